What follows belongs to an exercise in optimizing a design on an open flow for small area, a short achievable clock period and few clock cycles per item; a production flow would make more cautious choices. RTL that was checked went through simulation tests only; none was proved equivalent to the original. Runs are listed by start time; runs that overlapped did not see each other's results, and the first one shown may already differ from the original design. Some runs may be left out. An edit can pass the tests and still lose a function that they never use. No functional check of the RTL was part of runs 7 to 28, 32, 37, 38, 40, 41, 44, 47, 50, 73 to 76, 81 to 83, 94, 98, 99, 106 to 111 and 124 to 126. The clock cells of runs 10 to 13, 15 and 17 to 126 come from the design's own scripts or RTL, not from TritonCTS. The clock input has no modelled driver; a real chip could not lean on it and would need a root buffer or a full tree.

==> flow/design.v <==
`timescale 1ns / 1ps
module automaton(
    input               clk,             
    input               rst,             
    input      [31:0]   rule,            
    output reg [5:0]    row,             
    output reg [5:0]    col,             
    output reg          world_we,        
    input               world_in,        
    output reg          world_out,       
    output reg          update_done);    
	reg [ 2:0]       state, next_state;
	reg [ 4:0]		  NVCES;
	integer 			  k;
	integer 			  buff_row;					 		 
	integer 			  buff_col;
	reg  buffer[ 2:0][65:0];						 	 
	always @(posedge clk) 
	begin
	 if(rst)
	 begin
		state  		= 0;		 				 
		row			= 1'b0;
		col			= 1'b0;
		buff_row	   = 1; 									 
		buff_col    = 0; 									
		update_done = 1'b0;
		world_we		= 1'b0;
		buffer[0][0]  = 1'b0;	buffer[1][0]  = 1'b0;   buffer[2][0]  = 1'b0;   
		buffer[0][65] = 1'b0;   buffer[1][65] = 1'b0;   buffer[2][65] = 1'b0;   
	 end
	 else
	 case(state)
		0:
		begin
			if(row == 0 && col == 0)
			begin
				for(k = 1; k < 65; k = k + 1)
						buffer[0][k] = 1'b0;
				buff_col = 1;
			end
			buffer[buff_row][buff_col] = world_in;  
			if(col < 63) 									 
			begin			 									 
				buff_col = buff_col + 1; 				 
				col = col + 1; 							 
				world_we = 1'b0;
				update_done = 1'b0;
				state = 0; 						 
			end
			else if(col == 63 && row == 0)          
			begin
				row = row + 1;     					    
				buff_row = buff_row + 1;             
				col = 0; 		                      
				buff_col = 1;		                   
				world_we = 1'b0;
				update_done = 1'b0;
				state = 0;
			end
			else if(col == 63)                       
			begin
				buff_col = 1; 								  
				buff_row = 1;								  
				NVCES[4] = buffer[0][buff_col];		    
				NVCES[3] = buffer[1][buff_col - 1];  	 
				NVCES[2] = buffer[1][buff_col];         
				NVCES[1] = buffer[1][buff_col + 1];     
				NVCES[0] = buffer[2][buff_col];	   	 
				world_out = rule[NVCES];  					 
				row = row - 1;
				col = 0;
				world_we = 1'b1;
				update_done = 1'b0;
				state = 1;
			end
		end
		1: 
		begin													 
			buff_col = buff_col + 1;					 
			NVCES[4] = buffer[0][buff_col];		    
			NVCES[3] = buffer[1][buff_col - 1];  	 
			NVCES[2] = buffer[1][buff_col];         
			NVCES[1] = buffer[1][buff_col + 1];     
			NVCES[0] = buffer[2][buff_col];	   	 
			world_out = rule[NVCES];  					 
			if(col < 63) 									 
			begin
				col = col + 1; 							 
				world_we = 1'b1;    
				update_done = 1'b0;
				state = 1;		
			end
			else if(col == 63 && row == 63)
			begin
				world_we = 1'b0;
				update_done = 1'b1;						 
				state = 2;
			end
			else if(col == 63) 							 
			begin
				if(row < 62)								 
				begin
					col = 0;
					row = row + 2; 						 
					for( k = 1; k < 65; k = k + 1)
					begin
						buffer[0][k] = buffer[1][k];   
						buffer[1][k] = buffer[2][k];
					end
					buff_row = 2;
					buff_col = 1;
					world_we = 1'b0;
					update_done = 1'b0;
					state = 0;
				end
				else if(row == 62)						 
				begin											 
					row = 63;
					col = 0;
					for( k = 1; k < 65; k = k + 1)
					begin
						buffer[0][k] = buffer[1][k];   
						buffer[1][k] = buffer[2][k];
					end
					for(k = 1; k < 65; k = k + 1)
						buffer[2][k] = 1'b0;				 
					buff_col = 1;
					buff_row = 1;
					NVCES[4] = buffer[0][buff_col];		  
					NVCES[3] = buffer[1][buff_col - 1];   
					NVCES[2] = buffer[1][buff_col];       
					NVCES[1] = buffer[1][buff_col + 1];   
					NVCES[0] = buffer[2][buff_col];		  
					world_out = rule[NVCES];   
					world_we = 1'b1;    
					update_done = 1'b0;
					state = 1;
				end
			end
		end
		2: 									 
		begin											 
			row = 0;
			col = 0;
			buff_col = 1;
			buff_row = 1;
			world_we = 1'b0;
			update_done = 1'b0;
			state = 0;
		end
	 endcase
	end
endmodule
==> flow/run.sh <==
#!/bin/bash
# synth_recipe.tcl (not shown) runs the flow's synth.tcl, then flattens the netlist and writes it again
# the make line also repeats each setting of config.mk as NAME=value (left out here)
make -C /OpenROAD-flow-scripts/flow DESIGN_CONFIG=/design/flow/config.mk WORK_HOME=/design/flow/orfs CLKGATE_MAP_FILE= SYNTH_SCRIPT=/design/flow/synth_recipe.tcl finish
==> flow/config.mk <==
export PLATFORM = sky130hd
export DESIGN_NAME = automaton
export DESIGN_NICKNAME = automaton
export VERILOG_FILES = /design/flow/design.v
export SDC_FILE = /design/flow/constraint.sdc
export NUM_CORES = 8
export LEC_CHECK = 0
export CAP_MARGIN = 20
export CORE_MARGIN = 2
export CORE_UTILIZATION = 20
export GPL_ROUTABILITY_DRIVEN = 1
export GPL_TIMING_DRIVEN = 1
export PLACE_DENSITY = 0.3
export SLEW_MARGIN = 20
==> flow/constraint.sdc <==
create_clock -name core_clock -period 10.0 [get_ports {clk}]
set_input_delay 2.0000 -clock core_clock [delete_from_list [all_inputs] [get_ports {clk}]]
set_output_delay 2.0000 -clock core_clock [all_outputs]
set_load 0.01 [all_outputs]
==> flow_metrics.tcl, run 1 <==
set metrics [dict create \
    status "complete, no violations" \
    antenna_found_initial 45 \
    gp_congestion 1.064 \
    synth_top_area_frac 0.2150 \
    cts.clk_slew.worst_paths_ns 0.07 \
    period_minus_slack_ns 8.056 \
    cap_violations 0 \
    wl_per_cell_um 43.24 \
    critPathBufInv 3 \
    syn_to_final_growth_pct 17.32 \
    numCtsBuffers 29 \
    coreArea_mm2 0.1336 \
    critPathTopFamily "simple AND/OR/NAND/NOR gates" \
    end_kind "flip-flop" \
    postSynthAreaPerCell_um2 7.294 \
    setup-violations-final 0 \
    ctsResizeCount 0 \
    grt_usage 0.3320 \
    hpwl_um 162800 \
    slowest_delay_ns 0.70 \
    chipWidth_um 371.1 \
    timing.critical_path.cells "buf_4 -> ha_2 -> xor2_2 -> inv_1 -> ha_1 -> xnor2_1 -> xor2_4 -> buf_12 -> nand2_1 -> a211oi_4 -> nor3_1 -> o21ai_0 -> nor2_1 -> or4_1 -> nor4_1 -> nand4_1 -> mux2i_4 -> and2b_2 -> a32o_2 -> a2111oi_4 -> nor3_2" \
    rows 134 \
    syn_inst 3695 \
    drive_above_1_share 0.1288 \
    wl_um 238000 \
    num_vias 36410 \
    netlist_area_mm2 0.02695 \
    grt_pass1_wl_um 316200 \
    crit_fanout 67 \
    yosysSeqAreaShare 0.2418 \
    synth_edf_count 193 \
    worst_pin_slew_ns 1.261 \
    cp-start-kind "flip-flop" \
    tritoncts "done" \
    finalSetupTns_ns 0 \
    clockRootBuffer "clkbuf_16" \
    final_nets 3761 \
    die_area_mm2 0.1377 \
    slew_headroom 0.1591 \
    rsz0062_at_grt "false" \
    min_path_type "reg2reg" \
    netlist_top_cells_area "edfxtp_1 22%, nand2_1 9.1%, a21oi_1 7.4%" \
    num-fill-cells 14840 \
    timing_worst_setup_path_type "reg2reg" \
    crit_arrival_ns 8.44 \
    initial_utilization 0.2017 \
    hold_viol 0 \
    port_buffers 49 \
    worstPathRequired_ns 10.38 \
    yosysWarningCount 2 \
    pin_count 50 \
    max_freq_ghz 0.1241 \
    firstDrtPassIters 13 \
    fin_util 0.2366 \
    drv_slew 0 \
    ys.flop_type "edfxtp_1" \
    ant_nets 0 \
    dieHeight_um 371.1 \
    globalRoute.totalOverflow 0 \
    clk_latency_ns 0.63 \
    drc 0 \
    ys_seq_elements 229 \
    postCtsSetupRepairBufs 0 \
    grt_pass1_vias 33210 \
    htree_levels 1 \
    synth_largest_area_cell "edfxtp_1" \
    period_share 0.8056 \
    cts.sinks 229 \
    fin_skew_ns 0.02713 \
    syn_nets 3766 \
    drt_iter0_drc 6033 \
    async_reset_ff_frac 0 \
    cts_hold_buf 0 \
    crit_slowest_cell "a211oi_4" \
    yosysUniqueCellTypes 112 \
    grt_max_degree 75 \
    viasPerCell 6.616 \
    clockBufferDepth 3 \
]
[cell type report]
cell class	count	area, µm²	share of cell area
well taps	1768	2212	0.06996
inverters	39	146.4	0.004630
clock inverters	16	125.1	0.003957
multi-input cells	3056	19150	0.6058
clock buffers	36	752.0	0.02378
diodes	25	62.56	0.001979
flip-flops and latches	229	6521	0.2063
repair buffers	335	2645	0.08366
[cell usage after synthesis (all sizes together) (39+ instances only)]
master and n:
a211oi 52, a21oi 400, a221oi 66, a222oi 65, a22o 114, a22oi 154
a31oi 49, a32oi 39, and3 41, buf 74, clkbuf 297, edfxtp 193
mux2i 53, nand2 653, nand3 167, nand4 64, nor2 233, nor3 123
nor4 66, o211ai 39, o21ai 156, o22ai 53
[final timing paths]
kind	from	endpoint	slack (ns)	cells past startpoint
hold reg to reg	update_done$_SDFFE_PP0P_	update_done$_SDFFE_PP0P_	0.51	2
setup / recovery	buff_col[1]$_SDFFE_PP0N_	world_out$_DFFE_PP_	1.94	21
setup reg to reg	buff_col[1]$_SDFFE_PP0N_	world_out$_DFFE_PP_	1.94	21
hold / removal	update_done$_SDFFE_PP0P_	update_done$_SDFFE_PP0P_	0.51	2
[cell usage in the layout (no fill, tap or decap), types with 49 or more instances in the layout]
cell type | synthesis | routed
nand2_1 | 652 | 650
a21oi_1 | 398 | 397
buf_4 | 6 | 285
nor2_1 | 233 | 212
edfxtp_1 | 193 | 193
nand3_1 | 166 | 166
a22oi_1 | 153 | 153
o21ai_0 | 143 | 143
a22o_1 | 114 | 114
nor3_1 | 119 | 104
a222oi_1 | 65 | 65
nand4_1 | 64 | 64
a221oi_1 | 64 | 63
nor4_1 | 62 | 58
o22ai_1 | 53 | 52
a211oi_1 | 50 | 50
mux2i_1 | 49 | 49
[metrics by stage]
step                instances  setup slack, ns  instance area (µm²)  hold slack, ns
finish                   5504            1.944                31620          0.5086
global route             5482            1.260                31560          0.5384
CTS                      5479            1.990                31550          0.5110
detailed placement       5427            1.972                30670          0.4943
global placement         5427            2.141                30670          0.4928
floorplan                3695            3.770                26950          0.4705
[state kept, by name (all words and copies together) (netlist names)]
signal       count
update_done      1
buff_row         7
row              6
col              6
state            2
world_out        1
buffer         198
buff_col         8
[worst min-delay path: stages (launching register included)]
cell and delay, ns:
dfxtp_1 0.31, nor2b_1 0.11, nor3_1 0.05
[layer usage]
layer  share of wire  global-route usage  vias up
li1                -                   -    14440
met1            0.42              0.4387    18330
met2            0.40              0.4673     2815
met3            0.11              0.1070      799
met4           0.072              0.1935       36
met5          0.0019            0.009441        -
[cell families after synthesis]
group / synth area share
multiplexers: 0.03728
buffers and inverters: 0.06124
AND/OR/NAND/NOR: 0.2526
adder cells (fa/ha/maj): 0.01699
flip-flops: 0.2418
AO/OA/AOI/OAI: 0.3700
XOR/XNOR: 0.02006
Testbench counts, summed over its fixed seeds: cycles 3,146,112, generations 384.
Power of run 1 is not shown: the default activity estimate is doubtful for this run.
==> run 2, diff against run 1 <==
==> flow/design.v (replaced) <==
`timescale 1ns / 1ps
module automaton(
    input               clk,
    input               rst,
    input      [31:0]   rule,
    output reg [5:0]    row,
    output reg [5:0]    col,
    output reg          world_we,
    input               world_in,
    output reg          world_out,
    output reg          update_done);
    reg [127:0] sr;         
    reg         c0, c1;     
    reg         we_d;       
    reg         first;      
    reg         d1, d2;     
    wire        is_read = ~world_we;
    wire mN = (row == 6'd1);                
    wire mS = (row == 6'd0);                
    wire mW = (col == 6'd0);
    wire mE = (col == 6'd63);
    wire supp = first & mS;                 
    wire bN = sr[127] & ~mN;
    wire bW = sr[64]  & ~mW;
    wire bC = sr[63];
    wire bE = sr[62]  & ~mE;
    wire r0 = rule[{bN, bW, bC, bE, 1'b0}];
    wire r1 = rule[{bN, bW, bC, bE, 1'b1}];
    wire ch      = sr[0] ? c1 : c0;
    wire do_wr   = ~we_d & ch;
    wire [11:0] cur = {row, col};
    reg  [11:0] nxt;
    always @* begin
        if (is_read)
            nxt = do_wr ? cur - 12'd65 : cur + 12'd1;
        else if (~we_d)
            nxt = do_wr ? cur + 12'd1 : cur + 12'd66;
        else
            nxt = cur + 12'd65;
    end
    always @(posedge clk) begin
        if (is_read)
            sr <= {sr[126:0], world_in};
        c0 <= ~supp & (r0 ^ bC);
        c1 <= ~supp & ((mS ? r0 : r1) ^ bC);
        world_out <= ~sr[64];
        if (rst) begin
            row <= 6'd0;
            col <= 6'd0;
            world_we <= 1'b0;
            we_d <= 1'b1;
            first <= 1'b1;
            d1 <= 1'b0;
            d2 <= 1'b0;
            update_done <= 1'b0;
        end else begin
            {row, col} <= nxt;
            world_we <= do_wr;
            we_d <= world_we;
            first <= first & mS;
            d1 <= is_read & ~first & (cur == 12'd63);
            d2 <= d1;
            update_done <= d2;
        end
    end
endmodule
==> run 2 against run 1 <==
- still clean on timing, DRC and antenna
- register-to-register slack gained 5.0 ns
- setup slack gained 4.3 ns
- routed wire length shrank 95%
- final area shrank 77%
- sequential share of layout area grew 39 points
- sequential cell count shrank 80
- utilization grew 2.0 points
- via count shrank 91%
- first-iteration DRC count shrank 96%
- synthesized cell count shrank 90%
- maximum frequency grew 110%
==> flow_metrics.tcl, run 2 <==
set metrics [dict create \
    status "complete, no violations" \
    clockRootBuffer "clkbuf_16" \
    cap_violations 0 \
    synth.mux.area_fraction 0.03505 \
    end_kind "primary output" \
    port_buffers 49 \
    crit_arrival_ns 1.77 \
    grt.busiest_layer "met1" \
    rows 61 \
    drt_iter0_drc 220 \
    fin_skew_ns 0.01635 \
    timing_worst_setup_path_type "reg2out" \
    synth_compound_area_frac 0.08119 \
    slowest_delay_ns 0.71 \
    worst_pin_slew_ns 0.9190 \
    layout.cells.non_filler 798 \
    synthAdderAreaFrac 0.01331 \
    cts_hold_buf 0 \
    yosysWarningCount 1 \
    ctsResizeCount 0 \
    r2r-end "c1$_DFF_P_" \
    yosysSeqAreaShare 0.7560 \
    startpoint "row[0]$_SDFF_PP0_" \
    gr-usage-met3 0.02380 \
    pin_count 50 \
    met1_usage 0.1201 \
    ys_seq_elements 149 \
    critPathBufInv 1 \
    chipWidth_um 171.9 \
    grt_usage 0.08395 \
    yosysUniqueCellTypes 61 \
    firstDrtPassIters 4 \
    synth_top_area_frac 0.6815 \
    slew_headroom 0.3698 \
    multi_input_area_mm2 0.001252 \
    fin_util 0.2567 \
    crit_fanout 15 \
    yosys-top-cells-count "128 x edfxtp_1, 21 x dfxtp_1, 17 x nand2_1, 16 x nor2_1, 12 x clkbuf_1" \
    final.setup.worst_slack_ns 6.226 \
    worstPathRequired_ns 8.00 \
    hold_slack_ns 0.4155 \
    placed_cells 766 \
    period_share 0.3774 \
    grtUsageMet2 0.1196 \
    postCtsSetupRepairBufs 0 \
    max_freq_ghz 0.2650 \
    async_reset_ff_frac 0 \
    syn_nets 396 \
    ys.flop_type "edfxtp_1" \
]
==> run 2: changes by cell type after synthesis, moves of 113 or more <==
cell	previous run	this run
a21oi_1	398	11
nand3_1	166	9
clkbuf_1	297	12
nand2_1	652	17
a22oi_1	153	1
o21ai_0	143	10
a22o_1	114	1
nor2_1	233	16
==> run 2: per-layer routing <==
metal | wire [µm] | share of wire | up-vias
li1 | - | - | 1477
met1 | 6121 | 0.53 | 1588
met2 | 4970 | 0.43 | 49
met3 | 378 | 0.033 | 9
met4 | 115 | 0.0099 | 0
met5 | 0 | 0 | -
==> run 2: final cells by class <==
type / count / area share
Tap cell: 378 / 0.06633
Clock buffer: 17 / 0.05966
Sequential cell: 149 / 0.5980
Clock inverter: 15 / 0.02334
Timing Repair Buffer: 52 / 0.07194
Inverter: 9 / 0.005089
Multi-Input combinational cell: 178 / 0.1756
Testbench counts for the RTL of run 2, summed over its fixed seeds: cycles 2,305,733, generations 384.
Power of run 2 is not shown: the default activity estimate is doubtful for this run.
==> run 3, diff against run 2 <==
==> flow/flow/run.sh (new file) <==
#!/bin/bash
set -euo pipefail
bash standard.sh SETUP_SLACK_MARGIN=7.3 finish > standard.log 2>&1
==> flow/standard.sh (new file) <==
#!/bin/bash
# synth_recipe.tcl (not shown) runs the flow's synth.tcl, then flattens the netlist and writes it again
# the make line also repeats each setting of config.mk as NAME=value (left out here)
make -C /OpenROAD-flow-scripts/flow DESIGN_CONFIG=/design/flow/config.mk WORK_HOME=/design/flow/orfs CLKGATE_MAP_FILE= SYNTH_SCRIPT=/design/flow/synth_recipe.tcl "${@:-finish}"
removed: flow/run.sh
==> run 3 against run 2 <==
- critical path depth did not move
- sequential cell count did not move
- sequential share of layout area fell by 1.5 points
- still clean
- highest routed layer unchanged
- area after synthesis did not move
- largest cell class unchanged
==> flow_metrics.tcl, run 3 <==
set metrics [dict create \
    min_path_type "reg2reg" \
    status "complete, no violations" \
    slowest_delay_ns 0.35 \
    drt_iter0_drc 243 \
    pin_count 50 \
    grt_usage 0.08601 \
    crit_fanout 2 \
    yosysSeqAreaShare 0.7560 \
    layout.cells.non_filler 813 \
    syn_nets 396 \
    postCtsSetupRepairBufs 15 \
    synth_top_area_frac 0.6815 \
    rows 61 \
    seq_area_frac 0.5834 \
    placed_cells 765 \
    port_buffers 49 \
    max_freq_ghz 0.3457 \
    yosysWarningCount 1 \
    final.setup.worst_slack_ns 7.107 \
    yosys-top-cells-count "128 x edfxtp_1, 21 x dfxtp_1, 17 x nand2_1, 16 x nor2_1, 12 x clkbuf_1" \
    multi_input_area_share 0.1857 \
    nMultiInputCombCells 178 \
    reg2reg_slack_ns 7.26 \
    hold_slack_ns 0.4161 \
    synth.mux.area_fraction 0.03505 \
    worst_pin_slew_ns 0.8519 \
    n_all_buffers 66 \
    nonClockInverterCount 9 \
    drv_slew 0 \
    async_reset_ff_frac 0 \
    critPathBufInv 1 \
    fin_skew_ns 0.01686 \
    yosysUniqueCellTypes 61 \
    end_kind "primary output" \
    timing_worst_setup_path_type "reg2out" \
    fin_util 0.2661 \
    ys_seq_elements 149 \
    clk_share 0.07871 \
    ys.flop_type "edfxtp_1" \
    worstPathRequired_ns 8.00 \
    period_share 0.2893 \
    crit_arrival_ns 0.89 \
    synth_compound_area_frac 0.08119 \
    firstDrtPassIters 4 \
    cts_hold_buf 0 \
    ctsResizeCount 167 \
    largest_class "flip-flops and latches" \
    clockRootBuffer "clkbuf_16" \
    synthAdderAreaFrac 0.01331 \
]
-- run 3: cell counts after synthesis --
Identical to the previous run, type by type.
-- run 3: per-layer routing --
| metal | vias to the layer above | GRT usage | part of all wire |
|---|---|---|---|
| met2 | 40 | 0.1210 | 0.43 |
| met1 | 1603 | 0.1233 | 0.53 |
| met5 | - | 0 | 0 |
| met4 | 0 | 0.03398 | 0.016 |
| li1 | 1509 | - | - |
| met3 | 14 | 0.02495 | 0.030 |
-- run 3: worst max-delay path by stage --
stage | from | end | slack [ns]
final | row[3]$_SDFF_PP0_ | row[3] | 7.11
after global routing | col[0]$_SDFFE_PP0P_ | col[0] | 7.08
after CTS | col[0]$_SDFFE_PP0P_ | col[0] | 7.08
after detailed placement | rule[10] | c1$_DFF_P_ | 6.29
after global placement | rule[10] | c1$_DFF_P_ | 6.28
after floorplan | world_we$_SDFF_PP0_ | row[5]$_SDFF_PP0_ | 6.30
Power of run 3 is not shown: the default activity estimate is doubtful for this run.
==> run 4, diff against run 3 <==
==> flow/flow/run.sh (replaced) <==
#!/bin/bash
set -euo pipefail
bash standard.sh SETUP_SLACK_MARGIN=7.3 BUFFER_PORTS_ARGS="-buffer_cell sky130_fd_sc_hd__buf_1" finish > standard.log 2>&1
==> run 4 against run 3 <==
- sequential cell count stayed put
- non-clock buffer count stayed put
- cell count is 0.12% lower
- area after synthesis stayed put
- setup slack worse by 0.0050 ns
- final area is 3.8% lower
- die area stayed put
- sequential share of layout area is 2.3 points higher
- largest cell class unchanged
==> flow_metrics.tcl, run 4 <==
set metrics [dict create \
    status "complete, no violations" \
    drt_iter0_drc 280 \
    firstDrtPassIters 4 \
    grtUsageMet2 0.1193 \
    pin_count 50 \
    timing_worst_setup_path_type "reg2out" \
    synth_top_area_frac 0.6815 \
    yosysMostFrequentCell "edfxtp_1" \
    critPathBufInv 1 \
    clockRootBuffer "clkbuf_16" \
    top_layer_used "met4" \
    port_buffers 49 \
    rows 61 \
    yosysUniqueCellTypes 61 \
    layout.cells.non_filler 812 \
    fin_util 0.2559 \
    hold_slack_ns 0.4195 \
    max_freq_ghz 0.3451 \
    wl_met2_um 5042 \
    min_path_type "reg2reg" \
    yosys-top-cells-count "128 x edfxtp_1, 21 x dfxtp_1, 17 x nand2_1, 16 x nor2_1, 12 x clkbuf_1" \
    grt_pass1_wl_um 18570 \
    wl_met1_um 6268 \
    met3_wirelength_um 361 \
    crit_arrival_ns 0.90 \
    period_minus_slack_ns 2.898 \
    yosysWarningCount 1 \
    async_reset_ff_frac 0 \
    grt.busiest_layer "met2" \
    grt_usage 0.08386 \
    ys.flop_type "edfxtp_1" \
    worstPathRequired_ns 8.00 \
    rsz0062_at_grt "true" \
    postCtsSetupRepairBufs 14 \
    fin_skew_ns 0.01972 \
    gr-usage-met3 0.02632 \
    drv_slew 0 \
    end_kind "primary output" \
    worst_pin_slew_ns 0.7137 \
    crit_fanout 2 \
    period_share 0.2898 \
    synth_largest_area_cell "edfxtp_1" \
    final.setup.worst_slack_ns 7.102 \
    met1_usage 0.1190 \
    ctsResizeCount 59 \
    placed_cells 766 \
    cts_hold_buf 0 \
    ys_seq_elements 149 \
    num_antenna_cells 0 \
]
## run 4: worst paths after layout
path,startpoint,to,slack [ns],cells past startpoint
setup / recovery,col[3]$_SDFF_PP0_,col[3],7.10,1
hold / removal,sr[94]$_DFFE_PN_,sr[95]$_DFFE_PN_,0.42,0
setup reg to reg,col[0]$_SDFFE_PP0P_,c1$_DFF_P_,7.27,8
hold reg to reg,sr[94]$_DFFE_PN_,sr[95]$_DFFE_PN_,0.42,0
## run 4: logic make-up after synthesis
family	after synthesis	share of synthesized area
compound gates	64	0.08119
xor+xnor	12	0.01863
fa+ha+maj	6	0.01331
buf+inv	28	0.02196
flops	149	0.7560
mux	16	0.03505
simple gates	80	0.07387
## run 4: area by class of cell
class                      instances  area, µm²
timing repair buffer              66      439.2
clock buffer                      18      429.2
sequential                       149       4313
clock inverter                    14      142.6
multi-input combinational        178       1275
fill                            2902      20670
inverter                           9      37.54
tap                              378      473.0
Power of run 4 is not shown: the default activity estimate is doubtful for this run.
==> run 5, diff against run 4 <==
==> flow/flow/run.sh (replaced) <==
#!/bin/bash
set -euo pipefail
bash standard.sh SETUP_SLACK_MARGIN=7.3  finish > standard.log 2>&1
--- a/flow/config.mk
+++ b/flow/config.mk
@@ -8,6 +8,9 @@
 export CAP_MARGIN = 20
 export CORE_MARGIN = 2
 export CORE_UTILIZATION = 20
+export CTS_BUF_LIST = sky130_fd_sc_hd__clkbuf_4 sky130_fd_sc_hd__clkbuf_8
+export CTS_CLUSTER_DIAMETER = 100
+export CTS_CLUSTER_SIZE = 40
 export GPL_ROUTABILITY_DRIVEN = 1
 export GPL_TIMING_DRIVEN = 1
 export PLACE_DENSITY = 0.3
==> run 5 against run 4 <==
- sequential cell count unchanged
- maximum frequency decreased by 1.1%
- utilization increased by 0.46 points
- final area increased by 1.8%
- synthesized cell count unchanged
- clock-buffer cell count increased by 1
- setup slack got worse by 0.033 ns
- via count increased by 1.4%
- first-iteration DRC count decreased by 13%
- critical path type unchanged
- highest routed layer unchanged
==> flow_metrics.tcl, run 5 <==
set metrics [dict create \
    status "complete, no violations" \
    seq_cell_count 149 \
    grt_pass1_wl_um 18900 \
    multi_input_area_share 0.1900 \
    nClkBuffers 19 \
    ys_seq_elements 149 \
    synth_largest_area_cell "edfxtp_1" \
    multi_input_area_mm2 0.001375 \
    clk_share 0.05498 \
    period_share 0.2931 \
    num-fill-cells 2911 \
    nonClockInverterCount 9 \
    n_all_buffers 70 \
    worstHoldStart "sr[34]$_DFFE_PN_" \
    fin_util 0.2605 \
    buf_share 0.08766 \
    yosysUniqueCellTypes 61 \
    async_reset_ff_frac 0 \
    taps 378 \
    crit_fanout 2 \
    period_minus_slack_ns 2.931 \
    port_buffers 49 \
    drt_iter0_drc 243 \
    largest_class "flip-flops and latches" \
    postCtsSetupRepairBufs 15 \
    reg2reg_depth 7 \
    min_to "sr[35]$_DFFE_PN_" \
    ctsResizeCount 163 \
    synth_top_area_frac 0.6815 \
    yosys-top-cells-count "128 x edfxtp_1, 21 x dfxtp_1, 17 x nand2_1, 16 x nor2_1, 12 x clkbuf_1" \
    worstPathRequired_ns 8.00 \
    ys.flop_type "edfxtp_1" \
    yosysMostFrequentCell "edfxtp_1" \
    drv_slew 0 \
    final_cell_mix "128 x edfxtp_1, 21 x buf_4, 18 x buf_6, 17 x clkbuf_8" \
    num_antenna_cells 1 \
    rsz0062_at_grt "true" \
    cts_hold_buf 0 \
    seq_area_frac 0.5960 \
    end_kind "primary output" \
    critPathCapture "col[3]" \
    firstDrtPassIters 5 \
    yosysWarningCount 1 \
    min_path_type "reg2reg" \
    grt_usage 0.08488 \
    crit_arrival_ns 0.93 \
    fin_skew_ns 0.02660 \
    max_freq_ghz 0.3412 \
    worst_pin_slew_ns 0.8528 \
]
-- run 5: cell counts after synthesis --
No cell type changed its count.
-- run 5: stage by stage --
step                cell area (µm²)  std cells  hold slack [ns]  setup WS (ns)
CTS                            7184        812           0.4220          6.890
global route                   7237        817           0.4283          7.026
detailed placement             6543        765           0.4045          6.291
global placement               6543        765           0.4009          6.283
floorplan                      5664        355           0.4003          6.298
finish                         7237        817           0.4211          7.069
-- run 5: metal layers --
layer | GRT usage | routed length [µm] | vias to the layer above
met2 | 0.1189 | 5272 | 45
met3 | 0.02289 | 371 | 11
met1 | 0.1224 | 6372 | 1644
li1 | - | - | 1509
met4 | 0.03544 | 194 | 0
met5 | 0 | 0 | -
-- run 5: cells by family after synthesis --
kind of cell    share of synthesized area
buf+inv                           0.02196
flops                              0.7560
compound gates                    0.08119
fa+ha+maj                         0.01331
simple gates                      0.07387
mux                               0.03505
xor+xnor                          0.01863
Power of run 5 is not shown: the default activity estimate is doubtful for this run.
==> run 6, diff against run 5 <==
==> flow/config.mk (replaced) <==
export PLATFORM = sky130hd
export DESIGN_NAME = automaton
export DESIGN_NICKNAME = automaton
export VERILOG_FILES = /design/flow/design.v
export SDC_FILE = /design/flow/constraint.sdc
export NUM_CORES = 8
export LEC_CHECK = 0
export CAP_MARGIN = 20
export CORE_MARGIN = 2
export CORE_UTILIZATION = 60
export GPL_ROUTABILITY_DRIVEN = 1
export GPL_TIMING_DRIVEN = 1
export PLACE_DENSITY = 0.7
export SLEW_MARGIN = 20
==> run 6 against run 5 <==
- final area decreased by 3.5%
- first-iteration DRC count decreased by 27%
- cell count decreased by 33%
- hold slack got worse by 0.0046 ns
- clock skew decreased by 0.019 ns
- die area decreased by 66%
- routed wire length decreased by 18%
- synthesized cell count unchanged
==> flow_metrics.tcl, run 6 <==
set metrics [dict create \
    grt_pass1_wl_um 15740 \
    synth_largest_area_cell "edfxtp_1" \
    synthAdderAreaFrac 0.01331 \
    rsz0062_at_grt "true" \
    final.setup.worst_slack_ns 7.008 \
    fin_area_mm2 0.006985 \
    crit_fanout 2 \
    period_share 0.2992 \
    synth.mux.area_fraction 0.03505 \
    status "complete, no violations" \
    async_reset_ff_frac 0 \
    fin_util 0.7596 \
    synth_xor_area_frac 0.01863 \
    synth_top_area_frac 0.6815 \
    num_antenna_cells 0 \
    ys.flop_type "edfxtp_1" \
    worstPathRequired_ns 8.00 \
    ctsResizeCount 161 \
    placed_cells 497 \
    port_buffers 49 \
    yosys-top-cells-count "128 x edfxtp_1, 21 x dfxtp_1, 17 x nand2_1, 16 x nor2_1, 12 x clkbuf_1" \
    layout.cells.non_filler 547 \
    yosysUniqueCellTypes 61 \
    fin_skew_ns 0.007278 \
    post-place-ws_ns 6.311 \
    crit_arrival_ns 0.99 \
    max_freq_ghz 0.3342 \
    postCtsSetupRepairBufs 16 \
    drv_slew 0 \
    final_cell_mix "128 x edfxtp_1, 18 x buf_4, 16 x nor2_1, 16 x clkbuf_16, 16 x buf_6" \
    firstDrtPassIters 5 \
    ys_seq_elements 149 \
    cts_hold_buf 0 \
    hold_slack_ns 0.4166 \
]
==> run 6: cell counts after synthesis <==
No cell type changed its count.
==> run 6: final cells by class <==
type                            instances  area (µm²)
Timing Repair Buffer                   67       604.3
Timing Repair inverter                  1       7.507
Clock inverter                          9       82.58
Tap cell                              111       138.9
Fill cell                             548        2211
Multi-Input combinational cell        178        1358
Sequential cell                       149        4310
Clock buffer                           23       446.7
Inverter                                9       37.54
==> run 6: worst paths after layout <==
check | endpoint | cells after the start
worst max-delay path | row[4] | 1
worst min-delay path | sr[122]$_DFFE_PN_ | 0
worst max register to register | c0$_DFF_P_ | 8
worst min register to register | sr[122]$_DFFE_PN_ | 0
==> run 6: metal layers <==
metal,GRT usage,vias up,wire length (µm)
met4,0.08732,0,121
li1,-,1504,-
met2,0.2867,105,4465
met5,0,-,0
met3,0.07836,16,565
met1,0.3141,1568,4919
Power of run 6 is not shown: the default activity estimate is doubtful for this run.
==> run 7, diff against run 6 <==
--- a/flow/design.v
+++ b/flow/design.v
@@ -29,15 +29,16 @@
     wire ch      = sr[0] ? c1 : c0;
     wire do_wr   = ~we_d & ch;
     wire [11:0] cur = {row, col};
-    reg  [11:0] nxt;
+    reg  [11:0] k;
     always @* begin
         if (is_read)
-            nxt = do_wr ? cur - 12'd65 : cur + 12'd1;
+            k = do_wr ? -12'd65 : 12'd1;
         else if (~we_d)
-            nxt = do_wr ? cur + 12'd1 : cur + 12'd66;
+            k = do_wr ? 12'd1 : 12'd66;
         else
-            nxt = cur + 12'd65;
+            k = 12'd65;
     end
+    wire [11:0] nxt = cur + k;
     always @(posedge clk) begin
         if (is_read)
             sr <= {sr[126:0], world_in};
==> flow/flow/run.sh (replaced) <==
#!/bin/bash
set -euo pipefail
bash standard.sh SETUP_SLACK_MARGIN=7.0 BUFFER_PORTS_ARGS="-buffer_cell sky130_fd_sc_hd__buf_1" finish > standard.log 2>&1
--- a/flow/config.mk
+++ b/flow/config.mk
@@ -5,10 +5,11 @@
 export SDC_FILE = /design/flow/constraint.sdc
 export NUM_CORES = 8
 export LEC_CHECK = 0
+export ABC_AREA = 1
 export CAP_MARGIN = 20
 export CORE_MARGIN = 2
-export CORE_UTILIZATION = 60
+export CORE_UTILIZATION = 20
 export GPL_ROUTABILITY_DRIVEN = 1
 export GPL_TIMING_DRIVEN = 1
-export PLACE_DENSITY = 0.7
+export PLACE_DENSITY = 0.3
 export SLEW_MARGIN = 20
==> run 7 against run 6 <==
- still clean on timing, DRC and antenna
- first-iteration DRC count rose by 38%
- via count fell by 8.4%
- cell count rose by 42%
- clock skew rose by 0.0038 ns
- non-clock buffer count fell by 12
- synthesized cell count rose by 0.28%
- hold slack got worse by 0.013 ns
==> flow_metrics.tcl, run 7 <==
set metrics [dict create \
    status "complete, no violations" \
    clk_share 0.08158 \
    met3_wirelength_um 475 \
    seq_area_frac 0.6486 \
    largest_class "flip-flops and latches" \
    crit_arrival_ns 0.94 \
    min_to "update_done$_SDFF_PP0_" \
    yosysUniqueCellTypes 32 \
    final.setup.worst_slack_ns 7.059 \
    drv_slew 0 \
    wl_met2_um 3779 \
    post-place-ws_ns 6.760 \
    port_buffers 49 \
    ys_seq_elements 149 \
    fin_skew_ns 0.01106 \
    nMultiInputCombCells 174 \
    placed_cells 743 \
    num_antenna_cells 0 \
    critPathCapture "row[3]" \
    async_reset_ff_frac 0 \
    multi_input_area_share 0.1487 \
    min_path_cells 2 \
    grt_pass1_wl_um 15310 \
    max_freq_ghz 0.3400 \
    taps 341 \
    crit_fanout 3 \
    synth_top_area_frac 0.7131 \
    synthAdderAreaFrac 0.02925 \
    yosys-top-cells-count "128 x edfxtp_1, 44 x nand3_1, 38 x nand2_1, 27 x inv_1" \
    r2r-end "row[3]$_SDFF_PP0_" \
    rsz0062_at_grt "false" \
    reg2reg_depth 19 \
    multi_input_area_um2 980.9 \
    num-fill-cells 2802 \
    final_cell_mix "128 x edfxtp_1, 45 x buf_1, 44 x nand3_1, 38 x nand2_1, 26 x inv_1" \
    nonClockInverterCount 27 \
    cts_hold_buf 0 \
    nClkBuffers 18 \
    worstPathRequired_ns 8.00 \
    top_layer_used "met4" \
    wl_met1_um 5072 \
    period_share 0.2941 \
    firstDrtPassIters 6 \
    synth.mux.area_fraction 0 \
    ys.flop_type "edfxtp_1" \
    seqCellArea_mm2 0.004278 \
    layout.cells.non_filler 776 \
    n_all_buffers 55 \
    seq_cell_count 149 \
]
run 7: cell count changes after synthesis, moves of 5 or more:
cell | before | now
nor2_1 | 16 | 21
nand2_1 | 17 | 38
nand2b_1 | 5 | 0
inv_1 | 9 | 27
nand3_1 | 9 | 44
mux2i_1 | 7 | 0
clkbuf_1 | 12 | 0
ha_1 | 6 | 11
nor3_1 | 10 | 2
mux2_2 | 5 | 0
xnor2_1 | 7 | 0
a21oi_1 | 11 | 20
run 7: per-stage QoR:
stage                     area [µm²]    util
after floorplan                 5403       -
after global placement          5962  0.2231
after detailed placement        6010  0.2249
after CTS                       6560  0.2455
after global routing            6595  0.2468
final                           6595  0.2468
run 7: metal layers:
layer,global-route usage,vias up
met5,0,-
met2,0.09540,70
met4,0.03823,0
met1,0.09730,1404
met3,0.02562,14
li1,-,1436
run 7: timing repair:
item	CTS	global route
setup endpoints to repair	11	9
pin swaps	0	1
setup buffers	0	3
gates resized for setup	9	6
Power of run 7 is not shown: the default activity estimate is doubtful for this run.
==> run 8, diff against run 7 <==
==> flow/flow/run.sh (replaced) <==
#!/bin/bash
set -euo pipefail
bash standard.sh SETUP_SLACK_MARGIN=7.3 BUFFER_PORTS_ARGS="-buffer_cell sky130_fd_sc_hd__buf_1" finish > standard.log 2>&1
==> run 8 against run 7 <==
- via count is 3.1% higher
- register-to-register slack improved by 0.06 ns
- clock skew shrank 0.00051 ns
- global-route usage increased by 0.090 points
- area after synthesis did not move
- synthesized cell count unchanged
- cell count increased by 1.9%
==> flow_metrics.tcl, run 8 <==
set metrics [dict create \
    status "complete, no violations" \
    dpl_cell_area_mm2 0.005982 \
    n_all_buffers 68 \
    async_reset_ff_frac 0 \
    multi_input_area_mm2 0.001017 \
    fin_skew_ns 0.01056 \
    min_path_cells 2 \
    viasPerCell 3.813 \
    ctsResizeCount 44 \
    final_cell_mix "128 x edfxtp_1, 44 x nand3_1, 38 x nand2_1, 34 x buf_1, 25 x inv_1" \
    clk_share 0.08370 \
    port_buffers 49 \
    nMultiInputCombCells 174 \
    num_antenna_cells 0 \
    post-place-ws_ns 6.758 \
    synth_top_area_frac 0.7131 \
    max_freq_ghz 0.3474 \
    crit_arrival_ns 0.88 \
    yosysUniqueCellTypes 32 \
    period_share 0.2878 \
    timing_worst_setup_path_type "reg2out" \
    clk_latency_ns 0.42 \
    layout.cells.non_filler 791 \
    cts.clk_slew.worst_paths_ns 0.07 \
    num-fill-cells 2743 \
    crit_fanout 2 \
    worstHoldStart "d2$_SDFF_PP0_" \
    reg2reg_depth 16 \
    taps 341 \
    yosys-top-cells-count "128 x edfxtp_1, 44 x nand3_1, 38 x nand2_1, 27 x inv_1" \
    fin_area_mm2 0.006847 \
    nClkBuffers 17 \
    fin_util 0.2562 \
    cts_hold_buf 0 \
    postCtsSetupRepairBufs 15 \
    placed_cells 742 \
    critPathCapture "row[3]" \
    drv_slew 0 \
    seqCellArea_mm2 0.004285 \
    seq_cell_count 149 \
    ys_seq_elements 149 \
    ys.flop_type "edfxtp_1" \
    syn_to_final_growth_pct 27.02 \
    final.setup.worst_slack_ns 7.122 \
    ant_nets 0 \
    r2r-end "row[5]$_SDFF_PP0_" \
    setup-violations-final 0 \
    rsz0062_at_grt "true" \
    firstDrtPassIters 4 \
]
[run 8: cell types whose count changed in the layout (fill, tap and decap cells not counted), moves of 4 or more]
cell | before | now
inv_8 | 0 | 4
clkinv_4 | 5 | 1
buf_1 | 45 | 34
inv_6 | 1 | 8
buf_4 | 4 | 18
a21oi_1 | 20 | 16
dfxtp_1 | 12 | 8
buf_6 | 0 | 13
[run 8: cell families (layout without fill, tap and decap cells)]
| group | after synthesis | count (layout) | share of synthesized area |
|---|---|---|---|
| AO/OA/AOI/OAI | 42 | 42 | 0.04387 |
| XOR/XNOR | 2 | 2 | 0.003250 |
| adder cells (fa/ha/maj) | 12 | 12 | 0.02925 |
| buffers and inverters | 33 | 127 | 0.02971 |
| flip-flops | 149 | 149 | 0.7911 |
| AND/OR/NAND/NOR | 118 | 118 | 0.1028 |
[run 8: routing by layer]
metal  GRT usage  share of wire
met4     0.03598          0.018
met3     0.02680          0.052
met2     0.09792           0.41
met1     0.09807           0.52
met5           0              0
Power of run 8 is not shown: the default activity estimate is doubtful for this run.
==> run 9, diff against run 8 <==
--- a/flow/config.mk
+++ b/flow/config.mk
@@ -8,8 +8,8 @@
 export ABC_AREA = 1
 export CAP_MARGIN = 20
 export CORE_MARGIN = 2
-export CORE_UTILIZATION = 20
+export CORE_UTILIZATION = 40
 export GPL_ROUTABILITY_DRIVEN = 1
 export GPL_TIMING_DRIVEN = 1
-export PLACE_DENSITY = 0.3
+export PLACE_DENSITY = 0.5
 export SLEW_MARGIN = 20
==> run 9 against run 8 <==
- still clean on timing, DRC and antenna
- hold slack got worse by 0.0061 ns
- non-clock buffer count decreased by 4
- sequential share of layout area increased by 3.0 points
- critical path depth unchanged
- synthesized cell count unchanged
- largest cell class unchanged
==> flow_metrics.tcl, run 9 <==
set metrics [dict create \
    synth_xor_area_frac 0.003250 \
    min_path_cells 2 \
    critPathCapture "row[2]" \
    port_buffers 49 \
    num_antenna_cells 0 \
    fin_util 0.4953 \
    setup-violations-final 0 \
    r2r-end "row[3]$_SDFF_PP0_" \
    async_reset_ff_frac 0 \
    syn_to_final_growth_pct 21.19 \
    worstHoldStart "d2$_SDFF_PP0_" \
    synth.mux.area_fraction 0 \
    rsz0062_at_grt "true" \
    dpl_cell_area_mm2 0.005756 \
    yosys-top-cells-count "128 x edfxtp_1, 44 x nand3_1, 38 x nand2_1, 27 x inv_1" \
    crit_fanout 3 \
    met1_usage 0.1814 \
    ant_nets 0 \
    synth_compound_area_frac 0.04387 \
    synthAdderAreaFrac 0.02925 \
    synthSimpleGateAreaFrac 0.1028 \
    timing_worst_setup_path_type "reg2out" \
    post-place-ws_ns 6.917 \
    crit_arrival_ns 0.87 \
    placed_cells 576 \
    layout.cells.non_filler 622 \
    yosysUniqueCellTypes 32 \
    grtUsageMet2 0.1612 \
    num-fill-cells 1124 \
    final_cell_mix "128 x edfxtp_1, 44 x nand3_1, 38 x nand2_1, 34 x buf_1, 26 x inv_1" \
    status "complete, no violations" \
    gr-usage-met3 0.05181 \
    fin_area_mm2 0.006533 \
    grt.busiest_layer "met1" \
]
## run 9: cell counts after synthesis
Identical to the previous run, type by type.
## run 9: final cells by class
class / count / area, µm² / area share
Sequential cell: 149 / 4288 / 0.6564
Multi-Input combinational cell: 174 / 991.0 / 0.1517
Clock buffer: 18 / 429.2 / 0.06570
Timing Repair Buffer: 64 / 425.4 / 0.06512
Tap cell: 176 / 220.2 / 0.03371
Inverter: 27 / 105.1 / 0.01609
Clock inverter: 13 / 68.82 / 0.01053
Timing Repair inverter: 1 / 5.005 / 0.0007661
## run 9: routing by layer
| metal | part of all wire | up-vias |
|---|---|---|
| li1 | - | 1460 |
| met3 | 0.061 | 12 |
| met4 | 0.015 | 0 |
| met1 | 0.51 | 1420 |
| met5 | 0 | - |
| met2 | 0.41 | 87 |
## run 9: repair_timing
item | CTS | global route
resized for setup | 42 | 10
pin swaps | 0 | 1
endpoints found under the setup margin | 19 | 20
hold buffers | 0 | 0
buffers inserted | 12 | 2
gates cloned | 0 | 1
Power of run 9 is not shown: the default activity estimate is doubtful for this run.
--- run 10: outline of the changes from run 9 ---
new, not shown: flow/flow/own_cts.tcl
==> flow/flow/run.sh (replaced) <==
#!/bin/bash
set -euo pipefail
bash standard.sh SETUP_SLACK_MARGIN=7.3 BUFFER_PORTS_ARGS="-buffer_cell sky130_fd_sc_hd__buf_1" PRE_CTS_TCL=$(pwd)/flow/own_cts.tcl OWN_CTS_NBUF=4 OWN_CTS_BUF=sky130_fd_sc_hd__clkbuf_16 finish > standard.log 2>&1
--- a/flow/config.mk
+++ b/flow/config.mk
@@ -8,8 +8,8 @@
 export ABC_AREA = 1
 export CAP_MARGIN = 20
 export CORE_MARGIN = 2
-export CORE_UTILIZATION = 40
+export CORE_UTILIZATION = 50
 export GPL_ROUTABILITY_DRIVEN = 1
 export GPL_TIMING_DRIVEN = 1
-export PLACE_DENSITY = 0.5
+export PLACE_DENSITY = 0.6
 export SLEW_MARGIN = 20
==> run 10 against run 9 <==
- still clean on timing, DRC and antenna
- via count shrank 3.9%
- critical path depth rose by 9
- cell count fell by 11%
- first-iteration DRC count up 97%
- hold slack better by 0.020 ns
- sequential share of layout area rose by 5.6 points
- maximum frequency grew 5.8%
- utilization grew 8.2 points
- routed wire length decreased by 4.7%
- area after synthesis unchanged
- synthesized cell count is the same
==> flow_metrics.tcl, run 10 <==
set metrics [dict create \
    status "complete, no violations" \
    taps 136 \
    seqCellArea_mm2 0.004283 \
    ant_nets 0 \
    postCtsSetupRepairBufs 9 \
    rsz0062_at_grt "true" \
    grtUsageMet2 0.2017 \
    met1_usage 0.2204 \
    largest_class "flip-flops and latches" \
    r2r-end "row[3]$_SDFF_PP0_" \
    yosys-top-cells-count "128 x edfxtp_1, 44 x nand3_1, 38 x nand2_1, 27 x inv_1" \
    nMultiInputCombCells 174 \
    timing_worst_setup_path_type "in2reg" \
    crit_fanout 2 \
    cts_hold_buf 0 \
    seq_cell_count 149 \
    placed_cells 537 \
    multi_input_area_share 0.1679 \
    gr-usage-met3 0.01150 \
    synth_xor_area_frac 0.003250 \
    ctsResizeCount 26 \
    async_reset_ff_frac 0 \
    setup-violations-final 0 \
    yosysUniqueCellTypes 32 \
    final_cell_mix "128 x edfxtp_1, 42 x nand3_1, 37 x nand2_1, 34 x buf_1, 25 x inv_1" \
    worstHoldStart "d2$_SDFF_PP0_" \
    port_buffers 49 \
    critPathCapture "c1$_DFF_P_" \
    synthAdderAreaFrac 0.02925 \
    seq_area_frac 0.7121 \
    wl_met1_um 4205 \
    top_layer_used "met4" \
    num-fill-cells 866 \
    nonClockInverterCount 27 \
]
==> run 10: per-stage QoR <==
| step | setup WS, ns | area [µm²] | hold WS, ns | utilization |
|---|---|---|---|---|
| 2_1_floorplan | 6.596 | 5403 | 0.3883 | - |
| 3_3_place_gp | 7.022 | 5713 | 0.3990 | 0.5485 |
| 3_5_place_dp | 6.869 | 5713 | 0.3973 | 0.5485 |
| 4_1_cts | 7.293 | 5918 | 0.4161 | 0.5682 |
| 5_1_grt | 7.200 | 6015 | 0.4368 | 0.5774 |
| 6_report | 7.288 | 6015 | 0.4144 | 0.5774 |
==> run 10: worst min path at each step <==
| stage | to | cells after the start |
|---|---|---|
| after detailed placement | update_done$_SDFF_PP0_ | 2 |
| after floorplan | d2$_SDFF_PP0_ | 2 |
| after global routing | update_done$_SDFF_PP0_ | 2 |
| after CTS | update_done$_SDFF_PP0_ | 2 |
| after global placement | update_done$_SDFF_PP0_ | 2 |
| final | update_done$_SDFF_PP0_ | 2 |
Power of run 10 is not shown: the default activity estimate is doubtful for this run.
--- run 11: outline of the changes from run 10 ---
changed, not shown: flow/flow/own_cts.tcl
==> flow/flow/run.sh (replaced) <==
#!/bin/bash
set -euo pipefail
bash standard.sh SETUP_SLACK_MARGIN=7.3 BUFFER_PORTS_ARGS="-buffer_cell sky130_fd_sc_hd__buf_1" PRE_CTS_TCL=$(pwd)/flow/own_cts.tcl OWN_CTS_BUF=sky130_fd_sc_hd__clkbuf_16 finish > standard.log 2>&1
--- a/flow/config.mk
+++ b/flow/config.mk
@@ -8,8 +8,8 @@
 export ABC_AREA = 1
 export CAP_MARGIN = 20
 export CORE_MARGIN = 2
-export CORE_UTILIZATION = 50
+export CORE_UTILIZATION = 60
 export GPL_ROUTABILITY_DRIVEN = 1
 export GPL_TIMING_DRIVEN = 1
-export PLACE_DENSITY = 0.6
+export PLACE_DENSITY = 0.65
 export SLEW_MARGIN = 20
==> run 11 against run 10 <==
- maximum frequency rose by 0.32%
- critical path depth fell by 9
- clock skew fell by 0.0092 ns
- setup slack improved by 0.0088 ns
- global-route usage rose by 1.6 points
- routed wire length fell by 2.0%
- cell count fell by 4.3%
- synthesized cell count did not move
- register-to-register slack barely moved
- sequential share of layout area rose by 0.47 points
- area after synthesis did not move
- highest routed layer unchanged
==> flow_metrics.tcl, run 11 <==
set metrics [dict create \
    min_to "update_done$_SDFF_PP0_" \
    cts_hold_buf 0 \
    top_layer_used "met4" \
    yosysUniqueCellTypes 32 \
    synth_xor_area_frac 0.003250 \
    wl_met1_um 4163 \
    status "complete, no violations" \
    placed_cells 508 \
    grtUsageMet2 0.2334 \
    ant_nets 0 \
    fin_area_mm2 0.005978 \
    met1_usage 0.2485 \
    setup-violations-final 0 \
    crit_fanout 4 \
    gr-usage-met3 0.01418 \
    min_path_type "reg2reg" \
    fin_util 0.6855 \
    dpl_cell_area_mm2 0.005670 \
    min_path_cells 2 \
    yosys-top-cells-count "128 x edfxtp_1, 44 x nand3_1, 38 x nand2_1, 27 x inv_1" \
    cts.clk_slew.worst_paths_ns 0.12 \
    final_nets 471 \
    port_buffers 49 \
    async_reset_ff_frac 0 \
    r2r-end "row[3]$_SDFF_PP0_" \
    synth.mux.area_fraction 0 \
    ctsResizeCount 26 \
    worstHoldStart "d2$_SDFF_PP0_" \
    post-place-ws_ns 6.882 \
    ys.flop_type "edfxtp_1" \
    reg2reg_slack_ns 7.49 \
    final_cell_mix "128 x edfxtp_1, 43 x nand3_1, 37 x nand2_1, 35 x buf_1, 24 x inv_1" \
    final.setup.worst_slack_ns 7.297 \
    timing_worst_setup_path_type "reg2out" \
]
==> run 11: worst max-delay path by stage <==
stage	start	end	slack (ns)	depth (start not counted)
6_report	col[0]$_SDFF_PP0_	col[0]	7.30	1
2_1_floorplan	world_we$_SDFF_PP0_	row[5]$_SDFF_PP0_	6.60	10
4_1_cts	col[0]$_SDFF_PP0_	col[0]	7.30	1
3_5_place_dp	sr[0]$_DFFE_PN_	row[3]$_SDFF_PP0_	6.88	20
5_1_grt	sr[0]$_DFFE_PN_	row[3]$_SDFF_PP0_	7.15	20
3_3_place_gp	sr[0]$_DFFE_PN_	row[3]$_SDFF_PP0_	7.03	20
==> run 11: area by class of cell <==
cell class	instances	area, µm²
repair buffers	67	336.6
well taps	108	135.1
inverters	27	107.6
flip-flops and latches	149	4285
repair inverters	1	5.005
multi-input cells	174	1008
plain buffers	4	100.1
fillers	618	2743
Power of run 11 is not shown: the default activity estimate is doubtful for this run.
==> run 12, diff against run 11 <==
--- a/flow/config.mk
+++ b/flow/config.mk
@@ -8,8 +8,8 @@
 export ABC_AREA = 1
 export CAP_MARGIN = 20
 export CORE_MARGIN = 2
-export CORE_UTILIZATION = 60
+export CORE_UTILIZATION = 50
 export GPL_ROUTABILITY_DRIVEN = 1
 export GPL_TIMING_DRIVEN = 1
-export PLACE_DENSITY = 0.65
+export PLACE_DENSITY = 0.6
 export SLEW_MARGIN = 20
==> run 12 against run 11 <==
- final area up 1.0%
- utilization shrank 11 points
- critical path depth rose by 9
- hold slack better by 0.00093 ns
- global-route usage shrank 1.6 points
- sequential cell count unchanged
- synthesized cell count did not move
- still clean on timing, DRC and antenna
- highest routed layer unchanged
==> flow_metrics.tcl, run 12 <==
set metrics [dict create \
    min_path_cells 2 \
    post-place-ws_ns 6.869 \
    grt.busiest_layer "met1" \
    ctsResizeCount 30 \
    yosys-top-cells-count "128 x edfxtp_1, 44 x nand3_1, 38 x nand2_1, 27 x inv_1" \
    crit_fanout 2 \
    cts.clk_slew.worst_paths_ns 0.12 \
    reg2reg_slack_ns 7.51 \
    ant_nets 0 \
    min_path_type "reg2reg" \
    grtUsageMet2 0.2004 \
    met3_wirelength_um 321 \
    fin_area_mm2 0.006040 \
    worstHoldStart "d2$_SDFF_PP0_" \
    final.setup.worst_slack_ns 7.277 \
    pin_count 50 \
    timing_worst_setup_path_type "in2reg" \
    synth_xor_area_frac 0.003250 \
    max_freq_ghz 0.3673 \
    async_reset_ff_frac 0 \
    yosysUniqueCellTypes 32 \
    cts_hold_buf 0 \
    final_nets 468 \
    top_layer_used "met4" \
    wl_per_cell_um 14.82 \
    status "complete, no violations" \
    gr-usage-met3 0.007264 \
    rsz0062_at_grt "true" \
    met1_usage 0.2220 \
    final_common_cell "edfxtp_1" \
    wl_met1_um 4225 \
    ys.flop_type "edfxtp_1" \
    port_buffers 49 \
    min_to "update_done$_SDFF_PP0_" \
]
## run 12: worst max-delay path by stage
stage | startpoint | endpoint | slack (ns) | cells after the start
global placement | sr[0]$_DFFE_PN_ | row[3]$_SDFF_PP0_ | 7.02 | 20
finish | rule[19] | c1$_DFF_P_ | 7.28 | 10
global route | rule[3] | c1$_DFF_P_ | 7.21 | 10
floorplan | world_we$_SDFF_PP0_ | row[5]$_SDFF_PP0_ | 6.60 | 10
CTS | rule[18] | c1$_DFF_P_ | 7.29 | 10
detailed placement | sr[0]$_DFFE_PN_ | row[3]$_SDFF_PP0_ | 6.87 | 20
## run 12: final cells by class
cell class	count	area, µm²
fillers	865	4377
plain buffers	4	100.1
repair buffers	65	345.3
flip-flops and latches	149	4283
inverters	27	107.6
well taps	136	170.2
multi-input cells	174	1033
Power of run 12 is not shown: the default activity estimate is doubtful for this run.
==> run 13, diff against run 12 <==
--- a/flow/config.mk
+++ b/flow/config.mk
@@ -8,8 +8,8 @@
 export ABC_AREA = 1
 export CAP_MARGIN = 20
 export CORE_MARGIN = 2
-export CORE_UTILIZATION = 50
+export CORE_UTILIZATION = 40
 export GPL_ROUTABILITY_DRIVEN = 1
 export GPL_TIMING_DRIVEN = 1
-export PLACE_DENSITY = 0.6
+export PLACE_DENSITY = 0.5
 export SLEW_MARGIN = 20
==> run 13 against run 12 <==
- cell count increased by 6.8%
- first-iteration DRC count shrank 56%
- die area increased by 24%
- sequential cell count did not move
- final area grew 0.39%
- register-to-register slack is essentially flat
==> flow_metrics.tcl, run 13 <==
set metrics [dict create \
    status "complete, no violations" \
    synth_edf_count 128 \
    taps 176 \
    top_layer_used "met4" \
    timing_worst_setup_path_type "in2reg" \
    largest_class "flip-flops and latches" \
    synth_xor_area_frac 0.003250 \
    worstHoldStart "d2$_SDFF_PP0_" \
    multi_input_area_share 0.1641 \
    fin_util 0.4597 \
    final_nets 466 \
    period_share 0.2710 \
    cts.clk_slew.worst_paths_ns 0.12 \
    grtUsageMet2 0.1566 \
    max_freq_ghz 0.3690 \
    num_antenna_cells 0 \
    async_reset_ff_frac 0 \
    syn_inst 356 \
    final_common_cell "edfxtp_1" \
    globalRoute.totalOverflow 0 \
    wl_per_cell_um 13.83 \
    crit_fanout 2 \
    rsz0062_at_grt "true" \
    grt.busiest_layer "met1" \
    ys.flop_type "edfxtp_1" \
    seq_cell_count 149 \
    nonClockInverterCount 28 \
    ctsResizeCount 26 \
    wl_met1_um 4459 \
    reg2reg_slack_ns 7.50 \
    met3_wirelength_um 354 \
    pin_count 50 \
    ant_nets 0 \
    num-fill-cells 1159 \
    min_path_cells 2 \
    seqCellArea_mm2 0.004282 \
    clk_latency_ns 0.18 \
    cap_violations 0 \
    min_to "update_done$_SDFF_PP0_" \
    multi_input_area_um2 994.7 \
    largest_register_ffs 128 \
    min_path_type "reg2reg" \
    cts_hold_buf 0 \
    met1_usage 0.1714 \
    gr-usage-met3 0.008555 \
    port_buffers 49 \
    nMultiInputCombCells 174 \
    yosysUniqueCellTypes 32 \
    yosys-top-cells-count "128 x edfxtp_1, 44 x nand3_1, 38 x nand2_1, 27 x inv_1" \
]
[run 13: how the worst max path moves through the flow]
stage                             start           endpoint  slack, ns  cells after the start
CTS                     sr[0]$_DFFE_PN_  row[3]$_SDFF_PP0_       7.26                     20
global placement        sr[0]$_DFFE_PN_  row[3]$_SDFF_PP0_       7.00                     20
finish                          rule[6]         c1$_DFF_P_       7.29                     10
detailed placement      sr[0]$_DFFE_PN_  row[3]$_SDFF_PP0_       6.92                     20
global route            sr[0]$_DFFE_PN_  row[3]$_SDFF_PP0_       7.20                     19
floorplan           world_we$_SDFF_PP0_  row[5]$_SDFF_PP0_       6.60                     10
[run 13: metrics by stage]
| stage | cell area (µm²) | hold slack, ns | setup slack (ns) |
|---|---|---|---|
| after floorplan | 5403 | 0.3883 | 6.596 |
| after global placement | 5756 | 0.4022 | 7.000 |
| after detailed placement | 5756 | 0.3963 | 6.917 |
| after CTS | 5929 | 0.4134 | 7.261 |
| after global routing | 6063 | 0.4180 | 7.201 |
| final | 6063 | 0.4109 | 7.290 |
Power of run 13 is not shown: the default activity estimate is doubtful for this run.
--- run 14: outline of the changes from run 13 ---
flow/design.v: 67 -> 82 lines; modules unchanged: 0
  automaton_rule: new, 16 lines, not shown
  automaton: edited, 66 -> 65 lines, not shown
changed, not shown: flow/flow/own_cts.tcl
==> flow/flow/run.sh (replaced) <==
#!/bin/bash
set -euo pipefail
bash standard.sh SETUP_SLACK_MARGIN=7.4 BUFFER_PORTS_ARGS="-buffer_cell sky130_fd_sc_hd__buf_1" PRE_CTS_TCL=$(pwd)/flow/own_cts.tcl OWN_CTS_INV1=sky130_fd_sc_hd__inv_16 OWN_CTS_INV2=sky130_fd_sc_hd__inv_16 finish > standard.log 2>&1
--- a/flow/config.mk
+++ b/flow/config.mk
@@ -8,8 +8,9 @@
 export ABC_AREA = 1
 export CAP_MARGIN = 20
 export CORE_MARGIN = 2
-export CORE_UTILIZATION = 40
+export CORE_UTILIZATION = 60
 export GPL_ROUTABILITY_DRIVEN = 1
 export GPL_TIMING_DRIVEN = 1
-export PLACE_DENSITY = 0.5
+export PLACE_DENSITY = 0.65
 export SLEW_MARGIN = 20
+export SYNTH_HIERARCHICAL = 1
==> run 14 against run 13 <==
- the flow now stops in 4_1_cts
- area after synthesis increased by 2.0%
- synthesized cell count up 14%
==> flow_metrics.tcl, run 14 <==
set metrics [dict create \
    synth_top_area_frac 0.6988 \
    status "did not finish" \
    yosysSeqAreaShare 0.7789 \
    gp_congestion 0.8538 \
    haltStage "4_1_cts" \
    synth_edf_count 128 \
    synth_largest_area_cell "edfxtp_1" \
    chipWidth_um 99.75 \
    pin_count 50 \
    netlist_area_mm2 0.005500 \
    syn_inst 407 \
    tool.error "[ERROR DPL-0038] Utilization greater than 100%, impossible to legalize" \
    rows 34 \
    initial_utilization 0.6246 \
    async_reset_ff_frac 0 \
    yosysUniqueCellTypes 25 \
    yosysWarningCount 7 \
    ys_seq_elements 150 \
    netlist_top_cells_area "edfxtp_1 70%, dfxtp_1 8.0%, nand2_1 5.8%" \
    post-place-ws_ns 7.014 \
    hpwl_um 5025 \
    syn_nets 454 \
    yosys-top-cells-count "128 x edfxtp_1, 85 x nand2_1, 44 x inv_1, 40 x nor2_1, 22 x dfxtp_1" \
    port_buffers 49 \
    dieHeight_um 99.75 \
    placed_cells 564 \
    postSynthAreaPerCell_um2 13.51 \
    yosysMostFrequentCell "edfxtp_1" \
    ys.flop_type "edfxtp_1" \
]
[run 14: cell count changes after synthesis, sizes merged, moves of 3 or more]
cell / previous run / this run
nor2: 22 / 40
nand3: 47 / 19
nand4: 1 / 4
o21ai: 12 / 15
nand2: 43 / 89
inv: 27 / 50
buf: 5 / 0
[run 14: logic make-up after synthesis]
group	Yosys count	share of synthesized area
AO/OA/AOI/OAI	36	0.03344
flip-flops	150	0.7789
buffers and inverters	51	0.03526
AND/OR/NAND/NOR	158	0.1237
adder cells (fa/ha/maj)	12	0.02866
[run 14: stage by stage]
stage	util	hold WS, ns	cell area (µm²)
after detailed placement	0.6640	0.4045	5847
after floorplan	-	0.3883	5524
after global placement	0.6640	0.4009	5847
[run 14: per-module statistics from Yosys, one instance, submodules excluded]
| module | flip-flops and latches | copies in the design | area [µm²] |
|---|---|---|---|
| automaton | 150 | 1 | 5233 |
| automaton_rule | 0 | 1 | 267.8 |
==> run 15, diff against run 14 <==
==> flow/flow/run.sh (replaced) <==
#!/bin/bash
set -euo pipefail
bash standard.sh SETUP_SLACK_MARGIN=7.4 BUFFER_PORTS_ARGS="-buffer_cell sky130_fd_sc_hd__buf_1" PRE_CTS_TCL=$(pwd)/flow/own_cts.tcl  finish > standard.log 2>&1
==> run 15 against run 14 <==
- now clean on timing, DRC and antenna
- synthesized cell count unchanged
- area after synthesis unchanged
==> flow_metrics.tcl, run 15 <==
set metrics [dict create \
    coreArea_mm2 0.008806 \
    ant_nets 0 \
    postSynthAreaPerCell_um2 13.51 \
    met3_wirelength_um 233 \
    yosysUniqueCellTypes 25 \
    syn_nets 454 \
    initial_utilization 0.6246 \
    hold_viol 0 \
    largest_register_ffs 128 \
    end_kind "primary output" \
    port_buffers 49 \
    clk_latency_ns 0.18 \
    rows 34 \
    synth_top_area_frac 0.6988 \
    yosysMostFrequentCell "edfxtp_1" \
    syn_inst 407 \
    nonClockInverterCount 51 \
    chipWidth_um 99.75 \
    taps 108 \
    top_layer_used "met4" \
    critPathTopFamily "flip-flops" \
    fin_skew_ns 0.01379 \
    wl_met2_um 3636 \
    layout.cells.non_filler 590 \
    viasPerCell 5.169 \
    hpwl_um 5025 \
    timing_worst_setup_path_type "reg2out" \
    gp_congestion 0.8538 \
    crit_arrival_ns 0.67 \
    dieHeight_um 99.75 \
    ys.flop_type "edfxtp_1" \
    nMultiInputCombCells 206 \
    pin_count 50 \
    post-place-ws_ns 7.014 \
    synth_edf_count 128 \
    yosysSeqAreaShare 0.7789 \
    async_reset_ff_frac 0 \
    dpl_cell_area_mm2 0.005847 \
    yosys-top-cells-count "128 x edfxtp_1, 85 x nand2_1, 44 x inv_1, 40 x nor2_1, 22 x dfxtp_1" \
    yosysWarningCount 7 \
    placed_cells 564 \
    slew_headroom 0.4418 \
    critPathBufInv 1 \
    ys_seq_elements 150 \
    num_vias 3050 \
    synth_largest_area_cell "edfxtp_1" \
    netlist_area_mm2 0.005500 \
    netlist_top_cells_area "edfxtp_1 70%, dfxtp_1 8.0%, nand2_1 5.8%" \
    status "complete, no violations" \
]
run 15: cell counts after synthesis:
No cell type changed its count.
run 15: final timing paths:
| kind | start | to | cells past startpoint |
|---|---|---|---|
| worst max-delay path | col[2]$_SDFF_PP0_ | col[2] | 1 |
| worst min-delay path | sr[72]$_DFFE_PN_ | sr[73]$_DFFE_PN_ | 0 |
| worst max register to register | sr[0]$_DFFE_PN_ | row[0]$_SDFF_PP0_ | 18 |
| worst min register to register | sr[72]$_DFFE_PN_ | sr[73]$_DFFE_PN_ | 0 |
run 15: modules after synthesis, one instance, submodules excluded:
module | times used | flops+latches | cells | area [µm²]
automaton | 1 | 150 | 337 | 5233
automaton_rule | 1 | 0 | 70 | 267.8
run 15: kinds of logic (layout without fill, tap and decap cells):
group | count (synthesis) | count (layout) | synth area share
adders and majority gates | 12 | 12 | 0.02866
buffers and inverters | 51 | 126 | 0.03526
DFF | 150 | 150 | 0.7789
and+or+nand+nor | 158 | 158 | 0.1237
AOI/OAI and AO/OA | 36 | 36 | 0.03344
Power of run 15 is not shown: the default activity estimate is doubtful for this run.
--- run 16: outline of the changes from run 15 ---
flow/design.v: 82 -> 67 lines; modules unchanged: 0
  automaton: edited, 65 -> 66 lines, shown in part
  removed: automaton_rule
==> module automaton, changes in run 16, first 9 of 42 lines <==
@@ -10,7 +10,6 @@
     output reg          update_done);
     reg [127:0] sr;         
     reg         c0, c1;     
-    reg         s_out;      
     reg         we_d;       
     reg         first;      
     reg         d1, d2;     
@@ -19,12 +18,15 @@
==> flow/flow/run.sh (replaced) <==
#!/bin/bash
set -euo pipefail
bash standard.sh SETUP_SLACK_MARGIN=7.4 BUFFER_PORTS_ARGS="-buffer_cell sky130_fd_sc_hd__buf_1" PRE_CTS_TCL=$(pwd)/flow/own_cts.tcl OWN_CTS_INV1=sky130_fd_sc_hd__inv_16 OWN_CTS_INV2=sky130_fd_sc_hd__inv_16 finish > standard.log 2>&1
--- a/flow/config.mk
+++ b/flow/config.mk
@@ -13,4 +13,3 @@
 export GPL_TIMING_DRIVEN = 1
 export PLACE_DENSITY = 0.65
 export SLEW_MARGIN = 20
-export SYNTH_HIERARCHICAL = 1
==> run 16 against run 15 <==
- the flow now stops in 4_1_cts
- synthesized cell count down 13%
- area after synthesis down 2.0%
==> flow_metrics.tcl, run 16 <==
set metrics [dict create \
    synthSimpleGateAreaFrac 0.1028 \
    synth_compound_area_frac 0.04387 \
    tool.error "[ERROR DPL-0038] Utilization greater than 100%, impossible to legalize" \
    chipWidth_um 98.78 \
    synthAdderAreaFrac 0.02925 \
    ys.flop_type "edfxtp_1" \
    synth.mux.area_fraction 0 \
    hpwl_um 4761 \
    yosysMostFrequentCell "edfxtp_1" \
    ys_seq_elements 149 \
    placed_cells 508 \
    haltStage "4_1_cts" \
    async_reset_ff_frac 0 \
    synth_top_family_by_area "simple AND/OR/NAND/NOR gates" \
    syn_inst 356 \
    synth_largest_area_cell "edfxtp_1" \
    yosys-top-cells-count "128 x edfxtp_1, 44 x nand3_1, 38 x nand2_1, 27 x inv_1" \
    netlist_top_cells_area "edfxtp_1 71%, dfxtp_1 7.8%, nand3_1 4.1%" \
    synth_xor_area_frac 0.003250 \
    yosysSeqAreaShare 0.7911 \
    yosysWarningCount 1 \
    postSynthAreaPerCell_um2 15.14 \
    synth_edf_count 128 \
    netlist_area_mm2 0.005390 \
    gp_congestion 0.8588 \
    yosysUniqueCellTypes 32 \
    synth_top_area_frac 0.7131 \
    initial_utilization 0.6181 \
    pin_count 50 \
    dieHeight_um 98.78 \
    rows 34 \
    port_buffers 49 \
    status "did not finish" \
    syn_nets 403 \
]
## run 16: cell types whose count changed after synthesis, moves of 2 or more
cell,previous run,this run
a21o_1,0,2
inv_2,5,0
nand2_1,85,38
nand3_1,19,44
buf_2,0,2
inv_1,44,27
o21ai_0,7,12
o21ai_1,8,0
nand3_2,0,3
nor2_1,40,21
xor2_1,0,2
nand4_1,4,1
## run 16: stage by stage
| stage | setup slack [ns] | cell area [µm²] | hold WS, ns |
|---|---|---|---|
| 3_5_place_dp | 6.864 | 5715 | 0.4045 |
| 3_3_place_gp | 7.035 | 5715 | 0.4028 |
| 2_1_floorplan | 6.596 | 5448 | 0.3883 |
## run 16: kinds of logic after synthesis
kind of cell | Yosys count
xor+xnor | 2
flops | 149
simple gates | 118
fa+ha+maj | 12
compound gates | 42
buf+inv | 33
==> run 17, diff against run 16 <==
--- a/flow/config.mk
+++ b/flow/config.mk
@@ -8,8 +8,8 @@
 export ABC_AREA = 1
 export CAP_MARGIN = 20
 export CORE_MARGIN = 2
-export CORE_UTILIZATION = 60
+export CORE_UTILIZATION = 50
 export GPL_ROUTABILITY_DRIVEN = 1
 export GPL_TIMING_DRIVEN = 1
-export PLACE_DENSITY = 0.65
+export PLACE_DENSITY = 0.6
 export SLEW_MARGIN = 20
==> run 17 against run 16 <==
- the run now finishes clean
- area after synthesis is the same
- synthesized cell count is the same
==> flow_metrics.tcl, run 17 <==
set metrics [dict create \
    fin_area_mm2 0.009520 \
    hpwl_um 4962 \
    multi_input_area_mm2 0.001294 \
    chipWidth_um 107.8 \
    reg2reg_depth 19 \
    synth_top_area_frac 0.7131 \
    nonClockInverterCount 29 \
    async_reset_ff_frac 0 \
    synthSimpleGateAreaFrac 0.1028 \
    pin_count 50 \
    cts.clk_slew.worst_paths_ns 0.08 \
    syn_inst 356 \
    synth_xor_area_frac 0.003250 \
    rows 37 \
    postSynthAreaPerCell_um2 15.14 \
    dieHeight_um 107.8 \
    final_nets 639 \
    clk_latency_ns 0.58 \
    multi_input_area_share 0.1359 \
    netlist_top_cells_area "edfxtp_1 71%, dfxtp_1 7.8%, nand3_1 4.1%" \
    synthAdderAreaFrac 0.02925 \
    syn_nets 403 \
    ys_seq_elements 149 \
    wl_per_cell_um 28.16 \
    end_kind "flip-flop" \
    yosysSeqAreaShare 0.7911 \
    yosys-top-cells-count "128 x edfxtp_1, 44 x nand3_1, 38 x nand2_1, 27 x inv_1" \
    crit_arrival_ns 3.53 \
    initial_utilization 0.5175 \
    synth_compound_area_frac 0.04387 \
    port_buffers 49 \
    yosysMostFrequentCell "edfxtp_1" \
    fin_util 0.9140 \
    grt_usage 0.2859 \
    gp_congestion 0.8324 \
    synth_edf_count 128 \
    yosysWarningCount 1 \
    synth.mux.area_fraction 0 \
    status "complete, no violations" \
    netlist_area_mm2 0.005390 \
    dpl_cell_area_mm2 0.005751 \
    synth_largest_area_cell "edfxtp_1" \
    yosysUniqueCellTypes 32 \
    antenna_found_initial 2 \
    ys.flop_type "edfxtp_1" \
    synth_top_family_by_area "simple AND/OR/NAND/NOR gates" \
    firstDrtPassIters 7 \
    placed_cells 536 \
    worst_pin_slew_ns 1.261 \
]
-- run 17: cell counts after synthesis --
Identical to the previous run, type by type.
-- run 17: cells by family after synthesis --
logic type               Yosys count
AO/OA/AOI/OAI                     42
adder cells (fa/ha/maj)           12
XOR/XNOR                           2
buffers and inverters             33
flip-flops                       149
AND/OR/NAND/NOR                  118
-- run 17: metal layers --
metal | GRT usage | up-vias | wire length [µm]
li1 | - | 1821 | -
met1 | 0.3346 | 2152 | 7287
met2 | 0.4739 | 411 | 9888
met3 | 0.09443 | 134 | 1831
met4 | 0.1401 | 2 | 1454
met5 | 0 | - | 12
-- run 17: metrics by stage --
step	setup WS (ns)	hold WS (ns)
3_3_place_gp	6.993	0.3939
6_report	6.862	0.2551
3_5_place_dp	6.830	0.3923
5_1_grt	6.874	0.4306
4_1_cts	7.024	0.3959
2_1_floorplan	6.596	0.3883
Power of run 17 is not shown: the default activity estimate is doubtful for this run.
--- run 18: outline of the changes from run 17 ---
flow/design.v: 67 -> 82 lines; modules unchanged: 0
  automaton_rule: new, 16 lines, not shown
  automaton: edited, 66 -> 65 lines, shown in part
==> module automaton, changes in run 18, first 18 of 42 lines <==
@@ -10,6 +10,7 @@
     output reg          update_done);
     reg [127:0] sr;         
     reg         c0, c1;     
+    reg         s_out;      
     reg         we_d;       
     reg         first;      
     reg         d1, d2;     
@@ -18,15 +19,12 @@
     wire mS = (row == 6'd0);                
     wire mW = (col == 6'd0);
     wire mE = (col == 6'd63);
-    wire supp = first & mS;                 
-    wire bN = sr[127] & ~mN;
-    wire bW = sr[64]  & ~mW;
-    wire bC = sr[63];
-    wire bE = sr[62]  & ~mE;
-    wire r0 = rule[{bN, bW, bC, bE, 1'b0}];
--- a/flow/config.mk
+++ b/flow/config.mk
@@ -13,3 +13,4 @@
 export GPL_TIMING_DRIVEN = 1
 export PLACE_DENSITY = 0.6
 export SLEW_MARGIN = 20
+export SYNTH_HIERARCHICAL = 1
==> run 18 against run 17 <==
- still clean on timing, DRC and antenna
- maximum frequency is 4.7% higher
- global-route usage is 6.3 points lower
- critical path depth is 18 lower
- via count is 9.0% lower
- setup slack better by 0.14 ns
- synthesized cell count is 14% higher
- sequential cell count is 1 higher
- final area is 0.80% lower
- area after synthesis is 2.0% higher
- clock skew is 0.029 ns lower
- routed wire length is 28% lower
- die area is 2.0% higher
- critical path type is now reg2out
- critical endpoint is now world_out
- largest cell class unchanged
==> flow_metrics.tcl, run 18 <==
set metrics [dict create \
    crit_arrival_ns 1.00 \
    yosys-top-cells-count "128 x edfxtp_1, 85 x nand2_1, 44 x inv_1, 40 x nor2_1, 22 x dfxtp_1" \
    gp_congestion 0.8045 \
    fin_util 0.8750 \
    syn_nets 454 \
    antenna_found_initial 0 \
    yosysSeqAreaShare 0.7789 \
    ys_seq_elements 150 \
    initial_utilization 0.5096 \
    synthAdderAreaFrac 0.02866 \
    end_kind "primary output" \
    dpl_cell_area_mm2 0.005894 \
    postSynthAreaPerCell_um2 13.51 \
    netlist_top_cells_area "edfxtp_1 70%, dfxtp_1 8.0%, nand2_1 5.8%" \
    synthSimpleGateAreaFrac 0.1237 \
    synth_edf_count 128 \
    final_nets 685 \
    status "complete, no violations" \
    syn_inst 407 \
    final.setup.worst_slack_ns 7.003 \
    hold_slack_ns 0.2944 \
    synth_top_area_frac 0.6988 \
    worst_pin_slew_ns 1.259 \
    cts.clk_slew.worst_paths_ns 0.09 \
    yosysUniqueCellTypes 25 \
    grt_usage 0.2230 \
    yosysMostFrequentCell "edfxtp_1" \
    clk_latency_ns 0.58 \
    synth_xor_area_frac 0 \
    synth_top_family_by_area "simple AND/OR/NAND/NOR gates" \
    chipWidth_um 108.9 \
    placed_cells 597 \
    synth_compound_area_frac 0.03344 \
    wl_per_cell_um 18.91 \
]
[run 18: cell types whose count changed in the layout (fill, tap and decap cells not counted), moves of 7 or more]
cell,delta
nor2_1,+26
nor2_2,-7
nand3_2,-8
inv_1,+18
buf_4,-9
nand2_1,+49
nand3_1,-20
[run 18: area by class of cell]
type	instances	area [µm²]	share of cell area
clock inverter	154	3083	0.3264
inverter	50	200.2	0.02120
multi-input combinational	206	1124	0.1190
sequential	150	4322	0.4576
tap	140	175.2	0.01855
timing repair buffer	76	540.5	0.05723
[run 18: routing by layer]
layer,GRT usage,vias to the layer above,share of wire,wire [µm]
li1,-,1908,-,-
met1,0.2821,1997,0.40,5855
met2,0.3607,172,0.52,7658
met3,0.07173,37,0.050,735
met4,0.08333,0,0.029,425
met5,0,-,0,0
[run 18: repair_timing]
item	4_1_cts	5_1_grt
gates resized for setup	59	19
pin swaps	2	6
setup buffers	15	8
gates cloned	0	2
endpoints found under the setup margin	24	24
endpoints found under the hold margin	0	0
Power of run 18 is not shown: the default activity estimate is doubtful for this run.
--- run 19: outline of the changes from run 18 ---
flow/design.v: 82 -> 67 lines; modules unchanged: 0
  automaton: edited, 65 -> 66 lines, shown in part
  removed: automaton_rule
==> module automaton, changes in run 19, first 12 of 42 lines <==
@@ -10,7 +10,6 @@
     output reg          update_done);
     reg [127:0] sr;         
     reg         c0, c1;     
-    reg         s_out;      
     reg         we_d;       
     reg         first;      
     reg         d1, d2;     
@@ -19,12 +18,15 @@
     wire mS = (row == 6'd0);                
     wire mW = (col == 6'd0);
     wire mE = (col == 6'd63);
==> flow/flow/run.sh (replaced) <==
#!/bin/bash
set -euo pipefail
bash standard.sh SETUP_SLACK_MARGIN=7.4 BUFFER_PORTS_ARGS="-buffer_cell sky130_fd_sc_hd__buf_1" PRE_CTS_TCL=$(pwd)/flow/own_cts.tcl  finish > standard.log 2>&1
--- a/flow/config.mk
+++ b/flow/config.mk
@@ -13,4 +13,3 @@
 export GPL_TIMING_DRIVEN = 1
 export PLACE_DENSITY = 0.6
 export SLEW_MARGIN = 20
-export SYNTH_HIERARCHICAL = 1
==> run 19 against run 18 <==
- register-to-register slack gained 0.23 ns
- area after synthesis shrank 2.0%
- sequential cell count shrank 1
- setup slack improved by 0.24 ns
- via count decreased by 28%
- final area fell by 34%
- maximum frequency is 8.8% higher
- critical path type is now in2reg
- hold slack improved by 0.11 ns
- global-route usage fell by 8.7 points
==> flow_metrics.tcl, run 19 <==
set metrics [dict create \
    seq_area_frac 0.6856 \
    multi_input_area_mm2 0.001106 \
    netlist_top_cells_area "edfxtp_1 71%, dfxtp_1 7.8%, nand3_1 4.1%" \
    placed_cells 536 \
    postCtsSetupRepairBufs 16 \
    yosysMostFrequentCell "edfxtp_1" \
    worst_pin_slew_ns 0.9241 \
    synth_edf_count 128 \
    synth_top_area_frac 0.7131 \
    fin_util 0.6006 \
    yosys-top-cells-count "128 x edfxtp_1, 44 x nand3_1, 38 x nand2_1, 27 x inv_1" \
    antenna_found_initial 1 \
    largest_class "flip-flops and latches" \
    nonClockInverterCount 29 \
    multi_input_area_share 0.1768 \
    yosysUniqueCellTypes 32 \
    final.setup.worst_slack_ns 7.244 \
    syn_nets 403 \
    initial_utilization 0.5175 \
    chipWidth_um 107.8 \
    ctsResizeCount 50 \
    taps 136 \
    hold_slack_ns 0.4076 \
    crit_arrival_ns 2.89 \
    syn_inst 356 \
    final_nets 476 \
    end_kind "flip-flop" \
    seqCellArea_mm2 0.004289 \
    nMultiInputCombCells 174 \
    seq_cell_count 149 \
    cts.clk_slew.worst_paths_ns 0.12 \
    status "complete, no violations" \
    clk_latency_ns 0.18 \
    wl_per_cell_um 15.43 \
]
## run 19: cell types whose count changed in the layout (fill, tap and decap cells not counted), sizes merged, moves of 2 or more
cell	before	now
a21o	0	2
buf	74	70
clkbuf	2	5
inv	202	26
a21oi	19	21
nand3	19	47
nand4	4	1
o21ai	15	12
nor2	40	22
xor2	0	2
nand2	89	43
## run 19: cells by family after synthesis
family	count (synthesis)	share of synthesized area
AOI/OAI and AO/OA	42	0.04387
adders and majority gates	12	0.02925
and+or+nand+nor	118	0.1028
DFF	149	0.7911
buffers and inverters	33	0.02971
xor gates and xnor gates	2	0.003250
## run 19: worst max-delay path, delay by kind of cell
kind	cells	cell delay [ns]
buffers and inverters	1	0.08
AND/OR/NAND/NOR	9	0.81
## run 19: per-layer routing
layer,wire (µm),share of wire,up-vias,global-route usage
met1,4284,0.49,1445,0.2121
met2,3856,0.44,80,0.2120
li1,-,-,1430,-
met3,430,0.049,12,0.01755
met5,13,0.0015,-,0
met4,104,0.012,2,0.01648
Power of run 19 is not shown: the default activity estimate is doubtful for this run.
--- run 20: outline of the changes from run 19 ---
changed, not shown: flow/flow/own_cts.tcl
==> flow/flow/run.sh (replaced) <==
#!/bin/bash
set -euo pipefail
bash standard.sh SETUP_SLACK_MARGIN=7.3 BUFFER_PORTS_ARGS="-buffer_cell sky130_fd_sc_hd__buf_1" PRE_CTS_TCL=$(pwd)/flow/own_cts.tcl OWN_CTS_INV1=sky130_fd_sc_hd__inv_16 OWN_CTS_INV2=sky130_fd_sc_hd__inv_16 finish > standard.log 2>&1
==> run 20 against run 19 <==
- final area down 4.4%
- hold slack improved by 0.0035 ns
- via count is 4.3% lower
- routed wire length down 6.3%
- highest routed layer is now met4
==> flow_metrics.tcl, run 20 <==
set metrics [dict create \
    synth_top_area_frac 0.7131 \
    fin_util 0.5743 \
    multi_input_area_share 0.1707 \
    coreArea_mm2 0.01042 \
    crit_arrival_ns 2.80 \
    cap_violations 0 \
    yosysMostFrequentCell "edfxtp_1" \
    met3_wirelength_um 290 \
    wl_met1_um 4227 \
    critPathBufInv 1 \
    seqCellArea_mm2 0.004279 \
    grt.busiest_layer "met1" \
    end_kind "flip-flop" \
    wl_per_cell_um 14.83 \
    num_vias 2841 \
    clk_latency_ns 0.12 \
    initial_utilization 0.5175 \
    drive_above_1_share 0.1308 \
    top_layer_used "met4" \
    final_nets 462 \
    met1_usage 0.2205 \
    nMultiInputCombCells 174 \
    yosys-top-cells-count "128 x edfxtp_1, 44 x nand3_1, 38 x nand2_1, 27 x inv_1" \
    cp.depth 10 \
    gp_congestion 0.8582 \
    period_share 0.2777 \
    seq_cell_count 149 \
    hold_viol 0 \
    worst_pin_slew_ns 0.8346 \
    wl_met2_um 3440 \
    postCtsSetupRepairBufs 1 \
    cts.clk_slew.worst_paths_ns 0.10 \
    syn_inst 356 \
    multi_input_area_mm2 0.001021 \
    firstDrtPassIters 4 \
    hold_slack_ns 0.4112 \
    finalSetupTns_ns 0 \
    status "complete, no violations" \
    final.setup.worst_slack_ns 7.223 \
    chipWidth_um 107.8 \
    ctsResizeCount 10 \
    netlist_top_cells_area "edfxtp_1 71%, dfxtp_1 7.8%, nand3_1 4.1%" \
    yosysUniqueCellTypes 32 \
    syn_nets 403 \
    synth_edf_count 128 \
    taps 136 \
    gr-usage-met3 0.01271 \
    critPathTopFamily "simple AND/OR/NAND/NOR gates" \
    largest_class "flip-flops and latches" \
]
==> run 20: cell counts after synthesis <==
Identical to the previous run, type by type.
==> run 20: logic make-up after synthesis <==
logic type      share of synthesized area
flops                              0.7911
xor+xnor                         0.003250
simple gates                       0.1028
fa+ha+maj                         0.02925
compound gates                    0.04387
buf+inv                           0.02971
==> run 20: worst min-delay path by stage <==
stage | slack [ns] | from | depth (start not counted) | end
finish | 0.41 | d2$_SDFF_PP0_ | 2 | update_done$_SDFF_PP0_
global route | 0.43 | d2$_SDFF_PP0_ | 2 | update_done$_SDFF_PP0_
CTS | 0.41 | d2$_SDFF_PP0_ | 2 | update_done$_SDFF_PP0_
detailed placement | 0.40 | d2$_SDFF_PP0_ | 2 | update_done$_SDFF_PP0_
global placement | 0.40 | d2$_SDFF_PP0_ | 2 | update_done$_SDFF_PP0_
floorplan | 0.39 | d1$_SDFF_PP0_ | 2 | d2$_SDFF_PP0_
Power of run 20 is not shown: the default activity estimate is doubtful for this run.
--- run 21: outline of the changes from run 20 ---
flow/design.v: 67 -> 82 lines; modules unchanged: 0
  automaton_rule: new, 16 lines, not shown
  automaton: edited, 66 -> 65 lines, shown in part
==> module automaton, changes in run 21, first 11 of 42 lines <==
@@ -10,6 +10,7 @@
     output reg          update_done);
     reg [127:0] sr;         
     reg         c0, c1;     
+    reg         s_out;      
     reg         we_d;       
     reg         first;      
     reg         d1, d2;     
@@ -18,15 +19,12 @@
     wire mS = (row == 6'd0);                
     wire mW = (col == 6'd0);
==> flow/flow/run.sh (replaced) <==
#!/bin/bash
set -euo pipefail
bash standard.sh SETUP_SLACK_MARGIN=7.3 BUFFER_PORTS_ARGS="-buffer_cell sky130_fd_sc_hd__buf_1" PRE_CTS_TCL=$(pwd)/flow/own_cts.tcl  finish > standard.log 2>&1
--- a/flow/config.mk
+++ b/flow/config.mk
@@ -13,3 +13,4 @@
 export GPL_TIMING_DRIVEN = 1
 export PLACE_DENSITY = 0.6
 export SLEW_MARGIN = 20
+export SYNTH_HIERARCHICAL = 1
==> run 21 against run 20 <==
- area after synthesis up 2.0%
- final area grew 3.6%
- sequential cell count increased by 1
- routed wire length increased by 3.8%
- global-route usage grew 0.65 points
- cell count up 12%
- still clean
- die area up 2.0%
==> flow_metrics.tcl, run 21 <==
set metrics [dict create \
    multi_input_area_share 0.1715 \
    period_share 0.2688 \
    cap_violations 0 \
    top_layer_used "met4" \
    critPathBufInv 1 \
    status "complete, no violations" \
    min_path_cells 2 \
    yosysMostFrequentCell "edfxtp_1" \
    critPathTopFamily "flip-flops" \
    drive_above_1_share 0.1519 \
    wl_per_cell_um 13.77 \
    end_kind "primary output" \
    wl_met1_um 4518 \
    final_common_cell "edfxtp_1" \
    crit_arrival_ns 0.69 \
    yosysUniqueCellTypes 25 \
    yosysSeqAreaShare 0.7789 \
    grt.busiest_layer "met1" \
    worst_pin_slew_ns 0.8772 \
    met1_usage 0.2383 \
    coreArea_mm2 0.01079 \
    synth_top_area_frac 0.6988 \
    wl_met2_um 3570 \
    final_nets 523 \
    min_to "d2$_SDFF_PP0_" \
    yosys-top-cells-count "128 x edfxtp_1, 85 x nand2_1, 44 x inv_1, 40 x nor2_1, 22 x dfxtp_1" \
    largest_class "flip-flops and latches" \
    num_antenna_cells 0 \
    worstHoldStart "d1$_SDFF_PP0_" \
    multi_input_area_mm2 0.001064 \
    clk_latency_ns 0.19 \
    hold_slack_ns 0.4209 \
    cp.depth 1 \
    hold_viol 0 \
    synth_edf_count 128 \
    chipWidth_um 108.9 \
    seq_cell_count 150 \
    gr-usage-met3 0.006575 \
    syn_nets 454 \
    taps 140 \
    crit_slowest_cell "dfxtp_4" \
    syn_inst 407 \
    initial_utilization 0.5096 \
    firstDrtPassIters 4 \
    finalSetupTns_ns 0 \
    seqCellArea_mm2 0.004314 \
    nMultiInputCombCells 206 \
    gp_congestion 0.8045 \
    final.setup.worst_slack_ns 7.312 \
]
## run 21: cell types whose count changed after synthesis, moves of 3 or more
cell     previous run  this run
nand2_1            38        85
nand3_1            44        19
inv_2               0         5
o21ai_1             0         8
nor2_1             21        40
nand4_1             1         4
o21ai_0            12         7
inv_1              27        44
nand3_2             3         0
## run 21: worst reg2reg max path: cells and delay by family (launching register included)
kind	cells	cell delay, ns
flops	1	0.47
fa+ha+maj	2	0.54
compound gates	2	0.17
buf+inv	4	0.26
simple gates	11	0.94
## run 21: kinds of logic after synthesis
kind of cell	share of synthesized area
AOI/OAI and AO/OA	0.03344
and+or+nand+nor	0.1237
DFF	0.7789
adders and majority gates	0.02866
buffers and inverters	0.03526
## run 21: what timing repair did
| item | in CTS | in global routing |
|---|---|---|
| hold buffers | 0 | 0 |
| buffers inserted | 9 | 4 |
| pin swaps | 0 | 0 |
| hold endpoints to repair | 0 | 0 |
| endpoints found under the setup margin | 16 | 15 |
| gates resized for setup | 30 | 20 |
Power of run 21 is not shown: the default activity estimate is doubtful for this run.
==> run 22, diff against run 21 <==
==> flow/flow/run.sh (replaced) <==
#!/bin/bash
set -euo pipefail
bash standard.sh SETUP_SLACK_MARGIN=7.3 BUFFER_PORTS_ARGS="-buffer_cell sky130_fd_sc_hd__buf_1" PRE_CTS_TCL=$(pwd)/flow/own_cts.tcl OWN_CTS_INV1=sky130_fd_sc_hd__inv_16 OWN_CTS_INV2=sky130_fd_sc_hd__inv_16 finish > standard.log 2>&1
==> run 22 against run 21 <==
- largest cell class unchanged
- routed wire length fell by 1.6%
- first-iteration DRC count rose by 14%
- clock skew fell by 0.0014 ns
- die area did not move
- highest routed layer unchanged
==> flow_metrics.tcl, run 22 <==
set metrics [dict create \
    worstPathRequired_ns 8.00 \
    largest_class "flip-flops and latches" \
    chipWidth_um 108.9 \
    syn_nets 454 \
    multi_input_area_mm2 0.001061 \
    clk_latency_ns 0.13 \
    crit_arrival_ns 0.67 \
    initial_utilization 0.5096 \
    firstDrtPassIters 4 \
    synth_largest_area_cell "edfxtp_1" \
    num_antenna_cells 0 \
    cap_violations 0 \
    synth_top_area_frac 0.6988 \
    cts_hold_buf 0 \
    post-place-ws_ns 7.024 \
    viasPerCell 4.954 \
    met1_usage 0.2388 \
    wl_met2_um 3507 \
    nMultiInputCombCells 206 \
    synth_top_family_by_area "simple AND/OR/NAND/NOR gates" \
    gr-usage-met3 0.01435 \
    multi_input_area_share 0.1727 \
    critPathBufInv 1 \
    yosysMostFrequentCell "edfxtp_1" \
    synthAdderAreaFrac 0.02866 \
    wl_per_cell_um 13.71 \
    drive_above_1_share 0.1285 \
    grt.busiest_layer "met1" \
    syn_inst 407 \
    period_share 0.2674 \
    seq_cell_count 150 \
    end_kind "primary output" \
    yosysSeqAreaShare 0.7789 \
    crit_slowest_cell "dfxtp_2" \
    hold_slack_ns 0.4192 \
    yosys-top-cells-count "128 x edfxtp_1, 85 x nand2_1, 44 x inv_1, 40 x nor2_1, 22 x dfxtp_1" \
    yosysUniqueCellTypes 25 \
    gp_congestion 0.8045 \
    synth.mux.area_fraction 0 \
    synth_xor_area_frac 0 \
    critPathTopFamily "flip-flops" \
    hold_viol 0 \
    synth_compound_area_frac 0.03344 \
    final_nets 516 \
    taps 140 \
    worst_pin_slew_ns 0.8717 \
    final.setup.worst_slack_ns 7.326 \
    status "complete, no violations" \
    final_common_cell "edfxtp_1" \
]
run 22: cell counts after synthesis:
Identical to the previous run, type by type.
run 22: timing repair:
item                       in CTS  in global routing
resized for setup              13                 26
hold endpoints to repair        0                  0
setup buffers                   0                  2
setup endpoints to repair      14                 19
run 22: tightest hold or removal path, stage by stage, from the launching register on:
cell and delay (ns):
dfxtp_1 0.31, inv_1 0.04, nor2_1 0.03
run 22: path summary, 6_finish.rpt:
check / from / endpoint / slack [ns] / cells past startpoint
setup reg to reg: sr[0]$_DFFE_PN_ / row[2]$_SDFF_PP0_ / 7.52 / 19
hold reg to reg: d1$_SDFF_PP0_ / d2$_SDFF_PP0_ / 0.42 / 2
setup / recovery: row[4]$_SDFF_PP0_ / row[4] / 7.33 / 1
hold / removal: d1$_SDFF_PP0_ / d2$_SDFF_PP0_ / 0.42 / 2
run 22: cell families after synthesis:
family / Yosys count
AOI/OAI and AO/OA: 36
adders and majority gates: 12
DFF: 150
buffers and inverters: 51
and+or+nand+nor: 158
Power of run 22 is not shown: the default activity estimate is doubtful for this run.
--- run 23: outline of the changes from run 22 ---
flow/design.v: 82 -> 83 lines; modules unchanged: 0
  automaton: edited, 65 -> 82 lines, shown in part
  removed: automaton_rule
==> module automaton, changes in run 23, first 11 of 115 lines <==
@@ -8,58 +8,75 @@
     input               world_in,
     output reg          world_out,
     output reg          update_done);
-    reg [127:0] sr;         
-    reg         c0, c1;     
-    reg         s_out;      
-    reg         we_d;       
-    reg         first;      
-    reg         d1, d2;     
-    wire        is_read = ~world_we;
==> flow/flow/run.sh (replaced) <==
#!/bin/bash
set -euo pipefail
bash standard.sh SETUP_SLACK_MARGIN=7.3 BUFFER_PORTS_ARGS="-buffer_cell sky130_fd_sc_hd__buf_1" PRE_CTS_TCL=$(pwd)/flow/own_cts.tcl  finish > standard.log 2>&1
--- a/flow/config.mk
+++ b/flow/config.mk
@@ -13,4 +13,3 @@
 export GPL_TIMING_DRIVEN = 1
 export PLACE_DENSITY = 0.6
 export SLEW_MARGIN = 20
-export SYNTH_HIERARCHICAL = 1
==> run 23 against run 22 <==
- register-to-register slack lost 0.44 ns
- hold slack got worse by 0.015 ns
- first-iteration DRC count fell by 53%
- critical path depth rose by 22
- setup slack worse by 0.24 ns
- clock skew up 0.00061 ns
- highest routed layer unchanged
==> flow_metrics.tcl, run 23 <==
set metrics [dict create \
    status "complete, no violations" \
    min_to "update_done$_SDFF_PP0_" \
    period_share 0.2915 \
    grt.busiest_layer "met2" \
    yosysSeqAreaShare 0.6737 \
    cp.depth 23 \
    critPathTopFamily "simple AND/OR/NAND/NOR gates" \
    reg2reg_slack_ns 7.08 \
    num_antenna_cells 0 \
    cap_violations 0 \
    viasPerCell 5.308 \
    cts_hold_buf 0 \
    firstDrtPassIters 6 \
    crit_slowest_cell "dfxtp_4" \
    post-place-ws_ns 6.611 \
    ctsResizeCount 50 \
    reg2reg_from "col[0]$_SDFF_PP0_" \
    synth_top_area_frac 0.5795 \
    synth_largest_area_cell "edfxtp_1" \
    grt_pass1_vias 2462 \
    worst_pin_slew_ns 1.015 \
    met1_usage 0.2514 \
    max_freq_ghz 0.3430 \
    netlist_top_cells_area "edfxtp_1 58%, dfxtp_1 9.4%, nand3_1 8.0%" \
    crit_arrival_ns 2.96 \
    dpl_cell_area_mm2 0.004587 \
    hold_viol 0 \
    syn_inst 366 \
    wl_met2_um 3694 \
    startpoint "col[0]$_SDFF_PP0_" \
    yosysMostFrequentCell "edfxtp_1" \
    critPathCapture "c1$_SDFF_PP0_" \
    slowest_delay_ns 0.37 \
    clk_latency_ns 0.16 \
    syn_nets 409 \
    reg2reg_depth 23 \
    worstHoldStart "d1$_SDFF_PP0_" \
    drive_above_1_share 0.2995 \
    worstPathRequired_ns 10.05 \
    min_path_cells 2 \
    gr-usage-met3 0.007048 \
    coreArea_mm2 0.008217 \
    final_common_cell "edfxtp_1" \
    final.setup.worst_slack_ns 7.085 \
    chipWidth_um 96.19 \
    gp_congestion 0.8214 \
    initial_utilization 0.5171 \
    postCtsSetupRepairBufs 9 \
    globalRoute.totalOverflow 0 \
]
[run 23: changes by cell type after synthesis, sizes merged, moves of 6 or more]
cell,delta
a21oi,-14
nand3,+49
o22ai,+6
inv,-16
edfxtp,-46
nor2,-15
nand2,-18
xor2,+8
[run 23: cell families (layout without fill, tap and decap cells)]
| family | Yosys count | count (layout) | share of synthesized area |
|---|---|---|---|
| and+or+nand+nor | 172 | 175 | 0.1938 |
| DFF | 102 | 102 | 0.6737 |
| AOI/OAI and AO/OA | 30 | 30 | 0.04034 |
| buffers and inverters | 43 | 118 | 0.04417 |
| adders and majority gates | 8 | 8 | 0.02356 |
| xor gates and xnor gates | 11 | 11 | 0.02444 |
[run 23: layout make-up]
class                   count  area, µm²
inverters                  37      153.9
multi-input cells         224       1484
well taps                 105      131.4
fillers                   672       2965
plain buffers               4      100.1
repair buffers             77      475.5
flip-flops and latches    102       2907
Power of run 23 is not shown: the default activity estimate is doubtful for this run.
==> run 24, diff against run 23 <==
--- a/flow/config.mk
+++ b/flow/config.mk
@@ -8,8 +8,8 @@
 export ABC_AREA = 1
 export CAP_MARGIN = 20
 export CORE_MARGIN = 2
-export CORE_UTILIZATION = 50
+export CORE_UTILIZATION = 60
 export GPL_ROUTABILITY_DRIVEN = 1
 export GPL_TIMING_DRIVEN = 1
-export PLACE_DENSITY = 0.6
+export PLACE_DENSITY = 0.65
 export SLEW_MARGIN = 20
==> run 24 against run 23 <==
- still clean on timing, DRC and antenna
- setup slack gained 0.032 ns
- area after synthesis is the same
- first-iteration DRC count grew 82%
- critical endpoint is now c0$_SDFF_PP0_
- highest routed layer unchanged
==> flow_metrics.tcl, run 24 <==
set metrics [dict create \
    final.setup.worst_slack_ns 7.116 \
    status "complete, no violations" \
    met1_usage 0.3217 \
    synthSimpleGateAreaFrac 0.1938 \
    syn_nets 409 \
    synth.mux.area_fraction 0 \
    grt.busiest_layer "met1" \
    reg2reg_from "col[0]$_SDFF_PP0_" \
    syn_inst 366 \
    num_antenna_cells 0 \
    gp_congestion 0.8360 \
    postCtsSetupRepairBufs 17 \
    yosysSeqAreaShare 0.6737 \
    period_share 0.2884 \
    gr-usage-met3 0.01697 \
    worstPathRequired_ns 10.05 \
    hold_viol 0 \
    grt_pass1_vias 2593 \
    min_to "update_done$_SDFF_PP0_" \
    min_path_cells 2 \
    multi_input_area_mm2 0.001608 \
    seqCellArea_mm2 0.002909 \
    crit_arrival_ns 2.93 \
    critPathCapture "c0$_SDFF_PP0_" \
    yosysMostFrequentCell "edfxtp_1" \
    synthAdderAreaFrac 0.02356 \
    ctsResizeCount 79 \
    reg2reg_slack_ns 7.12 \
    viasPerCell 5.592 \
    synth_top_family_by_area "simple AND/OR/NAND/NOR gates" \
    num-fill-cells 427 \
    startpoint "col[0]$_SDFF_PP0_" \
    chipWidth_um 88.16 \
    synth_top_area_frac 0.5795 \
    synth_compound_area_frac 0.04034 \
    cts_hold_buf 0 \
    min_path_type "reg2reg" \
    worstHoldStart "d1$_SDFF_PP0_" \
    initial_utilization 0.6220 \
    clk_latency_ns 0.16 \
    cap_violations 0 \
    worst_pin_slew_ns 1.016 \
    hpwl_um 5004 \
    synth_largest_area_cell "edfxtp_1" \
    final_cell_mix "82 x edfxtp_1, 49 x nand2_1, 49 x nand3_1, 35 x buf_1, 25 x buf_4" \
    globalRoute.totalOverflow 0 \
    dpl_cell_area_mm2 0.004576 \
    drive_above_1_share 0.3289 \
    coreArea_mm2 0.006832 \
]
run 24: final cells by class:
cell class,count,area share
plain buffers,4,0.01842
inverters,37,0.02832
flip-flops and latches,102,0.5353
repair buffers,83,0.09993
multi-input cells,224,0.2959
well taps,96,0.02210
run 24: critical path, stage by stage (launching register included):
cell,delay [ns]
dfxtp_4,0.38
ha_4,0.15
inv_4,0.04
nor2_4,0.13
nand2_4,0.07
nor2_4,0.13
ha_4,0.19
nand2_4,0.06
o21ai_4,0.14
nand2_1,0.07
nand2_1,0.08
nand3_2,0.08
nand2_4,0.11
nor2_4,0.04
nand2_2,0.08
nand2_4,0.11
nand2_8,0.13
nand2_8,0.10
nand2_4,0.12
nand3_2,0.06
nand3_2,0.09
nand3_2,0.09
nand2_2,0.08
xor2_1,0.16
nor2_1,0.06
Power of run 24 is not shown: the default activity estimate is doubtful for this run.
==> run 25, diff against run 24 <==
==> flow/flow/run.sh (replaced) <==
#!/bin/bash
set -euo pipefail
bash standard.sh SETUP_SLACK_MARGIN=7.3 BUFFER_PORTS_ARGS="-buffer_cell sky130_fd_sc_hd__buf_1" PRE_CTS_TCL=$(pwd)/flow/own_cts.tcl OWN_CTS_INV1=sky130_fd_sc_hd__inv_16 OWN_CTS_INV2=sky130_fd_sc_hd__inv_16 finish > standard.log 2>&1
--- a/flow/config.mk
+++ b/flow/config.mk
@@ -8,8 +8,8 @@
 export ABC_AREA = 1
 export CAP_MARGIN = 20
 export CORE_MARGIN = 2
-export CORE_UTILIZATION = 60
+export CORE_UTILIZATION = 50
 export GPL_ROUTABILITY_DRIVEN = 1
 export GPL_TIMING_DRIVEN = 1
-export PLACE_DENSITY = 0.65
+export PLACE_DENSITY = 0.6
 export SLEW_MARGIN = 20
==> run 25 against run 24 <==
- clock skew is 0.0025 ns higher
- setup slack worse by 0.047 ns
- die area is 19% higher
- critical path type unchanged
- critical endpoint is now c1$_SDFF_PP0_
- via count down 5.5%
- still clean on timing, DRC and antenna
- first-iteration DRC count shrank 40%
- area after synthesis stayed put
- sequential cell count is the same
- final area decreased by 3.0%
==> flow_metrics.tcl, run 25 <==
set metrics [dict create \
    period_share 0.2931 \
    syn_nets 409 \
    coreArea_mm2 0.008217 \
    synthSimpleGateAreaFrac 0.1938 \
    crit_arrival_ns 2.92 \
    crit_slowest_cell "dfxtp_4" \
    startpoint "col[0]$_SDFF_PP0_" \
    globalRoute.totalOverflow 0 \
    synthAdderAreaFrac 0.02356 \
    synth_compound_area_frac 0.04034 \
    synth_top_area_frac 0.5795 \
    critPathTopFamily "simple AND/OR/NAND/NOR gates" \
    synth.mux.area_fraction 0 \
    reg2reg_slack_ns 7.07 \
    postCtsSetupRepairBufs 12 \
    worstHoldStart "d1$_SDFF_PP0_" \
    initial_utilization 0.5171 \
    dpl_cell_area_mm2 0.004587 \
    grt_pass1_vias 2601 \
    yosysSeqAreaShare 0.6737 \
    slowest_delay_ns 0.37 \
    gp_congestion 0.8214 \
    ctsResizeCount 54 \
    grt.busiest_layer "met2" \
    num_antenna_cells 0 \
    final_cell_mix "82 x edfxtp_1, 47 x nand2_1, 47 x nand3_1, 39 x buf_1, 23 x inv_1" \
    cap_violations 0 \
    drive_above_1_share 0.3114 \
    synth_largest_area_cell "edfxtp_1" \
    status "complete, no violations" \
    syn_inst 366 \
    path_common_cell "nand2_2" \
    met1_usage 0.2558 \
    min_path_type "reg2reg" \
]
==> run 25: cell count changes in the layout (fill, tap and decap cells not counted), moves of 4 or more <==
cell | before | now
buf_4 | 25 | 15
inv_16 | 0 | 8
nand2_2 | 11 | 19
dfxtp_2 | 1 | 8
dfxtp_4 | 12 | 5
buf_2 | 7 | 1
buf_6 | 11 | 5
nand2_4 | 10 | 4
clkbuf_2 | 2 | 7
buf_1 | 35 | 39
clkbuf_16 | 4 | 0
==> run 25: area by class of cell <==
| cell class | count | area, µm² |
|---|---|---|
| fill | 656 | 2947 |
| inverter | 45 | 317.8 |
| multi-input combinational | 224 | 1539 |
| sequential | 102 | 2892 |
| tap | 105 | 131.4 |
| timing repair buffer | 69 | 390.4 |
==> run 25: worst paths after layout <==
path	endpoint	cells after the start
min	update_done$_SDFF_PP0_	2
min reg2reg	update_done$_SDFF_PP0_	2
max	c1$_SDFF_PP0_	24
max reg2reg	c1$_SDFF_PP0_	24
Power of run 25 is not shown: the default activity estimate is doubtful for this run.
==> run 26, diff against run 25 <==
--- a/flow/design.v
+++ b/flow/design.v
@@ -30,11 +30,17 @@
             nr_halo = (row[2:0] == 3'd7);
         end
     end
-    wire       ncol0 = (nr_col == 6'd0);
-    wire       mN = ncol0 ? (nr_row == 6'd8) : (nr_row == 6'd0);
-    wire       mS = ncol0 ? (nr_row == 6'd7) : (nr_row == 6'd63);
-    wire       mW = (nr_col == 6'd1);
-    wire       j0 = (nr_row[2:0] == 3'd0);      
+    wire       rh = is_read & halo;             
+    wire       rd = is_read & ~halo;            
+    wire       ncol0 = rd ? (col == 6'd0) : (col == 6'd63);    
+    wire       mW    = rd ? (col == 6'd1) : (col == 6'd0);     
+    wire       j0    = rh | (row[2:0] == 3'd7);                
+    wire       mN    = rh ? (row == 6'd8) :                    
+                       rd ? ((col == 6'd0) ? (row == 6'd7) : (row == 6'd63)) :
+                            (row == 6'd63);
+    wire       mS    = rh ? 1'b0 :                             
+                       rd ? ((col == 6'd0) ? (row == 6'd6) : (row == 6'd62)) :
+                            (row == 6'd62);
     wire       tS = is_read ? sr[6]  : sr[7];
     wire       tC = is_read ? sr[7]  : sr[8];
     wire       tN = is_read ? sr[8]  : sr[9];
@@ -74,7 +80,7 @@
             end
             world_we <= do_wr;
             c0 <= valid & (r0 ^ tC);
-            c1 <= valid & (((nr_col == 6'd0) ? r0 : r1) ^ tC);
+            c1 <= valid & ((ncol0 ? r0 : r1) ^ tC);
             first <= first & (col == 6'd0);
             d1 <= is_read & ~first & (row == 6'd7) & (col == 6'd0);
             update_done <= d1;
==> run 26 against run 25 <==
- maximum frequency shrank 8.4%
- die area is 2.1% lower
- global-route usage is 1.1 points lower
- sequential share of layout area grew 4.0 points
- sequential cell count is the same
- clock skew is 0.00065 ns higher
- routed wire length is 6.1% lower
- critical path type is now in2reg
==> flow_metrics.tcl, run 26 <==
set metrics [dict create \
    status "complete, no violations" \
    ant_nets 0 \
    yosysSeqAreaShare 0.6889 \
    gp_congestion 0.8683 \
    gr-usage-met3 0.01265 \
    rows 33 \
    grt.busiest_layer "met1" \
    dpl_cell_area_mm2 0.004446 \
    syn_nets 384 \
    period_share 0.3199 \
    synthAdderAreaFrac 0.03011 \
    rsz0062_at_grt "true" \
    synth.mux.area_fraction 0.002409 \
    reg2reg_slack_ns 7.30 \
    finalSetupTns_ns 0 \
    min_path_cells 0 \
    met1_usage 0.2581 \
    syn_inst 339 \
    cap_violations 0 \
    globalRoute.totalOverflow 0 \
    timing_worst_setup_path_type "in2reg" \
    grt_max_degree 65 \
    startpoint "world_in" \
    reg2reg_depth 15 \
    synth_top_area_frac 0.5926 \
    critPathCapture "row[5]$_SDFFE_PP0P_" \
    drive_above_1_share 0.2000 \
    post-place-ws_ns 6.464 \
    crit_arrival_ns 3.23 \
    wl_met1_um 3811 \
    synth_compound_area_frac 0.05872 \
    coreArea_mm2 0.008134 \
    initial_utilization 0.5108 \
    port_buffers 49 \
    r2r-end "row[5]$_SDFFE_PP0P_" \
    firstDrtPassIters 5 \
    fin_area_mm2 0.004892 \
    synth_largest_area_cell "edfxtp_1" \
    min_path_type "reg2reg" \
    num-fill-cells 654 \
    synthSimpleGateAreaFrac 0.1653 \
    dieHeight_um 95.16 \
    min_to "sr[5]$_DFFE_PN_" \
    final_cell_mix "82 x edfxtp_1, 46 x nand2_1, 45 x buf_1, 44 x nand3_1, 28 x inv_1" \
    final_common_cell "edfxtp_1" \
    worstHoldStart "sr[4]$_DFFE_PN_" \
    num_antenna_cells 0 \
    ys_seq_elements 102 \
    grt_pass1_vias 2309 \
]
-- run 26: area by class of cell --
| type | count | area, µm² | area share |
|---|---|---|---|
| Multi-Input combinational cell | 195 | 1260 | 0.2575 |
| Inverter | 44 | 300.3 | 0.06138 |
| Timing Repair Buffer | 64 | 322.8 | 0.06598 |
| Sequential cell | 102 | 2878 | 0.5882 |
| Tap cell | 105 | 131.4 | 0.02685 |
-- run 26: critical path: stages --
cell	delay, ns
buf_8	0.08
mux2i_4	0.25
nor2_4	0.08
inv_4	0.09
nor2_4	0.05
a31oi_4	0.18
inv_2	0.08
a31oi_1	0.13
o21ai_1	0.11
a21oi_1	0.18
-- run 26: timing repair --
item,in CTS,in global routing
pin swaps,16,11
gates resized for setup,35,28
endpoints found under the setup margin,24,22
cloned,0,0
setup buffers,11,2
Power of run 26 is not shown: the default activity estimate is doubtful for this run.
==> run 27, diff against run 26 <==
==> flow/flow/run.sh (replaced) <==
#!/bin/bash
set -euo pipefail
bash standard.sh SETUP_SLACK_MARGIN=7.3 BUFFER_PORTS_ARGS="-buffer_cell sky130_fd_sc_hd__buf_1" PRE_CTS_TCL=$(pwd)/flow/own_cts.tcl  finish > standard.log 2>&1
==> run 27 against run 26 <==
- still clean on timing, DRC and antenna
- global-route usage fell by 0.36 points
- via count decreased by 1.7%
- hold slack gained 0.0015 ns
- setup slack better by 0.047 ns
- sequential cell count unchanged
- utilization down 1.4 points
- cell count decreased by 1.4%
- largest cell class unchanged
- highest routed layer unchanged
==> flow_metrics.tcl, run 27 <==
set metrics [dict create \
    status "complete, no violations" \
    final_common_cell "edfxtp_1" \
    synth_compound_area_frac 0.05872 \
    grt_max_degree 65 \
    initial_utilization 0.5108 \
    gr-usage-met3 0.01423 \
    critPathTopFamily "compound AO/OA/AOI/OAI gates" \
    wl_met1_um 3769 \
    port_buffers 49 \
    rows 33 \
    min_path_type "reg2reg" \
    timing_worst_setup_path_type "in2reg" \
    dpl_cell_area_mm2 0.004446 \
    syn_inst 339 \
    reg2reg_slack_ns 7.58 \
    synth_top_area_frac 0.5926 \
    coreArea_mm2 0.008134 \
    synthSimpleGateAreaFrac 0.1653 \
    reg2reg_depth 15 \
    seqCellArea_mm2 0.002884 \
    period_share 0.3152 \
    drive_above_1_share 0.1935 \
    critPathBufInv 4 \
    r2r-end "row[5]$_SDFFE_PP0P_" \
    firstDrtPassIters 4 \
    dieHeight_um 95.16 \
    rsz0062_at_grt "true" \
    cp.depth 10 \
    timing.critical_path.cells "buf_8 -> mux2i_4 -> nor2_4 -> inv_2 -> nor2_2 -> a31oi_1 -> inv_1 -> buf_4 -> a31oi_1 -> a221oi_1" \
    grt_pass1_vias 2225 \
    gp_congestion 0.8683 \
    num-fill-cells 673 \
    crit_arrival_ns 3.20 \
    crit_slowest_cell "mux2i_4" \
]
## run 27: cell counts after synthesis
No cell type changed its count.
## run 27: final cells by class
| class | count | share of cell area |
|---|---|---|
| flip-flops and latches | 102 | 0.6037 |
| multi-input cells | 195 | 0.2541 |
| repair buffers | 61 | 0.06496 |
| inverters | 36 | 0.02881 |
| well taps | 105 | 0.02750 |
| plain buffers | 4 | 0.02095 |
## run 27: worst min-delay path by stage
stage / start / to / slack (ns) / cells past startpoint
after floorplan: d1$_SDFF_PP0_ / update_done$_SDFF_PP0_ / 0.39 / 2
after CTS: d1$_SDFF_PP0_ / update_done$_SDFF_PP0_ / 0.43 / 2
final: sr[4]$_DFFE_PN_ / sr[5]$_DFFE_PN_ / 0.42 / 0
after global placement: sr[2]$_DFFE_PN_ / sr[3]$_DFFE_PN_ / 0.40 / 0
after global routing: st[30]$_DFFE_PP_ / st[31]$_DFFE_PP_ / 0.43 / 0
after detailed placement: sr[2]$_DFFE_PN_ / sr[3]$_DFFE_PN_ / 0.40 / 0
Power of run 27 is not shown: the default activity estimate is doubtful for this run.
==> run 28, diff against run 27 <==
==> flow/flow/run.sh (replaced) <==
#!/bin/bash
set -euo pipefail
bash standard.sh SETUP_SLACK_MARGIN=7.0 BUFFER_PORTS_ARGS="-buffer_cell sky130_fd_sc_hd__buf_1" PRE_CTS_TCL=$(pwd)/flow/own_cts.tcl  finish > standard.log 2>&1
==> run 28 against run 27 <==
- register-to-register slack worse by 0.27 ns
- synthesized cell count unchanged
- area after synthesis unchanged
- final area down 1.8%
- critical path depth unchanged
- utilization down 1.0 points
- sequential cell count unchanged
- critical path type unchanged
- highest routed layer unchanged
==> flow_metrics.tcl, run 28 <==
set metrics [dict create \
    status "complete, no violations" \
    port_buffers 49 \
    gp_congestion 0.8696 \
    grt_pass1_vias 2223 \
    synthSimpleGateAreaFrac 0.1653 \
    drive_above_1_share 0.1215 \
    critPathTopFamily "compound AO/OA/AOI/OAI gates" \
    synth_edf_count 82 \
    coreArea_mm2 0.008134 \
    synth_top_area_frac 0.5926 \
    critPathBufInv 3 \
    reg2reg_depth 15 \
    worstHoldStart "d1$_SDFF_PP0_" \
    firstDrtPassIters 4 \
    cp.depth 10 \
    final_cell_mix "82 x edfxtp_1, 51 x nand3_1, 48 x buf_1, 47 x nand2_1, 29 x inv_1" \
    drt_iter0_drc 132 \
    crit_arrival_ns 3.21 \
    synth_compound_area_frac 0.05872 \
    num-fill-cells 673 \
    reg2reg_slack_ns 7.31 \
    grt_max_degree 65 \
    r2r-end "row[5]$_SDFFE_PP0P_" \
    period_share 0.3119 \
    initial_utilization 0.5108 \
    netlist_area_mm2 0.004155 \
    final_common_cell "edfxtp_1" \
    timing.critical_path.cells "buf_8 -> mux2i_4 -> nor2_4 -> inv_4 -> nor2_4 -> a31oi_4 -> inv_2 -> a31oi_1 -> o21ai_1 -> a21oi_1" \
    min_path_cells 2 \
    min_path_type "reg2reg" \
    rsz0062_at_grt "true" \
    min_to "update_done$_SDFF_PP0_" \
    dpl_cell_area_mm2 0.004446 \
    postSynthAreaPerCell_um2 12.26 \
]
run 28: cell types whose count changed in the layout (fill, tap and decap cells not counted), sizes merged:
cell / before / now
clkbuf: 6 / 4
buf: 59 / 58
run 28: final cells by class:
type | instances | area [µm²] | area share
Sequential cell | 102 | 2864 | 0.6102
Multi-Input combinational cell | 195 | 1194 | 0.2543
Inverter | 36 | 137.6 | 0.02933
Timing Repair Buffer | 58 | 266.5 | 0.05678
Tap cell | 105 | 131.4 | 0.02799
Buffer | 4 | 100.1 | 0.02133
run 28: metrics by stage:
step / hold slack (ns) / cells / worst slack (ns)
floorplan: 0.3883 / 339 / 6.847
global placement: 0.3957 / 489 / 6.517
detailed placement: 0.3956 / 489 / 6.452
CTS: 0.4122 / 500 / 6.916
global route: 0.4272 / 500 / 6.835
finish: 0.4084 / 500 / 6.881
run 28: per-layer routing:
metal	track usage	vias up
met4	0.02053	0
met1	0.2552	1181
met2	0.2195	51
met5	0	-
li1	-	1307
met3	0.008696	8
Power of run 28 is not shown: the default activity estimate is doubtful for this run.
--- run 29: outline of the changes from run 28 ---
flow/design.v: 89 -> 102 lines; modules unchanged: 0
  automaton_pick: new, 12 lines, not shown
  automaton: edited, 88 -> 89 lines, shown in part
==> module automaton, changes in run 29, first 8 of 42 lines <==
@@ -15,7 +15,6 @@
     reg        first;       
     reg        d1;          
     wire       is_read = ~world_we;
-    wire       do_wr = is_read & (world_in ? c1 : c0);
     reg  [5:0] nr_row, nr_col;
     reg        nr_halo;
     always @* begin
==> flow/flow/run.sh (replaced) <==
#!/bin/bash
set -euo pipefail
bash standard.sh SETUP_SLACK_MARGIN=7.3 BUFFER_PORTS_ARGS="-buffer_cell sky130_fd_sc_hd__buf_1" PRE_CTS_TCL=$(pwd)/flow/own_cts.tcl OWN_CTS_INV1=sky130_fd_sc_hd__inv_16 OWN_CTS_INV2=sky130_fd_sc_hd__inv_16 finish > standard.log 2>&1
--- a/flow/config.mk
+++ b/flow/config.mk
@@ -13,3 +13,4 @@
 export GPL_TIMING_DRIVEN = 1
 export PLACE_DENSITY = 0.6
 export SLEW_MARGIN = 20
+export SYNTH_HIERARCHICAL = 1
==> run 29 against run 28 <==
- first-iteration DRC count is 17% higher
- via count is 14% higher
- highest routed layer unchanged
- critical path depth is 1 lower
==> flow_metrics.tcl, run 29 <==
set metrics [dict create \
    end_kind "flip-flop" \
    worstHoldStart "d1$_SDFF_PP0_" \
    reg2reg_depth 14 \
    gp_congestion 0.8696 \
    final_cell_mix "82 x edfxtp_1, 62 x nand2_1, 59 x nand3_1, 49 x inv_1, 41 x buf_1" \
    coreArea_mm2 0.008721 \
    wl_per_cell_um 14.47 \
    final_common_cell "edfxtp_1" \
    grt_pass1_vias 2799 \
    netlist_area_mm2 0.004479 \
    period_share 0.2769 \
    viasPerCell 5.136 \
    ys.flop_type "edfxtp_1" \
    crit_arrival_ns 2.77 \
    drc 0 \
    netlist_top_cells_area "edfxtp_1 55%, dfxtp_1 8.9%, nand3_1 7.3%" \
    hpwl_um 5167 \
    yosys-top-cells-count "82 x edfxtp_1, 67 x nand2_1, 65 x nand3_1, 49 x inv_1, 36 x nor2_1" \
    max_freq_ghz 0.3611 \
    grt_pass1_wl_um 13740 \
    initial_utilization 0.5136 \
    dpl_cell_area_mm2 0.004732 \
    synth_edf_count 82 \
    clk_latency_ns 0.11 \
    rsz0062_at_grt "true" \
    min_to "update_done$_SDFF_PP0_" \
    hold_slack_ns 0.4134 \
    r2r-end "c1$_SDFF_PP0_" \
    firstDrtPassIters 4 \
    synth_top_area_frac 0.5497 \
    reg2reg_slack_ns 7.43 \
    status "complete, no violations" \
    min_path_type "reg2reg" \
    synth.mux.area_fraction 0.002235 \
    synth_compound_area_frac 0.03547 \
    port_buffers 49 \
    yosysSeqAreaShare 0.6391 \
    drt_iter0_drc 154 \
    postCtsSetupRepairBufs 2 \
    num_vias 2912 \
    cap_violations 0 \
    min_path_cells 2 \
    reg2reg_from "world_we$_SDFF_PP0_" \
    rows 34 \
    drive_above_1_share 0.1503 \
    synthSimpleGateAreaFrac 0.2053 \
    startpoint "rule[25]" \
    grt_max_degree 65 \
    postSynthAreaPerCell_um2 10.98 \
]
[run 29: critical path: stages]
cell	delay, ns
buf_1	0.07
nand3_1	0.07
nand3_1	0.09
nand3_2	0.10
nand3_2	0.10
nand3_2	0.09
nand2_2	0.06
nor2_1	0.13
nor2_2	0.06
[run 29: area by class of cell]
cell class	instances	area (µm²)
multi-input cells	241	1418
repair buffers	54	241.5
well taps	108	135.1
flip-flops and latches	102	2892
fillers	745	3670
inverters	62	365.4
[run 29: through the flow]
stage,cells,setup slack (ns)
after floorplan,408,7.310
after global placement,555,6.882
after detailed placement,555,6.844
after CTS,566,7.214
after global routing,567,7.122
final,567,7.231
[run 29: metal layers]
| metal | vias to the layer above | part of all wire | GRT usage |
|---|---|---|---|
| li1 | 1470 | - | - |
| met1 | 1380 | 0.48 | 0.2589 |
| met2 | 55 | 0.46 | 0.2684 |
| met3 | 7 | 0.043 | 0.01986 |
| met4 | 0 | 0.013 | 0.02424 |
| met5 | - | 0 | 0 |
Testbench counts for the RTL of run 29, summed over its fixed seeds: cycles 2,499,616, generations 384.
Power of run 29 is not shown: the default activity estimate is doubtful for this run.
==> run 30, diff against run 29 <==
==> flow/flow/run.sh (replaced) <==
#!/bin/bash
set -euo pipefail
bash standard.sh SETUP_SLACK_MARGIN=7.3 BUFFER_PORTS_ARGS="-buffer_cell sky130_fd_sc_hd__buf_1" PRE_CTS_TCL=$(pwd)/flow/own_cts.tcl  finish > standard.log 2>&1
==> run 30 against run 29 <==
- first-iteration DRC count increased by 7.8%
- die area unchanged
- sequential cell count unchanged
- area after synthesis is the same
- critical path depth down 8
- clock skew down 0.0041 ns
- maximum frequency grew 0.82%
- global-route usage is 0.40 points lower
- utilization up 0.23 points
- setup slack improved by 0.022 ns
==> flow_metrics.tcl, run 30 <==
set metrics [dict create \
    period_share 0.2747 \
    rows 34 \
    reg2reg_depth 12 \
    yosysSeqAreaShare 0.6391 \
    status "complete, no violations" \
    end_kind "primary output" \
    reg2reg_slack_ns 7.50 \
    wl_per_cell_um 14.22 \
    wl_met2_um 3658 \
    drt_iter0_drc 166 \
    gp_congestion 0.8696 \
    grt_pass1_vias 2747 \
    min_path_type "reg2reg" \
    firstDrtPassIters 4 \
    top_layer_used "met4" \
    met1_usage 0.2551 \
    timing.critical_path.cells "buf_1" \
    grt_max_degree 65 \
    grt_pass1_wl_um 13480 \
    drc 0 \
    crit_slowest_cell "dfxtp_4" \
    drive_above_1_share 0.1767 \
    initial_utilization 0.5136 \
    hpwl_um 5167 \
    grt.busiest_layer "met2" \
    cap_violations 0 \
    reg2reg_from "world_we$_SDFF_PP0_" \
    coreArea_mm2 0.008721 \
    postSynthAreaPerCell_um2 10.98 \
    critPathTopFamily "flip-flops" \
    final.setup.worst_slack_ns 7.253 \
    crit_arrival_ns 0.75 \
    ys.flop_type "edfxtp_1" \
    placed_cells 555 \
]
[run 30: layout make-up]
class	count	area (µm²)
buffer	4	100.1
fill	741	3650
inverter	54	206.4
multi-input combinational	241	1413
sequential	102	2909
tap	108	135.1
timing repair buffer	63	307.8
[run 30: cells by family after synthesis]
| group | share of synthesized area |
|---|---|
| xor+xnor | 0.02151 |
| flops | 0.6391 |
| simple gates | 0.2053 |
| buf+inv | 0.06760 |
| other cells | 0.0008372 |
| compound gates | 0.03548 |
| fa+ha+maj | 0.02793 |
| mux | 0.002235 |
[run 30: what timing repair did]
action,in CTS,in global routing
buffers inserted,2,9
cloned,0,2
setup endpoints to repair,32,25
gates resized for setup,37,21
pin swaps,8,11
[run 30: per-module statistics from Yosys (local to each module, per instance)]
| module | cell area, µm² | times used | flops+latches | cells inside |
|---|---|---|---|---|
| automaton | 4230 | 1 | 102 | 356 |
| automaton_pick | 249.0 | 1 | 0 | 52 |
Power of run 30 is not shown: the default activity estimate is doubtful for this run.
==> run 31, diff against run 30 <==
--- a/flow/config.mk
+++ b/flow/config.mk
@@ -5,7 +5,7 @@
 export SDC_FILE = /design/flow/constraint.sdc
 export NUM_CORES = 8
 export LEC_CHECK = 0
-export ABC_AREA = 1
+export ABC_AREA = 0
 export CAP_MARGIN = 20
 export CORE_MARGIN = 2
 export CORE_UTILIZATION = 50
==> run 31 against run 30 <==
- hold slack improved by 0.0095 ns
- final area decreased by 1.1%
- die area shrank 2.2%
- setup slack got worse by 0.29 ns
- global-route usage decreased by 2.1 points
- synthesized cell count down 32%
- sequential share of layout area is 0.66 points higher
- clock skew up 0.0051 ns
- maximum frequency is 9.4% lower
- sequential cell count stayed put
- via count down 20%
- largest cell class unchanged
==> flow_metrics.tcl, run 31 <==
set metrics [dict create \
    status "complete, no violations" \
    synthAdderAreaFrac 0.02860 \
    largest_class "flip-flops and latches" \
    end_kind "flip-flop" \
    num-fill-cells 699 \
    synth.mux.area_fraction 0.1218 \
    hpwl_um 4218 \
    nonClockInverterCount 14 \
    grt_pass1_vias 2221 \
    min_path_type "reg2reg" \
    period_share 0.3032 \
    drt_iter0_drc 118 \
    synth_compound_area_frac 0.04347 \
    drive_above_1_share 0.2870 \
    top_layer_used "met4" \
    postSynthAreaPerCell_um2 15.68 \
    grt_max_degree 65 \
    placed_cells 426 \
    coreArea_mm2 0.008593 \
    seq_area_frac 0.5803 \
    crit_slowest_cell "mux4_2" \
    rows 34 \
    ys.flop_type "edfxtp_1" \
    ctsResizeCount 41 \
    synth_edf_count 82 \
    synth_xor_area_frac 0.03203 \
    taps 108 \
    seqCellArea_mm2 0.002912 \
    grt.busiest_layer "met1" \
    ys_seq_elements 102 \
    final.setup.worst_slack_ns 6.968 \
    crit_arrival_ns 3.07 \
    wl_per_cell_um 15.57 \
    synthSimpleGateAreaFrac 0.08665 \
    met1_usage 0.2359 \
    synth_top_family_by_area "multiplexers" \
    nMultiInputCombCells 153 \
    seq_cell_count 102 \
    firstDrtPassIters 4 \
    yosysSeqAreaShare 0.6543 \
    postCtsSetupRepairBufs 12 \
    initial_utilization 0.5092 \
    multi_input_area_mm2 0.001454 \
    ant_nets 0 \
    critPathTopFamily "multiplexers" \
    drc 0 \
    pin_count 50 \
    cap_violations 0 \
    synth_top_area_frac 0.5628 \
]
-- run 31: cell types whose count changed in the layout (fill, tap and decap cells not counted), sizes merged, moves of 7 or more --
cell	delta
xnor2	+12
nand2	-53
mux2i	+8
nand3	-65
nor2	-32
mux2	+17
nor2b	+17
inv	-40
xor2	-7
mux4	+8
-- run 31: final timing paths --
check               startpoint                to  slack (ns)  cells past startpoint
min reg2reg   sr[15]$_DFFE_PN_  sr[16]$_DFFE_PN_        0.43                      0
max reg2reg  col[0]$_SDFF_PP0_     c1$_SDFF_PP0_        7.20                      9
min           sr[15]$_DFFE_PN_  sr[16]$_DFFE_PN_        0.43                      0
max                   rule[15]     c1$_SDFF_PP0_        6.97                      6
-- run 31: through the flow --
stage | hold WS, ns | utilization | area [µm²]
floorplan | 0.4003 | - | 4392
global placement | 0.4032 | 0.5377 | 4621
detailed placement | 0.4051 | 0.5377 | 4621
CTS | 0.4284 | 0.5748 | 4940
global route | 0.4349 | 0.5839 | 5017
finish | 0.4261 | 0.5839 | 5017
Power of run 31 is not shown: the default activity estimate is doubtful for this run.
--- run 32: outline of the changes from run 31 ---
flow/design.v: 102 -> 110 lines; modules unchanged: 1
  automaton: edited, 89 -> 97 lines, shown in part
==> module automaton, changes in run 32, first 22 of 68 lines <==
@@ -14,23 +14,29 @@
     reg        halo;        
     reg        first;       
     reg        d1;          
-    wire       is_read = ~world_we;
+    reg        is_read;     
+    wire [5:0] row_p1 = row + 6'd1;
+    wire [5:0] row_m8 = {row[5:3] - 3'd1, row[2:0]};
+    wire [5:0] row_p9 = {row_p1[5:3] + 3'd1, row_p1[2:0]};
+    wire [5:0] col_p1 = col + 6'd1;
+    wire [5:0] col_m1 = col - 6'd1;
+    wire       col63  = (col == 6'd63);
     reg  [5:0] nr_row, nr_col;
     reg        nr_halo;
     always @* begin
         if (is_read & halo) begin
-            nr_row  = (col == 6'd63) ? row : row - 6'd8;
-            nr_col  = col + 6'd1;
+            nr_row  = col63 ? row : row_m8;
+            nr_col  = col_p1;
             nr_halo = 1'b0;
         end else begin
==> run 32 against run 31 <==
- synthesized cell count increased by 14%
- utilization about the same
- area after synthesis increased by 1.9%
- maximum frequency decreased by 1.0%
- global-route usage increased by 0.80 points
- critical path depth increased by 1
- register-to-register slack got worse by 0.22 ns
- routed wire length increased by 7.3%
- largest cell class unchanged
- sequential share of layout area decreased by 0.16 points
- die area increased by 1.9%
==> flow_metrics.tcl, run 32 <==
set metrics [dict create \
    ys.flop_type "edfxtp_1" \
    fin_area_mm2 0.005066 \
    top_layer_used "met4" \
    initial_utilization 0.5140 \
    taps 108 \
    drt_iter0_drc 113 \
    rows 34 \
    min_path_cells 0 \
    grt.busiest_layer "met1" \
    seq_cell_count 103 \
    min_path_type "reg2reg" \
    met1_usage 0.2484 \
    r2r-end "c1$_SDFF_PP0_" \
    nMultiInputCombCells 186 \
    grt_max_degree 65 \
    worstHoldStart "st[32]$_DFFE_PP_" \
    firstDrtPassIters 4 \
    end_kind "flip-flop" \
    fin_util 0.5838 \
    reg2reg_from "row[3]$_SDFF_PP0_" \
    placed_cells 461 \
    period_share 0.3063 \
    setup-violations-final 0 \
    crit_arrival_ns 3.11 \
    nonClockInverterCount 15 \
    pin_count 50 \
    drc 0 \
    dpl_cell_area_mm2 0.004688 \
    grt_pass1_vias 2403 \
    synth_edf_count 82 \
    multi_input_area_mm2 0.001489 \
    coreArea_mm2 0.008678 \
    seq_area_frac 0.5787 \
    multi_input_area_share 0.2939 \
    largest_class "flip-flops and latches" \
    hpwl_um 4550 \
    postSynthAreaPerCell_um2 13.98 \
    final.setup.worst_slack_ns 6.937 \
    ant_nets 0 \
    critPathCapture "c1$_SDFF_PP0_" \
    startpoint "rule[9]" \
    max_freq_ghz 0.3265 \
    wl_per_cell_um 15.59 \
    status "complete, no violations" \
    synth_top_area_frac 0.5520 \
    ys_seq_elements 103 \
    drive_above_1_share 0.2189 \
    yosysSeqAreaShare 0.6463 \
    cap_violations 0 \
]
[run 32: modules after synthesis, one instance, submodules excluded]
module | times used | cells inside | flip-flops and latches | area (µm²)
automaton_pick | 1 | 17 | 0 | 230.2
automaton | 1 | 302 | 103 | 4230
[run 32: what timing repair did]
item	in CTS	in global routing
endpoints found under the setup margin	31	29
setup buffers	3	8
cloned	2	0
resized for setup	51	7
pin swaps	4	3
[run 32: logic make-up (layout without fill, tap and decap cells)]
kind of cell,count (synthesis),count (layout),share of synthesized area
flip-flops,103,103,0.6463
AND/OR/NAND/NOR,87,89,0.1072
AO/OA/AOI/OAI,41,41,0.06452
buffers and inverters,32,81,0.04095
multiplexers,26,26,0.07489
XOR/XNOR,19,19,0.03731
adder cells (fa/ha/maj),10,10,0.02805
other,1,1,0.0008407
[run 32: critical path: stages]
cell and delay (ns):
buf_1 0.07, nand2_1 0.06, a21oi_2 0.16, a311oi_1 0.06, mux4_2 0.55, nand4b_1 0.12
o211ai_1 0.09
Power of run 32 is not shown: the default activity estimate is doubtful for this run.
==> run 33, diff against run 32 <==
==> flow/design.v: back to that of run 29 <==
==> flow/flow/run.sh (replaced) <==
#!/bin/bash
set -euo pipefail
bash standard.sh SETUP_SLACK_MARGIN=7.5 BUFFER_PORTS_ARGS="-buffer_cell sky130_fd_sc_hd__buf_1" PRE_CTS_TCL=$(pwd)/flow/own_cts.tcl  finish > standard.log 2>&1
--- a/flow/config.mk
+++ b/flow/config.mk
@@ -5,7 +5,7 @@
 export SDC_FILE = /design/flow/constraint.sdc
 export NUM_CORES = 8
 export LEC_CHECK = 0
-export ABC_AREA = 0
+export ABC_AREA = 1
 export CAP_MARGIN = 20
 export CORE_MARGIN = 2
 export CORE_UTILIZATION = 50
==> run 33 against run 32 <==
- still clean
- register-to-register slack improved by 0.53 ns
- first-iteration DRC count rose by 27%
- area after synthesis rose by 0.42%
- maximum frequency rose by 15%
- via count rose by 15%
- setup slack improved by 0.39 ns
- die area rose by 0.41%
- sequential share of layout area fell by 3.9 points
- global-route usage rose by 1.2 points
- clock skew rose by 0.0014 ns
- hold slack got worse by 0.018 ns
- critical path type unchanged
- largest cell class unchanged
==> flow_metrics.tcl, run 33 <==
set metrics [dict create \
    setup-violations-final 0 \
    postSynthAreaPerCell_um2 10.98 \
    critPathBufInv 1 \
    fin_area_mm2 0.005389 \
    grt_max_degree 65 \
    drive_above_1_share 0.2290 \
    grt_pass1_vias 2699 \
    dpl_cell_area_mm2 0.004800 \
    critPathTopFamily "simple AND/OR/NAND/NOR gates" \
    rows 34 \
    synth_edf_count 82 \
    max_freq_ghz 0.3745 \
    period_share 0.2670 \
    final.setup.worst_slack_ns 7.330 \
    synth_top_family_by_area "simple AND/OR/NAND/NOR gates" \
    synth_xor_area_frac 0.02151 \
    ys.flop_type "edfxtp_1" \
    firstDrtPassIters 4 \
    initial_utilization 0.5136 \
    crit_arrival_ns 2.73 \
    synth_top_area_frac 0.5497 \
    status "complete, no violations" \
    end_kind "flip-flop" \
    drt_iter0_drc 144 \
    synth.mux.area_fraction 0.002235 \
    fin_util 0.6179 \
    placed_cells 555 \
    slowest_delay_ns 0.10 \
    drc 0 \
    hpwl_um 4864 \
    crit_slowest_cell "nand3_1" \
    timing.critical_path.cells "buf_1 -> nand3_1 -> nand3_1 -> nand3_1 -> nand3_1 -> nand3_1 -> nand2_2 -> nand2_1 -> nand2_1 -> nor2_2" \
    synthAdderAreaFrac 0.02793 \
    pin_count 50 \
]
run 33: changes by cell type after synthesis, moves of 15 or more:
cell and delta:
nand3_1 +61, nor2b_1 -15, xnor2_1 -16, nand2_1 +43, nor2_1 +25, inv_1 +34
run 33: layer usage:
layer,vias to the layer above,global-route usage
li1,1506,-
met1,1377,0.2727
met2,55,0.2486
met3,7,0.007092
met4,0,0.01897
met5,-,0
run 33: path summary, 6_finish.rpt:
kind / depth (start not counted) / slack, ns / end
max: 10 / 7.33 / c1$_SDFF_PP0_
min: 2 / 0.41 / update_done$_SDFF_PP0_
max reg2reg: 17 / 7.51 / c1$_SDFF_PP0_
min reg2reg: 2 / 0.41 / update_done$_SDFF_PP0_
run 33: final cells by class:
cell class	count	area, µm²	share of cell area
plain buffers	4	100.1	0.01857
flip-flops and latches	102	2907	0.5394
repair buffers	75	504.2	0.09357
inverters	54	221.5	0.04110
well taps	108	135.1	0.02508
multi-input cells	241	1521	0.2823
Testbench counts for the RTL of run 33, summed over its fixed seeds: cycles 2,499,616, generations 384.
Power of run 33 is not shown: the default activity estimate is doubtful for this run.
==> run 34, diff against run 33 <==
--- a/flow/design.v
+++ b/flow/design.v
@@ -10,6 +10,22 @@
     output [12:0] nxt);
     assign do_wr = is_read & (world_in ? c1 : c0);
     assign nxt   = do_wr ? wr : rd;
+endmodule
+module automaton_rule(
+    input  [31:0] rule,
+    input  [15:0] sel,          
+    output        n0,
+    output        n1);
+    wire [15:0] e0, e1;
+    genvar i;
+    generate
+        for (i = 0; i < 16; i = i + 1) begin : g
+            assign e0[i] = rule[{i[3:1], 1'b0, i[0]}];
+            assign e1[i] = rule[{i[3:1], 1'b1, i[0]}];
+        end
+    endgenerate
+    assign n0 = |(sel & e0);
+    assign n1 = |(sel & e1);
 endmodule
 module automaton(
     input               clk,
@@ -59,8 +75,9 @@
     wire       bN = (j0 ? st[63] : tN) & ~mN;
     wire       bW = tW & ~mW;
     wire       bS = tS & ~mS;
-    wire       r0 = rule[{bN, bW, tC, 1'b0, bS}];
-    wire       r1 = rule[{bN, bW, tC, 1'b1, bS}];
+    wire       r0, r1;
+    automaton_rule lut(.rule(rule), .sel(16'd1 << {bN, bW, tC, bS}),
+                       .n0(r0), .n1(r1));
     wire       valid = ~nr_halo & ~(first & ncol0);
     wire [5:0] wr_row = (col == 6'd0) ? row - 6'd8 : row;
     wire       do_wr;
==> flow/flow/run.sh (replaced) <==
#!/bin/bash
set -euo pipefail
bash standard.sh SETUP_SLACK_MARGIN=7.3 BUFFER_PORTS_ARGS="-buffer_cell sky130_fd_sc_hd__buf_1" PRE_CTS_TCL=$(pwd)/flow/own_cts.tcl  finish > standard.log 2>&1
==> run 34 against run 33 <==
- clock skew up 0.00066 ns
- die area up 1.0%
- sequential share of layout area up 2.7 points
- synthesized cell count up 7.4%
- global-route usage down 0.94 points
- hold slack better by 0.017 ns
- setup slack worse by 0.042 ns
- critical path type is now reg2out
- critical endpoint is now world_we
==> flow_metrics.tcl, run 34 <==
set metrics [dict create \
    worstHoldStart "sr[4]$_DFFE_PN_" \
    synth.mux.area_fraction 0 \
    synth_xor_area_frac 0.02515 \
    fin_skew_ns 0.007169 \
    synth_top_area_frac 0.5438 \
    crit_slowest_cell "dfxtp_4" \
    crit_fanout 5 \
    ctsResizeCount 41 \
    grt.busiest_layer "met2" \
    num-fill-cells 746 \
    max_freq_ghz 0.3687 \
    synth_largest_area_cell "edfxtp_1" \
    rows 34 \
    r2r-end "c1$_SDFF_PP0_" \
    seq_area_frac 0.5667 \
    synthAdderAreaFrac 0.02487 \
    yosysMostFrequentCell "nand2_1" \
    dpl_cell_area_mm2 0.004780 \
    initial_utilization 0.5167 \
    fin_util 0.5858 \
    taps 108 \
    hpwl_um 5010 \
    nMultiInputCombCells 269 \
    synth_top_family_by_area "simple AND/OR/NAND/NOR gates" \
    grt_pass1_vias 2668 \
    multi_input_area_mm2 0.001456 \
    firstDrtPassIters 4 \
    min_to "sr[5]$_DFFE_PN_" \
    crit_arrival_ns 0.71 \
    reg2reg_slack_ns 7.53 \
    min_path_cells 0 \
    ys.flop_type "edfxtp_1" \
    synth_edf_count 82 \
    postSynthAreaPerCell_um2 10.34 \
    gr-usage-met3 0.01054 \
    fin_area_mm2 0.005134 \
    pin_count 50 \
    drc 0 \
    setup-violations-final 0 \
    multi_input_area_share 0.2837 \
    status "complete, no violations" \
    final.setup.worst_slack_ns 7.288 \
    critPathTopFamily "flip-flops" \
    seqCellArea_mm2 0.002909 \
    reg2reg_depth 20 \
    placed_cells 585 \
    met1_usage 0.2428 \
    timing.critical_path.cells "clkbuf_2" \
    slowest_delay_ns 0.41 \
]
run 34: changes by cell type after synthesis, moves of 3 or more:
cell / before / now
inv_1: 49 / 52
nand3_1: 65 / 29
xnor2_1: 0 / 3
nor3_1: 6 / 3
nor2_1: 36 / 48
nor2_2: 1 / 6
nand2_1: 67 / 114
nand4_1: 2 / 11
run 34: modules after synthesis, one instance, submodules excluded:
| module | copies in the design | flops+latches |
|---|---|---|
| automaton_rule | 1 | 0 |
| automaton_pick | 1 | 0 |
| automaton | 1 | 102 |
run 34: worst max-delay path by stage:
stage                              endpoint  depth (start not counted)
after floorplan           col[0]$_SDFF_PP0_                          3
after global placement        c1$_SDFF_PP0_                          4
after detailed placement      d1$_SDFF_PP0_                          4
after CTS                          world_we                          1
after global routing          c1$_SDFF_PP0_                         11
final                              world_we                          1
Testbench counts for the RTL of run 34, summed over its fixed seeds: cycles 2,499,616, generations 384.
Power of run 34 is not shown: the default activity estimate is doubtful for this run.
==> run 35, diff against run 34 <==
==> flow/flow/run.sh (replaced) <==
#!/bin/bash
set -euo pipefail
bash standard.sh SETUP_SLACK_MARGIN=7.4 BUFFER_PORTS_ARGS="-buffer_cell sky130_fd_sc_hd__buf_1" PRE_CTS_TCL=$(pwd)/flow/own_cts.tcl  finish > standard.log 2>&1
==> run 35 against run 34 <==
- critical endpoint is now c1$_SDFF_PP0_
- die area unchanged
- final area grew 3.6%
- highest routed layer unchanged
- cell count grew 0.33%
==> flow_metrics.tcl, run 35 <==
set metrics [dict create \
    met1_usage 0.2632 \
    setup-violations-final 0 \
    cts_hold_buf 0 \
    reg2reg_slack_ns 7.53 \
    grt_pass1_vias 2880 \
    worstHoldStart "st[22]$_DFFE_PP_" \
    finalSetupTns_ns 0 \
    timing.critical_path.cells "buf_1 -> nand2_1 -> nand2_1 -> inv_1 -> nand2_1 -> nor2_2 -> nand2_1 -> nand3_1 -> nand2_1 -> nand2_1 -> a21oi_1" \
    yosysMostFrequentCell "nand2_1" \
    r2r-end "c1$_SDFF_PP0_" \
    min_to "st[23]$_DFFE_PP_" \
    synth_xor_area_frac 0.02515 \
    critPathTopFamily "simple AND/OR/NAND/NOR gates" \
    ctsResizeCount 57 \
    multi_input_area_mm2 0.001525 \
    synth_top_family_by_area "simple AND/OR/NAND/NOR gates" \
    placed_cells 585 \
    drc 0 \
    dpl_cell_area_mm2 0.004790 \
    min_path_cells 0 \
    postSynthAreaPerCell_um2 10.34 \
    taps 108 \
    crit_slowest_cell "nor2_2" \
    synth_edf_count 82 \
    final.setup.worst_slack_ns 7.341 \
    hold_slack_ns 0.4206 \
    initial_utilization 0.5167 \
    crit_fanout 2 \
    max_freq_ghz 0.3761 \
    gp_congestion 0.8404 \
    fin_area_mm2 0.005319 \
    status "complete, no violations" \
    seqCellArea_mm2 0.002908 \
    ys.flop_type "edfxtp_1" \
    fin_util 0.6069 \
    grt.busiest_layer "met1" \
    pin_count 50 \
    fin_skew_ns 0.007690 \
    nMultiInputCombCells 269 \
    yosysWarningCount 7 \
    synth.mux.area_fraction 0 \
    synth_top_area_frac 0.5438 \
    syn_to_final_growth_pct 17.46 \
    synthAdderAreaFrac 0.02487 \
    seq_area_frac 0.5467 \
    gr-usage-met3 0.01054 \
    slowest_delay_ns 0.12 \
    multi_input_area_share 0.2868 \
    firstDrtPassIters 4 \
]
[run 35: worst reg2reg max path, delay by kind of cell (launching register included)]
| family | cells | cell delay [ns] |
|---|---|---|
| buffers and inverters | 4 | 0.35 |
| flip-flops | 1 | 0.34 |
| adder cells (fa/ha/maj) | 1 | 0.22 |
| AO/OA/AOI/OAI | 1 | 0.14 |
| AND/OR/NAND/NOR | 15 | 1.35 |
[run 35: worst max path at each step]
stage                     cells past startpoint       endpoint     start
after floorplan                              10  c1$_SDFF_PP0_  rule[14]
after global placement                        4  c0$_SDFF_PP0_       rst
after detailed placement                      4  d1$_SDFF_PP0_       rst
after CTS                                    11  c1$_SDFF_PP0_  rule[25]
after global routing                         11  c1$_SDFF_PP0_  rule[29]
final                                        11  c1$_SDFF_PP0_  rule[31]
[run 35: per-module statistics from Yosys, one instance, submodules excluded]
module	flip-flops and latches	copies in the design
automaton_rule	0	1
automaton_pick	0	1
automaton	102	1
Power of run 35 is not shown: the default activity estimate is doubtful for this run.
==> run 36, diff against run 35 <==
==> flow/flow/run.sh (replaced) <==
#!/bin/bash
set -euo pipefail
bash standard.sh SETUP_SLACK_MARGIN=7.05 BUFFER_PORTS_ARGS="-buffer_cell sky130_fd_sc_hd__buf_1" PRE_CTS_TCL=$(pwd)/flow/own_cts.tcl  finish > standard.log 2>&1
==> run 36 against run 35 <==
- global-route usage is 1.3 points lower
- synthesized cell count stayed put
- routed wire length is 7.3% lower
- sequential cell count stayed put
- highest routed layer unchanged
==> flow_metrics.tcl, run 36 <==
set metrics [dict create \
    status "complete, no violations" \
    synth_edf_count 82 \
    critPathTopFamily "flip-flops" \
    gp_congestion 0.8301 \
    fin_skew_ns 0.01037 \
    fin_area_mm2 0.004885 \
    crit_fanout 10 \
    postSynthAreaPerCell_um2 10.34 \
    syn_nets 482 \
    post-place-ws_ns 6.989 \
    placed_cells 585 \
    fin_util 0.5574 \
    ctsResizeCount 1 \
    dpl_cell_area_mm2 0.004780 \
    cts_hold_buf 0 \
    synth_top_area_frac 0.5438 \
    grt_usage 0.1501 \
    yosysWarningCount 7 \
    final_common_cell "nand2_1" \
    syn_to_final_growth_pct 7.875 \
    firstDrtPassIters 5 \
    final.setup.worst_slack_ns 7.102 \
    taps 108 \
    seq_area_frac 0.5866 \
    timing.critical_path.cells "buf_1" \
    grt_pass1_vias 2689 \
    nMultiInputCombCells 267 \
    clk_latency_ns 0.16 \
    max_freq_ghz 0.3450 \
    dieHeight_um 99.17 \
    pin_count 50 \
    setup-violations-final 0 \
    yosysMostFrequentCell "nand2_1" \
    drt_iter0_drc 98 \
    initial_utilization 0.5167 \
    drc 0 \
    seqCellArea_mm2 0.002865 \
    crit_slowest_cell "dfxtp_2" \
    netlist_area_mm2 0.004528 \
    finalSetupTns_ns 0 \
    slowest_delay_ns 0.53 \
    largest_class "flip-flops and latches" \
    multi_input_area_share 0.2805 \
    hold_slack_ns 0.4202 \
    slew_headroom 0.4794 \
    multi_input_area_mm2 0.001370 \
    ys.flop_type "edfxtp_1" \
    critPathBufInv 1 \
    viasPerCell 4.898 \
]
==> run 36: cell counts after synthesis <==
No cell type changed its count.
==> run 36: final timing paths <==
check                           start          endpoint  slack [ns]  cells after the start
setup reg to reg  world_we$_SDFF_PP0_     c1$_SDFF_PP0_        7.45                     19
hold reg to reg      st[54]$_DFFE_PP_  st[55]$_DFFE_PP_        0.42                      0
hold / removal       st[54]$_DFFE_PP_  st[55]$_DFFE_PP_        0.42                      0
setup / recovery  world_we$_SDFF_PP0_          world_we        7.10                      1
==> run 36: cells by family after synthesis <==
kind of cell               share of synthesized area
and+or+nand+nor                               0.2299
DFF                                           0.6322
buffers and inverters                        0.06687
AOI/OAI and AO/OA                            0.02017
xor gates and xnor gates                     0.02515
adders and majority gates                    0.02487
other                                      0.0008282
==> run 36: layer usage <==
metal  share of wire  global-route usage  wire length, µm
met1            0.53              0.2310             3948
met2            0.43              0.2417             3195
met3           0.030             0.01195              228
met4           0.017             0.02213              127
met5               0                   0                0
Power of run 36 is not shown: the default activity estimate is doubtful for this run.
--- run 37: outline of the changes from run 36 ---
flow/design.v: 119 -> 116 lines; modules unchanged: 0
  automaton_rule: edited, 16 -> 16 lines, not shown
  automaton_pick: edited, 12 -> 12 lines
  automaton: edited, 90 -> 87 lines, shown in part
==> module automaton_pick as of run 37 <==
module automaton_pick(
    input         world_in,
    input         ch0,
    input         ch1,
    input         go,           
    input  [12:0] wr,           
    input  [12:0] rd,           
    output        do_wr,
    output [12:0] nxt);
    assign do_wr = go & (world_in ? ch1 : ch0);
    assign nxt   = do_wr ? wr : rd;
endmodule
==> module automaton, changes in run 37, first 9 of 66 lines <==
@@ -11,6 +11,7 @@
     reg [17:0] sr;          
     reg [63:0] st;          
     reg        c0, c1;      
+    reg        em;          
     reg        halo;        
     reg        first;       
     reg        d1;          
@@ -46,18 +47,19 @@
==> flow/flow/run.sh (replaced) <==
#!/bin/bash
set -euo pipefail
bash standard.sh SETUP_SLACK_MARGIN=7.35 BUFFER_PORTS_ARGS="-buffer_cell sky130_fd_sc_hd__buf_1" PRE_CTS_TCL=$(pwd)/flow/own_cts.tcl  finish > standard.log 2>&1
==> run 37 against run 36 <==
- critical endpoint is now c0$_DFF_P_
- global-route usage is 0.98 points higher
- hold slack worse by 0.0052 ns
- setup slack better by 0.012 ns
- area after synthesis is 0.36% higher
- routed wire length is 5.3% higher
==> flow_metrics.tcl, run 37 <==
set metrics [dict create \
    placed_cells 578 \
    min_path_cells 2 \
    slowest_delay_ns 0.18 \
    synth_top_family_by_area "simple AND/OR/NAND/NOR gates" \
    synth_top_area_frac 0.5419 \
    largest_class "flip-flops and latches" \
    yosysMostFrequentCell "nand2_1" \
    yosysWarningCount 7 \
    taps 108 \
    netlist_area_mm2 0.004544 \
    firstDrtPassIters 4 \
    clk_latency_ns 0.16 \
    cp.depth 12 \
    final_common_cell "nand2_1" \
    ctsResizeCount 31 \
    startpoint "rst" \
    critPathCapture "c0$_DFF_P_" \
    synthAdderAreaFrac 0.02478 \
    min_to "update_done$_SDFF_PP0_" \
    grt_usage 0.1599 \
    worstHoldStart "d1$_SDFF_PP0_" \
    initial_utilization 0.5186 \
    slew_headroom 0.4587 \
    syn_to_final_growth_pct 11.73 \
    synth_edf_count 82 \
    syn_nets 475 \
    synth_xor_area_frac 0.01156 \
    gp_congestion 0.8517 \
    fin_area_mm2 0.005077 \
    nMultiInputCombCells 258 \
    seq_area_frac 0.5717 \
    grt_pass1_vias 2751 \
    max_freq_ghz 0.3465 \
    synth.mux.area_fraction 0.002478 \
    viasPerCell 4.927 \
    postSynthAreaPerCell_um2 10.54 \
    reg2reg_from "world_we$_DFF_P_" \
    r2r-end "c1$_DFF_P_" \
    timing.critical_path.cells "buf_8 -> a21oi_2 -> nand2_1 -> inv_2 -> nand3_4 -> nor2_4 -> nand2_1 -> nand2_1 -> inv_1 -> nand2_1 -> nor2_2 -> nand2_1" \
    final.setup.worst_slack_ns 7.114 \
    dpl_cell_area_mm2 0.004832 \
    post-place-ws_ns 6.788 \
    reg2reg_slack_ns 7.66 \
    status "complete, no violations" \
    ys.flop_type "edfxtp_1" \
    drt_iter0_drc 199 \
    synthSimpleGateAreaFrac 0.2164 \
    multi_input_area_share 0.2856 \
    pin_count 50 \
]
[run 37: changes by cell type after synthesis, sizes merged, moves of 3 or more]
cell,previous run,this run
a21oi,4,16
nand2,120,111
nor2,57,40
o21ai,11,20
xnor2,3,0
xor2,10,6
[run 37: tightest hold or removal path: cells and delay by family (launching register included)]
family | cells | cell delay, ns
buffers and inverters | 1 | 0.04
DFF | 1 | 0.31
and+or+nand+nor | 1 | 0.03
[run 37: per-layer routing]
metal	up-vias	GRT usage	wire length [µm]	share of wire
li1	1523	-	-	-
met1	1309	0.2487	3891	0.49
met2	61	0.2578	3547	0.45
met3	4	0.01335	391	0.050
met4	0	0.01581	63	0.0080
met5	-	0	0	0
[run 37: modules after synthesis (local to each module, per instance)]
module / flip-flops and latches / cell area (µm²) / copies in the design
automaton_rule: 0 / 315.3 / 1
automaton_pick: 0 / 249.0 / 1
automaton: 103 / 3980 / 1
Power of run 37 is not shown: the default activity estimate is doubtful for this run.
==> run 38, diff against run 37 <==
==> flow/flow/run.sh (replaced) <==
#!/bin/bash
set -euo pipefail
bash standard.sh SETUP_SLACK_MARGIN=7.2 BUFFER_PORTS_ARGS="-buffer_cell sky130_fd_sc_hd__buf_1" PRE_CTS_TCL=$(pwd)/flow/own_cts.tcl  finish > standard.log 2>&1
==> run 38 against run 37 <==
- largest cell class unchanged
- final area is 0.37% lower
- critical path depth unchanged
- routed wire length hardly changed
- via count is 4.5% higher
- register-to-register slack worse by 0.02 ns
- maximum frequency decreased by 2.0%
- area after synthesis unchanged
- cell count increased by 0.51%
- synthesized cell count stayed put
- utilization shrank 0.21 points
- first-iteration DRC count fell by 18%
- critical endpoint unchanged
- clock skew hardly changed
==> flow_metrics.tcl, run 38 <==
set metrics [dict create \
    pin_count 50 \
    grtUsageMet2 0.2682 \
    crit_arrival_ns 3.04 \
    dpl_cell_area_mm2 0.004793 \
    synth_top_family_by_area "simple AND/OR/NAND/NOR gates" \
    ctsResizeCount 32 \
    placed_cells 578 \
    synth_edf_count 82 \
    slowest_delay_ns 0.19 \
    wl_met2_um 3707 \
    slew_headroom 0.4929 \
    gr-usage-met3 0.007730 \
    clk_latency_ns 0.16 \
    postSynthAreaPerCell_um2 10.54 \
    initial_utilization 0.5186 \
    final_common_cell "nand2_1" \
    firstDrtPassIters 4 \
    post-place-ws_ns 6.372 \
    synth_top_area_frac 0.5419 \
    ys.flop_type "edfxtp_1" \
    grt_usage 0.1567 \
    met1_usage 0.2336 \
    syn_to_final_growth_pct 11.32 \
    yosysMostFrequentCell "nand2_1" \
    wl_met1_um 3750 \
    met3_wirelength_um 370 \
    synthSimpleGateAreaFrac 0.2164 \
    synthAdderAreaFrac 0.02478 \
    gp_congestion 0.8315 \
    max_freq_ghz 0.3395 \
    drt_iter0_drc 164 \
    min_path_cells 2 \
    status "complete, no violations" \
    fin_skew_ns 0.01037 \
]
## run 38: path summary, 6_finish.rpt
path,slack (ns),end,start
max,7.05,c0$_DFF_P_,rst
min,0.41,update_done$_SDFF_PP0_,d1$_SDFF_PP0_
max reg2reg,7.64,c0$_DFF_P_,world_we$_DFF_P_
min reg2reg,0.41,update_done$_SDFF_PP0_,d1$_SDFF_PP0_
## run 38: final cells by class
class                           instances  share of cell area
Sequential cell                       103              0.5736
Multi-Input combinational cell        258              0.2827
Timing Repair Buffer                   57             0.05046
Inverter                               60             0.04526
Tap cell                              108             0.02671
Buffer                                  4             0.01979
Timing Repair inverter                  1            0.001484
## run 38: modules after synthesis (local to each module, per instance)
module	cell area, µm²	cells	copies in the design
automaton	3980	301	1
automaton_rule	315.3	78	1
automaton_pick	249.0	52	1
## run 38: tightest hold or removal path: stages, from the launching register on
cell and delay [ns]:
dfxtp_1 0.31, inv_1 0.04, nor2_1 0.03
Power of run 38 is not shown: the default activity estimate is doubtful for this run.
==> run 39, diff against run 38 <==
==> flow/design.v: back to that of run 34 <==
==> flow/flow/run.sh (replaced) <==
#!/bin/bash
set -euo pipefail
bash standard.sh SETUP_SLACK_MARGIN=7.15 BUFFER_PORTS_ARGS="-buffer_cell sky130_fd_sc_hd__buf_1" PRE_CTS_TCL=$(pwd)/flow/own_cts.tcl  finish > standard.log 2>&1
==> run 39 against run 38 <==
- via count is 5.2% lower
- die area is 0.34% lower
- setup slack better by 0.14 ns
- global-route usage is 0.54 points lower
- critical path type is now reg2out
- critical endpoint is now row[0]
- highest routed layer unchanged
==> flow_metrics.tcl, run 39 <==
set metrics [dict create \
    final_common_cell "nand2_1" \
    crit_arrival_ns 0.80 \
    met1_usage 0.2391 \
    syn_inst 438 \
    antenna_found_initial 0 \
    max_freq_ghz 0.3567 \
    met3_wirelength_um 280 \
    layout.cells.non_filler 589 \
    initial_utilization 0.5167 \
    synthAdderAreaFrac 0.02487 \
    coreArea_mm2 0.008763 \
    firstDrtPassIters 4 \
    synthSimpleGateAreaFrac 0.2299 \
    grt_usage 0.1514 \
    status "complete, no violations" \
    placed_cells 585 \
    slowest_delay_ns 0.47 \
    rsz0062_at_grt "true" \
    slew_headroom 0.4826 \
    drv_slew 0 \
    gp_congestion 0.8368 \
    wl_um 7399 \
    wl_met2_um 3254 \
    dpl_cell_area_mm2 0.004780 \
    drt_iter0_drc 132 \
    pin_count 50 \
    die_area_mm2 0.009834 \
    grtUsageMet2 0.2417 \
    postSynthAreaPerCell_um2 10.34 \
    synth_top_area_frac 0.5438 \
    gr-usage-met3 0.01054 \
    cp-start-kind "flip-flop" \
    cts.clk_slew.worst_paths_ns 0.09 \
    synth_largest_area_cell "edfxtp_1" \
    yosysMostFrequentCell "nand2_1" \
    ys.flop_type "edfxtp_1" \
    reg2reg_slack_ns 7.53 \
    post-place-ws_ns 6.954 \
    dieHeight_um 99.17 \
    drc 0 \
    fin_skew_ns 0.008352 \
    grt.busiest_layer "met2" \
    synth_top_family_by_area "simple AND/OR/NAND/NOR gates" \
    synth_edf_count 82 \
    fin_area_mm2 0.004900 \
    wl_met1_um 3774 \
    clk_latency_ns 0.16 \
    syn_to_final_growth_pct 8.207 \
    ctsResizeCount 3 \
]
-- run 39: logic make-up (layout without fill, tap and decap cells) --
family	count (synthesis)	in the layout
XOR/XNOR	13	13
other	1	1
flip-flops	102	102
AND/OR/NAND/NOR	228	228
adder cells (fa/ha/maj)	9	9
AO/OA/AOI/OAI	16	16
buffers and inverters	69	112
-- run 39: final cells by class --
type,instances,area share
Tap cell,108,0.02758
Sequential cell,102,0.5863
Multi-Input combinational cell,267,0.2806
Inverter,58,0.04545
Buffer,4,0.02043
Timing Repair Buffer,50,0.03958
-- run 39: path summary, 6_finish.rpt --
check / from / end / cells after the start
worst max-delay path: row[0]$_SDFF_PP0_ / row[0] / 1
worst min-delay path: st[34]$_DFFE_PP_ / st[35]$_DFFE_PP_ / 0
worst max register to register: col[0]$_SDFF_PP0_ / c1$_SDFF_PP0_ / 18
worst min register to register: st[34]$_DFFE_PP_ / st[35]$_DFFE_PP_ / 0
Testbench counts for the RTL of run 39, summed over its fixed seeds: cycles 2,499,616, generations 384.
Power of run 39 is not shown: the default activity estimate is doubtful for this run.
--- run 40: outline of the changes from run 39 ---
flow/design.v: 119 -> 118 lines; modules unchanged: 0
  automaton_rule: edited, 16 -> 16 lines, not shown
  automaton_pick: edited, 12 -> 12 lines
  automaton: edited, 90 -> 89 lines, shown in part
==> module automaton_pick as of run 40 <==
module automaton_pick(
    input         world_in,
    input         ch0,
    input         ch1,
    input         go,           
    input  [12:0] wr,           
    input  [12:0] rd,           
    output        do_wr,
    output [12:0] nxt);
    assign do_wr = go & (world_in ? ch1 : ch0);
    assign nxt   = do_wr ? wr : rd;
endmodule
==> module automaton, changes in run 40, first 9 of 66 lines <==
@@ -11,6 +11,7 @@
     reg [17:0] sr;          
     reg [63:0] st;          
     reg        c0, c1;      
+    reg        em;          
     reg        halo;        
     reg        first;       
     reg        d1;          
@@ -46,18 +47,19 @@
==> flow/flow/run.sh (replaced) <==
#!/bin/bash
set -euo pipefail
bash standard.sh SETUP_SLACK_MARGIN=7.35 BUFFER_PORTS_ARGS="-buffer_cell sky130_fd_sc_hd__buf_1" PRE_CTS_TCL=$(pwd)/flow/own_cts.tcl  finish > standard.log 2>&1
==> run 40 against run 39 <==
- global-route usage is 2.0 points higher
- first-iteration DRC count rose by 44%
- via count is 9.8% higher
- clock skew up 0.0050 ns
- routed wire length up 19%
- cell count increased by 3.4%
- hold slack worse by 0.012 ns
- critical endpoint is now world_we
==> flow_metrics.tcl, run 40 <==
set metrics [dict create \
    wl_um 8812 \
    pin_count 50 \
    gp_congestion 0.9015 \
    final_common_cell "nand2_1" \
    dieHeight_um 99.80 \
    drt_iter0_drc 190 \
    synth_top_area_frac 0.5367 \
    rsz0062_at_grt "true" \
    firstDrtPassIters 4 \
    seq_area_frac 0.5481 \
    nMultiInputCombCells 261 \
    taps 108 \
    slowest_delay_ns 0.37 \
    grtUsageMet2 0.2781 \
    fin_skew_ns 0.01332 \
    slew_headroom 0.4871 \
    syn_to_final_growth_pct 16.47 \
    crit_arrival_ns 0.65 \
    yosysMostFrequentCell "nand2_1" \
    drc 0 \
    initial_utilization 0.5210 \
    ys.flop_type "edfxtp_1" \
    postSynthAreaPerCell_um2 10.57 \
    synthAdderAreaFrac 0.02454 \
    gr-usage-met3 0.008357 \
    syn_inst 434 \
    grt.busiest_layer "met2" \
    synth_largest_area_cell "edfxtp_1" \
    status "complete, no violations" \
    drv_slew 0 \
    max_freq_ghz 0.3773 \
    grt_usage 0.1718 \
    largest_class "flip-flops and latches" \
    antenna_found_initial 0 \
]
## run 40: per-stage QoR
stage	cells	worst slack (ns)	instance area, µm²	util	hold slack, ns
after floorplan	434	7.257	4629	-	0.3883
after global placement	581	6.775	4840	0.5496	0.3949
after detailed placement	581	6.699	4840	0.5496	0.3969
after CTS	601	7.324	5150	0.5848	0.4100
after global routing	609	7.326	5344	0.6068	0.4329
final	609	7.350	5344	0.6068	0.4121
## run 40: final timing paths
check                   startpoint                     end  slack, ns  cells past startpoint
hold / removal       d1$_SDFF_PP0_  update_done$_SDFF_PP0_       0.41                      2
setup / recovery  world_we$_DFF_P_                world_we       7.35                      1
hold reg to reg      d1$_SDFF_PP0_  update_done$_SDFF_PP0_       0.41                      2
setup reg to reg    col[0]$_DFF_P_           c1$_SDFF_PP0_       7.60                     18
## run 40: layer usage
metal	vias up	wire length (µm)	part of all wire
li1	1569	-	-
met1	1471	4216	0.48
met2	96	3902	0.44
met3	14	504	0.057
met4	0	189	0.021
met5	-	0	0
Power of run 40 is not shown: the default activity estimate is doubtful for this run.
==> run 41, diff against run 40 <==
==> flow/flow/run.sh (replaced) <==
#!/bin/bash
set -euo pipefail
bash standard.sh SETUP_SLACK_MARGIN=7.2 BUFFER_PORTS_ARGS="-buffer_cell sky130_fd_sc_hd__buf_1" PRE_CTS_TCL=$(pwd)/flow/own_cts.tcl  finish > standard.log 2>&1
==> run 41 against run 40 <==
- clock skew is 0.0063 ns lower
- utilization fell by 4.0 points
- die area unchanged
- register-to-register slack gained 0.12 ns
- global-route usage down 1.6 points
- sequential share of layout area is 3.4 points higher
- area after synthesis unchanged
- critical path depth unchanged
- final area fell by 6.6%
- cell count fell by 3.4%
- critical endpoint unchanged
- synthesized cell count unchanged
- still clean
- setup slack lost 0.14 ns
- critical path type unchanged
==> flow_metrics.tcl, run 41 <==
set metrics [dict create \
    synth_xor_area_frac 0.01145 \
    placed_cells 581 \
    cp.depth 1 \
    dieHeight_um 99.80 \
    fin_util 0.5671 \
    fin_skew_ns 0.006974 \
    yosysMostFrequentCell "nand2_1" \
    synth_largest_area_cell "edfxtp_1" \
    synth_top_area_frac 0.5367 \
    status "complete, no violations" \
    reg2reg_depth 17 \
    wl_met1_um 3901 \
    wl_met2_um 3516 \
    top_layer_used "met4" \
    syn_to_final_growth_pct 8.836 \
    min_path_cells 2 \
    drt_iter0_drc 190 \
    rsz0062_at_grt "true" \
    gp_congestion 0.8379 \
    drc 0 \
    gr-usage-met3 0.02159 \
    drv_slew 0 \
    pin_count 50 \
    slew_headroom 0.4786 \
    grt.busiest_layer "met2" \
    final.setup.worst_slack_ns 7.214 \
    fin_area_mm2 0.004994 \
    postSynthAreaPerCell_um2 10.57 \
    synthAdderAreaFrac 0.02454 \
    syn_nets 478 \
    final_common_cell "nand2_1" \
    seq_area_frac 0.5826 \
    max_freq_ghz 0.3589 \
    grt_usage 0.1554 \
    layout.cells.non_filler 588 \
    antenna_found_initial 0 \
    grt_pass1_wl_um 12630 \
    globalRoute.totalOverflow 0 \
    grtUsageMet2 0.2578 \
    dpl_cell_area_mm2 0.004838 \
    firstDrtPassIters 4 \
    nMultiInputCombCells 260 \
    post-place-ws_ns 6.794 \
    slowest_delay_ns 0.46 \
    syn_inst 434 \
    ys.flop_type "edfxtp_1" \
    initial_utilization 0.5210 \
    hold_slack_ns 0.4158 \
    met3_wirelength_um 513 \
]
[run 41: cells by family after synthesis]
group                    Yosys count
XOR/XNOR                           6
multiplexers                       1
flip-flops                       103
AO/OA/AOI/OAI                     33
AND/OR/NAND/NOR                  210
other                              1
adder cells (fa/ha/maj)            9
buffers and inverters             71
[run 41: final timing paths]
| check | startpoint | endpoint | slack (ns) |
|---|---|---|---|
| max | world_we$_DFF_P_ | world_we | 7.21 |
| min | d1$_SDFF_PP0_ | update_done$_SDFF_PP0_ | 0.42 |
| max reg2reg | col[0]$_DFF_P_ | c0$_SDFF_PP0_ | 7.72 |
| min reg2reg | d1$_SDFF_PP0_ | update_done$_SDFF_PP0_ | 0.42 |
[run 41: repair_timing]
action	in CTS	in global routing
pin swaps	1	0
hold buffers	0	0
hold endpoints to repair	0	0
gates resized for setup	11	9
gates cloned	0	1
setup buffers	2	0
endpoints found under the setup margin	24	10
Power of run 41 is not shown: the default activity estimate is doubtful for this run.
==> run 42, diff against run 41 <==
==> flow/design.v: back to that of run 34 <==
==> flow/flow/run.sh (replaced) <==
#!/bin/bash
set -euo pipefail
bash standard.sh SYNTH_SCRIPT=$(pwd)/flow/synth_own.tcl SETUP_SLACK_MARGIN=7.2 BUFFER_PORTS_ARGS="-buffer_cell sky130_fd_sc_hd__buf_1" PRE_CTS_TCL=$(pwd)/flow/own_cts.tcl  finish > standard.log 2>&1
==> flow/flow/abc_own.script (new file) <==
strash
dch
map -a
mfs2
strash
dch
map -a
topo
stime -c
buffer -c
upsize -c
dnsize -c
==> flow/flow/synth_own.tcl (new file) <==
# The standard synthesis script (synth_recipe.tcl), with one change: the
# ABC mapping script is abc_own.script (beside this file), which maps for
# area with map -a and mfs2 instead of ORFS's abc_area.script. Registers,
# their names and their cell types are the standard synthesis's.
set own_abc_script [file normalize [file join [file dirname [info script]] abc_own.script]]
proc synth {args} { yosys synth -nofsm -noshare {*}$args }
proc abc {args} {
  set i [lsearch -exact $args -script]
  if {$i >= 0} { lset args [expr {$i + 1}] $::own_abc_script }
  yosys abc {*}$args
}
source $::env(SCRIPTS_DIR)/synth.tcl
# left out here: clear keep_hierarchy, flatten, clean up, hide names made inside functions, write 1_2_yosys.v
==> run 42 against run 41 <==
- sequential share of layout area down 0.86 points
- routed wire length decreased by 9.8%
- hold slack got worse by 0.0058 ns
- via count shrank 14%
- clock skew shrank 0.0015 ns
- maximum frequency fell by 5.3%
- highest routed layer unchanged
==> flow_metrics.tcl, run 42 <==
set metrics [dict create \
    reg2reg_slack_ns 7.18 \
    post-place-ws_ns 6.477 \
    top_layer_used "met4" \
    ys.flop_type "edfxtp_1" \
    status "complete, no violations" \
    ctsResizeCount 33 \
    drt_iter0_drc 124 \
    worstHoldStart "d1$_SDFF_PP0_" \
    grtUsageMet2 0.2222 \
    wl_met2_um 3202 \
    final_common_cell "edfxtp_1" \
    nMultiInputCombCells 176 \
    max_freq_ghz 0.3398 \
    cts_hold_buf 0 \
    grt_usage 0.1479 \
    layout.cells.non_filler 500 \
    fin_util 0.6103 \
    pin_count 50 \
    seq_area_frac 0.5740 \
    initial_utilization 0.5180 \
    reg2reg_from "col[1]$_SDFF_PP0_" \
    fin_skew_ns 0.005430 \
    hold_slack_ns 0.4100 \
    postSynthAreaPerCell_um2 12.92 \
    gr-usage-met3 0.01396 \
    antenna_found_initial 0 \
    firstDrtPassIters 4 \
    rsz0062_at_grt "true" \
    min_path_cells 2 \
    r2r-end "c1$_SDFF_PP0_" \
    synth_largest_area_cell "edfxtp_1" \
    grt.busiest_layer "met1" \
    syn_inst 331 \
    cp.depth 7 \
    reg2reg_depth 21 \
    gp_congestion 0.8758 \
    postCtsSetupRepairBufs 7 \
    startpoint "rule[26]" \
    fin_area_mm2 0.005040 \
    slew_headroom 0.4987 \
    grt_max_degree 65 \
    wl_met1_um 3709 \
    syn_to_final_growth_pct 17.81 \
    dieHeight_um 96.50 \
    grt_pass1_wl_um 10960 \
    synth_top_area_frac 0.5756 \
    syn_nets 375 \
    placed_cells 476 \
    met1_usage 0.2429 \
]
==> run 42: cell count changes in the layout (fill, tap and decap cells not counted), moves of 12 or more <==
cell	previous run	this run
nand2_1	102	22
mux2_4	0	13
nand3_1	24	10
inv_1	53	23
buf_4	3	16
o21ai_0	17	5
==> run 42: per-module statistics from Yosys, one instance, submodules excluded <==
| module | copies in the design | flops+latches |
|---|---|---|
| automaton_rule | 1 | 0 |
| automaton_pick | 1 | 0 |
| automaton | 1 | 102 |
==> run 42: logic make-up (layout without fill, tap and decap cells) <==
| logic type | count (synthesis) | in the layout | share of synthesized area |
|---|---|---|---|
| flops | 102 | 102 | 0.6692 |
| simple gates | 98 | 98 | 0.1047 |
| buf+inv | 53 | 117 | 0.05206 |
| compound gates | 39 | 39 | 0.07956 |
| xor+xnor | 15 | 15 | 0.03071 |
| mux | 14 | 14 | 0.03656 |
| fa+ha+maj | 9 | 9 | 0.02632 |
| other cells | 1 | 1 | 0.0008766 |
Testbench counts for the RTL of run 42, summed over its fixed seeds: cycles 2,499,616, generations 384.
Power of run 42 is not shown: the default activity estimate is doubtful for this run.
==> run 43, diff against run 42 <==
==> flow/flow/run.sh (replaced) <==
#!/bin/bash
set -euo pipefail
bash standard.sh SYNTH_SCRIPT=$(pwd)/flow/synth_own.tcl SETUP_SLACK_MARGIN=7.0 BUFFER_PORTS_ARGS="-buffer_cell sky130_fd_sc_hd__buf_1" PRE_CTS_TCL=$(pwd)/flow/own_cts.tcl  finish > standard.log 2>&1
==> run 43 against run 42 <==
- global-route usage is 0.59 points lower
- via count shrank 0.94%
- die area unchanged
- hold slack gained 0.0054 ns
- routed wire length fell by 1.5%
- setup slack worse by 0.030 ns
- maximum frequency shrank 1.0%
==> flow_metrics.tcl, run 43 <==
set metrics [dict create \
    synth.mux.area_fraction 0.03656 \
    synth_top_family_by_area "simple AND/OR/NAND/NOR gates" \
    placed_cells 476 \
    top_layer_used "met4" \
    reg2reg_slack_ns 7.05 \
    syn_to_final_growth_pct 14.01 \
    pin_count 50 \
    synth_xor_area_frac 0.03071 \
    worstHoldStart "st[47]$_DFFE_PP_" \
    r2r-end "c1$_SDFF_PP0_" \
    gr-usage-met3 0.009310 \
    antenna_found_initial 0 \
    synth_largest_area_cell "edfxtp_1" \
    max_freq_ghz 0.3364 \
    syn_inst 331 \
    layout.cells.non_filler 496 \
    grt.busiest_layer "met2" \
    ys.flop_type "edfxtp_1" \
    gp_congestion 0.8331 \
    reg2reg_depth 21 \
    drc 0 \
    final_common_cell "edfxtp_1" \
    met1_usage 0.2257 \
    hpwl_um 4360 \
    wl_met1_um 3609 \
    min_path_cells 0 \
    synthAdderAreaFrac 0.02632 \
    slew_headroom 0.4992 \
    drt_iter0_drc 89 \
    grt_pass1_wl_um 10490 \
    syn_nets 375 \
    synth_compound_area_frac 0.07956 \
    status "complete, no violations" \
    postSynthAreaPerCell_um2 12.92 \
    grt_usage 0.1419 \
    synth_top_area_frac 0.5756 \
    dieHeight_um 96.50 \
    grt_max_degree 65 \
    min_path_type "reg2reg" \
    wl_met2_um 3139 \
    startpoint "rule[12]" \
    fin_skew_ns 0.008678 \
    wl_per_cell_um 14.30 \
    cts_hold_buf 0 \
    grtUsageMet2 0.2263 \
    firstDrtPassIters 4 \
    rsz0062_at_grt "true" \
    fin_area_mm2 0.004877 \
    fin_util 0.5906 \
]
-- run 43: cell counts after synthesis --
No cell type changed its count.
-- run 43: cell type report --
| class | count | area, µm² |
|---|---|---|
| timing repair inverter | 1 | 5.005 |
| inverter | 43 | 170.2 |
| timing repair buffer | 65 | 319.1 |
| buffer | 4 | 100.1 |
| tap | 105 | 131.4 |
| sequential | 102 | 2874 |
| fill | 682 | 3381 |
| multi-input combinational | 176 | 1277 |
-- run 43: critical path: stages --
cell      delay (ns)
buf_1           0.08
a22o_1          0.21
a221oi_2        0.18
nand4_1         0.18
mux2i_1         0.22
o21bai_1        0.10
a21oi_1         0.10
-- run 43: per-module statistics from Yosys (local to each module, per instance) --
module,cells inside,flip-flops and latches
automaton,296,102
automaton_rule,18,0
automaton_pick,17,0
-- run 43: timing repair --
action / in CTS / in global routing
setup endpoints to repair: 16 / 14
setup buffers: 7 / 8
cloned: 0 / 1
gates resized for setup: 13 / 21
hold endpoints to repair: 0 / 0
pin swaps: 4 / 16
Power of run 43 is not shown: the default activity estimate is doubtful for this run.
==> run 44, diff against run 43 <==
==> flow/design.v: back to that of run 40 <==
==> flow/flow/run.sh (replaced) <==
#!/bin/bash
set -euo pipefail
bash standard.sh SYNTH_SCRIPT=$(pwd)/flow/synth_own.tcl SETUP_SLACK_MARGIN=7.2 BUFFER_PORTS_ARGS="-buffer_cell sky130_fd_sc_hd__buf_1" PRE_CTS_TCL=$(pwd)/flow/own_cts.tcl  finish > standard.log 2>&1
==> run 44 against run 43 <==
- critical path depth shrank 1
- final area rose by 0.38%
- die area up 1.1%
- first-iteration DRC count fell by 20%
- clock skew down 0.0018 ns
- via count fell by 0.36%
- sequential cell count grew 1
- hold slack lost 0.0026 ns
- setup slack gained 0.085 ns
- maximum frequency is 2.9% higher
- largest cell class unchanged
==> flow_metrics.tcl, run 44 <==
set metrics [dict create \
    grtUsageMet2 0.2244 \
    r2r-end "row[5]$_DFF_P_" \
    hpwl_um 4718 \
    min_path_type "reg2reg" \
    placed_cells 474 \
    crit_slowest_cell "mux2_4" \
    worstHoldStart "d1$_SDFF_PP0_" \
    top_layer_used "met4" \
    num-fill-cells 685 \
    fin_skew_ns 0.006871 \
    syn_to_final_growth_pct 13.13 \
    slowest_delay_ns 0.29 \
    synthAdderAreaFrac 0.02602 \
    synth_compound_area_frac 0.09801 \
    antenna_found_initial 0 \
    wl_per_cell_um 14.69 \
    reg2reg_depth 13 \
    grt_pass1_wl_um 11640 \
    dieHeight_um 97.04 \
    ys.flop_type "edfxtp_1" \
    synth_top_family_by_area "simple AND/OR/NAND/NOR gates" \
    gr-usage-met3 0.008671 \
    firstDrtPassIters 4 \
    min_path_cells 2 \
    grt_max_degree 65 \
    slew_headroom 0.4844 \
    synth_largest_area_cell "edfxtp_1" \
    syn_nets 371 \
    fin_util 0.5899 \
    met1_usage 0.2432 \
    synth_xor_area_frac 0.01214 \
    syn_inst 327 \
    status "complete, no violations" \
    synth.mux.area_fraction 0.03643 \
]
[run 44: cell types whose count changed after synthesis, sizes merged, moves of 2 or more]
cell and change:
nand3 -3, o21bai -2, xnor2 -2, o22ai +7
a22o -8, nand2 -5, a41oi -2, nor3 +2
nor2 -11, o21ai +9, inv +3, xor2 -7
a21oi +12
[run 44: modules after synthesis, one instance, submodules excluded]
| module | flip-flops and latches | cells inside | area (µm²) | times used |
|---|---|---|---|---|
| automaton | 103 | 284 | 3990 | 1 |
| automaton_pick | 0 | 17 | 175.2 | 1 |
| automaton_rule | 0 | 26 | 162.7 | 1 |
[run 44: what timing repair did]
action	4_1_cts	5_1_grt
gates cloned	1	0
hold endpoints to repair	0	0
gates resized for setup	19	13
pin swaps	1	1
setup endpoints to repair	22	21
hold buffers	0	0
setup buffers	5	0
[run 44: layout make-up]
class	count	share of cell area
multi-input combinational	170	0.2650
tap	105	0.02683
sequential	103	0.5924
inverter	46	0.03706
buffer	4	0.02044
timing repair buffer	56	0.05827
Power of run 44 is not shown: the default activity estimate is doubtful for this run.
==> run 45, diff against run 44 <==
==> flow/design.v: back to that of run 34 <==
==> flow/flow/synth_own.tcl (replaced) <==
# The standard synthesis script (synth_recipe.tcl), with one change: ABC
# maps the top module with abc_own.script (beside this file: map -a and mfs2,
# for area) and the two small modules that carry the late inputs (rule and
# world_in) with ORFS's own script. Registers, their names and their cell
# types are the standard synthesis's.
set own_abc_script [file normalize [file join [file dirname [info script]] abc_own.script]]
proc synth {args} { yosys synth -nofsm -noshare {*}$args }
proc abc {args} {
  set i [lsearch -exact $args -script]
  if {$i < 0} { yosys abc {*}$args; return }
  set late {automaton_rule automaton_pick}
  set own $args
  lset own [expr {$i + 1}] $::own_abc_script
  yosys abc {*}$own automaton
  yosys abc {*}$args {*}$late
}
source $::env(SCRIPTS_DIR)/synth.tcl
# left out here: clear keep_hierarchy, flatten, clean up, hide names made inside functions, write 1_2_yosys.v
==> run 45 against run 44 <==
- global-route usage fell by 0.35 points
- register-to-register slack got worse by 0.20 ns
- hold slack improved by 0.0047 ns
- die area rose by 2.0%
- area after synthesis rose by 2.1%
- critical path type is now reg2out
==> flow_metrics.tcl, run 45 <==
set metrics [dict create \
    status "complete, no violations" \
    min_path_type "reg2reg" \
    syn_inst 418 \
    slew_headroom 0.4912 \
    num-fill-cells 723 \
    coreArea_mm2 0.008636 \
    synth_compound_area_frac 0.03088 \
    synthAdderAreaFrac 0.02550 \
    synth.mux.area_fraction 0.002266 \
    drt_iter0_drc 153 \
    slowest_delay_ns 0.37 \
    firstDrtPassIters 4 \
    dieHeight_um 97.99 \
    ctsResizeCount 17 \
    worstHoldStart "st[50]$_DFFE_PP_" \
    hold_slack_ns 0.4175 \
    crit_slowest_cell "dfxtp_4" \
    synth_top_family_by_area "simple AND/OR/NAND/NOR gates" \
    cts_hold_buf 0 \
    placed_cells 565 \
    fin_skew_ns 0.009552 \
    fin_util 0.5745 \
    end_kind "primary output" \
    hpwl_um 4775 \
    pin_count 50 \
    grt_max_degree 65 \
    ys.flop_type "edfxtp_1" \
    final_nets 516 \
    postCtsSetupRepairBufs 1 \
    syn_to_final_growth_pct 12.32 \
    synth_xor_area_frac 0.02975 \
    min_path_cells 0 \
    reg2reg_depth 24 \
    grt_pass1_vias 2462 \
]
## run 45: cell count changes after synthesis, sizes merged, moves of 12 or more
cell | previous run | this run
nand2 | 21 | 109
nor2 | 38 | 53
a21oi | 19 | 6
inv | 46 | 58
nand3 | 8 | 25
mux2 | 14 | 0
## run 45: layer usage
metal | vias up | wire length (µm) | GRT usage
met5 | - | 0 | 0
met4 | 0 | 115 | 0.01709
met3 | 9 | 193 | 0.007158
met2 | 43 | 3481 | 0.2302
met1 | 1312 | 3621 | 0.2280
li1 | 1452 | - | -
## run 45: area by class of cell
type | count | area share
Buffer | 4 | 0.02018
Timing Repair Buffer | 60 | 0.05422
Inverter | 58 | 0.04565
Sequential cell | 102 | 0.5826
Multi-Input combinational cell | 246 | 0.2701
Tap cell | 108 | 0.02724
## run 45: Yosys stat by module, one instance, submodules excluded
| module | cells | flip-flops and latches |
|---|---|---|
| automaton | 296 | 102 |
| automaton_pick | 52 | 0 |
| automaton_rule | 70 | 0 |
Testbench counts for the RTL of run 45, summed over its fixed seeds: cycles 2,499,616, generations 384.
Power of run 45 is not shown: the default activity estimate is doubtful for this run.
==> run 46, diff against run 45 <==
==> flow/flow/run.sh (replaced) <==
#!/bin/bash
set -euo pipefail
bash standard.sh SYNTH_SCRIPT=$(pwd)/flow/synth_own.tcl SETUP_SLACK_MARGIN=7.3 BUFFER_PORTS_ARGS="-buffer_cell sky130_fd_sc_hd__buf_1" PRE_CTS_TCL=$(pwd)/flow/own_cts.tcl  finish > standard.log 2>&1
==> run 46 against run 45 <==
- still clean on timing, DRC and antenna
- die area is the same
- clock skew fell by 0.0030 ns
- setup slack improved by 0.022 ns
- critical path depth grew 8
- maximum frequency is 0.78% higher
- final area grew 5.1%
- synthesized cell count stayed put
- hold slack improved by 0.0015 ns
- area after synthesis stayed put
- global-route usage increased by 0.40 points
- sequential share of layout area shrank 2.6 points
- first-iteration DRC count shrank 12%
- critical path type is now in2reg
- critical endpoint is now c0$_SDFF_PP0_
- largest cell class unchanged
==> flow_metrics.tcl, run 46 <==
set metrics [dict create \
    seq_area_frac 0.5570 \
    cts_hold_buf 0 \
    ys.flop_type "edfxtp_1" \
    slew_headroom 0.4864 \
    syn_inst 418 \
    min_path_type "reg2reg" \
    critPathCapture "c0$_SDFF_PP0_" \
    postCtsSetupRepairBufs 7 \
    num-fill-cells 692 \
    yosysUniqueCellTypes 36 \
    met3_wirelength_um 237 \
    wl_met2_um 3760 \
    pin_count 50 \
    reg2reg_slack_ns 7.24 \
    grtUsageMet2 0.2418 \
    multi_input_area_share 0.2719 \
    min_path_cells 2 \
    syn_to_final_growth_pct 18.05 \
    nMultiInputCombCells 248 \
    status "complete, no violations" \
    top_layer_used "met4" \
    placed_cells 565 \
    largest_class "flip-flops and latches" \
    wl_met1_um 3743 \
    globalRoute.totalOverflow 0 \
    firstDrtPassIters 4 \
    met1_usage 0.2280 \
    end_kind "flip-flop" \
    final_nets 531 \
    crit_slowest_cell "nor2_2" \
    grt.busiest_layer "met2" \
    timing_worst_setup_path_type "in2reg" \
    slowest_delay_ns 0.15 \
    worstHoldStart "d1$_SDFF_PP0_" \
    hpwl_um 4775 \
    dieHeight_um 97.99 \
    finalSetupTns_ns 0 \
    seq_cell_count 102 \
    gr-usage-met3 0.007874 \
    taps 108 \
    reg2reg_depth 24 \
    ctsResizeCount 41 \
    nonClockInverterCount 58 \
    num_vias 2955 \
    period_minus_slack_ns 2.797 \
    coreArea_mm2 0.008636 \
    grt_pass1_vias 2547 \
    drt_iter0_drc 134 \
    port_buffers 49 \
]
-- run 46: cell counts after synthesis --
Identical to the previous run, type by type.
-- run 46: per-stage QoR --
| step | hold WS, ns | worst slack (ns) |
|---|---|---|
| after floorplan | 0.3883 | 7.285 |
| after global placement | 0.4016 | 6.884 |
| after detailed placement | 0.4045 | 6.857 |
| after CTS | 0.4238 | 7.202 |
| after global routing | 0.4351 | 6.966 |
| final | 0.4190 | 7.203 |
-- run 46: logic make-up (layout without fill, tap and decap cells) --
| kind of cell | Yosys count | after routing | synth area share |
|---|---|---|---|
| adders and majority gates | 9 | 9 | 0.02550 |
| AOI/OAI and AO/OA | 21 | 21 | 0.03088 |
| muxes | 1 | 1 | 0.002266 |
| DFF | 102 | 102 | 0.6482 |
| other | 1 | 1 | 0.0008490 |
| xor gates and xnor gates | 15 | 15 | 0.02975 |
| buffers and inverters | 70 | 135 | 0.06742 |
| and+or+nand+nor | 199 | 201 | 0.1952 |
Power of run 46 is not shown: the default activity estimate is doubtful for this run.
==> run 47, diff against run 46 <==
==> flow/design.v: back to that of run 40 <==
==> flow/flow/run.sh (replaced) <==
#!/bin/bash
set -euo pipefail
bash standard.sh SYNTH_SCRIPT=$(pwd)/flow/synth_own.tcl SETUP_SLACK_MARGIN=7.2 BUFFER_PORTS_ARGS="-buffer_cell sky130_fd_sc_hd__buf_1" PRE_CTS_TCL=$(pwd)/flow/own_cts.tcl  finish > standard.log 2>&1
==> run 47 against run 46 <==
- cell count is 3.9% lower
- global-route usage is 0.93 points higher
- die area is 3.0% higher
- still clean on timing, DRC and antenna
- hold slack hardly changed
- setup slack better by 0.0032 ns
==> flow_metrics.tcl, run 47 <==
set metrics [dict create \
    status "complete, no violations" \
    num-fill-cells 781 \
    reg2reg_depth 14 \
    taps 108 \
    seq_cell_count 103 \
    postCtsSetupRepairBufs 3 \
    ctsResizeCount 11 \
    seq_area_frac 0.5843 \
    wl_met2_um 3558 \
    final.setup.worst_slack_ns 7.206 \
    period_minus_slack_ns 2.794 \
    worstHoldStart "d1$_SDFF_PP0_" \
    ys.flop_type "edfxtp_1" \
    port_buffers 49 \
    met3_wirelength_um 253 \
    post-place-ws_ns 6.222 \
    finalSetupTns_ns 0 \
    grtUsageMet2 0.2495 \
    firstDrtPassIters 4 \
    dieHeight_um 99.44 \
    pin_count 50 \
    crit_slowest_cell "dfxtp_1" \
    nMultiInputCombCells 236 \
    drt_iter0_drc 107 \
    globalRoute.totalOverflow 0 \
    cts_hold_buf 0 \
    nonClockInverterCount 66 \
    end_kind "primary output" \
    worst_pin_slew_ns 0.7547 \
    hold_slack_ns 0.4191 \
    critPathCapture "row[2]" \
    grt_pass1_vias 2660 \
    timing_worst_setup_path_type "reg2out" \
    grt_pass1_wl_um 12900 \
    yosysUniqueCellTypes 39 \
    grt.busiest_layer "met2" \
    reg2reg_slack_ns 7.45 \
    multi_input_area_share 0.2731 \
    hpwl_um 5381 \
    syn_to_final_growth_pct 9.038 \
    hold_viol 0 \
    gr-usage-met3 0.008433 \
    min_path_type "reg2reg" \
    syn_inst 414 \
    min_path_cells 2 \
    placed_cells 562 \
    final_cell_mix "92 x nand2_1, 82 x edfxtp_1, 54 x inv_1, 48 x buf_1, 29 x nor2_1" \
    num_vias 2871 \
    met1_usage 0.2465 \
]
==> run 47: cells by family after synthesis <==
logic type / Yosys count / synth area share
AOI/OAI and AO/OA: 41 / 0.06374
xor gates and xnor gates: 6 / 0.01154
adders and majority gates: 9 / 0.02473
buffers and inverters: 75 / 0.07445
DFF: 103 / 0.6330
muxes: 1 / 0.002472
other: 1 / 0.0008234
and+or+nand+nor: 178 / 0.1893
==> run 47: Yosys stat by module, one instance, submodules excluded <==
module	cells inside	flip-flops and latches
automaton	284	103
automaton_pick	52	0
automaton_rule	78	0
==> run 47: worst reg2reg max path: cells and delay by family (launching register included) <==
| kind | cells | cell delay, ns |
|---|---|---|
| fa+ha+maj | 1 | 0.26 |
| buf+inv | 4 | 0.40 |
| compound gates | 2 | 0.52 |
| simple gates | 6 | 0.80 |
| xor+xnor | 1 | 0.10 |
| flops | 1 | 0.42 |
Power of run 47 is not shown: the default activity estimate is doubtful for this run.
==> run 48, diff against run 47 <==
==> flow/design.v: back to that of run 34 <==
==> flow/flow/run.sh (replaced) <==
#!/bin/bash
set -euo pipefail
bash standard.sh SETUP_SLACK_MARGIN=7.2 BUFFER_PORTS_ARGS="-buffer_cell sky130_fd_sc_hd__buf_1" PRE_CTS_TCL=$(pwd)/flow/own_cts.tcl  finish > standard.log 2>&1
removed: flow/flow/abc_own.script
removed: flow/flow/synth_own.tcl
==> run 48 against run 47 <==
- still clean
- setup slack improved by 0.046 ns
- global-route usage decreased by 0.60 points
- maximum frequency increased by 1.7%
- synthesized cell count increased by 5.8%
- hold slack improved by 0.0050 ns
- utilization decreased by 0.10 points
- die area decreased by 0.55%
- sequential cell count decreased by 1
- register-to-register slack improved by 0.09 ns
- critical endpoint is now row[4]
- largest cell class unchanged
==> flow_metrics.tcl, run 48 <==
set metrics [dict create \
    status "complete, no violations" \
    synthAdderAreaFrac 0.02487 \
    reg2reg_depth 19 \
    grt_pass1_wl_um 12450 \
    final_cell_mix "113 x nand2_1, 82 x edfxtp_1, 52 x inv_1, 47 x buf_1, 46 x nor2_1" \
    synth_compound_area_frac 0.02017 \
    seq_area_frac 0.5813 \
    worst_pin_slew_ns 0.7767 \
    syn_to_final_growth_pct 9.478 \
    num-fill-cells 764 \
    worstHoldStart "st[34]$_DFFE_PP_" \
    dieHeight_um 99.17 \
    finalSetupTns_ns 0 \
    synth_top_family_by_area "simple AND/OR/NAND/NOR gates" \
    end_kind "primary output" \
    cts_hold_buf 0 \
    nonClockInverterCount 58 \
    period_minus_slack_ns 2.748 \
    hold_viol 0 \
    synth_xor_area_frac 0.02515 \
    multi_input_area_share 0.2827 \
    min_path_cells 0 \
    grt_pass1_vias 2637 \
    reg2reg_slack_ns 7.54 \
    syn_inst 438 \
    nMultiInputCombCells 268 \
    synthSimpleGateAreaFrac 0.2299 \
    yosysUniqueCellTypes 30 \
    crit_slowest_cell "dfxtp_2" \
    synth.mux.area_fraction 0 \
    globalRoute.totalOverflow 0 \
    firstDrtPassIters 4 \
    drt_iter0_drc 127 \
    timing_worst_setup_path_type "reg2out" \
]
-- run 48: cell count changes after synthesis, moves of 5 or more --
cell,delta
nand4_1,+7
nand3_1,+9
xor2_1,+5
nor3_1,-5
nor2_1,+17
nand2_1,+22
a21oi_1,-13
-- run 48: per-layer routing --
layer	vias to the layer above	track usage
met2	44	0.2417
met3	8	0.01054
met1	1335	0.2390
met5	-	0
li1	1520	-
met4	0	0.01475
-- run 48: stage by stage --
step	area, µm²	hold WS (ns)	setup slack (ns)	utilization	std cells
finish	4957	0.4241	7.252	0.5657	593
global route	4957	0.4315	7.145	0.5657	593
CTS	4890	0.4279	7.105	0.5580	589
detailed placement	4780	0.4045	6.954	0.5454	585
global placement	4780	0.4028	7.030	0.5454	585
floorplan	4536	0.3883	7.308	-	438
-- run 48: repair_timing --
| item | in CTS | in global routing |
|---|---|---|
| resized for setup | 8 | 14 |
| cloned | 0 | 1 |
| setup endpoints to repair | 10 | 21 |
| pin swaps | 0 | 2 |
| setup buffers | 0 | 3 |
Testbench counts for the RTL of run 48, summed over its fixed seeds: cycles 2,499,616, generations 384.
Power of run 48 is not shown: the default activity estimate is doubtful for this run.
==> run 49, diff against run 48 <==
--- a/flow/config.mk
+++ b/flow/config.mk
@@ -8,9 +8,9 @@
 export ABC_AREA = 1
 export CAP_MARGIN = 20
 export CORE_MARGIN = 2
-export CORE_UTILIZATION = 50
+export CORE_UTILIZATION = 40
 export GPL_ROUTABILITY_DRIVEN = 1
 export GPL_TIMING_DRIVEN = 1
-export PLACE_DENSITY = 0.6
+export PLACE_DENSITY = 0.5
 export SLEW_MARGIN = 20
 export SYNTH_HIERARCHICAL = 1
==> run 49 against run 48 <==
- sequential cell count did not move
- register-to-register slack got worse by 0.04 ns
- area after synthesis did not move
- first-iteration DRC count rose by 67%
- critical path type unchanged
==> flow_metrics.tcl, run 49 <==
set metrics [dict create \
    final.setup.worst_slack_ns 7.245 \
    timing_worst_setup_path_type "reg2out" \
    cts.clk_slew.worst_paths_ns 0.10 \
    placed_cells 618 \
    seq_area_frac 0.5794 \
    drc 0 \
    postSynthAreaPerCell_um2 10.34 \
    num-fill-cells 1051 \
    end_kind "primary output" \
    fin_util 0.4551 \
    clk_latency_ns 0.16 \
    dieHeight_um 110.4 \
    syn_to_final_growth_pct 9.920 \
    finalSetupTns_ns 0 \
    drt_iter0_drc 212 \
    firstDrtPassIters 4 \
    layout.cells.non_filler 623 \
    cp-start-kind "flip-flop" \
    met1_usage 0.2069 \
    grt.busiest_layer "met1" \
    hold_viol 0 \
    worst_pin_slew_ns 0.7815 \
    post-place-ws_ns 6.973 \
    cts_hold_buf 0 \
    min_path_type "reg2reg" \
    nonClockInverterCount 58 \
    period_minus_slack_ns 2.755 \
    gr-usage-met3 0.009994 \
    status "complete, no violations" \
    hold_slack_ns 0.4248 \
    fin_area_mm2 0.004977 \
    final_common_cell "nand2_1" \
    crit_slowest_cell "dfxtp_2" \
    crit_arrival_ns 0.76 \
    drive_above_1_share 0.1139 \
    final_cell_mix "113 x nand2_1, 82 x edfxtp_1, 52 x inv_1, 47 x buf_1, 44 x nor2_1" \
    nMultiInputCombCells 267 \
    largest_class "flip-flops and latches" \
    syn_inst 438 \
    multi_input_area_share 0.2790 \
    wl_um 7866 \
    globalRoute.totalOverflow 0 \
    slowest_delay_ns 0.42 \
    hpwl_um 5411 \
    dpl_cell_area_mm2 0.004827 \
    grtUsageMet2 0.2003 \
    slew_headroom 0.4790 \
    grt_pass1_wl_um 12670 \
    grt_pass1_vias 2619 \
]
==> run 49: kinds of logic (layout without fill, tap and decap cells) <==
family | count (synthesis) | count (layout) | share of synthesized area
compound gates | 16 | 16 | 0.02017
xor+xnor | 13 | 13 | 0.02515
fa+ha+maj | 9 | 9 | 0.02487
buf+inv | 69 | 114 | 0.06687
flops | 102 | 102 | 0.6322
other cells | 1 | 1 | 0.0008282
simple gates | 228 | 228 | 0.2299
==> run 49: path summary, 6_finish.rpt <==
check	slack [ns]	cells past startpoint	start	to
worst max-delay path	7.24	1	row[4]$_SDFF_PP0_	row[4]
worst min-delay path	0.42	0	st[5]$_DFFE_PP_	st[6]$_DFFE_PP_
worst max register to register	7.50	19	world_we$_SDFF_PP0_	c1$_SDFF_PP0_
worst min register to register	0.42	0	st[5]$_DFFE_PP_	st[6]$_DFFE_PP_
==> run 49: what timing repair did <==
action | CTS | global route
resized for setup | 9 | 13
setup buffers | 0 | 1
setup endpoints to repair | 11 | 20
pin swaps | 0 | 1
cloned | 0 | 0
Power of run 49 is not shown: the default activity estimate is doubtful for this run.
==> run 50, diff against run 49 <==
--- a/flow/design.v
+++ b/flow/design.v
@@ -43,7 +43,7 @@
     reg        halo;        
     reg        first;       
     reg        d1;          
-    wire       is_read = ~world_we;
+    reg        is_read;     
     reg  [5:0] nr_row, nr_col;
     reg        nr_halo;
     always @* begin
@@ -98,6 +98,7 @@
             row <= 6'd0;
             col <= 6'd0;
             world_we <= 1'b0;
+            is_read <= 1'b1;
             halo <= 1'b0;
             first <= 1'b1;
             c0 <= 1'b0;
@@ -109,6 +110,7 @@
             col <= n_col;
             halo <= n_halo;
             world_we <= do_wr;
+            is_read <= ~do_wr;
             c0 <= valid & (r0 ^ tC);
             c1 <= valid & ((ncol0 ? r0 : r1) ^ tC);
             first <= first & (col == 6'd0);
--- a/flow/config.mk
+++ b/flow/config.mk
@@ -8,9 +8,9 @@
 export ABC_AREA = 1
 export CAP_MARGIN = 20
 export CORE_MARGIN = 2
-export CORE_UTILIZATION = 40
+export CORE_UTILIZATION = 50
 export GPL_ROUTABILITY_DRIVEN = 1
 export GPL_TIMING_DRIVEN = 1
-export PLACE_DENSITY = 0.5
+export PLACE_DENSITY = 0.6
 export SLEW_MARGIN = 20
 export SYNTH_HIERARCHICAL = 1
==> run 50 against run 49 <==
- via count is 2.3% higher
- global-route usage is 2.3 points higher
- largest cell class unchanged
- routed wire length is 0.66% higher
- critical path type is now in2reg
- area after synthesis rose by 4.0%
- still clean
- critical path depth is 9 higher
==> flow_metrics.tcl, run 50 <==
set metrics [dict create \
    status "complete, no violations" \
    startpoint "rule[30]" \
    min_path_type "reg2reg" \
    postSynthAreaPerCell_um2 10.61 \
    syn_to_final_growth_pct 8.767 \
    grt_pass1_vias 2655 \
    num-fill-cells 824 \
    period_minus_slack_ns 2.773 \
    critPathCapture "c1$_SDFF_PP0_" \
    crit_slowest_cell "nand3b_1" \
    min_path_cells 0 \
    drive_above_1_share 0.1561 \
    wl_um 7918 \
    nMultiInputCombCells 267 \
    largest_class "flip-flops and latches" \
    drc 0 \
    final.setup.worst_slack_ns 7.227 \
    end_kind "flip-flop" \
    seq_area_frac 0.5689 \
    synth.mux.area_fraction 0 \
    crit_arrival_ns 2.83 \
    worst_pin_slew_ns 0.7862 \
    synth_compound_area_frac 0.02232 \
    cp.depth 10 \
    firstDrtPassIters 6 \
    globalRoute.totalOverflow 0 \
    placed_cells 593 \
    reg2reg_from "is_read$_SDFF_PP1_" \
    slew_headroom 0.4759 \
    reg2reg_slack_ns 7.45 \
    fin_util 0.5570 \
    layout.cells.non_filler 598 \
    timing_worst_setup_path_type "in2reg" \
    synth_xor_area_frac 0.02418 \
    largest_register_ffs 64 \
    slowest_delay_ns 0.18 \
    grt_pass1_wl_um 12740 \
    multi_input_area_share 0.2970 \
    num_vias 2973 \
    synthAdderAreaFrac 0.02391 \
    final_cell_mix "109 x nand2_1, 82 x edfxtp_1, 52 x inv_1, 47 x buf_1, 34 x nor2_1" \
    finalSetupTns_ns 0 \
    syn_inst 444 \
    synthSimpleGateAreaFrac 0.2439 \
    hold_viol 0 \
    final_common_cell "nand2_1" \
    min_to "st[46]$_DFFE_PP_" \
    dieHeight_um 101.1 \
    clk_latency_ns 0.16 \
]
## run 50: layer usage
layer  vias up  wire [µm]  global-route usage
li1       1528          -                   -
met2        39       3440              0.2394
met3         9        226            0.009709
met4         0        116             0.01975
met5         -          0                   0
met1      1397       4134              0.2435
## run 50: metrics by stage
stage               hold slack (ns)  instance area (µm²)
global route                 0.4385                 5122
finish                       0.4224                 5122
detailed placement           0.4045                 4949
floorplan                    0.3883                 4711
global placement             0.4011                 4949
CTS                          0.4264                 5067
## run 50: modules after synthesis (local to each module, per instance)
| module | flip-flops and latches | cells | copies in the design |
|---|---|---|---|
| automaton_rule | 0 | 70 | 1 |
| automaton_pick | 0 | 52 | 1 |
| automaton | 103 | 322 | 1 |
## run 50: repair_timing
item,in CTS,in global routing
cloned,0,1
resized for setup,12,17
setup endpoints to repair,12,24
pin swaps,1,1
Power of run 50 is not shown: the default activity estimate is doubtful for this run.
==> run 51, diff against run 50 <==
--- a/flow/design.v
+++ b/flow/design.v
@@ -43,7 +43,7 @@
     reg        halo;        
     reg        first;       
     reg        d1;          
-    reg        is_read;     
+    wire       is_read = ~world_we;
     reg  [5:0] nr_row, nr_col;
     reg        nr_halo;
     always @* begin
@@ -98,7 +98,6 @@
             row <= 6'd0;
             col <= 6'd0;
             world_we <= 1'b0;
-            is_read <= 1'b1;
             halo <= 1'b0;
             first <= 1'b1;
             c0 <= 1'b0;
@@ -110,7 +109,6 @@
             col <= n_col;
             halo <= n_halo;
             world_we <= do_wr;
-            is_read <= ~do_wr;
             c0 <= valid & (r0 ^ tC);
             c1 <= valid & ((ncol0 ? r0 : r1) ^ tC);
             first <= first & (col == 6'd0);
--- a/flow/config.mk
+++ b/flow/config.mk
@@ -9,7 +9,7 @@
 export CAP_MARGIN = 20
 export CORE_MARGIN = 2
 export CORE_UTILIZATION = 50
-export GPL_ROUTABILITY_DRIVEN = 1
+export GPL_ROUTABILITY_DRIVEN = 0
 export GPL_TIMING_DRIVEN = 1
 export PLACE_DENSITY = 0.6
 export SLEW_MARGIN = 20
==> run 51 against run 50 <==
- hold slack gained 0.0015 ns
- routed wire length is 3.9% lower
- largest cell class unchanged
- maximum frequency is 0.98% higher
- final area fell by 3.2%
- still clean
- die area shrank 3.7%
- setup slack improved by 0.027 ns
- synthesized cell count down 1.4%
- register-to-register slack better by 0.09 ns
- area after synthesis down 3.9%
- utilization grew 0.87 points
- critical endpoint is now row[4]
- sequential cell count down 1
==> flow_metrics.tcl, run 51 <==
set metrics [dict create \
    status "complete, no violations" \
    clk_latency_ns 0.16 \
    final_cell_mix "113 x nand2_1, 82 x edfxtp_1, 52 x inv_1, 47 x buf_1, 46 x nor2_1" \
    crit_arrival_ns 0.75 \
    final_common_cell "nand2_1" \
    met3_wirelength_um 285 \
    met1_usage 0.2390 \
    grt_pass1_vias 2638 \
    postSynthAreaPerCell_um2 10.34 \
    drc 0 \
    grt_pass1_wl_um 12480 \
    globalRoute.totalOverflow 0 \
    syn_to_final_growth_pct 9.478 \
    grtUsageMet2 0.2427 \
    min_path_cells 0 \
    final.setup.worst_slack_ns 7.254 \
    fin_util 0.5657 \
    dieHeight_um 99.17 \
    finalSetupTns_ns 0 \
    syn_inst 438 \
    timing_worst_setup_path_type "reg2out" \
    crit_slowest_cell "dfxtp_2" \
    firstDrtPassIters 4 \
    gr-usage-met3 0.01054 \
    placed_cells 585 \
    grt.busiest_layer "met2" \
    fin_area_mm2 0.004957 \
    ctsResizeCount 9 \
    wl_met2_um 3371 \
    worst_pin_slew_ns 0.7747 \
    hold_slack_ns 0.4238 \
    num_vias 2899 \
    slew_headroom 0.4836 \
    min_to "sr[5]$_DFFE_PN_" \
]
## run 51: how the worst max path moves through the flow
stage,endpoint,startpoint,cells past startpoint
after floorplan,col[0]$_SDFF_PP0_,rst,3
after global placement,c1$_SDFF_PP0_,rst,4
after detailed placement,d1$_SDFF_PP0_,rst,4
after CTS,world_we,world_we$_SDFF_PP0_,1
after global routing,row[5]$_SDFF_PP0_,world_in,7
final,row[4],row[4]$_SDFF_PP0_,1
## run 51: cells by family after synthesis
logic type,Yosys count,share of synthesized area
other,1,0.0008282
buffers and inverters,69,0.06687
xor gates and xnor gates,13,0.02515
adders and majority gates,9,0.02487
DFF,102,0.6322
AOI/OAI and AO/OA,16,0.02017
and+or+nand+nor,228,0.2299
## run 51: layout make-up
type	instances	area [µm²]	share of cell area
tap	108	135.1	0.02726
inverter	58	222.7	0.04493
multi-input combinational	268	1401	0.2827
timing repair buffer	53	216.5	0.04366
buffer	4	100.1	0.02019
sequential	102	2882	0.5813
Testbench counts for the RTL of run 51, summed over its fixed seeds: cycles 2,499,616, generations 384.
Power of run 51 is not shown: the default activity estimate is doubtful for this run.
==> run 52, diff against run 51 <==
--- a/flow/config.mk
+++ b/flow/config.mk
@@ -6,11 +6,11 @@
 export NUM_CORES = 8
 export LEC_CHECK = 0
 export ABC_AREA = 1
-export CAP_MARGIN = 20
+export CAP_MARGIN = 0
 export CORE_MARGIN = 2
 export CORE_UTILIZATION = 50
-export GPL_ROUTABILITY_DRIVEN = 0
+export GPL_ROUTABILITY_DRIVEN = 1
 export GPL_TIMING_DRIVEN = 1
 export PLACE_DENSITY = 0.6
-export SLEW_MARGIN = 20
+export SLEW_MARGIN = 0
 export SYNTH_HIERARCHICAL = 1
==> run 52 against run 51 <==
- global-route usage hardly changed
- hold slack hardly changed
- maximum frequency hardly changed
- utilization stayed put
- first-iteration DRC count is 3.8% lower
- cell count stayed put
- sequential cell count stayed put
- critical path depth stayed put
- via count is 0.28% higher
==> flow_metrics.tcl, run 52 <==
set metrics [dict create \
    num_vias 2907 \
    globalRoute.totalOverflow 0 \
    synth_edf_count 82 \
    wl_met2_um 3364 \
    seq_area_frac 0.5813 \
    critPathCapture "row[4]" \
    largest_class "flip-flops and latches" \
    taps 108 \
    seqCellArea_mm2 0.002882 \
    met3_wirelength_um 270 \
    firstDrtPassIters 4 \
    status "complete, no violations" \
    slew_headroom 0.4822 \
    worst_pin_slew_ns 0.7767 \
    final_common_cell "nand2_1" \
    timing_worst_setup_path_type "reg2out" \
    finalSetupTns_ns 0 \
    final_nets 531 \
    grtUsageMet2 0.2417 \
    clk_latency_ns 0.16 \
    synth_top_family_by_area "simple AND/OR/NAND/NOR gates" \
    met1_usage 0.2390 \
    grt_pass1_wl_um 12450 \
    seq_cell_count 102 \
    multi_input_area_share 0.2827 \
    crit_arrival_ns 0.75 \
    postSynthAreaPerCell_um2 10.34 \
    gr-usage-met3 0.01054 \
    nMultiInputCombCells 268 \
    crit_slowest_cell "dfxtp_2" \
    dieHeight_um 99.17 \
    syn_to_final_growth_pct 9.478 \
    r2r-end "c1$_SDFF_PP0_" \
    synthAdderAreaFrac 0.02487 \
    synthSimpleGateAreaFrac 0.2299 \
    final_cell_mix "113 x nand2_1, 82 x edfxtp_1, 52 x inv_1, 47 x buf_1, 46 x nor2_1" \
    wl_met1_um 3854 \
    syn_inst 438 \
    drc 0 \
    reg2reg_depth 19 \
    min_path_cells 0 \
    synth_compound_area_frac 0.02017 \
    multi_input_area_mm2 0.001401 \
    startpoint "row[4]$_SDFF_PP0_" \
    grt.busiest_layer "met2" \
    pin_count 50 \
    hold_slack_ns 0.4241 \
    nonClockInverterCount 58 \
    synth_xor_area_frac 0.02515 \
]
[run 52: what timing repair did]
item | 4_1_cts | 5_1_grt
buffers inserted | 0 | 3
cloned | 0 | 1
gates resized for setup | 8 | 14
endpoints found under the setup margin | 10 | 21
pin swaps | 0 | 2
hold endpoints to repair | 0 | 0
[run 52: logic make-up (layout without fill, tap and decap cells)]
kind of cell    count (synthesis)  in the layout
flops                         102            102
xor+xnor                       13             13
buf+inv                        69            115
fa+ha+maj                       9              9
simple gates                  228            229
other cells                     1              1
compound gates                 16             16
[run 52: stage by stage]
stage / instance area, µm² / utilization / instances / setup WS [ns]
2_1_floorplan: 4536 / - / 438 / 7.308
3_3_place_gp: 4780 / 0.5454 / 585 / 7.030
3_5_place_dp: 4780 / 0.5454 / 585 / 6.954
4_1_cts: 4890 / 0.5580 / 589 / 7.105
5_1_grt: 4957 / 0.5657 / 593 / 7.145
6_report: 4957 / 0.5657 / 593 / 7.252
Power of run 52 is not shown: the default activity estimate is doubtful for this run.
==> run 53, diff against run 52 <==
--- a/flow/config.mk
+++ b/flow/config.mk
@@ -6,11 +6,11 @@
 export NUM_CORES = 8
 export LEC_CHECK = 0
 export ABC_AREA = 1
-export CAP_MARGIN = 0
+export CAP_MARGIN = 20
 export CORE_MARGIN = 2
 export CORE_UTILIZATION = 50
 export GPL_ROUTABILITY_DRIVEN = 1
-export GPL_TIMING_DRIVEN = 1
+export GPL_TIMING_DRIVEN = 0
 export PLACE_DENSITY = 0.6
-export SLEW_MARGIN = 0
+export SLEW_MARGIN = 20
 export SYNTH_HIERARCHICAL = 1
==> run 53 against run 52 <==
- still clean
- sequential cell count did not move
- sequential share of layout area fell by 1.2 points
- hold slack got worse by 0.0072 ns
- via count rose by 0.62%
- critical path depth rose by 1
- utilization rose by 1.2 points
- die area did not move
- routed wire length rose by 0.13%
- register-to-register slack barely moved
- critical endpoint is now row[0]
==> flow_metrics.tcl, run 53 <==
set metrics [dict create \
    synthSimpleGateAreaFrac 0.2299 \
    final_cell_mix "113 x nand2_1, 82 x edfxtp_1, 52 x inv_1, 46 x nor2_1, 44 x buf_1" \
    postCtsSetupRepairBufs 0 \
    nonClockInverterCount 58 \
    syn_inst 438 \
    postSynthAreaPerCell_um2 10.34 \
    hold_viol 0 \
    startpoint "row[0]$_SDFF_PP0_" \
    cts_hold_buf 0 \
    firstDrtPassIters 4 \
    seq_cell_count 102 \
    crit_slowest_cell "dfxtp_4" \
    final.setup.worst_slack_ns 7.225 \
    num_vias 2925 \
    pin_count 50 \
    wl_met2_um 3357 \
    wl_met1_um 3845 \
    synthAdderAreaFrac 0.02487 \
    hold_slack_ns 0.4169 \
    drc 0 \
    timing_worst_setup_path_type "reg2out" \
    nMultiInputCombCells 267 \
    layout.cells.non_filler 602 \
    gp_congestion 0.8613 \
    placed_cells 596 \
    fin_util 0.5777 \
    grt.busiest_layer "met2" \
    dpl_cell_area_mm2 0.004898 \
    critPathTopFamily "flip-flops" \
    coreArea_mm2 0.008763 \
    post-place-ws_ns 6.967 \
    slew_headroom 0.6629 \
    finalSetupTns_ns 0 \
    taps 108 \
    reg2reg_slack_ns 7.55 \
    synth_edf_count 82 \
    initial_utilization 0.5167 \
    seqCellArea_mm2 0.002880 \
    met1_usage 0.2395 \
    globalRoute.totalOverflow 0 \
    status "complete, no violations" \
    grtUsageMet2 0.2495 \
    crit_arrival_ns 0.78 \
    multi_input_area_mm2 0.001380 \
    synth_top_family_by_area "simple AND/OR/NAND/NOR gates" \
    ctsResizeCount 9 \
    worst_pin_slew_ns 0.5011 \
    met3_wirelength_um 320 \
    seq_area_frac 0.5690 \
]
-- run 53: cell counts after synthesis --
Identical to the previous run, type by type.
-- run 53: logic make-up (layout without fill, tap and decap cells) --
| kind of cell | Yosys count | after routing |
|---|---|---|
| AND/OR/NAND/NOR | 228 | 228 |
| flip-flops | 102 | 102 |
| buffers and inverters | 69 | 125 |
| AO/OA/AOI/OAI | 16 | 16 |
| XOR/XNOR | 13 | 13 |
| adder cells (fa/ha/maj) | 9 | 9 |
| other | 1 | 1 |
-- run 53: per-module statistics from Yosys (local to each module, per instance) --
module          flops+latches  cell area, µm²
automaton                 102            4011
automaton_pick              0           249.0
automaton_rule              0           267.8
-- run 53: final timing paths --
kind,endpoint,cells after the start
worst min-delay path,update_done$_SDFF_PP0_,2
worst max register to register,c1$_SDFF_PP0_,20
worst max-delay path,row[0],2
worst min register to register,update_done$_SDFF_PP0_,2
Power of run 53 is not shown: the default activity estimate is doubtful for this run.
--- run 54: outline of the changes from run 53 ---
flow/design.v: 119 -> 116 lines; modules unchanged: 0
  automaton_rule: edited, 16 -> 16 lines, not shown
  automaton_pick: edited, 12 -> 12 lines, not shown
  automaton: edited, 90 -> 87 lines, shown in part
==> module automaton, changes in run 54, first 6 of 76 lines <==
@@ -11,10 +11,10 @@
     reg [17:0] sr;          
     reg [63:0] st;          
     reg        c0, c1;      
+    reg        em;          
     reg        halo;        
==> flow/flow/run.sh (replaced) <==
#!/bin/bash
set -euo pipefail
bash standard.sh SETUP_SLACK_MARGIN=7.3 BUFFER_PORTS_ARGS="-buffer_cell sky130_fd_sc_hd__buf_1" PRE_CTS_TCL=$(pwd)/flow/own_cts.tcl  finish > standard.log 2>&1
--- a/flow/config.mk
+++ b/flow/config.mk
@@ -10,7 +10,7 @@
 export CORE_MARGIN = 2
 export CORE_UTILIZATION = 50
 export GPL_ROUTABILITY_DRIVEN = 1
-export GPL_TIMING_DRIVEN = 0
+export GPL_TIMING_DRIVEN = 1
 export PLACE_DENSITY = 0.6
 export SLEW_MARGIN = 20
 export SYNTH_HIERARCHICAL = 1
==> run 54 against run 53 <==
- first-iteration DRC count is 12% higher
- register-to-register slack better by 0.11 ns
- area after synthesis is 0.72% lower
- cell count is 2.0% lower
- global-route usage is 0.67 points higher
- die area is 0.69% lower
- utilization is 0.50 points higher
- critical path depth is 3 higher
- setup slack better by 0.10 ns
- synthesized cell count is 4.1% lower
- final area is 0.37% higher
==> flow_metrics.tcl, run 54 <==
set metrics [dict create \
    status "complete, no violations" \
    postCtsSetupRepairBufs 4 \
    nonClockInverterCount 57 \
    met1_usage 0.2582 \
    slew_headroom 0.4852 \
    layout.cells.non_filler 590 \
    timing_worst_setup_path_type "in2reg" \
    min_path_cells 0 \
    seq_cell_count 103 \
    firstDrtPassIters 4 \
    startpoint "rst" \
    reg2reg_slack_ns 7.66 \
    critPathCapture "col[0]$_DFF_P_" \
    wl_per_cell_um 13.52 \
    finalSetupTns_ns 0 \
    min_to "sr[4]$_DFFE_PP_" \
    final_cell_mix "106 x nand2_1, 82 x edfxtp_1, 45 x inv_1, 35 x buf_1, 31 x nor2_1" \
    syn_inst 420 \
    dpl_cell_area_mm2 0.004753 \
    num_vias 2963 \
    crit_arrival_ns 2.78 \
    coreArea_mm2 0.008721 \
    wl_met2_um 3517 \
    ctsResizeCount 37 \
    gp_congestion 0.7829 \
    pin_count 50 \
    seqCellArea_mm2 0.002928 \
    grtUsageMet2 0.2521 \
    nMultiInputCombCells 251 \
    placed_cells 568 \
    reg2reg_depth 17 \
    multi_input_area_share 0.2645 \
    drc 0 \
    top_layer_used "met4" \
    post-place-ws_ns 6.708 \
    hold_slack_ns 0.4213 \
    multi_input_area_mm2 0.001344 \
    yosysMostFrequentCell "nand2_1" \
    final.setup.worst_slack_ns 7.327 \
    r2r-end "c0$_SDFF_PP0_" \
    taps 108 \
    wl_met1_um 3967 \
    hold_viol 0 \
    cts_hold_buf 0 \
    worst_pin_slew_ns 0.7722 \
    initial_utilization 0.5155 \
    postSynthAreaPerCell_um2 10.70 \
    fin_util 0.5826 \
    seq_area_frac 0.5762 \
]
==> run 54: cell count changes after synthesis, moves of 4 or more <==
cell and change:
inv_2 +4, a21oi_1 +8, nor2_1 -15, nand2_1 -8, nand3_1 -6, inv_1 -6
xor2_1 -4
==> run 54: cells by family (layout without fill, tap and decap cells) <==
| group | Yosys count | count (layout) | synth area share |
|---|---|---|---|
| simple gates | 200 | 201 | 0.2093 |
| flops | 103 | 103 | 0.6412 |
| buf+inv | 67 | 128 | 0.06707 |
| compound gates | 31 | 31 | 0.03813 |
| fa+ha+maj | 9 | 9 | 0.02505 |
| xor+xnor | 7 | 7 | 0.01364 |
| mux | 2 | 2 | 0.004731 |
| other cells | 1 | 1 | 0.0008342 |
==> run 54: critical path: stages <==
cell,delay [ns]
buf_4,0.18
nor2_4,0.21
buf_6,0.19
nand3_1,0.10
nand2_1,0.09
Testbench counts for the RTL of run 54, summed over its fixed seeds: cycles 2,499,633, generations 384.
Power of run 54 is not shown: the default activity estimate is doubtful for this run.
==> run 55, diff against run 54 <==
==> flow/flow/run.sh (replaced) <==
#!/bin/bash
set -euo pipefail
bash standard.sh SETUP_SLACK_MARGIN=7.1 BUFFER_PORTS_ARGS="-buffer_cell sky130_fd_sc_hd__buf_1" PRE_CTS_TCL=$(pwd)/flow/own_cts.tcl  finish > standard.log 2>&1
==> run 55 against run 54 <==
- still clean
- critical path depth fell by 4
- via count fell by 3.2%
- setup slack got worse by 0.16 ns
- routed wire length fell by 4.1%
- area after synthesis did not move
- register-to-register slack got worse by 0.15 ns
- die area did not move
- global-route usage fell by 0.77 points
- sequential cell count did not move
- sequential share of layout area rose by 1.3 points
- clock skew fell by 0.0025 ns
- critical path type is now reg2out
==> flow_metrics.tcl, run 55 <==
set metrics [dict create \
    finalSetupTns_ns 0 \
    firstDrtPassIters 4 \
    layout.cells.non_filler 577 \
    gp_congestion 0.8031 \
    slowest_delay_ns 0.48 \
    postSynthAreaPerCell_um2 10.70 \
    min_to "sr[5]$_DFFE_PP_" \
    yosysMostFrequentCell "nand2_1" \
    post-place-ws_ns 6.566 \
    status "complete, no violations" \
    reg2reg_depth 17 \
    min_path_cells 0 \
    syn_inst 420 \
    worst_pin_slew_ns 0.7089 \
    timing_worst_setup_path_type "reg2out" \
    placed_cells 568 \
    dpl_cell_area_mm2 0.004748 \
    startpoint "row[3]$_DFF_P_" \
    hold_viol 0 \
    critPathBufInv 1 \
    drc 0 \
    initial_utilization 0.5155 \
    critPathCapture "row[3]" \
    pin_count 50 \
    final_cell_mix "106 x nand2_1, 82 x edfxtp_1, 48 x buf_1, 46 x inv_1, 31 x nor2_1" \
    reg2reg_slack_ns 7.51 \
    slew_headroom 0.5274 \
    final.setup.worst_slack_ns 7.169 \
    r2r-end "c1$_SDFF_PP0_" \
    fin_util 0.5618 \
    timing.critical_path.cells "buf_1" \
    num_vias 2868 \
    cts_hold_buf 0 \
    crit_arrival_ns 0.83 \
]
## run 55: cell type report
cell class                      count  area, µm²
Multi-Input combinational cell    250       1326
Sequential cell                   103       2887
Timing Repair Buffer               56      241.5
Tap cell                          108      135.1
Inverter                           56      210.2
Fill cell                         772       3821
Buffer                              4      100.1
## run 55: routing by layer
layer / vias to the layer above / track usage / wire [µm]
met2: 74 / 0.2588 / 3442
met4: 0 / 0.01897 / 122
met3: 9 / 0.007801 / 385
met1: 1301 / 0.2295 / 3698
met5: - / 0 / 0
li1: 1484 / - / -
## run 55: cells by family (layout without fill, tap and decap cells)
group	count (synthesis)	count (layout)	synth area share
compound gates	31	31	0.03813
xor+xnor	7	7	0.01364
fa+ha+maj	9	9	0.02505
buf+inv	67	116	0.06707
flops	103	103	0.6412
mux	2	2	0.004731
other cells	1	1	0.0008342
simple gates	200	200	0.2093
## run 55: what timing repair did
action                     CTS  global route
setup endpoints to repair   15            18
pin swaps                    1             1
setup buffers                0             5
resized for setup            2             4
Power of run 55 is not shown: the default activity estimate is doubtful for this run.
--- run 56: outline of the changes from run 55 ---
flow/design.v: 116 -> 118 lines; modules unchanged: 0
  automaton_rule: edited, 16 -> 16 lines, not shown
  automaton_pick: edited, 12 -> 12 lines
  automaton: edited, 87 -> 89 lines, shown in part
==> module automaton_pick as of run 56 <==
module automaton_pick(
    input         world_in,
    input         ch0,
    input         ch1,
    input         is_read,
    input  [12:0] wr,           
    input  [12:0] rd,           
    output        do_wr,
    output [12:0] nxt);
    assign do_wr = is_read & (world_in ? ch1 : ch0);
    assign nxt   = do_wr ? wr : rd;
endmodule
==> module automaton, changes in run 56, first 8 of 58 lines <==
@@ -12,6 +12,7 @@
     reg [63:0] st;          
     reg        c0, c1;      
     reg        em;          
+    reg        vq;          
     reg        halo;        
     reg        first;       
     reg        is_read;     
==> flow/flow/run.sh (replaced) <==
#!/bin/bash
set -euo pipefail
bash standard.sh SETUP_SLACK_MARGIN=7.3 BUFFER_PORTS_ARGS="-buffer_cell sky130_fd_sc_hd__buf_1" PRE_CTS_TCL=$(pwd)/flow/own_cts.tcl  finish > standard.log 2>&1
==> run 56 against run 55 <==
- register-to-register slack better by 0.16 ns
- via count increased by 6.5%
- critical endpoint is now col[3]$_DFF_P_
- still clean
- synthesized cell count up 1.4%
- hold slack is essentially flat
- area after synthesis increased by 0.70%
==> flow_metrics.tcl, run 56 <==
set metrics [dict create \
    status "complete, no violations" \
    placed_cells 577 \
    largest_register_ffs 64 \
    synth_top_area_frac 0.5439 \
    wl_um 8238 \
    min_to "st[60]$_DFFE_PP_" \
    drc 0 \
    reg2reg_slack_ns 7.67 \
    multi_input_area_mm2 0.001416 \
    critPathCapture "col[3]$_DFF_P_" \
    gp_congestion 0.8250 \
    firstDrtPassIters 5 \
    synth_xor_area_frac 0.003870 \
    syn_inst 426 \
    post-place-ws_ns 6.693 \
    met1_usage 0.2373 \
    synth_compound_area_frac 0.05224 \
    min_path_cells 0 \
    slew_headroom 0.6121 \
    wl_met1_um 3919 \
    slowest_delay_ns 0.16 \
    top_layer_used "met4" \
    num-fill-cells 756 \
    synthAdderAreaFrac 0.02764 \
    wl_met2_um 3820 \
    grt.busiest_layer "met2" \
    initial_utilization 0.5166 \
    reg2reg_depth 15 \
    ant_nets 0 \
    final.setup.worst_slack_ns 7.311 \
    finalSetupTns_ns 0 \
    crit_arrival_ns 2.79 \
    synthSimpleGateAreaFrac 0.2197 \
    pin_count 50 \
    num_vias 3055 \
    timing.critical_path.cells "buf_8 -> clkinvlp_4 -> buf_8 -> o21ai_0 -> a21oi_1 -> nand3_1 -> nand2_1" \
    met3_wirelength_um 372 \
    timing_worst_setup_path_type "in2reg" \
    synth.mux.area_fraction 0.002211 \
    gr-usage-met3 0.007730 \
    startpoint "rst" \
    final_cell_mix "109 x nand2_1, 82 x edfxtp_1, 39 x inv_1, 36 x nor2_1, 36 x buf_1" \
    grtUsageMet2 0.2687 \
    layout.cells.non_filler 596 \
    dpl_cell_area_mm2 0.004805 \
    seqCellArea_mm2 0.002949 \
    port_buffers 49 \
    worst_pin_slew_ns 0.5757 \
    synth_top_family_by_area "simple AND/OR/NAND/NOR gates" \
]
-- run 56: final cells by class --
class | instances | area share
multi-input combinational | 270 | 0.2751
tap | 108 | 0.02625
inverter | 45 | 0.03402
sequential | 104 | 0.5728
timing repair buffer | 65 | 0.07242
buffer | 4 | 0.01944
-- run 56: cells by family (layout without fill, tap and decap cells) --
| family | count (synthesis) | in the layout |
|---|---|---|
| other cells | 1 | 1 |
| buf+inv | 53 | 114 |
| fa+ha+maj | 10 | 10 |
| compound gates | 46 | 46 |
| mux | 1 | 1 |
| flops | 104 | 104 |
| xor+xnor | 2 | 2 |
| simple gates | 209 | 210 |
-- run 56: modules after synthesis (local to each module, per instance) --
module	copies in the design	cells inside
automaton_pick	1	52
automaton_rule	1	70
automaton	1	304
-- run 56: repair_timing --
action	in CTS	in global routing
hold buffers	0	0
gates resized for setup	37	14
gates cloned	0	2
pin swaps	0	2
setup buffers	6	7
endpoints found under the setup margin	28	86
Testbench counts for the RTL of run 56, summed over its fixed seeds: cycles 2,499,633, generations 384.
Power of run 56 is not shown: the default activity estimate is doubtful for this run.
==> run 57, diff against run 56 <==
==> flow/flow/run.sh (replaced) <==
#!/bin/bash
set -euo pipefail
bash standard.sh SETUP_SLACK_MARGIN=7.2 BUFFER_PORTS_ARGS="-buffer_cell sky130_fd_sc_hd__buf_1" PRE_CTS_TCL=$(pwd)/flow/own_cts.tcl  finish > standard.log 2>&1
==> run 57 against run 56 <==
- sequential cell count is the same
- hold slack lost 0.0049 ns
- synthesized cell count is the same
- first-iteration DRC count is the same
- area after synthesis is the same
- critical path depth shrank 6
- sequential share of layout area grew 1.8 points
- highest routed layer unchanged
==> flow_metrics.tcl, run 57 <==
set metrics [dict create \
    status "complete, no violations" \
    synth_xor_area_frac 0.003870 \
    yosysWarningCount 7 \
    syn_inst 426 \
    firstDrtPassIters 4 \
    grtUsageMet2 0.2453 \
    placed_cells 577 \
    gr-usage-met3 0.005622 \
    top_layer_used "met4" \
    synthAdderAreaFrac 0.02764 \
    timing_worst_setup_path_type "reg2out" \
    wl_met1_um 3786 \
    met1_usage 0.2367 \
    synth_compound_area_frac 0.05224 \
    worst_pin_slew_ns 0.7652 \
    synth.mux.area_fraction 0.002211 \
    num_vias 2970 \
    fin_area_mm2 0.004951 \
    synth_top_family_by_area "simple AND/OR/NAND/NOR gates" \
    critPathTopFamily "flip-flops" \
    met3_wirelength_um 295 \
    slew_headroom 0.4899 \
    wl_met2_um 3429 \
    synth_top_area_frac 0.5439 \
    dpl_cell_area_mm2 0.004803 \
    finalSetupTns_ns 0 \
    largest_register_ffs 64 \
    die_area_mm2 0.009831 \
    drc 0 \
    ant_nets 0 \
    grt_pass1_vias 2698 \
    slowest_delay_ns 0.43 \
    grt.busiest_layer "met2" \
    gp_congestion 0.8011 \
    port_buffers 49 \
    synthSimpleGateAreaFrac 0.2197 \
    pin_count 50 \
    wl_um 7592 \
    viasPerCell 5.094 \
    initial_utilization 0.5166 \
    final.setup.worst_slack_ns 7.241 \
    yosysUniqueCellTypes 32 \
    syn_nets 471 \
    crit_fanout 9 \
    timing.critical_path.cells "buf_1" \
    post-place-ws_ns 6.704 \
    crit_arrival_ns 0.76 \
    layout.cells.non_filler 583 \
    final_cell_mix "110 x nand2_1, 82 x edfxtp_1, 48 x buf_1, 39 x inv_1, 36 x nor2_1" \
]
run 57: cell counts after synthesis:
Identical to the previous run, type by type.
run 57: area by class of cell:
cell class	instances	area, µm²
fill	790	3812
sequential	104	2924
multi-input combinational	269	1395
timing repair buffer	53	221.5
inverter	45	175.2
tap	108	135.1
buffer	4	100.1
run 57: final timing paths:
kind | startpoint | to | slack, ns | cells past startpoint
worst max register to register | is_read$_DFF_P_ | st[31]$_DFFE_PP_ | 7.69 | 5
worst min-delay path | st[54]$_DFFE_PP_ | st[55]$_DFFE_PP_ | 0.42 | 0
worst max-delay path | col[3]$_DFF_P_ | col[3] | 7.24 | 1
worst min register to register | st[54]$_DFFE_PP_ | st[55]$_DFFE_PP_ | 0.42 | 0
run 57: repair_timing:
| action | CTS | global route |
|---|---|---|
| hold buffers | 0 | 0 |
| setup endpoints to repair | 22 | 64 |
| endpoints found under the hold margin | 0 | 0 |
| gates resized for setup | 10 | 8 |
| buffers inserted | 2 | 0 |
Power of run 57 is not shown: the default activity estimate is doubtful for this run.
==> run 58, diff against run 57 <==
==> flow/flow/run.sh (replaced) <==
#!/bin/bash
set -euo pipefail
bash standard.sh SETUP_SLACK_MARGIN=7.1 BUFFER_PORTS_ARGS="-buffer_cell sky130_fd_sc_hd__buf_1" PRE_CTS_TCL=$(pwd)/flow/own_cts.tcl  finish > standard.log 2>&1
==> run 58 against run 57 <==
- register-to-register slack about the same
- critical path depth did not move
- hold slack about the same
- critical path type unchanged
- critical endpoint unchanged
==> flow_metrics.tcl, run 58 <==
set metrics [dict create \
    timing_worst_setup_path_type "reg2out" \
    yosysSeqAreaShare 0.6412 \
    synthSimpleGateAreaFrac 0.2197 \
    synth_xor_area_frac 0.003870 \
    cp-start-kind "flip-flop" \
    slowest_delay_ns 0.47 \
    met3_wirelength_um 263 \
    dpl_cell_area_mm2 0.004803 \
    syn_inst 426 \
    top_layer_used "met4" \
    grt.busiest_layer "met2" \
    ant_nets 0 \
    placed_cells 577 \
    synth_compound_area_frac 0.05224 \
    port_buffers 49 \
    firstDrtPassIters 4 \
    pin_count 50 \
    fin_area_mm2 0.004930 \
    final_cell_mix "110 x nand2_1, 82 x edfxtp_1, 48 x buf_1, 39 x inv_1, 36 x nor2_1" \
    crit_arrival_ns 0.82 \
    synthAdderAreaFrac 0.02764 \
    wl_met2_um 3451 \
    grt_pass1_vias 2698 \
    status "complete, no violations" \
    synth_top_family_by_area "simple AND/OR/NAND/NOR gates" \
    met1_usage 0.2373 \
    layout.cells.non_filler 583 \
    largest_register_ffs 64 \
    worst_pin_slew_ns 0.7621 \
    die_area_mm2 0.009831 \
    crit_fanout 9 \
    gp_congestion 0.8011 \
    final_common_cell "nand2_1" \
    min_path_cells 0 \
    yosysMostFrequentCell "nand2_1" \
    grtUsageMet2 0.2453 \
    slew_headroom 0.4919 \
    cp.depth 1 \
    initial_utilization 0.5166 \
    post-place-ws_ns 6.704 \
    synth_top_area_frac 0.5439 \
    cts_hold_buf 0 \
    num-fill-cells 790 \
    min_path_type "reg2reg" \
    finalSetupTns_ns 0 \
    drc 0 \
    dieHeight_um 99.15 \
    timing.critical_path.cells "buf_1" \
    viasPerCell 5.074 \
]
run 58: cell counts after synthesis:
No cell type changed its count.
run 58: cell type report:
class / instances / area (µm²) / area share
flip-flops and latches: 104 / 2909 / 0.5901
multi-input cells: 269 / 1395 / 0.2830
repair buffers: 53 / 215.2 / 0.04365
inverters: 45 / 175.2 / 0.03553
well taps: 108 / 135.1 / 0.02741
plain buffers: 4 / 100.1 / 0.02030
run 58: final timing paths:
| kind | startpoint | to | slack (ns) |
|---|---|---|---|
| worst min-delay path | st[54]$_DFFE_PP_ | st[55]$_DFFE_PP_ | 0.42 |
| worst max register to register | is_read$_DFF_P_ | st[31]$_DFFE_PP_ | 7.70 |
| worst min register to register | st[54]$_DFFE_PP_ | st[55]$_DFFE_PP_ | 0.42 |
| worst max-delay path | col[3]$_DFF_P_ | col[3] | 7.18 |
run 58: repair_timing:
action | 4_1_cts | 5_1_grt
pin swaps | 0 | 0
setup endpoints to repair | 17 | 3
buffers inserted | 2 | 0
gates resized for setup | 4 | 3
hold endpoints to repair | 0 | 0
Power of run 58 is not shown: the default activity estimate is doubtful for this run.
==> run 59, diff against run 58 <==
==> flow/design.v: back to that of run 54 <==
==> flow/flow/run.sh (replaced) <==
#!/bin/bash
set -euo pipefail
bash standard.sh SETUP_SLACK_MARGIN=7.2 BUFFER_PORTS_ARGS="-buffer_cell sky130_fd_sc_hd__buf_1" PRE_CTS_TCL=$(pwd)/flow/own_cts.tcl  finish > standard.log 2>&1
==> run 59 against run 58 <==
- utilization down 0.17 points
- clock skew down 0.0024 ns
- sequential share of layout area increased by 0.29 points
- still clean
- critical path depth unchanged
- critical path type unchanged
- maximum frequency grew 2.5%
- setup slack improved by 0.068 ns
==> flow_metrics.tcl, run 59 <==
set metrics [dict create \
    status "complete, no violations" \
    initial_utilization 0.5155 \
    yosysMostFrequentCell "nand2_1" \
    nMultiInputCombCells 250 \
    cts_hold_buf 0 \
    timing_worst_setup_path_type "reg2out" \
    gp_congestion 0.8138 \
    dpl_cell_area_mm2 0.004753 \
    die_area_mm2 0.009765 \
    nonClockInverterCount 57 \
    critPathCapture "row[3]" \
    timing.critical_path.cells "buf_1" \
    grt.busiest_layer "met2" \
    reg2reg_slack_ns 7.69 \
    crit_arrival_ns 0.75 \
    top_layer_used "met4" \
    seq_area_frac 0.5930 \
    met3_wirelength_um 283 \
    grt_pass1_vias 2685 \
    cp.depth 1 \
    ctsResizeCount 9 \
    grtUsageMet2 0.2599 \
    slew_headroom 0.4930 \
    seqCellArea_mm2 0.002900 \
    taps 108 \
    seq_cell_count 103 \
    cp-start-kind "flip-flop" \
    viasPerCell 5.003 \
    pin_count 50 \
    multi_input_area_mm2 0.001326 \
    reg2reg_from "col[0]$_DFF_P_" \
    synth_top_area_frac 0.5477 \
    postCtsSetupRepairBufs 1 \
    startpoint "row[3]$_DFF_P_" \
    r2r-end "c1$_SDFF_PP0_" \
    port_buffers 49 \
    firstDrtPassIters 4 \
    dieHeight_um 98.82 \
    final_cell_mix "106 x nand2_1, 82 x edfxtp_1, 48 x buf_1, 45 x inv_1, 31 x nor2_1" \
    layout.cells.non_filler 574 \
    multi_input_area_share 0.2712 \
    wl_met2_um 3533 \
    placed_cells 568 \
    syn_inst 420 \
    slowest_delay_ns 0.42 \
    yosysSeqAreaShare 0.6412 \
    crit_fanout 7 \
    drc 0 \
    largest_class "flip-flops and latches" \
]
[run 59: cell families (layout without fill, tap and decap cells)]
kind of cell    count (synthesis)  after routing  synth area share
mux                             2              2          0.004731
buf+inv                        67            113           0.06707
compound gates                 31             31           0.03813
fa+ha+maj                       9              9           0.02505
other cells                     1              1         0.0008342
xor+xnor                        7              7           0.01364
simple gates                  200            200            0.2093
flops                         103            103            0.6412
[run 59: how the worst min path moves through the flow]
stage                                start                to  slack [ns]  cells after the start
after global placement    st[61]$_DFFE_PP_  st[62]$_DFFE_PP_        0.40                      0
after floorplan           sr[10]$_DFFE_PP_  sr[11]$_DFFE_PP_        0.40                      0
after global routing      st[41]$_DFFE_PP_  st[42]$_DFFE_PP_        0.43                      0
after detailed placement   st[1]$_DFFE_PP_   st[2]$_DFFE_PP_        0.41                      0
after CTS                 st[51]$_DFFE_PP_  st[52]$_DFFE_PP_        0.43                      0
final                     st[51]$_DFFE_PP_  st[52]$_DFFE_PP_        0.42                      0
Testbench counts for the RTL of run 59, summed over its fixed seeds: cycles 2,499,633, generations 384.
Power of run 59 is not shown: the default activity estimate is doubtful for this run.
==> run 60, diff against run 59 <==
==> flow/flow/run.sh (replaced) <==
#!/bin/bash
set -euo pipefail
bash standard.sh SYNTH_SCRIPT=$(pwd)/flow/synth_own.tcl SETUP_SLACK_MARGIN=7.2 BUFFER_PORTS_ARGS="-buffer_cell sky130_fd_sc_hd__buf_1" PRE_CTS_TCL=$(pwd)/flow/own_cts.tcl  finish > standard.log 2>&1
==> flow/flow/abc_own.script (new file) <==
strash
dch
map -a
mfs2
strash
dch
map -a
topo
stime -c
buffer -c
upsize -c
dnsize -c
==> flow/flow/synth_own.tcl (new file) <==
# The standard synthesis script (synth_recipe.tcl), with one change: ABC
# maps the top module with abc_own.script (beside this file: map -a and mfs2,
# for area) and the two small modules that carry the late inputs (rule and
# world_in) with ORFS's own script. Registers, their names and their cell
# types are the standard synthesis's.
set own_abc_script [file normalize [file join [file dirname [info script]] abc_own.script]]
proc synth {args} { yosys synth -nofsm -noshare {*}$args }
proc abc {args} {
  set i [lsearch -exact $args -script]
  if {$i < 0} { yosys abc {*}$args; return }
  set late {automaton_rule automaton_pick}
  set own $args
  lset own [expr {$i + 1}] $::own_abc_script
  yosys abc {*}$own automaton
  yosys abc {*}$args {*}$late
}
source $::env(SCRIPTS_DIR)/synth.tcl
# left out here: clear keep_hierarchy, flatten, clean up, hide names made inside functions, write 1_2_yosys.v
==> run 60 against run 59 <==
- cell count decreased by 1.6%
- critical path depth unchanged
- utilization grew 0.42 points
- critical path type unchanged
==> flow_metrics.tcl, run 60 <==
set metrics [dict create \
    dieHeight_um 98.28 \
    firstDrtPassIters 4 \
    min_to "st[6]$_DFFE_PP_" \
    postCtsSetupRepairBufs 1 \
    startpoint "col[2]$_DFF_P_" \
    num-fill-cells 761 \
    ys.flop_type "edfxtp_1" \
    initial_utilization 0.5121 \
    grt_pass1_vias 2645 \
    r2r-end "c1$_SDFF_PP0_" \
    viasPerCell 5.028 \
    pin_count 50 \
    synth_top_area_frac 0.5541 \
    synth.mux.area_fraction 0.002534 \
    synth_compound_area_frac 0.05574 \
    worstHoldStart "st[5]$_DFFE_PP_" \
    timing_worst_setup_path_type "reg2out" \
    syn_inst 407 \
    synthAdderAreaFrac 0.02534 \
    layout.cells.non_filler 565 \
    yosysSeqAreaShare 0.6486 \
    cts_hold_buf 0 \
    timing.critical_path.cells "buf_1" \
    reg2reg_from "is_read$_DFF_P_" \
    synth_xor_area_frac 0.01182 \
    status "complete, no violations" \
    port_buffers 49 \
    critPathCapture "col[2]" \
    dpl_cell_area_mm2 0.004728 \
    slowest_delay_ns 0.42 \
    die_area_mm2 0.009659 \
    yosysUniqueCellTypes 38 \
    placed_cells 556 \
    crit_arrival_ns 0.75 \
    final_cell_mix "92 x nand2_1, 82 x edfxtp_1, 59 x inv_1, 48 x buf_1, 32 x nor2_1" \
    yosysMostFrequentCell "nand2_1" \
    ctsResizeCount 9 \
    slew_headroom 0.4799 \
    syn_nets 451 \
    grt_max_degree 65 \
    drc 0 \
    crit_fanout 9 \
    gp_congestion 0.8723 \
    final.setup.worst_slack_ns 7.253 \
    cp.depth 1 \
    reg2reg_slack_ns 7.48 \
    min_path_cells 0 \
    synth_top_family_by_area "simple AND/OR/NAND/NOR gates" \
    cp-start-kind "flip-flop" \
]
## run 60: cell types whose count changed after synthesis, sizes merged, moves of 2 or more
cell	before	now
nor3	6	9
inv	55	63
nor4	1	3
buf	10	8
nor2	41	36
a211oi	2	0
a2111oi	0	2
o41ai	0	2
nand2	112	97
nand3	27	24
o31ai	0	2
nand4	12	9
## run 60: metal layers
layer	wire, µm	share of wire	track usage
met1	3772	0.50	0.2469
met2	3398	0.45	0.2339
met3	282	0.037	0.007158
met4	108	0.014	0.02213
met5	0	0	0
## run 60: final cells by class
class / instances / area [µm²] / area share
Inverter: 63 / 239.0 / 0.04874
Buffer: 4 / 100.1 / 0.02041
Multi-Input combinational cell: 232 / 1292 / 0.2636
Tap cell: 108 / 135.1 / 0.02756
Timing Repair Buffer: 55 / 230.2 / 0.04695
Sequential cell: 103 / 2907 / 0.5928
## run 60: modules after synthesis (local to each module, per instance)
module,cells inside,copies in the design,flip-flops and latches
automaton,277,1,103
automaton_pick,52,1,0
automaton_rule,78,1,0
Power of run 60 is not shown: the default activity estimate is doubtful for this run.
==> run 61, diff against run 60 <==
==> flow/design.v: back to that of run 56 <==
==> run 61 against run 60 <==
- sequential share of layout area increased by 0.68 points
- still clean on timing, DRC and antenna
- critical path type unchanged
- maximum frequency fell by 0.28%
- die area unchanged
- area after synthesis unchanged
- clock skew decreased by 0.0012 ns
- global-route usage increased by 0.44 points
==> flow_metrics.tcl, run 61 <==
set metrics [dict create \
    cp-start-kind "flip-flop" \
    yosysMostFrequentCell "nand2_1" \
    layout.cells.non_filler 568 \
    yosysSeqAreaShare 0.6532 \
    cts_hold_buf 0 \
    firstDrtPassIters 4 \
    initial_utilization 0.5121 \
    reg2reg_slack_ns 7.58 \
    syn_inst 412 \
    r2r-end "c1$_DFF_P_" \
    viasPerCell 4.989 \
    startpoint "col[4]$_DFF_P_" \
    status "complete, no violations" \
    grt_pass1_vias 2650 \
    synth_top_area_frac 0.5541 \
    drc 0 \
    seq_cell_count 104 \
    min_to "st[4]$_DFFE_PP_" \
    worstHoldStart "st[3]$_DFFE_PP_" \
    die_area_mm2 0.009659 \
    multi_input_area_share 0.2724 \
    final_cell_mix "94 x nand2_1, 82 x edfxtp_1, 48 x buf_1, 40 x inv_1, 39 x nor2_1" \
    crit_arrival_ns 0.75 \
    slew_headroom 0.4918 \
    cp.depth 1 \
    num-fill-cells 761 \
    min_path_cells 0 \
    slowest_delay_ns 0.42 \
    timing.critical_path.cells "buf_1" \
    gp_congestion 0.8482 \
    yosysUniqueCellTypes 31 \
    nMultiInputCombCells 253 \
    multi_input_area_mm2 0.001329 \
    dieHeight_um 98.28 \
    min_path_type "reg2reg" \
    seq_area_frac 0.5995 \
    timing_worst_setup_path_type "reg2out" \
    taps 108 \
    grt_max_degree 65 \
    yosys-top-cells-count "94 x nand2_1, 82 x edfxtp_1, 41 x inv_1, 40 x nor2_1, 24 x nand3_1" \
    reg2reg_from "is_read$_DFF_P_" \
    placed_cells 564 \
    postCtsSetupRepairBufs 0 \
    syn_nets 457 \
    largest_class "flip-flops and latches" \
    nonClockInverterCount 49 \
    hold_viol 0 \
    port_buffers 49 \
    ys_seq_elements 104 \
]
==> run 61: cells by family after synthesis <==
kind of cell,count (synthesis),share of synthesized area
AOI/OAI and AO/OA,49,0.06644
and+or+nand+nor,191,0.1965
other,1,0.0008438
adders and majority gates,10,0.02815
xor gates and xnor gates,2,0.003942
buffers and inverters,55,0.05096
DFF,104,0.6532
==> run 61: stage by stage <==
stage	utilization	worst slack, ns	cell area [µm²]
floorplan	-	7.183	4467
global placement	0.5474	6.496	4751
detailed placement	0.5474	6.467	4751
CTS	0.5603	7.205	4862
global route	0.5620	7.205	4877
finish	0.5620	7.245	4877
==> run 61: per-layer routing <==
metal,wire (µm),track usage,vias to the layer above
met3,330,0.01217,5
met1,3796,0.2494,1282
met4,83,0.02213,0
li1,-,-,1492
met5,0,0,-
met2,3352,0.2423,55
==> run 61: what timing repair did <==
item | in CTS | in global routing
endpoints found under the setup margin | 23 | 11
hold endpoints to repair | 0 | 0
gates resized for setup | 12 | 8
pin swaps | 0 | 0
Testbench counts for the RTL of run 61, summed over its fixed seeds: cycles 2,499,633, generations 384.
Power of run 61 is not shown: the default activity estimate is doubtful for this run.
==> run 62, diff against run 61 <==
--- a/flow/flow/synth_own.tcl
+++ b/flow/flow/synth_own.tcl
@@ -8,10 +8,10 @@
 proc abc {args} {
   set i [lsearch -exact $args -script]
   if {$i < 0} { yosys abc {*}$args; return }
-  set late {automaton_rule automaton_pick}
+  set late {automaton_pick}
   set own $args
   lset own [expr {$i + 1}] $::own_abc_script
-  yosys abc {*}$own automaton
+  yosys abc {*}$own automaton automaton_rule
   yosys abc {*}$args {*}$late
 }
 source $::env(SCRIPTS_DIR)/synth.tcl
==> run 62 against run 61 <==
- still clean
- cell count shrank 9.2%
- sequential cell count unchanged
- routed wire length is 2.8% higher
- clock skew increased by 0.0037 ns
- sequential share of layout area increased by 0.81 points
- critical path depth stayed put
- utilization down 0.24 points
- via count down 2.5%
- area after synthesis fell by 1.5%
- highest routed layer unchanged
==> flow_metrics.tcl, run 62 <==
set metrics [dict create \
    dieHeight_um 97.59 \
    post-place-ws_ns 6.478 \
    reg2reg_depth 10 \
    reg2reg_from "is_read$_DFF_P_" \
    grt_max_degree 65 \
    reg2reg_slack_ns 7.41 \
    seq_cell_count 104 \
    yosysSeqAreaShare 0.6629 \
    final.setup.worst_slack_ns 7.242 \
    hold_viol 0 \
    synth_top_area_frac 0.5623 \
    largest_class "flip-flops and latches" \
    fin_area_mm2 0.004808 \
    status "complete, no violations" \
    taps 108 \
    nonClockInverterCount 37 \
    met3_wirelength_um 334 \
    netlist_area_mm2 0.004379 \
    syn_nets 405 \
    worstHoldStart "st[57]$_DFFE_PP_" \
    gp_congestion 0.8427 \
    cp-start-kind "flip-flop" \
    min_path_cells 0 \
    die_area_mm2 0.009523 \
    viasPerCell 5.353 \
    startpoint "row[2]$_DFF_P_" \
    num-fill-cells 725 \
    slowest_delay_ns 0.43 \
    grt_pass1_vias 2552 \
    wl_met2_um 3506 \
    min_to "st[58]$_DFFE_PP_" \
    initial_utilization 0.5096 \
    drive_above_1_share 0.1299 \
    multi_input_area_mm2 0.001309 \
    min_path_type "reg2reg" \
    yosys-top-cells-count "82 x edfxtp_1, 42 x nand2_1, 36 x nor2_1, 29 x inv_1, 24 x nand3_1" \
    ys_seq_elements 104 \
    dpl_cell_area_mm2 0.004686 \
    ctsResizeCount 13 \
    syn_inst 360 \
    nMultiInputCombCells 213 \
    port_buffers 49 \
    crit_arrival_ns 0.76 \
    yosysUniqueCellTypes 33 \
    timing_worst_setup_path_type "reg2out" \
    firstDrtPassIters 4 \
    wl_met1_um 3789 \
    drc 0 \
    seq_area_frac 0.6076 \
]
-- run 62: cell count changes after synthesis --
cell      delta
inv_1       -12
nor2_1       -4
a22o_1       +8
nand2_1     -52
a221oi_2     +8
-- run 62: cells by family (layout without fill, tap and decap cells) --
logic type      Yosys count  count (layout)  synth area share
fa+ha+maj                10              10           0.02857
other cells               1               1         0.0008563
buf+inv                  43              91           0.04143
simple gates            135             135            0.1514
compound gates           65              65            0.1109
flops                   104             104            0.6629
xor+xnor                  2               2          0.004001
-- run 62: metal layers --
metal  vias to the layer above  global-route usage
met1                      1299              0.2371
met2                        69              0.2483
met4                         0             0.02671
met5                         -                   0
met3                        10            0.009353
li1                       1384                   -
-- run 62: through the flow --
stage | hold slack, ns | utilization | std cells
global route | 0.4341 | 0.5596 | 516
floorplan | 0.4003 | - | 360
detailed placement | 0.4045 | 0.5453 | 512
CTS | 0.4257 | 0.5587 | 516
global placement | 0.4003 | 0.5453 | 512
finish | 0.4245 | 0.5596 | 516
Power of run 62 is not shown: the default activity estimate is doubtful for this run.
==> run 63, diff against run 62 <==
==> flow/flow/run.sh (replaced) <==
#!/bin/bash
set -euo pipefail
bash standard.sh SYNTH_SCRIPT=$(pwd)/flow/synth_own.tcl SETUP_SLACK_MARGIN=7.28 BUFFER_PORTS_ARGS="-buffer_cell sky130_fd_sc_hd__buf_1" PRE_CTS_TCL=$(pwd)/flow/own_cts.tcl  finish > standard.log 2>&1
==> run 63 against run 62 <==
- sequential share of layout area shrank 1.0 points
- register-to-register slack better by 0.14 ns
- global-route usage decreased by 0.36 points
==> flow_metrics.tcl, run 63 <==
set metrics [dict create \
    status "complete, no violations" \
    hold_viol 0 \
    reg2reg_from "is_read$_DFF_P_" \
    synth_compound_area_frac 0.1109 \
    wl_met1_um 3785 \
    startpoint "col[1]$_DFF_P_" \
    synth_xor_area_frac 0.004000 \
    port_buffers 49 \
    reg2reg_slack_ns 7.55 \
    min_path_cells 0 \
    syn_nets 405 \
    initial_utilization 0.5096 \
    num-fill-cells 737 \
    nMultiInputCombCells 213 \
    grt_pass1_vias 2493 \
    synth_top_area_frac 0.5623 \
    timing_worst_setup_path_type "reg2out" \
    yosysSeqAreaShare 0.6629 \
    yosys-top-cells-count "82 x edfxtp_1, 42 x nand2_1, 36 x nor2_1, 29 x inv_1, 24 x nand3_1" \
    met3_wirelength_um 258 \
    final_nets 464 \
    cap_violations 0 \
    taps 108 \
    min_to "sr[15]$_DFFE_PP_" \
    reg2reg_depth 10 \
    seq_cell_count 104 \
    dieHeight_um 97.59 \
    drive_above_1_share 0.1799 \
    largest_class "flip-flops and latches" \
    netlist_area_mm2 0.004379 \
    synth_top_family_by_area "simple AND/OR/NAND/NOR gates" \
    yosysUniqueCellTypes 33 \
    nonClockInverterCount 37 \
    grt_max_degree 65 \
    seq_area_frac 0.5972 \
    die_area_mm2 0.009523 \
    crit_arrival_ns 0.70 \
    grt.busiest_layer "met2" \
    firstDrtPassIters 4 \
    worstHoldStart "sr[14]$_DFFE_PP_" \
    grtUsageMet2 0.2371 \
    viasPerCell 5.347 \
    synthSimpleGateAreaFrac 0.1514 \
    min_path_type "reg2reg" \
    met1_usage 0.2349 \
    cp-start-kind "flip-flop" \
    wl_met2_um 3379 \
    multi_input_area_mm2 0.001314 \
    synth.mux.area_fraction 0 \
]
run 63: stage by stage:
step	cells	utilization	hold WS [ns]	setup WS, ns	instance area (µm²)
after CTS	517	0.5629	0.4261	7.280	4837
after detailed placement	512	0.5453	0.4045	6.480	4686
final	525	0.5737	0.4218	7.302	4930
after floorplan	360	-	0.4003	7.183	4403
after global routing	525	0.5737	0.4325	7.276	4930
after global placement	512	0.5453	0.4012	6.540	4686
run 63: repair_timing:
| item | 4_1_cts | 5_1_grt |
|---|---|---|
| resized for setup | 28 | 15 |
| endpoints found under the setup margin | 31 | 28 |
| buffers inserted | 1 | 8 |
| endpoints found under the hold margin | 0 | 0 |
| hold buffers | 0 | 0 |
run 63: per-module statistics from Yosys, one instance, submodules excluded:
| module | area, µm² | flops+latches | cells inside | copies in the design |
|---|---|---|---|---|
| automaton | 3928 | 104 | 290 | 1 |
| automaton_pick | 249.0 | 0 | 52 | 1 |
| automaton_rule | 202.7 | 0 | 18 | 1 |
Power of run 63 is not shown: the default activity estimate is doubtful for this run.
==> run 64, diff against run 63 <==
==> flow/flow/run.sh (replaced) <==
#!/bin/bash
set -euo pipefail
bash standard.sh SYNTH_SCRIPT=$(pwd)/flow/synth_own.tcl SETUP_SLACK_MARGIN=7.2 BUFFER_PORTS_ARGS="-buffer_cell sky130_fd_sc_hd__buf_1" PRE_CTS_TCL=$(pwd)/flow/own_cts.tcl  finish > standard.log 2>&1
--- a/flow/config.mk
+++ b/flow/config.mk
@@ -8,9 +8,9 @@
 export ABC_AREA = 1
 export CAP_MARGIN = 20
 export CORE_MARGIN = 2
-export CORE_UTILIZATION = 50
+export CORE_UTILIZATION = 40
 export GPL_ROUTABILITY_DRIVEN = 1
 export GPL_TIMING_DRIVEN = 1
-export PLACE_DENSITY = 0.6
+export PLACE_DENSITY = 0.5
 export SLEW_MARGIN = 20
 export SYNTH_HIERARCHICAL = 1
==> run 64 against run 63 <==
- utilization fell by 12 points
- synthesized cell count is the same
- area after synthesis unchanged
- maximum frequency is 2.0% lower
- clock skew is 0.0042 ns lower
- still clean on timing, DRC and antenna
- via count down 0.32%
- die area is 24% higher
==> flow_metrics.tcl, run 64 <==
set metrics [dict create \
    rsz0062_at_grt "true" \
    fin_util 0.4553 \
    final.setup.worst_slack_ns 7.248 \
    ant_nets 0 \
    final_cell_mix "82 x edfxtp_1, 48 x buf_1, 42 x nand2_1, 35 x nor2_1, 28 x inv_1" \
    syn_nets 405 \
    port_buffers 49 \
    layout.cells.non_filler 552 \
    initial_utilization 0.4075 \
    largest_register_ffs 64 \
    netlist_area_mm2 0.004379 \
    slowest_delay_ns 0.42 \
    hpwl_um 5046 \
    yosysSeqAreaShare 0.6629 \
    critPathTopFamily "flip-flops" \
    synth_xor_area_frac 0.004000 \
    placed_cells 545 \
    dieHeight_um 108.6 \
    drive_above_1_share 0.1335 \
    viasPerCell 5.069 \
    coreArea_mm2 0.01075 \
    cap_violations 0 \
    grt_max_degree 65 \
    period_minus_slack_ns 2.752 \
    yosys-top-cells-count "82 x edfxtp_1, 42 x nand2_1, 36 x nor2_1, 29 x inv_1, 24 x nand3_1" \
    dpl_cell_area_mm2 0.004733 \
    cp-start-kind "flip-flop" \
    die_area_mm2 0.01180 \
    min_path_type "reg2reg" \
    setup-violations-final 0 \
    status "complete, no violations" \
    grt_pass1_vias 2489 \
    hold_viol 0 \
    synth_compound_area_frac 0.1109 \
    synth.mux.area_fraction 0 \
    final_nets 459 \
    globalRoute.totalOverflow 0 \
    worstPathRequired_ns 8.00 \
    synth_top_family_by_area "simple AND/OR/NAND/NOR gates" \
    yosysWarningCount 7 \
    synthSimpleGateAreaFrac 0.1514 \
    fin_area_mm2 0.004892 \
    yosysUniqueCellTypes 33 \
    firstDrtPassIters 4 \
    post-place-ws_ns 6.896 \
    crit_arrival_ns 0.75 \
    hold_slack_ns 0.4257 \
    synth_top_area_frac 0.5623 \
    timing_worst_setup_path_type "reg2out" \
]
run 64: repair_timing:
action,CTS,global route
hold buffers,0,0
cloned,1,0
setup endpoints to repair,16,16
setup buffers,1,1
resized for setup,9,7
run 64: layout make-up:
type	instances	area, µm²
flip-flops and latches	104	2920
plain buffers	4	100.1
well taps	140	175.2
multi-input cells	213	1309
repair inverters	1	7.507
fillers	999	5853
repair buffers	53	230.2
inverters	37	150.1
run 64: worst paths after layout:
path,startpoint,to,slack (ns),cells after the start
max,col[2]$_DFF_P_,col[2],7.25,1
max reg2reg,is_read$_DFF_P_,c0$_DFF_P_,7.54,10
min,st[57]$_DFFE_PP_,st[58]$_DFFE_PP_,0.43,0
min reg2reg,st[57]$_DFFE_PP_,st[58]$_DFFE_PP_,0.43,0
run 64: per-layer routing:
layer	vias to the layer above	share of wire	track usage
met1	1343	0.49	0.2002
met2	47	0.47	0.2147
met3	8	0.040	0.009564
li1	1400	-	-
met5	-	0	0
met4	0	0.0076	0.01007
Power of run 64 is not shown: the default activity estimate is doubtful for this run.
==> run 65, diff against run 64 <==
==> flow/flow/run.sh (replaced) <==
#!/bin/bash
set -euo pipefail
bash standard.sh SYNTH_SCRIPT=$(pwd)/flow/synth_own.tcl SETUP_SLACK_MARGIN=7.2 BUFFER_PORTS_ARGS="-buffer_cell sky130_fd_sc_hd__buf_1" PRE_CTS_TCL=$(pwd)/flow/own_cts.tcl OWN_CTS_BUF=sky130_fd_sc_hd__buf_16 finish > standard.log 2>&1
--- a/flow/config.mk
+++ b/flow/config.mk
@@ -8,9 +8,9 @@
 export ABC_AREA = 1
 export CAP_MARGIN = 20
 export CORE_MARGIN = 2
-export CORE_UTILIZATION = 40
+export CORE_UTILIZATION = 50
 export GPL_ROUTABILITY_DRIVEN = 1
 export GPL_TIMING_DRIVEN = 1
-export PLACE_DENSITY = 0.5
+export PLACE_DENSITY = 0.6
 export SLEW_MARGIN = 20
 export SYNTH_HIERARCHICAL = 1
==> run 65 against run 64 <==
- die area is 19% lower
- clock skew is 0.00081 ns lower
- sequential share of layout area is 0.87 points higher
- cell count is 6.5% lower
- maximum frequency is 0.93% lower
- area after synthesis stayed put
- setup slack worse by 0.026 ns
- first-iteration DRC count is 70% higher
- register-to-register slack worse by 0.11 ns
- critical path type unchanged
==> flow_metrics.tcl, run 65 <==
set metrics [dict create \
    status "complete, no violations" \
    worstPathRequired_ns 8.00 \
    dieHeight_um 97.59 \
    timing_worst_setup_path_type "reg2out" \
    coreArea_mm2 0.008593 \
    critPathCapture "row[2]" \
    startpoint "row[2]$_DFF_P_" \
    min_to "st[58]$_DFFE_PP_" \
    min_path_type "reg2reg" \
    yosysWarningCount 7 \
    wl_met2_um 3458 \
    grt_max_degree 65 \
    period_minus_slack_ns 2.777 \
    cp.depth 1 \
    largest_register_ffs 64 \
    final_nets 455 \
    grt.busiest_layer "met2" \
    post-place-ws_ns 6.478 \
    netlist_area_mm2 0.004379 \
    fin_area_mm2 0.004816 \
    yosysUniqueCellTypes 33 \
    final_cell_mix "82 x edfxtp_1, 47 x buf_1, 42 x nand2_1, 35 x nor2_1, 28 x inv_1" \
    met1_usage 0.2371 \
    grtUsageMet2 0.2456 \
    met3_wirelength_um 410 \
    fin_util 0.5604 \
    min_path_cells 0 \
    critPathTopFamily "flip-flops" \
    setup-violations-final 0 \
    reg2reg_from "is_read$_DFF_P_" \
    slowest_delay_ns 0.46 \
    die_area_mm2 0.009523 \
    initial_utilization 0.5096 \
    ctsResizeCount 10 \
    synth_top_area_frac 0.5623 \
    wl_met1_um 3722 \
    grt_pass1_vias 2521 \
    final.setup.worst_slack_ns 7.223 \
    viasPerCell 5.424 \
    hold_slack_ns 0.4256 \
    drive_above_1_share 0.1250 \
    rsz0062_at_grt "false" \
    port_buffers 49 \
    reg2reg_depth 10 \
    top_layer_used "met4" \
    syn_nets 405 \
    ant_nets 0 \
    seqCellArea_mm2 0.002917 \
    num-fill-cells 725 \
]
[run 65: changes by cell type in the layout (fill, tap and decap cells not counted), sizes merged]
cell      change
clkbuf        -3
inv           +1
clkinvlp      -2
[run 65: logic make-up (layout without fill, tap and decap cells)]
family,after synthesis,in the layout,share of synthesized area
other,1,1,0.0008563
buffers and inverters,43,91,0.04143
flip-flops,104,104,0.6629
AO/OA/AOI/OAI,65,65,0.1109
adder cells (fa/ha/maj),10,10,0.02857
AND/OR/NAND/NOR,135,135,0.1514
XOR/XNOR,2,2,0.004001
[run 65: cell type report]
cell class,count,share of cell area
buffer,4,0.02286
inverter,37,0.03092
multi-input combinational,213,0.2718
sequential,104,0.6056
tap,108,0.02806
timing repair buffer,50,0.04079
[run 65: Yosys stat by module (local to each module, per instance)]
module / times used / cells inside / flops+latches
automaton_pick: 1 / 52 / 0
automaton_rule: 1 / 18 / 0
automaton: 1 / 290 / 104
Power of run 65 is not shown: the default activity estimate is doubtful for this run.
==> run 66, diff against run 65 <==
==> flow/flow/run.sh (replaced) <==
#!/bin/bash
set -euo pipefail
bash standard.sh SYNTH_SCRIPT=$(pwd)/flow/synth_own.tcl SETUP_SLACK_MARGIN=7.2 BUFFER_PORTS_ARGS="-buffer_cell sky130_fd_sc_hd__buf_1" PRE_CTS_TCL=$(pwd)/flow/own_cts.tcl OWN_CTS_INV1=sky130_fd_sc_hd__inv_16 OWN_CTS_INV2=sky130_fd_sc_hd__inv_16 finish > standard.log 2>&1
==> run 66 against run 65 <==
- still clean
- critical path depth did not move
- first-iteration DRC count down 5.8%
- die area stayed put
- global-route usage grew 0.22 points
- sequential cell count stayed put
- synthesized cell count did not move
- setup slack gained 0.014 ns
- cell count grew 0.78%
- hold slack worse by 0.0080 ns
- highest routed layer unchanged
==> flow_metrics.tcl, run 66 <==
set metrics [dict create \
    status "complete, no violations" \
    min_path_type "reg2reg" \
    top_layer_used "met4" \
    yosysWarningCount 7 \
    syn_nets 405 \
    die_area_mm2 0.009523 \
    met3_wirelength_um 273 \
    largest_register_ffs 64 \
    yosysUniqueCellTypes 33 \
    synth.mux.area_fraction 0 \
    seqCellArea_mm2 0.002912 \
    num-fill-cells 725 \
    synthAdderAreaFrac 0.02857 \
    seq_cell_count 104 \
    final.setup.worst_slack_ns 7.236 \
    nonClockInverterCount 45 \
    worstPathRequired_ns 8.00 \
    synth_top_family_by_area "simple AND/OR/NAND/NOR gates" \
    cp.depth 1 \
    nMultiInputCombCells 213 \
    rsz0062_at_grt "false" \
    taps 108 \
    netlist_area_mm2 0.004379 \
    dieHeight_um 97.59 \
    viasPerCell 5.398 \
    critPathTopFamily "flip-flops" \
    synth_xor_area_frac 0.004000 \
    grtUsageMet2 0.2462 \
    critPathCapture "col[0]" \
    fin_util 0.5657 \
    setup-violations-final 0 \
    coreArea_mm2 0.008593 \
    ant_nets 0 \
    startpoint "col[0]$_DFF_P_" \
]
## run 66: cell types whose count changed in the layout (fill, tap and decap cells not counted)
cell,change
dfxtp_1,+4
buf_16,-4
buf_2,+1
inv_16,+8
clkbuf_2,-1
dfxtp_2,-4
## run 66: how the worst min path moves through the flow
stage                           startpoint          endpoint  slack (ns)  cells after the start
after floorplan           sr[10]$_DFFE_PP_  sr[11]$_DFFE_PP_        0.40                      0
after global placement     sr[5]$_DFFE_PP_   sr[6]$_DFFE_PP_        0.40                      0
after detailed placement  st[34]$_DFFE_PP_  st[35]$_DFFE_PP_        0.40                      0
after CTS                 sr[12]$_DFFE_PP_  sr[13]$_DFFE_PP_        0.42                      0
after global routing      sr[15]$_DFFE_PP_  sr[16]$_DFFE_PP_        0.43                      0
final                     st[57]$_DFFE_PP_  st[58]$_DFFE_PP_        0.42                      0
## run 66: timing repair
action,in CTS,in global routing
hold buffers,0,0
endpoints found under the setup margin,20,10
resized for setup,9,4
hold endpoints to repair,0,0
buffers inserted,0,0
Power of run 66 is not shown: the default activity estimate is doubtful for this run.
==> run 67, diff against run 66 <==
==> flow/flow/run.sh (replaced) <==
#!/bin/bash
set -euo pipefail
bash standard.sh SYNTH_SCRIPT=$(pwd)/flow/synth_own.tcl SETUP_SLACK_MARGIN=7.2 BUFFER_PORTS_ARGS="-buffer_cell sky130_fd_sc_hd__buf_1" PRE_CTS_TCL=$(pwd)/flow/own_cts.tcl OWN_CTS_INV1=sky130_fd_sc_hd__inv_8 OWN_CTS_INV2=sky130_fd_sc_hd__inv_16 finish > standard.log 2>&1
==> run 67 against run 66 <==
- sequential cell count unchanged
- first-iteration DRC count decreased by 12%
- area after synthesis unchanged
- critical path depth unchanged
- highest routed layer unchanged
- die area unchanged
- maximum frequency increased by 0.22%
- setup slack improved by 0.0059 ns
- global-route usage decreased by 0.062 points
- routed wire length decreased by 0.55%
==> flow_metrics.tcl, run 67 <==
set metrics [dict create \
    synthAdderAreaFrac 0.02857 \
    setup-violations-final 0 \
    die_area_mm2 0.009523 \
    synth_xor_area_frac 0.004000 \
    synth_edf_count 82 \
    syn_inst 360 \
    dpl_cell_area_mm2 0.004686 \
    netlist_area_mm2 0.004379 \
    coreArea_mm2 0.008593 \
    postCtsSetupRepairBufs 0 \
    min_path_cells 0 \
    viasPerCell 5.394 \
    ctsResizeCount 9 \
    syn_nets 405 \
    synth_largest_area_cell "edfxtp_1" \
    synth_top_family_by_area "simple AND/OR/NAND/NOR gates" \
    yosysSeqAreaShare 0.6629 \
    grt_pass1_vias 2580 \
    worstHoldStart "st[57]$_DFFE_PP_" \
    pin_count 50 \
    final_common_cell "edfxtp_1" \
    cts_hold_buf 0 \
    rsz0062_at_grt "false" \
    startpoint "col[0]$_DFF_P_" \
    synth.mux.area_fraction 0 \
    grt_pass1_wl_um 12410 \
    ant_nets 0 \
    worstPathRequired_ns 8.00 \
    num-fill-cells 729 \
    yosysWarningCount 7 \
    crit_fanout 7 \
    yosysUniqueCellTypes 33 \
    min_path_type "reg2reg" \
    final_nets 459 \
    largest_register_ffs 64 \
    dieHeight_um 97.59 \
    cp.depth 1 \
    min_to "st[58]$_DFFE_PP_" \
    hold_viol 0 \
    port_buffers 49 \
    ys_seq_elements 104 \
    reg2reg_slack_ns 7.41 \
    critPathTopFamily "flip-flops" \
    timing_worst_setup_path_type "reg2out" \
    critPathCapture "col[0]" \
    crit_slowest_cell "dfxtp_1" \
    r2r-end "c0$_DFF_P_" \
    status "complete, no violations" \
    final.setup.worst_slack_ns 7.242 \
]
## run 67: per-module statistics from Yosys, one instance, submodules excluded
module	cell area, µm²	cells inside	copies in the design
automaton_rule	202.7	18	1
automaton_pick	249.0	52	1
automaton	3928	290	1
## run 67: area by class of cell
cell class / count / area [µm²] / area share
tap: 108 / 135.1 / 0.02800
timing repair buffer: 50 / 196.4 / 0.04071
sequential: 104 / 2912 / 0.6033
inverter: 45 / 274.0 / 0.05678
multi-input combinational: 213 / 1309 / 0.2712
## run 67: through the flow
stage	util	std cells	hold slack, ns
4_1_cts	0.5609	520	0.4218
3_5_place_dp	0.5453	512	0.4045
3_3_place_gp	0.5453	512	0.4003
5_1_grt	0.5616	520	0.4293
2_1_floorplan	-	360	0.4003
6_report	0.5616	520	0.4182
## run 67: routing by layer
metal	share of wire	vias to the layer above	GRT usage
met1	0.49	1333	0.2376
met4	0.013	0	0.02457
li1	-	1398	-
met3	0.041	8	0.01223
met5	0	-	0
met2	0.46	66	0.2462
Power of run 67 is not shown: the default activity estimate is doubtful for this run.
--- run 68: outline of the changes from run 67 ---
flow/design.v: 118 -> 111 lines; modules unchanged: 2
  automaton: edited, 89 -> 82 lines, shown in part
==> module automaton, changes in run 68, first 17 of 55 lines <==
@@ -16,30 +16,23 @@
     reg        halo;        
     reg        first;       
     reg        is_read;     
-    reg  [5:0] nr_row, nr_col;
-    reg        nr_halo;
-    always @* begin
-        if (is_read & halo) begin
-            nr_row  = (col == 6'd63) ? row : row - 6'd8;
-            nr_col  = col + 6'd1;
-            nr_halo = 1'b0;
-        end else begin
-            nr_row  = row + ((~is_read & (col == 6'd63)) ? 6'd9 : 6'd1);
-            nr_col  = is_read ? col : col + 6'd1;
-            nr_halo = (row[2:0] == 3'd7);
-        end
-    end
removed: flow/flow/abc_own.script
removed: flow/flow/synth_own.tcl
==> flow/flow/run.sh (replaced) <==
#!/bin/bash
set -euo pipefail
bash standard.sh SETUP_SLACK_MARGIN=7.2 BUFFER_PORTS_ARGS="-buffer_cell sky130_fd_sc_hd__buf_1" PRE_CTS_TCL=$(pwd)/flow/own_cts.tcl  finish > standard.log 2>&1
==> run 68 against run 67 <==
- still clean on timing, DRC and antenna
- hold slack better by 0.0056 ns
- cell count grew 11%
- clock skew down 0.0039 ns
- final area is 1.9% higher
- synthesized cell count rose by 16%
==> flow_metrics.tcl, run 68 <==
set metrics [dict create \
    ys_seq_elements 104 \
    viasPerCell 5.014 \
    pin_count 50 \
    wl_met2_um 3261 \
    min_path_cells 0 \
    syn_nets 467 \
    min_path_type "reg2reg" \
    crit_slowest_cell "dfxtp_2" \
    startpoint "col[4]$_DFF_P_" \
    reg2reg_depth 12 \
    met3_wirelength_um 317 \
    grtUsageMet2 0.2344 \
    wl_met1_um 3676 \
    layout.cells.non_filler 575 \
    postCtsSetupRepairBufs 2 \
    final_common_cell "nand2_1" \
    dieHeight_um 98.78 \
    gr-usage-met3 0.01064 \
    timing_worst_setup_path_type "reg2out" \
    final.setup.worst_slack_ns 7.240 \
    fin_util 0.5638 \
    grt.busiest_layer "met2" \
    largest_register_ffs 64 \
    yosysSeqAreaShare 0.6462 \
    cp.depth 1 \
    coreArea_mm2 0.008721 \
    die_area_mm2 0.009757 \
    rsz0062_at_grt "true" \
    hold_slack_ns 0.4238 \
    cts.clk_slew.worst_paths_ns 0.09 \
    drv_slew 0 \
    yosysWarningCount 7 \
    status "complete, no violations" \
    hold_viol 0 \
    critPathTopFamily "flip-flops" \
    grt_pass1_wl_um 12030 \
    yosysUniqueCellTypes 30 \
    syn_inst 416 \
    reg2reg_slack_ns 7.54 \
    grt_pass1_vias 2499 \
    worstPathRequired_ns 8.00 \
    top_layer_used "met4" \
    crit_fanout 8 \
    setup-violations-final 0 \
    cts_hold_buf 0 \
    min_to "st[52]$_DFFE_PP_" \
    ant_nets 0 \
    synth_edf_count 82 \
    netlist_area_mm2 0.004492 \
]
-- run 68: cell count changes in the layout (fill, tap and decap cells not counted), moves of 5 or more --
cell,before,now
a21oi_1,23,16
a221oi_2,8,0
a22o_1,8,0
ha_1,10,15
inv_1,28,39
nand2_1,42,110
nor3_1,11,2
-- run 68: cell families after synthesis --
| group | Yosys count | synth area share |
|---|---|---|
| buffers and inverters | 54 | 0.05237 |
| adders and majority gates | 16 | 0.04624 |
| DFF | 104 | 0.6462 |
| and+or+nand+nor | 203 | 0.2095 |
| muxes | 1 | 0.002229 |
| AOI/OAI and AO/OA | 36 | 0.04067 |
| other | 1 | 0.0008349 |
| xor gates and xnor gates | 1 | 0.001950 |
-- run 68: modules after synthesis, one instance, submodules excluded --
module,times used,flip-flops and latches
automaton,1,104
automaton_rule,1,0
automaton_pick,1,0
-- run 68: final cells by class --
class,count,area [µm²]
tap,108,135.1
sequential,104,2913
multi-input combinational,258,1361
buffer,4,100.1
fill,752,3804
timing repair buffer,53,217.7
inverter,48,190.2
Testbench counts for the RTL of run 68, summed over its fixed seeds: cycles 2,499,633, generations 384.
Power of run 68 is not shown: the default activity estimate is doubtful for this run.
==> run 69, diff against run 68 <==
==> flow/flow/run.sh (replaced) <==
#!/bin/bash
set -euo pipefail
bash standard.sh SYNTH_SCRIPT=$(pwd)/flow/synth_own.tcl SETUP_SLACK_MARGIN=7.2 BUFFER_PORTS_ARGS="-buffer_cell sky130_fd_sc_hd__buf_1" PRE_CTS_TCL=$(pwd)/flow/own_cts.tcl  finish > standard.log 2>&1
==> flow/flow/abc_own.script (new file) <==
strash
dch
map -a
mfs2
strash
dch
map -a
topo
stime -c
buffer -c
upsize -c
dnsize -c
==> flow/flow/synth_own.tcl (new file) <==
# The standard synthesis script (synth_recipe.tcl), with one change: ABC
# maps the top module with abc_own.script (beside this file: map -a and mfs2,
# for area) and the two small modules that carry the late inputs (rule and
# world_in) with ORFS's own script. Registers, their names and their cell
# types are the standard synthesis's.
set own_abc_script [file normalize [file join [file dirname [info script]] abc_own.script]]
proc synth {args} { yosys synth -nofsm -noshare {*}$args }
proc abc {args} {
  set i [lsearch -exact $args -script]
  if {$i < 0} { yosys abc {*}$args; return }
  set late {automaton_pick}
  set own $args
  lset own [expr {$i + 1}] $::own_abc_script
  yosys abc {*}$own automaton automaton_rule
  yosys abc {*}$args {*}$late
}
source $::env(SCRIPTS_DIR)/synth.tcl
# left out here: clear keep_hierarchy, flatten, clean up, hide names made inside functions, write 1_2_yosys.v
==> run 69 against run 68 <==
- critical endpoint is now col[2]
- die area decreased by 2.5%
- cell count decreased by 10%
- critical path depth unchanged
- via count decreased by 6.7%
- clock skew about the same
- maximum frequency decreased by 0.30%
- hold slack improved by 0.0023 ns
- largest cell class unchanged
==> flow_metrics.tcl, run 69 <==
set metrics [dict create \
    status "complete, no violations" \
    multi_input_area_share 0.2671 \
    viasPerCell 5.205 \
    wl_met2_um 3231 \
    yosysUniqueCellTypes 37 \
    grt_pass1_wl_um 12490 \
    coreArea_mm2 0.008593 \
    reg2reg_depth 15 \
    drv_slew 0 \
    fin_util 0.5588 \
    synth_edf_count 82 \
    ant_nets 0 \
    reg2reg_slack_ns 7.46 \
    cts.clk_slew.worst_paths_ns 0.09 \
    rsz0062_at_grt "false" \
    crit_fanout 5 \
    nonClockInverterCount 40 \
    syn_inst 359 \
    multi_input_area_mm2 0.001282 \
    largest_class "flip-flops and latches" \
    yosysSeqAreaShare 0.6632 \
    synthAdderAreaFrac 0.04746 \
    largest_register_ffs 64 \
    met3_wirelength_um 332 \
    cp.depth 1 \
    layout.cells.non_filler 517 \
    final_common_cell "edfxtp_1" \
    timing_worst_setup_path_type "reg2out" \
    synth.mux.area_fraction 0 \
    setup-violations-final 0 \
    hold_slack_ns 0.4260 \
    synth_xor_area_frac 0.002001 \
    nMultiInputCombCells 209 \
    hold_viol 0 \
    synth_compound_area_frac 0.09320 \
    die_area_mm2 0.009518 \
    grtUsageMet2 0.2403 \
    seq_area_frac 0.6068 \
    min_path_type "reg2reg" \
    seq_cell_count 104 \
    startpoint "col[2]$_DFF_P_" \
    yosysWarningCount 7 \
    worstPathRequired_ns 8.00 \
    chipWidth_um 97.56 \
    wl_met1_um 3681 \
    netlist_area_mm2 0.004377 \
    num-fill-cells 765 \
    synth_top_family_by_area "simple AND/OR/NAND/NOR gates" \
    synthSimpleGateAreaFrac 0.1472 \
]
-- run 69: changes by cell type after synthesis, sizes merged, moves of 4 or more --
cell    previous run  this run
nand2            117        54
inv               47        38
a221oi             0         8
a22o               0         8
nand3             29        24
o21ai             18        13
nand4              8         4
nor3               2         6
-- run 69: how the worst min path moves through the flow --
stage / start / to / cells after the start
floorplan: sr[10]$_DFFE_PP_ / sr[11]$_DFFE_PP_ / 0
global placement: sr[3]$_DFFE_PP_ / sr[4]$_DFFE_PP_ / 0
detailed placement: st[2]$_DFFE_PP_ / st[3]$_DFFE_PP_ / 0
CTS: st[7]$_DFFE_PP_ / st[8]$_DFFE_PP_ / 0
global route: sr[0]$_DFFE_PP_ / sr[1]$_DFFE_PP_ / 0
finish: st[7]$_DFFE_PP_ / st[8]$_DFFE_PP_ / 0
-- run 69: what timing repair did --
item,in CTS,in global routing
setup endpoints to repair,17,7
gates resized for setup,7,7
buffers inserted,1,0
hold buffers,0,0
cloned,1,0
Power of run 69 is not shown: the default activity estimate is doubtful for this run.
==> run 70, diff against run 69 <==
==> flow/flow/run.sh (replaced) <==
#!/bin/bash
set -euo pipefail
bash standard.sh SYNTH_SCRIPT=$(pwd)/flow/synth_own.tcl SETUP_SLACK_MARGIN=7.25 BUFFER_PORTS_ARGS="-buffer_cell sky130_fd_sc_hd__buf_1" PRE_CTS_TCL=$(pwd)/flow/own_cts.tcl  finish > standard.log 2>&1
==> run 70 against run 69 <==
- final area up 0.57%
- area after synthesis unchanged
- sequential cell count unchanged
- highest routed layer unchanged
==> flow_metrics.tcl, run 70 <==
set metrics [dict create \
    grt_pass1_vias 2524 \
    hold_slack_ns 0.4219 \
    yosysSeqAreaShare 0.6632 \
    fin_util 0.5620 \
    netlist_area_mm2 0.004377 \
    viasPerCell 5.259 \
    yosysUniqueCellTypes 37 \
    crit_fanout 7 \
    rsz0062_at_grt "true" \
    post-place-ws_ns 6.649 \
    gp_congestion 0.9020 \
    hold_viol 0 \
    final_common_cell "edfxtp_1" \
    drv_slew 0 \
    cts.clk_slew.worst_paths_ns 0.10 \
    taps 108 \
    coreArea_mm2 0.008593 \
    cts_hold_buf 0 \
    slew_headroom 0.5117 \
    yosysWarningCount 7 \
    min_path_type "reg2reg" \
    worstPathRequired_ns 8.00 \
    timing_worst_setup_path_type "reg2out" \
    startpoint "col[3]$_DFF_P_" \
    largest_class "flip-flops and latches" \
    seq_cell_count 104 \
    multi_input_area_share 0.2676 \
    setup-violations-final 0 \
    num-fill-cells 742 \
    status "complete, no violations" \
    largest_register_ffs 64 \
    multi_input_area_mm2 0.001292 \
    seq_area_frac 0.6057 \
    die_area_mm2 0.009518 \
    syn_inst 359 \
    netlist_top_cells_area "edfxtp_1 56%, dfxtp_1 10%, ha_1 4.3%" \
    firstDrtPassIters 4 \
    slowest_delay_ns 0.41 \
    grt_pass1_wl_um 12280 \
    ant_nets 0 \
    synth_edf_count 82 \
    crit_slowest_cell "dfxtp_4" \
    layout.cells.non_filler 517 \
    worstHoldStart "sr[4]$_DFFE_PP_" \
    hpwl_um 4805 \
    period_minus_slack_ns 2.721 \
    chipWidth_um 97.56 \
    nonClockInverterCount 39 \
    nMultiInputCombCells 209 \
]
run 70: worst paths after layout:
check | to | slack, ns | depth (start not counted)
worst min-delay path | sr[5]$_DFFE_PP_ | 0.42 | 0
worst min register to register | sr[5]$_DFFE_PP_ | 0.42 | 0
worst max register to register | c0$_DFF_P_ | 7.54 | 15
worst max-delay path | col[3] | 7.28 | 1
run 70: layer usage:
metal / part of all wire / global-route usage
met4: 0.019 / 0.02671
met3: 0.044 / 0.01007
met1: 0.50 / 0.2487
met5: 0 / 0
met2: 0.43 / 0.2308
run 70: kinds of logic after synthesis:
family,share of synthesized area
other cells,0.0008568
compound gates,0.09320
xor+xnor,0.002002
buf+inv,0.04603
flops,0.6632
fa+ha+maj,0.04746
simple gates,0.1472
run 70: modules after synthesis (local to each module, per instance):
module	times used	flops+latches
automaton	1	104
automaton_rule	1	0
automaton_pick	1	0
run 70: what timing repair did:
item | 4_1_cts | 5_1_grt
resized for setup | 14 | 13
setup buffers | 0 | 2
pin swaps | 0 | 1
setup endpoints to repair | 28 | 17
Power of run 70 is not shown: the default activity estimate is doubtful for this run.
==> run 71, diff against run 70 <==
==> flow/flow/run.sh (replaced) <==
#!/bin/bash
set -euo pipefail
bash standard.sh SYNTH_SCRIPT=$(pwd)/flow/synth_own.tcl SETUP_SLACK_MARGIN=7.3 BUFFER_PORTS_ARGS="-buffer_cell sky130_fd_sc_hd__buf_1" PRE_CTS_TCL=$(pwd)/flow/own_cts.tcl OWN_OUTBUF=sky130_fd_sc_hd__buf_2 finish > standard.log 2>&1
--- a/flow/flow/own_cts.tcl
+++ b/flow/flow/own_cts.tcl
@@ -134,8 +134,27 @@
   }
 }
 
+# With OWN_OUTBUF set, the port buffers of the outputs (which start as buf_1,
+# like those of the inputs) are swapped for that buffer before the tree is
+# built; the CTS step's legalisation places them.
+proc own_outbuf {} {
+  if {![info exists ::env(OWN_OUTBUF)]} { return }
+  set block [ord::get_db_block]
+  set master [[ord::get_db] findMaster $::env(OWN_OUTBUF)]
+  foreach bt [$block getBTerms] {
+    if {[$bt getIoType] ne "OUTPUT"} { continue }
+    set drv [[$bt getNet] getFirstOutput]
+    if {$drv eq "NULL" || $drv eq ""} { continue }
+    set inst [$drv getInst]
+    if {[string match "*buf_1" [[$inst getMaster] getName]]} {
+      $inst swapMaster $master
+    }
+  }
+}
+
 rename clock_tree_synthesis tritoncts_unused
 proc clock_tree_synthesis {args} {
+  own_outbuf
   own_cts_build
   puts "own_cts: clock tree built by own_cts.tcl, TritonCTS skipped"
   set_propagated_clock [all_clocks]
==> run 71 against run 70 <==
- synthesized cell count did not move
- die area unchanged
- setup slack gained 0.039 ns
- area after synthesis is the same
- clock skew is 0.0024 ns lower
- critical path depth unchanged
- largest cell class unchanged
- highest routed layer unchanged
==> flow_metrics.tcl, run 71 <==
set metrics [dict create \
    yosysUniqueCellTypes 37 \
    slowest_delay_ns 0.38 \
    crit_slowest_cell "dfxtp_2" \
    r2r-end "row[5]$_DFF_P_" \
    grt_pass1_vias 2539 \
    reg2reg_depth 15 \
    drv_slew 0 \
    layout.cells.non_filler 521 \
    num-fill-cells 742 \
    coreArea_mm2 0.008593 \
    grt_pass1_wl_um 12680 \
    synthSimpleGateAreaFrac 0.1472 \
    syn_to_final_growth_pct 12.46 \
    wl_met1_um 3961 \
    synth_xor_area_frac 0.002001 \
    hold_slack_ns 0.4206 \
    slew_headroom 0.4925 \
    synth_top_family_by_area "simple AND/OR/NAND/NOR gates" \
    gp_congestion 0.8295 \
    rsz0062_at_grt "true" \
    setup-violations-final 0 \
    syn_inst 359 \
    synthAdderAreaFrac 0.04746 \
    hold_viol 0 \
    status "complete, no violations" \
    firstDrtPassIters 4 \
    fin_util 0.5728 \
    chipWidth_um 97.56 \
    top_layer_used "met4" \
    synth.mux.area_fraction 0 \
    min_to "st[63]$_DFFE_PP_" \
    synth_edf_count 82 \
    die_area_mm2 0.009518 \
    yosysSeqAreaShare 0.6632 \
    viasPerCell 5.159 \
    final_common_cell "edfxtp_1" \
    reg2reg_slack_ns 7.48 \
    met3_wirelength_um 413 \
    timing_worst_setup_path_type "reg2out" \
    post-place-ws_ns 6.710 \
    wl_met2_um 3165 \
    netlist_area_mm2 0.004377 \
    largest_register_ffs 64 \
    synth_compound_area_frac 0.09320 \
    min_path_cells 0 \
    min_path_type "reg2reg" \
    cts_hold_buf 0 \
    period_minus_slack_ns 2.681 \
    crit_fanout 4 \
]
run 71: cell counts after synthesis:
No cell type changed its count.
run 71: metal layers:
layer,up-vias,track usage
met3,4,0.01655
met1,1266,0.2632
met5,-,0
li1,1363,-
met2,55,0.2377
met4,0,0.01603
run 71: worst max-delay path by stage:
| stage | from | end | slack, ns | depth (start not counted) |
|---|---|---|---|---|
| floorplan | rst | col[3]$_DFF_P_ | 7.30 | 7 |
| global placement | rst | col[3]$_DFF_P_ | 6.71 | 6 |
| detailed placement | rst | col[3]$_DFF_P_ | 6.71 | 6 |
| CTS | col[5]$_DFF_P_ | col[5] | 7.30 | 1 |
| global route | col[3]$_DFF_P_ | row[5]$_DFF_P_ | 7.26 | 15 |
| finish | row[5]$_DFF_P_ | row[5] | 7.32 | 1 |
run 71: area by class of cell:
type	instances	area [µm²]	area share
multi-input combinational	209	1311	0.2664
sequential	104	2944	0.5981
timing repair buffer	57	275.3	0.05592
tap	108	135.1	0.02745
buffer	4	100.1	0.02034
inverter	39	156.4	0.03177
Power of run 71 is not shown: the default activity estimate is doubtful for this run.
==> run 72, diff against run 71 <==
==> flow/flow/run.sh (replaced) <==
#!/bin/bash
set -euo pipefail
bash standard.sh SYNTH_SCRIPT=$(pwd)/flow/synth_own.tcl SETUP_SLACK_MARGIN=7.25 BUFFER_PORTS_ARGS="-buffer_cell sky130_fd_sc_hd__buf_1" PRE_CTS_TCL=$(pwd)/flow/own_cts.tcl OWN_OUTBUF=sky130_fd_sc_hd__buf_2 finish > standard.log 2>&1
==> run 72 against run 71 <==
- die area unchanged
- sequential share of layout area is 0.42 points higher
- routed wire length down 3.4%
- register-to-register slack improved by 0.06 ns
- via count grew 1.3%
- maximum frequency is 1.3% lower
- sequential cell count unchanged
- synthesized cell count is the same
- setup slack lost 0.035 ns
- clock skew up 0.0015 ns
- cell count is 0.77% lower
- global-route usage is 0.70 points lower
- critical endpoint is now col[4]
- largest cell class unchanged
==> flow_metrics.tcl, run 72 <==
set metrics [dict create \
    status "complete, no violations" \
    yosysSeqAreaShare 0.6632 \
    multi_input_area_share 0.2681 \
    largest_class "flip-flops and latches" \
    min_path_type "reg2reg" \
    setup-violations-final 0 \
    grt_pass1_vias 2525 \
    seq_area_frac 0.6023 \
    critPathBufInv 1 \
    gp_congestion 0.9020 \
    crit_slowest_cell "dfxtp_2" \
    largest_register_ffs 64 \
    critPathCapture "col[4]" \
    syn_to_final_growth_pct 10.78 \
    firstDrtPassIters 4 \
    cp.depth 1 \
    final_nets 462 \
    hold_slack_ns 0.4221 \
    multi_input_area_mm2 0.001300 \
    min_to "sr[5]$_DFFE_PP_" \
    final_common_cell "edfxtp_1" \
    yosysUniqueCellTypes 37 \
    min_path_cells 0 \
    netlist_area_mm2 0.004377 \
    slowest_delay_ns 0.41 \
    timing_worst_setup_path_type "reg2out" \
    grt_pass1_wl_um 12250 \
    nMultiInputCombCells 209 \
    crit_fanout 8 \
    synth_edf_count 82 \
    coreArea_mm2 0.008593 \
    syn_inst 359 \
    reg2reg_depth 15 \
    num-fill-cells 738 \
    startpoint "col[4]$_DFF_P_" \
    r2r-end "c0$_DFF_P_" \
    reg2reg_slack_ns 7.54 \
    taps 108 \
    period_minus_slack_ns 2.716 \
    chipWidth_um 97.56 \
    seq_cell_count 104 \
    hold_viol 0 \
    seqCellArea_mm2 0.002920 \
    grt_max_degree 65 \
    slew_headroom 0.5118 \
    die_area_mm2 0.009518 \
    cts_hold_buf 0 \
    rows 34 \
    drv_slew 0 \
]
## run 72: cell counts after synthesis
Identical to the previous run, type by type.
## run 72: kinds of logic after synthesis
logic type,count (synthesis),synth area share
simple gates,137,0.1472
flops,104,0.6632
compound gates,54,0.09320
buf+inv,46,0.04603
fa+ha+maj,16,0.04746
xor+xnor,1,0.002002
other cells,1,0.0008568
## run 72: metal layers
metal	wire length, µm	track usage	part of all wire
met5	0	0	0
met4	137	0.02671	0.019
met3	331	0.01007	0.045
met2	3162	0.2302	0.43
met1	3716	0.2477	0.51
## run 72: stage by stage
| stage | worst slack (ns) | util | instance area [µm²] |
|---|---|---|---|
| finish | 7.284 | 0.5642 | 4848 |
| floorplan | 7.255 | - | 4395 |
| detailed placement | 6.649 | 0.5430 | 4666 |
| global placement | 6.734 | 0.5430 | 4666 |
| CTS | 7.252 | 0.5582 | 4797 |
| global route | 7.258 | 0.5642 | 4848 |
Power of run 72 is not shown: the default activity estimate is doubtful for this run.
--- run 73: outline of the changes from run 72 ---
flow/design.v: 111 -> 105 lines; modules unchanged: 2
  automaton: edited, 82 -> 76 lines, shown in part
==> module automaton, changes in run 73, first 14 of 49 lines <==
@@ -11,8 +11,6 @@
     reg [17:0] sr;          
     reg [63:0] st;          
     reg        c0, c1;      
-    reg        em;          
-    reg        vq;          
     reg        halo;        
     reg        first;       
     reg        is_read;     
@@ -27,7 +25,6 @@
     wire [5:0] nr_row = {s_ + sd, rh ? j_ : j_ + 3'd1};
     wire [5:0] nr_col = col + {5'd0, ~rd};
     wire       nr_halo = ~rh & j7;
-    wire       ncol0 = rd ? col0 : col63;                      
==> flow/flow/run.sh (replaced) <==
#!/bin/bash
set -euo pipefail
bash standard.sh SYNTH_SCRIPT=$(pwd)/flow/synth_own.tcl SETUP_SLACK_MARGIN=7.25 BUFFER_PORTS_ARGS="-buffer_cell sky130_fd_sc_hd__buf_1" PRE_CTS_TCL=$(pwd)/flow/own_cts.tcl  finish > standard.log 2>&1
==> run 73 against run 72 <==
- maximum frequency about the same
- synthesized cell count shrank 0.56%
- hold slack about the same
- highest routed layer unchanged
- setup slack worse by 0.00058 ns
- area after synthesis down 1.6%
- first-iteration DRC count shrank 2.1%
- global-route usage decreased by 0.15 points
- sequential share of layout area barely moved
- clock skew up 0.0018 ns
- utilization increased by 1.4 points
- still clean
==> flow_metrics.tcl, run 73 <==
set metrics [dict create \
    seq_area_frac 0.6022 \
    synthAdderAreaFrac 0.04823 \
    hold_viol 0 \
    r2r-end "row[5]$_DFF_P_" \
    seqCellArea_mm2 0.002889 \
    multi_input_area_share 0.2629 \
    syn_to_final_growth_pct 11.39 \
    gp_congestion 0.8427 \
    status "complete, no violations" \
    wl_met2_um 3254 \
    timing_worst_setup_path_type "reg2out" \
    startpoint "col[3]$_DFF_P_" \
    final_common_cell "edfxtp_1" \
    largest_class "flip-flops and latches" \
    slew_headroom 0.4873 \
    cts_hold_buf 0 \
    reg2reg_slack_ns 7.48 \
    cp.depth 1 \
    grt_pass1_vias 2588 \
    drv_slew 0 \
    min_path_type "reg2reg" \
    num-fill-cells 725 \
    rows 33 \
    seq_cell_count 102 \
    largest_register_ffs 64 \
    yosysSeqAreaShare 0.6647 \
    wl_met1_um 3602 \
    setup-violations-final 0 \
    top_layer_used "met4" \
    critPathCapture "col[3]" \
    min_to "sr[16]$_DFFE_PP_" \
    coreArea_mm2 0.008299 \
    firstDrtPassIters 4 \
    grtUsageMet2 0.2527 \
    synthSimpleGateAreaFrac 0.1514 \
    multi_input_area_mm2 0.001261 \
    chipWidth_um 96.81 \
    crit_slowest_cell "dfxtp_4" \
    synth_top_family_by_area "simple AND/OR/NAND/NOR gates" \
    netlist_area_mm2 0.004307 \
    min_path_cells 0 \
    grt.busiest_layer "met2" \
    synth_xor_area_frac 0.002034 \
    taps 105 \
    slowest_delay_ns 0.41 \
    synth_edf_count 82 \
    reg2reg_depth 14 \
    met1_usage 0.2264 \
    die_area_mm2 0.009371 \
]
## run 73: cell types whose count changed in the layout (fill, tap and decap cells not counted), sizes merged, moves of 2 or more
cell,before,now
nor2,45,43
dfxtp,22,20
a21oi,19,15
inv,38,36
nand2,54,62
buf,53,56
o21ai,13,15
clkbuf,4,6
## run 73: per-module statistics from Yosys (local to each module, per instance)
module / copies in the design / area [µm²] / flops+latches / cells inside
automaton: 1 / 3855 / 102 / 287
automaton_pick: 1 / 249.0 / 0 / 52
automaton_rule: 1 / 202.7 / 0 / 18
## run 73: stage by stage
stage | instances | worst slack (ns) | area [µm²] | util | hold slack, ns
2_1_floorplan | 357 | 7.286 | 4317 | - | 0.4003
3_3_place_gp | 507 | 6.524 | 4599 | 0.5542 | 0.4017
3_5_place_dp | 507 | 6.510 | 4599 | 0.5542 | 0.4045
4_1_cts | 513 | 7.251 | 4735 | 0.5705 | 0.4283
5_1_grt | 518 | 7.248 | 4797 | 0.5780 | 0.4341
6_report | 518 | 7.283 | 4797 | 0.5780 | 0.4223
Power of run 73 is not shown: the default activity estimate is doubtful for this run.
==> run 74, diff against run 73 <==
==> flow/flow/run.sh (replaced) <==
#!/bin/bash
set -euo pipefail
bash standard.sh SYNTH_SCRIPT=$(pwd)/flow/synth_own.tcl SETUP_SLACK_MARGIN=7.3 BUFFER_PORTS_ARGS="-buffer_cell sky130_fd_sc_hd__buf_1" PRE_CTS_TCL=$(pwd)/flow/own_cts.tcl  finish > standard.log 2>&1
==> run 74 against run 73 <==
- still clean on timing, DRC and antenna
- clock skew shrank 0.0025 ns
- sequential share of layout area fell by 1.7 points
- cell count up 1.9%
- critical path depth rose by 1
- sequential cell count unchanged
- setup slack got worse by 0.019 ns
- final area increased by 3.3%
- via count up 2.6%
- die area unchanged
- synthesized cell count unchanged
- register-to-register slack got worse by 0.10 ns
- area after synthesis stayed put
- critical path type unchanged
- largest cell class unchanged
==> flow_metrics.tcl, run 74 <==
set metrics [dict create \
    setup-violations-final 0 \
    rows 33 \
    netlist_area_mm2 0.004307 \
    final_common_cell "edfxtp_1" \
    slowest_delay_ns 0.36 \
    reg2reg_depth 17 \
    synth_edf_count 82 \
    min_path_type "reg2reg" \
    firstDrtPassIters 4 \
    placed_cells 506 \
    wl_met2_um 3381 \
    syn_to_final_growth_pct 15.08 \
    reg2reg_slack_ns 7.38 \
    status "complete, no violations" \
    slew_headroom 0.5002 \
    r2r-end "c1$_DFF_P_" \
    fin_area_mm2 0.004956 \
    dpl_cell_area_mm2 0.004593 \
    hold_viol 0 \
    yosysSeqAreaShare 0.6647 \
    grtUsageMet2 0.2436 \
    num-fill-cells 692 \
    min_path_cells 0 \
    met1_usage 0.2339 \
    layout.cells.non_filler 528 \
    drv_slew 0 \
    min_to "st[8]$_DFFE_PP_" \
    largest_register_ffs 64 \
    final.setup.worst_slack_ns 7.264 \
    chipWidth_um 96.81 \
    critPathCapture "col[0]" \
    startpoint "col[0]$_DFF_P_" \
    post-place-ws_ns 6.620 \
    grt.busiest_layer "met2" \
]
[run 74: final cells by class]
type                            instances  area (µm²)  area share
Multi-Input combinational cell        212        1306      0.2636
Timing Repair Buffer                   67       364.1     0.07347
Inverter                               38       152.6     0.03080
Tap cell                              105       131.4     0.02651
Buffer                                  4       100.1     0.02020
Sequential cell                       102        2902      0.5855
[run 74: what timing repair did]
action | CTS | global route
pin swaps | 0 | 6
gates cloned | 0 | 1
setup buffers | 3 | 14
setup endpoints to repair | 30 | 26
resized for setup | 29 | 25
[run 74: kinds of logic after synthesis]
group,after synthesis,share of synthesized area
other,1,0.0008708
xor gates and xnor gates,1,0.002034
DFF,102,0.6647
adders and majority gates,16,0.04823
buffers and inverters,44,0.04532
AOI/OAI and AO/OA,50,0.08745
and+or+nand+nor,143,0.1514
[run 74: modules after synthesis, one instance, submodules excluded]
module | area (µm²) | flops+latches | cells inside | times used
automaton_pick | 249.0 | 0 | 52 | 1
automaton_rule | 202.7 | 0 | 18 | 1
automaton | 3855 | 102 | 287 | 1
Power of run 74 is not shown: the default activity estimate is doubtful for this run.
==> run 75, diff against run 74 <==
==> flow/flow/run.sh (replaced) <==
#!/bin/bash
set -euo pipefail
bash standard.sh SYNTH_SCRIPT=$(pwd)/flow/synth_own.tcl SETUP_SLACK_MARGIN=7.2 BUFFER_PORTS_ARGS="-buffer_cell sky130_fd_sc_hd__buf_1" PRE_CTS_TCL=$(pwd)/flow/own_cts.tcl  finish > standard.log 2>&1
==> run 75 against run 74 <==
- critical path depth shrank 1
- cell count shrank 2.7%
- via count down 2.8%
- clock skew is essentially flat
- still clean on timing, DRC and antenna
- utilization is 2.5 points lower
- highest routed layer unchanged
==> flow_metrics.tcl, run 75 <==
set metrics [dict create \
    seq_cell_count 102 \
    final.setup.worst_slack_ns 7.250 \
    crit_slowest_cell "dfxtp_2" \
    fin_area_mm2 0.004747 \
    dpl_cell_area_mm2 0.004599 \
    num-fill-cells 729 \
    reg2reg_slack_ns 7.47 \
    reg2reg_depth 14 \
    seq_area_frac 0.6049 \
    multi_input_area_mm2 0.001261 \
    rows 33 \
    met1_usage 0.2311 \
    nMultiInputCombCells 211 \
    fin_skew_ns 0.01037 \
    ctsResizeCount 8 \
    syn_to_final_growth_pct 10.23 \
    final_common_cell "edfxtp_1" \
    seqCellArea_mm2 0.002872 \
    hold_viol 0 \
    max_freq_ghz 0.3637 \
    grt.busiest_layer "met2" \
    postCtsSetupRepairBufs 3 \
    grtUsageMet2 0.2404 \
    viasPerCell 5.237 \
    taps 105 \
    slowest_delay_ns 0.43 \
    drv_slew 0 \
    netlist_area_mm2 0.004307 \
    setup-violations-final 0 \
    r2r-end "row[5]$_DFF_P_" \
    min_to "sr[16]$_DFFE_PP_" \
    multi_input_area_share 0.2657 \
    wl_um 7231 \
    wl_met2_um 3214 \
    largest_register_ffs 64 \
    nonClockInverterCount 38 \
    yosysWarningCount 7 \
    slew_headroom 0.4894 \
    placed_cells 507 \
    largest_class "flip-flops and latches" \
    post-place-ws_ns 6.474 \
    drive_above_1_share 0.1100 \
    final_nets 462 \
    status "complete, no violations" \
    min_path_cells 0 \
    globalRoute.totalOverflow 0 \
    chipWidth_um 96.81 \
    finalSetupTns_ns 0 \
    firstDrtPassIters 4 \
]
==> run 75: logic make-up after synthesis <==
| kind of cell | count (synthesis) | share of synthesized area |
|---|---|---|
| AND/OR/NAND/NOR | 143 | 0.1514 |
| AO/OA/AOI/OAI | 50 | 0.08745 |
| flip-flops | 102 | 0.6647 |
| buffers and inverters | 44 | 0.04532 |
| adder cells (fa/ha/maj) | 16 | 0.04823 |
| other | 1 | 0.0008708 |
| XOR/XNOR | 1 | 0.002034 |
==> run 75: worst max path at each step <==
stage                   startpoint              to  slack (ns)  cells after the start
CTS                 row[3]$_DFF_P_          row[3]        7.21                      1
finish              col[3]$_DFF_P_          col[3]        7.25                      1
floorplan                      rst  row[0]$_DFF_P_        7.22                      6
global route        col[3]$_DFF_P_          col[3]        7.21                      1
global placement               rst  row[0]$_DFF_P_        6.53                      6
detailed placement             rst  row[0]$_DFF_P_        6.47                      6
Power of run 75 is not shown: the default activity estimate is doubtful for this run.
==> run 76, diff against run 75 <==
==> flow/flow/run.sh (replaced) <==
#!/bin/bash
set -euo pipefail
bash standard.sh SETUP_SLACK_MARGIN=7.25 BUFFER_PORTS_ARGS="-buffer_cell sky130_fd_sc_hd__buf_1" PRE_CTS_TCL=$(pwd)/flow/own_cts.tcl  finish > standard.log 2>&1
removed: flow/flow/abc_own.script
removed: flow/flow/synth_own.tcl
==> run 76 against run 75 <==
- critical path type unchanged
- area after synthesis rose by 3.5%
- sequential cell count is the same
- global-route usage grew 0.11 points
- cell count increased by 12%
- first-iteration DRC count rose by 89%
- die area increased by 3.4%
- synthesized cell count grew 16%
==> flow_metrics.tcl, run 76 <==
set metrics [dict create \
    final.setup.worst_slack_ns 7.284 \
    multi_input_area_mm2 0.001385 \
    wl_met2_um 3238 \
    slowest_delay_ns 0.41 \
    fin_area_mm2 0.004925 \
    netlist_area_mm2 0.004459 \
    wl_um 7373 \
    firstDrtPassIters 4 \
    cp.depth 1 \
    critPathCapture "col[4]" \
    met1_usage 0.2324 \
    max_freq_ghz 0.3682 \
    hpwl_um 4923 \
    grt.busiest_layer "met2" \
    synth_compound_area_frac 0.03984 \
    worstHoldStart "st[1]$_DFFE_PP_" \
    setup-violations-final 0 \
    synth.mux.area_fraction 0 \
    drive_above_1_share 0.1330 \
    worstPathRequired_ns 8.00 \
    rows 34 \
    startpoint "col[4]$_DFF_P_" \
    synth_xor_area_frac 0.001964 \
    finalSetupTns_ns 0 \
    largest_register_ffs 64 \
    slew_headroom 0.4933 \
    drv_slew 0 \
    reg2reg_slack_ns 7.50 \
    syn_to_final_growth_pct 10.44 \
    min_to "st[2]$_DFFE_PP_" \
    reg2reg_depth 12 \
    viasPerCell 4.930 \
    dpl_cell_area_mm2 0.004763 \
    yosysWarningCount 7 \
    r2r-end "row[5]$_DFF_P_" \
    placed_cells 568 \
    synthAdderAreaFrac 0.04658 \
    synthSimpleGateAreaFrac 0.2186 \
    fin_skew_ns 0.01328 \
    period_share 0.2716 \
    crit_slowest_cell "dfxtp_4" \
    hold_viol 0 \
    seqCellArea_mm2 0.002890 \
    wl_met1_um 3726 \
    post-place-ws_ns 6.700 \
    status "complete, no violations" \
    min_path_cells 0 \
    async_reset_ff_frac 0 \
    final_common_cell "nand2_1" \
]
[run 76: cells by family (layout without fill, tap and decap cells)]
group	after synthesis	in the layout
AO/OA/AOI/OAI	34	34
XOR/XNOR	1	1
flip-flops	102	102
AND/OR/NAND/NOR	208	208
buffers and inverters	52	104
adder cells (fa/ha/maj)	16	16
other	1	1
[run 76: per-module statistics from Yosys (local to each module, per instance)]
| module | flip-flops and latches | area (µm²) |
|---|---|---|
| automaton_pick | 0 | 249.0 |
| automaton | 102 | 3943 |
| automaton_rule | 0 | 267.8 |
[run 76: cell type report]
class | count | area share
Inverter | 47 | 0.03862
Buffer | 4 | 0.02033
Timing Repair inverter | 1 | 0.001524
Tap cell | 108 | 0.02744
Sequential cell | 102 | 0.5869
Timing Repair Buffer | 52 | 0.04395
Multi-Input combinational cell | 260 | 0.2813
[run 76: what timing repair did]
action / CTS / global route
cloned: 1 / 0
buffers inserted: 1 / 0
endpoints found under the setup margin: 22 / 23
gates resized for setup: 13 / 14
Power of run 76 is not shown: the default activity estimate is doubtful for this run.
==> run 77, diff against run 76 <==
--- a/flow/design.v
+++ b/flow/design.v
@@ -42,7 +42,7 @@
     reg        c0, c1;      
     reg        halo;        
     reg        first;       
-    reg        is_read;     
+    wire       is_read = ~world_we;
     wire [2:0] s_ = row[5:3];
     wire [2:0] j_ = row[2:0];
     wire       rh = is_read & halo;             
@@ -91,7 +91,6 @@
         col <= n_col;
         halo <= n_halo;
         world_we <= do_wr & ~rst;
-        is_read <= ~(do_wr & ~rst);
         c0 <= n0;
         c1 <= n1;
         if (rst) begin
==> flow/flow/run.sh (replaced) <==
#!/bin/bash
set -euo pipefail
bash standard.sh SYNTH_SCRIPT=$(pwd)/flow/synth_own.tcl SETUP_SLACK_MARGIN=7.2 BUFFER_PORTS_ARGS="-buffer_cell sky130_fd_sc_hd__buf_1" PRE_CTS_TCL=$(pwd)/flow/own_cts.tcl  finish > standard.log 2>&1
==> flow/flow/abc_own.script (new file) <==
strash
dch
map -a
mfs2
strash
dch
map -a
topo
stime -c
buffer -c
upsize -c
dnsize -c
==> flow/flow/synth_own.tcl (new file) <==
# The standard synthesis script (synth_recipe.tcl), with one change: ABC
# maps the top module with abc_own.script (beside this file: map -a and mfs2,
# for area) and the two small modules that carry the late inputs (rule and
# world_in) with ORFS's own script. Registers, their names and their cell
# types are the standard synthesis's.
set own_abc_script [file normalize [file join [file dirname [info script]] abc_own.script]]
proc synth {args} { yosys synth -nofsm -noshare {*}$args }
proc abc {args} {
  set i [lsearch -exact $args -script]
  if {$i < 0} { yosys abc {*}$args; return }
  set late {automaton_pick}
  set own $args
  lset own [expr {$i + 1}] $::own_abc_script
  yosys abc {*}$own automaton automaton_rule
  yosys abc {*}$args {*}$late
}
source $::env(SCRIPTS_DIR)/synth.tcl
# left out here: clear keep_hierarchy, flatten, clean up, hide names made inside functions, write 1_2_yosys.v
==> run 77 against run 76 <==
- still clean on timing, DRC and antenna
- critical path depth did not move
- setup slack got worse by 0.048 ns
- register-to-register slack worse by 0.03 ns
- via count down 6.7%
- highest routed layer unchanged
==> flow_metrics.tcl, run 77 <==
set metrics [dict create \
    status "complete, no violations" \
    seq_cell_count 101 \
    wl_met1_um 3798 \
    postSynthAreaPerCell_um2 12.18 \
    cp.depth 1 \
    firstDrtPassIters 4 \
    worstHoldStart "st[61]$_DFFE_PP_" \
    min_to "st[62]$_DFFE_PP_" \
    synth_compound_area_frac 0.09335 \
    slew_headroom 0.4963 \
    nMultiInputCombCells 208 \
    crit_slowest_cell "dfxtp_1" \
    yosysWarningCount 7 \
    async_reset_ff_frac 0 \
    nonClockInverterCount 37 \
    max_freq_ghz 0.3618 \
    drive_above_1_share 0.1290 \
    synthSimpleGateAreaFrac 0.1482 \
    grt.busiest_layer "met1" \
    largest_register_ffs 64 \
    hpwl_um 4855 \
    netlist_area_mm2 0.004289 \
    rows 33 \
    synth.mux.area_fraction 0 \
    final_common_cell "edfxtp_1" \
    min_path_cells 0 \
    largest_class "flip-flops and latches" \
    seq_area_frac 0.6050 \
    viasPerCell 5.199 \
    r2r-end "row[5]$_DFF_P_" \
    wl_met2_um 3152 \
    reg2reg_slack_ns 7.47 \
    num_antenna_cells 0 \
    synth_xor_area_frac 0.002042 \
    postCtsSetupRepairBufs 1 \
    drv_slew 0 \
    startpoint "col[5]$_DFF_P_" \
    hold_viol 0 \
    setup-violations-final 0 \
    timing.critical_path.cells "buf_1" \
    wl_um 7277 \
    critPathCapture "col[5]" \
    period_share 0.2764 \
    met1_usage 0.2457 \
    worst_pin_slew_ns 0.7555 \
    synthAdderAreaFrac 0.04842 \
    finalSetupTns_ns 0 \
    slowest_delay_ns 0.43 \
    seqCellArea_mm2 0.002859 \
]
## run 77: cell families (layout without fill, tap and decap cells)
| kind of cell | count (synthesis) | count (layout) |
|---|---|---|
| xor gates and xnor gates | 1 | 1 |
| buffers and inverters | 43 | 94 |
| DFF | 101 | 101 |
| and+or+nand+nor | 136 | 136 |
| adders and majority gates | 16 | 16 |
| AOI/OAI and AO/OA | 54 | 54 |
| other | 1 | 1 |
## run 77: stage by stage
step             util  instances  worst slack (ns)  hold WS (ns)  instance area [µm²]
6_report       0.5723        508             7.236        0.4169                 4726
5_1_grt        0.5723        508             7.204        0.4272                 4726
4_1_cts        0.5706        507             7.210        0.4220                 4712
3_5_place_dp   0.5539        501             6.559        0.4045                 4574
3_3_place_gp   0.5539        501             6.615        0.4007                 4574
2_1_floorplan       -        352             7.218        0.4003                 4300
## run 77: modules after synthesis, one instance, submodules excluded
module	times used	flip-flops and latches	cells inside	area, µm²
automaton_pick	1	0	52	249.0
automaton	1	101	282	3837
automaton_rule	1	0	18	202.7
Testbench counts for the RTL of run 77, summed over its fixed seeds: cycles 2,499,633, generations 384.
Power of run 77 is not shown: the default activity estimate is doubtful for this run.
==> run 78, diff against run 77 <==
==> flow/flow/run.sh (replaced) <==
#!/bin/bash
set -euo pipefail
bash standard.sh SYNTH_SCRIPT=$(pwd)/flow/synth_own.tcl SETUP_SLACK_MARGIN=7.25 BUFFER_PORTS_ARGS="-buffer_cell sky130_fd_sc_hd__buf_1" PRE_CTS_TCL=$(pwd)/flow/own_cts.tcl  finish > standard.log 2>&1
==> run 78 against run 77 <==
- via count decreased by 1.6%
- highest routed layer unchanged
- setup slack improved by 0.044 ns
- still clean on timing, DRC and antenna
- maximum frequency increased by 1.6%
- largest cell class unchanged
- critical path type unchanged
- critical endpoint is now row[5]
- area after synthesis unchanged
- cell count decreased by 0.20%
- final area increased by 0.32%
- first-iteration DRC count increased by 15%
- utilization increased by 0.18 points
- global-route usage increased by 0.37 points
- sequential cell count unchanged
==> flow_metrics.tcl, run 78 <==
set metrics [dict create \
    yosysUniqueCellTypes 35 \
    min_path_type "reg2reg" \
    dieHeight_um 96.62 \
    seq_area_frac 0.6060 \
    netlist_area_mm2 0.004289 \
    ys_seq_elements 101 \
    max_freq_ghz 0.3676 \
    postSynthAreaPerCell_um2 12.18 \
    slowest_delay_ns 0.40 \
    dpl_cell_area_mm2 0.004574 \
    placed_cells 501 \
    firstDrtPassIters 4 \
    grt_pass1_wl_um 12140 \
    hold_viol 0 \
    num_antenna_cells 0 \
    viasPerCell 5.124 \
    finalSetupTns_ns 0 \
    crit_slowest_cell "dfxtp_2" \
    met1_usage 0.2485 \
    yosysWarningCount 7 \
    setup-violations-final 0 \
    final_common_cell "edfxtp_1" \
    largest_class "flip-flops and latches" \
    fin_util 0.5741 \
    wl_met1_um 3780 \
    layout.cells.non_filler 507 \
    seqCellArea_mm2 0.002873 \
    post-place-ws_ns 6.728 \
    final.setup.worst_slack_ns 7.280 \
    worst_pin_slew_ns 0.7558 \
    rows 33 \
    grt.busiest_layer "met1" \
    drv_slew 0 \
    rsz0062_at_grt "false" \
    top_layer_used "met4" \
    timing.critical_path.cells "buf_1" \
    fin_area_mm2 0.004741 \
    critPathTopFamily "flip-flops" \
    cp-start-kind "flip-flop" \
    seq_cell_count 101 \
    async_reset_ff_frac 0 \
    wl_met2_um 3104 \
    status "complete, no violations" \
    slew_headroom 0.4961 \
    wl_um 7291 \
    hpwl_um 4791 \
    largest_register_ffs 64 \
    nMultiInputCombCells 208 \
    met3_wirelength_um 332 \
]
-- run 78: worst paths after layout --
check | start | cells past startpoint | slack [ns] | to
min | st[53]$_DFFE_PP_ | 0 | 0.42 | st[54]$_DFFE_PP_
max | row[5]$_DFF_P_ | 1 | 7.28 | row[5]
min reg2reg | st[53]$_DFFE_PP_ | 0 | 0.42 | st[54]$_DFFE_PP_
max reg2reg | world_we$_DFF_P_ | 10 | 7.49 | c0$_DFF_P_
-- run 78: timing repair --
item | CTS | global route
endpoints found under the setup margin | 29 | 20
setup buffers | 2 | 0
hold endpoints to repair | 0 | 0
gates resized for setup | 16 | 12
-- run 78: cell families after synthesis --
family          count (synthesis)  share of synthesized area
simple gates                  136                     0.1482
other cells                     1                  0.0008743
buf+inv                        43                    0.04434
compound gates                 54                    0.09335
xor+xnor                        1                   0.002042
flops                         101                     0.6628
fa+ha+maj                      16                    0.04842
Power of run 78 is not shown: the default activity estimate is doubtful for this run.
--- run 79: outline of the changes from run 78 ---
new, not shown: flow/flow/own_post_cts.tcl
==> flow/flow/run.sh (replaced) <==
#!/bin/bash
set -euo pipefail
bash standard.sh SYNTH_SCRIPT=$(pwd)/flow/synth_own.tcl SETUP_SLACK_MARGIN=7.25 BUFFER_PORTS_ARGS="-buffer_cell sky130_fd_sc_hd__buf_1" PRE_CTS_TCL=$(pwd)/flow/own_cts.tcl POST_CTS_TCL=$(pwd)/flow/own_post_cts.tcl  finish > standard.log 2>&1
==> run 79 against run 78 <==
- routed wire length up 3.9%
- synthesized cell count unchanged
- cell count up 3.6%
- still clean on timing, DRC and antenna
- die area unchanged
- setup slack better by 0.063 ns
- maximum frequency up 2.4%
- hold slack better by 0.0018 ns
- critical path depth unchanged
- first-iteration DRC count down 1.3%
==> flow_metrics.tcl, run 79 <==
set metrics [dict create \
    status "complete, no violations" \
    met1_usage 0.2524 \
    gp_congestion 0.8506 \
    crit_fanout 2 \
    synth_top_family_by_area "simple AND/OR/NAND/NOR gates" \
    min_path_type "reg2reg" \
    async_reset_ff_frac 0 \
    wl_met2_um 3296 \
    grt.busiest_layer "met1" \
    viasPerCell 5.147 \
    finalSetupTns_ns 0 \
    largest_register_ffs 64 \
    cp-start-kind "flip-flop" \
    timing.critical_path.cells "buf_2" \
    final_cell_mix "82 x edfxtp_1, 52 x nand2_1, 42 x buf_1, 35 x nor2_1, 30 x inv_1" \
    seqCellArea_mm2 0.002860 \
    seq_cell_count 101 \
    postSynthAreaPerCell_um2 12.18 \
    nonClockInverterCount 36 \
    drv_slew 0 \
    slowest_delay_ns 0.35 \
    critPathTopFamily "flip-flops" \
    final_common_cell "edfxtp_1" \
    seq_area_frac 0.5896 \
    ys_seq_elements 101 \
    top_layer_used "met4" \
    setup-violations-final 0 \
    synthSimpleGateAreaFrac 0.1482 \
    nMultiInputCombCells 208 \
    firstDrtPassIters 4 \
    synth_compound_area_frac 0.09335 \
    dieHeight_um 96.62 \
    rows 33 \
    synth.mux.area_fraction 0 \
    netlist_area_mm2 0.004289 \
    crit_slowest_cell "dfxtp_1" \
    synth_xor_area_frac 0.002042 \
    period_minus_slack_ns 2.658 \
    rsz0062_at_grt "true" \
    grt_pass1_wl_um 12500 \
    multi_input_area_mm2 0.001281 \
    met3_wirelength_um 367 \
    yosysWarningCount 7 \
    wl_um 7572 \
    port_buffers 49 \
    reg2reg_slack_ns 7.44 \
    num_antenna_cells 0 \
    largest_class "flip-flops and latches" \
    hpwl_um 4791 \
]
## run 79: cell counts after synthesis
Identical to the previous run, type by type.
## run 79: path summary, 6_finish.rpt
| kind | start | to | depth (start not counted) |
|---|---|---|---|
| worst max register to register | col[3]$_DFF_P_ | row[5]$_DFF_P_ | 15 |
| worst min register to register | sr[12]$_DFFE_PN_ | sr[13]$_DFFE_PN_ | 0 |
| worst max-delay path | row[1]$_DFF_P_ | row[1] | 1 |
| worst min-delay path | sr[12]$_DFFE_PN_ | sr[13]$_DFFE_PN_ | 0 |
## run 79: through the flow
stage	setup slack, ns	util	cells	hold WS (ns)	cell area, µm²
after floorplan	7.263	-	352	0.4003	4309
after global placement	6.753	0.5539	501	0.4021	4574
after detailed placement	6.728	0.5539	501	0.4045	4574
after global routing	7.232	0.5874	525	0.4342	4851
final	7.342	0.5874	525	0.4206	4851
Power of run 79 is not shown: the default activity estimate is doubtful for this run.
==> run 80, diff against run 79 <==
==> flow/flow/run.sh (replaced) <==
#!/bin/bash
set -euo pipefail
bash standard.sh SYNTH_SCRIPT=$(pwd)/flow/synth_own.tcl SETUP_SLACK_MARGIN=7.3 BUFFER_PORTS_ARGS="-buffer_cell sky130_fd_sc_hd__buf_1" PRE_CTS_TCL=$(pwd)/flow/own_cts.tcl POST_CTS_TCL=$(pwd)/flow/own_post_cts.tcl  finish > standard.log 2>&1
==> run 80 against run 79 <==
- still clean on timing, DRC and antenna
- cell count did not move
- utilization up 0.23 points
- global-route usage about the same
- setup slack better by 0.0091 ns
- area after synthesis is the same
- first-iteration DRC count fell by 7.4%
- clock skew increased by 0.00085 ns
- hold slack worse by 0.0041 ns
- via count rose by 0.89%
- synthesized cell count did not move
==> flow_metrics.tcl, run 80 <==
set metrics [dict create \
    startpoint "col[3]$_DFF_P_" \
    reg2reg_depth 16 \
    wl_um 7667 \
    met1_usage 0.2455 \
    reg2reg_slack_ns 7.38 \
    firstDrtPassIters 4 \
    dpl_cell_area_mm2 0.004577 \
    slowest_delay_ns 0.36 \
    status "complete, no violations" \
    r2r-end "row[5]$_DFF_P_" \
    post-place-ws_ns 6.776 \
    netlist_area_mm2 0.004289 \
    critPathTopFamily "flip-flops" \
    cp.depth 1 \
    rsz0062_at_grt "true" \
    finalSetupTns_ns 0 \
    crit_slowest_cell "dfxtp_4" \
    viasPerCell 5.192 \
    setup-violations-final 0 \
    num_antenna_cells 0 \
    final_common_cell "edfxtp_1" \
    min_path_type "reg2reg" \
    final_cell_mix "82 x edfxtp_1, 52 x nand2_1, 42 x buf_1, 35 x nor2_1, 27 x inv_1" \
    hpwl_um 4925 \
    ys_seq_elements 101 \
    min_path_cells 0 \
    min_to "st[45]$_DFFE_PP_" \
    grt.busiest_layer "met2" \
    dieHeight_um 96.62 \
    placed_cells 501 \
    drv_slew 0 \
    crit_fanout 2 \
    yosysWarningCount 7 \
    layout.cells.non_filler 525 \
]
[run 80: cell counts after synthesis]
Identical to the previous run, type by type.
[run 80: cells by family after synthesis]
logic type | count (synthesis) | share of synthesized area
AOI/OAI and AO/OA | 54 | 0.09335
buffers and inverters | 43 | 0.04434
other | 1 | 0.0008743
and+or+nand+nor | 136 | 0.1482
xor gates and xnor gates | 1 | 0.002042
adders and majority gates | 16 | 0.04842
DFF | 101 | 0.6628
[run 80: per-layer routing]
| layer | wire, µm | vias to the layer above | part of all wire |
|---|---|---|---|
| met3 | 322 | 8 | 0.042 |
| met4 | 103 | 0 | 0.013 |
| met2 | 3406 | 57 | 0.44 |
| met5 | 0 | - | 0 |
| li1 | - | 1376 | - |
| met1 | 3835 | 1285 | 0.50 |
[run 80: layout make-up]
type | count | area, µm²
Sequential cell | 101 | 2877
Buffer | 17 | 152.6
Timing Repair Buffer | 58 | 282.8
Inverter | 36 | 142.6
Tap cell | 105 | 131.4
Multi-Input combinational cell | 208 | 1284
Fill cell | 693 | 3388
Power of run 80 is not shown: the default activity estimate is doubtful for this run.
--- run 81: outline of the changes from run 80 ---
flow/design.v: 104 -> 106 lines; modules unchanged: 1
  automaton_pick: edited, 12 -> 14 lines, not shown
  automaton: edited, 75 -> 75 lines, shown in part
==> module automaton, changes in run 81, first 11 of 29 lines <==
@@ -44,14 +44,14 @@
     wire       ch0 = valid & (c0 ^ sr[8]);
     wire       ch1 = valid & ((col0 ? c0 : c1) ^ sr[8]);
     wire [5:0] wr_row = {col0 ? s_ - 3'd1 : s_, j_};
-    wire       do_wr;
+    wire       we_n;
     wire [5:0] n_row, n_col;
     wire       n_halo;
-    automaton_pick pick(.world_in(world_in), .ch0(ch0), .ch1(ch1),
+    automaton_pick pick(.world_in(world_in), .rst(rst), .ch0(ch0), .ch1(ch1),
                         .is_read(is_read),
removed: flow/flow/own_post_cts.tcl
==> flow/flow/run.sh (replaced) <==
#!/bin/bash
set -euo pipefail
bash standard.sh SYNTH_SCRIPT=$(pwd)/flow/synth_own.tcl SETUP_SLACK_MARGIN=7.2 BUFFER_PORTS_ARGS="-buffer_cell sky130_fd_sc_hd__buf_1" PRE_CTS_TCL=$(pwd)/flow/own_cts.tcl  finish > standard.log 2>&1
==> run 81 against run 80 <==
- critical path depth did not move
- highest routed layer unchanged
- sequential cell count did not move
- synthesized cell count fell by 0.85%
- sequential share of layout area rose by 1.2 points
- clock skew fell by 0.0029 ns
- still clean on timing, DRC and antenna
- register-to-register slack barely moved
- area after synthesis rose by 1.3%
- utilization fell by 3.5 points
- first-iteration DRC count fell by 17%
==> flow_metrics.tcl, run 81 <==
set metrics [dict create \
    layout.cells.non_filler 503 \
    post-place-ws_ns 7.074 \
    min_path_type "reg2reg" \
    placed_cells 497 \
    rsz0062_at_grt "true" \
    crit_fanout 6 \
    crit_slowest_cell "dfxtp_2" \
    taps 108 \
    hpwl_um 4426 \
    final_common_cell "edfxtp_1" \
    synthAdderAreaFrac 0.04781 \
    wl_um 6760 \
    synth_compound_area_frac 0.08065 \
    multi_input_area_mm2 0.001282 \
    finalSetupTns_ns 0 \
    synthSimpleGateAreaFrac 0.1331 \
    largest_class "flip-flops and latches" \
    seq_cell_count 101 \
    synth_xor_area_frac 0.02621 \
    status "complete, no violations" \
    seq_area_frac 0.6025 \
    num_antenna_cells 0 \
    dpl_cell_area_mm2 0.004592 \
    seqCellArea_mm2 0.002860 \
    ys_seq_elements 101 \
    synth.mux.area_fraction 0 \
    multi_input_area_share 0.2702 \
    yosysWarningCount 7 \
    nMultiInputCombCells 196 \
    critPathTopFamily "flip-flops" \
    setup-violations-final 0 \
    dieHeight_um 97.21 \
    viasPerCell 4.913 \
    firstDrtPassIters 4 \
]
-- run 81: cell count changes after synthesis, sizes merged, moves of 2 or more --
cell,before,now
nand2,58,38
o21ai,14,3
xor2,0,10
nor2,41,50
inv,36,41
buf,4,8
xnor2,1,3
-- run 81: per-layer routing --
| layer | up-vias | track usage | routed length, µm | share of wire |
|---|---|---|---|---|
| met5 | - | 0 | 0 | 0 |
| met2 | 55 | 0.2078 | 2866 | 0.42 |
| met3 | 12 | 0.01583 | 331 | 0.049 |
| met4 | 0 | 0.02778 | 144 | 0.021 |
| li1 | 1294 | - | - | - |
| met1 | 1110 | 0.2225 | 3418 | 0.51 |
-- run 81: final timing paths --
path	slack, ns	startpoint	depth (start not counted)	to
worst max-delay path	7.25	col[5]$_DFF_P_	1	col[5]
worst min-delay path	0.42	sr[13]$_DFFE_PN_	0	sr[14]$_DFFE_PN_
worst max register to register	7.39	col[1]$_DFF_P_	16	c0$_DFF_P_
worst min register to register	0.42	sr[13]$_DFFE_PN_	0	sr[14]$_DFFE_PN_
Power of run 81 is not shown: the default activity estimate is doubtful for this run.
--- run 82: outline of the changes from run 81 ---
new, not shown: flow/flow/own_post_cts.tcl
==> flow/flow/run.sh (replaced) <==
#!/bin/bash
set -euo pipefail
bash standard.sh SYNTH_SCRIPT=$(pwd)/flow/synth_own.tcl SETUP_SLACK_MARGIN=7.3 BUFFER_PORTS_ARGS="-buffer_cell sky130_fd_sc_hd__buf_1" PRE_CTS_TCL=$(pwd)/flow/own_cts.tcl POST_CTS_TCL=$(pwd)/flow/own_post_cts.tcl  finish > standard.log 2>&1
==> run 82 against run 81 <==
- area after synthesis unchanged
- cell count up 4.6%
- global-route usage up 0.51 points
- sequential cell count unchanged
- utilization up 3.3 points
- hold slack worse by 0.0021 ns
- setup slack better by 0.10 ns
- routed wire length up 10%
- largest cell class unchanged
==> flow_metrics.tcl, run 82 <==
set metrics [dict create \
    hpwl_um 4426 \
    wl_um 7453 \
    top_layer_used "met4" \
    yosysWarningCount 7 \
    wl_met2_um 3353 \
    final_common_cell "edfxtp_1" \
    reg2reg_from "col[1]$_DFF_P_" \
    setup-violations-final 0 \
    synth_top_area_frac 0.5668 \
    worstHoldStart "sr[13]$_DFFE_PN_" \
    crit_fanout 14 \
    placed_cells 497 \
    reg2reg_slack_ns 7.36 \
    viasPerCell 5.010 \
    startpoint "world_in" \
    min_path_type "reg2reg" \
    grtUsageMet2 0.2190 \
    final.setup.worst_slack_ns 7.353 \
    period_minus_slack_ns 2.647 \
    chipWidth_um 97.21 \
    syn_nets 400 \
    status "complete, no violations" \
    cp.depth 5 \
    layout.cells.non_filler 526 \
    dpl_cell_area_mm2 0.004592 \
    rsz0062_at_grt "true" \
    num_antenna_cells 0 \
    timing.critical_path.cells "clkbuf_2 -> nand2_2 -> nand2_8 -> a21oi_1 -> nor2_1" \
    finalSetupTns_ns 0 \
    grt.busiest_layer "met1" \
    gr-usage-met3 0.01511 \
    syn_inst 349 \
    crit_slowest_cell "nand2_2" \
    yosys-top-cells-count "82 x edfxtp_1, 45 x nor2_1, 39 x inv_1, 35 x nand2_1, 19 x dfxtp_1" \
    num-fill-cells 669 \
    critPathTopFamily "simple AND/OR/NAND/NOR gates" \
    post-place-ws_ns 7.074 \
    gp_congestion 0.8209 \
    grt_pass1_vias 2366 \
    seqCellArea_mm2 0.002877 \
    r2r-end "c1$_DFF_P_" \
    dieHeight_um 97.21 \
    reg2reg_depth 17 \
    min_path_cells 0 \
    antenna_found_initial 0 \
    met1_usage 0.2290 \
    wl_met1_um 3655 \
    firstDrtPassIters 4 \
    ant_nets 0 \
]
[run 82: cell counts after synthesis]
Identical to the previous run, type by type.
[run 82: Yosys stat by module (local to each module, per instance)]
module | times used | cells | cell area [µm²]
automaton | 1 | 253 | 3727
automaton_pick | 1 | 78 | 414.1
automaton_rule | 1 | 18 | 202.7
[run 82: layout make-up]
class / count / share of cell area
well taps: 108 / 0.02688
multi-input cells: 198 / 0.2763
inverters: 41 / 0.03235
repair buffers: 61 / 0.05849
flip-flops and latches: 101 / 0.5722
plain buffers: 17 / 0.03385
[run 82: logic make-up (layout without fill, tap and decap cells)]
family / after synthesis / in the layout / share of synthesized area
AND/OR/NAND/NOR: 122 / 124 / 0.1331
flip-flops: 101 / 101 / 0.6544
buffers and inverters: 52 / 119 / 0.05703
AO/OA/AOI/OAI: 44 / 44 / 0.08065
adder cells (fa/ha/maj): 16 / 16 / 0.04781
XOR/XNOR: 13 / 13 / 0.02621
other: 1 / 1 / 0.0008632
Power of run 82 is not shown: the default activity estimate is doubtful for this run.
==> run 83, diff against run 82 <==
==> flow/flow/run.sh (replaced) <==
#!/bin/bash
set -euo pipefail
bash standard.sh SYNTH_SCRIPT=$(pwd)/flow/synth_own.tcl SETUP_SLACK_MARGIN=7.25 BUFFER_PORTS_ARGS="-buffer_cell sky130_fd_sc_hd__buf_1" PRE_CTS_TCL=$(pwd)/flow/own_cts.tcl  finish > standard.log 2>&1
removed: flow/flow/own_post_cts.tcl
==> run 83 against run 82 <==
- still clean
- clock skew shrank 0.00086 ns
- cell count shrank 3.8%
- area after synthesis is the same
- synthesized cell count is the same
- sequential share of layout area grew 2.6 points
- maximum frequency shrank 2.7%
- critical path depth shrank 4
- sequential cell count is the same
- critical path type is now reg2out
- highest routed layer unchanged
==> flow_metrics.tcl, run 83 <==
set metrics [dict create \
    crit_slowest_cell "dfxtp_2" \
    top_layer_used "met4" \
    gr-usage-met3 0.01583 \
    synth_top_family_by_area "simple AND/OR/NAND/NOR gates" \
    chipWidth_um 97.21 \
    grt_pass1_vias 2287 \
    dpl_cell_area_mm2 0.004592 \
    dieHeight_um 97.21 \
    layout.cells.non_filler 506 \
    grtUsageMet2 0.2078 \
    finalSetupTns_ns 0 \
    timing.critical_path.cells "buf_1" \
    status "complete, no violations" \
    syn_nets 400 \
    setup-violations-final 0 \
    grt.busiest_layer "met1" \
    cp.depth 1 \
    hpwl_um 4426 \
    synth.mux.area_fraction 0 \
    yosysWarningCount 7 \
    reg2reg_slack_ns 7.44 \
    reg2reg_depth 16 \
    crit_fanout 6 \
    viasPerCell 4.968 \
    min_path_type "reg2reg" \
    firstDrtPassIters 4 \
    met1_usage 0.2225 \
    period_minus_slack_ns 2.722 \
    synthSimpleGateAreaFrac 0.1331 \
    synth_xor_area_frac 0.02621 \
    final_common_cell "edfxtp_1" \
    post-place-ws_ns 7.074 \
    rsz0062_at_grt "true" \
    critPathTopFamily "flip-flops" \
]
[run 83: layout make-up]
cell class / count / area, µm²
Buffer: 4 / 100.1
Inverter: 41 / 153.9
Timing Repair Buffer: 55 / 232.7
Multi-Input combinational cell: 197 / 1313
Fill cell: 695 / 3737
Sequential cell: 101 / 2879
Tap cell: 108 / 135.1
[run 83: how the worst min path moves through the flow]
stage / start / endpoint / slack [ns] / cells past startpoint
after floorplan: sr[10]$_DFFE_PN_ / sr[11]$_DFFE_PN_ / 0.40 / 0
after CTS: sr[13]$_DFFE_PN_ / sr[14]$_DFFE_PN_ / 0.42 / 0
after global placement: st[62]$_DFFE_PP_ / st[63]$_DFFE_PP_ / 0.40 / 0
final: sr[13]$_DFFE_PN_ / sr[14]$_DFFE_PN_ / 0.42 / 0
after global routing: sr[2]$_DFFE_PN_ / sr[3]$_DFFE_PN_ / 0.43 / 0
after detailed placement: st[19]$_DFFE_PP_ / st[20]$_DFFE_PP_ / 0.40 / 0
Power of run 83 is not shown: the default activity estimate is doubtful for this run.
--- run 84: outline of the changes from run 83 ---
flow/design.v: 106 -> 104 lines; modules unchanged: 1
  automaton_pick: edited, 14 -> 12 lines, not shown
  automaton: edited, 75 -> 75 lines, shown in part
==> module automaton, changes in run 84, first 10 of 29 lines <==
@@ -44,14 +44,14 @@
     wire       ch0 = valid & (c0 ^ sr[8]);
     wire       ch1 = valid & ((col0 ? c0 : c1) ^ sr[8]);
     wire [5:0] wr_row = {col0 ? s_ - 3'd1 : s_, j_};
-    wire       we_n;
+    wire       do_wr;
     wire [5:0] n_row, n_col;
     wire       n_halo;
-    automaton_pick pick(.world_in(world_in), .rst(rst), .ch0(ch0), .ch1(ch1),
+    automaton_pick pick(.world_in(world_in), .ch0(ch0), .ch1(ch1),
changed, not shown: flow/flow/synth_own.tcl
==> flow/flow/run.sh (replaced) <==
#!/bin/bash
set -euo pipefail
bash standard.sh SYNTH_SCRIPT=$(pwd)/flow/synth_own.tcl SETUP_SLACK_MARGIN=7.25 BUFFER_PORTS_ARGS="-buffer_cell sky130_fd_sc_hd__buf_1" PRE_CTS_TCL=$(pwd)/flow/own_cts.tcl OWN_ABC_PICK=speed finish > standard.log 2>&1
==> run 84 against run 83 <==
- via count is 1.9% higher
- sequential share of layout area down 0.99 points
- still clean on timing, DRC and antenna
- sequential cell count unchanged
- register-to-register slack got worse by 0.04 ns
- first-iteration DRC count grew 65%
==> flow_metrics.tcl, run 84 <==
set metrics [dict create \
    synth_compound_area_frac 0.09376 \
    postCtsSetupRepairBufs 6 \
    dieHeight_um 96.42 \
    postSynthAreaPerCell_um2 13.47 \
    coreArea_mm2 0.008258 \
    finalSetupTns_ns 0 \
    crit_fanout 7 \
    multi_input_area_share 0.2680 \
    seq_area_frac 0.5882 \
    grtUsageMet2 0.2413 \
    multi_input_area_mm2 0.001306 \
    yosysWarningCount 7 \
    timing_worst_setup_path_type "in2reg" \
    seqCellArea_mm2 0.002867 \
    end_kind "flip-flop" \
    cts.clk_slew.worst_paths_ns 0.10 \
    period_minus_slack_ns 2.846 \
    final_common_cell "edfxtp_1" \
    syn_nets 368 \
    num-fill-cells 705 \
    met1_usage 0.2540 \
    wl_per_cell_um 15.18 \
    viasPerCell 5.263 \
    grt_pass1_vias 2361 \
    gr-usage-met3 0.009310 \
    nMultiInputCombCells 179 \
    wl_met2_um 3266 \
    firstDrtPassIters 4 \
    crit_arrival_ns 2.90 \
    status "complete, no violations" \
    layout.cells.non_filler 487 \
    rsz0062_at_grt "true" \
    chipWidth_um 96.42 \
    synthSimpleGateAreaFrac 0.1037 \
    taps 105 \
    synth_top_family_by_area "simple AND/OR/NAND/NOR gates" \
    grt.busiest_layer "met1" \
    hpwl_um 4676 \
    wl_met1_um 3724 \
    synth.mux.area_fraction 0.04571 \
    min_path_type "reg2reg" \
    nonClockInverterCount 34 \
    setup-violations-final 0 \
    die_area_mm2 0.009296 \
    synth_xor_area_frac 0.002051 \
    dpl_cell_area_mm2 0.004558 \
    post-place-ws_ns 6.454 \
    seq_cell_count 101 \
    largest_class "flip-flops and latches" \
]
run 84: cell types whose count changed after synthesis, sizes merged, moves of 2 or more:
| cell | change |
|---|---|
| xor2 | -10 |
| o21ai | +11 |
| buf | -6 |
| mux2 | +14 |
| nor2 | -9 |
| nand3 | -15 |
| xnor2 | -2 |
| nand2 | -10 |
| inv | -8 |
run 84: worst paths after layout:
check | startpoint | end | slack (ns) | cells after the start
worst min-delay path | st[60]$_DFFE_PP_ | st[61]$_DFFE_PP_ | 0.42 | 0
worst max-delay path | world_in | col[1]$_DFF_P_ | 7.15 | 4
worst max register to register | col[3]$_DFF_P_ | row[5]$_DFF_P_ | 7.40 | 13
worst min register to register | st[60]$_DFFE_PP_ | st[61]$_DFFE_PP_ | 0.42 | 0
run 84: per-module statistics from Yosys (local to each module, per instance):
module	times used	cell area, µm²
automaton	1	3837
automaton_rule	1	202.7
automaton_pick	1	230.2
run 84: critical path, cell delays in order:
cell	delay, ns
buf_8	0.10
mux2_4	0.36
nand2_8	0.13
mux2_4	0.31
Testbench counts for the RTL of run 84, summed over its fixed seeds: cycles 2,499,633, generations 384.
Power of run 84 is not shown: the default activity estimate is doubtful for this run.
--- run 85: outline of the changes from run 84 ---
new, not shown: flow/flow/own_post_cts.tcl
==> flow/flow/run.sh (replaced) <==
#!/bin/bash
set -euo pipefail
bash standard.sh SYNTH_SCRIPT=$(pwd)/flow/synth_own.tcl SETUP_SLACK_MARGIN=7.25 BUFFER_PORTS_ARGS="-buffer_cell sky130_fd_sc_hd__buf_1" PRE_CTS_TCL=$(pwd)/flow/own_cts.tcl POST_CTS_TCL=$(pwd)/flow/own_post_cts.tcl OWN_ABC_PICK=speed finish > standard.log 2>&1
==> run 85 against run 84 <==
- global-route usage rose by 0.34 points
- critical endpoint is now row[2]$_DFF_P_
- sequential share of layout area down 0.82 points
- synthesized cell count did not move
- final area grew 1.1%
- die area did not move
- cell count is 2.1% higher
- critical path depth unchanged
- critical path type unchanged
- hold slack better by 0.00064 ns
- utilization grew 0.62 points
- routed wire length is 1.1% higher
- setup slack worse by 0.00075 ns
==> flow_metrics.tcl, run 85 <==
set metrics [dict create \
    status "complete, no violations" \
    coreArea_mm2 0.008258 \
    wl_per_cell_um 15.05 \
    largest_class "flip-flops and latches" \
    yosysWarningCount 7 \
    dieHeight_um 96.42 \
    cp.depth 4 \
    crit_fanout 7 \
    timing_worst_setup_path_type "in2reg" \
    taps 105 \
    multi_input_area_share 0.2683 \
    setup-violations-final 0 \
    viasPerCell 5.235 \
    postSynthAreaPerCell_um2 13.47 \
    die_area_mm2 0.009296 \
    num_antenna_cells 0 \
    min_path_type "reg2reg" \
    hold_viol 0 \
    met1_usage 0.2556 \
    dpl_cell_area_mm2 0.004558 \
    multi_input_area_mm2 0.001321 \
    layout.cells.non_filler 497 \
    period_minus_slack_ns 2.846 \
    post-place-ws_ns 6.454 \
    final_common_cell "edfxtp_1" \
    slowest_delay_ns 0.36 \
    reg2reg_depth 14 \
    seqCellArea_mm2 0.002856 \
    critPathTopFamily "multiplexers" \
    wl_met2_um 3321 \
    wl_met1_um 3760 \
    cts.clk_slew.worst_paths_ns 0.10 \
    path_common_cell "mux2_4" \
    grt_pass1_vias 2412 \
    crit_arrival_ns 2.90 \
    min_path_cells 0 \
    nonClockInverterCount 34 \
    reg2reg_slack_ns 7.34 \
    hpwl_um 4676 \
    finalSetupTns_ns 0 \
    gr-usage-met3 0.009310 \
    firstDrtPassIters 4 \
    syn_nets 368 \
    grtUsageMet2 0.2512 \
    seq_cell_count 101 \
    drv_slew 0 \
    seq_area_frac 0.5800 \
    chipWidth_um 96.42 \
    num-fill-cells 702 \
]
==> run 85: cell types whose count changed in the layout (fill, tap and decap cells not counted), moves of 2 or more <==
cell,delta
dfxtp_1,+4
dfxtp_4,-2
dfxtp_2,-2
buf_2,+14
buf_4,-3
==> run 85: cell families after synthesis <==
kind of cell / after synthesis / synth area share
AOI/OAI and AO/OA: 54 / 0.09376
DFF: 101 / 0.6657
muxes: 14 / 0.04571
buffers and inverters: 38 / 0.03955
and+or+nand+nor: 92 / 0.1037
other: 1 / 0.0008781
adders and majority gates: 16 / 0.04864
xor gates and xnor gates: 1 / 0.002051
==> run 85: path summary, 6_finish.rpt <==
check,from,end
max,world_in,row[2]$_DFF_P_
min,st[60]$_DFFE_PP_,st[61]$_DFFE_PP_
max reg2reg,col[3]$_DFF_P_,row[5]$_DFF_P_
min reg2reg,st[60]$_DFFE_PP_,st[61]$_DFFE_PP_
Power of run 85 is not shown: the default activity estimate is doubtful for this run.
==> run 86, diff against run 85 <==
==> flow/flow/run.sh (replaced) <==
#!/bin/bash
set -euo pipefail
bash standard.sh SYNTH_SCRIPT=$(pwd)/flow/synth_own.tcl SETUP_SLACK_MARGIN=7.25 BUFFER_PORTS_ARGS="-buffer_cell sky130_fd_sc_hd__buf_1" PRE_CTS_TCL=$(pwd)/flow/own_cts.tcl  finish > standard.log 2>&1
removed: flow/flow/own_post_cts.tcl
==> run 86 against run 85 <==
- still clean
- via count down 0.15%
- utilization shrank 2.2 points
- sequential share of layout area rose by 2.6 points
- critical path depth decreased by 3
- highest routed layer unchanged
==> flow_metrics.tcl, run 86 <==
set metrics [dict create \
    status "complete, no violations" \
    gp_congestion 0.8506 \
    grt_pass1_vias 2482 \
    hpwl_um 4791 \
    reg2reg_slack_ns 7.49 \
    timing_worst_setup_path_type "reg2out" \
    synthSimpleGateAreaFrac 0.1482 \
    num-fill-cells 723 \
    initial_utilization 0.5194 \
    final_common_cell "edfxtp_1" \
    coreArea_mm2 0.008258 \
    wl_per_cell_um 14.38 \
    ys_seq_elements 101 \
    die_area_mm2 0.009335 \
    synth.mux.area_fraction 0 \
    wl_met1_um 3780 \
    min_path_type "reg2reg" \
    slowest_delay_ns 0.40 \
    syn_nets 403 \
    postSynthAreaPerCell_um2 12.18 \
    hold_viol 0 \
    yosysWarningCount 7 \
    viasPerCell 5.124 \
    dpl_cell_area_mm2 0.004574 \
    syn_to_final_growth_pct 10.53 \
    layout.cells.non_filler 507 \
    period_minus_slack_ns 2.720 \
    wl_met2_um 3104 \
    num_antenna_cells 0 \
    dieHeight_um 96.62 \
    critPathTopFamily "flip-flops" \
    crit_arrival_ns 0.72 \
    setup-violations-final 0 \
    netlist_area_mm2 0.004289 \
    met1_usage 0.2485 \
    synth_top_family_by_area "simple AND/OR/NAND/NOR gates" \
    chipWidth_um 96.62 \
    post-place-ws_ns 6.728 \
    synthAdderAreaFrac 0.04842 \
    synth_xor_area_frac 0.002042 \
    gr-usage-met3 0.01590 \
    cts.clk_slew.worst_paths_ns 0.10 \
    synth_compound_area_frac 0.09335 \
    firstDrtPassIters 4 \
    synth_largest_area_cell "edfxtp_1" \
    finalSetupTns_ns 0 \
    drv_slew 0 \
    crit_fanout 5 \
    grtUsageMet2 0.2292 \
]
run 86: path summary, 6_finish.rpt:
check / start / depth (start not counted) / endpoint
setup / recovery: row[5]$_DFF_P_ / 1 / row[5]
hold / removal: st[53]$_DFFE_PP_ / 0 / st[54]$_DFFE_PP_
setup reg to reg: world_we$_DFF_P_ / 10 / c0$_DFF_P_
hold reg to reg: st[53]$_DFFE_PP_ / 0 / st[54]$_DFFE_PP_
run 86: modules after synthesis (local to each module, per instance):
| module | cell area [µm²] | flip-flops and latches | copies in the design |
|---|---|---|---|
| automaton | 3837 | 101 | 1 |
| automaton_pick | 249.0 | 0 | 1 |
| automaton_rule | 202.7 | 0 | 1 |
run 86: final cells by class:
cell class	instances	area [µm²]	area share
tap	105	131.4	0.02771
timing repair buffer	53	224.0	0.04724
buffer	4	100.1	0.02111
inverter	36	143.9	0.03035
multi-input combinational	208	1269	0.2676
sequential	101	2873	0.6060
Power of run 86 is not shown: the default activity estimate is doubtful for this run.
==> run 87, diff against run 86 <==
==> flow/flow/run.sh (replaced) <==
#!/bin/bash
set -euo pipefail
bash standard.sh SYNTH_SCRIPT=$(pwd)/flow/synth_own.tcl SETUP_SLACK_MARGIN=7.25 BUFFER_PORTS_ARGS="-buffer_cell sky130_fd_sc_hd__buf_1" PRE_CTS_TCL=$(pwd)/flow/own_cts.tcl OWN_CTS_INV1=sky130_fd_sc_hd__inv_8 OWN_CTS_INV2=sky130_fd_sc_hd__inv_16 finish > standard.log 2>&1
==> run 87 against run 86 <==
- still clean
- sequential share of layout area down 0.60 points
- via count up 1.8%
- critical path depth unchanged
- area after synthesis unchanged
- register-to-register slack about the same
- sequential cell count unchanged
- synthesized cell count unchanged
- routed wire length up 1.2%
==> flow_metrics.tcl, run 87 <==
set metrics [dict create \
    reg2reg_depth 14 \
    timing.critical_path.cells "buf_1" \
    synthAdderAreaFrac 0.04842 \
    synth.mux.area_fraction 0 \
    crit_fanout 5 \
    chipWidth_um 96.62 \
    reg2reg_from "col[3]$_DFF_P_" \
    reg2reg_slack_ns 7.50 \
    viasPerCell 5.178 \
    slowest_delay_ns 0.42 \
    finalSetupTns_ns 0 \
    gp_congestion 0.8506 \
    post-place-ws_ns 6.728 \
    taps 105 \
    coreArea_mm2 0.008258 \
    nonClockInverterCount 44 \
    yosysWarningCount 7 \
    num_antenna_cells 0 \
    netlist_area_mm2 0.004289 \
    num-fill-cells 721 \
    wl_per_cell_um 14.44 \
    status "complete, no violations" \
    layout.cells.non_filler 511 \
    multi_input_area_share 0.2700 \
    startpoint "col[2]$_DFF_P_" \
    pin_count 50 \
    postSynthAreaPerCell_um2 12.18 \
    critPathCapture "col[2]" \
    cp.depth 1 \
    dpl_cell_area_mm2 0.004574 \
    seq_cell_count 101 \
    worstHoldStart "st[31]$_DFFE_PP_" \
    hpwl_um 4791 \
    largest_class "flip-flops and latches" \
    min_path_type "reg2reg" \
    synthSimpleGateAreaFrac 0.1482 \
    timing_worst_setup_path_type "reg2out" \
    final_common_cell "edfxtp_1" \
    seq_area_frac 0.5999 \
    grt_pass1_vias 2514 \
    synth_xor_area_frac 0.002042 \
    nMultiInputCombCells 209 \
    multi_input_area_mm2 0.001286 \
    min_path_cells 0 \
    synth_top_family_by_area "simple AND/OR/NAND/NOR gates" \
    dieHeight_um 96.62 \
    die_area_mm2 0.009335 \
    firstDrtPassIters 4 \
    r2r-end "row[5]$_DFF_P_" \
]
[run 87: modules after synthesis, one instance, submodules excluded]
module | copies in the design | cell area [µm²] | cells
automaton_rule | 1 | 202.7 | 18
automaton | 1 | 3837 | 282
automaton_pick | 1 | 249.0 | 52
[run 87: timing repair]
item                       4_1_cts  5_1_grt
gates resized for setup          8       13
buffers inserted                 0        1
cloned                           0        1
setup endpoints to repair       22       23
[run 87: worst register-to-register path, delay by kind of cell (launching register included)]
kind	cells	cell delay, ns
buffers and inverters	1	0.10
AND/OR/NAND/NOR	7	0.70
adder cells (fa/ha/maj)	3	0.80
AO/OA/AOI/OAI	2	0.24
flip-flops	1	0.42
XOR/XNOR	1	0.20
[run 87: layer usage]
layer  share of wire  up-vias  GRT usage
li1                -     1349          -
met3           0.052        9    0.02023
met5               0        -          0
met2            0.44       57     0.2324
met1            0.50     1231     0.2441
met4           0.012        0    0.02275
Power of run 87 is not shown: the default activity estimate is doubtful for this run.
==> run 88, diff against run 87 <==
==> flow/flow/run.sh (replaced) <==
#!/bin/bash
set -euo pipefail
bash standard.sh SYNTH_SCRIPT=$(pwd)/flow/synth_own.tcl SETUP_SLACK_MARGIN=7.25 BUFFER_PORTS_ARGS="-buffer_cell sky130_fd_sc_hd__buf_1" PRE_CTS_TCL=$(pwd)/flow/own_cts.tcl  finish > standard.log 2>&1
--- a/flow/config.mk
+++ b/flow/config.mk
@@ -7,10 +7,11 @@
 export LEC_CHECK = 0
 export ABC_AREA = 1
 export CAP_MARGIN = 20
+export CELL_PAD_IN_SITES_DETAIL_PLACEMENT = 0
 export CORE_MARGIN = 2
-export CORE_UTILIZATION = 50
+export CORE_UTILIZATION = 58
 export GPL_ROUTABILITY_DRIVEN = 1
 export GPL_TIMING_DRIVEN = 1
-export PLACE_DENSITY = 0.6
+export PLACE_DENSITY = 0.7
 export SLEW_MARGIN = 20
 export SYNTH_HIERARCHICAL = 1
==> run 88 against run 87 <==
- critical path depth unchanged
- cell count down 2.0%
- first-iteration DRC count up 20%
- final area down 0.74%
- maximum frequency down 0.53%
- utilization up 7.9 points
- still clean
- sequential cell count unchanged
- area after synthesis unchanged
==> flow_metrics.tcl, run 88 <==
set metrics [dict create \
    min_path_cells 0 \
    cts.clk_slew.worst_paths_ns 0.09 \
    gp_congestion 0.8328 \
    finalSetupTns_ns 0 \
    timing_worst_setup_path_type "reg2out" \
    crit_fanout 4 \
    netlist_top_cells_area "edfxtp_1 57%, dfxtp_1 8.9%, nand2_1 4.6%" \
    syn_to_final_growth_pct 10.24 \
    grt_pass1_wl_um 11320 \
    taps 99 \
    dieHeight_um 90.00 \
    die_area_mm2 0.008099 \
    seq_area_frac 0.6081 \
    reg2reg_from "world_we$_DFF_P_" \
    nMultiInputCombCells 208 \
    critPathCapture "row[1]" \
    seq_cell_count 101 \
    firstDrtPassIters 4 \
    drive_above_1_share 0.1343 \
    multi_input_area_mm2 0.001264 \
    worstHoldStart "st[3]$_DFFE_PP_" \
    grt_pass1_vias 2364 \
    netlist_area_mm2 0.004289 \
    dpl_cell_area_mm2 0.004567 \
    timing.critical_path.cells "clkbuf_2" \
    num-fill-cells 572 \
    wl_per_cell_um 14.27 \
    coreArea_mm2 0.007214 \
    cp.depth 1 \
    viasPerCell 5.263 \
    syn_nets 403 \
    reg2reg_slack_ns 7.42 \
    hpwl_um 4655 \
    reg2reg_depth 14 \
    layout.cells.non_filler 501 \
    num_antenna_cells 0 \
    startpoint "row[1]$_DFF_P_" \
    setup-violations-final 0 \
    largest_register_ffs 64 \
    slowest_delay_ns 0.39 \
    largest_class "flip-flops and latches" \
    pin_count 50 \
    chipWidth_um 90.00 \
    final_common_cell "edfxtp_1" \
    min_path_type "reg2reg" \
    nonClockInverterCount 36 \
    postSynthAreaPerCell_um2 12.18 \
    status "complete, no violations" \
    yosysWarningCount 7 \
]
[run 88: cell counts after synthesis]
No cell type changed its count.
[run 88: modules after synthesis (local to each module, per instance)]
| module | times used | flip-flops and latches |
|---|---|---|
| automaton_rule | 1 | 0 |
| automaton | 1 | 101 |
| automaton_pick | 1 | 0 |
[run 88: kinds of logic after synthesis]
kind of cell / synth area share
AO/OA/AOI/OAI: 0.09335
other: 0.0008743
AND/OR/NAND/NOR: 0.1482
XOR/XNOR: 0.002042
flip-flops: 0.6628
buffers and inverters: 0.04434
adder cells (fa/ha/maj): 0.04842
[run 88: per-layer routing]
layer	routed length, µm	track usage	vias to the layer above
met1	3383	0.2639	1225
met4	87	0.02051	0
met5	0	0	-
li1	-	-	1338
met2	3303	0.2734	66
met3	373	0.01341	8
[run 88: what timing repair did]
action,in CTS,in global routing
resized for setup,15,11
endpoints found under the setup margin,24,18
setup buffers,2,0
hold buffers,0,0
Power of run 88 is not shown: the default activity estimate is doubtful for this run.
==> run 89, diff against run 88 <==
--- a/flow/config.mk
+++ b/flow/config.mk
@@ -7,11 +7,10 @@
 export LEC_CHECK = 0
 export ABC_AREA = 1
 export CAP_MARGIN = 20
-export CELL_PAD_IN_SITES_DETAIL_PLACEMENT = 0
 export CORE_MARGIN = 2
-export CORE_UTILIZATION = 58
+export CORE_UTILIZATION = 40
 export GPL_ROUTABILITY_DRIVEN = 1
 export GPL_TIMING_DRIVEN = 1
-export PLACE_DENSITY = 0.7
+export PLACE_DENSITY = 0.45
 export SLEW_MARGIN = 20
 export SYNTH_HIERARCHICAL = 1
==> run 89 against run 88 <==
- still clean
- utilization shrank 19 points
- cell count grew 7.4%
- critical path depth is the same
- sequential share of layout area shrank 0.72 points
- sequential cell count is the same
- clock skew shrank 0.0016 ns
- die area grew 43%
- highest routed layer unchanged
==> flow_metrics.tcl, run 89 <==
set metrics [dict create \
    ys.flop_type "edfxtp_1" \
    grtUsageMet2 0.2026 \
    layout.cells.non_filler 538 \
    cts.clk_slew.worst_paths_ns 0.10 \
    num_antenna_cells 0 \
    met3_wirelength_um 217 \
    critPathBufInv 1 \
    netlist_area_mm2 0.004289 \
    drive_above_1_share 0.1493 \
    largest_register_ffs 64 \
    synth_compound_area_frac 0.09335 \
    synthSimpleGateAreaFrac 0.1482 \
    netlist_top_cells_area "edfxtp_1 57%, dfxtp_1 8.9%, nand2_1 4.6%" \
    wl_per_cell_um 14.09 \
    crit_fanout 8 \
    syn_to_final_growth_pct 11.61 \
    synthAdderAreaFrac 0.04842 \
    chipWidth_um 107.6 \
    postCtsSetupRepairBufs 0 \
    slowest_delay_ns 0.40 \
    grt.busiest_layer "met1" \
    synth.mux.area_fraction 0 \
    final_common_cell "edfxtp_1" \
    coreArea_mm2 0.01037 \
    postSynthAreaPerCell_um2 12.18 \
    status "complete, no violations" \
    top_layer_used "met4" \
    wl_met2_um 3351 \
    die_area_mm2 0.01157 \
    wl_met1_um 3879 \
    hpwl_um 4989 \
    grt_pass1_vias 2389 \
    met1_usage 0.2063 \
    pin_count 50 \
    setup-violations-final 0 \
    viasPerCell 4.846 \
    finalSetupTns_ns 0 \
    dieHeight_um 107.6 \
    gr-usage-met3 0.004843 \
    synth_xor_area_frac 0.002042 \
    syn_nets 403 \
    wl_um 7579 \
    cts_hold_buf 0 \
    grt_pass1_wl_um 12240 \
    timing_worst_setup_path_type "reg2out" \
    ctsResizeCount 17 \
    timing.critical_path.cells "buf_2" \
    synth_top_family_by_area "simple AND/OR/NAND/NOR gates" \
    min_path_type "reg2reg" \
]
==> run 89: cell counts after synthesis <==
Identical to the previous run, type by type.
==> run 89: area by class of cell <==
cell class | count | area, µm²
inverters | 36 | 142.6
fillers | 995 | 5583
multi-input cells | 208 | 1266
repair buffers | 53 | 231.5
well taps | 136 | 170.2
plain buffers | 4 | 100.1
flip-flops and latches | 101 | 2877
==> run 89: cells by family after synthesis <==
kind of cell | Yosys count
DFF | 101
other | 1
buffers and inverters | 43
adders and majority gates | 16
and+or+nand+nor | 136
AOI/OAI and AO/OA | 54
xor gates and xnor gates | 1
==> run 89: path summary, 6_finish.rpt <==
kind	slack, ns	depth (start not counted)	from	end
worst min-delay path	0.42	0	st[46]$_DFFE_PP_	st[47]$_DFFE_PP_
worst max-delay path	7.29	1	world_we$_DFF_P_	world_we
worst min register to register	0.42	0	st[46]$_DFFE_PP_	st[47]$_DFFE_PP_
worst max register to register	7.53	13	world_we$_DFF_P_	row[5]$_DFF_P_
Power of run 89 is not shown: the default activity estimate is doubtful for this run.
--- run 90: outline of the changes from run 89 ---
flow/design.v: 104 -> 95 lines; modules unchanged: 1
  automaton_rule: edited, 16 -> 8 lines, not shown
  automaton: edited, 75 -> 74 lines, not shown
==> flow/flow/run.sh (replaced) <==
#!/bin/bash
set -euo pipefail
bash standard.sh SYNTH_SCRIPT=$(pwd)/flow/synth_own.tcl SETUP_SLACK_MARGIN=7.2 BUFFER_PORTS_ARGS="-buffer_cell sky130_fd_sc_hd__buf_1" PRE_CTS_TCL=$(pwd)/flow/own_cts.tcl  finish > standard.log 2>&1
--- a/flow/config.mk
+++ b/flow/config.mk
@@ -8,9 +8,9 @@
 export ABC_AREA = 1
 export CAP_MARGIN = 20
 export CORE_MARGIN = 2
-export CORE_UTILIZATION = 40
+export CORE_UTILIZATION = 50
 export GPL_ROUTABILITY_DRIVEN = 1
 export GPL_TIMING_DRIVEN = 1
-export PLACE_DENSITY = 0.45
+export PLACE_DENSITY = 0.6
 export SLEW_MARGIN = 20
 export SYNTH_HIERARCHICAL = 1
==> run 90 against run 89 <==
- still clean
- die area down 20%
- maximum frequency down 1.5%
- sequential cell count unchanged
- synthesized cell count up 0.57%
- global-route usage up 2.3 points
- routed wire length down 5.5%
- first-iteration DRC count down 9.7%
- clock skew down 0.0045 ns
- register-to-register slack worse by 0.02 ns
- largest cell class unchanged
- highest routed layer unchanged
==> flow_metrics.tcl, run 90 <==
set metrics [dict create \
    synth.mux.area_fraction 0 \
    crit_fanout 11 \
    wl_met2_um 3118 \
    pin_count 50 \
    finalSetupTns_ns 0 \
    cp.depth 1 \
    wl_per_cell_um 13.90 \
    num_antenna_cells 0 \
    largest_register_ffs 64 \
    slowest_delay_ns 0.43 \
    synthAdderAreaFrac 0.05178 \
    ctsResizeCount 9 \
    die_area_mm2 0.009259 \
    dieHeight_um 96.23 \
    drive_above_1_share 0.1341 \
    startpoint "world_we$_DFF_P_" \
    timing_worst_setup_path_type "reg2out" \
    gr-usage-met3 0.007831 \
    final_common_cell "edfxtp_1" \
    synth_xor_area_frac 0.002059 \
    netlist_top_cells_area "edfxtp_1 58%, dfxtp_1 8.9%, ha_1 4.7%" \
    syn_to_final_growth_pct 11.00 \
    cts_hold_buf 0 \
    status "complete, no violations" \
    top_layer_used "met4" \
    postSynthAreaPerCell_um2 12.01 \
    wl_um 7159 \
    synth_top_family_by_area "simple AND/OR/NAND/NOR gates" \
    syn_nets 406 \
    critPathCapture "world_we" \
    ys.flop_type "edfxtp_1" \
    grt_pass1_wl_um 11250 \
    synthSimpleGateAreaFrac 0.1297 \
    cts.clk_slew.worst_paths_ns 0.09 \
]
-- run 90: cell types whose count changed after synthesis, sizes merged, moves of 3 or more --
cell,change
o21ai,+20
nand2,-9
a22o,-8
o221ai,+8
a221oi,-7
a21oi,-4
inv,+4
nor2,-3
-- run 90: final cells by class --
type                    count  area share
multi-input cells         204      0.2526
well taps                 105     0.02783
repair buffers             61     0.06043
flip-flops and latches    101      0.6054
plain buffers               4     0.02120
inverters                  40     0.03260
-- run 90: metrics by stage --
| stage | setup WS [ns] | area [µm²] | cells | utilization | hold WS (ns) |
|---|---|---|---|---|---|
| after detailed placement | 6.590 | 4523 | 502 | 0.5505 | 0.4045 |
| after global routing | 7.206 | 4721 | 515 | 0.5745 | 0.4276 |
| after CTS | 7.209 | 4666 | 510 | 0.5678 | 0.4219 |
| after floorplan | 7.219 | 4258 | 354 | - | 0.4003 |
| after global placement | 6.635 | 4523 | 502 | 0.5505 | 0.4019 |
| final | 7.250 | 4721 | 515 | 0.5745 | 0.4195 |
Testbench counts for the RTL of run 90, summed over its fixed seeds: cycles 2,499,633, generations 384.
Power of run 90 is not shown: the default activity estimate is doubtful for this run.
==> run 91, diff against run 90 <==
==> flow/flow/run.sh (replaced) <==
#!/bin/bash
set -euo pipefail
bash standard.sh SYNTH_SCRIPT=$(pwd)/flow/synth_own.tcl SETUP_SLACK_MARGIN=7.25 BUFFER_PORTS_ARGS="-buffer_cell sky130_fd_sc_hd__buf_1" PRE_CTS_TCL=$(pwd)/flow/own_cts.tcl  finish > standard.log 2>&1
==> run 91 against run 90 <==
- hold slack gained 0.0033 ns
- highest routed layer unchanged
- maximum frequency increased by 1.1%
- critical path type unchanged
- largest cell class unchanged
- die area stayed put
==> flow_metrics.tcl, run 91 <==
set metrics [dict create \
    status "complete, no violations" \
    nMultiInputCombCells 204 \
    startpoint "col[3]$_DFF_P_" \
    placed_cells 502 \
    post-place-ws_ns 6.740 \
    synthAdderAreaFrac 0.05178 \
    final.setup.worst_slack_ns 7.279 \
    largest_register_ffs 64 \
    syn_to_final_growth_pct 10.80 \
    dieHeight_um 96.23 \
    ys.flop_type "edfxtp_1" \
    num_antenna_cells 0 \
    slowest_delay_ns 0.41 \
    synth_top_family_by_area "simple AND/OR/NAND/NOR gates" \
    timing_worst_setup_path_type "reg2out" \
    synth_edf_count 82 \
    finalSetupTns_ns 0 \
    drive_above_1_share 0.1527 \
    fin_util 0.5735 \
    synth.mux.area_fraction 0 \
    gp_congestion 0.8259 \
    max_freq_ghz 0.3675 \
    wl_per_cell_um 14.05 \
    taps 105 \
    multi_input_area_share 0.2541 \
    seq_cell_count 101 \
    pin_count 50 \
    synthSimpleGateAreaFrac 0.1297 \
    seqCellArea_mm2 0.002868 \
    die_area_mm2 0.009259 \
    cts.clk_slew.worst_paths_ns 0.09 \
    syn_nets 406 \
    fin_area_mm2 0.004712 \
    hpwl_um 4624 \
    dpl_cell_area_mm2 0.004523 \
    hold_slack_ns 0.4228 \
    netlist_top_cells_area "edfxtp_1 58%, dfxtp_1 8.9%, ha_1 4.7%" \
    largest_class "flip-flops and latches" \
    layout.cells.non_filler 511 \
    wl_um 7182 \
    final_common_cell "edfxtp_1" \
    synth_xor_area_frac 0.002059 \
    cap_violations 0 \
    critPathCapture "col[3]" \
    seq_area_frac 0.6086 \
    cts_hold_buf 0 \
    cp.depth 1 \
    grt_pass1_wl_um 11440 \
    nonClockInverterCount 40 \
]
-- run 91: kinds of logic (layout without fill, tap and decap cells) --
| logic type | Yosys count | count (layout) |
|---|---|---|
| and+or+nand+nor | 120 | 120 |
| adders and majority gates | 17 | 17 |
| DFF | 101 | 101 |
| other | 1 | 1 |
| buffers and inverters | 49 | 101 |
| AOI/OAI and AO/OA | 65 | 65 |
| xor gates and xnor gates | 1 | 1 |
-- run 91: per-layer routing --
metal | routed length (µm) | track usage
met1 | 3543 | 0.2349
met2 | 3256 | 0.2604
met3 | 306 | 0.006265
met4 | 75 | 0.01429
met5 | 0 | 0
-- run 91: Yosys stat by module (local to each module, per instance) --
module / cells / flip-flops and latches / cell area (µm²)
automaton_rule: 52 / 0 / 295.3
automaton_pick: 52 / 0 / 249.0
automaton: 250 / 101 / 3709
-- run 91: repair_timing --
item | CTS | global route
gates cloned | 0 | 0
endpoints found under the setup margin | 26 | 24
buffers inserted | 0 | 5
resized for setup | 15 | 16
pin swaps | 0 | 0
Power of run 91 is not shown: the default activity estimate is doubtful for this run.
==> run 92, diff against run 91 <==
--- a/flow/design.v
+++ b/flow/design.v
@@ -47,15 +47,13 @@
     wire [5:0] nr_col = col + {5'd0, ~rd};
     wire       nr_halo = ~rh & j7;
     wire       mW    = rd ? (col == 6'd1) : col0;              
-    wire       j0    = rh | j7;                                
-    wire       q     = (rd & col0) ? (s_ == 3'd0) : (s_ == 3'd7);
-    wire       mN    = rh ? (s_ == 3'd1) : (j7 & q);           
-    wire       mS    = ~rh & (j_ == 3'd6) & q;                 
+    wire       mN    = rh & (s_ == 3'd1);
+    wire       mS    = ~rh & (j_ == 3'd6) & ((rd & col0) ? (s_ == 3'd0) : (s_ == 3'd7));
     wire       tS = is_read ? sr[6]  : sr[7];
     wire       tC = is_read ? sr[7]  : sr[8];
     wire       tN = is_read ? sr[8]  : sr[9];
     wire       tW = is_read ? sr[16] : sr[17];
-    wire       bN = (j0 ? st[63] : tN) & ~mN;
+    wire       bN = (rh ? st[63] : tN) & ~mN;
     wire       bW = tW & ~mW;
     wire       bS = tS & ~mS;
     wire       n0, n1;
@@ -75,8 +73,8 @@
     always @(posedge clk) begin
         if (is_read)
             sr <= {sr[16:0], world_in};
-        if (is_read & ~halo & (row[2:0] == 3'd0))
-            st <= {st[62:0], sr[1]};
+        if (is_read & halo)
+            st <= {st[62:0], sr[0]};
         world_out <= ~sr[8];
         row <= n_row;
         col <= n_col;
==> flow/flow/run.sh (replaced) <==
#!/bin/bash
set -euo pipefail
bash standard.sh SYNTH_SCRIPT=$(pwd)/flow/synth_own.tcl SETUP_SLACK_MARGIN=7.3 BUFFER_PORTS_ARGS="-buffer_cell sky130_fd_sc_hd__buf_1" PRE_CTS_TCL=$(pwd)/flow/own_cts.tcl  finish > standard.log 2>&1
==> run 92 against run 91 <==
- critical endpoint is now row[4]
- utilization rose by 1.4 points
- still clean
- hold slack improved by 0.0033 ns
- first-iteration DRC count fell by 17%
- setup slack improved by 0.030 ns
==> flow_metrics.tcl, run 92 <==
set metrics [dict create \
    finalSetupTns_ns 0 \
    pin_count 50 \
    grt.busiest_layer "met1" \
    syn_to_final_growth_pct 13.53 \
    slew_headroom 0.5340 \
    wl_um 7336 \
    synthSimpleGateAreaFrac 0.1368 \
    post-place-ws_ns 6.732 \
    max_freq_ghz 0.3715 \
    antenna_found_initial 0 \
    die_area_mm2 0.009259 \
    slowest_delay_ns 0.39 \
    wl_per_cell_um 14.19 \
    largest_class "flip-flops and latches" \
    synth_xor_area_frac 0.002059 \
    hpwl_um 4590 \
    synth_top_family_by_area "simple AND/OR/NAND/NOR gates" \
    worst_pin_slew_ns 0.6944 \
    multi_input_area_share 0.2529 \
    final.setup.worst_slack_ns 7.308 \
    synth_edf_count 82 \
    synthAdderAreaFrac 0.05178 \
    status "complete, no violations" \
    nonClockInverterCount 37 \
    netlist_top_cells_area "edfxtp_1 58%, dfxtp_1 8.9%, ha_1 4.7%" \
    taps 105 \
    seq_area_frac 0.5983 \
    num-fill-cells 690 \
    met1_usage 0.2658 \
    synth.mux.area_fraction 0 \
    syn_nets 404 \
    crit_slowest_cell "dfxtp_4" \
    dieHeight_um 96.23 \
    cap_violations 0 \
    cts.clk_slew.worst_paths_ns 0.09 \
    final_common_cell "edfxtp_1" \
    largest_register_ffs 64 \
    gp_congestion 0.7762 \
    seqCellArea_mm2 0.002889 \
    ys.flop_type "edfxtp_1" \
    fin_util 0.5876 \
    grt_pass1_wl_um 11650 \
    gr-usage-met3 0.007831 \
    wl_met1_um 3845 \
    hold_slack_ns 0.4261 \
    nMultiInputCombCells 206 \
    met3_wirelength_um 244 \
    num_antenna_cells 0 \
    timing_worst_setup_path_type "reg2out" \
]
run 92: what timing repair did:
item | CTS | global route
setup endpoints to repair | 29 | 25
pin swaps | 0 | 2
buffers inserted | 1 | 11
gates resized for setup | 29 | 18
hold buffers | 0 | 0
run 92: worst max path at each step:
stage / from / to / slack [ns] / cells after the start
after floorplan: rst / col[0]$_DFF_P_ / 7.32 / 5
after global placement: rst / row[5]$_DFF_P_ / 6.79 / 6
after detailed placement: rst / row[4]$_DFF_P_ / 6.73 / 6
after CTS: halo$_DFF_P_ / row[5]$_DFF_P_ / 7.13 / 12
after global routing: row[4]$_DFF_P_ / row[4] / 7.28 / 1
final: row[4]$_DFF_P_ / row[4] / 7.31 / 1
run 92: stage by stage:
step | instances | area (µm²)
after floorplan | 352 | 4255
after CTS | 505 | 4674
final | 517 | 4828
after global routing | 517 | 4828
after global placement | 500 | 4518
after detailed placement | 500 | 4518
Testbench counts for the RTL of run 92, summed over its fixed seeds: cycles 2,499,633, generations 384.
Power of run 92 is not shown: the default activity estimate is doubtful for this run.
==> run 93, diff against run 92 <==
==> flow/flow/run.sh (replaced) <==
#!/bin/bash
set -euo pipefail
bash standard.sh SYNTH_SCRIPT=$(pwd)/flow/synth_own.tcl SETUP_SLACK_MARGIN=7.2 BUFFER_PORTS_ARGS="-buffer_cell sky130_fd_sc_hd__buf_1" PRE_CTS_TCL=$(pwd)/flow/own_cts.tcl  finish > standard.log 2>&1
==> run 93 against run 92 <==
- sequential share of layout area up 1.3 points
- largest cell class unchanged
- critical path depth unchanged
- die area unchanged
- final area down 3.2%
- still clean on timing, DRC and antenna
- hold slack worse by 0.0011 ns
- critical path type unchanged
- synthesized cell count unchanged
- register-to-register slack worse by 0.06 ns
- critical endpoint is now col[3]
- global-route usage down 0.11 points
- routed wire length down 1.4%
==> flow_metrics.tcl, run 93 <==
set metrics [dict create \
    status "complete, no violations" \
    ctsResizeCount 7 \
    num_antenna_cells 0 \
    crit_arrival_ns 0.77 \
    cts.clk_slew.worst_paths_ns 0.09 \
    critPathCapture "col[3]" \
    final_common_cell "edfxtp_1" \
    cp.depth 1 \
    wl_um 7234 \
    crit_fanout 5 \
    crit_slowest_cell "dfxtp_1" \
    seqCellArea_mm2 0.002856 \
    hold_slack_ns 0.4250 \
    slowest_delay_ns 0.44 \
    finalSetupTns_ns 0 \
    antenna_found_initial 0 \
    ys.flop_type "edfxtp_1" \
    worst_pin_slew_ns 0.7893 \
    grt_max_degree 66 \
    gr-usage-met3 0.008614 \
    synth.mux.area_fraction 0 \
    synth_xor_area_frac 0.002059 \
    startpoint "col[3]$_DFF_P_" \
    dieHeight_um 96.23 \
    netlist_top_cells_area "edfxtp_1 58%, dfxtp_1 8.9%, ha_1 4.7%" \
    grt.busiest_layer "met1" \
    synthSimpleGateAreaFrac 0.1368 \
    cts_hold_buf 0 \
    critPathTopFamily "flip-flops" \
    syn_to_final_growth_pct 9.915 \
    synth_top_family_by_area "simple AND/OR/NAND/NOR gates" \
    wl_met1_um 3828 \
    syn_nets 404 \
    synthAdderAreaFrac 0.05178 \
    met3_wirelength_um 225 \
    met1_usage 0.2598 \
    max_freq_ghz 0.3608 \
    postCtsSetupRepairBufs 0 \
    grt_pass1_wl_um 11480 \
    pin_count 50 \
    wl_per_cell_um 14.21 \
    timing_worst_setup_path_type "reg2out" \
    num-fill-cells 695 \
    cap_violations 0 \
    gp_congestion 0.7681 \
    hpwl_um 4594 \
    die_area_mm2 0.009259 \
    slew_headroom 0.4738 \
    synth_edf_count 82 \
]
run 93: cell counts after synthesis:
Identical to the previous run, type by type.
run 93: kinds of logic (layout without fill, tap and decap cells):
group | count (synthesis) | in the layout
adders and majority gates | 17 | 17
DFF | 101 | 101
and+or+nand+nor | 125 | 125
other | 1 | 1
buffers and inverters | 45 | 97
xor gates and xnor gates | 1 | 1
AOI/OAI and AO/OA | 62 | 62
run 93: through the flow:
step                std cells  instance area, µm²  setup WS (ns)    util
CTS                       505                4636          7.203  0.5642
detailed placement        501                4526          6.605  0.5508
global placement          501                4526          6.651  0.5508
global route              509                4674          7.203  0.5689
finish                    509                4674          7.229  0.5689
floorplan                 352                4254          7.201       -
run 93: final cells by class:
type | instances | area share
well taps | 105 | 0.02810
plain buffers | 4 | 0.02141
repair buffers | 56 | 0.05086
inverters | 37 | 0.03105
flip-flops and latches | 101 | 0.6111
multi-input cells | 206 | 0.2575
Power of run 93 is not shown: the default activity estimate is doubtful for this run.
==> run 94, diff against run 93 <==
--- a/flow/design.v
+++ b/flow/design.v
@@ -27,7 +27,7 @@
     output reg [5:0]    col,
     output reg          world_we,
     input               world_in,
-    output reg          world_out,
+    output              world_out,
     output reg          update_done);
     reg [17:0] sr;          
     reg [63:0] st;          
@@ -35,6 +35,7 @@
     reg        halo;        
     reg        first;       
     wire       is_read = ~world_we;
+    assign world_out = ~sr[9];
     wire [2:0] s_ = row[5:3];
     wire [2:0] j_ = row[2:0];
     wire       rh = is_read & halo;             
@@ -75,7 +76,6 @@
             sr <= {sr[16:0], world_in};
         if (is_read & halo)
             st <= {st[62:0], sr[0]};
-        world_out <= ~sr[8];
         row <= n_row;
         col <= n_col;
         halo <= n_halo;
==> flow/flow/run.sh (replaced) <==
#!/bin/bash
set -euo pipefail
bash standard.sh SYNTH_SCRIPT=$(pwd)/flow/synth_own.tcl SETUP_SLACK_MARGIN=7.25 BUFFER_PORTS_ARGS="-buffer_cell sky130_fd_sc_hd__buf_1" PRE_CTS_TCL=$(pwd)/flow/own_cts.tcl  finish > standard.log 2>&1
==> run 94 against run 93 <==
- still clean on timing, DRC and antenna
- area after synthesis shrank 0.44%
- sequential cell count shrank 1
- register-to-register slack gained 0.04 ns
- setup slack gained 0.044 ns
- routed wire length shrank 0.86%
- maximum frequency grew 1.6%
- synthesized cell count is the same
- critical path type unchanged
- critical endpoint is now world_out
- highest routed layer unchanged
==> flow_metrics.tcl, run 94 <==
set metrics [dict create \
    status "complete, no violations" \
    worst_pin_slew_ns 0.6920 \
    dieHeight_um 96.02 \
    nMultiInputCombCells 206 \
    startpoint "sr[9]$_DFFE_PN_" \
    cts.clk_slew.worst_paths_ns 0.09 \
    ctsResizeCount 14 \
    pin_count 50 \
    finalSetupTns_ns 0 \
    nonClockInverterCount 39 \
    wl_per_cell_um 14.12 \
    multi_input_area_mm2 0.001201 \
    gr-usage-met3 0.009397 \
    synthAdderAreaFrac 0.05201 \
    multi_input_area_share 0.2568 \
    hold_slack_ns 0.4225 \
    seq_cell_count 100 \
    crit_slowest_cell "edfxtp_1" \
    timing_worst_setup_path_type "reg2out" \
    die_area_mm2 0.009220 \
    wl_um 7172 \
    synth_edf_count 82 \
    final_common_cell "edfxtp_1" \
    postCtsSetupRepairBufs 2 \
    cap_violations 0 \
    seq_area_frac 0.6108 \
    min_to "sr[5]$_DFFE_PN_" \
    syn_to_final_growth_pct 10.46 \
    final.setup.worst_slack_ns 7.273 \
    antenna_found_initial 0 \
    synthSimpleGateAreaFrac 0.1401 \
    synth_top_family_by_area "simple AND/OR/NAND/NOR gates" \
    synth_xor_area_frac 0.004137 \
    syn_nets 404 \
    slew_headroom 0.5356 \
    slowest_delay_ns 0.40 \
    crit_fanout 2 \
    num-fill-cells 713 \
    largest_class "flip-flops and latches" \
    post-place-ws_ns 6.598 \
    met1_usage 0.2595 \
    gp_congestion 0.8038 \
    grt_max_degree 72 \
    grt_pass1_wl_um 11480 \
    synth.mux.area_fraction 0 \
    hpwl_um 4506 \
    seqCellArea_mm2 0.002856 \
    critPathCapture "world_out" \
    ys.flop_type "edfxtp_1" \
]
[run 94: changes by cell type after synthesis, moves of 2 or more]
cell     previous run  this run
inv_1              27        30
nand2_2             2         4
nor2_2              5         3
o21ai_0            21        25
o21ai_1             5         1
[run 94: metrics by stage]
stage,std cells,cell area (µm²),util
after detailed placement,501,4501,0.5477
after global routing,508,4677,0.5692
final,508,4677,0.5692
after floorplan,352,4237,-
after global placement,501,4501,0.5477
after CTS,507,4636,0.5642
[run 94: layer usage]
layer | part of all wire | routed length, µm
met5 | 0 | 0
met4 | 0.011 | 77
met3 | 0.036 | 261
met2 | 0.43 | 3082
met1 | 0.52 | 3750
[run 94: worst max-delay path, delay by kind of cell (launching register included)]
| family | cells | cell delay [ns] |
|---|---|---|
| buffers and inverters | 2 | 0.18 |
| flip-flops | 1 | 0.40 |
Power of run 94 is not shown: the default activity estimate is doubtful for this run.
==> run 95, diff against run 94 <==
--- a/flow/design.v
+++ b/flow/design.v
@@ -27,7 +27,7 @@
     output reg [5:0]    col,
     output reg          world_we,
     input               world_in,
-    output              world_out,
+    output reg          world_out,
     output reg          update_done);
     reg [17:0] sr;          
     reg [63:0] st;          
@@ -35,7 +35,6 @@
     reg        halo;        
     reg        first;       
     wire       is_read = ~world_we;
-    assign world_out = ~sr[9];
     wire [2:0] s_ = row[5:3];
     wire [2:0] j_ = row[2:0];
     wire       rh = is_read & halo;             
@@ -76,6 +75,7 @@
             sr <= {sr[16:0], world_in};
         if (is_read & halo)
             st <= {st[62:0], sr[0]};
+        world_out <= ~sr[8];
         row <= n_row;
         col <= n_col;
         halo <= n_halo;
==> run 95 against run 94 <==
- critical path depth shrank 1
- die area rose by 0.43%
- via count grew 0.88%
- hold slack got worse by 0.0025 ns
- sequential cell count up 1
- area after synthesis up 0.44%
- critical endpoint is now row[3]
==> flow_metrics.tcl, run 95 <==
set metrics [dict create \
    antenna_found_initial 0 \
    dpl_cell_area_mm2 0.004518 \
    multi_input_area_share 0.2593 \
    wl_um 7272 \
    fin_area_mm2 0.004684 \
    largest_class "flip-flops and latches" \
    slew_headroom 0.3667 \
    synthSimpleGateAreaFrac 0.1368 \
    ys.flop_type "edfxtp_1" \
    grt_max_degree 37 \
    critPathBufInv 1 \
    cap_violations 0 \
    nMultiInputCombCells 207 \
    placed_cells 500 \
    synthAdderAreaFrac 0.05178 \
    dieHeight_um 96.23 \
    synth_xor_area_frac 0.002059 \
    grt_pass1_wl_um 11670 \
    die_area_mm2 0.009259 \
    finalSetupTns_ns 0 \
    multi_input_area_mm2 0.001215 \
    final_common_cell "edfxtp_1" \
    syn_nets 404 \
    cts.clk_slew.worst_paths_ns 0.09 \
    wl_per_cell_um 14.34 \
    hold_slack_ns 0.4200 \
    timing_worst_setup_path_type "reg2out" \
    seq_cell_count 101 \
    critPathTopFamily "flip-flops" \
    synth_top_family_by_area "simple AND/OR/NAND/NOR gates" \
    status "complete, no violations" \
    synth.mux.area_fraction 0 \
    gr-usage-met3 0.01018 \
    post-place-ws_ns 6.618 \
    slowest_delay_ns 0.40 \
    seq_area_frac 0.6130 \
    crit_fanout 5 \
    nonClockInverterCount 38 \
    synth_edf_count 82 \
    wl_met1_um 3758 \
    gp_congestion 0.7954 \
    num-fill-cells 728 \
    layout.cells.non_filler 507 \
    worst_pin_slew_ns 0.9477 \
    pin_count 50 \
    seqCellArea_mm2 0.002872 \
    wl_met2_um 3138 \
    final.setup.worst_slack_ns 7.288 \
    fin_util 0.5701 \
]
==> run 95: what timing repair did <==
action / in CTS / in global routing
setup endpoints to repair: 25 / 15
pin swaps: 1 / 0
setup buffers: 1 / 0
hold buffers: 0 / 0
gates resized for setup: 13 / 12
gates cloned: 1 / 1
==> run 95: final timing paths <==
kind | start | end | slack, ns | cells past startpoint
worst max-delay path | row[3]$_DFF_P_ | row[3] | 7.29 | 1
worst min register to register | st[7]$_DFFE_PP_ | st[8]$_DFFE_PP_ | 0.42 | 0
worst min-delay path | st[7]$_DFFE_PP_ | st[8]$_DFFE_PP_ | 0.42 | 0
worst max register to register | halo$_DFF_P_ | row[5]$_DFF_P_ | 7.51 | 12
==> run 95: kinds of logic after synthesis <==
logic type	count (synthesis)
adders and majority gates	17
AOI/OAI and AO/OA	62
xor gates and xnor gates	1
buffers and inverters	45
DFF	101
and+or+nand+nor	125
other	1
Testbench counts for the RTL of run 95, summed over its fixed seeds: cycles 2,499,633, generations 384.
Power of run 95 is not shown: the default activity estimate is doubtful for this run.
==> run 96, diff against run 95 <==
--- a/flow/config.mk
+++ b/flow/config.mk
@@ -8,9 +8,9 @@
 export ABC_AREA = 1
 export CAP_MARGIN = 20
 export CORE_MARGIN = 2
-export CORE_UTILIZATION = 50
+export CORE_UTILIZATION = 40
 export GPL_ROUTABILITY_DRIVEN = 1
 export GPL_TIMING_DRIVEN = 1
-export PLACE_DENSITY = 0.6
+export PLACE_DENSITY = 0.45
 export SLEW_MARGIN = 20
 export SYNTH_HIERARCHICAL = 1
==> run 96 against run 95 <==
- die area rose by 24%
- critical path depth did not move
- sequential cell count did not move
- final area rose by 0.77%
- sequential share of layout area fell by 0.42 points
- routed wire length rose by 8.4%
- area after synthesis did not move
- critical path type unchanged
- register-to-register slack improved by 0.07 ns
- setup slack got worse by 0.0028 ns
- clock skew fell by 0.0024 ns
- synthesized cell count did not move
==> flow_metrics.tcl, run 96 <==
set metrics [dict create \
    status "complete, no violations" \
    synth_top_family_by_area "simple AND/OR/NAND/NOR gates" \
    timing_worst_setup_path_type "reg2out" \
    pin_count 50 \
    cp.depth 1 \
    critPathBufInv 1 \
    reg2reg_depth 14 \
    slew_headroom 0.5093 \
    yosysUniqueCellTypes 40 \
    synth_edf_count 82 \
    ant_nets 0 \
    finalSetupTns_ns 0 \
    min_path_type "reg2reg" \
    startpoint "col[4]$_DFF_P_" \
    met3_wirelength_um 286 \
    synth.mux.area_fraction 0 \
    r2r-end "row[5]$_DFF_P_" \
    timing.critical_path.cells "clkbuf_2" \
    dieHeight_um 107.1 \
    min_path_cells 0 \
    syn_nets 404 \
    initial_utilization 0.4120 \
    synthAdderAreaFrac 0.05178 \
    grt_pass1_wl_um 12730 \
    final_common_cell "edfxtp_1" \
    syn_inst 352 \
    gp_congestion 0.8003 \
    critPathTopFamily "flip-flops" \
    min_to "st[39]$_DFFE_PP_" \
    cap_violations 0 \
    reg2reg_slack_ns 7.58 \
    die_area_mm2 0.01147 \
    worstHoldStart "st[38]$_DFFE_PP_" \
    reg2reg_from "col[3]$_DFF_P_" \
    postCtsSetupRepairBufs 1 \
    num_vias 2606 \
    synthSimpleGateAreaFrac 0.1368 \
    antenna_found_initial 0 \
    cts_hold_buf 0 \
    ctsResizeCount 20 \
    wl_per_cell_um 14.68 \
    wl_met2_um 3291 \
    synth_xor_area_frac 0.002059 \
    gr-usage-met3 0.007295 \
    cts.clk_slew.worst_paths_ns 0.10 \
    grt_max_degree 62 \
    wl_met1_um 4230 \
    crit_fanout 6 \
    wl_um 7884 \
]
run 96: stage by stage:
step | hold WS (ns) | setup WS (ns) | std cells | area (µm²) | util
finish | 0.4267 | 7.285 | 537 | 4721 | 0.4573
floorplan | 0.4003 | 7.284 | 352 | 4255 | -
global placement | 0.4012 | 6.548 | 532 | 4564 | 0.4421
CTS | 0.4281 | 7.256 | 537 | 4696 | 0.4549
detailed placement | 0.4045 | 6.489 | 532 | 4564 | 0.4421
global route | 0.4356 | 7.251 | 537 | 4721 | 0.4573
run 96: cell type report:
type                            count  area [µm²]
Buffer                              4       100.1
Fill cell                         980        5603
Inverter                           37       146.4
Multi-Input combinational cell    206        1209
Sequential cell                   101        2874
Tap cell                          136       170.2
Timing Repair Buffer               53       221.5
run 96: Yosys stat by module, one instance, submodules excluded:
module / times used / cells
automaton: 1 / 248
automaton_rule: 1 / 52
automaton_pick: 1 / 52
Power of run 96 is not shown: the default activity estimate is doubtful for this run.
==> run 97, diff against run 96 <==
--- a/flow/config.mk
+++ b/flow/config.mk
@@ -8,9 +8,9 @@
 export ABC_AREA = 1
 export CAP_MARGIN = 20
 export CORE_MARGIN = 2
-export CORE_UTILIZATION = 40
+export CORE_UTILIZATION = 45
 export GPL_ROUTABILITY_DRIVEN = 1
 export GPL_TIMING_DRIVEN = 1
-export PLACE_DENSITY = 0.45
+export PLACE_DENSITY = 0.55
 export SLEW_MARGIN = 20
 export SYNTH_HIERARCHICAL = 1
==> run 97 against run 96 <==
- via count up 0.96%
- critical path depth unchanged
- final area about the same
- first-iteration DRC count down 24%
- sequential cell count did not move
- sequential share of layout area about the same
- routed wire length fell by 4.0%
- synthesized cell count unchanged
- die area shrank 11%
- global-route usage rose by 1.1 points
- register-to-register slack improved by 0.04 ns
==> flow_metrics.tcl, run 97 <==
set metrics [dict create \
    synth_edf_count 82 \
    num_vias 2631 \
    synthSimpleGateAreaFrac 0.1368 \
    initial_utilization 0.4624 \
    seq_area_frac 0.6090 \
    min_path_type "reg2reg" \
    wl_per_cell_um 14.70 \
    nMultiInputCombCells 208 \
    postCtsSetupRepairBufs 1 \
    die_area_mm2 0.01024 \
    status "complete, no violations" \
    finalSetupTns_ns 0 \
    multi_input_area_mm2 0.001231 \
    synth_top_family_by_area "simple AND/OR/NAND/NOR gates" \
    final_nets 458 \
    wl_um 7572 \
    met3_wirelength_um 258 \
    cts_hold_buf 0 \
    dpl_cell_area_mm2 0.004533 \
    synth_largest_area_cell "edfxtp_1" \
    nonClockInverterCount 38 \
    placed_cells 507 \
    dieHeight_um 101.2 \
    timing_worst_setup_path_type "reg2out" \
    taps 111 \
    synthAdderAreaFrac 0.05178 \
    ctsResizeCount 14 \
    syn_nets 404 \
    multi_input_area_share 0.2607 \
    critPathTopFamily "flip-flops" \
    seq_cell_count 101 \
    seqCellArea_mm2 0.002877 \
    wl_met1_um 4074 \
    grt_pass1_vias 2420 \
    layout.cells.non_filler 515 \
    num-fill-cells 830 \
    gp_congestion 0.7972 \
    grt_max_degree 37 \
    grt_pass1_wl_um 12330 \
    final_common_cell "edfxtp_1" \
    synth.mux.area_fraction 0 \
    hold_slack_ns 0.4220 \
    timing.critical_path.cells "clkbuf_2" \
    antenna_found_initial 0 \
    ant_nets 0 \
    final.setup.worst_slack_ns 7.294 \
    wl_met2_um 3177 \
    syn_inst 352 \
    cts.clk_slew.worst_paths_ns 0.10 \
]
-- run 97: cell types whose count changed in the layout (fill, tap and decap cells not counted), sizes merged --
cell,delta
buf,+2
clkbuf,-2
clkinvlp,+2
nor2,+2
clkinv,-1
-- run 97: path summary, 6_finish.rpt --
| kind | start | to | slack (ns) | cells after the start |
|---|---|---|---|---|
| worst max-delay path | row[3]$_DFF_P_ | row[3] | 7.29 | 1 |
| worst min-delay path | sr[4]$_DFFE_PN_ | sr[5]$_DFFE_PN_ | 0.42 | 0 |
| worst max register to register | col[3]$_DFF_P_ | row[5]$_DFF_P_ | 7.62 | 14 |
| worst min register to register | sr[4]$_DFFE_PN_ | sr[5]$_DFFE_PN_ | 0.42 | 0 |
-- run 97: cells by family after synthesis --
kind of cell | after synthesis
xor+xnor | 1
compound gates | 62
simple gates | 125
other cells | 1
flops | 101
fa+ha+maj | 17
buf+inv | 45
Power of run 97 is not shown: the default activity estimate is doubtful for this run.
--- run 98: outline of the changes from run 97 ---
flow/design.v: 93 -> 95 lines; modules unchanged: 1
  automaton_pick: edited, 12 -> 14 lines, not shown
  automaton: edited, 72 -> 72 lines, shown in part
==> module automaton, changes in run 98, first 8 of 25 lines <==
@@ -44,11 +44,11 @@
     wire       do_wr;
     wire [5:0] n_row, n_col;
     wire       n_halo;
-    automaton_pick pick(.world_in(world_in), .ch0(ch0), .ch1(ch1),
+    automaton_pick pick(.world_in(world_in), .rst(rst), .ch0(ch0), .ch1(ch1),
                         .is_read(is_read),
-                        .wr(rst ? 13'd0 : {wr_row, col - 6'd1, 1'b0}),
--- a/flow/config.mk
+++ b/flow/config.mk
@@ -8,9 +8,9 @@
 export ABC_AREA = 1
 export CAP_MARGIN = 20
 export CORE_MARGIN = 2
-export CORE_UTILIZATION = 45
+export CORE_UTILIZATION = 50
 export GPL_ROUTABILITY_DRIVEN = 1
 export GPL_TIMING_DRIVEN = 1
-export PLACE_DENSITY = 0.55
+export PLACE_DENSITY = 0.6
 export SLEW_MARGIN = 20
 export SYNTH_HIERARCHICAL = 1
==> run 98 against run 97 <==
- final area grew 0.53%
- register-to-register slack got worse by 0.15 ns
- synthesized cell count is 1.7% lower
- utilization increased by 6.1 points
- still clean
- die area down 8.6%
- critical endpoint unchanged
- critical path type unchanged
- sequential share of layout area decreased by 0.32 points
- hold slack got worse by 0.0011 ns
==> flow_metrics.tcl, run 98 <==
set metrics [dict create \
    synth_edf_count 82 \
    synth_compound_area_frac 0.07999 \
    grt_pass1_vias 2456 \
    ctsResizeCount 14 \
    wl_met1_um 3684 \
    ys.flop_type "edfxtp_1" \
    antenna_found_initial 0 \
    hold_slack_ns 0.4209 \
    dpl_cell_area_mm2 0.004526 \
    met3_wirelength_um 261 \
    drc 0 \
    synth_largest_area_cell "edfxtp_1" \
    timing_worst_setup_path_type "reg2out" \
    synth.mux.area_fraction 0 \
    synthSimpleGateAreaFrac 0.1161 \
    cts_hold_buf 0 \
    wl_per_cell_um 14.55 \
    num_vias 2586 \
    final_cell_mix "82 x edfxtp_1, 44 x buf_1, 42 x inv_1, 37 x nor2_1, 29 x nand2_1" \
    initial_utilization 0.5209 \
    grt.busiest_layer "met1" \
    critPathTopFamily "flip-flops" \
    final_common_cell "edfxtp_1" \
    coreArea_mm2 0.008258 \
    postCtsSetupRepairBufs 0 \
    min_path_type "reg2reg" \
    cap_violations 0 \
    fin_skew_ns 0.01081 \
    fin_area_mm2 0.004748 \
    syn_inst 346 \
    yosys-top-cells-count "82 x edfxtp_1, 42 x inv_1, 38 x nor2_1, 30 x nand2_1, 19 x dfxtp_1" \
    cp-start-kind "flip-flop" \
    die_area_mm2 0.009362 \
    yosysUniqueCellTypes 37 \
    status "complete, no violations" \
    grt_pass1_wl_um 11910 \
    timing.critical_path.cells "buf_1" \
    syn_nets 397 \
    synth_top_family_by_area "simple AND/OR/NAND/NOR gates" \
    yosysWarningCount 7 \
    dieHeight_um 96.76 \
    cts.clk_slew.worst_paths_ns 0.09 \
    ant_nets 0 \
    final_nets 449 \
    synthAdderAreaFrac 0.04828 \
    finalSetupTns_ns 0 \
    grt_max_degree 75 \
    wl_met2_um 3284 \
    gp_congestion 0.7713 \
]
-- run 98: final timing paths --
check / slack, ns / cells past startpoint / startpoint / to
worst max-delay path: 7.29 / 1 / row[3]$_DFF_P_ / row[3]
worst min-delay path: 0.42 / 0 / st[52]$_DFFE_PP_ / st[53]$_DFFE_PP_
worst max register to register: 7.47 / 13 / col[0]$_DFF_P_ / c0$_DFF_P_
worst min register to register: 0.42 / 0 / st[52]$_DFFE_PP_ / st[53]$_DFFE_PP_
-- run 98: metrics by stage --
step                cells  worst slack, ns
floorplan             346            7.356
global placement      490            7.164
detailed placement    490            7.101
CTS                   494            7.190
global route          501            7.232
finish                501            7.288
-- run 98: layout make-up --
class / count / area (µm²)
fill: 714 / 3510
sequential: 101 / 2877
buffer: 4 / 100.1
timing repair buffer: 59 / 269.0
tap: 105 / 131.4
inverter: 43 / 161.4
multi-input combinational: 189 / 1210
Power of run 98 is not shown: the default activity estimate is doubtful for this run.
==> run 99, diff against run 98 <==
--- a/flow/design.v
+++ b/flow/design.v
@@ -9,17 +9,15 @@
 endmodule
 module automaton_pick(
     input         world_in,
-    input         rst,
     input         ch0,
     input         ch1,
     input         is_read,
     input  [12:0] wr,           
     input  [12:0] rd,           
-    output        we,           
-    output [12:0] nxt);         
-    wire   do_wr = is_read & (world_in ? ch1 : ch0);
-    assign we  = do_wr & ~rst;
-    assign nxt = rst ? 13'd0 : do_wr ? wr : rd;
+    output        do_wr,
+    output [12:0] nxt);
+    assign do_wr = is_read & (world_in ? ch1 : ch0);
+    assign nxt   = do_wr ? wr : rd;
 endmodule
 module automaton(
     input               clk,
@@ -67,27 +65,30 @@
     wire       do_wr;
     wire [5:0] n_row, n_col;
     wire       n_halo;
-    automaton_pick pick(.world_in(world_in), .rst(rst), .ch0(ch0), .ch1(ch1),
+    automaton_pick pick(.world_in(world_in), .ch0(ch0), .ch1(ch1),
                         .is_read(is_read),
                         .wr({wr_row, col - 6'd1, 1'b0}),
                         .rd({nr_row, nr_col, nr_halo}),
-                        .we(do_wr), .nxt({n_row, n_col, n_halo}));
+                        .do_wr(do_wr), .nxt({n_row, n_col, n_halo}));
     always @(posedge clk) begin
         if (is_read)
             sr <= {sr[16:0], world_in};
         if (is_read & halo)
             st <= {st[62:0], sr[0]};
         world_out <= ~sr[8];
-        row <= n_row;
-        col <= n_col;
-        halo <= n_halo;
-        world_we <= do_wr;
+        world_we <= do_wr & ~rst;
         c0 <= n0;
         c1 <= n1;
         if (rst) begin
+            row <= 6'd0;
+            col <= 6'd0;
+            halo <= 1'b0;
             first <= 1'b1;
             update_done <= 1'b0;
         end else begin
+            row <= n_row;
+            col <= n_col;
+            halo <= n_halo;
             first <= first & col0;
             update_done <= is_read & halo & ~first & (row == 6'd8) & (col == 6'd0);
         end
==> run 99 against run 98 <==
- via count shrank 3.5%
- critical path depth is the same
- setup slack worse by 0.0065 ns
- first-iteration DRC count down 42%
- sequential cell count unchanged
- maximum frequency decreased by 0.24%
- hold slack gained 0.0039 ns
- cell count is 0.80% higher
- routed wire length decreased by 8.1%
- global-route usage down 0.34 points
==> flow_metrics.tcl, run 99 <==
set metrics [dict create \
    ys.flop_type "edfxtp_1" \
    syn_nets 401 \
    drc 0 \
    seqCellArea_mm2 0.002877 \
    syn_inst 350 \
    yosys-top-cells-count "82 x edfxtp_1, 47 x nand2_1, 42 x inv_1, 38 x nor2_1, 22 x nand3_1" \
    status "complete, no violations" \
    min_path_type "reg2reg" \
    nMultiInputCombCells 191 \
    synthSimpleGateAreaFrac 0.1272 \
    cp-start-kind "flip-flop" \
    reg2reg_from "world_we$_DFF_P_" \
    synth_compound_area_frac 0.06303 \
    reg2reg_slack_ns 7.46 \
    seq_cell_count 101 \
    cts.clk_slew.worst_paths_ns 0.09 \
    synth_edf_count 82 \
    num_vias 2495 \
    synthAdderAreaFrac 0.04890 \
    grt_pass1_wl_um 10750 \
    yosysUniqueCellTypes 35 \
    taps 105 \
    cap_violations 0 \
    critPathTopFamily "flip-flops" \
    grt.busiest_layer "met1" \
    fin_skew_ns 0.008817 \
    final_common_cell "edfxtp_1" \
    gp_congestion 0.7938 \
    coreArea_mm2 0.008217 \
    seq_area_frac 0.6132 \
    wl_per_cell_um 13.26 \
    antenna_found_initial 0 \
    die_area_mm2 0.009249 \
    dieHeight_um 96.17 \
]
run 99: what timing repair did:
item	in CTS	in global routing
buffers inserted	0	6
hold buffers	0	0
pin swaps	0	2
resized for setup	16	12
setup endpoints to repair	11	26
run 99: modules after synthesis (local to each module, per instance):
module          area [µm²]  copies in the design  flops+latches  cells inside
automaton             3704                     1            101           246
automaton_rule       295.3                     1              0            52
automaton_pick       249.0                     1              0            52
run 99: per-stage QoR:
stage          std cells  area [µm²]  setup WS, ns    util  hold WS, ns
3_5_place_dp         495        4498         7.089  0.5474       0.4045
5_1_grt              505        4691         7.248  0.5709       0.4345
2_1_floorplan        350        4250         7.317       -       0.4003
6_report             505        4691         7.282  0.5709       0.4248
3_3_place_gp         495        4498         7.113  0.5474       0.4017
4_1_cts              499        4624         7.210  0.5628       0.4267
run 99: worst paths after layout:
path                       endpoint  cells after the start
setup reg to reg  row[5]$_SDFF_PP0_                     14
hold / removal     st[38]$_DFFE_PP_                      0
setup / recovery             row[3]                      1
hold reg to reg    st[38]$_DFFE_PP_                      0
Power of run 99 is not shown: the default activity estimate is doubtful for this run.
--- run 100: outline of the changes from run 99 ---
changed, not shown: flow/flow/own_cts.tcl
--- a/flow/design.v
+++ b/flow/design.v
@@ -66,9 +66,9 @@
     wire [5:0] n_row, n_col;
     wire       n_halo;
     automaton_pick pick(.world_in(world_in), .ch0(ch0), .ch1(ch1),
-                        .is_read(is_read),
+                        .is_read(is_read & ~rst),
                         .wr({wr_row, col - 6'd1, 1'b0}),
-                        .rd({nr_row, nr_col, nr_halo}),
+                        .rd(rst ? 13'd0 : {nr_row, nr_col, nr_halo}),
                         .do_wr(do_wr), .nxt({n_row, n_col, n_halo}));
     always @(posedge clk) begin
         if (is_read)
@@ -76,19 +76,16 @@
         if (is_read & halo)
             st <= {st[62:0], sr[0]};
         world_out <= ~sr[8];
-        world_we <= do_wr & ~rst;
+        row <= n_row;
+        col <= n_col;
+        halo <= n_halo;
+        world_we <= do_wr;
         c0 <= n0;
         c1 <= n1;
         if (rst) begin
-            row <= 6'd0;
-            col <= 6'd0;
-            halo <= 1'b0;
             first <= 1'b1;
             update_done <= 1'b0;
         end else begin
-            row <= n_row;
-            col <= n_col;
-            halo <= n_halo;
             first <= first & col0;
             update_done <= is_read & halo & ~first & (row == 6'd8) & (col == 6'd0);
         end
==> run 100 against run 99 <==
- still clean on timing, DRC and antenna
- sequential cell count is the same
- routed wire length is 4.9% higher
- largest cell class unchanged
- sequential share of layout area is 0.20 points higher
- clock skew down 0.00060 ns
- register-to-register slack better by 0.05 ns
- critical endpoint is now col[2]
==> flow_metrics.tcl, run 100 <==
set metrics [dict create \
    wl_per_cell_um 14.13 \
    synthAdderAreaFrac 0.05216 \
    gp_congestion 0.8021 \
    cts.clk_slew.worst_paths_ns 0.09 \
    ctsResizeCount 15 \
    largest_register_ffs 64 \
    cp-start-kind "flip-flop" \
    cp.depth 1 \
    cts_hold_buf 0 \
    synth_edf_count 82 \
    reg2reg_depth 10 \
    ys.flop_type "edfxtp_1" \
    period_share 0.2711 \
    coreArea_mm2 0.008217 \
    async_reset_ff_frac 0 \
    syn_nets 395 \
    startpoint "col[2]$_DFF_P_" \
    syn_inst 343 \
    final_common_cell "edfxtp_1" \
    cap_violations 0 \
    critPathCapture "col[2]" \
    fin_skew_ns 0.008220 \
    critPathTopFamily "flip-flops" \
    met3_wirelength_um 241 \
    min_to "st[63]$_DFFE_PP_" \
    wl_met1_um 3668 \
    num_vias 2553 \
    synth_compound_area_frac 0.07795 \
    reg2reg_from "halo$_DFF_P_" \
    antenna_found_initial 0 \
    yosysUniqueCellTypes 36 \
    reg2reg_slack_ns 7.51 \
    die_area_mm2 0.009194 \
    synthSimpleGateAreaFrac 0.1292 \
    fin_util 0.5691 \
    grt.busiest_layer "met1" \
    grt_pass1_wl_um 11240 \
    yosys-top-cells-count "82 x edfxtp_1, 53 x nand2_1, 28 x nor2_1, 27 x inv_1, 21 x nand3_1" \
    clk_latency_ns 0.15 \
    firstDrtPassIters 4 \
    synth_top_area_frac 0.5833 \
    min_path_cells 0 \
    dieHeight_um 95.89 \
    end_kind "primary output" \
    r2r-end "c0$_DFF_P_" \
    drc 0 \
    postCtsSetupRepairBufs 3 \
    min_path_type "reg2reg" \
    status "complete, no violations" \
]
-- run 100: stage by stage --
| stage | setup slack, ns | hold WS [ns] | cell area (µm²) | instances |
|---|---|---|---|---|
| CTS | 7.253 | 0.4273 | 4649 | 497 |
| detailed placement | 6.854 | 0.4045 | 4497 | 490 |
| floorplan | 7.211 | 0.4003 | 4259 | 343 |
| finish | 7.289 | 0.4243 | 4676 | 497 |
| global route | 7.253 | 0.4332 | 4676 | 497 |
| global placement | 6.878 | 0.4025 | 4497 | 490 |
-- run 100: final cells by class --
type	count	area, µm²
multi-input cells	196	1192
repair buffers	55	240.2
fillers	702	3541
plain buffers	4	100.1
well taps	105	131.4
flip-flops and latches	101	2877
inverters	36	135.1
-- run 100: per-module statistics from Yosys (local to each module, per instance) --
module / flops+latches / copies in the design / cells inside / cell area, µm²
automaton: 101 / 1 / 239 / 3677
automaton_pick: 0 / 1 / 52 / 249.0
automaton_rule: 0 / 1 / 52 / 295.3
Testbench counts for the RTL of run 100, summed over its fixed seeds: cycles 2,499,633, generations 384.
Power of run 100 is not shown: the default activity estimate is doubtful for this run.
==> run 101, diff against run 100 <==
--- a/flow/design.v
+++ b/flow/design.v
@@ -66,8 +66,8 @@
     wire [5:0] n_row, n_col;
     wire       n_halo;
     automaton_pick pick(.world_in(world_in), .ch0(ch0), .ch1(ch1),
-                        .is_read(is_read & ~rst),
-                        .wr({wr_row, col - 6'd1, 1'b0}),
+                        .is_read(is_read),
+                        .wr(rst ? 13'd0 : {wr_row, col - 6'd1, 1'b0}),
                         .rd(rst ? 13'd0 : {nr_row, nr_col, nr_halo}),
                         .do_wr(do_wr), .nxt({n_row, n_col, n_halo}));
     always @(posedge clk) begin
@@ -79,7 +79,7 @@
         row <= n_row;
         col <= n_col;
         halo <= n_halo;
-        world_we <= do_wr;
+        world_we <= do_wr & ~rst;
         c0 <= n0;
         c1 <= n1;
         if (rst) begin
==> flow/flow/run.sh (replaced) <==
#!/bin/bash
set -euo pipefail
bash standard.sh SYNTH_SCRIPT=$(pwd)/flow/synth_own.tcl SETUP_SLACK_MARGIN=7.25 BUFFER_PORTS_ARGS="-buffer_cell sky130_fd_sc_hd__buf_1" PRE_CTS_TCL=$(pwd)/flow/own_cts.tcl OWN_CTS_NBUF=3 finish > standard.log 2>&1
==> run 101 against run 100 <==
- still clean
- critical path depth stayed put
- global-route usage is 0.35 points higher
- routed wire length is 2.4% higher
- sequential cell count stayed put
- hold slack better by 0.0061 ns
- die area is 0.71% higher
- synthesized cell count is 2.6% higher
- largest cell class unchanged
==> flow_metrics.tcl, run 101 <==
set metrics [dict create \
    status "complete, no violations" \
    antenna_found_initial 0 \
    syn_nets 404 \
    placed_cells 500 \
    min_path_type "reg2reg" \
    reg2reg_slack_ns 7.54 \
    startpoint "row[5]$_DFF_P_" \
    grt.busiest_layer "met1" \
    yosys-top-cells-count "82 x edfxtp_1, 50 x nand2_1, 32 x nor2_1, 27 x inv_1, 22 x nand3_1" \
    r2r-end "row[5]$_DFF_P_" \
    coreArea_mm2 0.008217 \
    end_kind "primary output" \
    critPathTopFamily "flip-flops" \
    cap_violations 0 \
    cts.clk_slew.worst_paths_ns 0.11 \
    reg2reg_from "halo$_DFF_P_" \
    die_area_mm2 0.009259 \
    min_path_cells 0 \
    cts_hold_buf 0 \
    async_reset_ff_frac 0 \
    syn_inst 352 \
    synth_compound_area_frac 0.09150 \
    cp-start-kind "flip-flop" \
    postCtsSetupRepairBufs 1 \
    critPathCapture "row[5]" \
    ctsResizeCount 20 \
    dieHeight_um 96.23 \
    layout.cells.non_filler 512 \
    gp_congestion 0.7954 \
    grt_pass1_wl_um 11560 \
    synth_edf_count 82 \
    period_share 0.2731 \
    min_to "st[50]$_DFFE_PP_" \
    synthSimpleGateAreaFrac 0.1368 \
    num_vias 2654 \
    pin_count 50 \
    wl_met1_um 3783 \
    dpl_cell_area_mm2 0.004518 \
    drc 0 \
    cp.depth 1 \
    clk_latency_ns 0.17 \
    reg2reg_depth 12 \
    synth_top_area_frac 0.5790 \
    fin_util 0.5742 \
    largest_register_ffs 64 \
    ys.flop_type "edfxtp_1" \
    final_common_cell "edfxtp_1" \
    firstDrtPassIters 4 \
    wl_per_cell_um 14.05 \
]
## run 101: cells by family (layout without fill, tap and decap cells)
group           Yosys count  count (layout)
compound gates           62              62
simple gates            125             126
other cells               1               1
flops                   101             101
xor+xnor                  1               1
buf+inv                  45              99
fa+ha+maj                17              17
## run 101: area by class of cell
cell class | count | area [µm²] | share of cell area
sequential | 101 | 2879 | 0.6102
multi-input combinational | 207 | 1215 | 0.2575
timing repair buffer | 58 | 267.8 | 0.05675
inverter | 37 | 145.1 | 0.03076
tap | 105 | 131.4 | 0.02784
buffer | 3 | 75.07 | 0.01591
timing repair inverter | 1 | 5.005 | 0.001061
## run 101: stage by stage
step | setup slack, ns | hold WS, ns
5_1_grt | 7.227 | 0.4416
3_3_place_gp | 6.664 | 0.4021
6_report | 7.269 | 0.4304
4_1_cts | 7.252 | 0.4327
2_1_floorplan | 7.284 | 0.4003
3_5_place_dp | 6.618 | 0.4045
Testbench counts for the RTL of run 101, summed over its fixed seeds: cycles 2,499,633, generations 384.
Power of run 101 is not shown: the default activity estimate is doubtful for this run.
==> run 102, diff against run 101 <==
--- a/flow/design.v
+++ b/flow/design.v
@@ -66,8 +66,8 @@
     wire [5:0] n_row, n_col;
     wire       n_halo;
     automaton_pick pick(.world_in(world_in), .ch0(ch0), .ch1(ch1),
-                        .is_read(is_read),
-                        .wr(rst ? 13'd0 : {wr_row, col - 6'd1, 1'b0}),
+                        .is_read(is_read & ~rst),
+                        .wr({wr_row, col - 6'd1, 1'b0}),
                         .rd(rst ? 13'd0 : {nr_row, nr_col, nr_halo}),
                         .do_wr(do_wr), .nxt({n_row, n_col, n_halo}));
     always @(posedge clk) begin
@@ -79,7 +79,7 @@
         row <= n_row;
         col <= n_col;
         halo <= n_halo;
-        world_we <= do_wr & ~rst;
+        world_we <= do_wr;
         c0 <= n0;
         c1 <= n1;
         if (rst) begin
==> run 102 against run 101 <==
- still clean on timing, DRC and antenna
- maximum frequency grew 0.50%
- final area shrank 0.72%
- utilization shrank 0.41 points
- area after synthesis shrank 0.74%
- critical path type unchanged
- critical endpoint is now col[3]
==> flow_metrics.tcl, run 102 <==
set metrics [dict create \
    fin_util 0.5701 \
    cts.clk_slew.worst_paths_ns 0.11 \
    viasPerCell 5.202 \
    async_reset_ff_frac 0 \
    ant_nets 0 \
    critPathTopFamily "flip-flops" \
    coreArea_mm2 0.008217 \
    gp_congestion 0.8021 \
    layout.cells.non_filler 499 \
    num_vias 2596 \
    grt_pass1_wl_um 11200 \
    largest_register_ffs 64 \
    antenna_found_initial 0 \
    clk_latency_ns 0.17 \
    period_minus_slack_ns 2.718 \
    status "complete, no violations" \
    placed_cells 490 \
    syn_inst 343 \
    ys.flop_type "edfxtp_1" \
    final_common_cell "edfxtp_1" \
    yosys-top-cells-count "82 x edfxtp_1, 53 x nand2_1, 28 x nor2_1, 27 x inv_1, 21 x nand3_1" \
    period_share 0.2718 \
    final.setup.worst_slack_ns 7.282 \
    num-fill-cells 707 \
    hold_slack_ns 0.4314 \
    syn_nets 395 \
    die_area_mm2 0.009194 \
    rows 33 \
    reg2reg_from "world_we$_DFF_P_" \
    firstDrtPassIters 4 \
    synth_edf_count 82 \
    cap_violations 0 \
    worstPathRequired_ns 8.00 \
    dpl_cell_area_mm2 0.004497 \
    synth_compound_area_frac 0.07795 \
    finalSetupTns_ns 0 \
    dieHeight_um 95.89 \
    synthSimpleGateAreaFrac 0.1292 \
    fin_area_mm2 0.004684 \
    wl_per_cell_um 14.08 \
    drc 0 \
    min_path_type "reg2reg" \
    startpoint "col[3]$_DFF_P_" \
    post-place-ws_ns 6.854 \
    synth_top_family_by_area "simple AND/OR/NAND/NOR gates" \
    hpwl_um 4549 \
    cp-start-kind "flip-flop" \
    pin_count 50 \
    synth_top_area_frac 0.5833 \
]
[run 102: area by class of cell]
class / instances / area (µm²) / area share
flip-flops and latches: 101 / 2888 / 0.6165
plain buffers: 3 / 75.07 / 0.01603
repair buffers: 58 / 267.8 / 0.05716
multi-input cells: 196 / 1187 / 0.2535
well taps: 105 / 131.4 / 0.02804
inverters: 36 / 135.1 / 0.02885
[run 102: metal layers]
metal,wire length [µm],vias up,GRT usage
li1,-,1287,-
met1,3666,1254,0.2509
met2,3038,52,0.2319
met3,285,3,0.008614
met4,38,0,0.007143
met5,0,-,0
[run 102: timing repair]
action                     in CTS  in global routing
cloned                          0                  0
resized for setup              22                 13
setup buffers                   2                  4
setup endpoints to repair      28                 16
pin swaps                       1                  0
[run 102: final timing paths]
check	endpoint	depth (start not counted)	slack, ns
min	st[59]$_DFFE_PP_	0	0.43
min reg2reg	st[59]$_DFFE_PP_	0	0.43
max reg2reg	c0$_DFF_P_	10	7.47
max	col[3]	1	7.28
Testbench counts for the RTL of run 102, summed over its fixed seeds: cycles 2,499,633, generations 384.
Power of run 102 is not shown: the default activity estimate is doubtful for this run.
==> run 103, diff against run 102 <==
==> flow/flow/run.sh (replaced) <==
#!/bin/bash
set -euo pipefail
bash standard.sh SYNTH_SCRIPT=$(pwd)/flow/synth_own.tcl SETUP_SLACK_MARGIN=7.25 BUFFER_PORTS_ARGS="-buffer_cell sky130_fd_sc_hd__buf_1" PRE_CTS_TCL=$(pwd)/flow/own_cts.tcl  finish > standard.log 2>&1
==> flow/flow/own_cts.tcl: back to that of run 71 <==
==> run 103 against run 102 <==
- via count is 1.7% lower
- critical path depth unchanged
- global-route usage up 0.099 points
- synthesized cell count unchanged
- routed wire length about the same
- clock skew up 0.0029 ns
- area after synthesis unchanged
- sequential share of layout area down 0.13 points
- setup slack better by 0.0068 ns
- utilization down 0.11 points
- die area unchanged
- hold slack worse by 0.0071 ns
- critical path type unchanged
==> flow_metrics.tcl, run 103 <==
set metrics [dict create \
    rows 33 \
    min_path_cells 0 \
    status "complete, no violations" \
    synth_top_area_frac 0.5833 \
    grt_pass1_wl_um 11240 \
    critPathCapture "col[2]" \
    ys.flop_type "edfxtp_1" \
    clk_latency_ns 0.15 \
    die_area_mm2 0.009194 \
    period_share 0.2711 \
    min_path_type "reg2reg" \
    yosys-top-cells-count "82 x edfxtp_1, 53 x nand2_1, 28 x nor2_1, 27 x inv_1, 21 x nand3_1" \
    dpl_cell_area_mm2 0.004497 \
    ant_nets 0 \
    fin_area_mm2 0.004676 \
    synth_top_family_by_area "simple AND/OR/NAND/NOR gates" \
    synth_edf_count 82 \
    cap_violations 0 \
    synthSimpleGateAreaFrac 0.1292 \
    hold_slack_ns 0.4243 \
    reg2reg_from "halo$_DFF_P_" \
    reg2reg_depth 10 \
    cp-start-kind "flip-flop" \
    reg2reg_slack_ns 7.51 \
    wl_per_cell_um 14.13 \
    hpwl_um 4549 \
    min_to "st[63]$_DFFE_PP_" \
    syn_inst 343 \
    period_minus_slack_ns 2.711 \
    async_reset_ff_frac 0 \
    viasPerCell 5.137 \
    firstDrtPassIters 4 \
    multi_input_area_mm2 0.001192 \
    finalSetupTns_ns 0 \
    critPathTopFamily "flip-flops" \
    dieHeight_um 95.89 \
    final_common_cell "edfxtp_1" \
    placed_cells 490 \
    coreArea_mm2 0.008217 \
    startpoint "col[2]$_DFF_P_" \
    syn_nets 395 \
    worstPathRequired_ns 8.00 \
    cts.clk_slew.worst_paths_ns 0.09 \
    num-fill-cells 702 \
    r2r-end "c0$_DFF_P_" \
    gp_congestion 0.8021 \
    cp.depth 1 \
    layout.cells.non_filler 497 \
    largest_register_ffs 64 \
]
-- run 103: cell types whose count changed in the layout (fill, tap and decap cells not counted), moves of 3 or more --
cell / change
buf_1: +4
clkbuf_2: -3
dfxtp_2: +3
dfxtp_4: -4
buf_4: -3
-- run 103: metal layers --
layer | wire, µm | vias to the layer above | track usage
met5 | 0 | - | 0
met4 | 45 | 0 | 0.009524
met3 | 241 | 5 | 0.009397
met2 | 3066 | 39 | 0.2337
met1 | 3668 | 1223 | 0.2508
li1 | - | 1286 | -
-- run 103: area by class of cell --
cell class                 instances  share of cell area
tap                              105             0.02810
inverter                          36             0.02890
sequential                       101              0.6152
timing repair buffer              55             0.05138
multi-input combinational        196              0.2550
buffer                             4             0.02141
-- run 103: what timing repair did --
item,in CTS,in global routing
buffers inserted,3,0
pin swaps,1,0
resized for setup,15,12
hold buffers,0,0
setup endpoints to repair,28,12
Power of run 103 is not shown: the default activity estimate is doubtful for this run.
==> run 104, diff against run 103 <==
--- a/flow/design.v
+++ b/flow/design.v
@@ -37,7 +37,7 @@
     wire       is_read = ~world_we;
     wire [2:0] s_ = row[5:3];
     wire [2:0] j_ = row[2:0];
-    wire       rh = is_read & halo;             
+    wire       rh = halo;                       
     wire       rd = is_read & ~halo;            
     wire       col0  = (col == 6'd0);
     wire       col63 = (col == 6'd63);
@@ -73,7 +73,7 @@
     always @(posedge clk) begin
         if (is_read)
             sr <= {sr[16:0], world_in};
-        if (is_read & halo)
+        if (halo)
             st <= {st[62:0], sr[0]};
         world_out <= ~sr[8];
         row <= n_row;
@@ -87,7 +87,7 @@
             update_done <= 1'b0;
         end else begin
             first <= first & col0;
-            update_done <= is_read & halo & ~first & (row == 6'd8) & (col == 6'd0);
+            update_done <= halo & ~first & (s_ == 3'd1) & col0;
         end
     end
 endmodule
==> flow/flow/run.sh (replaced) <==
#!/bin/bash
set -euo pipefail
bash standard.sh SYNTH_SCRIPT=$(pwd)/flow/synth_own.tcl SETUP_SLACK_MARGIN=7.2 BUFFER_PORTS_ARGS="-buffer_cell sky130_fd_sc_hd__buf_1" PRE_CTS_TCL=$(pwd)/flow/own_cts.tcl  finish > standard.log 2>&1
==> flow/flow/own_cts.tcl: back to that of run 100 <==
==> run 104 against run 103 <==
- still clean
- sequential cell count unchanged
- first-iteration DRC count shrank 4.8%
- synthesized cell count is 1.5% lower
- clock skew grew 0.0070 ns
- sequential share of layout area increased by 0.41 points
- register-to-register slack worse by 0.06 ns
- die area down 0.36%
- global-route usage fell by 0.10 points
- critical path depth did not move
- highest routed layer unchanged
==> flow_metrics.tcl, run 104 <==
set metrics [dict create \
    wl_per_cell_um 14.42 \
    critPathTopFamily "flip-flops" \
    largest_register_ffs 64 \
    critPathCapture "col[3]" \
    yosys-top-cells-count "82 x edfxtp_1, 50 x nand2_1, 29 x nor2_1, 28 x inv_1" \
    async_reset_ff_frac 0 \
    top_layer_used "met4" \
    reg2reg_slack_ns 7.45 \
    wl_met1_um 3610 \
    die_area_mm2 0.009160 \
    final_common_cell "edfxtp_1" \
    finalSetupTns_ns 0 \
    synth_edf_count 82 \
    gp_congestion 0.8624 \
    coreArea_mm2 0.008175 \
    cts.clk_slew.worst_paths_ns 0.10 \
    ys.flop_type "edfxtp_1" \
    ant_nets 0 \
    chipWidth_um 95.71 \
    worst_pin_slew_ns 0.8397 \
    grt_pass1_wl_um 11020 \
    period_share 0.2745 \
    startpoint "col[3]$_DFF_P_" \
    drc 0 \
    hold_slack_ns 0.4134 \
    grt.busiest_layer "met2" \
    critPathBufInv 1 \
    drv_slew 0 \
    cp.depth 1 \
    status "complete, no violations" \
    layout.cells.non_filler 491 \
    rows 33 \
    worstPathRequired_ns 8.00 \
    wl_met2_um 3090 \
    synth_top_area_frac 0.5855 \
    placed_cells 482 \
    clk_latency_ns 0.16 \
    yosysMostFrequentCell "edfxtp_1" \
    syn_inst 338 \
    met1_usage 0.2345 \
    gr-usage-met3 0.01488 \
    dieHeight_um 95.71 \
    cap_violations 0 \
    cts_hold_buf 0 \
    grtUsageMet2 0.2448 \
    dpl_cell_area_mm2 0.004451 \
    met3_wirelength_um 326 \
    syn_nets 389 \
    min_path_type "reg2reg" \
]
==> run 104: Yosys stat by module, one instance, submodules excluded <==
module	flip-flops and latches	copies in the design	cells inside	area (µm²)
automaton	101	1	234	3661
automaton_pick	0	1	52	249.0
automaton_rule	0	1	52	295.3
==> run 104: logic make-up after synthesis <==
group,synth area share
other cells,0.0008917
compound gates,0.08034
buf+inv,0.05236
simple gates,0.1262
xor+xnor,0.01250
flops,0.6760
fa+ha+maj,0.04939
mux,0.002380
==> run 104: cell type report <==
class                   instances  area (µm²)
plain buffers                   4       100.1
repair buffers                 54       236.5
fillers                       703        3557
repair inverters                1       5.005
flip-flops and latches        101        2860
inverters                      35       135.1
well taps                     105       131.4
multi-input cells             191        1150
==> run 104: repair_timing <==
item,in CTS,in global routing
cloned,1,0
buffers inserted,1,3
gates resized for setup,9,5
pin swaps,1,0
endpoints found under the setup margin,20,10
Testbench counts for the RTL of run 104, summed over its fixed seeds: cycles 2,499,633, generations 384.
Power of run 104 is not shown: the default activity estimate is doubtful for this run.
==> run 105, diff against run 104 <==
==> flow/flow/run.sh (replaced) <==
#!/bin/bash
set -euo pipefail
bash standard.sh SYNTH_SCRIPT=$(pwd)/flow/synth_own.tcl SETUP_SLACK_MARGIN=7.3 BUFFER_PORTS_ARGS="-buffer_cell sky130_fd_sc_hd__buf_1" PRE_CTS_TCL=$(pwd)/flow/own_cts.tcl  finish > standard.log 2>&1
==> run 105 against run 104 <==
- sequential cell count did not move
- synthesized cell count is the same
- first-iteration DRC count decreased by 31%
- final area up 2.9%
- register-to-register slack barely moved
- cell count up 1.8%
- clock skew down 0.00060 ns
- die area unchanged
- hold slack got worse by 0.0039 ns
==> flow_metrics.tcl, run 105 <==
set metrics [dict create \
    final_common_cell "edfxtp_1" \
    syn_inst 338 \
    synth_top_area_frac 0.5855 \
    die_area_mm2 0.009160 \
    cts.clk_slew.worst_paths_ns 0.10 \
    largest_class "flip-flops and latches" \
    startpoint "row[3]$_DFF_P_" \
    dpl_cell_area_mm2 0.004451 \
    cp.depth 1 \
    critPathTopFamily "flip-flops" \
    cts_hold_buf 0 \
    chipWidth_um 95.71 \
    taps 105 \
    worst_pin_slew_ns 0.8503 \
    reg2reg_slack_ns 7.44 \
    drc 0 \
    critPathBufInv 1 \
    synth_edf_count 82 \
    yosysMostFrequentCell "edfxtp_1" \
    cap_violations 0 \
    seq_area_frac 0.6072 \
    seqCellArea_mm2 0.002885 \
    grtUsageMet2 0.2593 \
    layout.cells.non_filler 500 \
    drv_slew 0 \
    status "complete, no violations" \
    gp_congestion 0.8118 \
    multi_input_area_mm2 0.001175 \
    worstPathRequired_ns 8.00 \
    slowest_delay_ns 0.39 \
    grt.busiest_layer "met2" \
    ant_nets 0 \
    postCtsSetupRepairBufs 7 \
    placed_cells 482 \
    seq_cell_count 101 \
    grt_pass1_wl_um 11210 \
    min_path_type "reg2reg" \
    ctsResizeCount 28 \
    period_minus_slack_ns 2.683 \
    num-fill-cells 679 \
    period_share 0.2683 \
    dieHeight_um 95.71 \
    wl_met2_um 3369 \
    rows 33 \
    async_reset_ff_frac 0 \
    gr-usage-met3 0.01175 \
    top_layer_used "met4" \
    coreArea_mm2 0.008175 \
    yosys-top-cells-count "82 x edfxtp_1, 50 x nand2_1, 29 x nor2_1, 28 x inv_1" \
]
run 105: changes by cell type in the layout (fill, tap and decap cells not counted), sizes merged:
cell | before | now
buf | 54 | 57
clkbuf | 4 | 10
run 105: through the flow:
| step | hold slack (ns) | util | setup WS [ns] |
|---|---|---|---|
| after global placement | 0.4024 | 0.5444 | 6.877 |
| after floorplan | 0.4003 | - | 7.293 |
| after global routing | 0.4202 | 0.5813 | 7.256 |
| final | 0.4095 | 0.5813 | 7.317 |
| after detailed placement | 0.4057 | 0.5444 | 6.848 |
| after CTS | 0.4159 | 0.5707 | 7.235 |
run 105: kinds of logic after synthesis:
| kind of cell | count (synthesis) | synth area share |
|---|---|---|
| AND/OR/NAND/NOR | 117 | 0.1262 |
| flip-flops | 101 | 0.6760 |
| AO/OA/AOI/OAI | 50 | 0.08034 |
| buffers and inverters | 46 | 0.05236 |
| adder cells (fa/ha/maj) | 16 | 0.04939 |
| XOR/XNOR | 6 | 0.01250 |
| other | 1 | 0.0008917 |
| multiplexers | 1 | 0.002380 |
Power of run 105 is not shown: the default activity estimate is doubtful for this run.
==> run 106, diff against run 105 <==
--- a/flow/design.v
+++ b/flow/design.v
@@ -43,7 +43,7 @@
     wire       col63 = (col == 6'd63);
     wire       j7 = (j_ == 3'd7);
     wire [2:0] sd = rh ? (col63 ? 3'd0 : 3'd7) : {2'b00, j7} + {2'b00, ~is_read & col63};
-    wire [5:0] nr_row = {s_ + sd, rh ? j_ : j_ + 3'd1};
+    wire [5:0] nr_row = {s_ + sd, rh ? 3'd0 : j_ + 3'd1};    
     wire [5:0] nr_col = col + {5'd0, ~rd};
     wire       nr_halo = ~rh & j7;
     wire       mW    = rd ? (col == 6'd1) : col0;              
@@ -58,7 +58,7 @@
     wire       bS = tS & ~mS;
     wire       n0, n1;
     automaton_rule lut(.rule(rule), .idx({bN, bW, tC, bS}), .n0(n0), .n1(n1));
-    wire       valid = ~halo & ~(first & col0);
+    wire       valid = ~halo & ~first;
     wire       ch0 = valid & (c0 ^ sr[8]);
     wire       ch1 = valid & ((col0 ? c0 : c1) ^ sr[8]);
     wire [5:0] wr_row = {col0 ? s_ - 3'd1 : s_, j_};
==> flow/flow/run.sh (replaced) <==
#!/bin/bash
set -euo pipefail
bash standard.sh SYNTH_SCRIPT=$(pwd)/flow/synth_own.tcl SETUP_SLACK_MARGIN=7.22 BUFFER_PORTS_ARGS="-buffer_cell sky130_fd_sc_hd__buf_1" PRE_CTS_TCL=$(pwd)/flow/own_cts.tcl  finish > standard.log 2>&1
==> run 106 against run 105 <==
- still clean on timing, DRC and antenna
- area after synthesis shrank 0.48%
- maximum frequency shrank 2.2%
- cell count shrank 1.6%
- final area shrank 3.6%
- first-iteration DRC count grew 28%
- sequential cell count is the same
- largest cell class unchanged
==> flow_metrics.tcl, run 106 <==
set metrics [dict create \
    multi_input_area_mm2 0.001139 \
    postCtsSetupRepairBufs 1 \
    finalSetupTns_ns 0 \
    dpl_cell_area_mm2 0.004449 \
    ant_nets 0 \
    grt_pass1_wl_um 10530 \
    taps 105 \
    post-place-ws_ns 6.779 \
    min_path_type "reg2reg" \
    seqCellArea_mm2 0.002858 \
    cts_hold_buf 0 \
    rows 33 \
    hold_slack_ns 0.4256 \
    period_minus_slack_ns 2.743 \
    drc 0 \
    cts.clk_slew.worst_paths_ns 0.09 \
    async_reset_ff_frac 0 \
    seq_cell_count 101 \
    critPathBufInv 1 \
    cap_violations 0 \
    die_area_mm2 0.009118 \
    seq_area_frac 0.6240 \
    worstPathRequired_ns 8.00 \
    layout.cells.non_filler 492 \
    yosysMostFrequentCell "edfxtp_1" \
    synth_largest_area_cell "edfxtp_1" \
    largest_class "flip-flops and latches" \
    final.setup.worst_slack_ns 7.257 \
    chipWidth_um 95.49 \
    dieHeight_um 95.49 \
    worst_pin_slew_ns 0.7734 \
    synth_edf_count 82 \
    critPathTopFamily "flip-flops" \
    end_kind "primary output" \
    slowest_delay_ns 0.43 \
    top_layer_used "met4" \
    num-fill-cells 726 \
    wl_met1_um 3467 \
    syn_inst 340 \
    status "complete, no violations" \
    period_share 0.2743 \
    wl_met2_um 2831 \
    ctsResizeCount 10 \
    placed_cells 487 \
    drv_slew 0 \
    yosys-top-cells-count "82 x edfxtp_1, 51 x nand2_1, 35 x nor2_1, 26 x inv_1, 21 x nand3_1" \
    coreArea_mm2 0.008175 \
    final_common_cell "edfxtp_1" \
    reg2reg_slack_ns 7.51 \
]
run 106: worst paths after layout:
path / from / depth (start not counted) / endpoint
worst max-delay path: world_we$_DFF_P_ / 1 / world_we
worst min-delay path: st[10]$_DFFE_PP_ / 0 / st[11]$_DFFE_PP_
worst max register to register: col[0]$_DFF_P_ / 13 / row[5]$_DFF_P_
worst min register to register: st[10]$_DFFE_PP_ / 0 / st[11]$_DFFE_PP_
run 106: cells by family (layout without fill, tap and decap cells):
family	after synthesis	after routing	synth area share
AO/OA/AOI/OAI	44	44	0.06547
flip-flops	101	101	0.6792
AND/OR/NAND/NOR	125	125	0.1381
adder cells (fa/ha/maj)	16	16	0.04963
buffers and inverters	46	93	0.05202
XOR/XNOR	7	7	0.01465
other	1	1	0.0008960
run 106: metal layers:
layer  up-vias  track usage
met2        43       0.2248
li1       1259            -
met3         5     0.009486
met1      1161       0.2323
met4         0      0.01429
met5         -            0
Power of run 106 is not shown: the default activity estimate is doubtful for this run.
==> run 107, diff against run 106 <==
==> flow/flow/run.sh (replaced) <==
#!/bin/bash
set -euo pipefail
bash standard.sh SYNTH_SCRIPT=$(pwd)/flow/synth_own.tcl SETUP_SLACK_MARGIN=7.28 BUFFER_PORTS_ARGS="-buffer_cell sky130_fd_sc_hd__buf_1" PRE_CTS_TCL=$(pwd)/flow/own_cts.tcl  finish > standard.log 2>&1
==> run 107 against run 106 <==
- routed wire length grew 5.5%
- sequential share of layout area shrank 0.69 points
- via count grew 1.8%
- critical endpoint is now row[3]$_DFF_P_
- synthesized cell count is the same
- setup slack gained 0.038 ns
==> flow_metrics.tcl, run 107 <==
set metrics [dict create \
    min_path_type "reg2reg" \
    num-fill-cells 717 \
    end_kind "flip-flop" \
    chipWidth_um 95.49 \
    synth_edf_count 82 \
    seq_cell_count 101 \
    cap_violations 0 \
    hold_slack_ns 0.4245 \
    rows 33 \
    layout.cells.non_filler 498 \
    max_freq_ghz 0.3697 \
    seq_area_frac 0.6171 \
    final.setup.worst_slack_ns 7.295 \
    ant_nets 0 \
    async_reset_ff_frac 0 \
    coreArea_mm2 0.008175 \
    syn_nets 391 \
    synth_compound_area_frac 0.06547 \
    drv_slew 0 \
    period_minus_slack_ns 2.705 \
    grt_pass1_vias 2335 \
    critPathBufInv 1 \
    multi_input_area_mm2 0.001147 \
    yosysMostFrequentCell "edfxtp_1" \
    critPathTopFamily "simple AND/OR/NAND/NOR gates" \
    yosys-top-cells-count "82 x edfxtp_1, 51 x nand2_1, 35 x nor2_1, 26 x inv_1, 21 x nand3_1" \
    worst_pin_slew_ns 0.7672 \
    grt_pass1_wl_um 11230 \
    drt_iter0_drc 103 \
    synth_largest_area_cell "edfxtp_1" \
    dpl_cell_area_mm2 0.004453 \
    slowest_delay_ns 0.21 \
    synth_xor_area_frac 0.01465 \
    hpwl_um 4429 \
    syn_inst 340 \
    synth_top_family_by_area "simple AND/OR/NAND/NOR gates" \
    synth.mux.area_fraction 0 \
    initial_utilization 0.5119 \
    clk_latency_ns 0.15 \
    dieHeight_um 95.49 \
    taps 105 \
    seqCellArea_mm2 0.002878 \
    placed_cells 487 \
    post-place-ws_ns 6.738 \
    largest_class "flip-flops and latches" \
    status "complete, no violations" \
    synthAdderAreaFrac 0.04963 \
    worstPathRequired_ns 10.05 \
    finalSetupTns_ns 0 \
]
run 107: cell counts after synthesis:
Identical to the previous run, type by type.
run 107: what timing repair did:
item | CTS | global route
pin swaps | 1 | 2
cloned | 1 | 1
setup endpoints to repair | 29 | 14
hold buffers | 0 | 0
gates resized for setup | 23 | 11
buffers inserted | 3 | 2
run 107: final timing paths:
check,start,endpoint,slack (ns),cells past startpoint
min,st[7]$_DFFE_PP_,st[8]$_DFFE_PP_,0.42,0
max,rst,row[3]$_DFF_P_,7.29,5
min reg2reg,st[7]$_DFFE_PP_,st[8]$_DFFE_PP_,0.42,0
max reg2reg,world_we$_DFF_P_,row[5]$_DFF_P_,7.42,13
run 107: metal layers:
| layer | vias up | track usage | part of all wire |
|---|---|---|---|
| li1 | 1274 | - | - |
| met1 | 1190 | 0.2384 | 0.51 |
| met2 | 40 | 0.2459 | 0.44 |
| met3 | 8 | 0.01502 | 0.040 |
| met4 | 0 | 0.01667 | 0.013 |
| met5 | - | 0 | 0 |
Power of run 107 is not shown: the default activity estimate is doubtful for this run.
==> run 108, diff against run 107 <==
==> flow/flow/run.sh (replaced) <==
#!/bin/bash
set -euo pipefail
bash standard.sh SYNTH_SCRIPT=$(pwd)/flow/synth_own.tcl SETUP_SLACK_MARGIN=7.25 BUFFER_PORTS_ARGS="-buffer_cell sky130_fd_sc_hd__buf_1" PRE_CTS_TCL=$(pwd)/flow/own_cts.tcl  finish > standard.log 2>&1
==> run 108 against run 107 <==
- utilization fell by 0.18 points
- sequential cell count did not move
- maximum frequency fell by 0.73%
- setup slack got worse by 0.020 ns
- register-to-register slack improved by 0.04 ns
- global-route usage fell by 0.64 points
- largest cell class unchanged
==> flow_metrics.tcl, run 108 <==
set metrics [dict create \
    grtUsageMet2 0.2218 \
    initial_utilization 0.5119 \
    viasPerCell 5.064 \
    ctsResizeCount 12 \
    wl_met2_um 2948 \
    syn_nets 391 \
    cap_violations 0 \
    dieHeight_um 95.49 \
    slowest_delay_ns 0.40 \
    critPathBufInv 1 \
    rows 33 \
    period_minus_slack_ns 2.725 \
    seqCellArea_mm2 0.002872 \
    synth_edf_count 82 \
    worstPathRequired_ns 8.00 \
    fin_area_mm2 0.004648 \
    status "complete, no violations" \
    syn_inst 340 \
    timing.critical_path.cells "buf_1" \
    postCtsSetupRepairBufs 3 \
    cts_hold_buf 0 \
    synth_xor_area_frac 0.01465 \
    max_freq_ghz 0.3670 \
    coreArea_mm2 0.008175 \
    drv_slew 0 \
    drt_iter0_drc 150 \
    min_path_type "reg2reg" \
    synth_largest_area_cell "edfxtp_1" \
    num_antenna_cells 0 \
    met3_wirelength_um 327 \
    num-fill-cells 707 \
    grt_pass1_wl_um 10700 \
    synthSimpleGateAreaFrac 0.1381 \
    top_layer_used "met4" \
    multi_input_area_mm2 0.001132 \
    yosys-top-cells-count "82 x edfxtp_1, 51 x nand2_1, 35 x nor2_1, 26 x inv_1, 21 x nand3_1" \
    chipWidth_um 95.49 \
    dpl_cell_area_mm2 0.004442 \
    clk_latency_ns 0.16 \
    yosysSeqAreaShare 0.6792 \
    hpwl_um 4331 \
    end_kind "primary output" \
    critPathTopFamily "flip-flops" \
    wl_per_cell_um 13.92 \
    synth_top_family_by_area "simple AND/OR/NAND/NOR gates" \
    synth.mux.area_fraction 0 \
    ant_nets 0 \
    gr-usage-met3 0.01186 \
    wl_met1_um 3645 \
]
==> run 108: layout make-up <==
| type | instances | share of cell area |
|---|---|---|
| inverters | 36 | 0.02988 |
| repair buffers | 60 | 0.05787 |
| plain buffers | 4 | 0.02153 |
| repair inverters | 1 | 0.001077 |
| well taps | 105 | 0.02826 |
| flip-flops and latches | 101 | 0.6178 |
| multi-input cells | 193 | 0.2436 |
==> run 108: path summary, 6_finish.rpt <==
kind | from | to | slack (ns) | cells past startpoint
max | col[3]$_DFF_P_ | col[3] | 7.27 | 1
min | sr[5]$_DFFE_PN_ | sr[6]$_DFFE_PN_ | 0.42 | 0
max reg2reg | world_we$_DFF_P_ | c1$_DFF_P_ | 7.46 | 8
min reg2reg | sr[5]$_DFFE_PN_ | sr[6]$_DFFE_PN_ | 0.42 | 0
==> run 108: metrics by stage <==
stage          setup WS [ns]  std cells
2_1_floorplan          7.241        340
3_3_place_gp           6.854        486
3_5_place_dp           6.802        486
4_1_cts                7.250        494
5_1_grt                7.252        500
6_report               7.275        500
Power of run 108 is not shown: the default activity estimate is doubtful for this run.
==> run 109, diff against run 108 <==
--- a/flow/design.v
+++ b/flow/design.v
@@ -86,7 +86,7 @@
             first <= 1'b1;
             update_done <= 1'b0;
         end else begin
-            first <= first & col0;
+            first <= first & ~halo;           
             update_done <= halo & ~first & (s_ == 3'd1) & col0;
         end
     end
==> flow/flow/run.sh (replaced) <==
#!/bin/bash
set -euo pipefail
bash standard.sh SYNTH_SCRIPT=$(pwd)/flow/synth_own.tcl SETUP_SLACK_MARGIN=7.22 BUFFER_PORTS_ARGS="-buffer_cell sky130_fd_sc_hd__buf_1" PRE_CTS_TCL=$(pwd)/flow/own_cts.tcl  finish > standard.log 2>&1
==> run 109 against run 108 <==
- cell count fell by 1.0%
- critical endpoint is now col[4]
- clock skew fell by 0.0017 ns
- final area fell by 0.75%
- sequential share of layout area rose by 0.28 points
- area after synthesis barely moved
- first-iteration DRC count fell by 19%
- register-to-register slack got worse by 0.06 ns
- largest cell class unchanged
- critical path depth did not move
- still clean
- global-route usage rose by 0.61 points
- setup slack got worse by 0.029 ns
- die area barely moved
==> flow_metrics.tcl, run 109 <==
set metrics [dict create \
    startpoint "col[4]$_DFF_P_" \
    reg2reg_slack_ns 7.40 \
    multi_input_area_mm2 0.001142 \
    initial_utilization 0.5124 \
    critPathCapture "col[4]" \
    cp.depth 1 \
    drv_slew 0 \
    seq_cell_count 101 \
    grt_pass1_wl_um 11140 \
    seq_area_frac 0.6206 \
    dieHeight_um 95.53 \
    clk_latency_ns 0.15 \
    slowest_delay_ns 0.42 \
    num-fill-cells 738 \
    largest_class "flip-flops and latches" \
    ant_nets 0 \
    synth_edf_count 82 \
    rows 33 \
    min_path_cells 0 \
    yosysSeqAreaShare 0.6786 \
    timing.critical_path.cells "buf_1" \
    yosys-top-cells-count "82 x edfxtp_1, 51 x nand2_1, 35 x nor2_1, 26 x inv_1, 21 x nand3_1" \
    nonClockInverterCount 37 \
    end_kind "primary output" \
    taps 105 \
    reg2reg_from "world_we$_DFF_P_" \
    worstPathRequired_ns 8.00 \
    critPathBufInv 1 \
    placed_cells 486 \
    syn_nets 391 \
    coreArea_mm2 0.008175 \
    layout.cells.non_filler 495 \
    dpl_cell_area_mm2 0.004449 \
    period_minus_slack_ns 2.754 \
    multi_input_area_share 0.2476 \
    r2r-end "row[5]$_DFF_P_" \
    syn_inst 340 \
    ys_seq_elements 101 \
    ctsResizeCount 10 \
    seqCellArea_mm2 0.002863 \
    postCtsSetupRepairBufs 4 \
    status "complete, no violations" \
    chipWidth_um 95.53 \
    min_to "st[34]$_DFFE_PP_" \
    nMultiInputCombCells 193 \
    cap_violations 0 \
    reg2reg_depth 13 \
    hpwl_um 4500 \
    max_freq_ghz 0.3631 \
]
==> run 109: stage by stage <==
step / setup WS (ns) / hold WS, ns
after floorplan: 7.233 / 0.4003
after global placement: 6.760 / 0.4014
after detailed placement: 6.761 / 0.4045
after CTS: 7.223 / 0.4267
after global routing: 7.216 / 0.4301
final: 7.246 / 0.4208
==> run 109: kinds of logic after synthesis <==
| family | count (synthesis) | share of synthesized area |
|---|---|---|
| fa+ha+maj | 16 | 0.04958 |
| other cells | 1 | 0.0008952 |
| simple gates | 125 | 0.1368 |
| xor+xnor | 7 | 0.01464 |
| compound gates | 44 | 0.06720 |
| buf+inv | 46 | 0.05227 |
| flops | 101 | 0.6786 |
==> run 109: layer usage <==
metal	vias to the layer above	track usage	routed length [µm]
met5	-	0	0
met2	46	0.2448	3079
li1	1267	-	-
met1	1171	0.2437	3481
met4	0	0.009524	47
met3	6	0.01107	269
Power of run 109 is not shown: the default activity estimate is doubtful for this run.
==> run 110, diff against run 109 <==
==> flow/flow/run.sh (replaced) <==
#!/bin/bash
set -euo pipefail
bash standard.sh SYNTH_SCRIPT=$(pwd)/flow/synth_own.tcl SETUP_SLACK_MARGIN=7.28 BUFFER_PORTS_ARGS="-buffer_cell sky130_fd_sc_hd__buf_1" PRE_CTS_TCL=$(pwd)/flow/own_cts.tcl  finish > standard.log 2>&1
==> run 110 against run 109 <==
- still clean on timing, DRC and antenna
- die area is the same
- sequential share of layout area down 0.44 points
- via count grew 1.6%
- setup slack better by 0.051 ns
- sequential cell count is the same
- first-iteration DRC count shrank 3.3%
- register-to-register slack improved by 0.16 ns
- hold slack improved by 0.0049 ns
- final area rose by 1.3%
- critical path depth unchanged
- clock skew rose by 0.00054 ns
- largest cell class unchanged
==> flow_metrics.tcl, run 110 <==
set metrics [dict create \
    reg2reg_depth 13 \
    min_to "st[36]$_DFFE_PP_" \
    grtUsageMet2 0.2308 \
    multi_input_area_mm2 0.001142 \
    critPathBufInv 1 \
    coreArea_mm2 0.008175 \
    ys_seq_elements 101 \
    num-fill-cells 696 \
    slowest_delay_ns 0.39 \
    max_freq_ghz 0.3699 \
    drv_slew 0 \
    period_minus_slack_ns 2.704 \
    reg2reg_from "col[1]$_DFF_P_" \
    post-place-ws_ns 6.723 \
    reg2reg_slack_ns 7.56 \
    clk_latency_ns 0.16 \
    grt.busiest_layer "met1" \
    wl_met1_um 3562 \
    end_kind "primary output" \
    top_layer_used "met4" \
    startpoint "col[3]$_DFF_P_" \
    ant_nets 0 \
    hold_slack_ns 0.4257 \
    placed_cells 486 \
    rows 33 \
    wl_met2_um 2986 \
    gr-usage-met3 0.01028 \
    hpwl_um 4388 \
    seqCellArea_mm2 0.002880 \
    status "complete, no violations" \
    grt_pass1_wl_um 10740 \
    syn_inst 340 \
    cp.depth 1 \
    initial_utilization 0.5124 \
]
run 110: cell counts after synthesis:
Identical to the previous run, type by type.
run 110: repair_timing:
item	in CTS	in global routing
pin swaps	1	0
setup buffers	3	5
setup endpoints to repair	29	14
gates resized for setup	23	10
cloned	1	0
run 110: cell type report:
cell class                      instances  share of cell area
Timing Repair inverter                  1            0.001071
Inverter                               36             0.02998
Sequential cell                       101              0.6162
Tap cell                              105             0.02810
Timing Repair Buffer                   59             0.05889
Multi-Input combinational cell        193              0.2444
Buffer                                  4             0.02141
run 110: logic make-up (layout without fill, tap and decap cells):
kind of cell               after synthesis  count (layout)  synth area share
DFF                                    101             101            0.6786
and+or+nand+nor                        125             125            0.1368
AOI/OAI and AO/OA                       44              44           0.06720
other                                    1               1         0.0008952
xor gates and xnor gates                 7               7           0.01464
adders and majority gates               16              16           0.04958
buffers and inverters                   46             100           0.05227
run 110: Yosys stat by module (local to each module, per instance):
module          times used  cell area, µm²
automaton_pick           1           249.0
automaton                1            3645
automaton_rule           1           295.3
Power of run 110 is not shown: the default activity estimate is doubtful for this run.
==> run 111, diff against run 110 <==
==> flow/flow/run.sh (replaced) <==
#!/bin/bash
set -euo pipefail
bash standard.sh SYNTH_SCRIPT=$(pwd)/flow/synth_own.tcl SETUP_SLACK_MARGIN=7.25 BUFFER_PORTS_ARGS="-buffer_cell sky130_fd_sc_hd__buf_1" PRE_CTS_TCL=$(pwd)/flow/own_cts.tcl  finish > standard.log 2>&1
==> run 111 against run 110 <==
- global-route usage is 0.23 points higher
- die area unchanged
- still clean
- routed wire length increased by 1.9%
- sequential cell count unchanged
- first-iteration DRC count fell by 18%
- cell count is 1.0% lower
- via count fell by 0.51%
- largest cell class unchanged
- sequential share of layout area is 0.51 points higher
- maximum frequency decreased by 0.36%
- synthesized cell count stayed put
==> flow_metrics.tcl, run 111 <==
set metrics [dict create \
    max_freq_ghz 0.3685 \
    reg2reg_from "world_we$_DFF_P_" \
    ys_seq_elements 101 \
    hpwl_um 4513 \
    ant_nets 0 \
    grt.busiest_layer "met1" \
    end_kind "primary output" \
    timing.critical_path.cells "clkbuf_2" \
    largest_register_ffs 64 \
    cp.depth 1 \
    num_antenna_cells 0 \
    rows 33 \
    globalRoute.totalOverflow 0 \
    status "complete, no violations" \
    min_to "st[36]$_DFFE_PP_" \
    post-place-ws_ns 6.793 \
    period_minus_slack_ns 2.714 \
    ctsResizeCount 15 \
    grt_pass1_vias 2240 \
    num_vias 2518 \
    initial_utilization 0.5124 \
    reg2reg_depth 13 \
    drv_slew 0 \
    top_layer_used "met4" \
    postSynthAreaPerCell_um2 12.32 \
    worstHoldStart "st[35]$_DFFE_PP_" \
    startpoint "row[5]$_DFF_P_" \
    crit_slowest_cell "dfxtp_2" \
    final_nets 442 \
    hold_slack_ns 0.4257 \
    pin_count 50 \
    critPathBufInv 1 \
    antenna_found_initial 0 \
    postCtsSetupRepairBufs 3 \
    grt_pass1_wl_um 10890 \
    dieHeight_um 95.53 \
    wl_met1_um 3646 \
    gr-usage-met3 0.01186 \
    hold_viol 0 \
    syn_inst 340 \
    slowest_delay_ns 0.40 \
    wl_met2_um 2942 \
    placed_cells 486 \
    coreArea_mm2 0.008175 \
    met3_wirelength_um 321 \
    met1_usage 0.2422 \
    grtUsageMet2 0.2284 \
    reg2reg_slack_ns 7.44 \
    clk_latency_ns 0.16 \
]
[run 111: cell count changes in the layout (fill, tap and decap cells not counted), moves of 2 or more]
cell / previous run / this run
clkbuf_2: 7 / 2
dfxtp_2: 6 / 8
buf_1: 38 / 45
buf_4: 10 / 4
dfxtp_4: 8 / 6
[run 111: kinds of logic (layout without fill, tap and decap cells)]
kind of cell	after synthesis	after routing	synth area share
buf+inv	46	95	0.05227
other cells	1	1	0.0008952
compound gates	44	44	0.06720
xor+xnor	7	7	0.01464
fa+ha+maj	16	16	0.04958
simple gates	125	125	0.1368
flops	101	101	0.6786
[run 111: per-module statistics from Yosys (local to each module, per instance)]
module,flops+latches,times used,cell area [µm²],cells inside
automaton,101,1,3645,236
automaton_pick,0,1,249.0,52
automaton_rule,0,1,295.3,52
[run 111: cell type report]
type	count	area, µm²
buffer	4	100.1
fill	691	3547
inverter	36	140.1
multi-input combinational	193	1142
sequential	101	2875
tap	105	131.4
timing repair buffer	54	234.0
timing repair inverter	1	5.005
Power of run 111 is not shown: the default activity estimate is doubtful for this run.
==> run 112, diff against run 111 <==
--- a/flow/design.v
+++ b/flow/design.v
@@ -43,7 +43,7 @@
     wire       col63 = (col == 6'd63);
     wire       j7 = (j_ == 3'd7);
     wire [2:0] sd = rh ? (col63 ? 3'd0 : 3'd7) : {2'b00, j7} + {2'b00, ~is_read & col63};
-    wire [5:0] nr_row = {s_ + sd, rh ? 3'd0 : j_ + 3'd1};    
+    wire [5:0] nr_row = {s_ + sd, rh ? j_ : j_ + 3'd1};
     wire [5:0] nr_col = col + {5'd0, ~rd};
     wire       nr_halo = ~rh & j7;
     wire       mW    = rd ? (col == 6'd1) : col0;              
@@ -58,7 +58,7 @@
     wire       bS = tS & ~mS;
     wire       n0, n1;
     automaton_rule lut(.rule(rule), .idx({bN, bW, tC, bS}), .n0(n0), .n1(n1));
-    wire       valid = ~halo & ~first;
+    wire       valid = ~halo & ~(first & col0);
     wire       ch0 = valid & (c0 ^ sr[8]);
     wire       ch1 = valid & ((col0 ? c0 : c1) ^ sr[8]);
     wire [5:0] wr_row = {col0 ? s_ - 3'd1 : s_, j_};
@@ -86,7 +86,7 @@
             first <= 1'b1;
             update_done <= 1'b0;
         end else begin
-            first <= first & ~halo;           
+            first <= first & col0;
             update_done <= halo & ~first & (s_ == 3'd1) & col0;
         end
     end
==> run 112 against run 111 <==
- utilization about the same
- hold slack got worse by 0.0064 ns
- synthesized cell count decreased by 0.59%
- clock skew grew 0.0032 ns
- first-iteration DRC count fell by 21%
- final area about the same
- cell count decreased by 0.61%
==> flow_metrics.tcl, run 112 <==
set metrics [dict create \
    reg2reg_slack_ns 7.48 \
    cts_hold_buf 0 \
    ctsResizeCount 13 \
    period_minus_slack_ns 2.707 \
    ant_nets 0 \
    worst_pin_slew_ns 0.7956 \
    antenna_found_initial 0 \
    crit_slowest_cell "dfxtp_2" \
    critPathTopFamily "flip-flops" \
    max_freq_ghz 0.3694 \
    slowest_delay_ns 0.40 \
    die_area_mm2 0.009160 \
    timing.critical_path.cells "clkbuf_2" \
    placed_cells 483 \
    status "complete, no violations" \
    post-place-ws_ns 6.779 \
    ys_seq_elements 101 \
    cp.depth 1 \
    postSynthAreaPerCell_um2 12.44 \
    worstPathRequired_ns 8.00 \
    largest_register_ffs 64 \
    grt_pass1_vias 2255 \
    initial_utilization 0.5144 \
    clk_latency_ns 0.16 \
    min_to "sr[2]$_DFFE_PN_" \
    dieHeight_um 95.71 \
    num_vias 2531 \
    synth_top_area_frac 0.5855 \
    pin_count 50 \
    num_antenna_cells 0 \
    syn_inst 338 \
    wl_per_cell_um 14.64 \
    grt_pass1_wl_um 11170 \
    hold_slack_ns 0.4194 \
    hpwl_um 4555 \
    port_buffers 49 \
    postCtsSetupRepairBufs 3 \
    async_reset_ff_frac 0 \
    worstHoldStart "sr[1]$_DFFE_PN_" \
    drv_slew 0 \
    globalRoute.totalOverflow 0 \
    grt_max_degree 38 \
    final_nets 439 \
    coreArea_mm2 0.008175 \
    reg2reg_from "col[0]$_DFF_P_" \
    end_kind "primary output" \
    startpoint "col[0]$_DFF_P_" \
    critPathBufInv 1 \
    hold_viol 0 \
]
run 112: cells by family after synthesis:
family	after synthesis	synth area share
simple gates	117	0.1262
buf+inv	46	0.05236
other cells	1	0.0008917
flops	101	0.6760
xor+xnor	6	0.01250
mux	1	0.002380
fa+ha+maj	16	0.04939
compound gates	50	0.08034
run 112: cell type report:
class                           count  area, µm²  share of cell area
Multi-Input combinational cell    191       1150              0.2483
Buffer                              4      100.1             0.02162
Tap cell                          105      131.4             0.02837
Inverter                           35      135.1             0.02918
Sequential cell                   101       2870              0.6198
Timing Repair Buffer               54      239.0             0.05161
Timing Repair inverter              1      5.005            0.001081
run 112: Yosys stat by module, one instance, submodules excluded:
module	cell area (µm²)	flops+latches	cells	copies in the design
automaton	3661	101	234	1
automaton_rule	295.3	0	52	1
automaton_pick	249.0	0	52	1
run 112: routing by layer:
metal / wire length [µm] / GRT usage
met1: 3522 / 0.2324
met2: 3247 / 0.2552
met3: 349 / 0.01566
met4: 67 / 0.01190
met5: 0 / 0
Testbench counts for the RTL of run 112, summed over its fixed seeds: cycles 2,499,633, generations 384.
Power of run 112 is not shown: the default activity estimate is doubtful for this run.
==> run 113, diff against run 112 <==
==> flow/flow/run.sh (replaced) <==
#!/bin/bash
set -euo pipefail
bash standard.sh SETUP_SLACK_MARGIN=7.25 BUFFER_PORTS_ARGS="-buffer_cell sky130_fd_sc_hd__buf_1" PRE_CTS_TCL=$(pwd)/flow/own_cts.tcl  finish > standard.log 2>&1
removed: flow/flow/abc_own.script
removed: flow/flow/synth_own.tcl
==> run 113 against run 112 <==
- largest cell class unchanged
- routed wire length is 3.3% lower
- cell count is 12% higher
- synthesized cell count is 17% higher
==> flow_metrics.tcl, run 113 <==
set metrics [dict create \
    status "complete, no violations" \
    final_nets 495 \
    grtUsageMet2 0.2313 \
    ant_nets 0 \
    crit_slowest_cell "dfxtp_2" \
    largest_class "flip-flops and latches" \
    post-place-ws_ns 6.912 \
    hpwl_um 4577 \
    timing.critical_path.cells "buf_1" \
    critPathBufInv 1 \
    globalRoute.totalOverflow 0 \
    met3_wirelength_um 224 \
    synth_xor_area_frac 0.01206 \
    grt_pass1_vias 2486 \
    pin_count 50 \
    slowest_delay_ns 0.40 \
    worst_pin_slew_ns 0.6566 \
    synth.mux.area_fraction 0.002297 \
    seqCellArea_mm2 0.002869 \
    grt.busiest_layer "met2" \
    num_vias 2683 \
    clk_latency_ns 0.16 \
    die_area_mm2 0.009479 \
    worstPathRequired_ns 8.00 \
    hold_viol 0 \
    synth_top_area_frac 0.5650 \
    initial_utilization 0.5071 \
    reg2reg_slack_ns 7.43 \
    wl_per_cell_um 12.64 \
    synth_compound_area_frac 0.02354 \
    postSynthAreaPerCell_um2 11.00 \
    taps 108 \
    multi_input_area_share 0.2534 \
    placed_cells 542 \
    coreArea_mm2 0.008593 \
    port_buffers 49 \
    gr-usage-met3 0.008633 \
    postCtsSetupRepairBufs 3 \
    async_reset_ff_frac 0 \
    period_minus_slack_ns 2.717 \
    reg2reg_from "world_we$_DFF_P_" \
    met1_usage 0.2234 \
    synth_top_family_by_area "simple AND/OR/NAND/NOR gates" \
    num_antenna_cells 0 \
    drv_slew 0 \
    top_layer_used "met4" \
    antenna_found_initial 0 \
    multi_input_area_mm2 0.001210 \
    syn_inst 396 \
]
## run 113: cell count changes in the layout (fill, tap and decap cells not counted), moves of 3 or more
| cell | before | now |
|---|---|---|
| inv_2 | 8 | 5 |
| nor2_1 | 28 | 21 |
| o221ai_1 | 8 | 0 |
| o21ai_2 | 6 | 0 |
| a21oi_1 | 4 | 8 |
| inv_1 | 26 | 50 |
| nand2_1 | 50 | 99 |
| nand3_1 | 22 | 44 |
| o21ai_0 | 22 | 10 |
## run 113: worst max-delay path by stage
stage,from,to,slack (ns),cells after the start
after floorplan,rst,col[2]$_DFF_P_,7.25,6
after global placement,rst,col[5]$_DFF_P_,6.96,5
after detailed placement,rst,row[3]$_DFF_P_,6.91,5
after CTS,world_we$_DFF_P_,world_we,7.19,1
after global routing,world_we$_DFF_P_,row[5]$_DFF_P_,7.23,13
final,row[5]$_DFF_P_,row[5],7.28,1
Power of run 113 is not shown: the default activity estimate is doubtful for this run.
==> run 114, diff against run 113 <==
==> flow/flow/run.sh (replaced) <==
#!/bin/bash
set -euo pipefail
bash standard.sh SYNTH_SCRIPT=$(pwd)/flow/synth_own.tcl SETUP_SLACK_MARGIN=7.25 BUFFER_PORTS_ARGS="-buffer_cell sky130_fd_sc_hd__buf_1" PRE_CTS_TCL=$(pwd)/flow/own_cts.tcl  finish > standard.log 2>&1
==> flow/flow/abc_own.script (new file) <==
strash
dch
map -a
mfs2
strash
dch
map -a
topo
stime -c
buffer -c
upsize -c
dnsize -c
==> flow/flow/synth_own.tcl (new file) <==
# The standard synthesis script (synth_recipe.tcl), with one change to the
# ABC mapping: the top module is mapped with abc_own.script (beside this
# file: map -a and mfs2, for area), and the two small modules with ORFS's own
# script. Registers, their names and their cell types are the standard
# synthesis's.
set own_abc_script [file normalize [file join [file dirname [info script]] abc_own.script]]
proc synth {args} { yosys synth -nofsm -noshare {*}$args }
proc abc {args} {
  set i [lsearch -exact $args -script]
  if {$i < 0} { yosys abc {*}$args; return }
  set own $args
  lset own [expr {$i + 1}] $::own_abc_script
  yosys abc {*}$own automaton
  yosys abc {*}$args automaton_rule automaton_pick
}
source $::env(SCRIPTS_DIR)/synth.tcl
# left out here: clear keep_hierarchy, flatten, clean up, hide names made inside functions, write 1_2_yosys.v
==> run 114 against run 113 <==
- maximum frequency increased by 0.37%
- still clean on timing, DRC and antenna
- sequential cell count unchanged
- area after synthesis decreased by 0.63%
- cell count decreased by 2.7%
==> flow_metrics.tcl, run 114 <==
set metrics [dict create \
    worst_pin_slew_ns 0.8221 \
    postSynthAreaPerCell_um2 11.28 \
    synth_top_family_by_area "simple AND/OR/NAND/NOR gates" \
    hold_viol 0 \
    synth_compound_area_frac 0.03987 \
    post-place-ws_ns 6.825 \
    top_layer_used "met4" \
    largest_class "flip-flops and latches" \
    wl_per_cell_um 13.07 \
    drv_slew 0 \
    antenna_found_initial 0 \
    period_minus_slack_ns 2.706 \
    placed_cells 527 \
    crit_slowest_cell "dfxtp_2" \
    synth_top_area_frac 0.5686 \
    synth_xor_area_frac 0.01214 \
    critPathBufInv 1 \
    initial_utilization 0.5218 \
    grt_pass1_vias 2538 \
    die_area_mm2 0.009422 \
    num_vias 2632 \
    timing.critical_path.cells "clkbuf_2" \
    wl_um 6990 \
    port_buffers 49 \
    pin_count 50 \
    worstPathRequired_ns 8.00 \
    syn_inst 384 \
    final_nets 483 \
    synth.mux.area_fraction 0.002311 \
    synthSimpleGateAreaFrac 0.1653 \
    multi_input_area_mm2 0.001176 \
    grt.busiest_layer "met2" \
    cp.depth 1 \
    grtUsageMet2 0.2457 \
    globalRoute.totalOverflow 0 \
    ant_nets 0 \
    yosysMostFrequentCell "nand2_1" \
    async_reset_ff_frac 0 \
    nonClockInverterCount 60 \
    postCtsSetupRepairBufs 3 \
    hpwl_um 4540 \
    status "complete, no violations" \
    multi_input_area_share 0.2483 \
    final_common_cell "nand2_1" \
    reg2reg_depth 13 \
    coreArea_mm2 0.008299 \
    gr-usage-met3 0.01079 \
    slowest_delay_ns 0.40 \
    met1_usage 0.2407 \
]
-- run 114: cell types whose count changed in the layout (fill, tap and decap cells not counted), moves of 3 or more --
cell,previous run,this run
inv_2,5,8
clkbuf_2,5,2
a21oi_1,8,4
nand2_1,99,90
nor2_1,21,14
buf_1,42,45
-- run 114: worst paths after layout --
| path | from | to | slack (ns) |
|---|---|---|---|
| min reg2reg | st[39]$_DFFE_PP_ | st[40]$_DFFE_PP_ | 0.42 |
| max | col[0]$_DFF_P_ | col[0] | 7.29 |
| max reg2reg | world_we$_DFF_P_ | row[5]$_DFF_P_ | 7.48 |
| min | st[39]$_DFFE_PP_ | st[40]$_DFFE_PP_ | 0.42 |
-- run 114: logic make-up after synthesis --
| family | Yosys count |
|---|---|
| and+or+nand+nor | 161 |
| DFF | 101 |
| xor gates and xnor gates | 6 |
| other | 1 |
| adders and majority gates | 16 |
| AOI/OAI and AO/OA | 26 |
| muxes | 1 |
| buffers and inverters | 72 |
Power of run 114 is not shown: the default activity estimate is doubtful for this run.
==> run 115, diff against run 114 <==
==> flow/flow/synth_own.tcl (replaced) <==
# The standard synthesis script (synth_recipe.tcl), with one change to the
# ABC mapping: the top module and the rule lookup are mapped with
# abc_own.script (beside this file: map -a and mfs2, for area), and the module
# that carries the late inputs world_in and rst (automaton_pick) with ORFS's
# own script (abc_area.script, or abc_speed.script with OWN_ABC_PICK=speed).
# Registers, their names and their cell types are the standard synthesis's.
set own_abc_script [file normalize [file join [file dirname [info script]] abc_own.script]]
proc synth {args} { yosys synth -nofsm -noshare {*}$args }
proc abc {args} {
  set i [lsearch -exact $args -script]
  if {$i < 0} { yosys abc {*}$args; return }
  set own $args
  lset own [expr {$i + 1}] $::own_abc_script
  yosys abc {*}$own automaton automaton_rule
  set late $args
  if {[info exists ::env(OWN_ABC_PICK)] && $::env(OWN_ABC_PICK) eq "speed"} {
    lset late [expr {$i + 1}] $::env(SCRIPTS_DIR)/abc_speed.script
  }
  yosys abc {*}$late automaton_pick
}
source $::env(SCRIPTS_DIR)/synth.tcl
# left out here: clear keep_hierarchy, flatten, clean up, hide names made inside functions, write 1_2_yosys.v
--- a/flow/config.mk
+++ b/flow/config.mk
@@ -8,9 +8,9 @@
 export ABC_AREA = 1
 export CAP_MARGIN = 20
 export CORE_MARGIN = 2
-export CORE_UTILIZATION = 50
+export CORE_UTILIZATION = 40
 export GPL_ROUTABILITY_DRIVEN = 1
 export GPL_TIMING_DRIVEN = 1
-export PLACE_DENSITY = 0.6
+export PLACE_DENSITY = 0.45
 export SLEW_MARGIN = 20
 export SYNTH_HIERARCHICAL = 1
==> run 115 against run 114 <==
- setup slack improved by 0.0044 ns
- synthesized cell count decreased by 12%
- area after synthesis decreased by 2.9%
- routed wire length increased by 9.8%
- critical endpoint is now row[3]
- largest cell class unchanged
- highest routed layer unchanged
==> flow_metrics.tcl, run 115 <==
set metrics [dict create \
    crit_slowest_cell "dfxtp_2" \
    antenna_found_initial 0 \
    multi_input_area_mm2 0.001161 \
    async_reset_ff_frac 0 \
    r2r-end "row[5]$_DFF_P_" \
    startpoint "row[3]$_DFF_P_" \
    nonClockInverterCount 36 \
    critPathCapture "row[3]" \
    cp.depth 1 \
    timing_worst_setup_path_type "reg2out" \
    final_nets 439 \
    synth_compound_area_frac 0.08033 \
    port_buffers 49 \
    drv_slew 0 \
    wl_um 7676 \
    syn_inst 338 \
    pin_count 50 \
    synth.mux.area_fraction 0.002380 \
    postSynthAreaPerCell_um2 12.44 \
    final_common_cell "edfxtp_1" \
    worst_pin_slew_ns 0.8884 \
    top_layer_used "met4" \
    coreArea_mm2 0.01028 \
    timing.critical_path.cells "buf_1" \
    reg2reg_slack_ns 7.48 \
    placed_cells 513 \
    post-place-ws_ns 6.737 \
    cts.clk_slew.worst_paths_ns 0.10 \
    min_to "sr[3]$_DFFE_PN_" \
    hold_viol 0 \
    slowest_delay_ns 0.39 \
    rows 37 \
    reg2reg_depth 13 \
    hpwl_um 4757 \
    grt_pass1_vias 2343 \
    die_area_mm2 0.01135 \
    reg2reg_from "world_we$_DFF_P_" \
    synthSimpleGateAreaFrac 0.1262 \
    largest_class "flip-flops and latches" \
    critPathBufInv 1 \
    status "complete, no violations" \
    synth_xor_area_frac 0.01250 \
    period_minus_slack_ns 2.702 \
    num_vias 2502 \
    wl_per_cell_um 14.70 \
    worstPathRequired_ns 8.00 \
    multi_input_area_share 0.2477 \
    ant_nets 0 \
    synth_top_area_frac 0.5855 \
]
==> run 115: cell count changes in the layout (fill, tap and decap cells not counted), moves of 2 or more <==
cell      delta
nand2_1     -40
clkbuf_2     +2
nor2_2       +2
dfxtp_4      +3
nand3_1     -20
dfxtp_2      -2
o21ai_0     +12
o21ai_2      +4
o221ai_1     +8
nor2_1      +14
buf_1        -2
inv_1       -23
==> run 115: timing repair <==
item | 4_1_cts | 5_1_grt
buffers inserted | 4 | 0
hold endpoints to repair | 0 | 0
pin swaps | 1 | 0
setup endpoints to repair | 27 | 18
gates resized for setup | 14 | 14
hold buffers | 0 | 0
gates cloned | 1 | 0
==> run 115: routing by layer <==
layer / up-vias / global-route usage
li1: 1266 / -
met3: 4 / 0.008584
met5: - / 0
met4: 0 / 0.009276
met1: 1186 / 0.2067
met2: 46 / 0.2106
Power of run 115 is not shown: the default activity estimate is doubtful for this run.
==> run 116, diff against run 115 <==
==> flow/flow/run.sh (replaced) <==
#!/bin/bash
set -euo pipefail
bash standard.sh SYNTH_SCRIPT=$(pwd)/flow/synth_own.tcl SETUP_SLACK_MARGIN=7.25 BUFFER_PORTS_ARGS="-buffer_cell sky130_fd_sc_hd__buf_1" PRE_CTS_TCL=$(pwd)/flow/own_cts.tcl OWN_CTS_INV1=sky130_fd_sc_hd__inv_8 OWN_CTS_INV2=sky130_fd_sc_hd__inv_16 finish > standard.log 2>&1
--- a/flow/config.mk
+++ b/flow/config.mk
@@ -8,9 +8,9 @@
 export ABC_AREA = 1
 export CAP_MARGIN = 20
 export CORE_MARGIN = 2
-export CORE_UTILIZATION = 40
+export CORE_UTILIZATION = 50
 export GPL_ROUTABILITY_DRIVEN = 1
 export GPL_TIMING_DRIVEN = 1
-export PLACE_DENSITY = 0.45
+export PLACE_DENSITY = 0.6
 export SLEW_MARGIN = 20
 export SYNTH_HIERARCHICAL = 1
==> run 116 against run 115 <==
- clock skew up 0.00072 ns
- via count up 2.2%
- hold slack worse by 0.0070 ns
- sequential cell count unchanged
- area after synthesis unchanged
- critical path type unchanged
- final area down 0.35%
==> flow_metrics.tcl, run 116 <==
set metrics [dict create \
    status "complete, no violations" \
    rows 33 \
    cts.clk_slew.worst_paths_ns 0.08 \
    synth_xor_area_frac 0.01250 \
    syn_inst 338 \
    synth.mux.area_fraction 0.002380 \
    yosysUniqueCellTypes 38 \
    antenna_found_initial 0 \
    hold_viol 0 \
    grt.busiest_layer "met2" \
    synth_compound_area_frac 0.08033 \
    worstPathRequired_ns 8.00 \
    reg2reg_depth 13 \
    final_nets 446 \
    synthSimpleGateAreaFrac 0.1262 \
    gr-usage-met3 0.01958 \
    r2r-end "row[5]$_DFF_P_" \
    crit_arrival_ns 0.70 \
    worst_pin_slew_ns 0.7934 \
    wl_um 7234 \
    wl_per_cell_um 14.53 \
    postSynthAreaPerCell_um2 12.44 \
    critPathBufInv 1 \
    timing.critical_path.cells "buf_1" \
    grtUsageMet2 0.2587 \
    port_buffers 49 \
    pin_count 50 \
    critPathCapture "col[4]" \
    die_area_mm2 0.009160 \
    async_reset_ff_frac 0 \
    slowest_delay_ns 0.42 \
    num_vias 2558 \
    min_path_cells 0 \
    timing_worst_setup_path_type "reg2out" \
    period_minus_slack_ns 2.704 \
    reg2reg_from "col[1]$_DFF_P_" \
    cp.depth 1 \
    grt_pass1_vias 2317 \
    multi_input_area_share 0.2485 \
    multi_input_area_mm2 0.001161 \
    ant_nets 0 \
    startpoint "col[4]$_DFF_P_" \
    end_kind "primary output" \
    cts_hold_buf 0 \
    largest_class "flip-flops and latches" \
    hpwl_um 4555 \
    min_to "st[47]$_DFFE_PP_" \
    nonClockInverterCount 44 \
    reg2reg_slack_ns 7.48 \
]
## run 116: cell types whose count changed in the layout (fill, tap and decap cells not counted), moves of 4 or more
cell	previous run	this run
inv_16	0	4
clkbuf_16	4	0
dfxtp_4	6	2
inv_8	0	4
dfxtp_1	5	12
## run 116: per-stage QoR
step	worst slack, ns	hold WS [ns]	instances	util
CTS	7.259	0.4217	494	0.5658
floorplan	7.258	0.4003	338	-
finish	7.296	0.4134	498	0.5715
global route	7.247	0.4243	498	0.5715
global placement	6.836	0.4017	482	0.5444
detailed placement	6.779	0.4045	483	0.5450
## run 116: timing repair
| action | CTS | global route |
|---|---|---|
| gates resized for setup | 8 | 7 |
| pin swaps | 1 | 1 |
| buffers inserted | 2 | 4 |
| cloned | 1 | 0 |
| setup endpoints to repair | 20 | 18 |
## run 116: kinds of logic after synthesis
group | after synthesis
and+or+nand+nor | 117
DFF | 101
AOI/OAI and AO/OA | 50
buffers and inverters | 46
adders and majority gates | 16
xor gates and xnor gates | 6
other | 1
muxes | 1
Power of run 116 is not shown: the default activity estimate is doubtful for this run.
--- run 117: outline of the changes from run 116 ---
new, not shown: flow/flow/own_post_cts.tcl
==> flow/flow/run.sh (replaced) <==
#!/bin/bash
set -euo pipefail
bash standard.sh SYNTH_SCRIPT=$(pwd)/flow/synth_own.tcl SETUP_SLACK_MARGIN=7.3 BUFFER_PORTS_ARGS="-buffer_cell sky130_fd_sc_hd__buf_1" PRE_CTS_TCL=$(pwd)/flow/own_cts.tcl POST_CTS_TCL=$(pwd)/flow/own_post_cts.tcl  finish > standard.log 2>&1
==> run 117 against run 116 <==
- still clean on timing, DRC and antenna
- maximum frequency increased by 1.1%
- hold slack got worse by 0.0033 ns
- critical path depth increased by 4
- area after synthesis unchanged
- sequential cell count unchanged
- critical path type is now in2reg
- highest routed layer unchanged
==> flow_metrics.tcl, run 117 <==
set metrics [dict create \
    grt_usage 0.1612 \
    antenna_found_initial 0 \
    crit_arrival_ns 2.79 \
    slowest_delay_ns 0.19 \
    die_area_mm2 0.009160 \
    fin_area_mm2 0.004770 \
    final.setup.worst_slack_ns 7.326 \
    min_path_cells 0 \
    placed_cells 482 \
    reg2reg_from "world_we$_DFF_P_" \
    wl_um 7516 \
    worstPathRequired_ns 10.11 \
    ant_nets 0 \
    port_buffers 49 \
    async_reset_ff_frac 0 \
    num_vias 2593 \
    netlist_top_cells_area "edfxtp_1 59%, dfxtp_1 9.0%, ha_1 4.5%" \
    syn_inst 338 \
    synth_xor_area_frac 0.01250 \
    hold_slack_ns 0.4101 \
    grt_pass1_vias 2388 \
    synth_compound_area_frac 0.08033 \
    r2r-end "row[5]$_DFF_P_" \
    synth_top_area_frac 0.5855 \
    timing.critical_path.cells "buf_2 -> nor2_4 -> nand3_4 -> buf_4 -> inv_2" \
    startpoint "rst" \
    synth.mux.area_fraction 0.002380 \
    reg2reg_slack_ns 7.42 \
    cp.depth 5 \
    cts.clk_slew.worst_paths_ns 0.10 \
    finalSetupTns_ns 0 \
    pin_count 50 \
    wl_per_cell_um 14.80 \
    critPathBufInv 3 \
    critPathCapture "world_we$_DFF_P_" \
    status "complete, no violations" \
    synthSimpleGateAreaFrac 0.1262 \
    postSynthAreaPerCell_um2 12.44 \
    min_to "st[33]$_DFFE_PP_" \
    yosysUniqueCellTypes 38 \
    hold_viol 0 \
    worst_pin_slew_ns 0.8620 \
    hpwl_um 4443 \
    fin_util 0.5834 \
    layout.cells.non_filler 508 \
    multi_input_area_mm2 0.001181 \
    final_nets 456 \
    end_kind "flip-flop" \
    timing_worst_setup_path_type "in2reg" \
]
==> run 117: layer usage <==
layer	up-vias	track usage
li1	1306	-
met3	8	0.01253
met1	1213	0.2363
met5	-	0
met4	0	0.02143
met2	66	0.2739
==> run 117: per-module statistics from Yosys (local to each module, per instance) <==
| module | flops+latches | copies in the design | cell area [µm²] |
|---|---|---|---|
| automaton_rule | 0 | 1 | 295.3 |
| automaton | 101 | 1 | 3661 |
| automaton_pick | 0 | 1 | 249.0 |
==> run 117: layout make-up <==
class / instances / area share
timing repair buffer: 58 / 0.06060
timing repair inverter: 1 / 0.001049
sequential: 101 / 0.6031
tap: 105 / 0.02754
buffer: 17 / 0.03122
multi-input combinational: 191 / 0.2476
inverter: 35 / 0.02886
Power of run 117 is not shown: the default activity estimate is doubtful for this run.
--- run 118: outline of the changes from run 117 ---
changed, not shown: flow/flow/own_cts.tcl
removed: flow/flow/own_post_cts.tcl
==> flow/flow/run.sh (replaced) <==
#!/bin/bash
set -euo pipefail
bash standard.sh SYNTH_SCRIPT=$(pwd)/flow/synth_own.tcl SETUP_SLACK_MARGIN=7.35 BUFFER_PORTS_ARGS="-buffer_cell sky130_fd_sc_hd__buf_1" PRE_CTS_TCL=$(pwd)/flow/own_cts.tcl OWN_SPLIT=1 finish > standard.log 2>&1
==> run 118 against run 117 <==
- still clean on timing, DRC and antenna
- hold slack got worse by 0.0020 ns
- critical path depth fell by 4
- final area shrank 0.34%
- first-iteration DRC count increased by 47%
- clock skew increased by 0.0016 ns
- sequential cell count unchanged
- synthesized cell count unchanged
- register-to-register slack barely moved
- routed wire length decreased by 1.7%
- global-route usage is 0.38 points lower
- setup slack better by 0.028 ns
- die area unchanged
- critical endpoint is now row[5]
- highest routed layer unchanged
==> flow_metrics.tcl, run 118 <==
set metrics [dict create \
    grt.busiest_layer "met2" \
    final_nets 453 \
    reg2reg_from "col[1]$_DFF_P_" \
    worstPathRequired_ns 8.00 \
    layout.cells.non_filler 505 \
    min_path_cells 0 \
    ant_nets 0 \
    num_vias 2599 \
    postSynthAreaPerCell_um2 12.44 \
    antenna_found_initial 0 \
    crit_arrival_ns 0.65 \
    cp.depth 1 \
    r2r-end "row[5]$_DFF_P_" \
    end_kind "primary output" \
    hold_viol 0 \
    netlist_top_cells_area "edfxtp_1 59%, dfxtp_1 9.0%, ha_1 4.5%" \
    placed_cells 482 \
    timing_worst_setup_path_type "reg2out" \
    worst_pin_slew_ns 0.8715 \
    wl_per_cell_um 14.63 \
    die_area_mm2 0.009160 \
    fin_util 0.5814 \
    hold_slack_ns 0.4080 \
    grtUsageMet2 0.2675 \
    status "complete, no violations" \
    yosysUniqueCellTypes 38 \
    met1_usage 0.2306 \
    synth_top_area_frac 0.5855 \
    reg2reg_slack_ns 7.43 \
    final.setup.worst_slack_ns 7.354 \
    port_buffers 49 \
    timing.critical_path.cells "buf_2" \
    async_reset_ff_frac 0 \
    critPathCapture "row[5]" \
]
## run 118: cell counts after synthesis
No cell type changed its count.
## run 118: modules after synthesis (local to each module, per instance)
module / flip-flops and latches / cell area, µm² / copies in the design / cells
automaton: 101 / 3661 / 1 / 234
automaton_rule: 0 / 295.3 / 1 / 52
automaton_pick: 0 / 249.0 / 1 / 52
## run 118: cell type report
cell class / count / area [µm²] / area share
Timing Repair Buffer: 54 / 269.0 / 0.05659
Inverter: 35 / 135.1 / 0.02843
Sequential cell: 101 / 2860 / 0.6017
Buffer: 17 / 157.7 / 0.03317
Multi-Input combinational cell: 192 / 1195 / 0.2514
Timing Repair inverter: 1 / 5.005 / 0.001053
Tap cell: 105 / 131.4 / 0.02764
## run 118: cells by family after synthesis
kind of cell | synth area share
simple gates | 0.1262
xor+xnor | 0.01250
fa+ha+maj | 0.04939
mux | 0.002380
other cells | 0.0008917
compound gates | 0.08034
buf+inv | 0.05236
flops | 0.6760
Power of run 118 is not shown: the default activity estimate is doubtful for this run.
==> run 119, diff against run 118 <==
==> flow/flow/run.sh (replaced) <==
#!/bin/bash
set -euo pipefail
bash standard.sh SYNTH_SCRIPT=$(pwd)/flow/synth_own.tcl SETUP_SLACK_MARGIN=7.3 BUFFER_PORTS_ARGS="-buffer_cell sky130_fd_sc_hd__buf_1" PRE_CTS_TCL=$(pwd)/flow/own_cts.tcl OWN_SPLIT=1 finish > standard.log 2>&1
==> run 119 against run 118 <==
- via count decreased by 0.96%
- still clean
- global-route usage fell by 0.051 points
- area after synthesis did not move
==> flow_metrics.tcl, run 119 <==
set metrics [dict create \
    cp-start-kind "flip-flop" \
    hold_viol 0 \
    critPathTopFamily "flip-flops" \
    seq_area_frac 0.6047 \
    seqCellArea_mm2 0.002846 \
    slowest_delay_ns 0.38 \
    synth_top_family_by_area "simple AND/OR/NAND/NOR gates" \
    met1_usage 0.2306 \
    status "complete, no violations" \
    die_area_mm2 0.009160 \
    synthAdderAreaFrac 0.04939 \
    hold_slack_ns 0.4108 \
    grtUsageMet2 0.2657 \
    synth_compound_area_frac 0.08033 \
    seq_cell_count 101 \
    synth.mux.area_fraction 0.002380 \
    rows 33 \
    num_vias 2574 \
    largest_class "flip-flops and latches" \
    timing_worst_setup_path_type "reg2out" \
    gp_congestion 0.8118 \
    multi_input_area_mm2 0.001175 \
    drt_iter0_drc 89 \
    worstPathRequired_ns 8.00 \
    ant_nets 0 \
    timing.critical_path.cells "buf_2" \
    async_reset_ff_frac 0 \
    grt.busiest_layer "met2" \
    dieHeight_um 95.71 \
    synthSimpleGateAreaFrac 0.1262 \
    worst_pin_slew_ns 0.8786 \
    multi_input_area_share 0.2496 \
    port_buffers 49 \
    end_kind "primary output" \
    netlist_top_cells_area "edfxtp_1 59%, dfxtp_1 9.0%, ha_1 4.5%" \
    final_nets 452 \
    syn_to_final_growth_pct 11.93 \
    synth_xor_area_frac 0.01250 \
    postSynthAreaPerCell_um2 12.44 \
    antenna_found_initial 0 \
    crit_arrival_ns 0.68 \
    yosysUniqueCellTypes 38 \
    taps 105 \
    nonClockInverterCount 36 \
    fin_area_mm2 0.004707 \
    syn_inst 338 \
    wl_per_cell_um 14.44 \
    synth_top_area_frac 0.5855 \
    nMultiInputCombCells 191 \
]
run 119: stage by stage:
| stage | cells | setup WS (ns) | utilization |
|---|---|---|---|
| floorplan | 338 | 7.293 | - |
| finish | 504 | 7.318 | 0.5758 |
| global route | 504 | 7.227 | 0.5758 |
| global placement | 482 | 6.877 | 0.5444 |
| CTS | 502 | 7.144 | 0.5696 |
| detailed placement | 482 | 6.848 | 0.5444 |
run 119: path summary, 6_finish.rpt:
path / start / endpoint / slack, ns / depth (start not counted)
min reg2reg: st[32]$_DFFE_PP_ / st[33]$_DFFE_PP_ / 0.41 / 0
max reg2reg: col[1]$_DFF_P_ / row[5]$_DFF_P_ / 7.39 / 14
max: col[1]$_DFF_P_ / col[1] / 7.32 / 1
min: st[32]$_DFFE_PP_ / st[33]$_DFFE_PP_ / 0.41 / 0
run 119: repair_timing:
item | in CTS | in global routing
cloned | 1 | 0
setup endpoints to repair | 17 | 16
setup buffers | 2 | 2
pin swaps | 1 | 2
resized for setup | 3 | 13
hold buffers | 0 | 0
Power of run 119 is not shown: the default activity estimate is doubtful for this run.
==> run 120, diff against run 119 <==
==> flow/flow/run.sh (replaced) <==
#!/bin/bash
set -euo pipefail
bash standard.sh SYNTH_SCRIPT=$(pwd)/flow/synth_own.tcl SETUP_SLACK_MARGIN=7.25 BUFFER_PORTS_ARGS="-buffer_cell sky130_fd_sc_hd__buf_1" PRE_CTS_TCL=$(pwd)/flow/own_cts.tcl OWN_SPLIT=1 finish > standard.log 2>&1
==> run 120 against run 119 <==
- still clean
- sequential share of layout area up 0.20 points
- routed wire length is 1.5% higher
- area after synthesis is the same
- final area down 0.29%
- highest routed layer unchanged
==> flow_metrics.tcl, run 120 <==
set metrics [dict create \
    timing.critical_path.cells "buf_2" \
    netlist_top_cells_area "edfxtp_1 59%, dfxtp_1 9.0%, ha_1 4.5%" \
    post-place-ws_ns 6.779 \
    min_path_cells 0 \
    status "complete, no violations" \
    fin_area_mm2 0.004693 \
    dieHeight_um 95.71 \
    fin_util 0.5741 \
    drt_iter0_drc 104 \
    cts_hold_buf 0 \
    placed_cells 483 \
    hold_viol 0 \
    postCtsSetupRepairBufs 2 \
    yosysUniqueCellTypes 38 \
    worstPathRequired_ns 8.00 \
    gp_congestion 0.8501 \
    cp-start-kind "flip-flop" \
    crit_arrival_ns 0.67 \
    critPathTopFamily "flip-flops" \
    rows 33 \
    hold_slack_ns 0.4187 \
    synth.mux.area_fraction 0.002380 \
    synthAdderAreaFrac 0.04939 \
    num-fill-cells 696 \
    yosys-top-cells-count "82 x edfxtp_1, 50 x nand2_1, 29 x nor2_1, 28 x inv_1" \
    min_to "st[47]$_DFFE_PP_" \
    yosysSeqAreaShare 0.6760 \
    ctsResizeCount 4 \
    end_kind "primary output" \
    wl_per_cell_um 14.66 \
    critPathCapture "col[0]" \
    r2r-end "row[5]$_DFF_P_" \
    startpoint "col[0]$_DFF_P_" \
    reg2reg_depth 14 \
    ant_nets 0 \
    antenna_found_initial 0 \
    timing_worst_setup_path_type "reg2out" \
    syn_inst 338 \
    num_vias 2584 \
    synthSimpleGateAreaFrac 0.1262 \
    synth_compound_area_frac 0.08033 \
    slowest_delay_ns 0.37 \
    port_buffers 49 \
    reg2reg_slack_ns 7.39 \
    final_nets 452 \
    worstHoldStart "st[46]$_DFFE_PP_" \
    async_reset_ff_frac 0 \
    layout.cells.non_filler 504 \
    syn_to_final_growth_pct 11.60 \
]
-- run 120: cell counts after synthesis --
Identical to the previous run, type by type.
-- run 120: per-layer routing --
metal	vias to the layer above	part of all wire	global-route usage
li1	1297	-	-
met1	1224	0.48	0.2355
met2	56	0.45	0.2681
met3	7	0.052	0.01644
met4	0	0.012	0.01548
met5	-	0	0
-- run 120: cell type report --
| type | instances | area (µm²) | share of cell area |
|---|---|---|---|
| plain buffers | 17 | 158.9 | 0.03386 |
| inverters | 35 | 135.1 | 0.02879 |
| multi-input cells | 191 | 1164 | 0.2479 |
| flip-flops and latches | 101 | 2848 | 0.6068 |
| well taps | 105 | 131.4 | 0.02799 |
| repair buffers | 54 | 251.5 | 0.05359 |
| repair inverters | 1 | 5.005 | 0.001066 |
-- run 120: Yosys stat by module, one instance, submodules excluded --
module,flip-flops and latches,cells
automaton_rule,0,52
automaton_pick,0,52
automaton,101,234
Power of run 120 is not shown: the default activity estimate is doubtful for this run.
--- run 121: outline of the changes from run 120 ---
changed, not shown: flow/flow/own_cts.tcl
==> flow/flow/run.sh (replaced) <==
#!/bin/bash
set -euo pipefail
bash standard.sh SYNTH_SCRIPT=$(pwd)/flow/synth_own.tcl SETUP_SLACK_MARGIN=7.25 \
  BUFFER_PORTS_ARGS="-buffer_cell sky130_fd_sc_hd__buf_1" \
  PRE_CTS_TCL=$(pwd)/flow/own_cts.tcl finish > standard.log 2>&1
==> flow/flow/synth_own.tcl (replaced) <==
# The standard synthesis script (synth_recipe.tcl), with one change to the
# ABC mapping: the top module and the rule lookup are mapped with
# abc_own.script (beside this file: map -a and mfs2, for area), and the
# module that carries the late inputs world_in and rst (automaton_pick) with
# ORFS's own script, as the standard synthesis does. Registers, their names
# and their cell types are the standard synthesis's.
set own_abc_script [file normalize [file join [file dirname [info script]] abc_own.script]]
proc synth {args} { yosys synth -nofsm -noshare {*}$args }
proc abc {args} {
  set i [lsearch -exact $args -script]
  if {$i < 0} { yosys abc {*}$args; return }
  set own $args
  lset own [expr {$i + 1}] $::own_abc_script
  yosys abc {*}$own automaton automaton_rule
  yosys abc {*}$args automaton_pick
}
source $::env(SCRIPTS_DIR)/synth.tcl
# left out here: clear keep_hierarchy, flatten, clean up, hide names made inside functions, write 1_2_yosys.v
==> run 121 against run 120 <==
- cell count decreased by 2.6%
- clock skew increased by 0.00087 ns
- via count decreased by 2.1%
- routed wire length decreased by 2.8%
- first-iteration DRC count decreased by 27%
- maximum frequency decreased by 1.5%
- final area decreased by 1.3%
- sequential cell count unchanged
- area after synthesis unchanged
- synthesized cell count unchanged
- register-to-register slack improved by 0.09 ns
- sequential share of layout area increased by 1.3 points
==> flow_metrics.tcl, run 121 <==
set metrics [dict create \
    async_reset_ff_frac 0 \
    nonClockInverterCount 36 \
    dieHeight_um 95.71 \
    seq_cell_count 101 \
    syn_inst 338 \
    postCtsSetupRepairBufs 3 \
    gp_congestion 0.8501 \
    synthSimpleGateAreaFrac 0.1262 \
    yosys-top-cells-count "82 x edfxtp_1, 50 x nand2_1, 29 x nor2_1, 28 x inv_1" \
    placed_cells 483 \
    gr-usage-met3 0.01566 \
    ant_nets 0 \
    syn_to_final_growth_pct 10.12 \
    largest_class "flip-flops and latches" \
    critPathTopFamily "flip-flops" \
    startpoint "col[0]$_DFF_P_" \
    status "complete, no violations" \
    seq_area_frac 0.6198 \
    reg2reg_depth 13 \
    worstPathRequired_ns 8.00 \
    drt_iter0_drc 76 \
    timing_worst_setup_path_type "reg2out" \
    met3_wirelength_um 349 \
    yosysSeqAreaShare 0.6760 \
    critPathCapture "col[0]" \
    r2r-end "row[5]$_DFF_P_" \
    seqCellArea_mm2 0.002870 \
    hold_viol 0 \
    cp-start-kind "flip-flop" \
    met1_usage 0.2324 \
    ctsResizeCount 13 \
    grtUsageMet2 0.2552 \
    yosysUniqueCellTypes 38 \
    antenna_found_initial 0 \
    synthAdderAreaFrac 0.04939 \
    synth.mux.area_fraction 0.002380 \
    nMultiInputCombCells 191 \
    crit_arrival_ns 0.71 \
    num-fill-cells 684 \
    taps 105 \
    wl_met1_um 3522 \
    netlist_top_cells_area "edfxtp_1 59%, dfxtp_1 9.0%, ha_1 4.5%" \
    layout.cells.non_filler 491 \
    fin_util 0.5664 \
    wl_per_cell_um 14.64 \
    port_buffers 49 \
    wl_met2_um 3247 \
    rows 33 \
    final_nets 439 \
]
[run 121: worst min path at each step]
stage,slack (ns),cells past startpoint,from,end
after floorplan,0.40,0,sr[10]$_DFFE_PN_,sr[11]$_DFFE_PN_
after global placement,0.40,0,st[29]$_DFFE_PP_,st[30]$_DFFE_PP_
after detailed placement,0.40,0,st[6]$_DFFE_PP_,st[7]$_DFFE_PP_
after CTS,0.42,0,st[46]$_DFFE_PP_,st[47]$_DFFE_PP_
after global routing,0.43,0,st[61]$_DFFE_PP_,st[62]$_DFFE_PP_
final,0.42,0,sr[1]$_DFFE_PN_,sr[2]$_DFFE_PN_
[run 121: metrics by stage]
step           hold slack (ns)  worst slack [ns]
2_1_floorplan           0.4003             7.258
4_1_cts                 0.4243             7.261
3_5_place_dp            0.4045             6.779
3_3_place_gp            0.4017             6.836
5_1_grt                 0.4283             7.250
6_report                0.4194             7.293
Power of run 121 is not shown: the default activity estimate is doubtful for this run.
==> run 122, diff against run 121 <==
==> flow/flow/run.sh (replaced) <==
#!/bin/bash
set -euo pipefail
bash standard.sh SYNTH_SCRIPT=$(pwd)/flow/synth_own.tcl SETUP_SLACK_MARGIN=7.25 BUFFER_PORTS_ARGS="-buffer_cell sky130_fd_sc_hd__buf_1" PRE_CTS_TCL=$(pwd)/flow/own_cts.tcl RECOVER_POWER=100 finish > standard.log 2>&1
==> flow/flow/own_cts.tcl: back to that of run 100 <==
==> flow/flow/synth_own.tcl (replaced) <==
# The standard synthesis script (synth_recipe.tcl), with one change to the
# ABC mapping: the top module and the rule lookup are mapped with
# abc_own.script (beside this file: map -a and mfs2, for area), and the module
# that carries the late inputs world_in and rst (automaton_pick) with ORFS's
# own script (abc_area.script, or abc_speed.script with OWN_ABC_PICK=speed).
# Registers, their names and their cell types are the standard synthesis's.
set own_abc_script [file normalize [file join [file dirname [info script]] abc_own.script]]
proc synth {args} { yosys synth -nofsm -noshare {*}$args }
proc abc {args} {
  set i [lsearch -exact $args -script]
  if {$i < 0} { yosys abc {*}$args; return }
  set own $args
  lset own [expr {$i + 1}] $::own_abc_script
  yosys abc {*}$own automaton automaton_rule
  set late $args
  if {[info exists ::env(OWN_ABC_PICK)] && $::env(OWN_ABC_PICK) eq "speed"} {
    lset late [expr {$i + 1}] $::env(SCRIPTS_DIR)/abc_speed.script
  }
  yosys abc {*}$late automaton_pick
}
source $::env(SCRIPTS_DIR)/synth.tcl
# left out here: clear keep_hierarchy, flatten, clean up, hide names made inside functions, write 1_2_yosys.v
==> run 122 against run 121 <==
- the layout now fails its checks (capacitance limit, slew limit)
- via count up 0.32%
- routed wire length up 0.19%
- area after synthesis unchanged
- synthesized cell count unchanged
- critical path depth up 9
- clock skew about the same
- critical endpoint is now c1$_DFF_P_
==> flow_metrics.tcl, run 122 <==
set metrics [dict create \
    drt_iter0_drc 82 \
    status "finished with violations" \
    min_to "st[47]$_DFFE_PP_" \
    syn_to_final_growth_pct 8.569 \
    met3_wirelength_um 405 \
    r2r-end "c1$_DFF_P_" \
    seq_area_frac 0.6226 \
    fin_util 0.5585 \
    final.setup.worst_slack_ns 6.066 \
    reg2reg_depth 10 \
    gr-usage-met3 0.01566 \
    nonClockInverterCount 36 \
    async_reset_ff_frac 0 \
    hold_viol 0 \
    ant_nets 0 \
    post-place-ws_ns 6.779 \
    taps 105 \
    worstPathRequired_ns 10.06 \
    grtUsageMet2 0.2552 \
    worstHoldStart "st[46]$_DFFE_PP_" \
    antenna_found_initial 0 \
    ctsResizeCount 13 \
    wl_met1_um 3485 \
    port_buffers 49 \
    largest_class "flip-flops and latches" \
    nMultiInputCombCells 191 \
    timing_worst_setup_path_type "reg2reg" \
    min_path_cells 0 \
    wl_met2_um 3241 \
    gp_congestion 0.8501 \
    netlist_top_cells_area "edfxtp_1 59%, dfxtp_1 9.0%, ha_1 4.5%" \
    num-fill-cells 705 \
    seqCellArea_mm2 0.002843 \
    num_antenna_cells 0 \
    drv_slew 75 \
    yosys-top-cells-count "82 x edfxtp_1, 50 x nand2_1, 29 x nor2_1, 28 x inv_1" \
    placed_cells 483 \
    critPathTopFamily "flip-flops" \
    hold_slack_ns 0.4164 \
    cap_violations 2 \
    final_nets 439 \
    wl_per_cell_um 14.66 \
    yosysUniqueCellTypes 38 \
    rows 33 \
    failed_checks "capacitance limit, slew limit" \
    cp-start-kind "flip-flop" \
    yosysSeqAreaShare 0.6760 \
    layout.cells.non_filler 491 \
    met1_usage 0.2324 \
]
-- run 122: cell counts after synthesis --
No cell type changed its count.
-- run 122: how the worst max path moves through the flow --
stage / start / end / depth (start not counted)
after global routing: halo$_DFF_P_ / c1$_DFF_P_ / 10
after floorplan: rst / row[1]$_DFF_P_ / 6
after detailed placement: rst / row[2]$_DFF_P_ / 6
final: halo$_DFF_P_ / c1$_DFF_P_ / 10
after CTS: col[1]$_DFF_P_ / col[1] / 1
after global placement: rst / row[2]$_DFF_P_ / 6
-- run 122: kinds of logic (layout without fill, tap and decap cells) --
kind of cell | Yosys count | after routing | share of synthesized area
and+or+nand+nor | 117 | 117 | 0.1262
AOI/OAI and AO/OA | 50 | 50 | 0.08034
buffers and inverters | 46 | 94 | 0.05236
muxes | 1 | 1 | 0.002380
other | 1 | 1 | 0.0008917
DFF | 101 | 101 | 0.6760
xor gates and xnor gates | 6 | 6 | 0.01250
adders and majority gates | 16 | 16 | 0.04939
Power of run 122 is not shown: the default activity estimate is doubtful for this run.
==> run 123, diff against run 122 <==
==> flow/flow/run.sh (replaced) <==
#!/bin/bash
set -euo pipefail
bash standard.sh SYNTH_SCRIPT=$(pwd)/flow/synth_own.tcl SETUP_SLACK_MARGIN=7.25 BUFFER_PORTS_ARGS="-buffer_cell sky130_fd_sc_hd__buf_1" PRE_CTS_TCL=$(pwd)/flow/own_cts.tcl RECOVER_POWER=30 finish > standard.log 2>&1
==> run 123 against run 122 <==
- area after synthesis is the same
- critical path depth shrank 9
- final area grew 1.4%
- critical endpoint is now col[0]
- maximum frequency grew 45%
- the run now finishes clean
==> flow_metrics.tcl, run 123 <==
set metrics [dict create \
    num_antenna_cells 0 \
    synth_top_family_by_area "simple AND/OR/NAND/NOR gates" \
    synthSimpleGateAreaFrac 0.1262 \
    min_to "sr[2]$_DFFE_PN_" \
    syn_inst 338 \
    r2r-end "row[5]$_DFF_P_" \
    placed_cells 483 \
    final.setup.worst_slack_ns 7.293 \
    gr-usage-met3 0.01566 \
    status "complete, no violations" \
    cap_violations 0 \
    grtUsageMet2 0.2552 \
    viasPerCell 5.155 \
    async_reset_ff_frac 0 \
    rows 33 \
    drv_slew 0 \
    crit_slowest_cell "dfxtp_2" \
    num-fill-cells 684 \
    synth.mux.area_fraction 0.002380 \
    hold_slack_ns 0.4194 \
    port_buffers 49 \
    gp_congestion 0.8501 \
    worstHoldStart "sr[1]$_DFFE_PN_" \
    min_path_cells 0 \
    synthAdderAreaFrac 0.04939 \
    critPathTopFamily "flip-flops" \
    yosys-top-cells-count "82 x edfxtp_1, 50 x nand2_1, 29 x nor2_1, 28 x inv_1" \
    antenna_found_initial 0 \
    end_kind "primary output" \
    worstPathRequired_ns 8.00 \
    synth_xor_area_frac 0.01250 \
    ant_nets 0 \
    cp-start-kind "flip-flop" \
    netlist_top_cells_area "edfxtp_1 59%, dfxtp_1 9.0%, ha_1 4.5%" \
    ys_seq_elements 101 \
    yosysUniqueCellTypes 38 \
    cp.depth 1 \
    timing_worst_setup_path_type "reg2out" \
    met1_usage 0.2324 \
    layout.cells.non_filler 491 \
    wl_per_cell_um 14.64 \
    startpoint "col[0]$_DFF_P_" \
    reg2reg_depth 13 \
    final_nets 439 \
    drt_iter0_drc 76 \
    syn_to_final_growth_pct 10.12 \
    period_share 0.2707 \
    yosysSeqAreaShare 0.6760 \
    critPathCapture "col[0]" \
]
==> run 123: changes by cell type in the layout (fill, tap and decap cells not counted), sizes merged <==
cell	before	now
clkbuf	12	8
buf	46	50
==> run 123: area by class of cell <==
| type | instances | area, µm² | area share |
|---|---|---|---|
| Inverter | 35 | 135.1 | 0.02918 |
| Multi-Input combinational cell | 191 | 1150 | 0.2483 |
| Sequential cell | 101 | 2870 | 0.6198 |
| Timing Repair inverter | 1 | 5.005 | 0.001081 |
| Timing Repair Buffer | 54 | 239.0 | 0.05161 |
| Buffer | 4 | 100.1 | 0.02162 |
| Tap cell | 105 | 131.4 | 0.02837 |
==> run 123: routing by layer <==
metal,part of all wire,up-vias
li1,-,1270
met1,0.49,1200
met2,0.45,56
met3,0.049,5
met4,0.0093,0
met5,0,-
==> run 123: repair_timing <==
item | in CTS | in global routing
setup buffers | 3 | 0
cloned | 0 | 1
endpoints found under the setup margin | 26 | 11
resized for setup | 13 | 11
pin swaps | 1 | 0
Power of run 123 is not shown: the default activity estimate is doubtful for this run.
--- run 124: outline of the changes from run 123 ---
flow/design.v: 93 -> 108 lines; modules unchanged: 1
  automaton_pick: edited, 12 -> 11 lines, not shown
  automaton_pick1: new, 11 lines, not shown
  automaton: edited, 72 -> 77 lines, not shown
changed, not shown: flow/flow/own_cts.tcl
==> flow/flow/run.sh (replaced) <==
#!/bin/bash
set -euo pipefail
bash standard.sh SYNTH_SCRIPT=$(pwd)/flow/synth_own.tcl SETUP_SLACK_MARGIN=7.3 BUFFER_PORTS_ARGS="-buffer_cell sky130_fd_sc_hd__buf_1" PRE_CTS_TCL=$(pwd)/flow/own_cts.tcl OWN_SPLIT=1 finish > standard.log 2>&1
==> flow/flow/synth_own.tcl (replaced) <==
# The standard synthesis script (synth_recipe.tcl), with one change to the
# ABC mapping: the top module and the rule lookup are mapped with
# abc_own.script (beside this file: map -a and mfs2, for area), and the
# module that carries the late inputs world_in and rst (automaton_pick) with
# ORFS's own script, as the standard synthesis does. Registers, their names
# and their cell types are the standard synthesis's.
set own_abc_script [file normalize [file join [file dirname [info script]] abc_own.script]]
proc synth {args} { yosys synth -nofsm -noshare {*}$args }
proc abc {args} {
  set i [lsearch -exact $args -script]
  if {$i < 0} { yosys abc {*}$args; return }
  set own $args
  lset own [expr {$i + 1}] $::own_abc_script
  yosys abc {*}$own automaton automaton_rule
  yosys abc {*}$args automaton_pick automaton_pick1
}
source $::env(SCRIPTS_DIR)/synth.tcl
# left out here: clear keep_hierarchy, flatten, clean up, hide names made inside functions, write 1_2_yosys.v
==> run 124 against run 123 <==
- still clean on timing, DRC and antenna
- sequential share of layout area shrank 2.1 points
- routed wire length grew 3.8%
- maximum frequency increased by 1.7%
- hold slack worse by 0.0085 ns
- area after synthesis barely moved
==> flow_metrics.tcl, run 124 <==
set metrics [dict create \
    ant_nets 0 \
    critPathCapture "world_we" \
    top_layer_used "met4" \
    largest_class "flip-flops and latches" \
    end_kind "primary output" \
    period_share 0.2663 \
    timing_worst_setup_path_type "reg2out" \
    async_reset_ff_frac 0 \
    viasPerCell 5.133 \
    reg2reg_depth 15 \
    seqCellArea_mm2 0.002853 \
    ys_seq_elements 101 \
    r2r-end "row[5]$_DFF_P_" \
    met1_usage 0.2536 \
    antenna_found_initial 0 \
    layout.cells.non_filler 519 \
    syn_inst 346 \
    worstHoldStart "st[28]$_DFFE_PP_" \
    cp.depth 1 \
    wl_met2_um 3213 \
    ctsResizeCount 6 \
    met3_wirelength_um 418 \
    num-fill-cells 697 \
    wl_per_cell_um 14.37 \
    synth_xor_area_frac 0.01458 \
    nMultiInputCombCells 199 \
    num_antenna_cells 0 \
    multi_input_area_share 0.2491 \
    synth.mux.area_fraction 0 \
    final_nets 467 \
    drt_iter0_drc 130 \
    nonClockInverterCount 39 \
    critPathTopFamily "flip-flops" \
    yosysUniqueCellTypes 33 \
    yosysSeqAreaShare 0.6762 \
    seq_cell_count 101 \
    multi_input_area_mm2 0.001187 \
    status "complete, no violations" \
    taps 105 \
    cap_violations 0 \
    min_path_cells 0 \
    crit_slowest_cell "dfxtp_1" \
    hold_slack_ns 0.4108 \
    postCtsSetupRepairBufs 4 \
    netlist_top_cells_area "edfxtp_1 59%, dfxtp_1 9.0%, nand2_1 5.2%" \
    grtUsageMet2 0.2418 \
    syn_to_final_growth_pct 13.39 \
    synthSimpleGateAreaFrac 0.1339 \
    cp-start-kind "flip-flop" \
]
[run 124: cell count changes in the layout (fill, tap and decap cells not counted), sizes merged, moves of 2 or more]
cell	delta
inv	+3
nor2	+3
o21a	-2
nor3	-2
nand3	-3
buf	+17
nand2	+8
[run 124: worst reg2reg max path, cell delays in order (launching register included)]
cell	delay, ns
dfxtp_1	0.34
clkbuf_2	0.15
inv_1	0.09
nor2_2	0.13
nand4_1	0.15
nor2_1	0.14
ha_1	0.23
nand2_1	0.07
nand2_1	0.07
ha_1	0.19
fa_1	0.40
xnor2_2	0.16
o21ai_1	0.13
a21oi_1	0.05
nand2_1	0.06
nand2_1	0.04
[run 124: metrics by stage]
stage                     utilization  cell area [µm²]  setup slack (ns)
after detailed placement       0.5491             4489             6.907
final                          0.5831             4767             7.337
after CTS                      0.5758             4707             7.293
after global routing           0.5831             4767             7.280
after global placement         0.5491             4489             6.943
after floorplan                     -             4237             7.211
Power of run 124 is not shown: the default activity estimate is doubtful for this run.
==> run 125, diff against run 124 <==
==> flow/flow/run.sh (replaced) <==
#!/bin/bash
set -euo pipefail
bash standard.sh SYNTH_SCRIPT=$(pwd)/flow/synth_own.tcl SETUP_SLACK_MARGIN=7.25 BUFFER_PORTS_ARGS="-buffer_cell sky130_fd_sc_hd__buf_1" PRE_CTS_TCL=$(pwd)/flow/own_cts.tcl  finish > standard.log 2>&1
==> flow/flow/own_cts.tcl: back to that of run 121 <==
==> run 125 against run 124 <==
- sequential share of layout area up 1.3 points
- register-to-register slack is essentially flat
- clock skew decreased by 0.0025 ns
- final area fell by 1.5%
- global-route usage fell by 0.97 points
- critical path depth increased by 3
- synthesized cell count unchanged
- routed wire length decreased by 5.3%
- via count fell by 3.3%
- hold slack improved by 0.0037 ns
- first-iteration DRC count shrank 18%
- critical path type is now in2reg
- largest cell class unchanged
- highest routed layer unchanged
==> flow_metrics.tcl, run 125 <==
set metrics [dict create \
    ant_nets 0 \
    fin_area_mm2 0.004696 \
    syn_inst 346 \
    period_share 0.2718 \
    grtUsageMet2 0.2238 \
    final.setup.worst_slack_ns 7.282 \
    synth_xor_area_frac 0.01458 \
    hold_slack_ns 0.4145 \
    critPathCapture "update_done$_SDFF_PP0_" \
    met1_usage 0.2395 \
    post-place-ws_ns 6.907 \
    dpl_cell_area_mm2 0.004489 \
    netlist_top_cells_area "edfxtp_1 59%, dfxtp_1 9.0%, nand2_1 5.2%" \
    wl_met2_um 2969 \
    num_antenna_cells 0 \
    dieHeight_um 95.70 \
    viasPerCell 5.101 \
    ys_seq_elements 101 \
    cap_violations 0 \
    met3_wirelength_um 335 \
    syn_to_final_growth_pct 11.70 \
    cp.depth 4 \
    timing_worst_setup_path_type "in2reg" \
    antenna_found_initial 0 \
    reg2reg_depth 14 \
    min_path_type "reg2reg" \
    end_kind "flip-flop" \
    yosysUniqueCellTypes 33 \
    worstHoldStart "st[28]$_DFFE_PP_" \
    top_layer_used "met4" \
    worst_pin_slew_ns 0.6810 \
    yosysSeqAreaShare 0.6762 \
    wl_per_cell_um 13.98 \
    setup-violations-final 0 \
    crit_slowest_cell "nor4_1" \
    async_reset_ff_frac 0 \
    final_nets 453 \
    cp-start-kind "input port" \
    layout.cells.non_filler 505 \
    chipWidth_um 95.70 \
    synthSimpleGateAreaFrac 0.1339 \
    critPathTopFamily "simple AND/OR/NAND/NOR gates" \
    multi_input_area_mm2 0.001171 \
    num-fill-cells 703 \
    synth.mux.area_fraction 0 \
    drt_iter0_drc 107 \
    pin_count 50 \
    status "complete, no violations" \
    fin_util 0.5744 \
]
-- run 125: worst min path at each step --
stage,to,slack [ns],cells after the start
after floorplan,update_done$_SDFF_PP0_,0.40,1
after global placement,sr[16]$_DFFE_PN_,0.40,0
after detailed placement,st[14]$_DFFE_PP_,0.40,0
after CTS,st[29]$_DFFE_PP_,0.42,0
after global routing,st[29]$_DFFE_PP_,0.42,0
final,st[29]$_DFFE_PP_,0.41,0
-- run 125: area by class of cell --
class	count	share of cell area
Inverter	38	0.03117
Timing Repair Buffer	57	0.05729
Timing Repair inverter	1	0.001066
Buffer	4	0.02132
Multi-Input combinational cell	199	0.2494
Sequential cell	101	0.6118
Tap cell	105	0.02798
-- run 125: repair_timing --
action                                 4_1_cts  5_1_grt
setup endpoints to repair                   25       16
pin swaps                                    1        0
resized for setup                           14       15
endpoints found under the hold margin        0        0
cloned                                       0        1
setup buffers                                3        3
Power of run 125 is not shown: the default activity estimate is doubtful for this run.
==> run 126, diff against run 125 <==
==> flow/flow/run.sh (replaced) <==
#!/bin/bash
set -euo pipefail
bash standard.sh SYNTH_SCRIPT=$(pwd)/flow/synth_own.tcl SETUP_SLACK_MARGIN=7.3 BUFFER_PORTS_ARGS="-buffer_cell sky130_fd_sc_hd__buf_1" PRE_CTS_TCL=$(pwd)/flow/own_cts.tcl  finish > standard.log 2>&1
==> run 126 against run 125 <==
- still clean
- final area grew 2.8%
- sequential share of layout area shrank 1.3 points
- sequential cell count is the same
- setup slack gained 0.049 ns
- synthesized cell count is the same
- area after synthesis is the same
- cell count grew 2.0%
- utilization grew 1.6 points
- hold slack gained 0.0019 ns
- register-to-register slack is essentially flat
- clock skew shrank 0.0029 ns
- global-route usage grew 0.40 points
==> flow_metrics.tcl, run 126 <==
set metrics [dict create \
    fin_util 0.5905 \
    drc 0 \
    top_layer_used "met4" \
    yosysSeqAreaShare 0.6762 \
    layout.cells.non_filler 515 \
    post-place-ws_ns 6.907 \
    ys_seq_elements 101 \
    timing_worst_setup_path_type "reg2out" \
    synth_edf_count 82 \
    chipWidth_um 95.70 \
    syn_inst 346 \
    crit_slowest_cell "dfxtp_4" \
    final.setup.worst_slack_ns 7.332 \
    end_kind "primary output" \
    met3_wirelength_um 407 \
    min_path_type "reg2reg" \
    async_reset_ff_frac 0 \
    grtUsageMet2 0.2348 \
    antenna_found_initial 0 \
    netlist_top_cells_area "edfxtp_1 59%, dfxtp_1 9.0%, nand2_1 5.2%" \
    pin_count 50 \
    ctsResizeCount 33 \
    hold_slack_ns 0.4165 \
    worst_pin_slew_ns 0.6809 \
    dieHeight_um 95.70 \
    yosysMostFrequentCell "edfxtp_1" \
    postCtsSetupRepairBufs 6 \
    cap_violations 0 \
    viasPerCell 5.198 \
    met1_usage 0.2420 \
    firstDrtPassIters 4 \
    hpwl_um 4580 \
    multi_input_area_mm2 0.001179 \
    initial_utilization 0.5142 \
    gp_congestion 0.8008 \
    wl_met2_um 3218 \
    num_antenna_cells 0 \
    num-fill-cells 682 \
    dpl_cell_area_mm2 0.004489 \
    ant_nets 0 \
    fin_area_mm2 0.004827 \
    status "complete, no violations" \
    cp-start-kind "flip-flop" \
    syn_to_final_growth_pct 14.82 \
    setup-violations-final 0 \
    wl_per_cell_um 14.41 \
    rows 33 \
    final_nets 463 \
    critPathTopFamily "flip-flops" \
]
run 126: layout make-up:
type / instances / area share
Timing Repair inverter: 1 / 0.001037
Tap cell: 105 / 0.02722
Buffer: 4 / 0.02074
Inverter: 38 / 0.03033
Sequential cell: 101 / 0.5993
Timing Repair Buffer: 67 / 0.07724
Multi-Input combinational cell: 199 / 0.2442
run 126: worst paths after layout:
| check | end | slack, ns | cells past startpoint | from |
|---|---|---|---|---|
| max | row[3] | 7.33 | 1 | row[3]$_DFF_P_ |
| min | st[29]$_DFFE_PP_ | 0.42 | 0 | st[28]$_DFFE_PP_ |
| max reg2reg | row[5]$_DFF_P_ | 7.51 | 13 | row[1]$_DFF_P_ |
| min reg2reg | st[29]$_DFFE_PP_ | 0.42 | 0 | st[28]$_DFFE_PP_ |
run 126: kinds of logic after synthesis:
family                   synth area share
AO/OA/AOI/OAI                     0.07857
XOR/XNOR                          0.01458
adder cells (fa/ha/maj)           0.04940
buffers and inverters             0.04732
flip-flops                         0.6762
AND/OR/NAND/NOR                    0.1339
Power of run 126 is not shown: the default activity estimate is doubtful for this run.

## re-timing with driven ports
The results above use ideal ports. As a check the final layouts listed here were re-extracted and re-timed, cells and wires unchanged.
Step 1, drivers: a clkbuf_16 drives clk and a buf_2 each remaining input, both assumed.
Step 2 adds t to the input delays and takes it off the output delays; t is the mean of the earliest and latest rising clock arrival at the registers after step 1. Input paths then give back, and output paths get back, about the clock's delay inside the block.
Slacks: ideal ports / drivers / drivers and shift; pairs: ideal ports / drivers.
| run | t (ns) | setup WS [ns] | slew at the worst register clock pin (ns) | worst data-port slew with drivers (ns) | cell pins on the clock port's net |
|---|---|---|---|---|---|
| run 1 | 0.688 | 1.944 / 1.944 / 1.944 | 0.07 / 0.07 | 0.07 | 1 |
| run 2 | 0.454 | 6.226 / 6.183 / 6.183 | 0.07 / 0.07 | 0.04 | 1 |
| run 3 | 0.459 | 7.107 / 7.064 / 6.672 | 0.07 / 0.07 | 0.06 | 1 |
| run 4 | 0.459 | 7.102 / 7.058 / 6.693 | 0.07 / 0.07 | 0.03 | 1 |
| run 5 | 0.475 | 7.069 / 7.031 / 6.662 | 0.11 / 0.11 | 0.06 | 1 |
| run 6 | 0.542 | 7.008 / 6.978 / 6.646 | 0.06 / 0.06 | 0.05 | 1 |
| run 7 | 0.448 | 7.059 / 7.015 / 7.006 | 0.06 / 0.06 | 0.05 | 1 |
| run 8 | 0.456 | 7.122 / 7.080 / 7.041 | 0.07 / 0.07 | 0.05 | 1 |
| run 9 | 0.439 | 7.132 / 7.094 / 7.036 | 0.06 / 0.06 | 0.04 | 1 |
| run 10 | 0.254 | 7.288 / 7.252 / 7.089 | 0.12 / 0.12 | 0.03 | 4 |
| run 11 | 0.249 | 7.297 / 7.222 / 7.098 | 0.12 / 0.12 | 0.04 | 4 |
| run 12 | 0.254 | 7.277 / 7.249 / 7.077 | 0.12 / 0.12 | 0.03 | 4 |
| run 13 | 0.256 | 7.290 / 7.217 / 7.086 | 0.12 / 0.12 | 0.04 | 4 |
| run 15 | 0.255 | 7.332 / 7.252 / 7.291 | 0.12 / 0.12 | 0.03 | 4 |
| run 17 | 0.682 | 6.862 / 6.750 / 6.672 | 0.12 / 0.12 | 0.04 | 4 |
| run 18 | 0.686 | 7.003 / 6.802 / 6.909 | 0.12 / 0.12 | 0.05 | 4 |
| run 19 | 0.258 | 7.244 / 7.250 / 7.048 | 0.12 / 0.12 | 0.03 | 4 |
| run 20 | 0.286 | 7.223 / 7.159 / 7.079 | 0.10 / 0.10 | 0.03 | 4 |
| run 21 | 0.259 | 7.312 / 7.232 / 7.183 | 0.13 / 0.13 | 0.04 | 4 |
| run 22 | 0.290 | 7.326 / 7.162 / 7.227 | 0.11 / 0.11 | 0.04 | 4 |
| run 23 | 0.227 | 7.085 / 7.054 / 7.034 | 0.09 / 0.09 | 0.06 | 4 |
| run 24 | 0.226 | 7.116 / 7.069 / 7.009 | 0.09 / 0.09 | 0.05 | 4 |
| run 25 | 0.264 | 7.069 / 7.065 / 6.983 | 0.08 / 0.08 | 0.06 | 4 |
| run 26 | 0.268 | 6.801 / 6.915 / 6.648 | 0.08 / 0.08 | 0.05 | 4 |
| run 27 | 0.233 | 6.848 / 6.877 / 6.644 | 0.10 / 0.10 | 0.05 | 4 |
| run 28 | 0.230 | 6.881 / 6.905 / 6.675 | 0.10 / 0.10 | 0.05 | 4 |
| run 29 | 0.271 | 7.231 / 7.163 / 7.101 | 0.08 / 0.08 | 0.05 | 4 |
| run 30 | 0.229 | 7.253 / 7.177 / 7.102 | 0.09 / 0.09 | 0.04 | 4 |
| run 31 | 0.229 | 6.968 / 7.024 / 6.795 | 0.09 / 0.09 | 0.04 | 4 |
| run 32 | 0.232 | 6.937 / 6.975 / 6.762 | 0.09 / 0.09 | 0.04 | 4 |
| run 33 | 0.227 | 7.330 / 7.285 / 7.148 | 0.09 / 0.09 | 0.06 | 4 |
| run 34 | 0.235 | 7.288 / 7.206 / 7.116 | 0.09 / 0.09 | 0.03 | 4 |
| run 35 | 0.232 | 7.341 / 7.266 / 7.164 | 0.09 / 0.09 | 0.05 | 4 |
| run 36 | 0.236 | 7.102 / 7.020 / 7.012 | 0.10 / 0.10 | 0.03 | 4 |
| run 37 | 0.228 | 7.114 / 7.148 / 6.920 | 0.10 / 0.10 | 0.05 | 4 |
| run 38 | 0.224 | 7.054 / 7.087 / 6.863 | 0.09 / 0.09 | 0.05 | 4 |
| run 39 | 0.233 | 7.197 / 7.115 / 7.076 | 0.09 / 0.09 | 0.03 | 4 |
| run 40 | 0.229 | 7.350 / 7.276 / 7.128 | 0.10 / 0.10 | 0.12 | 4 |
| run 41 | 0.230 | 7.214 / 7.137 / 7.088 | 0.09 / 0.09 | 0.04 | 4 |
| run 42 | 0.238 | 7.057 / 7.055 / 6.876 | 0.09 / 0.09 | 0.05 | 4 |
| run 43 | 0.223 | 7.027 / 7.019 / 6.856 | 0.09 / 0.09 | 0.03 | 4 |
| run 44 | 0.226 | 7.112 / 7.135 / 6.909 | 0.09 / 0.09 | 0.06 | 4 |
| run 45 | 0.227 | 7.182 / 7.109 / 7.061 | 0.10 / 0.10 | 0.03 | 4 |
| run 46 | 0.228 | 7.203 / 7.151 / 7.029 | 0.10 / 0.10 | 0.03 | 4 |
| run 47 | 0.234 | 7.206 / 7.128 / 7.107 | 0.10 / 0.10 | 0.04 | 4 |
| run 48 | 0.236 | 7.252 / 7.169 / 7.096 | 0.09 / 0.09 | 0.03 | 4 |
| run 49 | 0.230 | 7.245 / 7.170 / 7.124 | 0.10 / 0.10 | 0.04 | 4 |
| run 50 | 0.232 | 7.227 / 7.177 / 7.051 | 0.10 / 0.10 | 0.04 | 4 |
| run 51 | 0.236 | 7.254 / 7.170 / 7.096 | 0.09 / 0.09 | 0.03 | 4 |
| run 52 | 0.236 | 7.252 / 7.169 / 7.096 | 0.09 / 0.09 | 0.03 | 4 |
| run 53 | 0.230 | 7.225 / 7.150 / 7.079 | 0.10 / 0.10 | 0.03 | 4 |
| run 54 | 0.228 | 7.327 / 7.255 / 7.148 | 0.10 / 0.10 | 0.04 | 4 |
| run 55 | 0.228 | 7.169 / 7.093 / 7.066 | 0.09 / 0.09 | 0.03 | 4 |
| run 56 | 0.231 | 7.311 / 7.246 / 7.119 | 0.10 / 0.10 | 0.05 | 4 |
| run 57 | 0.227 | 7.241 / 7.168 / 7.115 | 0.10 / 0.10 | 0.03 | 4 |
| run 58 | 0.227 | 7.182 / 7.109 / 7.042 | 0.10 / 0.10 | 0.03 | 4 |
| run 59 | 0.231 | 7.250 / 7.172 / 7.165 | 0.09 / 0.09 | 0.03 | 4 |
| run 60 | 0.233 | 7.253 / 7.174 / 7.129 | 0.09 / 0.09 | 0.03 | 4 |
| run 61 | 0.231 | 7.245 / 7.170 / 7.136 | 0.10 / 0.10 | 0.04 | 4 |
| run 62 | 0.232 | 7.242 / 7.165 / 7.129 | 0.10 / 0.10 | 0.03 | 4 |
| run 63 | 0.229 | 7.302 / 7.228 / 7.177 | 0.10 / 0.10 | 0.03 | 4 |
| run 64 | 0.232 | 7.248 / 7.171 / 7.074 | 0.10 / 0.10 | 0.03 | 4 |
| run 65 | 0.227 | 7.223 / 7.125 / 7.163 | 0.10 / 0.10 | 0.03 | 4 |
| run 66 | 0.271 | 7.236 / 7.070 / 7.160 | 0.08 / 0.08 | 0.03 | 4 |
| run 67 | 0.223 | 7.242 / 7.125 / 7.165 | 0.08 / 0.08 | 0.03 | 4 |
| run 68 | 0.230 | 7.240 / 7.166 / 7.134 | 0.10 / 0.10 | 0.04 | 4 |
| run 69 | 0.234 | 7.232 / 7.153 / 7.105 | 0.09 / 0.09 | 0.03 | 4 |
| run 70 | 0.237 | 7.279 / 7.197 / 7.187 | 0.10 / 0.10 | 0.04 | 4 |
| run 71 | 0.239 | 7.319 / 7.238 / 7.155 | 0.10 / 0.10 | 0.05 | 4 |
| run 72 | 0.235 | 7.284 / 7.203 / 7.194 | 0.10 / 0.10 | 0.04 | 4 |
| run 73 | 0.236 | 7.283 / 7.203 / 7.154 | 0.10 / 0.10 | 0.04 | 4 |
| run 74 | 0.232 | 7.264 / 7.186 / 7.206 | 0.10 / 0.10 | 0.03 | 4 |
| run 75 | 0.232 | 7.250 / 7.171 / 7.156 | 0.09 / 0.09 | 0.04 | 4 |
| run 76 | 0.226 | 7.284 / 7.212 / 7.155 | 0.10 / 0.10 | 0.03 | 4 |
| run 77 | 0.224 | 7.236 / 7.165 / 7.113 | 0.10 / 0.10 | 0.03 | 4 |
| run 78 | 0.232 | 7.280 / 7.203 / 7.190 | 0.10 / 0.10 | 0.04 | 4 |
| run 79 | 0.230 | 7.342 / 7.265 / 7.196 | 0.10 / 0.10 | 0.04 | 4 |
| run 80 | 0.227 | 7.351 / 7.278 / 7.215 | 0.10 / 0.10 | 0.03 | 4 |
| run 81 | 0.224 | 7.253 / 7.180 / 7.137 | 0.09 / 0.09 | 0.04 | 4 |
| run 82 | 0.225 | 7.353 / 7.287 / 7.181 | 0.09 / 0.09 | 0.03 | 4 |
| run 83 | 0.224 | 7.278 / 7.206 / 7.149 | 0.09 / 0.09 | 0.04 | 4 |
| run 84 | 0.233 | 7.154 / 7.179 / 6.957 | 0.10 / 0.10 | 0.06 | 4 |
| run 85 | 0.233 | 7.154 / 7.190 / 6.957 | 0.10 / 0.10 | 0.06 | 4 |
| run 86 | 0.232 | 7.280 / 7.203 / 7.190 | 0.10 / 0.10 | 0.04 | 4 |
| run 87 | 0.219 | 7.300 / 7.185 / 7.200 | 0.08 / 0.08 | 0.04 | 4 |
| run 88 | 0.226 | 7.286 / 7.212 / 7.164 | 0.10 / 0.10 | 0.04 | 4 |
| run 89 | 0.228 | 7.292 / 7.218 / 7.176 | 0.10 / 0.10 | 0.04 | 4 |
| run 90 | 0.229 | 7.250 / 7.174 / 7.130 | 0.09 / 0.09 | 0.04 | 4 |
| run 91 | 0.227 | 7.279 / 7.205 / 7.134 | 0.09 / 0.09 | 0.03 | 4 |
| run 92 | 0.223 | 7.308 / 7.240 / 7.227 | 0.10 / 0.10 | 0.04 | 4 |
| run 93 | 0.228 | 7.229 / 7.153 / 7.114 | 0.09 / 0.09 | 0.04 | 4 |
| run 94 | 0.222 | 7.273 / 7.203 / 7.183 | 0.09 / 0.09 | 0.04 | 4 |
| run 95 | 0.228 | 7.288 / 7.212 / 7.158 | 0.09 / 0.09 | 0.04 | 4 |
| run 96 | 0.230 | 7.285 / 7.211 / 7.158 | 0.10 / 0.10 | 0.04 | 4 |
| run 97 | 0.231 | 7.294 / 7.217 / 7.177 | 0.10 / 0.10 | 0.04 | 4 |
| run 98 | 0.224 | 7.288 / 7.216 / 7.127 | 0.09 / 0.09 | 0.04 | 4 |
| run 99 | 0.225 | 7.282 / 7.209 / 7.166 | 0.09 / 0.09 | 0.05 | 4 |
| run 100 | 0.222 | 7.289 / 7.218 / 7.188 | 0.09 / 0.09 | 0.04 | 4 |
| run 101 | 0.229 | 7.269 / 7.209 / 7.107 | 0.11 / 0.11 | 0.04 | 3 |
| run 102 | 0.229 | 7.282 / 7.222 / 7.192 | 0.11 / 0.11 | 0.04 | 3 |
| run 103 | 0.222 | 7.289 / 7.218 / 7.188 | 0.09 / 0.09 | 0.04 | 4 |
| run 104 | 0.228 | 7.255 / 7.181 / 7.176 | 0.10 / 0.10 | 0.03 | 4 |
| run 105 | 0.227 | 7.317 / 7.244 / 7.198 | 0.10 / 0.10 | 0.03 | 4 |
| run 106 | 0.224 | 7.257 / 7.184 / 7.164 | 0.09 / 0.09 | 0.03 | 4 |
| run 107 | 0.225 | 7.295 / 7.224 / 7.125 | 0.09 / 0.09 | 0.04 | 4 |
| run 108 | 0.227 | 7.275 / 7.202 / 7.160 | 0.10 / 0.10 | 0.03 | 4 |
| run 109 | 0.225 | 7.246 / 7.173 / 7.152 | 0.09 / 0.09 | 0.03 | 4 |
| run 110 | 0.223 | 7.296 / 7.227 / 7.165 | 0.09 / 0.09 | 0.04 | 4 |
| run 111 | 0.229 | 7.286 / 7.211 / 7.170 | 0.09 / 0.09 | 0.04 | 4 |
| run 112 | 0.229 | 7.293 / 7.218 / 7.161 | 0.10 / 0.10 | 0.03 | 4 |
| run 113 | 0.224 | 7.283 / 7.213 / 7.163 | 0.10 / 0.10 | 0.04 | 4 |
| run 114 | 0.226 | 7.294 / 7.220 / 7.168 | 0.09 / 0.09 | 0.04 | 4 |
| run 115 | 0.230 | 7.298 / 7.223 / 7.150 | 0.10 / 0.10 | 0.04 | 4 |
| run 116 | 0.220 | 7.296 / 7.179 / 7.175 | 0.08 / 0.08 | 0.03 | 4 |
| run 117 | 0.228 | 7.326 / 7.270 / 7.151 | 0.10 / 0.10 | 0.03 | 4 |
| run 118 | 0.228 | 7.354 / 7.280 / 7.187 | 0.10 / 0.10 | 0.03 | 4 |
| run 119 | 0.227 | 7.318 / 7.245 / 7.204 | 0.10 / 0.10 | 0.03 | 4 |
| run 120 | 0.230 | 7.333 / 7.257 / 7.164 | 0.10 / 0.10 | 0.03 | 4 |
| run 121 | 0.229 | 7.293 / 7.218 / 7.161 | 0.10 / 0.10 | 0.03 | 4 |
| run 122 | 0.229 | 6.066 / 6.066 / 6.066 | 0.10 / 0.10 | 0.03 | 4 |
| run 123 | 0.229 | 7.293 / 7.218 / 7.161 | 0.10 / 0.10 | 0.03 | 4 |
| run 124 | 0.229 | 7.337 / 7.262 / 7.180 | 0.10 / 0.10 | 0.04 | 4 |
| run 125 | 0.228 | 7.282 / 7.216 / 7.109 | 0.09 / 0.09 | 0.04 | 4 |
| run 126 | 0.227 | 7.332 / 7.256 / 7.192 | 0.09 / 0.09 | 0.04 | 4 |
For run 3, which loses most, drivers alone change the setup slack by -0.043 ns; drivers and shift together by -0.435 ns.
